This design comes from an exercise in tuning for small area, a short achievable clock period and few clock cycles per item on the open sky130 flow, not from production work.
RTL that was checked went through simulation tests only; none was proved equivalent to the original.
Runs are listed by start time; runs that overlapped did not see each other's results, and the first one shown may already differ from the original design.
Not every run is shown, and edits may drop behaviour that the tests do not exercise.
For runs 3, 4, 10 and 41, only the layout was checked, not whether the RTL still works.
Power figures rest on the tool's default switching activity, not on a simulated workload.

==> design/flow/design.v <==
`timescale 1ns / 1ps
module scr_search(clk,rst,start,R_fixed,angle1,adder,error,X,Y,done
    );
wire [13:0] R_LUT[255:0];
wire [13:0] tan_LUT[255:0];
wire [3:0] adder_LUT[255:0];
wire [13:0] sind_LUT[19:0];
assign sind_LUT[0]=14'b00000001001001;
assign sind_LUT[1]=14'b00000001010000;
assign sind_LUT[2]=14'b00000001011000;
assign sind_LUT[3]=14'b00000001011111;
assign sind_LUT[4]=14'b00000001100110;
assign sind_LUT[5]=14'b00000001101110;
assign sind_LUT[6]=14'b00000001110101;
assign sind_LUT[7]=14'b00000001111100;
assign sind_LUT[8]=14'b00000010000100;
assign sind_LUT[9]=14'b00000010001011;
assign sind_LUT[10]=14'b00000010010010;
assign sind_LUT[11]=14'b00000010011010;
assign sind_LUT[12]=14'b00000010100001;
assign sind_LUT[13]=14'b00000010101000;
assign sind_LUT[14]=14'b00000010110000;
assign sind_LUT[15]=14'b00000010110111;
assign sind_LUT[16]=14'b00000010111110;
assign sind_LUT[17]=14'b00000011000110;
assign sind_LUT[18]=14'b00000011001101;
assign sind_LUT[19]=14'b00000011010100;
assign R_LUT[0]=14'b000000000000000;
assign R_LUT[1]=14'b000000010000000;
assign R_LUT[2]=14'b000000100000000;
assign R_LUT[3]=14'b000000110000000;
assign R_LUT[4]=14'b000001000000000;
assign R_LUT[5]=14'b000001010000000;
assign R_LUT[6]=14'b000001100000000;
assign R_LUT[7]=14'b000001110000000;
assign R_LUT[8]=14'b000010000000000;
assign R_LUT[9]=14'b000010010000000;
assign R_LUT[10]=14'b00010100000000;
assign R_LUT[11]=14'b00010110000000;
assign R_LUT[12]=14'b00011000000000;
assign R_LUT[13]=14'b00011010000000;
assign R_LUT[14]=14'b00011100000000;
assign R_LUT[15]=14'b00011110000000;
assign R_LUT[16]=14'b00000010000000;
assign R_LUT[17]=14'b00000010110101;
assign R_LUT[18]=14'b00000100011110;
assign R_LUT[19]=14'b00000110010100;
assign R_LUT[20]=14'b00001000001111;
assign R_LUT[21]=14'b00001010001100;
assign R_LUT[22]=14'b00001100001010;
assign R_LUT[23]=14'b00001110001001;
assign R_LUT[24]=14'b00010000000111;
assign R_LUT[25]=14'b00010010000111;
assign R_LUT[26]=14'b00010100000110;
assign R_LUT[27]=14'b00010110000101;
assign R_LUT[28]=14'b00011000000101;
assign R_LUT[29]=14'b00011010000100;
assign R_LUT[30]=14'b00011100000100;
assign R_LUT[31]=14'b00011110000100;
assign R_LUT[32]=14'b00000100000000;
assign R_LUT[33]=14'b00000100011110;
assign R_LUT[34]=14'b00000101101010;
assign R_LUT[35]=14'b00000111001101;
assign R_LUT[36]=14'b00001000111100;
assign R_LUT[37]=14'b00001010110001;
assign R_LUT[38]=14'b00001100101001;
assign R_LUT[39]=14'b00001110100011;
assign R_LUT[40]=14'b00010000011111;
assign R_LUT[41]=14'b00010010011100;
assign R_LUT[42]=14'b00010100011001;
assign R_LUT[43]=14'b00010110010111;
assign R_LUT[44]=14'b00011000010101;
assign R_LUT[45]=14'b00011010010011;
assign R_LUT[46]=14'b00011100010010;
assign R_LUT[47]=14'b00011110010000;
assign R_LUT[48]=14'b00000110000000;
assign R_LUT[49]=14'b00000110010100;
assign R_LUT[50]=14'b00000111001101;
assign R_LUT[51]=14'b00001000011111;
assign R_LUT[52]=14'b00001010000000;
assign R_LUT[53]=14'b00001011101010;
assign R_LUT[54]=14'b00001101011010;
assign R_LUT[55]=14'b00001111001110;
assign R_LUT[56]=14'b00010001000101;
assign R_LUT[57]=14'b00010010111110;
assign R_LUT[58]=14'b00010100111000;
assign R_LUT[59]=14'b00010110110011;
assign R_LUT[60]=14'b00011000101111;
assign R_LUT[61]=14'b00011010101011;
assign R_LUT[62]=14'b00011100101000;
assign R_LUT[63]=14'b00011110100110;
assign R_LUT[64]=14'b00001000000000;
assign R_LUT[65]=14'b00001000001111;
assign R_LUT[66]=14'b00001000111100;
assign R_LUT[67]=14'b00001010000000;
assign R_LUT[68]=14'b00001011010100;
assign R_LUT[69]=14'b00001100110011;
assign R_LUT[70]=14'b00001110011011;
assign R_LUT[71]=14'b00010000000111;
assign R_LUT[72]=14'b00010001111000;
assign R_LUT[73]=14'b00010011101100;
assign R_LUT[74]=14'b00010101100010;
assign R_LUT[75]=14'b00010111011010;
assign R_LUT[76]=14'b00011001010011;
assign R_LUT[77]=14'b00011011001100;
assign R_LUT[78]=14'b00011101000111;
assign R_LUT[79]=14'b00011111000011;
assign R_LUT[80]=14'b00001010000000;
assign R_LUT[81]=14'b00001010001100;
assign R_LUT[82]=14'b00001010110001;
assign R_LUT[83]=14'b00001011101010;
assign R_LUT[84]=14'b00001100110011;
assign R_LUT[85]=14'b00001110001001;
assign R_LUT[86]=14'b00001111100111;
assign R_LUT[87]=14'b00010001001101;
assign R_LUT[88]=14'b00010010110111;
assign R_LUT[89]=14'b00010100100101;
assign R_LUT[90]=14'b00010110010111;
assign R_LUT[91]=14'b00011000001010;
assign R_LUT[92]=14'b00011010000000;
assign R_LUT[93]=14'b00011011110110;
assign R_LUT[94]=14'b00011101101110;
assign R_LUT[95]=14'b00011111100111;
assign R_LUT[96]=14'b00001100000000;
assign R_LUT[97]=14'b00001100001010;
assign R_LUT[98]=14'b00001100101001;
assign R_LUT[99]=14'b00001101011010;
assign R_LUT[100]=14'b00001110011011;
assign R_LUT[101]=14'b00001111100111;
assign R_LUT[102]=14'b00010000111110;
assign R_LUT[103]=14'b00010010011100;
assign R_LUT[104]=14'b00010100000000;
assign R_LUT[105]=14'b00010101101000;
assign R_LUT[106]=14'b00010111010100;
assign R_LUT[107]=14'b00011001000011;
assign R_LUT[108]=14'b00011010110101;
assign R_LUT[109]=14'b00011100101000;
assign R_LUT[110]=14'b00011110011101;
assign R_LUT[111]=14'b00100000010011;
assign R_LUT[112]=14'b00001110000000;
assign R_LUT[113]=14'b00001110001001;
assign R_LUT[114]=14'b00001110100011;
assign R_LUT[115]=14'b00001111001110;
assign R_LUT[116]=14'b00010000000111;
assign R_LUT[117]=14'b00010001001101;
assign R_LUT[118]=14'b00010010011100;
assign R_LUT[119]=14'b00010011110011;
assign R_LUT[120]=14'b00010101010000;
assign R_LUT[121]=14'b00010110110011;
assign R_LUT[122]=14'b00011000011010;
assign R_LUT[123]=14'b00011010000100;
assign R_LUT[124]=14'b00011011110010;
assign R_LUT[125]=14'b00011101100001;
assign R_LUT[126]=14'b00011111010011;
assign R_LUT[127]=14'b00100001000110;
assign R_LUT[128]=14'b00010000000000;
assign R_LUT[129]=14'b00010000000111;
assign R_LUT[130]=14'b00010000011111;
assign R_LUT[131]=14'b00010001000101;
assign R_LUT[132]=14'b00010001111000;
assign R_LUT[133]=14'b00010010110111;
assign R_LUT[134]=14'b00010100000000;
assign R_LUT[135]=14'b00010101010000;
assign R_LUT[136]=14'b00010110101000;
assign R_LUT[137]=14'b00011000000101;
assign R_LUT[138]=14'b00011001100111;
assign R_LUT[139]=14'b00011011001100;
assign R_LUT[140]=14'b00011100110110;
assign R_LUT[141]=14'b00011110100001;
assign R_LUT[142]=14'b00100000001111;
assign R_LUT[143]=14'b00100010000000;
assign R_LUT[144]=14'b00010010000000;
assign R_LUT[145]=14'b00010010000111;
assign R_LUT[146]=14'b00010010011100;
assign R_LUT[147]=14'b00010010111110;
assign R_LUT[148]=14'b00010011101100;
assign R_LUT[149]=14'b00010100100101;
assign R_LUT[150]=14'b00010101101000;
assign R_LUT[151]=14'b00010110110011;
assign R_LUT[152]=14'b00011000000101;
assign R_LUT[153]=14'b00011001011101;
assign R_LUT[154]=14'b00011010111010;
assign R_LUT[155]=14'b00011100011011;
assign R_LUT[156]=14'b00011110000000;
assign R_LUT[157]=14'b00011111100111;
assign R_LUT[158]=14'b00100001010010;
assign R_LUT[159]=14'b00100010111111;
assign R_LUT[160]=14'b00010100000000;
assign R_LUT[161]=14'b00010100000110;
assign R_LUT[162]=14'b00010100011001;
assign R_LUT[163]=14'b00010100111000;
assign R_LUT[164]=14'b00010101100010;
assign R_LUT[165]=14'b00010110010111;
assign R_LUT[166]=14'b00010111010100;
assign R_LUT[167]=14'b00011000011010;
assign R_LUT[168]=14'b00011001100111;
assign R_LUT[169]=14'b00011010111010;
assign R_LUT[170]=14'b00011100010010;
assign R_LUT[171]=14'b00011101101110;
assign R_LUT[172]=14'b00011111001111;
assign R_LUT[173]=14'b00100000110011;
assign R_LUT[174]=14'b00100010011010;
assign R_LUT[175]=14'b00100100000011;
assign R_LUT[176]=14'b00010110000000;
assign R_LUT[177]=14'b00010110000101;
assign R_LUT[178]=14'b00010110010111;
assign R_LUT[179]=14'b00010110110011;
assign R_LUT[180]=14'b00010111011010;
assign R_LUT[181]=14'b00011000001010;
assign R_LUT[182]=14'b00011001000011;
assign R_LUT[183]=14'b00011010000100;
assign R_LUT[184]=14'b00011011001100;
assign R_LUT[185]=14'b00011100011011;
assign R_LUT[186]=14'b00011101101110;
assign R_LUT[187]=14'b00011111000111;
assign R_LUT[188]=14'b00100000100011;
assign R_LUT[189]=14'b00100010000011;
assign R_LUT[190]=14'b00100011100110;
assign R_LUT[191]=14'b00100101001100;
assign R_LUT[192]=14'b00011000000000;
assign R_LUT[193]=14'b00011000000101;
assign R_LUT[194]=14'b00011000010101;
assign R_LUT[195]=14'b00011000101111;
assign R_LUT[196]=14'b00011001010011;
assign R_LUT[197]=14'b00011010000000;
assign R_LUT[198]=14'b00011010110101;
assign R_LUT[199]=14'b00011011110010;
assign R_LUT[200]=14'b00011100110110;
assign R_LUT[201]=14'b00011110000000;
assign R_LUT[202]=14'b00011111001111;
assign R_LUT[203]=14'b00100000100011;
assign R_LUT[204]=14'b00100001111100;
assign R_LUT[205]=14'b00100011011000;
assign R_LUT[206]=14'b00100100111000;
assign R_LUT[207]=14'b00100110011010;
assign R_LUT[208]=14'b00011010000000;
assign R_LUT[209]=14'b00011010000100;
assign R_LUT[210]=14'b00011010010011;
assign R_LUT[211]=14'b00011010101011;
assign R_LUT[212]=14'b00011011001100;
assign R_LUT[213]=14'b00011011110110;
assign R_LUT[214]=14'b00011100101000;
assign R_LUT[215]=14'b00011101100001;
assign R_LUT[216]=14'b00011110100001;
assign R_LUT[217]=14'b00011111100111;
assign R_LUT[218]=14'b00100000110011;
assign R_LUT[219]=14'b00100010000011;
assign R_LUT[220]=14'b00100011011000;
assign R_LUT[221]=14'b00100100110001;
assign R_LUT[222]=14'b00100110001101;
assign R_LUT[223]=14'b00100111101100;
assign R_LUT[224]=14'b00011100000000;
assign R_LUT[225]=14'b00011100000100;
assign R_LUT[226]=14'b00011100010010;
assign R_LUT[227]=14'b00011100101000;
assign R_LUT[228]=14'b00011101000111;
assign R_LUT[229]=14'b00011101101110;
assign R_LUT[230]=14'b00011110011101;
assign R_LUT[231]=14'b00011111010011;
assign R_LUT[232]=14'b00100000001111;
assign R_LUT[233]=14'b00100001010010;
assign R_LUT[234]=14'b00100010011010;
assign R_LUT[235]=14'b00100011100110;
assign R_LUT[236]=14'b00100100111000;
assign R_LUT[237]=14'b00100110001101;
assign R_LUT[238]=14'b00100111100110;
assign R_LUT[239]=14'b00101001000010;
assign R_LUT[240]=14'b00011110000000;
assign R_LUT[241]=14'b00011110000100;
assign R_LUT[242]=14'b00011110010000;
assign R_LUT[243]=14'b00011110100110;
assign R_LUT[244]=14'b00011111000011;
assign R_LUT[245]=14'b00011111100111;
assign R_LUT[246]=14'b00100000010011;
assign R_LUT[247]=14'b00100001000110;
assign R_LUT[248]=14'b00100010000000;
assign R_LUT[249]=14'b00100010111111;
assign R_LUT[250]=14'b00100100000011;
assign R_LUT[251]=14'b00100101001100;
assign R_LUT[252]=14'b00100110011010;
assign R_LUT[253]=14'b00100111101100;
assign R_LUT[254]=14'b00101001000010;
assign R_LUT[255]=14'b00101010011011;
assign adder_LUT[0]=4'b0010;
assign adder_LUT[1]=4'b0010;
assign adder_LUT[2]=4'b0011;
assign adder_LUT[3]=4'b0010;
assign adder_LUT[4]=4'b0011;
assign adder_LUT[5]=4'b0011;
assign adder_LUT[6]=4'b0100;
assign adder_LUT[7]=4'b0010;
assign adder_LUT[8]=4'b0011;
assign adder_LUT[9]=4'b0011;
assign adder_LUT[10]=4'b0100;
assign adder_LUT[11]=4'b0011;
assign adder_LUT[12]=4'b0100;
assign adder_LUT[13]=4'b0100;
assign adder_LUT[14]=4'b0101;
assign adder_LUT[15]=4'b0010;
assign adder_LUT[16]=4'b0010;
assign adder_LUT[17]=4'b0010;
assign adder_LUT[18]=4'b0011;
assign adder_LUT[19]=4'b0010;
assign adder_LUT[20]=4'b0011;
assign adder_LUT[21]=4'b0011;
assign adder_LUT[22]=4'b0100;
assign adder_LUT[23]=4'b0010;
assign adder_LUT[24]=4'b0011;
assign adder_LUT[25]=4'b0011;
assign adder_LUT[26]=4'b0100;
assign adder_LUT[27]=4'b011;
assign adder_LUT[28]=4'b0100;
assign adder_LUT[29]=4'b0100;
assign adder_LUT[30]=4'b0101;
assign adder_LUT[31]=4'b0010;
assign adder_LUT[32]=4'b0011;
assign adder_LUT[33]=4'b0011;
assign adder_LUT[34]=4'b0100;
assign adder_LUT[35]=4'b0011;
assign adder_LUT[36]=4'b0100;
assign adder_LUT[37]=4'b0100;
assign adder_LUT[38]=4'b0101;
assign adder_LUT[39]=4'b0011;
assign adder_LUT[40]=4'b0100;
assign adder_LUT[41]=4'b0100;
assign adder_LUT[42]=4'b0101;
assign adder_LUT[43]=4'b0100;
assign adder_LUT[44]=4'b0101;
assign adder_LUT[45]=4'b0101;
assign adder_LUT[46]=4'b0110;
assign adder_LUT[47]=4'b0011;
assign adder_LUT[48]=4'b0010;
assign adder_LUT[49]=4'b0010;
assign adder_LUT[50]=4'b0011;
assign adder_LUT[51]=4'b0010;
assign adder_LUT[52]=4'b0011;
assign adder_LUT[53]=4'b0011;
assign adder_LUT[54]=4'b0100;
assign adder_LUT[55]=4'b0010;
assign adder_LUT[56]=4'b0011;
assign adder_LUT[57]=4'b0011;
assign adder_LUT[58]=4'b0100;
assign adder_LUT[59]=4'b0011;
assign adder_LUT[60]=4'b0100;
assign adder_LUT[61]=4'b0100;
assign adder_LUT[62]=4'b0101;
assign adder_LUT[63]=4'b0010;
assign adder_LUT[64]=4'b0011;
assign adder_LUT[65]=4'b0011;
assign adder_LUT[66]=4'b0100;
assign adder_LUT[67]=4'b0011;
assign adder_LUT[68]=4'b0100;
assign adder_LUT[69]=4'b0100;
assign adder_LUT[70]=4'b0101;
assign adder_LUT[71]=4'b0011;
assign adder_LUT[72]=4'b0100;
assign adder_LUT[73]=4'b0100;
assign adder_LUT[74]=4'b0101;
assign adder_LUT[75]=4'b0100;
assign adder_LUT[76]=4'b0101;
assign adder_LUT[77]=4'b0101;
assign adder_LUT[78]=4'b0110;
assign adder_LUT[79]=4'b0011;
assign adder_LUT[80]=4'b0011;
assign adder_LUT[81]=4'b0011;
assign adder_LUT[82]=4'b0100;
assign adder_LUT[83]=4'b0011;
assign adder_LUT[84]=4'b0100;
assign adder_LUT[85]=4'b0100;
assign adder_LUT[86]=4'b0101;
assign adder_LUT[87]=4'b0011;
assign adder_LUT[88]=4'b0100;
assign adder_LUT[89]=4'b0100;
assign adder_LUT[90]=4'b0101;
assign adder_LUT[91]=4'b0100;
assign adder_LUT[92]=4'b0101;
assign adder_LUT[93]=4'b0101;
assign adder_LUT[94]=4'b0110;
assign adder_LUT[95]=4'b0011;
assign adder_LUT[96]=4'b0100;
assign adder_LUT[97]=4'b0100;
assign adder_LUT[98]=4'b0101;
assign adder_LUT[99]=4'b0100;
assign adder_LUT[100]=4'b0101;
assign adder_LUT[101]=4'b0101;
assign adder_LUT[102]=4'b0110;
assign adder_LUT[103]=4'b0100;
assign adder_LUT[104]=4'b0101;
assign adder_LUT[105]=4'b0101;
assign adder_LUT[106]=4'b0110;
assign adder_LUT[107]=4'b0101;
assign adder_LUT[108]=4'b0110;
assign adder_LUT[109]=4'b0110;
assign adder_LUT[110]=4'b0111;
assign adder_LUT[111]=4'b0100;
assign adder_LUT[112]=4'b0010;
assign adder_LUT[113]=4'b0010;
assign adder_LUT[114]=4'b0011;
assign adder_LUT[115]=4'b0010;
assign adder_LUT[116]=4'b0011;
assign adder_LUT[117]=4'b0011;
assign adder_LUT[118]=4'b0100;
assign adder_LUT[119]=4'b0010;
assign adder_LUT[120]=4'b0011;
assign adder_LUT[121]=4'b0011;
assign adder_LUT[122]=4'b0100;
assign adder_LUT[123]=4'b0011;
assign adder_LUT[124]=4'b0100;
assign adder_LUT[125]=4'b0100;
assign adder_LUT[126]=4'b0101;
assign adder_LUT[127]=4'b0010;
assign adder_LUT[128]=4'b0011;
assign adder_LUT[129]=4'b0011;
assign adder_LUT[130]=4'b0100;
assign adder_LUT[131]=4'b0011;
assign adder_LUT[132]=4'b0100;
assign adder_LUT[133]=4'b0100;
assign adder_LUT[134]=4'b0101;
assign adder_LUT[135]=4'b0011;
assign adder_LUT[136]=4'b0100;
assign adder_LUT[137]=4'b0100;
assign adder_LUT[138]=4'b0101;
assign adder_LUT[139]=4'b0100;
assign adder_LUT[140]=4'b0101;
assign adder_LUT[141]=4'b0101;
assign adder_LUT[142]=4'b0110;
assign adder_LUT[143]=4'b0011;
assign adder_LUT[144]=4'b0011;
assign adder_LUT[145]=4'b0011;
assign adder_LUT[146]=4'b0100;
assign adder_LUT[147]=4'b0011;
assign adder_LUT[148]=4'b0100;
assign adder_LUT[149]=4'b0100;
assign adder_LUT[150]=4'b0101;
assign adder_LUT[151]=4'b0011;
assign adder_LUT[152]=4'b0100;
assign adder_LUT[153]=4'b0100;
assign adder_LUT[154]=4'b0101;
assign adder_LUT[155]=4'b0100;
assign adder_LUT[156]=4'b0101;
assign adder_LUT[157]=4'b0101;
assign adder_LUT[158]=4'b0110;
assign adder_LUT[159]=4'b0011;
assign adder_LUT[160]=4'b0100;
assign adder_LUT[161]=4'b0100;
assign adder_LUT[162]=4'b0101;
assign adder_LUT[163]=4'b0100;
assign adder_LUT[164]=4'b0101;
assign adder_LUT[165]=4'b0101;
assign adder_LUT[166]=4'b0110;
assign adder_LUT[167]=4'b0100;
assign adder_LUT[168]=4'b0101;
assign adder_LUT[169]=4'b0101;
assign adder_LUT[170]=4'b0110;
assign adder_LUT[171]=4'b0101;
assign adder_LUT[172]=4'b0110;
assign adder_LUT[173]=4'b0110;
assign adder_LUT[174]=4'b0111;
assign adder_LUT[175]=4'b0100;
assign adder_LUT[176]=4'b0011;
assign adder_LUT[177]=4'b0011;
assign adder_LUT[178]=4'b0100;
assign adder_LUT[179]=4'b0011;
assign adder_LUT[180]=4'b0100;
assign adder_LUT[181]=4'b0100;
assign adder_LUT[182]=4'b0101;
assign adder_LUT[183]=4'b0011;
assign adder_LUT[184]=4'b0100;
assign adder_LUT[185]=4'b0100;
assign adder_LUT[186]=4'b0101;
assign adder_LUT[187]=4'b0100;
assign adder_LUT[188]=4'b0101;
assign adder_LUT[189]=4'b0101;
assign adder_LUT[190]=4'b0110;
assign adder_LUT[191]=4'b0011;
assign adder_LUT[192]=4'b0100;
assign adder_LUT[193]=4'b0100;
assign adder_LUT[194]=4'b0101;
assign adder_LUT[195]=4'b0100;
assign adder_LUT[196]=4'b0101;
assign adder_LUT[197]=4'b0101;
assign adder_LUT[198]=4'b0110;
assign adder_LUT[199]=4'b0100;
assign adder_LUT[200]=4'b0101;
assign adder_LUT[201]=4'b0101;
assign adder_LUT[202]=4'b0110;
assign adder_LUT[203]=4'b0101;
assign adder_LUT[204]=4'b0110;
assign adder_LUT[205]=4'b0110;
assign adder_LUT[206]=4'b0111;
assign adder_LUT[207]=4'b0100;
assign adder_LUT[208]=4'b0100;
assign adder_LUT[209]=4'b0100;
assign adder_LUT[210]=4'b0101;
assign adder_LUT[211]=4'b0100;
assign adder_LUT[212]=4'b0101;
assign adder_LUT[213]=4'b0101;
assign adder_LUT[214]=4'b0110;
assign adder_LUT[215]=4'b0100;
assign adder_LUT[216]=4'b0101;
assign adder_LUT[217]=4'b0101;
assign adder_LUT[218]=4'b0110;
assign adder_LUT[219]=4'b0101;
assign adder_LUT[220]=4'b0110;
assign adder_LUT[221]=4'b0110;
assign adder_LUT[222]=4'b0111;
assign adder_LUT[223]=4'b0100;
assign adder_LUT[224]=4'b0101;
assign adder_LUT[225]=4'b0101;
assign adder_LUT[226]=4'b0110;
assign adder_LUT[227]=4'b0101;
assign adder_LUT[228]=4'b0110;
assign adder_LUT[229]=4'b0110;
assign adder_LUT[230]=4'b0111;
assign adder_LUT[231]=4'b0101;
assign adder_LUT[232]=4'b0110;
assign adder_LUT[233]=4'b0110;
assign adder_LUT[234]=4'b0111;
assign adder_LUT[235]=4'b0110;
assign adder_LUT[236]=4'b0111;
assign adder_LUT[237]=4'b0111;
assign adder_LUT[238]=4'b1000;
assign adder_LUT[239]=4'b0101;
assign adder_LUT[240]=4'b0010;
assign adder_LUT[241]=4'b0010;
assign adder_LUT[242]=4'b00011;
assign adder_LUT[243]=4'b0010;
assign adder_LUT[244]=4'b0011;
assign adder_LUT[245]=4'b0011;
assign adder_LUT[246]=4'b0100;
assign adder_LUT[247]=4'b0010;
assign adder_LUT[248]=4'b0011;
assign adder_LUT[249]=4'b0011;
assign adder_LUT[250]=4'b0100;
assign adder_LUT[251]=4'b0011;
assign adder_LUT[252]=4'b0100;
assign adder_LUT[253]=4'b0100;
assign adder_LUT[254]=4'b0101;
assign adder_LUT[255]=4'b0010;
assign tan_LUT[0]=14'b10110100000000;
assign tan_LUT[1]=14'b10110100000000;
assign tan_LUT[2]=14'b10110100000000;
assign tan_LUT[3]=14'b10110100000000;
assign tan_LUT[4]=14'b10110100000000;
assign tan_LUT[5]=14'b10110100000000;
assign tan_LUT[6]=14'b10110100000000;
assign tan_LUT[7]=14'b10110100000000;
assign tan_LUT[8]=14'b10110100000000;
assign tan_LUT[9]=14'b10110100000000;
assign tan_LUT[10]=14'b10110100000000;
assign tan_LUT[11]=14'b10110100000000;
assign tan_LUT[12]=14'b10110100000000;
assign tan_LUT[13]=14'b10110100000000;
assign tan_LUT[14]=14'b10110100000000;
assign tan_LUT[15]=14'b10110100000000;
assign tan_LUT[16]=14'b00000000000000;
assign tan_LUT[17]=14'b01011010000000;
assign tan_LUT[18]=14'b01111110110111;
assign tan_LUT[19]=14'b10001111001000;
assign tan_LUT[20]=14'b10010111111011;
assign tan_LUT[21]=14'b10011101011000;
assign tan_LUT[22]=14'b10100001000100;
assign tan_LUT[23]=14'b10100011101111;
assign tan_LUT[24]=14'b10100101110000;
assign tan_LUT[25]=14'b10100111010100;
assign tan_LUT[26]=14'b10101000100101;
assign tan_LUT[27]=14'b10101001100111;
assign tan_LUT[28]=14'b10101010011110;
assign tan_LUT[29]=14'b10101011001100;
assign tan_LUT[30]=14'b10101011110101;
assign tan_LUT[31]=14'b10101100010111;
assign tan_LUT[32]=14'b00000000000000;
assign tan_LUT[33]=14'b00110101001000;
assign tan_LUT[34]=14'b01011010000000;
assign tan_LUT[35]=14'b01110000100111;
assign tan_LUT[36]=14'b01111110110111;
assign tan_LUT[37]=14'b10001000011001;
assign tan_LUT[38]=14'b10001111001000;
assign tan_LUT[39]=14'b10010100000110;
assign tan_LUT[40]=14'b10010111111011;
assign tan_LUT[41]=14'b10011010111100;
assign tan_LUT[42]=14'b10011101011000;
assign tan_LUT[43]=14'b10011111011000;
assign tan_LUT[44]=14'b10100001000100;
assign tan_LUT[45]=14'b10100010100000;
assign tan_LUT[46]=14'b10100011101111;
assign tan_LUT[47]=14'b10100100110011;
assign tan_LUT[48]=14'b00000000000000;
assign tan_LUT[49]=14'b00100100110111;
assign tan_LUT[50]=14'b01000011011000;
assign tan_LUT[51]=14'b01011010000000;
assign tan_LUT[52]=14'b01101010010000;
assign tan_LUT[53]=14'b01110110000100;
assign tan_LUT[54]=14'b01111110110111;
assign tan_LUT[55]=14'b10000101100110;
assign tan_LUT[56]=14'b10001010111000;
assign tan_LUT[57]=14'b10001111001000;
assign tan_LUT[58]=14'b10010010100110;
assign tan_LUT[59]=14'b10010101011111;
assign tan_LUT[60]=14'b10010111111011;
assign tan_LUT[61]=14'b10011010000000;
assign tan_LUT[62]=14'b10011011110011;
assign tan_LUT[63]=14'b10011101011000;
assign tan_LUT[64]=14'b00000000000000;
assign tan_LUT[65]=14'b00011100000100;
assign tan_LUT[66]=14'b00110101001000;
assign tan_LUT[67]=14'b01001001101111;
assign tan_LUT[68]=14'b01011010000000;
assign tan_LUT[69]=14'b01100110101011;
assign tan_LUT[70]=14'b01110000100111;
assign tan_LUT[71]=14'b01111000100000;
assign tan_LUT[72]=14'b01111110110111;
assign tan_LUT[73]=14'b10000100000100;
assign tan_LUT[74]=14'b10001000011001;
assign tan_LUT[75]=14'b10001100000010;
assign tan_LUT[76]=14'b10001111001000;
assign tan_LUT[77]=14'b10010001110010;
assign tan_LUT[78]=14'b10010100000110;
assign tan_LUT[79]=14'b10010110001000;
assign tan_LUT[80]=14'b00000000000000;
assign tan_LUT[81]=14'b00010110100111;
assign tan_LUT[82]=14'b00101011100110;
assign tan_LUT[83]=14'b00111101111011;
assign tan_LUT[84]=14'b01001101010100;
assign tan_LUT[85]=14'b01011010000000;
assign tan_LUT[86]=14'b01100100011000;
assign tan_LUT[87]=14'b01101100111011;
assign tan_LUT[88]=14'b01110011111111;
assign tan_LUT[89]=14'b01111001111001;
assign tan_LUT[90]=14'b01111110110111;
assign tan_LUT[91]=14'b10000011000111;
assign tan_LUT[92]=14'b10000110110000;
assign tan_LUT[93]=14'b10001001111011;
assign tan_LUT[94]=14'b10001100101100;
assign tan_LUT[95]=14'b10001111001000;
assign tan_LUT[96]=14'b00000000000000;
assign tan_LUT[97]=14'b00010010111011;
assign tan_LUT[98]=14'b00100100110111;
assign tan_LUT[99]=14'b00110101001000;
assign tan_LUT[100]=14'b01000011011000;
assign tan_LUT[101]=14'b01001111100111;
assign tan_LUT[102]=14'b01011010000000;
assign tan_LUT[103]=14'b01100010110011;
assign tan_LUT[104]=14'b01101010010000;
assign tan_LUT[105]=14'b01110000100111;
assign tan_LUT[106]=14'b01110110000100;
assign tan_LUT[107]=14'b01111010110001;
assign tan_LUT[108]=14'b01111110110111;
assign tan_LUT[109]=14'b10000010011100;
assign tan_LUT[110]=14'b10000101100110;
assign tan_LUT[111]=14'b10001000011001;
assign tan_LUT[112]=14'b00000000000000;
assign tan_LUT[113]=14'b00010000010000;
assign tan_LUT[114]=14'b00011111111001;
assign tan_LUT[115]=14'b00101110011001;
assign tan_LUT[116]=14'b00111011011111;
assign tan_LUT[117]=14'b01000111000100;
assign tan_LUT[118]=14'b01010001001100;
assign tan_LUT[119]=14'b01011010000000;
assign tan_LUT[120]=14'b01100001101000;
assign tan_LUT[121]=14'b01101000010000;
assign tan_LUT[122]=14'b01101110000001;
assign tan_LUT[123]=14'b01110011000011;
assign tan_LUT[124]=14'b01110111011111;
assign tan_LUT[125]=14'b01111011011001;
assign tan_LUT[126]=14'b01111110110111;
assign tan_LUT[127]=14'b10000001111101;
assign tan_LUT[128]=14'b00000000000000;
assign tan_LUT[129]=14'b00001110010000;
assign tan_LUT[130]=14'b00011100000100;
assign tan_LUT[131]=14'b00101001000111;
assign tan_LUT[132]=14'b00110101001000;
assign tan_LUT[133]=14'b01000000000000;
assign tan_LUT[134]=14'b01001001101111;
assign tan_LUT[135]=14'b01010010010111;
assign tan_LUT[136]=14'b01011010000000;
assign tan_LUT[137]=14'b01100000101110;
assign tan_LUT[138]=14'b01100110101011;
assign tan_LUT[139]=14'b01101011111100;
assign tan_LUT[140]=14'b01110000100111;
assign tan_LUT[141]=14'b01110100110010;
assign tan_LUT[142]=14'b01111000100000;
assign tan_LUT[143]=14'b01111011110110;
assign tan_LUT[144]=14'b00000000000000;
assign tan_LUT[145]=14'b00001100101011;
assign tan_LUT[146]=14'b00011001000011;
assign tan_LUT[147]=14'b00100100110111;
assign tan_LUT[148]=14'b00101111111011;
assign tan_LUT[149]=14'b00111010000110;
assign tan_LUT[150]=14'b01000011011000;
assign tan_LUT[151]=14'b01001011110000;
assign tan_LUT[152]=14'b01010011010001;
assign tan_LUT[153]=14'b01011010000000;
assign tan_LUT[154]=14'b01100000000001;
assign tan_LUT[155]=14'b01100101011010;
assign tan_LUT[156]=14'b01101010010000;
assign tan_LUT[157]=14'b01101110100111;
assign tan_LUT[158]=14'b01110010100001;
assign tan_LUT[159]=14'b01110110000100;
assign tan_LUT[160]=14'b00000000000000;
assign tan_LUT[161]=14'b00001011011010;
assign tan_LUT[162]=14'b00010110100111;
assign tan_LUT[163]=14'b00100001011001;
assign tan_LUT[164]=14'b00101011100110;
assign tan_LUT[165]=14'b00110101001000;
assign tan_LUT[166]=14'b00111101111011;
assign tan_LUT[167]=14'b01000101111110;
assign tan_LUT[168]=14'b01001101010100;
assign tan_LUT[169]=14'b01010011111110;
assign tan_LUT[170]=14'b01011010000000;
assign tan_LUT[171]=14'b01011111011100;
assign tan_LUT[172]=14'b01100100011000;
assign tan_LUT[173]=14'b01101000110111;
assign tan_LUT[174]=14'b01101100111011;
assign tan_LUT[175]=14'b01110000100111;
assign tan_LUT[176]=14'b00000000000000;
assign tan_LUT[177]=14'b00001010011000;
assign tan_LUT[178]=14'b00010100100111;
assign tan_LUT[179]=14'b00011110100000;
assign tan_LUT[180]=14'b00100111111101;
assign tan_LUT[181]=14'b00110000111000;
assign tan_LUT[182]=14'b00111001001110;
assign tan_LUT[183]=14'b01000000111100;
assign tan_LUT[184]=14'b01001000000011;
assign tan_LUT[185]=14'b01001110100101;
assign tan_LUT[186]=14'b01010100100011;
assign tan_LUT[187]=14'b01011010000000;
assign tan_LUT[188]=14'b01011110111110;
assign tan_LUT[189]=14'b01100011100001;
assign tan_LUT[190]=14'b01100111101011;
assign tan_LUT[191]=14'b01101011011111;
assign tan_LUT[192]=14'b00000000000000;
assign tan_LUT[193]=14'b00001001100001;
assign tan_LUT[194]=14'b00010010111011;
assign tan_LUT[195]=14'b00011100000100;
assign tan_LUT[196]=14'b00100100110111;
assign tan_LUT[197]=14'b00101101001111;
assign tan_LUT[198]=14'b00110101001000;
assign tan_LUT[199]=14'b00111100100000;
assign tan_LUT[200]=14'b01000011011000;
assign tan_LUT[201]=14'b01001001101111;
assign tan_LUT[202]=14'b01001111100111;
assign tan_LUT[203]=14'b01010101000001;
assign tan_LUT[204]=14'b01011010000000;
assign tan_LUT[205]=14'b01011110100101;
assign tan_LUT[206]=14'b01100010110011;
assign tan_LUT[207]=14'b01100110101011;
assign tan_LUT[208]=14'b00000000000000;
assign tan_LUT[209]=14'b00001000110011;
assign tan_LUT[210]=14'b00010001011111;
assign tan_LUT[211]=14'b00011001111111;
assign tan_LUT[212]=14'b00100010001101;
assign tan_LUT[213]=14'b00101010000100;
assign tan_LUT[214]=14'b00110001100011;
assign tan_LUT[215]=14'b00111000100110;
assign tan_LUT[216]=14'b00111111001101;
assign tan_LUT[217]=14'b01000101011000;
assign tan_LUT[218]=14'b01001011001000;
assign tan_LUT[219]=14'b01010000011110;
assign tan_LUT[220]=14'b01010101011010;
assign tan_LUT[221]=14'b01011010000000;
assign tan_LUT[222]=14'b01011110001111;
assign tan_LUT[223]=14'b01100010001010;
assign tan_LUT[224]=14'b00000000000000;
assign tan_LUT[225]=14'b00001000001010;
assign tan_LUT[226]=14'b00010000010000;
assign tan_LUT[227]=14'b00011000001100;
assign tan_LUT[228]=14'b00011111111001;
assign tan_LUT[229]=14'b00100111010011;
assign tan_LUT[230]=14'b00101110011001;
assign tan_LUT[231]=14'b00110101001000;
assign tan_LUT[232]=14'b00111011011111;
assign tan_LUT[233]=14'b01000001011110;
assign tan_LUT[234]=14'b01000111000100;
assign tan_LUT[235]=14'b01001100010100;
assign tan_LUT[236]=14'b01010001001100;
assign tan_LUT[237]=14'b01010101110000;
assign tan_LUT[238]=14'b01011010000000;
assign tan_LUT[239]=14'b01011101111100;
assign tan_LUT[240]=14'b00000000000000;
assign tan_LUT[241]=14'b00000111101000;
assign tan_LUT[242]=14'b00001111001100;
assign tan_LUT[243]=14'b00010110100111;
assign tan_LUT[244]=14'b00011101110111;
assign tan_LUT[245]=14'b00100100110111;
assign tan_LUT[246]=14'b00101011100110;
assign tan_LUT[247]=14'b00110010000010;
assign tan_LUT[248]=14'b00111000001001;
assign tan_LUT[249]=14'b00111101111011;
assign tan_LUT[250]=14'b01000011011000;
assign tan_LUT[251]=14'b01001000100000;
assign tan_LUT[252]=14'b01001101010100;
assign tan_LUT[253]=14'b01010001110101;
assign tan_LUT[254]=14'b01010110000011;
assign tan_LUT[255]=14'b01011010000000;
input clk;
input rst;
input start;
input [13:0] R_fixed ;
input [13:0] angle1;
input [3:0] adder;
input [4:0] error;
output [3:0] X;
output [3:0] Y;
output done;
reg [13:0] data_outR; 
reg [13:0] data_outtan; 
reg [3:0] data_outadder; 
reg [7:0] count;
reg [9:0] globalcount;
reg [13:0] temp;
reg [3:0] X;
reg [3:0] Y;
reg [13:0] temp_tan;
reg busy;
reg done;
always@(posedge clk)
begin
	if(rst)
	begin
		busy = 1'b0;
		done = 1'b0;
	end
	else if(!busy)
	begin
		if(start)
		begin
			busy = 1'b1;
			done = 1'b0;
			count = 8'b00000000;
			globalcount = 10'b0000000000;
			temp_tan = 14'b11111111111111;
			X = 4'b0000;
			Y = 4'b0000;
		end
	end
	else if(globalcount < 764)
	begin
	globalcount=globalcount+1;
	if(globalcount==1 || globalcount==4 || globalcount==7 || globalcount==10 || globalcount==13 || globalcount==16 || globalcount==19 || globalcount==22 || globalcount==25 || globalcount==28 || globalcount==31 || globalcount==34 || globalcount==37 || globalcount==40 || globalcount==43 || globalcount==46 || globalcount==49 || globalcount==52 || globalcount==55 || globalcount==58 || globalcount==61 || globalcount==64 || globalcount==67 || globalcount==70 || globalcount==73 || globalcount==76 || globalcount==79 || globalcount==82 || globalcount==85 || globalcount==88 || globalcount==91 || globalcount==94 || globalcount==97 ||globalcount==100 || globalcount==103 || globalcount==106 || globalcount==109 || globalcount==112 || globalcount==115 || globalcount==118 || globalcount==121 || globalcount==124 || globalcount==127 || globalcount==130 || globalcount==133 || globalcount==136 || globalcount==139 || globalcount==142 || globalcount==145 || globalcount==148 || globalcount==151 || globalcount==154 || globalcount==157 || globalcount==160 || globalcount==163 || globalcount==166 || globalcount==169 || globalcount==172 || globalcount==175 || globalcount==178 || globalcount==181 || globalcount==184 || globalcount==187 || globalcount==190 || globalcount==193 || globalcount==196 || globalcount==199 || globalcount==202 || globalcount==205 || globalcount==208 || globalcount==211 || globalcount==214 || globalcount==217 || globalcount==220 || globalcount==223 || globalcount==226 || globalcount==229 || globalcount==232 || globalcount==235 || globalcount==238 || globalcount==241 || globalcount==244 || globalcount==247 || globalcount==250 || globalcount==253 || globalcount==256 || globalcount==259 || globalcount==262 || globalcount==265 || globalcount==268 || globalcount==271 || globalcount==274 || globalcount==277 || globalcount==280 || globalcount==283 || globalcount==286 || globalcount==289 || globalcount==292 || globalcount==295 || globalcount==298 || globalcount==301 || globalcount==304 || globalcount==307 || globalcount==310 || globalcount==313 || globalcount==316 || globalcount==319 || globalcount==322 || globalcount==325 || globalcount==328 || globalcount==331 || globalcount==334 || globalcount==337 || globalcount==340 || globalcount==343 || globalcount==346 || globalcount==349 || globalcount==352 || globalcount==355 || globalcount==358 || globalcount==361 || globalcount==364 || globalcount==367 || globalcount==370 || globalcount==373 || globalcount==376 || globalcount==379 || globalcount==382 || globalcount==385 || globalcount==388 || globalcount==391 || globalcount==394 || globalcount==397 || globalcount==400 || globalcount==403 || globalcount==406 || globalcount==409 || globalcount==412 || globalcount==415 || globalcount==418 || globalcount==421 || globalcount==424 || globalcount==427 || globalcount==430 || globalcount==433 || globalcount==436 || globalcount==439 || globalcount==442 || globalcount==445 || globalcount==448 || globalcount==451 || globalcount==454 || globalcount==457 || globalcount==460 || globalcount==463 ||globalcount==466 || globalcount==469 || globalcount==472 || globalcount==475 || globalcount==478 || globalcount==481 || globalcount==484 || globalcount==487 || globalcount==490 || globalcount==493 || globalcount==496 || globalcount==499 || globalcount==502 || globalcount==505 || globalcount==508 || globalcount==511 || globalcount==514 || globalcount==517 || globalcount==520 || globalcount==523 || globalcount==526 || globalcount==529 || globalcount==532 || globalcount==535 || globalcount==538 || globalcount==541 || globalcount==544 || globalcount==547 || globalcount==550 || globalcount==553 || globalcount==556 || globalcount==559 || globalcount==562 || globalcount==565 || globalcount==568 || globalcount==571 || globalcount==574 || globalcount==577 || globalcount==580 || globalcount==583 || globalcount==586 || globalcount==589 || globalcount==592 || globalcount==595 || globalcount==598 || globalcount==601 || globalcount==604 || globalcount==607 || globalcount==610 || globalcount==613 || globalcount==616 || globalcount==619 || globalcount==622 || globalcount==625 || globalcount==628 || globalcount==631 || globalcount==634 || globalcount==637 || globalcount==640 || globalcount==643 || globalcount==646 || globalcount==649 || globalcount==652 || globalcount==655 || globalcount==658 || globalcount==661 || globalcount==664 || globalcount==667 || globalcount==670 || globalcount==673 || globalcount==676 || globalcount==679 || globalcount==682 || globalcount==685 || globalcount==688 || globalcount==691 || globalcount==694 || globalcount==697 || globalcount==700 || globalcount==703 || globalcount==706 || globalcount==709 || globalcount==712 || globalcount==715 || globalcount==718 || globalcount==721 || globalcount==724 || globalcount==727 || globalcount==730 ||globalcount==733 ||globalcount==736 || globalcount==739 || globalcount==742 || globalcount==745 || globalcount==748 || globalcount==751 || globalcount==754 || globalcount==757 || globalcount==760 || globalcount==763) 
	begin
		count = count + 8'b00000001;
		data_outR = R_LUT[count];
		data_outadder = adder_LUT[count];
		data_outtan = tan_LUT[count];
		temp=(data_outtan>angle1)?(data_outtan-angle1):(angle1-data_outtan);
		if(data_outR < R_fixed  && data_outadder < adder && (temp)< sind_LUT[error])
		begin
			if ( temp < temp_tan  ) 
			begin
				  temp_tan=temp;
				  X[3:0] = count[7:4];
				  Y[3:0] = count[3:0];
			end
			end	
		end
	end
	else
	begin
		busy = 1'b0;
		done = 1'b1;
	end
end
endmodule
==> design/flow/run.sh <==
#!/bin/bash
# synth_recipe.tcl (not shown) runs the flow's synth.tcl, then flattens the netlist and writes it again
# the make line also repeats each setting of config.mk as NAME=value (left out here)
make -C /OpenROAD-flow-scripts/flow DESIGN_CONFIG=/design/flow/config.mk WORK_HOME=/design/flow/orfs CLKGATE_MAP_FILE= SYNTH_SCRIPT=/design/flow/synth_recipe.tcl finish
==> design/flow/config.mk <==
export PLATFORM = sky130hd
export DESIGN_NAME = scr_search
export DESIGN_NICKNAME = scr_search
export VERILOG_FILES = /design/flow/design.v
export SDC_FILE = /design/flow/constraint.sdc
export NUM_CORES = 4
export LEC_CHECK = 0
export CAP_MARGIN = 20
export CORE_MARGIN = 2
export CORE_UTILIZATION = 25
export PLACE_DENSITY = 0.45
export SLEW_MARGIN = 20
==> design/flow/constraint.sdc <==
create_clock -name core_clock -period 12.0 [get_ports {clk}]
set_input_delay 2.4000 -clock core_clock [delete_from_list [all_inputs] [get_ports {clk}]]
set_output_delay 2.4000 -clock core_clock [all_outputs]
set_load 0.01 [all_outputs]
==> flow_metrics.tcl, run 1 <==
set metrics [dict create \
    fin_crit_sh 0.924 \
    n_antenna_cell 0 \
    async_flop_share 0 \
    utilization 0.290 \
    post_cts_buffers 0 \
    drc 0 \
    cp_max_fo 22 \
    cp_num_buf_inv 4 \
    syn_to_final_growth_pct 15.1 \
    cp-end-kind "register" \
    startpoint_type "register" \
    fp.dieW_um 223 \
    synth-main-ff-cell "edfxtp_1" \
    worstRegToRegCells 32 \
    routedWlPerCell_um 41.0 \
    clk_root_buffer_cell "clkbuf_16" \
    grt_pass1_wl_um 135000 \
    io_buffers 48 \
    initial_utilization 0.252 \
    grt_pass1_vias 16100 \
    drtAntennaViolNets 0 \
    ctsHoldBuffers 0 \
    row_count 80 \
    p_int_mw 0.836 \
    cts_sinks 42 \
    fp.dieH_um 223 \
    drive_gt1_frac 0.103 \
    p_clk_frac 0.080 \
    status "finished clean" \
    placedCellCount 2412 \
    reg2reg_slack_ns 0.92 \
    crit_path_frequent_cell "nand4_1" \
    wirelength_um 99200 \
    swShare 0.560 \
    die_area_sq_mm 0.0497 \
    fmax_mhz 90.2 \
    fp.coreArea_sq_mm 0.0475 \
    ys_seq_elements 42 \
    hp-start "done" \
    r2r_end "Y[1]" \
    clock_latency_ns 0.29 \
    vdd_drop_max_mv 0.0687 \
    p_per_area_mw_per_mm2 138 \
    firstDrtPassIters 6 \
    gp_congestion 1.04 \
    rsz0062_at_grt "no" \
    maxCapViolCount 0 \
    dp_hpwl_um 76200 \
    antenna_found_initial 4 \
    hold_viol_final 0 \
    worstMarginPinSlew_ns 1.16 \
    whs_path_depth 2 \
    finalPower_mw 1.90 \
    crit_path_top_delay_cell "edfxtp_1" \
    slowest_delay_ns 0.84 \
    yosysWarnings 1 \
    crit_family "simple AND/OR/NAND/NOR gates" \
    max-clock-path-buffers 2 \
    timing.rr.start "count[2]" \
    ys_types 100 \
    syn-cell-area_sq_mm 0.0120 \
    finClkSkew_ns 0.00325 \
    drv_slew 0 \
    drtIter0Drc 2983 \
    numCtsBuffers 5 \
    ctsHtreeMaxLevel 2 \
    slew_headroom 0.217 \
    final_nets 1917 \
    netSwitchingPower_mw 1.06 \
    grt_max_degree 34 \
    cts_resized 0 \
    cts.clk_slew.worst_paths_ns 0.06 \
    arrival_ns 11.08 \
    post-route-min-period_ns 11.08 \
    critPathKind "reg2reg" \
    nFillCells 5296 \
    p_leak_nw 5.39 \
    cts_tree "built" \
    ys_seq_area_frac 0.104 \
    pwr-share-comb 0.810 \
    io_pins 49 \
    viasPerCell 7.03 \
    synth_edf_count 40 \
    p_seq_frac 0.110 \
    hold_class "reg2reg" \
    track_usage 0.386 \
    grt.overflow.total 0 \
    instances_no_fill 2420 \
    setup_violations 0 \
    route.vias.total 17000 \
    synth_fp_nets 1905 \
    tns_ns 0 \
    holdWs_ns 0.508 \
    cp.required_ns 11.99 \
    avgSynthCellArea_sq_um 6.68 \
    hold_end "done" \
    syn_inst 1792 \
]
-- metrics by stage --
step / setup WS (ns) / instance area (sq um)
2_1_floorplan: 2.51 / 12000
3_3_place_gp: 0.953 / 13600
3_5_place_dp: 0.861 / 13600
4_1_cts: 0.809 / 13800
5_1_grt: 0.334 / 13800
6_report: 0.917 / 13800
-- layer usage --
| metal | GRT usage | share of wire |
|---|---|---|
| met2 | 0.598 | 0.42 |
| met5 | 0 | 0.00040 |
| met3 | 0.0918 | 0.11 |
| met4 | 0.238 | 0.081 |
| met1 | 0.482 | 0.39 |
-- registers in the layout, indices dropped and copies added (netlist names) --
register and cells:
Y 4, done 1, globalcount 10, X 4, busy 1, temp_tan 14
count 8
-- cells in the mapped netlist (all sizes together) (27+ instances only) --
cell type  instances  share of area
clkbuf            96          0.030
o221ai            30          0.022
inv               69          0.022
nor3              66          0.028
nand3             77          0.033
nor2             162          0.051
a22oi             37          0.023
a221oi            27          0.020
edfxtp            40           0.10
o22ai             53          0.028
buf               68          0.028
nand2            161          0.051
o21ai            115          0.049
nor4              59          0.033
ha                71          0.074
nand4             46          0.024
a21oi            136          0.057
-- power groups by stage --
stage	Combinational [mW]	Clock [mW]	Sequential (mW)
after floorplan	0.960	0	0.198
after detailed placement	1.49	0	0.212
after global placement	1.51	0	0.211
after global routing	1.65	0.161	0.212
after CTS	1.50	0.155	0.209
final	1.54	0.153	0.209
-- area by class of cell --
cell class | instances | area, sq um | area share
Sequential cell | 42 | 1240 | 0.0901
Timing Repair Buffer | 169 | 1430 | 0.104
Multi-Input combinational cell | 1516 | 9920 | 0.720
Tap cell | 615 | 769 | 0.0558
Clock inverter | 1 | 30.0 | 0.00218
Inverter | 70 | 263 | 0.0191
Clock buffer | 7 | 133 | 0.00962
-- worst max-delay path by stage --
stage | from | end | cells past startpoint
floorplan | count[0] | X[0] | 33
global placement | count[2] | X[0] | 31
detailed placement | count[2] | X[2] | 32
CTS | count[2] | Y[1] | 32
global route | count[2] | Y[1] | 32
finish | count[2] | Y[1] | 32
-- cells by family (layout without fill, tap and decap cells) --
logic type | Yosys count | in the layout | share of synthesized area
adders and majority gates | 73 | 73 | 0.0776
xor gates and xnor gates | 36 | 36 | 0.0282
and+or+nand+nor | 763 | 763 | 0.336
DFF | 42 | 42 | 0.104
buffers and inverters | 234 | 247 | 0.0796
muxes | 21 | 21 | 0.0191
AOI/OAI and AO/OA | 623 | 623 | 0.355
-- tightest hold or removal path, cell delays in order (launching register included) --
cell and delay [ns]:
dfxtp_1 0.31, nor2_1 0.10, a211oi_1 0.05
-- placed cells by master (no fill, tap or decap), types with 10 or more instances in the layout --
| master | instances |
|---|---|
| nor2_1 | 159 |
| nand2_1 | 158 |
| a21oi_1 | 129 |
| buf_4 | 118 |
| o21ai_0 | 100 |
| nand3_1 | 76 |
| ha_1 | 71 |
| inv_1 | 69 |
| nor3_1 | 63 |
| nor4_1 | 57 |
| o22ai_1 | 53 |
| clkdlybuf4s50_1 | 48 |
| nand4_1 | 46 |
| edfxtp_1 | 40 |
| a22oi_1 | 37 |
| o221ai_1 | 30 |
| a221oi_1 | 27 |
| o211ai_1 | 25 |
| a21o_1 | 24 |
| or3_1 | 24 |
| xnor2_1 | 23 |
| nand2b_1 | 20 |
| nor2b_1 | 19 |
| and3_1 | 19 |
| a211oi_1 | 19 |
| or4_1 | 17 |
| o2111ai_1 | 17 |
| and2_1 | 16 |
| o21a_1 | 16 |
| a31oi_1 | 16 |
| a32oi_1 | 16 |
| mux2i_1 | 15 |
| a2111oi_0 | 12 |
| o21ai_1 | 11 |
| nor3b_1 | 11 |
| nor4bb_1 | 10 |
| or2_2 | 10 |
| xor2_1 | 10 |
Testbench counts, summed over its fixed seeds: cycles 294,144, queries 384.
--- run 2: outline of the changes from run 1 ---
design/flow/design.v: 864 -> 1594 lines; modules unchanged: 0
  scr_search: edited, 863 -> 1594 lines, shown in part
  code outside the modules changed too, not shown
==> module scr_search as of run 2, first 49 of 1594 lines <==
module scr_search(clk,rst,start,R_fixed,angle1,adder,error,X,Y,done);
input clk; input rst; input start; input [13:0] R_fixed; input [13:0] angle1; input [3:0] adder; input [4:0] error;
output reg [3:0] X; output reg [3:0] Y; output reg done;
wire rl_128 = R_fixed > 14'd128;
wire rl_181 = R_fixed > 14'd181;
wire rl_256 = R_fixed > 14'd256;
wire rl_286 = R_fixed > 14'd286;
wire rl_362 = R_fixed > 14'd362;
wire rl_384 = R_fixed > 14'd384;
wire rl_404 = R_fixed > 14'd404;
wire rl_461 = R_fixed > 14'd461;
wire rl_512 = R_fixed > 14'd512;
wire rl_527 = R_fixed > 14'd527;
wire rl_543 = R_fixed > 14'd543;
wire rl_572 = R_fixed > 14'd572;
wire rl_640 = R_fixed > 14'd640;
wire rl_652 = R_fixed > 14'd652;
wire rl_689 = R_fixed > 14'd689;
wire rl_724 = R_fixed > 14'd724;
wire rl_746 = R_fixed > 14'd746;
wire rl_768 = R_fixed > 14'd768;
wire rl_778 = R_fixed > 14'd778;
wire rl_809 = R_fixed > 14'd809;
wire rl_819 = R_fixed > 14'd819;
wire rl_858 = R_fixed > 14'd858;
wire rl_896 = R_fixed > 14'd896;
wire rl_905 = R_fixed > 14'd905;
wire rl_923 = R_fixed > 14'd923;
wire rl_931 = R_fixed > 14'd931;
wire rl_974 = R_fixed > 14'd974;
wire rl_999 = R_fixed > 14'd999;
wire rl_1024 = R_fixed > 14'd1024;
wire rl_1031 = R_fixed > 14'd1031;
wire rl_1055 = R_fixed > 14'd1055;
wire rl_1086 = R_fixed > 14'd1086;
wire rl_1093 = R_fixed > 14'd1093;
wire rl_1101 = R_fixed > 14'd1101;
wire rl_1144 = R_fixed > 14'd1144;
wire rl_1152 = R_fixed > 14'd1152;
wire rl_1159 = R_fixed > 14'd1159;
wire rl_1180 = R_fixed > 14'd1180;
wire rl_1207 = R_fixed > 14'd1207;
wire rl_1214 = R_fixed > 14'd1214;
wire rl_1260 = R_fixed > 14'd1260;
wire rl_1267 = R_fixed > 14'd1267;
wire rl_1280 = R_fixed > 14'd1280;
wire rl_1286 = R_fixed > 14'd1286;
wire rl_1305 = R_fixed > 14'd1305;
wire rl_1317 = R_fixed > 14'd1317;
==> run 2 against run 1 <==
Effect of this change:
- area after synthesis grew 52%
- synthesized cell count grew 62%
- the run now fails in 5_1_grt
==> flow_metrics.tcl, run 2 <==
set metrics [dict create \
    status "aborted with a tool error" \
    failing_step "5_1_grt" \
    error "[ERROR GRT-0116] Global routing finished with congestion. Check the congestion regions in the DRC Viewer." \
    ys_types 102 \
    grt_max_degree 53 \
    cts_resized 0 \
    io_pins 49 \
    grt.overflow.total 70 \
    avgSynthCellArea_sq_um 6.26 \
    synth-main-ff-cell "edfxtp_1" \
    synth_area_leader_cell "nand2_1" \
    synth_edf_count 8 \
    gp_congestion 1.31 \
    row_count 98 \
    grt_pass1_wl_um 318000 \
    syn_inst 2898 \
    synth_most_common_cell "nand2_1" \
    post_cts_buffers 0 \
    numCtsBuffers 3 \
    grt_pass1_vias 33200 \
    synth_top_area_frac 0.0612 \
    clk_root_buffer_cell "clkbuf_16" \
    async_flop_share 0 \
    fp.dieH_um 273 \
    ys_seq_elements 9 \
    ys_seq_area_frac 0.0143 \
    syn-cell-area_sq_mm 0.0181 \
    dp_hpwl_um 187000 \
    ctsHoldBuffers 0 \
    synth.top_cells.by_count "296 x nand2_1, 280 x nor2_1, 145 x o21ai_0, 144 x nand4_1, 140 x a21oi_1" \
    post-place-ws_ns 0.0148 \
    synth_fp_nets 2981 \
    yosysWarnings 1 \
    max-clock-path-buffers 2 \
    synthTopCellsByArea "nand2_1 6.1%, nor2_1 5.8%, nand4_1 5.0%" \
    track_usage 0.623 \
    cts_sinks 9 \
    ctsHtreeMaxLevel 1 \
    io_buffers 48 \
    fp.dieW_um 273 \
    initial_utilization 0.253 \
]
run 2: cells by family after synthesis:
logic type | Yosys count | share of synthesized area
compound gates | 899 | 0.364
xor+xnor | 17 | 0.00821
fa+ha+maj | 43 | 0.0305
buf+inv | 251 | 0.0573
flops | 9 | 0.0143
mux | 5 | 0.00310
simple gates | 1674 | 0.523
run 2: worst max path at each step:
| stage | endpoint | depth (start not counted) | startpoint |
|---|---|---|---|
| floorplan | X[0] | 35 | R_fixed[13] |
| global placement | X[0] | 36 | angle1[1] |
| detailed placement | X[0] | 36 | R_fixed[6] |
| CTS | X[0] | 36 | R_fixed[6] |
run 2: routing by layer:
layer / GRT overflow / GRT usage
met3: 0 / 0.454
met5: 1 / 0.125
met4: 40 / 0.580
met2: 29 / 0.787
met1: 0 / 0.651
run 2: through the flow:
| stage | hold WS, ns | cells | util | cell area (sq um) | power (mW) |
|---|---|---|---|---|---|
| after floorplan | 0.503 | 2898 | - | 18100 | 0.699 |
| after CTS | 0.476 | 4159 | 0.316 | 22700 | 1.55 |
| after global placement | 0.453 | 4154 | 0.314 | 22500 | 1.52 |
| after detailed placement | 0.475 | 4155 | 0.315 | 22600 | 1.48 |
run 2: power groups by stage:
| stage | registers, mW | logic [mW] | clock network, mW |
|---|---|---|---|
| 2_1_floorplan | 0.0452 | 0.654 | 0 |
| 3_3_place_gp | 0.0431 | 1.48 | 0 |
| 3_5_place_dp | 0.0432 | 1.44 | 0 |
| 4_1_cts | 0.0429 | 1.45 | 0.0604 |
Testbench counts for the RTL of run 2, summed over its fixed seeds: cycles 384, queries 384.
--- run 3: outline of the changes from run 2 ---
design/flow/design.v: 1594 -> 1562 lines; modules unchanged: 0
  scr_search: edited, 1594 -> 1562 lines, shown in part
==> module scr_search, changes in run 3, first 60 of 1777 lines <==
@@ -401,49 +401,40 @@
 wire g_0 = angle1 >= 14'd0;
-wire bb_0 = v_0 & g_0;
+wire bb_0 = v_0 & g_0 & (angle1 < 14'd256);
 wire aa_0 = v_0 & ~g_0;
 wire v_1 = m_241;
-wire f_241 = 1'b1;
 wire g_1 = angle1 >= 14'd488;
-wire bb_1 = v_1 & g_1;
-wire aa_1 = v_1 & ~g_1;
+wire bb_1 = v_1 & g_1 & (angle1 < 14'd768);
+wire aa_1 = v_1 & ~g_1 & (angle1 >= 14'd256);
 wire v_2 = m_225;
-wire f_225 = 1'b1;
 wire g_2 = angle1 >= 14'd522;
-wire bb_2 = v_2 & g_2;
-wire aa_2 = v_2 & ~g_2;
+wire bb_2 = v_2 & g_2 & (angle1 < 14'd768);
+wire aa_2 = v_2 & ~g_2 & (angle1 >= 14'd256);
 wire v_3 = m_209;
-wire f_209 = 1'b1;
 wire g_3 = angle1 >= 14'd563;
-wire bb_3 = v_3 & g_3;
-wire aa_3 = v_3 & ~g_3;
+wire bb_3 = v_3 & g_3 & (angle1 < 14'd1024);
+wire aa_3 = v_3 & ~g_3 & (angle1 >= 14'd256);
 wire v_4 = m_193;
-wire f_193 = 1'b1;
 wire g_4 = angle1 >= 14'd609;
-wire bb_4 = v_4 & g_4;
-wire aa_4 = v_4 & ~g_4;
+wire bb_4 = v_4 & g_4 & (angle1 < 14'd1024);
+wire aa_4 = v_4 & ~g_4 & (angle1 >= 14'd256);
 wire v_5 = m_177;
-wire f_177 = 1'b1;
 wire g_5 = angle1 >= 14'd664;
-wire bb_5 = v_5 & g_5;
-wire aa_5 = v_5 & ~g_5;
+wire bb_5 = v_5 & g_5 & (angle1 < 14'd1024);
+wire aa_5 = v_5 & ~g_5 & (angle1 >= 14'd256);
 wire v_6 = m_161;
-wire f_161 = 1'b1;
 wire g_6 = angle1 >= 14'd730;
-wire bb_6 = v_6 & g_6;
-wire aa_6 = v_6 & ~g_6;
+wire bb_6 = v_6 & g_6 & (angle1 < 14'd1024);
+wire aa_6 = v_6 & ~g_6 & (angle1 >= 14'd512);
 wire v_7 = m_145;
-wire f_145 = 1'b1;
 wire g_7 = angle1 >= 14'd811;
-wire bb_7 = v_7 & g_7;
-wire aa_7 = v_7 & ~g_7;
+wire bb_7 = v_7 & g_7 & (angle1 < 14'd1024);
+wire aa_7 = v_7 & ~g_7 & (angle1 >= 14'd512);
 wire v_8 = m_129;
-wire f_129 = 1'b1;
 wire g_8 = angle1 >= 14'd912;
-wire bb_8 = v_8 & g_8;
-wire aa_8 = v_8 & ~g_8;
+wire bb_8 = v_8 & g_8 & (angle1 < 14'd1280);
--- a/design/flow/config.mk
+++ b/design/flow/config.mk
@@ -9,4 +9,4 @@
 export CORE_MARGIN = 2
-export CORE_UTILIZATION = 25
-export PLACE_DENSITY = 0.45
+export CORE_UTILIZATION = 15
+export PLACE_DENSITY = 0.3
 export SLEW_MARGIN = 20
==> run 3 against run 2 <==
Effect of this change:
- synthesized cell count grew 5.7%
- area after synthesis grew 6.2%
- the run now finishes clean
==> flow_metrics.tcl, run 3 <==
set metrics [dict create \
    maxCapViolCount 0 \
    p_int_mw 0.493 \
    synthTopCellsByArea "nand2_1 5.4%, nor2_1 5.2%, nor3_1 5.1%" \
    async_flop_share 0 \
    pwr-share-comb 0.934 \
    fin_ws_ns 0.630 \
    fin_crit_sh 0.948 \
    cts_resized 0 \
    fp.dieW_um 362 \
    cts_tree "built" \
    final_common_cell "buf_4" \
    firstDrtPassIters 9 \
    ctsHoldBuffers 0 \
    crit_path_top_delay_cell "clkdlybuf4s50_1" \
    viasPerCell 6.74 \
    post-route-min-period_ns 11.37 \
    max-clock-path-buffers 2 \
    die_area_sq_mm 0.131 \
    synth_fp_nets 3162 \
    fmax_mhz 87.9 \
    arrival_ns 11.30 \
    clk_root_buffer_cell "clkbuf_16" \
    tns_ns 0 \
    wirelength_um 272000 \
    rsz0062_at_grt "no" \
    clock_latency_ns 0.23 \
    ys_seq_elements 9 \
    netSwitchingPower_mw 1.13 \
    critPathKind "in2reg" \
    dp_hpwl_um 233000 \
    multiInputGateArea_sq_mm 0.0181 \
    finClkSkew_ns 0 \
    final_nets 3433 \
    fp.dieH_um 362 \
    row_count 131 \
    p_leak_nw 9.30 \
    slowest_delay_ns 0.87 \
    crit_family "simple AND/OR/NAND/NOR gates" \
    swShare 0.696 \
    final_cell_mix "427 x buf_4, 275 x nand2_1, 264 x nor2_1" \
    synth_top_area_frac 0.0536 \
    synth_edf_count 8 \
    grt_pass1_wl_um 344000 \
    syn_inst 3063 \
    cp_max_fo 12 \
    p_seq_frac 0.030 \
    worstMarginPinSlew_ns 1.27 \
    ys_types 112 \
    synth_most_common_cell "nand2_1" \
    synth_area_leader_cell "nand2_1" \
    regArea_sq_um 260 \
    grt_max_degree 69 \
    gp_congestion 1.15 \
    nFillCells 14900 \
    p_per_area_mw_per_mm2 66.0 \
    vdd_drop_max_mv 0.0383 \
    drc 0 \
    grt.overflow.total 0 \
    finalPower_mw 1.62 \
    status "finished clean" \
    post_cts_buffers 0 \
    numCtsBuffers 3 \
    io_buffers 48 \
    setup_violations 0 \
    syn-cell-area_sq_mm 0.0193 \
    hold_viol_final 0 \
    avgSynthCellArea_sq_um 6.29 \
    initial_utilization 0.151 \
    drtAntennaViolNets 0 \
    cp_num_buf_inv 6 \
    fp.coreArea_sq_mm 0.128 \
    antenna_found_initial 38 \
    startpoint_type "primary input" \
    cp.required_ns 11.93 \
    synth.top_cells.by_count "275 x nand2_1, 267 x nor2_1, 197 x nor3_1, 168 x nand3_1, 141 x nand4_1" \
    cp-end-kind "register" \
    routedWlPerCell_um 54.3 \
    slew_headroom 0.144 \
    p_clk_frac 0.036 \
    post-place-ws_ns 0.782 \
    synth-main-ff-cell "edfxtp_1" \
    io_pins 49 \
    hold_class "reg2reg" \
    ctsHtreeMaxLevel 1 \
    crit_path_frequent_cell "buf_4" \
    grt_pass1_vias 31400 \
    cts.clk_slew.worst_paths_ns 0.04 \
    cts_sinks 9 \
    drv_slew 0 \
    route.vias.total 33700 \
    drtIter0Drc 5871 \
    syn_to_final_growth_pct 27.7 \
    drive_gt1_frac 0.186 \
    yosysWarnings 1 \
    track_usage 0.396 \
    ys_seq_area_frac 0.0135 \
    utilization 0.193 \
]
[run 3: changes by cell type after synthesis, moves of 22 or more]
cell     delta
and4_1     +23
buf_2      +27
inv_1      +43
nand3_1    +41
nor3_1     +73
nor4_1     +23
o21ai_0    -22
or3_1      +24
[run 3: final timing paths]
| path | startpoint | to | slack [ns] | cells past startpoint |
|---|---|---|---|---|
| worst max-delay path | R_fixed[13] | Y[1] | 0.63 | 30 |
| worst min-delay path | done | done | 0.50 | 2 |
| worst min register to register | done | done | 0.50 | 2 |
| worst max register to register | done | done | 11.44 | 2 |
[run 3: cell families after synthesis]
family,synth area share
XOR/XNOR,0.00500
adder cells (fa/ha/maj),0.0461
flip-flops,0.0135
buffers and inverters,0.0666
AO/OA/AOI/OAI,0.302
multiplexers,0.00156
AND/OR/NAND/NOR,0.565
[run 3: power groups by stage]
stage | combinational [mW] | sequential (mW) | clock [mW]
finish | 1.52 | 0.0479 | 0.0585
global route | 1.50 | 0.0488 | 0.0611
CTS | 1.41 | 0.0486 | 0.0589
floorplan | 0.602 | 0.0501 | 0
detailed placement | 1.41 | 0.0486 | 0
global placement | 1.45 | 0.0489 | 0
[run 3: stage by stage]
stage | hold slack, ns | std cells | cell area, sq um
after floorplan | 0.503 | 3063 | 19300
after global placement | 0.483 | 4989 | 24400
after detailed placement | 0.480 | 4989 | 24500
after CTS | 0.492 | 4993 | 24500
after global routing | 0.502 | 4995 | 24600
final | 0.499 | 5004 | 24600
[run 3: worst register-to-register path, stage by stage (launching register included)]
cell	delay, ns
dfxtp_1	0.31
nor2_1	0.10
nor2_1	0.04
[run 3: cell type report]
cell class                      instances  area share
Inverter                               90      0.0137
Multi-Input combinational cell       2750       0.736
Tap cell                             1662      0.0845
Antenna cell                            9    0.000915
Clock buffer                            4     0.00320
Sequential cell                         9      0.0106
Timing Repair Buffer                  480       0.151
[run 3: layer usage]
layer / routed length [um] / global-route usage / vias to the layer above
met1: 109000 / 0.503 / 17100
met2: 105000 / 0.550 / 3036
met4: 24500 / 0.280 / 24
met5: 371 / 0.00962 / -
li1: - / - / 12700
met3: 33300 / 0.140 / 857
==> run 4, diff against run 3 <==
--- a/design/flow/config.mk
+++ b/design/flow/config.mk
@@ -7,2 +7,3 @@
 export LEC_CHECK = 0
+export ABC_CLOCK_PERIOD_IN_PS = 7000
 export CAP_MARGIN = 20
@@ -11,2 +12,3 @@
 export PLACE_DENSITY = 0.3
+export SETUP_SLACK_MARGIN = 4
 export SLEW_MARGIN = 20
==> run 4 against run 3 <==
Effect of this change:
- flip-flop and latch count unchanged
- sequential power down 2%
- combinational power up 18%
- non-clock buffer count up 187
- largest cell class unchanged
==> flow_metrics.tcl, run 4 <==
set metrics [dict create \
    r2r_end "done" \
    timing.rr.start "done" \
    final_common_cell "buf_4" \
    io_pins 49 \
    grt_pass1_vias 32700 \
    hold_viol_final 0 \
    cts_tree "built" \
    io_buffers 48 \
    ctsHoldBuffers 0 \
    dp_hpwl_um 234000 \
    wirelength_um 280000 \
    synth_area_leader_cell "nand2_1" \
    clk_root_buffer_cell "clkbuf_16" \
    holdWs_ns 0.472 \
    async_flop_share 0 \
    critPathKind "in2reg" \
    ys_types 112 \
    cp-end-kind "register" \
    syn_to_final_growth_pct 59.3 \
    ys_seq_elements 9 \
    place_area_sq_mm 0.0244 \
    slew_headroom 0.186 \
    tns_ns 0 \
    row_count 131 \
    p_per_area_mw_per_mm2 61.9 \
    drc 0 \
    drive_gt1_frac 0.385 \
    worstRegToRegCells 2 \
    hold_class "reg2reg" \
    worstMarginPinSlew_ns 1.21 \
    maxCapViolCount 0 \
    max-clock-path-buffers 2 \
    fp.dieH_um 362 \
    antenna_found_initial 28 \
    post-route-min-period_ns 9.14 \
    drtIter0Drc 5521 \
    whs_path_depth 2 \
    pwr-share-comb 0.945 \
    p_int_mw 0.643 \
    avgSynthCellArea_sq_um 6.29 \
    startpoint_type "primary input" \
    synth_edf_count 8 \
    ctsHtreeMaxLevel 1 \
    viasPerCell 6.75 \
    ys_seq_area_frac 0.0135 \
    setup_violations 0 \
    gp_congestion 1.13 \
    grt_max_degree 53 \
    synth_fp_nets 3162 \
    reg2reg_slack_ns 11.46 \
    vdd_drop_max_mv 0.0313 \
    cp_max_fo 13 \
    synth_top_area_frac 0.0536 \
    initial_utilization 0.151 \
    synth_most_common_cell "nand2_1" \
    status "finished clean" \
    clock_latency_ns 0.23 \
    arrival_ns 9.21 \
    rsz0062_at_grt "yes" \
    fmax_mhz 109 \
    swShare 0.662 \
    hold_end "done" \
    p_seq_frac 0.025 \
    final_nets 3623 \
    p_clk_frac 0.030 \
    drv_slew 0 \
    yosysWarnings 1 \
    synth.top_cells.by_count "275 x nand2_1, 267 x nor2_1, 197 x nor3_1, 168 x nand3_1, 141 x nand4_1" \
    numCtsBuffers 3 \
    final_cell_mix "537 x buf_4, 251 x nand2_1, 223 x nor2_1" \
    die_area_sq_mm 0.131 \
    cp.required_ns 12.06 \
    synth-main-ff-cell "edfxtp_1" \
    grt_pass1_wl_um 354000 \
    fp.coreArea_sq_mm 0.128 \
    syn_inst 3063 \
    fp.dieW_um 362 \
    track_usage 0.408 \
    final_cell_area_sq_mm 0.0307 \
    firstDrtPassIters 6 \
    finClkSkew_ns 0 \
    cts_sinks 9 \
    cts.clk_slew.worst_paths_ns 0.04 \
    fin_crit_sh 0.762 \
    grt.overflow.total 0 \
    netSwitchingPower_mw 1.26 \
    p_leak_nw 11.4 \
    syn-cell-area_sq_mm 0.0193 \
    drtAntennaViolNets 0 \
    synthTopCellsByArea "nand2_1 5.4%, nor2_1 5.2%, nor3_1 5.1%" \
    route.vias.total 35100 \
    hp-start "done" \
    routedWlPerCell_um 53.7 \
]
[run 4: cell counts after synthesis]
No cell type changed its count.
[run 4: power by group through the flow]
stage	Clock [mW]	Sequential (mW)	Combinational (mW)
4_1_cts	0.0591	0.0475	1.65
3_3_place_gp	0	0.0478	1.46
5_1_grt	0.0606	0.0479	1.78
2_1_floorplan	0	0.0501	0.627
3_5_place_dp	0	0.0477	1.41
6_report	0.0578	0.0470	1.80
[run 4: cell families (layout without fill, tap and decap cells)]
family | count (synthesis) | in the layout | synth area share
and+or+nand+nor | 1872 | 1875 | 0.565
AOI/OAI and AO/OA | 805 | 805 | 0.302
buffers and inverters | 304 | 761 | 0.0666
adders and majority gates | 59 | 59 | 0.0461
xor gates and xnor gates | 11 | 11 | 0.00500
DFF | 9 | 9 | 0.0135
muxes | 3 | 3 | 0.00156
other | 0 | 19 | 0
[run 4: through the flow]
stage               power [mW]  instances  utilization  setup WS (ns)
finish                    1.90       5204        0.241           2.86
global route              1.89       5185        0.240           2.82
CTS                       1.76       5165        0.237           3.18
detailed placement        1.46       4951        0.192          0.762
global placement          1.50       4950        0.191          0.508
floorplan                0.677       3063            -           3.93
[run 4: repair_timing]
action	4_1_cts	5_1_grt
cloned	11	0
hold endpoints to repair	0	0
gates resized for setup	879	57
endpoints found under the setup margin	8	8
setup buffers	199	19
pin swaps	155	21
[run 4: cell type report]
class	count	area [sq um]
Fill cell	14500	96800
Multi-Input combinational cell	2753	21800
Timing Repair Buffer	667	6040
Tap cell	1662	2080
Inverter	90	369
Sequential cell	9	260
Clock buffer	4	78.8
Antenna cell	19	47.5
[run 4: layer usage]
metal  wire (um)  vias to the layer above  share of wire  track usage
li1            -                    13200              -            -
met1      111000                    17900           0.40        0.507
met2      108000                     3191           0.39        0.568
met3       37800                      886           0.14        0.179
met4       23200                       20          0.083        0.261
met5         135                        -        0.00048     0.000370
[run 4: worst max-delay path: stages]
cell and delay, ns:
buf_8 0.22, buf_4 0.24, nor3_1 0.07, buf_4 0.17, buf_4 0.15, o21ai_0 0.53
nand4b_1 0.58, nand3_1 0.61, nand3_1 0.18, a21oi_1 0.50, nand4_1 0.30, or4_1 0.65
nor4_4 0.24, buf_4 0.19, ha_1 0.23, nand4_1 0.13, nand4b_1 0.11, a211oi_1 0.17
o21ai_1 0.12, nor4_2 0.18, o221ai_2 0.15, nor2b_1 0.15, o211ai_1 0.13, buf_4 0.15
and3_4 0.22, buf_6 0.13, nor2_2 0.04, a211oi_2 0.20
[run 4: worst max path at each step]
stage / start / to / cells past startpoint
floorplan: R_fixed[8] / Y[0] / 30
global placement: R_fixed[11] / Y[0] / 26
detailed placement: R_fixed[11] / Y[0] / 29
CTS: R_fixed[12] / Y[0] / 29
global route: R_fixed[13] / Y[3] / 36
finish: angle1[4] / Y[3] / 28
==> run 5: too many edits to list; what changed since run 4 <==
design/flow/design.v: 1562 -> 1257 lines; modules unchanged: 0
  scr_search: edited, 1562 -> 1257 lines, shown in part
==> module scr_search as of run 5, first 48 of 1257 lines <==
module scr_search(clk,rst,start,R_fixed,angle1,adder,error,X,Y,done);
input clk; input rst; input start; input [13:0] R_fixed; input [13:0] angle1; input [3:0] adder; input [4:0] error;
output reg [3:0] X; output reg [3:0] Y; output reg done;
wire rl_128 = R_fixed > 14'd128;
wire rl_181 = R_fixed > 14'd181;
wire rl_286 = R_fixed > 14'd286;
wire rl_404 = R_fixed > 14'd404;
wire rl_461 = R_fixed > 14'd461;
wire rl_527 = R_fixed > 14'd527;
wire rl_640 = R_fixed > 14'd640;
wire rl_652 = R_fixed > 14'd652;
wire rl_689 = R_fixed > 14'd689;
wire rl_746 = R_fixed > 14'd746;
wire rl_778 = R_fixed > 14'd778;
wire rl_819 = R_fixed > 14'd819;
wire rl_905 = R_fixed > 14'd905;
wire rl_931 = R_fixed > 14'd931;
wire rl_974 = R_fixed > 14'd974;
wire rl_999 = R_fixed > 14'd999;
wire rl_1031 = R_fixed > 14'd1031;
wire rl_1093 = R_fixed > 14'd1093;
wire rl_1101 = R_fixed > 14'd1101;
wire rl_1159 = R_fixed > 14'd1159;
wire rl_1180 = R_fixed > 14'd1180;
wire rl_1207 = R_fixed > 14'd1207;
wire rl_1260 = R_fixed > 14'd1260;
wire rl_1286 = R_fixed > 14'd1286;
wire rl_1317 = R_fixed > 14'd1317;
wire rl_1336 = R_fixed > 14'd1336;
wire rl_1360 = R_fixed > 14'd1360;
wire rl_1413 = R_fixed > 14'd1413;
wire rl_1431 = R_fixed > 14'd1431;
wire rl_1459 = R_fixed > 14'd1459;
wire rl_1498 = R_fixed > 14'd1498;
wire rl_1541 = R_fixed > 14'd1541;
wire rl_1546 = R_fixed > 14'd1546;
wire rl_1562 = R_fixed > 14'd1562;
wire rl_1603 = R_fixed > 14'd1603;
wire rl_1664 = R_fixed > 14'd1664;
wire rl_1668 = R_fixed > 14'd1668;
wire rl_1683 = R_fixed > 14'd1683;
wire rl_1707 = R_fixed > 14'd1707;
wire rl_1722 = R_fixed > 14'd1722;
wire rl_1740 = R_fixed > 14'd1740;
wire rl_1778 = R_fixed > 14'd1778;
wire rl_1782 = R_fixed > 14'd1782;
wire rl_1796 = R_fixed > 14'd1796;
wire rl_1819 = R_fixed > 14'd1819;
--- a/design/flow/config.mk
+++ b/design/flow/config.mk
@@ -7,3 +7,2 @@
 export LEC_CHECK = 0
-export ABC_CLOCK_PERIOD_IN_PS = 7000
 export CAP_MARGIN = 20
@@ -12,3 +11,2 @@
 export PLACE_DENSITY = 0.3
-export SETUP_SLACK_MARGIN = 4
 export SLEW_MARGIN = 20
==> run 5 against run 4 <==
Effect of this change:
- global-route usage decreased by 6.5 points
- via count decreased by 15%
- routed wire length decreased by 20%
- largest cell class unchanged
==> flow_metrics.tcl, run 5 <==
set metrics [dict create \
    status "finished clean" \
    cts_resized 0 \
    cp.required_ns 11.98 \
    viasPerCell 6.36 \
    setup_violations 0 \
    maxCapViolCount 0 \
    route.vias.total 29900 \
    synth.top_cells.by_count "314 x nand2_1, 288 x nor2_1, 177 x nand3_1, 164 x nor3_1, 125 x a21oi_1" \
    initial_utilization 0.151 \
    drive_gt1_frac 0.143 \
    crit_path_top_delay_cell "clkdlybuf4s50_1" \
    maxUsedRoutingLayer "met5" \
    cp-end-kind "register" \
    finClkSkew_ns 0 \
    grt_pass1_vias 28300 \
    max-clock-path-buffers 2 \
    synth_most_common_cell "nand2_1" \
    cts.clk_slew.worst_paths_ns 0.04 \
    fp.dieH_um 353 \
    numCtsBuffers 3 \
    nFillCells 14300 \
    io_pins 49 \
    tns_ns 0 \
    cts_tree "built" \
    slowest_delay_ns 0.92 \
    drtAntennaViolNets 0 \
    cp_max_fo 14 \
    fp.dieW_um 353 \
    routedWlPerCell_um 47.6 \
    critPathKind "in2reg" \
    fp.coreArea_sq_mm 0.122 \
    yosysWarnings 1 \
    avgSynthCellArea_sq_um 6.18 \
    reg2reg_slack_ns 11.45 \
    instances_no_fill 4696 \
    dp_hpwl_um 191000 \
    p_per_area_mw_per_mm2 64.7 \
    ys_seq_area_frac 0.0142 \
    synth_edf_count 8 \
    wirelength_um 223000 \
    drc 0 \
    final_nets 3163 \
    async_flop_share 0 \
    wl_met3_um 19700 \
    drtIter0Drc 4695 \
    track_usage 0.343 \
    placedCellCount 4683 \
    rsz0062_at_grt "no" \
    firstDrtPassIters 8 \
    p_seq_frac 0.033 \
    arrival_ns 11.45 \
    slew_headroom 0.134 \
    hold_viol_final 0 \
    syn_inst 2964 \
    p_leak_nw 8.22 \
    pwr-share-comb 0.926 \
    synth_area_leader_cell "nand2_1" \
    synthTopCellsByArea "nand2_1 6.4%, nor2_1 5.9%, nand3_1 4.8%" \
    antenna_found_initial 22 \
    fmax_mhz 87.2 \
    p_int_mw 0.448 \
    fin_crit_sh 0.956 \
    syn_to_final_growth_pct 20.2 \
    synth-main-ff-cell "edfxtp_1" \
    synth_top_area_frac 0.0643 \
    wl_met1_um 89700 \
    ctsHoldBuffers 0 \
    clk_root_buffer_cell "clkbuf_16" \
    synth_fp_nets 3063 \
    dr_wl_met2_um 93000 \
    cp_num_buf_inv 4 \
    worstMarginPinSlew_ns 1.29 \
    post_cts_buffers 0 \
    drv_slew 0 \
    syn-cell-area_sq_mm 0.0183 \
    vdd_drop_max_mv 0.0412 \
    post-route-min-period_ns 11.47 \
    ys_types 97 \
    swShare 0.686 \
    crit_family "simple AND/OR/NAND/NOR gates" \
    hold_class "reg2reg" \
    row_count 128 \
    startpoint_type "primary input" \
    crit_path_frequent_cell "a21oi_1" \
    final_common_cell "nand2_1" \
    grt.overflow.total 0 \
    gp_congestion 1.10 \
    final_cell_mix "314 x nand2_1, 286 x nor2_1, 251 x buf_4" \
    io_buffers 48 \
    ys_seq_elements 9 \
    clock_latency_ns 0.23 \
    ctsHtreeMaxLevel 1 \
    netSwitchingPower_mw 0.977 \
    cts_sinks 9 \
    die_area_sq_mm 0.125 \
    grt_pass1_wl_um 290000 \
    p_clk_frac 0.041 \
    grt_max_degree 50 \
]
-- run 5: cell types whose count changed after synthesis, moves of 15 or more --
cell,before,now
and4_1,38,20
buf_2,81,66
nand2_1,275,314
nand2b_1,49,65
nand4_1,141,105
nor2_1,267,288
nor3_1,197,164
nor4_1,139,121
or4_1,64,40
or4b_2,7,23
-- run 5: kinds of logic after synthesis --
group / count (synthesis) / synth area share
adders and majority gates: 59 / 0.0485
DFF: 9 / 0.0142
AOI/OAI and AO/OA: 744 / 0.291
xor gates and xnor gates: 15 / 0.00799
and+or+nand+nor: 1835 / 0.567
buffers and inverters: 292 / 0.0658
muxes: 10 / 0.00560
-- run 5: layout make-up --
class | instances | area, sq um | share of cell area
Tap cell | 1625 | 2030 | 0.0923
Inverter | 85 | 319 | 0.0145
Antenna cell | 8 | 20.0 | 0.000909
Sequential cell | 9 | 260 | 0.0118
Clock buffer | 4 | 78.8 | 0.00358
Timing Repair Buffer | 302 | 2300 | 0.105
Multi-Input combinational cell | 2663 | 17000 | 0.772
-- run 5: worst paths after layout --
check | startpoint | end | depth (start not counted)
max reg2reg | done | done | 2
min reg2reg | done | done | 2
min | done | done | 2
max | R_fixed[9] | Y[3] | 29
-- run 5: metal layers --
metal | up-vias | track usage
li1 | 11800 | -
met1 | 15000 | 0.437
met2 | 2405 | 0.519
met3 | 704 | 0.0616
met4 | 16 | 0.248
met5 | - | 0
-- run 5: worst reg2reg max path: stages (launching register included) --
cell and delay, ns:
dfxtp_1 0.31, nor2_1 0.10, nor2_1 0.04
-- run 5: stage by stage --
| step | hold WS [ns] | setup slack [ns] | power (mW) | instance area [sq um] | utilization |
|---|---|---|---|---|---|
| 6_report | 0.478 | 0.533 | 1.43 | 22000 | 0.181 |
| 5_1_grt | 0.564 | 0.241 | 1.44 | 22000 | 0.181 |
| 4_1_cts | 0.484 | 0.786 | 1.36 | 22000 | 0.181 |
| 3_5_place_dp | 0.471 | 0.551 | 1.29 | 21900 | 0.180 |
| 3_3_place_gp | 0.473 | 0.586 | 1.33 | 21900 | 0.180 |
| 2_1_floorplan | 0.503 | 2.77 | 0.638 | 18300 | - |
-- run 5: power by group through the flow --
stage / logic, mW / registers, mW / clock network [mW]
global placement: 1.29 / 0.0485 / 0
detailed placement: 1.24 / 0.0479 / 0
global route: 1.33 / 0.0482 / 0.0629
CTS: 1.25 / 0.0476 / 0.0605
floorplan: 0.588 / 0.0501 / 0
finish: 1.32 / 0.0471 / 0.0589
Testbench counts for the RTL of run 5, summed over its fixed seeds: cycles 384, queries 384.
==> run 6, diff against run 5 <==
--- a/design/flow/config.mk
+++ b/design/flow/config.mk
@@ -7,2 +7,3 @@
 export LEC_CHECK = 0
+export ABC_AREA = 1
 export CAP_MARGIN = 20
==> run 6 against run 5 <==
Effect of this change:
- area after synthesis grew 9.7%
- count of clock-buffer cells in the layout is the same
- flip-flop and latch count is the same
- combinational power grew 22%
- synthesized cell count grew 48%
- cell area grew 6.9%
- critical path depth grew 8
- critical endpoint is now Y[1]
- sequential share of layout area shrank 0.077 points
==> flow_metrics.tcl, run 6 <==
set metrics [dict create \
    fp.dieH_um 370 \
    cts_tree "built" \
    drc 0 \
    cp.required_ns 11.98 \
    wirelength_um 246000 \
    max-clock-path-buffers 2 \
    synth_area_leader_cell "nand2_1" \
    numCtsBuffers 3 \
    synth.top_cells.by_count "1247 x nand2_1, 934 x nor2_1, 691 x inv_1, 479 x nand3_1, 173 x nand4_1" \
    p_leak_nw 13.1 \
    placedCellCount 6275 \
    gp_congestion 1.11 \
    finClkSkew_ns 0 \
    ys_seq_elements 9 \
    synth_top_area_frac 0.233 \
    cts_resized 0 \
    drtIter0Drc 5952 \
    cts_sinks 9 \
    slew_headroom 0.235 \
    synth_fp_nets 4484 \
    drtAntennaViolNets 0 \
    hold_class "reg2reg" \
    slowest_delay_ns 0.85 \
    ctsHoldBuffers 0 \
    fp.coreArea_sq_mm 0.133 \
    tns_ns 0 \
    cts.clk_slew.worst_paths_ns 0.04 \
    synth-main-ff-cell "edfxtp_1" \
    status "finished clean" \
    io_buffers 48 \
    reg2reg_slack_ns 11.46 \
    crit_path_frequent_cell "inv_1" \
    grt.overflow.total 0 \
    final_nets 4611 \
    syn-cell-area_sq_mm 0.0201 \
    ys_seq_area_frac 0.0129 \
    track_usage 0.347 \
    p_per_area_mw_per_mm2 72.3 \
    synth_edf_count 8 \
    rsz0062_at_grt "no" \
    cp_max_fo 24 \
    row_count 134 \
    final_cell_mix "1247 x nand2_1, 933 x nor2_1, 691 x inv_1" \
    dp_hpwl_um 219000 \
    maxCapViolCount 0 \
    arrival_ns 10.86 \
    fp.dieW_um 370 \
    firstDrtPassIters 7 \
    drive_gt1_frac 0.0594 \
    grt_pass1_vias 32200 \
    syn_inst 4385 \
    critPathKind "in2reg" \
    worstMarginPinSlew_ns 1.14 \
    grt_max_degree 25 \
    vdd_drop_max_mv 0.0311 \
    startpoint_type "primary input" \
    avgSynthCellArea_sq_um 4.58 \
    synth_most_common_cell "nand2_1" \
    setup_violations 0 \
    viasPerCell 5.45 \
    async_flop_share 0 \
    crit_path_top_delay_cell "inv_1" \
    drv_slew 0 \
    yosysWarnings 1 \
    synthTopCellsByArea "nand2_1 23%, nor2_1 17%, inv_1 13%" \
    post-route-min-period_ns 10.88 \
    io_pins 49 \
    fin_crit_sh 0.907 \
    ctsHtreeMaxLevel 1 \
    clock_latency_ns 0.23 \
    ys_types 63 \
    fmax_mhz 91.9 \
    final_common_cell "nand2_1" \
    die_area_sq_mm 0.137 \
    post_cts_buffers 0 \
    hold_viol_final 0 \
    routedWlPerCell_um 39.2 \
    route.vias.total 34200 \
    grt_pass1_wl_um 316000 \
    initial_utilization 0.151 \
    antenna_found_initial 11 \
    cp-end-kind "register" \
    instances_no_fill 6282 \
    clk_root_buffer_cell "clkbuf_16" \
    syn_to_final_growth_pct 17.1 \
]
==> run 6: changes by cell type after synthesis, sizes merged, moves of 61 or more <==
cell / delta
nand2b: -64
nand4: +68
nor2: +693
nand3: +310
inv: +631
clkbuf: -115
nand2: +967
nor2b: -61
or3: -63
==> run 6: path summary, 6_finish.rpt <==
kind / startpoint / end / cells after the start
max: adder[1] / Y[1] / 37
max reg2reg: done / done / 2
min reg2reg: done / done / 2
min: done / done / 2
==> run 6: critical path: cells and delay by family <==
| kind | cells | cell delay (ns) |
|---|---|---|
| adder cells (fa/ha/maj) | 2 | 0.60 |
| buffers and inverters | 9 | 2.49 |
| AO/OA/AOI/OAI | 6 | 1.02 |
| AND/OR/NAND/NOR | 20 | 4.32 |
==> run 6: stage by stage <==
stage	hold slack, ns	setup WS (ns)	power, mW	util	cell area, sq um
floorplan	0.503	4.61	0.756	-	20100
global placement	0.460	0.685	1.59	0.176	23400
detailed placement	0.469	1.27	1.55	0.176	23500
CTS	0.478	1.51	1.61	0.177	23500
global route	0.521	0.827	1.72	0.177	23500
finish	0.472	1.12	1.70	0.177	23500
==> run 6: power by group <==
group,switching [mW],internal (mW),leakage (nW)
Combinational,1.27,0.337,13.0
Sequential,0.000841,0.0403,0.0802
Clock,0.0125,0.0442,0.0382
Total,1.28,0.421,13.1
==> run 6: per-layer routing <==
layer,GRT usage,vias to the layer above,wire length (um)
met5,0,-,65
met4,0.234,10,21100
met3,0.0708,640,23200
met2,0.514,2543,101000
met1,0.450,16700,101000
li1,-,14400,-
==> run 6: cell type report <==
cell class	count	area, sq um
diodes	3	7.51
clock buffers	4	78.8
fillers	16300	110000
inverters	720	2710
multi-input cells	3608	16900
flip-flops and latches	9	260
well taps	1768	2210
repair buffers	170	1400
==> run 6: cells by family (layout without fill, tap and decap cells) <==
logic type	count (synthesis)	in the layout	share of synthesized area
buffers and inverters	768	894	0.149
other	0	3	0
and+or+nand+nor	3248	3248	0.709
DFF	9	9	0.0129
xor gates and xnor gates	11	11	0.00479
AOI/OAI and AO/OA	290	290	0.0802
adders and majority gates	59	59	0.0442
--- run 7: outline of the changes from run 6 ---
design/flow/design.v: 1257 -> 1916 lines; modules unchanged: 0
  scr_search: edited, 1257 -> 1916 lines, shown in part
==> module scr_search, changes in run 7, first 50 of 1292 lines <==
@@ -3,68 +3,681 @@
 output reg [3:0] X; output reg [3:0] Y; output reg done;
-wire rl_128 = R_fixed > 14'd128;
-wire rl_181 = R_fixed > 14'd181;
-wire rl_286 = R_fixed > 14'd286;
-wire rl_404 = R_fixed > 14'd404;
-wire rl_461 = R_fixed > 14'd461;
-wire rl_527 = R_fixed > 14'd527;
-wire rl_640 = R_fixed > 14'd640;
-wire rl_652 = R_fixed > 14'd652;
-wire rl_689 = R_fixed > 14'd689;
-wire rl_746 = R_fixed > 14'd746;
-wire rl_778 = R_fixed > 14'd778;
-wire rl_819 = R_fixed > 14'd819;
-wire rl_905 = R_fixed > 14'd905;
-wire rl_931 = R_fixed > 14'd931;
-wire rl_974 = R_fixed > 14'd974;
-wire rl_999 = R_fixed > 14'd999;
-wire rl_1031 = R_fixed > 14'd1031;
-wire rl_1093 = R_fixed > 14'd1093;
-wire rl_1101 = R_fixed > 14'd1101;
-wire rl_1159 = R_fixed > 14'd1159;
-wire rl_1180 = R_fixed > 14'd1180;
-wire rl_1207 = R_fixed > 14'd1207;
-wire rl_1260 = R_fixed > 14'd1260;
-wire rl_1286 = R_fixed > 14'd1286;
-wire rl_1317 = R_fixed > 14'd1317;
-wire rl_1336 = R_fixed > 14'd1336;
-wire rl_1360 = R_fixed > 14'd1360;
-wire rl_1413 = R_fixed > 14'd1413;
-wire rl_1431 = R_fixed > 14'd1431;
-wire rl_1459 = R_fixed > 14'd1459;
-wire rl_1498 = R_fixed > 14'd1498;
-wire rl_1541 = R_fixed > 14'd1541;
-wire rl_1546 = R_fixed > 14'd1546;
-wire rl_1562 = R_fixed > 14'd1562;
-wire rl_1603 = R_fixed > 14'd1603;
-wire rl_1664 = R_fixed > 14'd1664;
-wire rl_1668 = R_fixed > 14'd1668;
-wire rl_1683 = R_fixed > 14'd1683;
-wire rl_1707 = R_fixed > 14'd1707;
-wire rl_1722 = R_fixed > 14'd1722;
-wire rl_1740 = R_fixed > 14'd1740;
-wire rl_1778 = R_fixed > 14'd1778;
-wire rl_1782 = R_fixed > 14'd1782;
-wire rl_1796 = R_fixed > 14'd1796;
-wire rl_1819 = R_fixed > 14'd1819;
-wire rl_1832 = R_fixed > 14'd1832;
-wire rl_1889 = R_fixed > 14'd1889;
-wire rl_1902 = R_fixed > 14'd1902;
--- a/design/flow/config.mk
+++ b/design/flow/config.mk
@@ -7,3 +7,2 @@
 export LEC_CHECK = 0
-export ABC_AREA = 1
 export CAP_MARGIN = 20
@@ -12,2 +11,3 @@
 export PLACE_DENSITY = 0.3
+export SETUP_SLACK_MARGIN = 3
 export SLEW_MARGIN = 20
==> run 7 against run 6 <==
Effect of this change:
- still clean
- hold slack improved by 0.0027 ns
- register-to-register slack about the same
- synthesized cell count is 35% lower
- sequential power is 8.3% higher
- die area is 11% lower
- count of clock-buffer cells in the layout unchanged
- non-clock buffer count grew 390
- via count is 12% lower
- cell area is 15% higher
- critical endpoint unchanged
==> flow_metrics.tcl, run 7 <==
set metrics [dict create \
    max-clock-path-buffers 2 \
    initial_utilization 0.151 \
    hold_viol_final 0 \
    drc 0 \
    synth.top_cells.by_count "311 x nand2_1, 304 x nor2_1, 176 x a21oi_1, 170 x nand3_1, 160 x nor3_1" \
    drtAntennaViolNets 0 \
    final_nets 3367 \
    post-route-min-period_ns 8.94 \
    grt_max_degree 36 \
    syn_to_final_growth_pct 51.7 \
    gp_congestion 1.09 \
    finalPower_mw 1.81 \
    syn_inst 2851 \
    synth.mux.area_fraction 0.00574 \
    grt.overflow.total 0 \
    synthXorXnorAreaFrac 0.0171 \
    ctsHtreeMaxLevel 1 \
    final_cell_mix "460 x buf_4, 277 x nand2_1, 247 x nor2_1" \
    instances_no_fill 4796 \
    cp_max_fo 14 \
    clk_root_buffer_cell "clkbuf_16" \
    slew_headroom 0.120 \
    synthTopCellsByArea "nand2_1 6.5%, nor2_1 6.4%, a21oi_1 4.9%" \
    drtIter0Drc 4108 \
    cts.clk_slew.worst_paths_ns 0.04 \
    fin_ws_ns 3.06 \
    yosysWarnings 1 \
    cts_tree "built" \
    worstMarginPinSlew_ns 1.31 \
    fp.dieW_um 349 \
    ys_seq_area_frac 0.0146 \
    grt_pass1_wl_um 310000 \
    cp.required_ns 11.93 \
    hold_class "reg2reg" \
    io_buffers 48 \
    synth_top_family_by_area "simple AND/OR/NAND/NOR gates" \
    avgSynthCellArea_sq_um 6.27 \
    track_usage 0.387 \
    fmax_mhz 112 \
    placedCellCount 4604 \
    drv_slew 0 \
    fp.dieH_um 349 \
    startpoint_type "primary input" \
    cts_sinks 9 \
    rsz0062_at_grt "yes" \
    utilization 0.230 \
    status "finished clean" \
    crit_start "R_fixed[6]" \
    ctsHoldBuffers 0 \
    async_flop_share 0 \
    clock_latency_ns 0.23 \
    fp.coreArea_sq_mm 0.118 \
    synth_most_common_cell "nand2_1" \
    synth_top_area_frac 0.0653 \
    critPathKind "in2reg" \
    arrival_ns 8.87 \
    ys_seq_elements 9 \
    antenna_found_initial 17 \
    ys_types 120 \
    vdd_drop_max_mv 0.0319 \
    numCtsBuffers 3 \
    cp-end-kind "register" \
    syn-cell-area_sq_mm 0.0179 \
    hp-start "done" \
    io_pins 49 \
    route.vias.total 30200 \
    fin_crit_sh 0.745 \
    p_per_area_mw_per_mm2 66.9 \
    routedWlPerCell_um 51.2 \
    drive_gt1_frac 0.370 \
    setup_violations 0 \
    tns_ns 0 \
    yosys.area_share.simple 0.499 \
    maxCapViolCount 0 \
    synth_fp_nets 2963 \
    timing.rr.start "done" \
    dp_hpwl_um 214000 \
    finClkSkew_ns 0 \
    wirelength_um 246000 \
    row_count 126 \
    die_area_sq_mm 0.122 \
    synth_edf_count 8 \
    worstRegToRegCells 2 \
    grt_pass1_vias 28300 \
    synth-main-ff-cell "edfxtp_1" \
    synthAdderAreaFrac 0.0547 \
    synth_area_leader_cell "nand2_1" \
    p_leak_nw 10.3 \
    firstDrtPassIters 7 \
    synth_compound_area_frac 0.334 \
    viasPerCell 6.29 \
    post-place-ws_ns 0.882 \
    final_common_cell "buf_4" \
    whs_path_depth 2 \
]
==> run 7: where the power goes <==
part | internal [mW] | switching (mW)
sequential | 0.0433 | 0.00124
combinational | 0.503 | 1.21
clock | 0.0444 | 0.0140
total | 0.590 | 1.22
==> run 7: final cells by class <==
type                            instances  area (sq um)
Fill cell                           13500         91000
Antenna cell                            6          15.0
Timing Repair Buffer                  560          4810
Inverter                               79           304
Sequential cell                         9           260
Tap cell                             1536          1920
Multi-Input combinational cell       2602         19700
Clock buffer                            4          78.8
==> run 7: metal layers <==
metal  up-vias  share of wire  track usage
li1      11800              -            -
met1     15300           0.41        0.497
met2      2308           0.40        0.562
met3       683          0.096       0.0954
met4         6          0.095        0.276
met5         -        0.00017            0
==> run 7: cells by family after synthesis <==
kind of cell / count (synthesis)
buffers and inverters: 241
DFF: 9
muxes: 10
AOI/OAI and AO/OA: 849
adders and majority gates: 73
xor gates and xnor gates: 35
and+or+nand+nor: 1634
==> run 7: timing repair <==
item	4_1_cts	5_1_grt
resized for setup	541	354
buffers inserted	84	94
hold endpoints to repair	0	0
setup endpoints to repair	8	8
pin swaps	67	97
gates cloned	0	4
==> run 7: worst paths after layout <==
path | endpoint | slack, ns
worst max-delay path | Y[1] | 3.06
worst min-delay path | done | 0.47
worst max register to register | done | 11.46
worst min register to register | done | 0.47
==> run 7: critical path: stages <==
cell             delay (ns)
clkdlybuf4s50_1        0.47
buf_12                 0.19
or4_4                  0.59
o21bai_1               0.36
a21o_1                 0.39
or4_1                  0.31
nand2_1                0.16
nor3_1                 0.58
nand2b_1               0.30
nor4_2                 0.07
and4_4                 0.21
fa_1                   0.59
inv_1                  0.06
ha_1                   0.30
xnor2_1                0.13
nor4_1                 0.18
nand4_1                0.25
a31oi_1                0.25
o32ai_1                0.11
and3_1                 0.20
o21bai_2               0.15
nand3_2                0.13
and2_4                 0.20
buf_4                  0.15
mux2i_1                0.12
==> run 7: through the flow <==
| stage | hold slack (ns) | cell area, sq um |
|---|---|---|
| 2_1_floorplan | 0.503 | 17900 |
| 3_3_place_gp | 0.473 | 21800 |
| 3_5_place_dp | 0.474 | 21800 |
| 4_1_cts | 0.483 | 24800 |
| 5_1_grt | 0.524 | 27100 |
| 6_report | 0.475 | 27100 |
Testbench counts for the RTL of run 7, summed over its fixed seeds: cycles 384, queries 384.
==> run 8, diff against run 7 <==
--- a/design/flow/config.mk
+++ b/design/flow/config.mk
@@ -9,5 +9,5 @@
 export CORE_MARGIN = 2
-export CORE_UTILIZATION = 15
-export PLACE_DENSITY = 0.3
-export SETUP_SLACK_MARGIN = 3
+export CORE_UTILIZATION = 20
+export PLACE_DENSITY = 0.35
+export SETUP_SLACK_MARGIN = 1.5
 export SLEW_MARGIN = 20
==> run 8 against run 7 <==
Effect of this change:
- still clean
- area after synthesis unchanged
- final cell count down 12%
- clock skew unchanged
- core utilization up 1.4 points
- first-iteration DRC count up 31%
- largest power group unchanged
- highest routed layer unchanged
==> flow_metrics.tcl, run 8 <==
set metrics [dict create \
    status "finished clean" \
    clock_latency_ns 0.23 \
    setup_violations 0 \
    tns_ns 0 \
    drv_slew 0 \
    hold_class "reg2reg" \
    synth-main-ff-cell "edfxtp_1" \
    ys_types 120 \
    io_pins 49 \
    syn_inst 2851 \
    io_buffers 48 \
    synth_area_leader_cell "nand2_1" \
    final_nets 3164 \
    synth_most_common_cell "nand2_1" \
    max-clock-path-buffers 2 \
    drtAntennaViolNets 0 \
    gp_congestion 1.15 \
    fp.dieH_um 303 \
    final_common_cell "nand2_1" \
    synth_fp_nets 2963 \
    clk_root_buffer_cell "clkbuf_16" \
    wirelength_um 229000 \
    row_count 109 \
    maxCapViolCount 0 \
    die_area_sq_mm 0.0918 \
    p_per_area_mw_per_mm2 73.0 \
    hold_viol_final 0 \
    drtIter0Drc 5386 \
    critPathKind "in2reg" \
    synth.top_cells.by_count "311 x nand2_1, 304 x nor2_1, 176 x a21oi_1, 170 x nand3_1, 160 x nor3_1" \
    fin_crit_sh 0.871 \
    synth_edf_count 8 \
    fp.coreArea_sq_mm 0.0885 \
    grt_pass1_wl_um 292000 \
    instances_no_fill 4223 \
    vdd_drop_max_mv 0.0361 \
    cp_max_fo 30 \
    cts.clk_slew.worst_paths_ns 0.04 \
    grt_max_degree 42 \
    ys_seq_area_frac 0.0146 \
    track_usage 0.485 \
    syn_to_final_growth_pct 20.6 \
    finClkSkew_ns 0 \
    placedCellCount 4204 \
    grt_pass1_vias 28000 \
    arrival_ns 10.39 \
    cts_sinks 9 \
    numCtsBuffers 3 \
    worstMarginPinSlew_ns 1.35 \
    grt.overflow.total 0 \
    cts_tree "built" \
    routedWlPerCell_um 54.2 \
    drc 0 \
    drive_gt1_frac 0.175 \
    cp-end-kind "register" \
    fp.dieW_um 303 \
    synth_top_area_frac 0.0653 \
    fmax_mhz 95.7 \
    rsz0062_at_grt "no" \
    synthTopCellsByArea "nand2_1 6.5%, nor2_1 6.4%, a21oi_1 4.9%" \
    antenna_found_initial 26 \
    route.vias.total 30000 \
    cp.required_ns 11.93 \
    slew_headroom 0.0875 \
    syn-cell-area_sq_mm 0.0179 \
    async_flop_share 0 \
    post-route-min-period_ns 10.45 \
    p_leak_nw 8.49 \
    final_cell_mix "310 x nand2_1, 305 x buf_4, 302 x nor2_1" \
    ys_seq_elements 9 \
    startpoint_type "primary input" \
    yosysWarnings 1 \
    ctsHtreeMaxLevel 1 \
    dp_hpwl_um 195000 \
    viasPerCell 7.10 \
    initial_utilization 0.202 \
    avgSynthCellArea_sq_um 6.27 \
    firstDrtPassIters 22 \
]
## run 8: routing by layer
layer  up-vias  part of all wire  global-route usage
met5         -           0.00099             0.00362
met4        30              0.10               0.380
met3       918              0.14               0.229
met2      2838              0.39               0.678
met1     14800              0.37               0.565
li1      11400                 -                   -
## run 8: area by class of cell
class                      instances  area [sq um]
tap                             1165          1460
timing repair buffer             358          2790
multi-input combinational       2601         16700
clock buffer                       4          78.8
fill                           10300         66900
sequential                         9           260
inverter                          79           297
antenna                            7          17.5
## run 8: timing repair
item | CTS | global route
resized for setup | 0 | 60
hold buffers | 0 | 0
setup endpoints to repair | 0 | 8
setup buffers | 0 | 4
## run 8: logic make-up (layout without fill, tap and decap cells)
kind of cell	count (synthesis)	count (layout)	synth area share
simple gates	1634	1634	0.499
compound gates	849	849	0.334
buf+inv	241	441	0.0754
fa+ha+maj	73	73	0.0547
xor+xnor	35	35	0.0171
mux	10	10	0.00574
flops	9	9	0.0146
other cells	0	7	0
## run 8: through the flow
stage               cell area (sq um)  hold WS (ns)  setup WS, ns   util  power [mW]
finish                          21600         0.464          1.55  0.244        1.57
global route                    21500         0.525          1.49  0.243        1.56
CTS                             21200         0.474          1.52  0.239        1.44
detailed placement              21100         0.465          1.33  0.238        1.38
global placement                21100         0.470          1.14  0.238        1.42
floorplan                       17900         0.503          3.99      -       0.665
## run 8: path summary, 6_finish.rpt
kind | end | depth (start not counted) | from | slack (ns)
setup / recovery | Y[2] | 25 | angle1[10] | 1.55
hold / removal | done | 2 | done | 0.46
setup reg to reg | done | 2 | done | 11.46
hold reg to reg | done | 2 | done | 0.46
## run 8: worst max-delay path, cell delays in order
cell and delay (ns):
buf_2 0.33, buf_4 0.34, nor4bb_1 0.81, nand2_1 0.40, nor3b_1 0.85, nand2_1 0.45
nand2_1 0.37, nand2_1 0.16, nor3_1 0.71, nand4_1 0.25, nor3_1 0.47, fa_1 0.55
inv_1 0.08, ha_1 0.23, xnor2_1 0.13, nor4_1 0.25, nand4_1 0.22, a31oi_1 0.21
o32ai_1 0.12, a21boi_0 0.14, o21ai_0 0.30, nand3_2 0.11, buf_4 0.17, a32oi_1 0.24
a311oi_1 0.07
## run 8: where the power goes
| part | switching, mW | total, mW | internal (mW) |
|---|---|---|---|
| clock network | 0.0132 | 0.0575 | 0.0443 |
| registers | 0.00125 | 0.0446 | 0.0433 |
| logic | 1.09 | 1.47 | 0.381 |
| total | 1.11 | 1.57 | 0.468 |
==> run 9, diff against run 8 <==
--- a/design/flow/config.mk
+++ b/design/flow/config.mk
@@ -9,4 +9,4 @@
 export CORE_MARGIN = 2
-export CORE_UTILIZATION = 20
-export PLACE_DENSITY = 0.35
+export CORE_UTILIZATION = 15
+export PLACE_DENSITY = 0.3
 export SETUP_SLACK_MARGIN = 1.5
==> run 9 against run 8 <==
Effect of this change:
- routed wire length is 6.1% higher
- core utilization shrank 5.4 points
- cell area is 3.9% higher
==> flow_metrics.tcl, run 9 <==
set metrics [dict create \
    routedWlPerCell_um 52.5 \
    cts.clk_slew.worst_paths_ns 0.04 \
    fp.dieW_um 349 \
    track_usage 0.385 \
    rsz0062_at_grt "no" \
    drive_gt1_frac 0.189 \
    p_per_area_mw_per_mm2 72.2 \
    viasPerCell 6.31 \
    synth_fp_nets 2963 \
    fin_crit_sh 0.863 \
    synth_most_common_cell "nand2_1" \
    syn-cell-area_sq_mm 0.0179 \
    slew_headroom 0.0807 \
    tns_ns 0 \
    max-clock-path-buffers 2 \
    async_flop_share 0 \
    cp_max_fo 10 \
    synth_area_leader_cell "nand2_1" \
    synthTopCellsByArea "nand2_1 6.5%, nor2_1 6.4%, a21oi_1 4.9%" \
    synth_edf_count 8 \
    ys_seq_elements 9 \
    drtIter0Drc 4515 \
    post-route-min-period_ns 10.35 \
    gp_congestion 1.09 \
    clock_latency_ns 0.23 \
    die_area_sq_mm 0.122 \
    syn_inst 2851 \
    grt_pass1_vias 27800 \
    finClkSkew_ns 0 \
    synth-main-ff-cell "edfxtp_1" \
    holdWs_ns 0.475 \
    drv_slew 0 \
    final_cell_mix "344 x buf_4, 311 x nand2_1, 300 x nor2_1" \
    critPathKind "in2reg" \
    vdd_drop_max_mv 0.0302 \
    setup_violations 0 \
    io_pins 49 \
    drc 0 \
    ctsHtreeMaxLevel 1 \
    startpoint_type "primary input" \
    hold_viol_final 0 \
    hold_class "reg2reg" \
    grt.overflow.total 0 \
    synth.top_cells.by_count "311 x nand2_1, 304 x nor2_1, 176 x a21oi_1, 170 x nand3_1, 160 x nor3_1" \
    utilization 0.190 \
    cp-end-kind "register" \
    final_common_cell "buf_4" \
    cts_sinks 9 \
    numCtsBuffers 3 \
    p_leak_nw 8.64 \
    status "finished clean" \
    avgSynthCellArea_sq_um 6.27 \
    antenna_found_initial 18 \
    fp.coreArea_sq_mm 0.118 \
    grt_pass1_wl_um 307000 \
    cts_tree "built" \
    synth_top_area_frac 0.0653 \
    worstMarginPinSlew_ns 1.38 \
    clk_root_buffer_cell "clkbuf_16" \
    wirelength_um 243000 \
    row_count 126 \
    fp.dieH_um 349 \
    io_buffers 48 \
    drtAntennaViolNets 0 \
    final_nets 3200 \
    route.vias.total 29200 \
    firstDrtPassIters 7 \
    dp_hpwl_um 214000 \
    maxCapViolCount 0 \
    ys_seq_area_frac 0.0146 \
    reg2reg_slack_ns 11.46 \
    initial_utilization 0.151 \
    syn_to_final_growth_pct 25.3 \
    ys_types 120 \
    grt_max_degree 36 \
    cp.required_ns 11.93 \
    arrival_ns 10.29 \
    fmax_mhz 96.6 \
    ctsHoldBuffers 0 \
    yosysWarnings 1 \
]
-- run 9: final cells by class --
class,count,area (sq um)
Clock buffer,4,78.8
Multi-Input combinational cell,2601,16800
Fill cell,13900,95700
Timing Repair Buffer,394,3040
Inverter,79,300
Tap cell,1536,1920
Antenna cell,6,15.0
Sequential cell,9,260
-- run 9: kinds of logic after synthesis --
kind of cell | Yosys count | share of synthesized area
compound gates | 849 | 0.334
xor+xnor | 35 | 0.0171
fa+ha+maj | 73 | 0.0547
buf+inv | 241 | 0.0754
flops | 9 | 0.0146
mux | 10 | 0.00574
simple gates | 1634 | 0.499
-- run 9: worst paths after layout --
check,from,cells after the start,to
worst min register to register,done,2,done
worst min-delay path,done,2,done
worst max register to register,done,2,done
worst max-delay path,angle1[0],27,Y[1]
-- run 9: what timing repair did --
| action | in CTS | in global routing |
|---|---|---|
| resized for setup | 9 | 66 |
| pin swaps | 1 | 6 |
| endpoints found under the setup margin | 8 | 8 |
| buffers inserted | 3 | 10 |
-- run 9: power by group --
group	internal, mW	switching, mW	total, mW
clock network	0.0444	0.0140	0.0584
logic	0.392	1.12	1.51
registers	0.0433	0.00124	0.0445
total	0.480	1.14	1.62
-- run 9: metal layers --
metal / global-route usage / share of wire / vias up
met5: 0 / 0.00029 / -
met2: 0.569 / 0.41 / 2205
met3: 0.0911 / 0.096 / 579
li1: - / - / 11500
met4: 0.250 / 0.085 / 8
met1: 0.496 / 0.41 / 14900
-- run 9: metrics by stage --
step           total power [mW]  instances  cell area (sq um)  setup slack (ns)
2_1_floorplan             0.665       2851              17900              3.99
3_3_place_gp               1.50       4604              21800             0.817
3_5_place_dp               1.46       4604              21800             0.882
4_1_cts                    1.52       4611              22000              1.51
5_1_grt                    1.62       4626              22400              1.51
6_report                   1.62       4629              22400              1.65
-- run 9: critical path: stages --
cell,delay (ns)
clkdlybuf4s50_1,0.54
ha_2,0.35
buf_4,0.23
a211oi_4,0.48
o31ai_1,0.36
a211oi_1,0.91
o21ai_1,0.32
and4b_1,0.42
nor2_1,0.19
and3_1,0.21
nand2_1,0.14
nor4_1,0.44
nand2_1,0.31
fa_1,0.64
inv_1,0.05
ha_1,0.21
xnor2_1,0.13
nor4_1,0.28
nand4_1,0.23
a31oi_1,0.23
o32ai_1,0.12
a21boi_0,0.13
o21ai_0,0.29
nand3_2,0.16
and2_1,0.21
buf_4,0.16
mux2i_1,0.12
==> run 10: too many edits to list; what changed since run 9 <==
design/flow/design.v: 1916 -> 1921 lines; modules unchanged: 0
  scr_search: edited, 1916 -> 1921 lines, shown in part
==> module scr_search, changes in run 10, first 8 of 116 lines <==
@@ -2,3 +2,3 @@
 input clk; input rst; input start; input [13:0] R_fixed; input [13:0] angle1; input [3:0] adder; input [4:0] error;
-output reg [3:0] X; output reg [3:0] Y; output reg done;
+output [3:0] X; output [3:0] Y; output reg done;
 wire [6:0] trH = R_fixed[13:7];
@@ -1783,48 +1783,53 @@
 wire ah_144 = aa_144 & ~1'b0;
-wire bv = ((((bh_0 | bh_1 | bh_2) | (bh_3 | bh_4 | bh_5) | (bh_6 | bh_7 | bh_8) | bh_9) | ((bh_10 | bh_11 | bh_12) | (bh_13 | bh_14 | bh_15) | (bh_16 | bh_17 | bh_18) | bh_19) | ((bh_20 | bh_21 | bh_22) | (bh_23 | bh_24 | bh_25) | (bh_26 | bh_27 | bh_28) | bh_29) | ((bh_30 | bh_31) | (bh_32 | bh_33) | (bh_34 | bh_35) | bh_36)) | (((bh_37 | bh_38 | bh_39) | (bh_40 | bh_41 | bh_42) | (bh_43 | bh_44 | bh_45) | bh_46) | ((bh_47 | bh_48 | bh_49) | (bh_50 | bh_51 | bh_52) | (bh_53 | bh_54 | bh_55) | bh_56) | ((bh_57 | bh_58 | bh_59) | (bh_60 | bh_61 | bh_62) | (bh_63 | bh_64 | bh_65) | bh_66) | ((bh_67 | bh_68) | (bh_69 | bh_70) | (bh_71 | bh_72) | bh_73)) | (((bh_74 | bh_75 | bh_76) | (bh_77 | bh_78 | bh_79) | (bh_80 | bh_81 | bh_82) | bh_83) | ((bh_84 | bh_85 | bh_86) | (bh_87 | bh_88 | bh_89) | (bh_90 | bh_91 | bh_92) | bh_93) | ((bh_94 | bh_95 | bh_96) | (bh_97 | bh_98 | bh_99) | (bh_100 | bh_101 | bh_102) | bh_103) | ((bh_104 | bh_105) | (bh_106 | bh_107) | (bh_108 | bh_109) | bh_110)) | (((bh_111 | bh_112 | bh_113) | (bh_114 | bh_115 | bh_116) | (bh_117 | bh_118 | bh_119)) | ((bh_120 | bh_121 | bh_122) | (bh_123 | bh_124 | bh_125) | (bh_126 | bh_127 | bh_128)) | ((bh_129 | bh_130 | bh_131) | (bh_132 | bh_133 | bh_134) | (bh_135 | bh_136 | bh_137)) | ((bh_138 | bh_139) | (bh_140 | bh_141) | (bh_142 | bh_143) | bh_144)));
==> run 10 against run 9 <==
Effect of this change:
- still clean
- die area rose by 10%
- cell area rose by 5.9%
- area after synthesis rose by 10%
- sequential power rose to 6.2 times the previous value
- total power rose by 36%
- first-iteration DRC count fell by 0.44%
- register-to-register slack got worse by 1.3 ns
- combinational power rose by 7%
- non-clock buffer count fell by 136
- clock power rose to 5.2 times the previous value
- hold slack improved by 0.013 ns
- critical path type unchanged
- critical endpoint is now Ya[3]
- largest power group unchanged
==> flow_metrics.tcl, run 10 <==
set metrics [dict create \
    status "finished clean" \
    fp.dieW_um 367 \
    p_leak_nw 8.40 \
    clock_latency_ns 0.38 \
    fin_ws_ns 3.72 \
    synth_top_area_frac 0.0806 \
    drtIter0Drc 4495 \
    crit_chain "clkdlybuf4s50_1 > o21ai_1 > o311ai_2 > nand2_1 > o32ai_1 > nor3_1 > a2111oi_0 > nand4_1 > nor3_1 > nand4_1" \
    hold_viol_final 0 \
    ctsHtreeMaxLevel 3 \
    crit_family "compound AO/OA/AOI/OAI gates" \
    placedCellCount 4740 \
    track_usage 0.341 \
    arrival_ns 8.38 \
    maxCapViolCount 0 \
    slowest_delay_ns 1.10 \
    finalPower_mw 2.20 \
    r2r_end "emax[1]" \
    hold_end "done" \
    ys_types 119 \
    rsz0062_at_grt "no" \
    die_area_sq_mm 0.135 \
    fin_crit_sh 0.690 \
    grt_max_degree 49 \
    final_cell_mix "275 x nor2_1, 214 x nand2_1, 208 x buf_4" \
    synth-main-ff-cell "edfxtp_1" \
    instances_no_fill 4764 \
    cp_max_fo 25 \
    cts_tree "built" \
    cts_resized 0 \
    initial_utilization 0.151 \
    gp_congestion 1.09 \
    cts_sinks 62 \
    ctsHoldBuffers 0 \
    avgSynthCellArea_sq_um 6.82 \
    whs_path_depth 2 \
    cts.clk_slew.worst_paths_ns 0.07 \
    synthXorXnorAreaFrac 0.0146 \
    max-clock-path-buffers 2 \
    cp.required_ns 12.10 \
    clk_root_buffer_cell "clkbuf_16" \
    synthTopCellsByArea "edfxtp_1 8.1%, nor2_1 5.3%, nor3_1 5.0%" \
    drive_gt1_frac 0.139 \
    worstRegToRegCells 5 \
    dp_hpwl_um 206000 \
    route.vias.total 30100 \
    drc 0 \
    row_count 133 \
    finClkSkew_ns 0.00747 \
    drv_slew 0 \
    timing.rr.start "err[1]" \
    utilization 0.181 \
    final_nets 3109 \
    tns_ns 0 \
    ys_seq_elements 62 \
    synth_top_family_by_area "simple AND/OR/NAND/NOR gates" \
    crit_path_top_delay_cell "clkdlybuf4s50_1" \
    io_pins 49 \
    yosys.area_share.simple 0.426 \
    hp-start "done" \
    ys_seq_area_frac 0.0897 \
    slew_headroom 0.0900 \
    drtAntennaViolNets 0 \
    hold_class "reg2reg" \
    synth_compound_area_frac 0.351 \
    final_common_cell "nor2_1" \
    post_cts_buffers 0 \
    io_buffers 48 \
    synth_fp_nets 3006 \
    yosysWarnings 1 \
    synth.top_cells.by_count "277 x nor2_1, 214 x nand2_1, 197 x nor3_1, 159 x nand3_1, 133 x a21oi_1" \
    routedWlPerCell_um 50.1 \
    critPathKind "in2reg" \
    post-place-ws_ns 3.67 \
    syn_to_final_growth_pct 20.1 \
    startpoint_type "primary input" \
    setup_violations 0 \
    grt.overflow.total 0 \
    synth_area_leader_cell "edfxtp_1" \
    synth_edf_count 53 \
    grt_pass1_wl_um 304000 \
    fmax_mhz 121 \
    syn_inst 2894 \
    antenna_found_initial 22 \
    vdd_drop_max_mv 0.0745 \
    fp.dieH_um 367 \
    synthAdderAreaFrac 0.0494 \
    wirelength_um 239000 \
    numCtsBuffers 9 \
    cp_num_buf_inv 1 \
    viasPerCell 6.32 \
    synth.mux.area_fraction 0.00640 \
    worstMarginPinSlew_ns 1.35 \
    nFillCells 15300 \
    grt_pass1_vias 28400 \
    async_flop_share 0 \
    post-route-min-period_ns 8.28 \
    cp-end-kind "register" \
    synth_most_common_cell "nor2_1" \
    syn-cell-area_sq_mm 0.0197 \
    fp.coreArea_sq_mm 0.131 \
    p_per_area_mw_per_mm2 92.6 \
    reg2reg_slack_ns 10.18 \
    firstDrtPassIters 8 \
]
[run 10: layout make-up]
class,instances,area (sq um),share of cell area
multi-input combinational,2580,17100,0.720
tap,1755,2200,0.0926
timing repair buffer,258,2000,0.0843
sequential,62,1770,0.0747
inverter,86,323,0.0136
clock buffer,9,225,0.00950
clock inverter,7,97.6,0.00412
antenna,7,17.5,0.000739
[run 10: metal layers]
| metal | global-route usage | wire length, um | part of all wire |
|---|---|---|---|
| met5 | 0 | 36 | 0.00015 |
| met1 | 0.426 | 95600 | 0.40 |
| met2 | 0.505 | 98200 | 0.41 |
| met3 | 0.0737 | 21200 | 0.089 |
| met4 | 0.267 | 23500 | 0.099 |
[run 10: worst reg2reg max path: stages, from the launching register on]
cell	delay [ns]
edfxtp_1	0.35
mux2i_1	0.43
inv_1	0.22
ha_1	0.25
a221oi_1	0.31
o22ai_1	0.14
[run 10: how the worst max path moves through the flow]
stage,start,to,slack (ns),cells past startpoint
after floorplan,ang[2],X[0],6.17,17
after global placement,angle1[7],Yb[3],3.37,12
after detailed placement,R_fixed[8],tb[4],3.67,10
after global routing,R_fixed[8],Ya[3],3.80,10
after CTS,R_fixed[8],tb[4],4.07,10
final,R_fixed[8],Ya[3],3.72,10
[run 10: report_power, final]
part           internal (mW)  total (mW)  switching, mW
Sequential             0.251       0.276         0.0250
Clock                  0.182       0.302          0.120
Combinational          0.426        1.62           1.19
[run 10: cell families after synthesis]
| logic type | count (synthesis) |
|---|---|
| XOR/XNOR | 33 |
| adder cells (fa/ha/maj) | 72 |
| multiplexers | 12 |
| AND/OR/NAND/NOR | 1531 |
| flip-flops | 62 |
| AO/OA/AOI/OAI | 932 |
| buffers and inverters | 252 |
[run 10: metrics by stage]
stage / hold WS, ns / instance area, sq um
finish: 0.487 / 23700
global route: 0.544 / 23700
CTS: 0.506 / 23700
detailed placement: 0.490 / 23400
global placement: 0.470 / 23300
floorplan: 0.503 / 19700
--- run 11: outline of the changes from run 10 ---
design/flow/design.v: 1921 -> 1226 lines; modules unchanged: 0
  scr_search: edited, 1921 -> 1226 lines, shown in part
==> module scr_search as of run 11, first 44 of 1226 lines <==
module scr_search(clk,rst,start,R_fixed,angle1,adder,error,X,Y,done);
input clk; input rst; input start; input [13:0] R_fixed; input [13:0] angle1; input [3:0] adder; input [4:0] error;
output [3:0] X; output [3:0] Y; output reg done;
wire [6:0] trH = R_fixed[13:7];
wire [2:0] trhH = trH[6:4];
wire trhh_1 = trhH[2:0] >= 3'd1;
wire trhh_2 = trhH[2:0] >= 3'd2;
wire [3:0] trhL = trH[3:0];
wire [1:0] trhlH = trhL[3:2];
wire trhlh_1 = trhlH[1:0] >= 2'd1;
wire trhlh_2 = trhlH[1:0] >= 2'd2;
wire trhlh_3 = trhlH[1:0] >= 2'd3;
wire [1:0] trhlL = trhL[1:0];
wire trhll_1 = trhlL[1:0] >= 2'd1;
wire trhll_2 = trhlL[1:0] >= 2'd2;
wire trhll_3 = trhlL[1:0] >= 2'd3;
wire trhl_1 = trhlh_1 | (1'b1 & trhll_1);
wire trhl_2 = trhlh_1 | (1'b1 & trhll_2);
wire trhl_3 = trhlh_1 | (1'b1 & trhll_3);
wire trhl_4 = trhlh_1;
wire trhl_5 = trhlh_2 | (trhlh_1 & trhll_1);
wire trhl_6 = trhlh_2 | (trhlh_1 & trhll_2);
wire trhl_7 = trhlh_2 | (trhlh_1 & trhll_3);
wire trhl_8 = trhlh_2;
wire trhl_9 = trhlh_3 | (trhlh_2 & trhll_1);
wire trhl_10 = trhlh_3 | (trhlh_2 & trhll_2);
wire trhl_11 = trhlh_3 | (trhlh_2 & trhll_3);
wire trhl_12 = trhlh_3;
wire trhl_13 = 1'b0 | (trhlh_3 & trhll_1);
wire trhl_14 = 1'b0 | (trhlh_3 & trhll_2);
wire trhl_15 = 1'b0 | (trhlh_3 & trhll_3);
wire trh_1 = trhh_1 | (1'b1 & trhl_1);
wire trh_2 = trhh_1 | (1'b1 & trhl_2);
wire trh_3 = trhh_1 | (1'b1 & trhl_3);
wire trh_4 = trhh_1 | (1'b1 & trhl_4);
wire trh_5 = trhh_1 | (1'b1 & trhl_5);
wire trh_6 = trhh_1 | (1'b1 & trhl_6);
wire trh_7 = trhh_1 | (1'b1 & trhl_7);
wire trh_8 = trhh_1 | (1'b1 & trhl_8);
wire trh_9 = trhh_1 | (1'b1 & trhl_9);
wire trh_10 = trhh_1 | (1'b1 & trhl_10);
wire trh_11 = trhh_1 | (1'b1 & trhl_11);
wire trh_12 = trhh_1 | (1'b1 & trhl_12);
wire trh_13 = trhh_1 | (1'b1 & trhl_13);
==> run 11 against run 10 <==
Effect of this change:
- still clean on timing, DRC and antenna
- combinational power shrank 14%
- worst setup slack lost 1.3 ns
- core utilization shrank 0.51 points
- non-clock buffer count shrank 145
- area after synthesis shrank 23%
- critical path type unchanged
- highest routed layer is now met4
==> flow_metrics.tcl, run 11 <==
set metrics [dict create \
    synthXorXnorAreaFrac 0.0231 \
    wirelength_um 116000 \
    slowest_delay_ns 1.08 \
    drc 0 \
    max-clock-path-buffers 2 \
    viasPerCell 5.73 \
    yosys.area_share.simple 0.358 \
    finClkSkew_ns 0.00887 \
    cp-end-kind "register" \
    initial_utilization 0.152 \
    fin_ws_ns 2.41 \
    cp_num_buf_inv 5 \
    syn_to_final_growth_pct 15.9 \
    yosysWarnings 1 \
    maxUsedRoutingLayer "met4" \
    crit_path_frequent_cell "buf_4" \
    vdd_drop_max_mv 0.0674 \
    track_usage 0.218 \
    ctsHoldBuffers 0 \
    fp.coreArea_sq_mm 0.100 \
    final_common_cell "nand2_1" \
    ys_types 103 \
    fp.dieW_um 322 \
    placedCellCount 3470 \
    status "finished clean" \
    clk_root_buffer_cell "clkbuf_16" \
    final_cell_mix "197 x nand2_1, 191 x nor2_1, 137 x nand3_1" \
    cts_sinks 63 \
    p_per_area_mw_per_mm2 112 \
    rsz0062_at_grt "no" \
    startpoint_type "primary input" \
    critPathKind "in2reg" \
    synth_top_family_by_area "simple AND/OR/NAND/NOR gates" \
    ys_seq_elements 63 \
    drtIter0Drc 2746 \
    synth_compound_area_frac 0.315 \
    crit_chain "clkdlybuf4s50_1 > buf_4 > inv_1 > ha_1 > and3b_1 > o32a_2 > inv_4 > buf_4 > mux2i_2 > nand2_1 > a311oi_2 > a211oi_2 > a2111oi_0 > nand4b_1 > nor4_1 > nand4_1" \
    maxCapViolCount 0 \
    die_area_sq_mm 0.104 \
    wl_met3_um 8930 \
    firstDrtPassIters 6 \
    io_pins 49 \
    syn_inst 2194 \
    worstMarginPinSlew_ns 1.24 \
    row_count 116 \
    cts_tree "built" \
    route.vias.total 20000 \
    numCtsBuffers 9 \
    instances_no_fill 3491 \
    clock_latency_ns 0.36 \
    p_leak_nw 6.43 \
    post-place-ws_ns 2.45 \
    grt_max_degree 63 \
    final_nets 2302 \
    fmax_mhz 104 \
    drtAntennaViolNets 0 \
    grt_pass1_vias 19300 \
    synth-main-ff-cell "edfxtp_1" \
    synth_top_area_frac 0.107 \
    cts_resized 0 \
    avgSynthCellArea_sq_um 6.92 \
    synth.mux.area_fraction 0.0541 \
    dr_wl_met2_um 52400 \
    cts.clk_slew.worst_paths_ns 0.07 \
    fp.dieH_um 322 \
    gp_congestion 1.01 \
    wl_met1_um 47400 \
    reg2reg_slack_ns 10.14 \
    ys_seq_area_frac 0.119 \
    synthTopCellsByArea "edfxtp_1 11%, ha_1 5.7%, nand2_1 4.9%" \
    holdWs_ns 0.478 \
    synthAdderAreaFrac 0.0700 \
    drive_gt1_frac 0.0868 \
    hold_viol_final 0 \
    crit_path_top_delay_cell "mux2i_2" \
    grt.overflow.total 0 \
    tns_ns 0 \
    synth.top_cells.by_count "197 x nand2_1, 191 x nor2_1, 137 x nand3_1, 135 x a21oi_1, 118 x nor3_1" \
    post_cts_buffers 0 \
    arrival_ns 9.65 \
    grt_pass1_wl_um 160000 \
    routedWlPerCell_um 33.3 \
    ctsHtreeMaxLevel 3 \
    post-route-min-period_ns 9.59 \
    cp.required_ns 12.06 \
    synth_most_common_cell "nand2_1" \
    synth_area_leader_cell "edfxtp_1" \
    async_flop_share 0 \
    drv_slew 0 \
    setup_violations 0 \
    hold_class "reg2reg" \
    cp_max_fo 62 \
    slew_headroom 0.166 \
    dp_hpwl_um 96500 \
    io_buffers 48 \
    crit_family "compound AO/OA/AOI/OAI gates" \
    fin_crit_sh 0.799 \
    synth_edf_count 54 \
    antenna_found_initial 1 \
    utilization 0.176 \
    synth_fp_nets 2313 \
    syn-cell-area_sq_mm 0.0152 \
]
[run 11: cell count changes in the layout (fill, tap and decap cells not counted), moves of 27 or more]
cell and change:
and3_1 -35, nor4_1 -27, nor3_1 -77, buf_4 -143, nand4_1 -42, o211ai_1 -27, mux2i_1 +35, nor2_1 -84
[run 11: path summary, 6_finish.rpt]
kind / from / end / depth (start not counted)
setup / recovery: angle1[8] / av / 16
hold / removal: done / done / 2
setup reg to reg: err[1] / emax[1] / 5
hold reg to reg: done / done / 2
[run 11: per-layer routing]
metal,vias to the layer above,GRT usage
li1,8481,-
met5,-,0
met4,0,0.114
met3,313,0.0372
met1,9967,0.274
met2,1236,0.356
[run 11: power by group]
group	switching [mW]	total, mW	leakage [nW]	internal, mW
combinational	0.959	1.40	5.69	0.441
sequential	0.0345	0.311	0.613	0.277
clock	0.115	0.257	0.136	0.142
[run 11: through the flow]
step           total power, mW  cell area (sq um)
2_1_floorplan             1.10              15200
3_3_place_gp              1.70              17300
3_5_place_dp              1.68              17300
4_1_cts                   1.95              17600
5_1_grt                   2.07              17600
6_report                  1.97              17600
[run 11: tightest hold or removal path, stage by stage (launching register included)]
cell and delay [ns]:
dfxtp_1 0.33, nor2_1 0.05, nor2_1 0.07
[run 11: final cells by class]
class	instances	area [sq um]
sequential	63	1800
fill	11500	82500
inverter	90	340
multi-input combinational	1906	12600
clock inverter	7	56.3
antenna	5	12.5
clock buffer	9	225
tap	1298	1620
timing repair buffer	113	958
[run 11: logic make-up after synthesis]
| family | Yosys count |
|---|---|
| xor gates and xnor gates | 40 |
| DFF | 63 |
| and+or+nand+nor | 1040 |
| AOI/OAI and AO/OA | 678 |
| adders and majority gates | 79 |
| muxes | 69 |
| buffers and inverters | 225 |
Testbench counts for the RTL of run 11, summed over its fixed seeds: cycles 384, queries 384.
==> run 12, diff against run 11 <==
--- a/design/flow/config.mk
+++ b/design/flow/config.mk
@@ -11,3 +11,3 @@
 export PLACE_DENSITY = 0.3
-export SETUP_SLACK_MARGIN = 1.5
+export SETUP_SLACK_MARGIN = 3
 export SLEW_MARGIN = 20
==> run 12 against run 11 <==
Effect of this change:
- still clean on timing, DRC and antenna
- total power is 0.17% higher
- first-iteration DRC count is 0.87% higher
- combinational power hardly changed
- register-to-register slack hardly changed
- die area stayed put
- count of clock-buffer cells in the layout stayed put
- final cell count hardly changed
- cell area is 0.11% higher
- critical path type unchanged
- largest power group unchanged
- highest routed layer is now met5
==> flow_metrics.tcl, run 12 <==
set metrics [dict create \
    fin_ws_ns 3.27 \
    place_area_sq_mm 0.0173 \
    drc 0 \
    cp.required_ns 12.09 \
    cp_max_fo 55 \
    slowest_delay_ns 0.96 \
    pwr-share-comb 0.712 \
    synthTopCellsByArea "edfxtp_1 11%, ha_1 5.7%, nand2_1 4.9%" \
    fmax_mhz 115 \
    r2r_end "emax[1]" \
    track_usage 0.218 \
    gp_congestion 1.01 \
    ys_seq_elements 63 \
    syn_inst 2194 \
    synth_fp_nets 2313 \
    fp.coreArea_sq_mm 0.100 \
    timing.rr.start "err[1]" \
    initial_utilization 0.152 \
    dp_hpwl_um 96500 \
    worstMarginPinSlew_ns 1.21 \
    wirelength_um 116000 \
    crit_path_top_delay_cell "a2111oi_0" \
    max-clock-path-buffers 2 \
    critPathKind "in2reg" \
    fp.dieW_um 322 \
    clock_latency_ns 0.36 \
    final_common_cell "nand2_1" \
    ys_types 103 \
    status "finished clean" \
    met2_usage 0.355 \
    avgSynthCellArea_sq_um 6.92 \
    numCtsBuffers 9 \
    cts.clk_slew.worst_paths_ns 0.07 \
    reg2reg_slack_ns 10.14 \
    final_cell_area_sq_mm 0.0176 \
    synth-main-ff-cell "edfxtp_1" \
    vdd_drop_max_mv 0.0675 \
    use_met3 0.0365 \
    antenna_found_initial 1 \
    p_seq_frac 0.158 \
    io_pins 49 \
    arrival_ns 8.82 \
    utilization 0.176 \
    met1_usage 0.276 \
    nFillCells 11500 \
    ys_seq_area_frac 0.119 \
    slew_headroom 0.184 \
    routedWlPerCell_um 33.3 \
    syn-cell-area_sq_mm 0.0152 \
    yosysWarnings 1 \
    final_nets 2304 \
    synth_top_area_frac 0.107 \
    fin_crit_sh 0.728 \
    tns_ns 0 \
    cts_sinks 63 \
    grt.busiest_layer "met2" \
    p_per_area_mw_per_mm2 112 \
    grt.overflow.total 0 \
    crit_chain "clkdlybuf4s50_1 > buf_4 > inv_1 > ha_1 > a211oi_1 > o32a_2 > buf_4 > mux2i_1 > o311ai_0 > a2111oi_0 > nor4_2 > a311oi_1 > nand2_1 > nor4_1 > nand4_1" \
    grt_pass1_wl_um 160000 \
    worstRegToRegCells 5 \
    swShare 0.564 \
    hold_class "reg2reg" \
    cts_tree "built" \
    synth.top_cells.by_count "197 x nand2_1, 191 x nor2_1, 137 x nand3_1, 135 x a21oi_1, 118 x nor3_1" \
    netSwitchingPower_mw 1.11 \
    finClkSkew_ns 0.00911 \
    synth_most_common_cell "nand2_1" \
    drv_slew 0 \
    final_cell_mix "197 x nand2_1, 191 x nor2_1, 137 x nand3_1" \
    crit_start "angle1[8]" \
    syn_to_final_growth_pct 16.0 \
    ctsHtreeMaxLevel 3 \
    holdWs_ns 0.478 \
    ctsHoldBuffers 0 \
    placedCellCount 3470 \
    drtAntennaViolNets 0 \
    die_area_sq_mm 0.104 \
    startpoint_type "primary input" \
    finalPower_mw 1.97 \
    post-route-min-period_ns 8.73 \
    hold_viol_final 0 \
    route.vias.total 20000 \
    firstDrtPassIters 7 \
    viasPerCell 5.73 \
    cp-end-kind "register" \
    grt_pass1_vias 19400 \
    io_buffers 48 \
    endpoint "bv" \
    drtIter0Drc 2770 \
    setup_violations 0 \
    p_int_mw 0.860 \
    drive_gt1_frac 0.0877 \
    rsz0062_at_grt "no" \
    maxCapViolCount 0 \
    post-place-ws_ns 2.45 \
    fp.dieH_um 322 \
    grt_max_degree 63 \
    instances_no_fill 3490 \
    row_count 116 \
    synth_area_leader_cell "edfxtp_1" \
    crit_path_frequent_cell "buf_4" \
    synth_edf_count 54 \
    p_clk_frac 0.130 \
    p_leak_nw 6.45 \
    async_flop_share 0 \
    clk_root_buffer_cell "clkbuf_16" \
]
-- run 12: cell types whose count changed in the layout (fill, tap and decap cells not counted) --
cell and change:
buf_6 +1, diode_2 -3, mux2i_4 +1, buf_4 +1, mux2i_2 -1
-- run 12: power by group through the flow --
stage,clock [mW],combinational [mW],sequential [mW]
2_1_floorplan,0,0.804,0.296
3_3_place_gp,0,1.39,0.318
4_1_cts,0.270,1.37,0.314
3_5_place_dp,0,1.36,0.318
6_report,0.257,1.40,0.311
5_1_grt,0.275,1.48,0.316
-- run 12: critical path, delay by kind of cell --
kind,cells,cell delay [ns]
fa+ha+maj,1,0.28
simple gates,4,1.13
compound gates,5,2.60
mux,1,0.60
buf+inv,4,1.73
-- run 12: cell families after synthesis --
group,share of synthesized area
simple gates,0.358
compound gates,0.315
buf+inv,0.0616
fa+ha+maj,0.0700
mux,0.0541
flops,0.119
xor+xnor,0.0231
-- run 12: worst min path at each step --
stage / startpoint / end / slack [ns] / cells after the start
after floorplan: done / done / 0.50 / 2
after global placement: done / done / 0.47 / 2
after detailed placement: done / done / 0.48 / 2
after CTS: done / done / 0.49 / 2
after global routing: done / done / 0.55 / 2
final: done / done / 0.48 / 2
-- run 12: layer usage --
metal	part of all wire	up-vias
li1	-	8490
met3	0.076	325
met4	0.065	4
met5	0.00025	-
met2	0.45	1244
met1	0.41	9932
-- run 12: timing repair --
item	in CTS	in global routing
setup endpoints to repair	1	7
gates resized for setup	1	1
setup buffers	0	2
-- run 12: cell type report --
| type | instances | area [sq um] | area share |
|---|---|---|---|
| Sequential cell | 63 | 1800 | 0.102 |
| Inverter | 90 | 340 | 0.0193 |
| Antenna cell | 2 | 5.00 | 0.000284 |
| Clock buffer | 9 | 225 | 0.0128 |
| Multi-Input combinational cell | 1906 | 12600 | 0.715 |
| Tap cell | 1298 | 1620 | 0.0922 |
| Timing Repair Buffer | 115 | 977 | 0.0555 |
| Clock inverter | 7 | 56.3 | 0.00320 |
==> run 13, diff against run 12 <==
==> design/flow/flow/run.sh (new file) <==
#!/bin/bash
# The standard layout (standard.sh, unchanged synthesis and steps), with one change:
# the port buffers that global placement inserts are plain buffers instead of the default cell.
set -euo pipefail
export BUFFER_PORTS_ARGS="-buffer_cell sky130_fd_sc_hd__buf_2"
bash standard.sh > standard_flow.log 2>&1
==> design/flow/standard.sh (new file) <==
#!/bin/bash
# synth_recipe.tcl (not shown) runs the flow's synth.tcl, then flattens the netlist and writes it again
# the make line also repeats each setting of config.mk as NAME=value (left out here)
make -C /OpenROAD-flow-scripts/flow DESIGN_CONFIG=/design/flow/config.mk WORK_HOME=/design/flow/orfs CLKGATE_MAP_FILE= SYNTH_SCRIPT=/design/flow/synth_recipe.tcl "${@:-finish}"
--- a/design/flow/config.mk
+++ b/design/flow/config.mk
@@ -11,3 +11,3 @@
 export PLACE_DENSITY = 0.3
-export SETUP_SLACK_MARGIN = 3
+export SETUP_SLACK_MARGIN = 1.5
 export SLEW_MARGIN = 20
removed: design/flow/run.sh
==> run 13 against run 12 <==
Effect of this change:
- worst setup slack got worse by 0.48 ns
- synthesized cell count is the same
- total power is 0.63% higher
- critical path type unchanged
- critical endpoint is now tb[1]
- largest power group unchanged
- highest routed layer unchanged
==> flow_metrics.tcl, run 13 <==
set metrics [dict create \
    status "finished clean" \
    finClkSkew_ns 0.00815 \
    arrival_ns 9.22 \
    synth_edf_count 54 \
    utilization 0.173 \
    io_pins 49 \
    drtIter0Drc 2629 \
    grt.overflow.total 0 \
    avgSynthCellArea_sq_um 6.92 \
    ys_seq_elements 63 \
    antenna_found_initial 3 \
    final_common_cell "nand2_1" \
    nFillCells 11500 \
    rsz0062_at_grt "no" \
    cp_max_fo 50 \
    synth_top_family_by_area "simple AND/OR/NAND/NOR gates" \
    die_area_sq_mm 0.104 \
    fp.dieW_um 322 \
    synth_top_area_frac 0.107 \
    vdd_drop_max_mv 0.0619 \
    track_usage 0.221 \
    synth-main-ff-cell "edfxtp_1" \
    post-route-min-period_ns 9.21 \
    final_cell_mix "197 x nand2_1, 191 x nor2_1, 137 x nand3_1" \
    startpoint_type "primary input" \
    placedCellCount 3458 \
    drv_slew 0 \
    hold_viol_final 0 \
    synthTopCellsByArea "edfxtp_1 11%, ha_1 5.7%, nand2_1 4.9%" \
    dp_hpwl_um 98400 \
    synth.top_cells.by_count "197 x nand2_1, 191 x nor2_1, 137 x nand3_1, 135 x a21oi_1, 118 x nor3_1" \
    tns_ns 0 \
    synth.mux.area_fraction 0.0541 \
    wirelength_um 118000 \
    maxCapViolCount 0 \
    synth_fp_nets 2313 \
    synth_area_leader_cell "edfxtp_1" \
    cp-end-kind "register" \
    drive_gt1_frac 0.106 \
    clk_root_buffer_cell "clkbuf_16" \
    cts_sinks 63 \
    fp.coreArea_sq_mm 0.100 \
    syn_to_final_growth_pct 14.3 \
    cts.clk_slew.worst_paths_ns 0.06 \
    route.vias.total 20000 \
    ys_types 103 \
    viasPerCell 5.75 \
    numCtsBuffers 9 \
    p_per_area_mw_per_mm2 114 \
    syn-cell-area_sq_mm 0.0152 \
    fmax_mhz 109 \
    gp_congestion 1.03 \
    synthAdderAreaFrac 0.0700 \
    slew_headroom 0.193 \
    grt_pass1_vias 19300 \
    ys_seq_area_frac 0.119 \
    yosysWarnings 1 \
    drtAntennaViolNets 0 \
    post_cts_buffers 0 \
    synth_most_common_cell "nand2_1" \
    syn_inst 2194 \
    p_leak_nw 6.43 \
    routedWlPerCell_um 34.0 \
    clock_latency_ns 0.35 \
    instances_no_fill 3475 \
    final_nets 2290 \
    cts_resized 0 \
    holdWs_ns 0.474 \
    ctsHtreeMaxLevel 3 \
    setup_violations 0 \
    critPathKind "in2reg" \
    drc 0 \
    cts_tree "built" \
    fin_crit_sh 0.768 \
    grt_max_degree 63 \
    initial_utilization 0.152 \
    max-clock-path-buffers 2 \
    cp.required_ns 12.01 \
    worstMarginPinSlew_ns 1.20 \
    synthXorXnorAreaFrac 0.0231 \
    firstDrtPassIters 6 \
    async_flop_share 0 \
    io_buffers 48 \
    ctsHoldBuffers 0 \
    grt_pass1_wl_um 161000 \
    fp.dieH_um 322 \
    synth_compound_area_frac 0.315 \
    row_count 116 \
    yosys.area_share.simple 0.358 \
    hold_class "reg2reg" \
]
[run 13: cell types whose count changed in the layout (fill, tap and decap cells not counted), sizes merged]
cell and delta:
clkdlybuf4s50 -46, buf +32, bufinv +2, clkinvlp -1, diode -1, inv -1
[run 13: stage by stage]
step                      cell area [sq um]  setup slack, ns  power (mW)
after global routing                  17400             2.61        2.09
after detailed placement              17000             2.70        1.66
after floorplan                       15200             5.61        1.10
final                                 17400             2.79        1.98
after CTS                             17300             3.06        1.97
after global placement                17000             2.17        1.68
[run 13: critical path, stage by stage]
cell and delay (ns):
buf_2 0.46, inv_1 0.31, ha_1 0.34, and3b_1 0.25, o32a_2 0.59, buf_4 0.71, mux2i_1 0.86, nand2_1 0.54
o311a_1 0.50, nand2_1 0.26, a2bb2oi_1 0.65, nand4b_1 0.21, nor4_1 0.73, nand4_1 0.34
[run 13: report_power, final]
group          internal (mW)  switching (mW)  total [mW]
logic                  0.421           0.953        1.37
registers              0.277          0.0368       0.314
clock network          0.183           0.113       0.296
total                  0.881            1.10        1.98
[run 13: worst paths after layout]
kind              cells past startpoint      start  slack, ns      end
setup reg to reg                      5     err[0]      10.15  emax[1]
hold / removal                        2       done       0.47     done
setup / recovery                     14  angle1[8]       2.79    tb[1]
hold reg to reg                       2       done       0.47     done
[run 13: cell type report]
type | count | area [sq um] | area share
antenna | 1 | 2.50 | 0.000144
clock buffer | 9 | 225 | 0.0130
clock inverter | 7 | 96.3 | 0.00555
inverter | 90 | 340 | 0.0196
multi-input combinational | 1906 | 12600 | 0.728
sequential | 63 | 1800 | 0.104
tap | 1298 | 1620 | 0.0936
timing repair buffer | 101 | 638 | 0.0368
[run 13: routing by layer]
| layer | wire, um | GRT usage | up-vias | part of all wire |
|---|---|---|---|---|
| li1 | - | - | 8481 | - |
| met1 | 48900 | 0.279 | 9971 | 0.41 |
| met2 | 53500 | 0.363 | 1230 | 0.45 |
| met3 | 8500 | 0.0352 | 305 | 0.072 |
| met4 | 7080 | 0.112 | 2 | 0.060 |
| met5 | 13 | 0 | - | 0.00011 |
[run 13: cells by family after synthesis]
logic type,after synthesis
flops,63
compound gates,678
mux,69
xor+xnor,40
simple gates,1040
fa+ha+maj,79
buf+inv,225
==> run 14, diff against run 13 <==
--- a/design/flow/config.mk
+++ b/design/flow/config.mk
@@ -11,3 +11,3 @@
 export PLACE_DENSITY = 0.3
-export SETUP_SLACK_MARGIN = 1.5
+export SETUP_SLACK_MARGIN = 5
 export SLEW_MARGIN = 20
==> run 14 against run 13 <==
Effect of this change:
- synthesized cell count did not move
- first-iteration DRC count rose by 0.76%
- combinational power rose by about 10%
- global-route usage rose by 0.45 points
- die area did not move
- clock power barely moved
- final cell count rose by 1.5%
- worst setup slack improved by 2.2 ns
- core utilization rose by 1.5 points
- total power rose by 6.9%
- non-clock buffer count rose by 49
- critical endpoint is now tb[5]
- largest cell class unchanged
- highest routed layer unchanged
==> flow_metrics.tcl, run 14 <==
set metrics [dict create \
    cp_max_fo 24 \
    p_leak_nw 6.92 \
    yosysWarnings 1 \
    grt_pass1_vias 19700 \
    routedWlPerCell_um 34.2 \
    final_cell_area_sq_mm 0.0189 \
    drive_gt1_frac 0.181 \
    synth_area_leader_cell "edfxtp_1" \
    grt_max_degree 63 \
    hold_viol_final 0 \
    cts_sinks 63 \
    wirelength_um 121000 \
    fp.dieW_um 322 \
    dp_hpwl_um 98400 \
    clock_latency_ns 0.35 \
    syn-cell-area_sq_mm 0.0152 \
    synth-main-ff-cell "edfxtp_1" \
    maxCapViolCount 0 \
    hold_class "reg2reg" \
    synth_most_common_cell "nand2_1" \
    grt.overflow.total 0 \
    ys_seq_area_frac 0.119 \
    arrival_ns 7.03 \
    vdd_drop_max_mv 0.0622 \
    place_area_sq_mm 0.0170 \
    slew_headroom 0.220 \
    syn_inst 2194 \
    ctsHoldBuffers 0 \
    p_per_area_mw_per_mm2 112 \
    grt_pass1_wl_um 164000 \
    worstMarginPinSlew_ns 1.15 \
    route.vias.total 20500 \
    io_buffers 48 \
    drtAntennaViolNets 0 \
    finClkSkew_ns 0.00542 \
    cp.required_ns 12.02 \
    hold_end "done" \
    final_cell_mix "194 x nand2_1, 183 x nor2_1, 131 x a21oi_1" \
    whs_path_depth 2 \
    n_antenna_cell 0 \
    fin_crit_sh 0.584 \
    fin_ws_ns 4.99 \
    synthTopCellsByArea "edfxtp_1 11%, ha_1 5.7%, nand2_1 4.9%" \
    holdWs_ns 0.474 \
    setup_violations 0 \
    status "finished clean" \
    drtIter0Drc 2649 \
    fp.dieH_um 322 \
    fmax_mhz 143 \
    utilization 0.189 \
    reg2reg_slack_ns 10.15 \
    viasPerCell 5.80 \
    synth.top_cells.by_count "197 x nand2_1, 191 x nor2_1, 137 x nand3_1, 135 x a21oi_1, 118 x nor3_1" \
    post-route-min-period_ns 7.01 \
    final_common_cell "nand2_1" \
    cts.clk_slew.worst_paths_ns 0.06 \
    critPathKind "in2reg" \
    drc 0 \
    synth_fp_nets 2313 \
    async_flop_share 0 \
    firstDrtPassIters 7 \
    track_usage 0.225 \
    ctsHtreeMaxLevel 3 \
    initial_utilization 0.152 \
    tns_ns 0 \
    hp-start "done" \
    ys_types 103 \
    fp.coreArea_sq_mm 0.100 \
    worstRegToRegCells 5 \
    r2r_end "emax[1]" \
    drv_slew 0 \
    ys_seq_elements 63 \
    cts_tree "built" \
    rsz0062_at_grt "yes" \
    synth_edf_count 54 \
    gp_congestion 1.03 \
    synth_top_area_frac 0.107 \
    io_pins 49 \
    numCtsBuffers 9 \
    post-place-ws_ns 2.70 \
    startpoint_type "primary input" \
    avgSynthCellArea_sq_um 6.92 \
    row_count 116 \
    syn_to_final_growth_pct 24.4 \
    cp-end-kind "register" \
    antenna_found_initial 2 \
    final_nets 2342 \
    max-clock-path-buffers 2 \
    clk_root_buffer_cell "clkbuf_16" \
    timing.rr.start "err[0]" \
    die_area_sq_mm 0.104 \
]
-- run 14: logic make-up (layout without fill, tap and decap cells) --
group           Yosys count  in the layout  share of synthesized area
simple gates           1040           1040                      0.358
flops                    63             63                      0.119
mux                      69             69                     0.0541
buf+inv                 225            256                     0.0616
xor+xnor                 40             40                     0.0231
fa+ha+maj                79             79                     0.0700
compound gates          678            681                      0.315
-- run 14: cell type report --
class,instances,area (sq um)
fillers,11400,81300
multi-input cells,1909,13600
flip-flops and latches,63,1800
well taps,1298,1620
repair buffers,150,1180
inverters,90,349
clock buffers,9,225
clock inverters,7,96.3
-- run 14: worst max-delay path by stage --
stage / from / end / depth (start not counted)
global placement: angle1[8] / tb[1] / 14
global route: xr[3] / Y[0] / 19
CTS: xr[3] / Y[0] / 19
finish: angle1[8] / tb[5] / 14
floorplan: angle1[8] / bv / 17
detailed placement: angle1[8] / tb[1] / 14
-- run 14: routing by layer --
| layer | up-vias | global-route usage | share of wire |
|---|---|---|---|
| met3 | 332 | 0.0368 | 0.077 |
| met5 | - | 0 | 0.00011 |
| met2 | 1308 | 0.370 | 0.45 |
| met4 | 2 | 0.112 | 0.064 |
| met1 | 10200 | 0.285 | 0.41 |
| li1 | 8582 | - | - |
-- run 14: metrics by stage --
step           total power, mW  cells
6_report                  2.12   3526
5_1_grt                   2.22   3526
4_1_cts                   2.06   3509
3_5_place_dp              1.66   3458
3_3_place_gp              1.68   3457
2_1_floorplan             1.10   2194
-- run 14: worst max-delay path, stage by stage --
cell	delay (ns)
buf_6	0.24
clkinvlp_4	0.20
ha_1	0.27
a211oi_4	0.37
o32a_4	0.30
buf_4	0.18
buf_4	0.15
mux2_2	0.44
or4_1	0.67
nor3_2	0.47
a31oi_1	0.13
a41o_1	0.41
nor3_1	0.46
nand4_1	0.31
-- run 14: report_power, final --
part           switching, mW  internal (mW)
Clock                  0.113          0.183
Sequential            0.0363          0.277
Combinational           1.02          0.492
-- run 14: timing repair --
item	in CTS	in global routing
gates resized for setup	140	68
buffers inserted	31	15
endpoints found under the hold margin	0	0
gates cloned	4	2
pin swaps	19	17
endpoints found under the setup margin	46	46
==> run 15, diff against run 14 <==
==> design/flow/run.sh (new file) <==
#!/bin/bash
# synth_recipe.tcl (not shown) runs the flow's synth.tcl, then flattens the netlist and writes it again
# the make line also repeats each setting of config.mk as NAME=value (left out here)
make -C /OpenROAD-flow-scripts/flow DESIGN_CONFIG=/design/flow/config.mk WORK_HOME=/design/flow/orfs CLKGATE_MAP_FILE= SYNTH_SCRIPT=/design/flow/synth_recipe.tcl finish
removed: design/flow/flow/run.sh
removed: design/flow/standard.sh
==> run 15 against run 14 <==
Effect of this change:
- synthesized cell count unchanged
- first-iteration DRC count up 0.45%
- area after synthesis unchanged
- sequential power about the same
- routed wire length down 0.94%
- largest cell class unchanged
- fmax down 1.1%
- combinational power up 6%
- largest power group unchanged
- still clean
- register-to-register slack about the same
==> flow_metrics.tcl, run 15 <==
set metrics [dict create \
    synth_most_common_cell "nand2_1" \
    clk_root_buffer_cell "clkbuf_16" \
    syn-cell-area_sq_mm 0.0152 \
    yosys.area_share.simple 0.358 \
    ys_seq_elements 63 \
    drv_slew 0 \
    drtIter0Drc 2661 \
    syn_inst 2194 \
    cp_num_buf_inv 5 \
    arrival_ns 7.14 \
    ys_types 103 \
    vdd_drop_max_mv 0.0675 \
    slew_headroom 0.182 \
    p_leak_nw 7.20 \
    ys_seq_area_frac 0.119 \
    cp_max_fo 31 \
    final_cell_area_sq_mm 0.0198 \
    numCtsBuffers 9 \
    hp-start "done" \
    cts_sinks 63 \
    grt_pass1_wl_um 164000 \
    regArea_sq_mm 0.00180 \
    final_common_cell "nand2_1" \
    synth_compound_area_frac 0.315 \
    synthXorXnorAreaFrac 0.0231 \
    io_buffers 48 \
    die_area_sq_mm 0.104 \
    finClkSkew_ns 0.00719 \
    fin_crit_sh 0.591 \
    multiInputGateArea_sq_mm 0.0140 \
    fmax_mhz 141 \
    crit_path_frequent_cell "nand3_1" \
    hold_class "reg2reg" \
    final_nets 2385 \
    maxCapViolCount 0 \
    max-clock-path-buffers 2 \
    synth-main-ff-cell "edfxtp_1" \
    antenna_found_initial 0 \
    post-route-min-period_ns 7.09 \
    final_cell_mix "190 x nand2_1, 182 x nor2_1, 128 x a21oi_1" \
    rsz0062_at_grt "yes" \
    viasPerCell 5.75 \
    crit_path_top_delay_cell "a31oi_1" \
    synth.top_cells.by_count "197 x nand2_1, 191 x nor2_1, 137 x nand3_1, 135 x a21oi_1, 118 x nor3_1" \
    clock_latency_ns 0.35 \
    route.vias.total 20500 \
    cts_tree "built" \
    critPathKind "in2reg" \
    syn_to_final_growth_pct 30.4 \
    grt.overflow.total 0 \
    row_count 116 \
    setup_violations 0 \
    gp_congestion 1.01 \
    slowest_delay_ns 0.77 \
    whs_path_depth 2 \
    routedWlPerCell_um 33.5 \
    fp.dieH_um 322 \
    drive_gt1_frac 0.203 \
    synth_top_family_by_area "simple AND/OR/NAND/NOR gates" \
    status "finished clean" \
    hold_end "done" \
    synthAdderAreaFrac 0.0700 \
    initial_utilization 0.152 \
    fin_ws_ns 4.91 \
    avgSynthCellArea_sq_um 6.92 \
    place_area_sq_mm 0.0173 \
    grt_max_degree 58 \
    nFillCells 11300 \
    reg2reg_slack_ns 10.16 \
    r2r_end "emax[1]" \
    synthTopCellsByArea "edfxtp_1 11%, ha_1 5.7%, nand2_1 4.9%" \
    cp.required_ns 12.04 \
    worstRegToRegCells 5 \
    tns_ns 0 \
    fp.coreArea_sq_mm 0.100 \
    post-place-ws_ns 2.45 \
    grt_pass1_vias 19800 \
    track_usage 0.224 \
    firstDrtPassIters 7 \
    synth_top_area_frac 0.107 \
    p_per_area_mw_per_mm2 109 \
    worstMarginPinSlew_ns 1.21 \
    wirelength_um 120000 \
    startpoint_type "primary input" \
    dp_hpwl_um 96500 \
    io_pins 49 \
    fp.dieW_um 322 \
    crit_chain "clkdlybuf4s15_2 > buf_12 > clkinvlp_4 > ha_2 > and3b_1 > o32a_4 > clkinv_8 > bufbuf_16 > o211ai_1 > nand3_1 > a21oi_1 > a211oi_1 > a31oi_1 > nand4_1 > nor3_1 > nand3_1" \
    hold_viol_final 0 \
    drc 0 \
    crit_family "compound AO/OA/AOI/OAI gates" \
    synth_edf_count 54 \
    cp-end-kind "register" \
    synth_fp_nets 2313 \
    timing.rr.start "err[1]" \
    ctsHtreeMaxLevel 3 \
    synth.mux.area_fraction 0.0541 \
    drtAntennaViolNets 0 \
    synth_area_leader_cell "edfxtp_1" \
    cts.clk_slew.worst_paths_ns 0.07 \
    yosysWarnings 1 \
    async_flop_share 0 \
]
[run 15: power by group]
part           total, mW  internal (mW)  switching [mW]
sequential         0.312          0.277          0.0347
clock              0.256          0.142           0.114
combinational       1.60          0.544            1.05
total               2.17          0.962            1.20
[run 15: metal layers]
metal,GRT usage,up-vias,share of wire
li1,-,8665,-
met1,0.285,10200,0.41
met2,0.362,1333,0.45
met3,0.0343,333,0.075
met4,0.123,0,0.069
met5,0,-,0
[run 15: cells by family after synthesis]
logic type	after synthesis
XOR/XNOR	40
multiplexers	69
buffers and inverters	225
adder cells (fa/ha/maj)	79
AND/OR/NAND/NOR	1040
AO/OA/AOI/OAI	678
flip-flops	63
[run 15: cell type report]
| cell class | instances | share of cell area |
|---|---|---|
| Multi-Input combinational cell | 1908 | 0.705 |
| Timing Repair Buffer | 193 | 0.0890 |
| Inverter | 90 | 0.0181 |
| Tap cell | 1298 | 0.0820 |
| Sequential cell | 63 | 0.0910 |
| Clock inverter | 7 | 0.00284 |
| Timing Repair inverter | 1 | 0.000379 |
| Clock buffer | 9 | 0.0114 |
| Antenna cell | 1 | 0.000126 |
[run 15: tightest hold or removal path: stages, from the launching register on]
cell and delay (ns):
dfxtp_1 0.33, nor2_1 0.05, nor2_1 0.07
[run 15: how the worst max path moves through the flow]
stage	from	endpoint	cells after the start
3_5_place_dp	angle1[8]	av	16
5_1_grt	xr[1]	Y[1]	17
2_1_floorplan	angle1[8]	bv	17
6_report	angle1[8]	tb[8]	16
3_3_place_gp	angle1[8]	av	16
4_1_cts	xr[3]	Y[1]	18
[run 15: per-stage QoR]
stage | utilization | cells | power (mW) | hold WS, ns
after floorplan | - | 2194 | 1.10 | 0.503
after global placement | 0.173 | 3470 | 1.70 | 0.467
after detailed placement | 0.173 | 3470 | 1.68 | 0.475
after CTS | 0.189 | 3545 | 2.06 | 0.490
after global routing | 0.198 | 3569 | 2.27 | 0.554
final | 0.198 | 3570 | 2.17 | 0.478
[run 15: what timing repair did]
item,4_1_cts,5_1_grt
endpoints found under the setup margin,46,43
hold endpoints to repair,0,0
resized for setup,212,131
pin swaps,33,38
gates cloned,6,0
buffers inserted,53,24
hold buffers,0,0
==> run 16, diff against run 15 <==
==> design/flow/flow/run.sh (new file) <==
#!/bin/bash
set -euo pipefail
export BUFFER_PORTS_ARGS="-buffer_cell sky130_fd_sc_hd__buf_2"
sed 's/SETUP_SLACK_MARGIN=[0-9.]*/SETUP_SLACK_MARGIN=7/' standard.sh > standard_m.sh
grep -q 'SETUP_SLACK_MARGIN=7' standard_m.sh
bash standard_m.sh > standard_flow.log 2>&1
==> design/flow/standard.sh (new file) <==
#!/bin/bash
# synth_recipe.tcl (not shown) runs the flow's synth.tcl, then flattens the netlist and writes it again
# the make line also repeats each setting of config.mk as NAME=value (left out here)
make -C /OpenROAD-flow-scripts/flow DESIGN_CONFIG=/design/flow/config.mk WORK_HOME=/design/flow/orfs CLKGATE_MAP_FILE= SYNTH_SCRIPT=/design/flow/synth_recipe.tcl "${@:-finish}"
removed: design/flow/run.sh
==> run 16 against run 15 <==
Effect of this change:
- critical endpoint is now X[0]
- register-to-register slack improved by 0.07 ns
- flip-flop and latch count did not move
- sequential power hardly changed
- routed wire length up 7.2%
- fmax up 1.4%
==> flow_metrics.tcl, run 16 <==
set metrics [dict create \
    dp_hpwl_um 96600 \
    post-route-min-period_ns 7.00 \
    synth_top_area_frac 0.107 \
    syn_inst 2194 \
    crit_chain "nor2_4 > nand3_4 > nor4_4 > xor2_2 > fa_2 > inv_2 > ha_4 > xor2_1 > nand4_1 > or2_4 > nor3_4 > a221oi_2 > a211o_1 > o211ai_1 > buf_4 > o21ai_4 > mux4_2 > a21boi_2 > buf_2" \
    utilization 0.261 \
    grt_pass1_wl_um 176000 \
    track_usage 0.240 \
    instances_no_fill 3866 \
    ys_seq_area_frac 0.119 \
    cts_tree "built" \
    antenna_found_initial 2 \
    netSwitchingPower_mw 1.40 \
    drtAntennaViolNets 0 \
    finClkSkew_ns 0.00270 \
    clock_latency_ns 0.36 \
    hold_viol_final 0 \
    fp.dieW_um 322 \
    swShare 0.517 \
    tns_ns 0 \
    routedWlPerCell_um 33.2 \
    avgSynthCellArea_sq_um 6.92 \
    startpoint_type "register" \
    drc 0 \
    slew_headroom 0.205 \
    holdWs_ns 0.468 \
    async_flop_share 0 \
    fin_crit_sh 0.583 \
    initial_utilization 0.152 \
    synth-main-ff-cell "edfxtp_1" \
    p_int_mw 1.31 \
    fmax_mhz 143 \
    synth_most_common_cell "nand2_1" \
    viasPerCell 5.75 \
    p_seq_frac 0.115 \
    syn_to_final_growth_pct 72.0 \
    final_cell_area_sq_mm 0.0261 \
    yosysWarnings 1 \
    p_per_area_mw_per_mm2 104 \
    n_antenna_cell 0 \
    critPathKind "reg2out" \
    route.vias.total 22200 \
    final_cell_mix "316 x buf_4, 163 x nand2_1, 159 x nor2_1" \
    syn-cell-area_sq_mm 0.0152 \
    status "finished clean" \
    cp-end-kind "output pin" \
    p_clk_frac 0.117 \
    io_buffers 48 \
    final_common_cell "buf_4" \
    worstMarginPinSlew_ns 1.19 \
    synth.top_cells.by_count "197 x nand2_1, 191 x nor2_1, 137 x nand3_1, 135 x a21oi_1, 118 x nor3_1" \
    max-clock-path-buffers 2 \
    cp.required_ns 9.60 \
    crit_path_top_delay_cell "mux4_2" \
    hold_class "reg2reg" \
    fp.dieH_um 322 \
    final_nets 2682 \
    placedCellCount 3445 \
    wirelength_um 128000 \
    numCtsBuffers 9 \
    cts_sinks 63 \
    p_leak_nw 9.73 \
    drive_gt1_frac 0.452 \
    pwr-share-comb 0.768 \
    grt.overflow.total 0 \
    row_count 116 \
    slowest_delay_ns 0.54 \
    grt_pass1_vias 21700 \
    cts.clk_slew.worst_paths_ns 0.07 \
    synth_area_leader_cell "edfxtp_1" \
    ctsHtreeMaxLevel 3 \
    nFillCells 10900 \
    die_area_sq_mm 0.104 \
    rsz0062_at_grt "yes" \
    vdd_drop_max_mv 0.0730 \
    synth_edf_count 54 \
    firstDrtPassIters 6 \
    maxCapViolCount 0 \
    cp_max_fo 4 \
    drtIter0Drc 2590 \
    synthTopCellsByArea "edfxtp_1 11%, ha_1 5.7%, nand2_1 4.9%" \
    drv_slew 0 \
    setup_violations 0 \
    clk_root_buffer_cell "clkbuf_16" \
    ys_seq_elements 63 \
    synth_fp_nets 2313 \
    gp_congestion 1.00 \
    reg2reg_slack_ns 10.23 \
    fp.coreArea_sq_mm 0.100 \
    grt_max_degree 61 \
    crit_family "compound AO/OA/AOI/OAI gates" \
    ys_types 103 \
    cp_num_buf_inv 3 \
    arrival_ns 4.60 \
    place_area_sq_mm 0.0177 \
    io_pins 49 \
]
run 16: cell types whose count changed in the layout (fill, tap and decap cells not counted), moves of 25 or more:
cell             previous run  this run
nor3_2                      8        35
nand2_1                   190       163
buf_2                       9        37
nor4_4                      7        32
clkdlybuf4s50_1            31         0
nor4_1                     41         8
buf_4                     122       316
nor3_1                    105        60
nand3_1                   125        90
buf_12                      6        35
buf_6                      11        70
run 16: power by group through the flow:
stage,registers [mW],clock network (mW),logic [mW]
global placement,0.320,0,1.41
CTS,0.315,0.331,1.87
global route,0.318,0.337,2.17
finish,0.312,0.317,2.08
detailed placement,0.321,0,1.38
floorplan,0.296,0,0.873
run 16: per-layer routing:
layer	vias up	track usage	share of wire
li1	9258	-	-
met1	11100	0.301	0.40
met2	1442	0.384	0.44
met3	442	0.0460	0.083
met4	2	0.135	0.075
met5	-	0	0.00010
run 16: worst min-delay path, stage by stage, from the launching register on:
cell and delay [ns]:
dfxtp_1 0.32, nor2_1 0.05, nor2_1 0.07
run 16: repair_timing:
item	4_1_cts	5_1_grt
gates cloned	20	1
pin swaps	236	170
buffers inserted	285	99
setup endpoints to repair	52	46
resized for setup	659	200
hold buffers	0	0
run 16: path summary, 6_finish.rpt:
| path | start | endpoint | cells after the start |
|---|---|---|---|
| setup / recovery | xr[2] | X[0] | 19 |
| hold / removal | done | done | 2 |
| setup reg to reg | err[1] | emax[1] | 5 |
| hold reg to reg | done | done | 2 |
run 16: cell families (layout without fill, tap and decap cells):
| family | count (synthesis) | count (layout) | synth area share |
|---|---|---|---|
| compound gates | 678 | 680 | 0.315 |
| flops | 63 | 63 | 0.119 |
| fa+ha+maj | 79 | 79 | 0.0700 |
| xor+xnor | 40 | 40 | 0.0231 |
| simple gates | 1040 | 1040 | 0.358 |
| mux | 69 | 70 | 0.0541 |
| buf+inv | 225 | 596 | 0.0616 |
run 16: cell type report:
cell class	instances	area, sq um	share of cell area
Clock inverter	7	120	0.00460
Timing Repair inverter	5	80.1	0.00307
Tap cell	1298	1620	0.0622
Sequential cell	63	1800	0.0690
Multi-Input combinational cell	1909	17200	0.659
Timing Repair Buffer	485	4670	0.179
Clock buffer	9	225	0.00862
Inverter	90	397	0.0152
run 16: per-stage QoR:
| step | worst slack, ns | power, mW |
|---|---|---|
| after floorplan | 5.93 | 1.17 |
| after global placement | 3.42 | 1.73 |
| after detailed placement | 3.48 | 1.70 |
| after CTS | 4.85 | 2.52 |
| after global routing | 4.75 | 2.82 |
| final | 5.00 | 2.71 |
--- run 17: outline of the changes from run 16 ---
design/flow/design.v: 1226 -> 1251 lines; modules unchanged: 0
  scr_search: edited, 1226 -> 1251 lines, shown in part
==> module scr_search, changes in run 17, first 52 of 283 lines <==
@@ -273,5 +273,5 @@
 wire al_7 = adder > 4'd7;
-wire mir = (angle1 >= 14'd5760) & (angle1 < 14'd11520);
-wire [13:0] xf = ~angle1 + 14'd11520;    
-wire [13:0] x = mir ? xf : angle1;
+wire mir = (angle1[13:8] >= 6'd22) & (angle1[13:8] < 6'd45);
+wire [5:0] xh = mir ? (6'd44 - angle1[13:8]) : angle1[13:8];
+wire [13:0] x = {xh, angle1[7:0] ^ {8{mir}}};
 wire [6:0] txH = x[13:7];
@@ -281,2 +281,3 @@
 wire txhh_3 = txhH[2:0] >= 3'd3;
+wire txhh_4 = txhH[2:0] >= 3'd4;
 wire txhh_5 = txhH[2:0] >= 3'd5;
@@ -351,3 +352,6 @@
 wire txh_45 = txhh_3 | (txhh_2 & txhl_13);
+wire txh_46 = txhh_3 | (txhh_2 & txhl_14);
+wire txh_47 = txhh_3 | (txhh_2 & txhl_15);
 wire txh_48 = txhh_3;
+wire txh_50 = txhh_4 | (txhh_3 & txhl_2);
 wire txh_88 = txhh_6 | (txhh_5 & txhl_8);
@@ -415,2 +419,3 @@
 wire txl_60 = txlh_4 | (txlh_3 & txll_12);
+wire txl_62 = txlh_4 | (txlh_3 & txll_14);
 wire txl_65 = txlh_5 | (txlh_4 & txll_1);
@@ -443,2 +448,3 @@
 wire txl_123 = 1'b0 | (txlh_7 & txll_11);
+wire txl_124 = 1'b0 | (txlh_7 & txll_12);
 wire txl_125 = 1'b0 | (txlh_7 & txll_13);
@@ -522,3 +528,7 @@
 wire tx_5760 = txh_45;
-wire tx_6144 = txh_48;
+wire tx_6012 = txh_47 | (txh_46 & txl_124);
+wire tx_6031 = txh_48 | (txh_47 & txl_15);
+wire tx_6053 = txh_48 | (txh_47 & txl_37);
+wire tx_6078 = txh_48 | (txh_47 & txl_62);
+wire tx_6400 = txh_50;
 wire tx_11264 = txh_88;
@@ -600,3 +610,7 @@
 wire g_72 = mir ? tx_5759 : tx_5760;
-wire g_73 = mir ? tx_11519 : tx_11520;
+wire g_73 = tx_6012;
+wire g_74 = tx_6031;
+wire g_75 = tx_6053;
+wire g_76 = tx_6078;
+wire g_77 = mir ? tx_11519 : tx_11520;
 wire m_16 = rl_128 & al_2;
@@ -894,8 +908,24 @@
 wire v_72 = m_17;
-wire bb_72 = v_72 & g_72 & ~tx_6144;
+wire bb_72 = v_72 & g_72 & ~g_73;
 wire aa_72 = v_72 & ~g_72 & g_71;
+wire m_239 = rl_2626 & al_5;
==> design/flow/flow/run.sh (replaced) <==
#!/bin/bash
# The standard layout (standard.sh, unchanged synthesis and steps), with one change:
# the port buffers that global placement inserts are plain buffers instead of the default cell.
set -euo pipefail
export BUFFER_PORTS_ARGS="-buffer_cell sky130_fd_sc_hd__buf_2"
bash standard.sh > standard_flow.log 2>&1
==> run 17 against run 16 <==
Effect of this change:
- still clean on timing, DRC and antenna
- fmax about the same
- non-clock buffer count is 346 lower
- sequential share of layout area increased by 2.8 points
- sequential power barely moved
- worst setup slack is essentially flat
- area after synthesis is 0.89% higher
- total power down 27%
- routed wire length is 0.33% lower
- via count fell by 10%
- final cell count fell by 8.0%
- largest power group unchanged
==> flow_metrics.tcl, run 17 <==
set metrics [dict create \
    io_buffers 48 \
    io_pins 49 \
    wirelength_um 128000 \
    firstDrtPassIters 5 \
    die_area_sq_mm 0.105 \
    whs_path_depth 2 \
    worstMarginPinSlew_ns 1.24 \
    synth-main-ff-cell "edfxtp_1" \
    synth.top_cells.by_count "186 x nand2_1, 185 x nor2_1, 148 x nor3_1, 122 x nand3_1, 117 x o21ai_0" \
    arrival_ns 7.22 \
    drtIter0Drc 2495 \
    cp_max_fo 41 \
    grt.overflow.total 0 \
    synth_area_leader_cell "edfxtp_1" \
    drc 0 \
    finalPower_mw 1.97 \
    p_seq_frac 0.158 \
    ys_seq_area_frac 0.118 \
    clock_latency_ns 0.36 \
    cp-end-kind "register" \
    setup_violations 0 \
    final_cell_area_sq_mm 0.0186 \
    grt_max_degree 61 \
    fin_crit_sh 0.583 \
    fp.dieH_um 324 \
    ys_seq_elements 63 \
    nFillCells 11700 \
    timing.rr.start "err[0]" \
    hold_viol_final 0 \
    avgSynthCellArea_sq_um 7.08 \
    final_cell_mix "184 x nand2_1, 181 x nor2_1, 134 x nor3_1" \
    critPathKind "in2reg" \
    p_leak_nw 6.64 \
    max-clock-path-buffers 2 \
    fp.coreArea_sq_mm 0.102 \
    place_area_sq_mm 0.0172 \
    p_clk_frac 0.134 \
    gp_congestion 0.990 \
    regArea_sq_mm 0.00180 \
    drive_gt1_frac 0.183 \
    finClkSkew_ns 0.00221 \
    cts_sinks 63 \
    swShare 0.571 \
    drtAntennaViolNets 0 \
    final_common_cell "nand2_1" \
    ys_types 119 \
    track_usage 0.239 \
    utilization 0.183 \
    drv_slew 0 \
    synth_fp_nets 2260 \
    route.vias.total 20000 \
    dp_hpwl_um 107000 \
    synthTopCellsByArea "edfxtp_1 11%, nor3_1 4.8%, nand2_1 4.6%" \
    ctsHtreeMaxLevel 3 \
    multiInputGateArea_sq_mm 0.0135 \
    worstRegToRegCells 5 \
    pwr-share-comb 0.708 \
    vdd_drop_max_mv 0.0541 \
    r2r_end "emax[1]" \
    numCtsBuffers 9 \
    status "finished clean" \
    cts_tree "built" \
    syn-cell-area_sq_mm 0.0153 \
    startpoint_type "primary input" \
    final_nets 2278 \
    hold_class "reg2reg" \
    grt_pass1_wl_um 172000 \
    syn_to_final_growth_pct 21.6 \
    hold_end "done" \
    initial_utilization 0.151 \
    viasPerCell 5.63 \
    tns_ns 0 \
    syn_inst 2164 \
    async_flop_share 0 \
    hp-start "done" \
    fmax_mhz 143 \
    reg2reg_slack_ns 10.03 \
    grt_pass1_vias 19500 \
    p_per_area_mw_per_mm2 106 \
    routedWlPerCell_um 35.9 \
    p_int_mw 0.843 \
    yosysWarnings 1 \
    antenna_found_initial 4 \
    synth_edf_count 54 \
    fp.dieW_um 324 \
    synth_top_area_frac 0.106 \
    row_count 117 \
    cp.required_ns 12.22 \
    synth_most_common_cell "nand2_1" \
    cts.clk_slew.worst_paths_ns 0.06 \
    netSwitchingPower_mw 1.12 \
    maxCapViolCount 0 \
    rsz0062_at_grt "yes" \
    post-route-min-period_ns 7.00 \
    slew_headroom 0.170 \
    clk_root_buffer_cell "clkbuf_16" \
]
[run 17: repair_timing]
item,in CTS,in global routing
hold buffers,0,0
endpoints found under the setup margin,46,44
gates resized for setup,100,71
setup buffers,12,10
pin swaps,7,14
cloned,2,0
[run 17: layout make-up]
cell class | instances | area share
timing repair buffer | 139 | 0.0546
multi-input combinational | 1878 | 0.723
antenna | 1 | 0.000134
clock inverter | 7 | 0.00296
sequential | 63 | 0.0968
tap | 1368 | 0.0919
clock buffer | 9 | 0.0121
inverter | 91 | 0.0187
[run 17: cells by family after synthesis]
family,synth area share
xor+xnor,0.0131
flops,0.118
simple gates,0.396
buf+inv,0.0689
fa+ha+maj,0.0565
compound gates,0.292
mux,0.0558
[run 17: per-stage QoR]
step | setup slack [ns] | std cells | hold slack (ns)
6_report | 5.00 | 3556 | 0.481
3_5_place_dp | 1.88 | 3514 | 0.482
3_3_place_gp | 1.98 | 3511 | 0.452
2_1_floorplan | 5.86 | 2164 | 0.503
5_1_grt | 4.94 | 3555 | 0.538
4_1_cts | 4.95 | 3544 | 0.492
[run 17: critical path: stages]
cell and delay (ns):
buf_6 0.17, inv_1 0.20, ha_4 0.29, and4b_2 0.36, a211o_4 0.38, buf_12 0.16, inv_8 0.19, buf_16 0.28
mux2i_1 0.18, o2111a_2 0.32, buf_4 0.18, nand4bb_1 0.43, nor2_1 0.29, nand3_1 0.32, a21oi_1 0.67, nor2b_1 0.18
nand4_1 0.16
[run 17: power by group through the flow]
stage | Sequential, mW | Combinational (mW) | Clock (mW)
after floorplan | 0.292 | 0.749 | 0
after global placement | 0.318 | 1.29 | 0
after detailed placement | 0.319 | 1.26 | 0
after CTS | 0.315 | 1.32 | 0.278
after global routing | 0.316 | 1.46 | 0.281
final | 0.311 | 1.39 | 0.263
[run 17: routing by layer]
metal / vias up / GRT usage / routed length [um]
met1: 10200 / 0.307 / 53500
met3: 286 / 0.0328 / 8710
li1: 8438 / - / -
met2: 1138 / 0.383 / 57000
met5: - / 0 / 13
met4: 2 / 0.135 / 8590
[run 17: worst max path at each step]
stage | startpoint | to | slack (ns) | cells past startpoint
2_1_floorplan | angle1[9] | av | 5.86 | 20
3_3_place_gp | angle1[8] | ta[9] | 1.98 | 15
3_5_place_dp | angle1[8] | ta[9] | 1.88 | 15
4_1_cts | angle1[8] | ta[9] | 4.95 | 12
5_1_grt | angle1[8] | Xa[3] | 4.94 | 16
6_report | angle1[8] | tb[2] | 5.00 | 17
Testbench counts for the RTL of run 17, summed over its fixed seeds: cycles 384, queries 384.
## Run 18: large edit since run 17, in outline
design/flow/design.v: 1251 -> 1474 lines; modules unchanged: 0
  scr_search: edited, 1251 -> 1474 lines, shown in part
==> module scr_search, changes in run 18, first 47 of 748 lines <==
@@ -276,263 +276,486 @@
 wire [13:0] x = {xh, angle1[7:0] ^ {8{mir}}};
-wire [6:0] txH = x[13:7];
-wire [2:0] txhH = txH[6:4];
-wire txhh_1 = txhH[2:0] >= 3'd1;
-wire txhh_2 = txhH[2:0] >= 3'd2;
-wire txhh_3 = txhH[2:0] >= 3'd3;
-wire txhh_4 = txhH[2:0] >= 3'd4;
-wire txhh_5 = txhH[2:0] >= 3'd5;
-wire txhh_6 = txhH[2:0] >= 3'd6;
-wire [3:0] txhL = txH[3:0];
-wire [1:0] txhlH = txhL[3:2];
-wire txhlh_1 = txhlH[1:0] >= 2'd1;
-wire txhlh_2 = txhlH[1:0] >= 2'd2;
-wire txhlh_3 = txhlH[1:0] >= 2'd3;
-wire [1:0] txhlL = txhL[1:0];
-wire txhll_1 = txhlL[1:0] >= 2'd1;
-wire txhll_2 = txhlL[1:0] >= 2'd2;
-wire txhll_3 = txhlL[1:0] >= 2'd3;
-wire txhl_1 = txhlh_1 | (1'b1 & txhll_1);
-wire txhl_2 = txhlh_1 | (1'b1 & txhll_2);
-wire txhl_3 = txhlh_1 | (1'b1 & txhll_3);
-wire txhl_4 = txhlh_1;
-wire txhl_5 = txhlh_2 | (txhlh_1 & txhll_1);
-wire txhl_6 = txhlh_2 | (txhlh_1 & txhll_2);
-wire txhl_7 = txhlh_2 | (txhlh_1 & txhll_3);
-wire txhl_8 = txhlh_2;
-wire txhl_9 = txhlh_3 | (txhlh_2 & txhll_1);
-wire txhl_10 = txhlh_3 | (txhlh_2 & txhll_2);
-wire txhl_11 = txhlh_3 | (txhlh_2 & txhll_3);
-wire txhl_12 = txhlh_3;
-wire txhl_13 = 1'b0 | (txhlh_3 & txhll_1);
-wire txhl_14 = 1'b0 | (txhlh_3 & txhll_2);
-wire txhl_15 = 1'b0 | (txhlh_3 & txhll_3);
-wire txh_2 = txhh_1 | (1'b1 & txhl_2);
-wire txh_3 = txhh_1 | (1'b1 & txhl_3);
-wire txh_4 = txhh_1 | (1'b1 & txhl_4);
-wire txh_5 = txhh_1 | (1'b1 & txhl_5);
-wire txh_6 = txhh_1 | (1'b1 & txhl_6);
-wire txh_7 = txhh_1 | (1'b1 & txhl_7);
-wire txh_8 = txhh_1 | (1'b1 & txhl_8);
-wire txh_9 = txhh_1 | (1'b1 & txhl_9);
-wire txh_10 = txhh_1 | (1'b1 & txhl_10);
-wire txh_11 = txhh_1 | (1'b1 & txhl_11);
-wire txh_12 = txhh_1 | (1'b1 & txhl_12);
-wire txh_13 = txhh_1 | (1'b1 & txhl_13);
-wire txh_14 = txhh_1 | (1'b1 & txhl_14);
==> design/flow/flow/run.sh (replaced) <==
#!/bin/bash
set -euo pipefail
export BUFFER_PORTS_ARGS="-buffer_cell sky130_fd_sc_hd__buf_2"
sed 's/SETUP_SLACK_MARGIN=[0-9.]*/SETUP_SLACK_MARGIN=5.5/' standard.sh > standard_m.sh
grep -q 'SETUP_SLACK_MARGIN=5.5' standard_m.sh
bash standard_m.sh > standard_flow.log 2>&1
==> run 18 against run 17 <==
Effect of this change:
- register-to-register slack gained 0.17 ns
- fmax grew 5.8%
- combinational power shrank 24%
- critical path type unchanged
- cell area shrank 8.3%
==> flow_metrics.tcl, run 18 <==
set metrics [dict create \
    place_area_sq_mm 0.0164 \
    antenna_found_initial 3 \
    async_flop_share 0 \
    hold_end "done" \
    setup_violations 0 \
    synth_most_common_cell "nor2_1" \
    crit_chain "buf_2 > buf_6 > and2_1 > nand4_1 > a31o_1 > nand4_1 > a21oi_1 > or3_1 > or3_1 > or4b_1 > or4_1" \
    drc 0 \
    r2r_end "emax[3]" \
    critPathKind "in2reg" \
    synth.top_cells.by_count "169 x nor2_1, 145 x nand2_1, 107 x a21oi_1, 103 x o21ai_0, 98 x nor3_1" \
    slowest_delay_ns 0.65 \
    io_buffers 48 \
    ys_types 116 \
    final_nets 2142 \
    post-route-min-period_ns 6.62 \
    crit_path_top_delay_cell "and2_1" \
    cp-end-kind "register" \
    fin_crit_sh 0.551 \
    grt_pass1_vias 18700 \
    wirelength_um 115000 \
    multiInputGateArea_sq_mm 0.0121 \
    numCtsBuffers 9 \
    yosysWarnings 1 \
    gp_congestion 0.992 \
    ys_seq_elements 63 \
    p_leak_nw 5.97 \
    fmax_mhz 151 \
    synth-main-ff-cell "edfxtp_1" \
    drtIter0Drc 2554 \
    final_common_cell "nor2_1" \
    final_cell_mix "167 x nor2_1, 144 x nand2_1, 103 x a21oi_1" \
    syn_to_final_growth_pct 15.0 \
    cp_max_fo 49 \
    die_area_sq_mm 0.101 \
    fp.coreArea_sq_mm 0.0983 \
    drive_gt1_frac 0.133 \
    worstRegToRegCells 7 \
    ctsHoldBuffers 0 \
    track_usage 0.219 \
    viasPerCell 5.74 \
    timing.rr.start "err[0]" \
    synth_fp_nets 2159 \
    drtAntennaViolNets 0 \
    cp_num_buf_inv 2 \
    route.vias.total 19200 \
    drv_slew 0 \
    reg2reg_slack_ns 10.20 \
    firstDrtPassIters 6 \
    regArea_sq_mm 0.00180 \
    finClkSkew_ns 0.00211 \
    grt.overflow.total 0 \
    routedWlPerCell_um 34.5 \
    fin_ws_ns 5.38 \
    fp.dieW_um 319 \
    io_pins 49 \
    clk_root_buffer_cell "clkbuf_16" \
    worstMarginPinSlew_ns 1.35 \
    slew_headroom 0.0936 \
    whs_path_depth 2 \
    cts.clk_slew.worst_paths_ns 0.05 \
    max-clock-path-buffers 2 \
    synth_area_leader_cell "edfxtp_1" \
    syn-cell-area_sq_mm 0.0148 \
    vdd_drop_max_mv 0.0783 \
    synth_edf_count 54 \
    syn_inst 2063 \
    maxCapViolCount 0 \
    avgSynthCellArea_sq_um 7.19 \
    finalPower_mw 1.65 \
    grt_pass1_wl_um 158000 \
    hold_viol_final 0 \
    arrival_ns 6.69 \
    synthTopCellsByArea "edfxtp_1 11%, nor2_1 4.3%, nand2_1 3.7%" \
    clock_latency_ns 0.34 \
    cp.required_ns 12.07 \
    ctsHtreeMaxLevel 3 \
    p_per_area_mw_per_mm2 96.5 \
    cts_sinks 63 \
    ys_seq_area_frac 0.121 \
    status "finished clean" \
    hold_class "reg2reg" \
    dp_hpwl_um 94800 \
    grt_max_degree 65 \
    initial_utilization 0.151 \
    startpoint_type "primary input" \
    hp-start "done" \
    tns_ns 0 \
    synth_top_area_frac 0.109 \
    rsz0062_at_grt "yes" \
    crit_family "simple AND/OR/NAND/NOR gates" \
    fp.dieH_um 319 \
    post-place-ws_ns 4.48 \
    final_cell_area_sq_mm 0.0171 \
    row_count 115 \
    cts_tree "built" \
    nFillCells 11300 \
]
[run 18: cell count changes after synthesis, sizes merged, moves of 21 or more]
cell    change
nand3      -29
buf        +38
nor3       -51
clkbuf     -26
mux2i      -21
nand2      -42
[run 18: how the worst max path moves through the flow]
stage	slack [ns]	cells past startpoint	endpoint	startpoint
2_1_floorplan	5.93	18	tb[0]	angle1[8]
3_3_place_gp	4.26	14	Xa[3]	angle1[12]
3_5_place_dp	4.48	12	tb[0]	angle1[13]
4_1_cts	5.30	11	tb[0]	angle1[5]
5_1_grt	5.35	13	tb[0]	angle1[12]
6_report	5.38	11	tb[0]	angle1[6]
[run 18: routing by layer]
metal  up-vias  routed length (um)  part of all wire  GRT usage
li1       8134                   -                 -          -
met1      9638               48400              0.42      0.286
met2      1141               50800              0.44      0.351
met3       269                8530             0.074     0.0299
met4         0                7460             0.065      0.117
met5         -                   0                 0          0
[run 18: final cells by class]
class	count	share of cell area
diodes	2	0.000293
clock buffers	11	0.0136
clock inverters	5	0.00623
inverters	94	0.0212
multi-input cells	1760	0.710
flip-flops and latches	63	0.106
well taps	1287	0.0943
repair buffers	118	0.0487
[run 18: what timing repair did]
action	CTS	global route
setup buffers	3	7
endpoints found under the setup margin	41	36
resized for setup	38	38
pin swaps	2	3
[run 18: power breakdown]
group	internal, mW	switching, mW
Sequential	0.265	0.0255
Combinational	0.318	0.731
Clock	0.204	0.105
[run 18: metrics by stage]
stage | utilization | cells | hold slack, ns
4_1_cts | 0.172 | 3331 | 0.469
6_report | 0.174 | 3340 | 0.463
3_5_place_dp | 0.166 | 3312 | 0.455
5_1_grt | 0.174 | 3338 | 0.489
2_1_floorplan | - | 2063 | 0.503
3_3_place_gp | 0.166 | 3312 | 0.450
[run 18: worst register-to-register path: stages (launching register included)]
cell and delay [ns]:
edfxtp_1 0.35, mux2i_1 0.42, inv_1 0.21, ha_1 0.27
nand2_1 0.05, o21ai_0 0.07, a21oi_1 0.19, o22ai_1 0.11
[run 18: logic make-up after synthesis]
family	Yosys count	synth area share
and+or+nand+nor	972	0.368
AOI/OAI and AO/OA	687	0.342
DFF	63	0.121
muxes	27	0.0186
buffers and inverters	240	0.0812
adders and majority gates	56	0.0583
xor gates and xnor gates	18	0.0106
Testbench counts for the RTL of run 18, summed over its fixed seeds: cycles 384, queries 384.
==> run 19, diff against run 18 <==
==> design/flow/flow/run.sh (replaced) <==
#!/bin/bash
set -euo pipefail
export BUFFER_PORTS_ARGS="-buffer_cell sky130_fd_sc_hd__buf_2"
sed 's/SETUP_SLACK_MARGIN=[0-9.]*/SETUP_SLACK_MARGIN=6.5/' standard.sh > standard_m.sh
grep -q 'SETUP_SLACK_MARGIN=6.5' standard_m.sh
bash standard_m.sh > standard_flow.log 2>&1
==> run 19 against run 18 <==
Effect of this change:
- clock power down 12%
- global-route usage up 2.3 points
- die area is the same
- fmax grew 7.5%
- count of clock-buffer cells in the layout fell by 2
- flip-flop and latch count did not move
- critical endpoint is now X[2]
- largest cell class unchanged
- largest power group unchanged
==> flow_metrics.tcl, run 19 <==
set metrics [dict create \
    status "finished clean" \
    nFillCells 10800 \
    n_antenna_cell 0 \
    final_cell_area_sq_mm 0.0235 \
    crit_path_top_delay_cell "fa_1" \
    fp.coreArea_sq_mm 0.0983 \
    row_count 115 \
    final_cell_mix "262 x buf_4, 142 x nor2_1, 132 x nand2_1" \
    crit_cells 13 \
    cp-end-kind "output pin" \
    fp.dieH_um 319 \
    drive_gt1_frac 0.424 \
    ys_seq_elements 63 \
    synth_edf_count 54 \
    instances_no_fill 3608 \
    endpoint "X[2]" \
    antenna_found_initial 3 \
    drtIter0Drc 2501 \
    syn-cell-area_sq_mm 0.0148 \
    synthTopCellsByArea "edfxtp_1 11%, nor2_1 4.3%, nand2_1 3.7%" \
    post-place-ws_ns 4.61 \
    gp_congestion 0.994 \
    cts.clk_slew.worst_paths_ns 0.06 \
    finClkSkew_ns 0.00301 \
    p_per_area_mw_per_mm2 84.4 \
    fp.dieW_um 319 \
    rsz0062_at_grt "yes" \
    hold_viol_final 0 \
    p_seq_frac 0.144 \
    final_common_cell "buf_4" \
    crit_chain "fa_1 > inv_1 > ha_1 > nand2_2 > or4_4 > nand3b_1 > mux2i_2 > a311oi_4 > buf_6 > mux2i_2 > mux2i_1 > and2_1 > buf_2" \
    worstRegToRegCells 5 \
    syn_to_final_growth_pct 58.4 \
    arrival_ns 3.75 \
    numCtsBuffers 9 \
    placedCellCount 3313 \
    synth_fp_nets 2159 \
    crit_start "xr[6]" \
    drtAntennaViolNets 0 \
    synth_top_area_frac 0.109 \
    ys_types 116 \
    fin_ws_ns 5.85 \
    syn_inst 2063 \
    critPathKind "reg2out" \
    synth-main-ff-cell "edfxtp_1" \
    io_pins 49 \
    cp.required_ns 9.60 \
    viasPerCell 5.90 \
    worstMarginPinSlew_ns 1.17 \
    clock_latency_ns 0.35 \
    route.vias.total 21300 \
    wirelength_um 129000 \
    finalPower_mw 1.99 \
    synth.top_cells.by_count "169 x nor2_1, 145 x nand2_1, 107 x a21oi_1, 103 x o21ai_0, 98 x nor3_1" \
    synth_area_leader_cell "edfxtp_1" \
    final_nets 2412 \
    die_area_sq_mm 0.101 \
    cts_sinks 63 \
    firstDrtPassIters 10 \
    regArea_sq_mm 0.00180 \
    holdWs_ns 0.470 \
    post-route-min-period_ns 6.15 \
    clk_root_buffer_cell "clkbuf_16" \
    drc 0 \
    maxCapViolCount 0 \
    tns_ns 0 \
    track_usage 0.242 \
    grt.overflow.total 0 \
    avgSynthCellArea_sq_um 7.19 \
    yosysWarnings 1 \
    routedWlPerCell_um 35.8 \
    hold_class "reg2reg" \
    pwr-share-comb 0.718 \
    grt_pass1_wl_um 173000 \
    crit_path_frequent_cell "mux2i_2" \
    swShare 0.520 \
    utilization 0.239 \
    slowest_delay_ns 0.57 \
    grt_max_degree 52 \
    p_int_mw 0.953 \
    synth_most_common_cell "nor2_1" \
    max-clock-path-buffers 2 \
    ctsHoldBuffers 0 \
    fin_crit_sh 0.513 \
    netSwitchingPower_mw 1.03 \
    setup_violations 0 \
    drv_slew 0 \
    initial_utilization 0.151 \
    cp_num_buf_inv 3 \
    fmax_mhz 162 \
    multiInputGateArea_sq_mm 0.0153 \
    crit_family "simple AND/OR/NAND/NOR gates" \
    p_clk_frac 0.138 \
    startpoint_type "register" \
    grt_pass1_vias 20300 \
    p_leak_nw 8.48 \
    cts_tree "built" \
    reg2reg_slack_ns 10.13 \
    ctsHtreeMaxLevel 3 \
    ys_seq_area_frac 0.121 \
    io_buffers 48 \
    slew_headroom 0.215 \
    place_area_sq_mm 0.0164 \
    dp_hpwl_um 98900 \
    cp_max_fo 7 \
    vdd_drop_max_mv 0.0548 \
    r2r_end "emax[1]" \
    async_flop_share 0 \
    timing.rr.start "err[1]" \
]
## run 19: cell counts after synthesis
Identical to the previous run, type by type.
## run 19: how the worst min path moves through the flow
stage | from | end | slack [ns] | cells past startpoint
floorplan | done | done | 0.50 | 2
detailed placement | done | done | 0.47 | 2
global placement | done | done | 0.45 | 2
finish | done | done | 0.47 | 2
global route | done | done | 0.50 | 2
CTS | done | done | 0.48 | 2
## run 19: worst reg2reg max path, cell delays in order, from the launching register on
cell,delay (ns)
edfxtp_1,0.35
mux2i_1,0.43
inv_1,0.22
ha_1,0.25
a221oi_1,0.34
o22ai_1,0.15
## run 19: kinds of logic after synthesis
family | count (synthesis) | share of synthesized area
and+or+nand+nor | 972 | 0.368
AOI/OAI and AO/OA | 687 | 0.342
buffers and inverters | 240 | 0.0812
DFF | 63 | 0.121
adders and majority gates | 56 | 0.0583
muxes | 27 | 0.0186
xor gates and xnor gates | 18 | 0.0106
## run 19: area by class of cell
| cell class | instances | area share |
|---|---|---|
| tap | 1287 | 0.0685 |
| inverter | 94 | 0.0164 |
| sequential | 63 | 0.0766 |
| multi-input combinational | 1760 | 0.653 |
| clock inverter | 7 | 0.00314 |
| clock buffer | 9 | 0.00958 |
| timing repair buffer | 388 | 0.173 |
## run 19: timing repair
item                                    4_1_cts  5_1_grt
endpoints found under the setup margin       46       45
cloned                                       22        6
resized for setup                           620      252
buffers inserted                            145      106
pin swaps                                   107      106
endpoints found under the hold margin         0        0
## run 19: power by group through the flow
stage	logic, mW	clock network, mW	registers [mW]
5_1_grt	1.47	0.296	0.290
4_1_cts	1.26	0.285	0.290
3_5_place_dp	0.999	0	0.297
2_1_floorplan	0.591	0	0.279
3_3_place_gp	1.02	0	0.297
6_report	1.43	0.273	0.287
## run 19: layer usage
layer  wire length, um  vias up  GRT usage
met5                 0        -   0.000473
met4             11200        0      0.155
met3             10800      470     0.0422
met2             55500     1483      0.382
met1             51600    10600      0.304
li1                  -     8701          -
==> run 20, diff against run 19 <==
==> design/flow/flow/run.sh (replaced) <==
#!/bin/bash
# The standard layout (standard.sh, unchanged synthesis and steps), with one change:
# the port buffers that global placement inserts are plain buffers instead of the default cell.
set -euo pipefail
export BUFFER_PORTS_ARGS="-buffer_cell sky130_fd_sc_hd__buf_2"
bash standard.sh > standard_flow.log 2>&1
==> run 20 against run 19 <==
Effect of this change:
- hold slack got worse by 0.0070 ns
- total power decreased by 18%
- fmax decreased by 13%
- via count decreased by 10%
- sequential power about the same
- critical path depth decreased by 3
- non-clock buffer count decreased by 279
- area after synthesis unchanged
- die area unchanged
- clock skew decreased by 0.00084 ns
- first-iteration DRC count decreased by 2.7%
- core utilization decreased by 6.9 points
==> flow_metrics.tcl, run 20 <==
set metrics [dict create \
    synth_fp_nets 2159 \
    cts_tree "built" \
    fin_crit_sh 0.586 \
    dp_hpwl_um 94800 \
    post-place-ws_ns 4.48 \
    tns_ns 0 \
    critPathKind "in2reg" \
    hold_viol_final 0 \
    drc 0 \
    track_usage 0.219 \
    crit_path_top_delay_cell "o311ai_0" \
    yosysWarnings 1 \
    drtAntennaViolNets 0 \
    syn-cell-area_sq_mm 0.0148 \
    finClkSkew_ns 0.00218 \
    gp_congestion 0.992 \
    finalPower_mw 1.62 \
    fmax_mhz 142 \
    drv_slew 0 \
    vdd_drop_max_mv 0.0776 \
    worstMarginPinSlew_ns 1.30 \
    post-route-min-period_ns 7.04 \
    nFillCells 11300 \
    crit_chain "buf_2 > o311ai_0 > nand2_1 > a221o_1 > nor3_1 > nor2b_1 > a21oi_1 > nand4_1 > nor3_1 > nand4_1" \
    holdWs_ns 0.463 \
    avgSynthCellArea_sq_um 7.19 \
    ys_seq_elements 63 \
    numCtsBuffers 9 \
    hold_class "reg2reg" \
    rsz0062_at_grt "yes" \
    ys_types 116 \
    route.vias.total 19100 \
    p_per_area_mw_per_mm2 96.9 \
    fp.dieW_um 319 \
    instances_no_fill 3330 \
    slowest_delay_ns 1.03 \
    async_flop_share 0 \
    final_nets 2133 \
    fin_ws_ns 4.96 \
    grt_pass1_wl_um 158000 \
    grt.overflow.total 0 \
    reg2reg_slack_ns 10.20 \
    syn_inst 2063 \
    drtIter0Drc 2433 \
    grt_max_degree 65 \
    ctsHtreeMaxLevel 3 \
    synth_area_leader_cell "edfxtp_1" \
    final_cell_area_sq_mm 0.0167 \
    io_pins 49 \
    grt_pass1_vias 18700 \
    initial_utilization 0.151 \
    utilization 0.170 \
    synth_most_common_cell "nor2_1" \
    startpoint_type "primary input" \
    synth_top_area_frac 0.109 \
    synth.top_cells.by_count "169 x nor2_1, 145 x nand2_1, 107 x a21oi_1, 103 x o21ai_0, 98 x nor3_1" \
    firstDrtPassIters 7 \
    syn_to_final_growth_pct 12.8 \
    max-clock-path-buffers 2 \
    cts.clk_slew.worst_paths_ns 0.06 \
    placedCellCount 3312 \
    slew_headroom 0.119 \
    clock_latency_ns 0.34 \
    cp_max_fo 36 \
    ys_seq_area_frac 0.121 \
    fp.coreArea_sq_mm 0.0983 \
    place_area_sq_mm 0.0164 \
    cp.required_ns 12.01 \
    io_buffers 48 \
    cts_sinks 63 \
    final_cell_mix "168 x nor2_1, 144 x nand2_1, 106 x a21oi_1" \
    wirelength_um 115000 \
    row_count 115 \
    drive_gt1_frac 0.110 \
    antenna_found_initial 3 \
    synth_edf_count 54 \
    fp.dieH_um 319 \
    routedWlPerCell_um 34.5 \
    cp-end-kind "register" \
    die_area_sq_mm 0.101 \
    status "finished clean" \
    arrival_ns 7.05 \
    clk_root_buffer_cell "clkbuf_16" \
    final_common_cell "nor2_1" \
    p_leak_nw 5.86 \
    synthTopCellsByArea "edfxtp_1 11%, nor2_1 4.3%, nand2_1 3.7%" \
    synth-main-ff-cell "edfxtp_1" \
    viasPerCell 5.75 \
    setup_violations 0 \
    maxCapViolCount 0 \
]
run 20: changes by cell type in the layout (fill, tap and decap cells not counted), moves of 23 or more:
cell	previous run	this run
nor4_1	18	66
a21oi_2	25	2
a21oi_1	77	106
o21ai_0	59	103
nand3_1	66	93
nor2_1	142	168
buf_6	36	3
buf_12	28	0
nor3_1	52	97
nor4_2	39	9
nor3_2	31	4
buf_4	262	58
buf_2	25	48
run 20: critical path, delay by kind of cell:
family / cells / cell delay, ns
compound gates: 3 / 1.96
buf+inv: 1 / 0.38
simple gates: 6 / 2.29
run 20: path summary, 6_finish.rpt:
kind	from	to	cells after the start
setup / recovery	angle1[1]	ta[4]	10
hold / removal	done	done	2
setup reg to reg	err[0]	emax[3]	7
hold reg to reg	done	done	2
run 20: kinds of logic after synthesis:
| kind of cell | synth area share |
|---|---|
| xor+xnor | 0.0106 |
| flops | 0.121 |
| mux | 0.0186 |
| fa+ha+maj | 0.0583 |
| simple gates | 0.368 |
| buf+inv | 0.0812 |
| compound gates | 0.342 |
run 20: cell type report:
type | instances | area, sq um | share of cell area
well taps | 1287 | 1610 | 0.0962
inverters | 94 | 355 | 0.0212
clock buffers | 11 | 233 | 0.0139
multi-input cells | 1760 | 11900 | 0.712
repair buffers | 109 | 709 | 0.0424
diodes | 1 | 2.50 | 0.000149
clock inverters | 5 | 106 | 0.00635
flip-flops and latches | 63 | 1800 | 0.108
run 20: metal layers:
layer / part of all wire / track usage / wire length, um
met1: 0.43 / 0.286 / 49000
met2: 0.44 / 0.349 / 50800
met3: 0.068 / 0.0276 / 7800
met4: 0.064 / 0.118 / 7370
met5: 0.00014 / 0 / 16
run 20: timing repair:
item / in CTS / in global routing
pin swaps: 0 / 2
hold buffers: 0 / 0
resized for setup: 2 / 9
setup endpoints to repair: 6 / 26
setup buffers: 0 / 1
run 20: power breakdown:
group | switching (mW) | internal (mW) | total (mW)
sequential | 0.0256 | 0.265 | 0.290
clock | 0.105 | 0.204 | 0.309
combinational | 0.722 | 0.302 | 1.02
total | 0.853 | 0.770 | 1.62
==> run 21, diff against run 20 <==
--- a/design/flow/design.v
+++ b/design/flow/design.v
@@ -1352,19 +1352,19 @@
 wire [9:0] tbA;
-assign tbA[0] = ((((bh_0 & mir) | bh_3 | bh_4) | (bh_7 | (bh_8 & mir) | bh_11) | (bh_12 | bh_13 | bh_14) | (bh_16 | bh_17)) | ((bh_19 | bh_21 | bh_22) | (bh_23 | bh_24 | bh_25) | (bh_26 | bh_27 | bh_30) | (bh_31 | bh_32)) | ((bh_34 | bh_37 | bh_41) | (bh_43 | bh_44 | bh_52) | (bh_54 | (bh_56 & mir) | bh_59) | (bh_60 | bh_63)) | ((bh_64 | bh_65 | bh_67) | (bh_68 | bh_71 | (bh_72 & mir)) | (bh_74 | bh_75 | (bh_77 & mir))));
-assign tbA[1] = ((((bh_0 & mir) | bh_2 | bh_3) | (bh_6 | bh_7 | (bh_8 & mir)) | (bh_11 | bh_12 | bh_13) | (bh_14 | bh_16)) | ((bh_17 | bh_19 | bh_24) | (bh_25 | bh_27 | bh_29) | (bh_30 | bh_32 | bh_34) | (bh_35 | bh_38)) | ((bh_39 | bh_40 | bh_41) | (bh_43 | bh_47 | bh_50) | (bh_52 | bh_54 | (bh_56 & mir)) | (bh_60 | bh_61)) | ((bh_64 | bh_66 | bh_67) | (bh_69 | bh_71 | (bh_72 & mir)) | (bh_74 | bh_76 | (bh_77 & mir))));
-assign tbA[2] = ((((bh_0 & mir) | (bh_8 & mir) | bh_9) | (bh_11 | bh_13 | bh_14) | (bh_15 | bh_17 | bh_18) | (bh_19 | bh_23)) | ((bh_24 | bh_26 | bh_27) | (bh_28 | bh_29 | bh_30) | (bh_38 | bh_39 | bh_40) | (bh_41 | bh_44)) | ((bh_46 | bh_47 | bh_50) | (bh_51 | bh_54 | (bh_56 & mir)) | (bh_57 | bh_58 | bh_59) | (bh_60 | bh_61)) | ((bh_62 | bh_63 | bh_64) | (bh_66 | (bh_72 & mir) | bh_73) | (bh_74 | bh_75 | bh_76) | (bh_77 & mir)));
-assign tbA[3] = ((((bh_0 & mir) | bh_1 | bh_2) | (bh_5 | bh_6 | bh_7) | ((bh_8 & mir) | bh_9 | bh_11) | (bh_12 | bh_15)) | ((bh_17 | bh_21 | bh_22) | (bh_23 | bh_26 | bh_30) | (bh_31 | bh_32 | bh_33) | (bh_36 | bh_37)) | ((bh_39 | bh_41 | bh_43) | (bh_44 | bh_46 | bh_47) | (bh_48 | bh_49 | bh_50) | (bh_54 | bh_55)) | (((bh_56 & mir) | bh_61 | bh_62) | (bh_66 | bh_69 | (bh_72 & mir)) | (bh_73 | bh_74 | bh_76) | (bh_77 & mir)));
-assign tbA[4] = ((((bh_0 & mir) | bh_3 | bh_5) | (bh_6 | (bh_8 & ~mir) | bh_10) | (bh_11 | bh_12 | bh_17) | bh_19) | ((bh_21 | bh_22 | bh_24) | (bh_25 | bh_26 | bh_31) | (bh_32 | bh_33 | bh_41) | bh_43) | ((bh_46 | bh_47 | bh_48) | (bh_49 | bh_50 | (bh_56 & ~mir)) | (bh_57 | bh_58 | bh_61) | bh_63) | ((bh_64 | bh_65 | bh_66) | (bh_69 | bh_70 | (bh_72 & mir)) | (bh_73 | bh_76 | (bh_77 & mir))));
-assign tbA[5] = ((((bh_0 & mir) | bh_1 | bh_3) | (bh_4 | bh_7 | bh_12) | (bh_13 | bh_14 | bh_17) | bh_19) | ((bh_20 | bh_21 | bh_24) | (bh_26 | bh_29 | bh_32) | (bh_33 | bh_34 | bh_38) | bh_42) | ((bh_43 | bh_46 | bh_50) | (bh_53 | bh_54 | bh_56) | (bh_59 | bh_60 | bh_63) | bh_66) | ((bh_67 | bh_70) | ((bh_72 & mir) | bh_73) | (bh_75 | bh_76) | (bh_77 & mir)));
-assign tbA[6] = ((((bh_0 & mir) | bh_1 | bh_4) | (bh_6 | bh_9 | bh_11) | (bh_16 | bh_17 | bh_19) | (bh_21 | bh_22)) | ((bh_25 | bh_26 | bh_27) | (bh_29 | bh_30 | bh_32) | (bh_34 | bh_36 | bh_39) | (bh_41 | bh_43)) | ((bh_44 | bh_47 | bh_48) | (bh_49 | bh_50 | bh_51) | (bh_54 | bh_55 | bh_56) | (bh_58 | bh_60)) | ((bh_62 | bh_63 | bh_65) | (bh_66 | bh_68 | bh_69) | (bh_70 | (bh_72 & mir) | bh_73) | (bh_77 & mir)));
-assign tbA[7] = ((((bh_0 & mir) | bh_1 | bh_5) | (bh_6 | bh_8 | bh_9) | (bh_12 | bh_14 | bh_20)) | ((bh_21 | bh_23 | bh_25) | (bh_26 | bh_28 | bh_29) | (bh_31 | bh_32 | bh_35)) | ((bh_40 | bh_41 | bh_44) | (bh_48 | bh_51 | bh_55) | (bh_56 | bh_59 | bh_60)) | ((bh_64 | bh_65 | bh_66) | (bh_71 | (bh_72 & ~mir) | bh_74) | (bh_75 | bh_76 | (bh_77 & mir))));
-assign tbA[8] = ((((bh_0 & mir) | bh_1 | bh_7) | (bh_8 | bh_9 | bh_13) | (bh_14 | bh_18 | bh_19) | bh_20) | ((bh_21 | bh_24 | bh_25) | (bh_26 | bh_30 | bh_31) | (bh_32 | bh_36 | bh_42) | bh_43) | ((bh_44 | bh_49 | bh_50) | (bh_51 | bh_57 | bh_58) | (bh_59 | bh_60 | bh_67) | bh_68) | ((bh_69 | bh_70) | (bh_71 | bh_73) | (bh_74 | bh_75) | (bh_76 | (bh_77 & ~mir))));
-assign tbA[9] = ((((bh_0 & mir) | bh_2 | bh_3) | (bh_4 | bh_5 | bh_6) | (bh_7 | bh_8 | bh_9) | (bh_15 | bh_16)) | ((bh_17 | bh_18 | bh_19) | (bh_20 | bh_21 | bh_27) | (bh_28 | bh_29 | bh_30) | (bh_31 | bh_32)) | ((bh_37 | bh_38 | bh_39) | (bh_40 | bh_41 | bh_42) | (bh_43 | bh_44 | bh_52) | (bh_53 | bh_54)) | ((bh_55 | bh_56 | bh_57) | (bh_58 | bh_59 | bh_60) | (bh_72 | bh_73 | bh_74) | (bh_75 | bh_76)));
+assign tbA[0] = ((((bh_0 & ~mir) | bh_1 | bh_2) | (bh_5 | bh_6 | (bh_8 & ~mir)) | (bh_9 | bh_10 | bh_15) | (bh_18 | bh_20)) | ((bh_28 | bh_29 | bh_33) | (bh_35 | bh_36 | bh_38) | (bh_39 | bh_40 | bh_42) | (bh_45 | bh_46)) | ((bh_47 | bh_48 | bh_49) | (bh_50 | bh_51 | bh_53) | (bh_55 | (bh_56 & ~mir) | bh_57) | (bh_58 | bh_61)) | ((bh_62 | bh_66) | (bh_69 | bh_70) | ((bh_72 & ~mir) | bh_73) | (bh_76 | (bh_77 & ~mir))));
+assign tbA[1] = ~(((bh_2 | bh_4) | (bh_6 | bh_21) | (bh_22 | bh_23) | bh_26) | ((bh_29 | bh_31) | (bh_35 | bh_37) | (bh_38 | bh_39) | bh_40) | ((bh_44 | bh_47) | (bh_50 | bh_59) | (bh_61 | bh_63) | bh_65) | ((bh_66 | bh_68) | (bh_69 | bh_75) | bh_76));
+assign tbA[2] = ~(((bh_2 | bh_3) | (bh_4 | bh_6) | (bh_7 | bh_9) | (bh_12 | bh_15)) | ((bh_16 | bh_18) | (bh_21 | bh_22) | (bh_25 | bh_28) | (bh_31 | bh_32)) | ((bh_34 | bh_35) | (bh_37 | bh_43) | (bh_46 | bh_51) | (bh_52 | bh_57)) | ((bh_58 | bh_62) | (bh_65 | bh_67) | (bh_68 | bh_69) | (bh_71 | bh_73)));
+assign tbA[3] = (((bh_1 | bh_3 | bh_4) | (bh_5 | bh_13 | bh_14) | (bh_16 | bh_18 | bh_19)) | ((bh_24 | bh_25 | bh_27) | (bh_28 | bh_29 | bh_33) | (bh_34 | bh_35 | bh_36)) | ((bh_38 | bh_40 | bh_48) | (bh_49 | bh_51 | bh_52) | (bh_55 | bh_57 | bh_58)) | ((bh_59 | bh_60 | bh_63) | (bh_64 | bh_65 | bh_67) | (bh_68 | bh_71 | bh_75)));
+assign tbA[4] = (((bh_2 | bh_3) | (bh_5 | bh_7) | (bh_8 | bh_9) | (bh_10 | bh_15)) | ((bh_19 | bh_23) | (bh_24 | bh_25) | (bh_30 | bh_33) | (bh_37 | bh_39)) | ((bh_44 | bh_48) | (bh_49 | bh_54) | (bh_56 | bh_57) | (bh_58 | bh_62)) | ((bh_63 | bh_64) | (bh_65 | bh_70) | bh_74));
+assign tbA[5] = ~(((bh_1 | bh_3) | (bh_4 | bh_6) | (bh_7 | bh_11) | (bh_13 | bh_14)) | ((bh_19 | bh_20) | (bh_22 | bh_24) | (bh_29 | bh_31) | (bh_33 | bh_34)) | ((bh_38 | bh_41) | (bh_42 | bh_47) | (bh_53 | bh_54) | (bh_56 | bh_59)) | ((bh_60 | bh_61) | (bh_63 | bh_67) | (bh_69 | bh_70) | bh_75));
+assign tbA[6] = ~(((bh_3 | bh_7 | bh_9) | (bh_12 | bh_13 | bh_14) | (bh_16 | bh_20 | bh_24)) | ((bh_25 | bh_27 | bh_30) | (bh_31 | bh_33 | bh_36) | (bh_38 | bh_39 | bh_42)) | ((bh_44 | bh_46 | bh_48) | (bh_49 | bh_51 | bh_53) | (bh_55 | bh_58 | bh_59)) | ((bh_61 | bh_62) | (bh_65 | bh_67) | (bh_68 | bh_75) | bh_76));
+assign tbA[7] = ~(((bh_0 | bh_1 | bh_2) | (bh_6 | bh_9 | bh_10) | (bh_12 | bh_14 | bh_15)) | ((bh_18 | bh_20 | bh_21) | (bh_25 | bh_26 | bh_29) | (bh_31 | bh_32 | bh_37)) | ((bh_41 | bh_44 | bh_45) | (bh_48 | bh_51 | bh_52) | (bh_55 | bh_56 | bh_57)) | ((bh_59 | bh_60) | (bh_65 | bh_66) | (bh_75 | bh_76) | bh_77));
+assign tbA[8] = ~(((bh_6 | bh_7) | (bh_8 | bh_12) | (bh_13 | bh_18) | (bh_19 | bh_24)) | ((bh_29 | bh_30) | (bh_36 | bh_41) | (bh_42 | bh_43) | (bh_48 | bh_49)) | ((bh_50 | bh_55) | (bh_56 | bh_57) | (bh_58 | bh_65) | (bh_66 | bh_67)) | ((bh_68 | bh_69) | (bh_70 | bh_71) | (bh_73 | bh_74) | bh_77));
+assign tbA[9] = ~(((bh_1 | bh_2 | bh_3) | (bh_4 | bh_5 | bh_12) | (bh_13 | bh_14 | bh_15) | bh_16) | ((bh_17 | bh_24 | bh_25) | (bh_26 | bh_27 | bh_28) | (bh_36 | bh_37 | bh_38) | bh_39) | ((bh_40 | bh_48 | bh_49) | (bh_50 | bh_51 | bh_52) | (bh_53 | bh_54 | bh_65) | bh_66) | ((bh_67 | bh_68) | (bh_69 | bh_70) | (bh_71 | bh_72) | bh_77));
 wire [3:0] XbA;
-assign XbA[0] = (((bh_0 | bh_1 | bh_3 | bh_5) | (bh_7 | bh_9 | bh_10 | bh_11) | (bh_13 | (bh_14 & f_81) | (bh_14 & f_243) | bh_16) | (bh_17 | bh_19)) | ((bh_20 | bh_21 | bh_23 | bh_24) | (bh_26 | bh_28 | bh_29 | bh_31) | (bh_32 | bh_33 | bh_34 | bh_35) | (bh_37 | bh_38)) | ((bh_39 | bh_40 | bh_41 | bh_43) | (bh_44 | bh_46 | bh_48 | bh_49) | (bh_51 | bh_52 | bh_53 | bh_55) | (bh_56 | bh_58)) | ((bh_59 | bh_61 | bh_62) | (bh_63 | bh_65 | bh_67) | (bh_69 | bh_71 | bh_72) | (bh_74 | bh_76)));
-assign XbA[1] = (((bh_1 | bh_2 | bh_5) | (bh_6 | bh_9 | bh_10) | (bh_12 | bh_13 | (bh_14 & f_243)) | (bh_15 | bh_19)) | ((bh_20 | bh_21 | bh_22) | (bh_24 | bh_25 | bh_26) | (bh_31 | bh_33 | bh_35) | (bh_36 | bh_37)) | ((bh_39 | bh_41 | bh_46) | (bh_47 | bh_48 | bh_50) | (bh_51 | bh_52 | bh_53) | (bh_57 | bh_59)) | ((bh_60 | bh_62 | bh_63) | (bh_66 | bh_67 | bh_70) | (bh_71 | bh_73 | bh_76)));
-assign XbA[2] = (((bh_1 | bh_2 | bh_3) | (bh_4 | bh_9 | bh_10) | (bh_11 | bh_12 | (bh_14 & f_81)) | ((bh_14 & f_243) | bh_15 | bh_17)) | ((bh_18 | bh_19 | bh_21) | (bh_23 | bh_25 | bh_28) | (bh_29 | bh_30 | bh_31) | (bh_34 | bh_35 | bh_37)) | ((bh_38 | bh_41 | bh_42) | (bh_43 | bh_44 | bh_47) | (bh_49 | bh_51 | bh_53) | (bh_54 | bh_55 | bh_57)) | ((bh_58 | bh_60 | bh_61) | (bh_62 | bh_63 | bh_68) | (bh_69 | bh_70 | bh_71) | (bh_73 | bh_74 | bh_75)));
-assign XbA[3] = (((bh_1 | bh_2 | bh_3 | bh_4) | (bh_5 | bh_6 | bh_7 | bh_8) | (bh_9 | bh_11 | bh_13 | (bh_14 & f_243)) | (bh_15 | bh_16 | bh_17)) | ((bh_19 | bh_20 | bh_22 | bh_23) | (bh_25 | bh_26 | bh_27 | bh_28) | (bh_30 | bh_32 | bh_33 | bh_34) | (bh_35 | bh_37 | bh_38)) | ((bh_39 | bh_40 | bh_42 | bh_44) | (bh_45 | bh_46 | bh_47 | bh_49) | (bh_50 | bh_52 | bh_53 | bh_55) | (bh_56 | bh_57 | bh_59)) | ((bh_61 | bh_63 | bh_64 | bh_65) | (bh_66 | bh_67 | bh_68 | bh_69) | (bh_70 | bh_71 | bh_73 | bh_74) | (bh_75 | bh_76)));
+assign XbA[0] = ~(((bh_2 | bh_4) | (bh_6 | bh_8) | (bh_12 | bh_15) | bh_18) | ((bh_22 | bh_25) | (bh_27 | bh_30) | (bh_36 | bh_42) | bh_45) | ((bh_47 | bh_50) | (bh_54 | bh_57) | (bh_60 | bh_64) | bh_66) | ((bh_68 | bh_70) | (bh_73 | bh_75) | bh_77));
+assign XbA[1] = ~(((bh_0 | bh_3 | bh_4) | (bh_7 | bh_8 | bh_11) | ((bh_14 & f_81) | bh_16 | bh_17) | bh_18) | ((bh_23 | bh_27 | bh_28) | (bh_29 | bh_30 | bh_32) | (bh_34 | bh_38 | bh_40) | bh_42) | ((bh_43 | bh_44 | bh_45) | (bh_49 | bh_54 | bh_55) | (bh_56 | bh_58 | bh_61) | bh_64) | ((bh_65 | bh_68) | (bh_69 | bh_72) | (bh_74 | bh_75) | bh_77));
+assign XbA[2] = ~(((bh_0 | bh_5) | (bh_6 | bh_7) | (bh_8 | bh_13) | (bh_16 | bh_20)) | ((bh_22 | bh_24) | (bh_26 | bh_27) | (bh_32 | bh_33) | (bh_36 | bh_39)) | ((bh_40 | bh_45) | (bh_46 | bh_48) | (bh_50 | bh_52) | (bh_56 | bh_59)) | ((bh_64 | bh_65) | (bh_66 | bh_67) | (bh_72 | bh_76) | bh_77));
+assign XbA[3] = ~(((bh_0 | bh_10) | (bh_12 | (bh_14 & f_81)) | bh_18) | ((bh_21 | bh_24) | (bh_29 | bh_31) | bh_36) | ((bh_41 | bh_43) | (bh_48 | bh_51) | bh_54) | ((bh_58 | bh_60) | (bh_62 | bh_72) | bh_77));
 wire [3:0] YbA;
-assign YbA[0] = (((bh_1 | bh_2 | bh_3 | bh_4) | (bh_5 | bh_6 | bh_7 | bh_8) | (bh_10 | bh_12 | (bh_14 & f_81) | (bh_14 & f_243)) | bh_15) | ((bh_17 | bh_18 | bh_20 | bh_22) | (bh_24 | bh_25 | bh_27 | bh_28) | (bh_30 | bh_31 | bh_33 | bh_35) | bh_36) | ((bh_38 | bh_40 | bh_42 | bh_43) | (bh_45 | bh_46 | bh_47 | bh_49) | (bh_50 | bh_51 | bh_53 | bh_54) | bh_56) | ((bh_57 | bh_59 | bh_60 | bh_61) | (bh_63 | bh_64 | bh_66 | bh_68) | (bh_70 | bh_72 | bh_73 | bh_75) | bh_77));
+assign YbA[0] = ~(((bh_0 | bh_9) | (bh_11 | bh_13) | (bh_16 | bh_19) | bh_21) | ((bh_23 | bh_26) | (bh_29 | bh_32) | (bh_34 | bh_37) | bh_39) | ((bh_41 | bh_44) | (bh_48 | bh_52) | (bh_55 | bh_58) | bh_62) | ((bh_65 | bh_67) | (bh_69 | bh_71) | (bh_74 | bh_76)));
 assign YbA[1] = (((bh_9 | bh_11 | bh_13) | ((bh_14 & f_243) | bh_15 | bh_16) | (bh_17 | bh_20 | bh_21)) | ((bh_22 | bh_27 | bh_29) | (bh_31 | bh_34 | bh_35) | (bh_38 | bh_39 | bh_42)) | ((bh_43 | bh_46 | bh_48) | (bh_50 | bh_53 | bh_54) | (bh_55 | bh_56 | bh_57)) | ((bh_61 | bh_62) | (bh_64 | bh_67) | (bh_68 | bh_71) | (bh_73 | bh_74)));
@@ -1373,19 +1373,19 @@
 wire [9:0] taA;
-assign taA[0] = ((((ah_0 & mir) | ah_3 | ah_4) | (ah_7 | (ah_8 & mir) | ah_11) | (ah_12 | ah_13 | ah_14) | (ah_16 | ah_17)) | ((ah_19 | ah_21 | ah_22) | (ah_23 | ah_24 | ah_25) | (ah_26 | ah_27 | ah_30) | (ah_31 | ah_32)) | ((ah_34 | ah_37 | ah_41) | (ah_43 | ah_44 | ah_52) | (ah_54 | (ah_56 & mir) | ah_59) | (ah_60 | ah_63)) | ((ah_64 | ah_65 | ah_67) | (ah_68 | ah_71 | (ah_72 & mir)) | (ah_74 | ah_75 | (ah_77 & mir))));
-assign taA[1] = ((((ah_0 & mir) | ah_2 | ah_3) | (ah_6 | ah_7 | (ah_8 & mir)) | (ah_11 | ah_12 | ah_13) | (ah_14 | ah_16)) | ((ah_17 | ah_19 | ah_24) | (ah_25 | ah_27 | ah_29) | (ah_30 | ah_32 | ah_34) | (ah_35 | ah_38)) | ((ah_39 | ah_40 | ah_41) | (ah_43 | ah_47 | ah_50) | (ah_52 | ah_54 | (ah_56 & mir)) | (ah_60 | ah_61)) | ((ah_64 | ah_66 | ah_67) | (ah_69 | ah_71 | (ah_72 & mir)) | (ah_74 | ah_76 | (ah_77 & mir))));
-assign taA[2] = ((((ah_0 & mir) | (ah_8 & mir) | ah_9) | (ah_11 | ah_13 | ah_14) | (ah_15 | ah_17 | ah_18) | (ah_19 | ah_23)) | ((ah_24 | ah_26 | ah_27) | (ah_28 | ah_29 | ah_30) | (ah_38 | ah_39 | ah_40) | (ah_41 | ah_44)) | ((ah_46 | ah_47 | ah_50) | (ah_51 | ah_54 | (ah_56 & mir)) | (ah_57 | ah_58 | ah_59) | (ah_60 | ah_61)) | ((ah_62 | ah_63 | ah_64) | (ah_66 | (ah_72 & mir) | ah_73) | (ah_74 | ah_75 | ah_76) | (ah_77 & mir)));
-assign taA[3] = ((((ah_0 & mir) | ah_1 | ah_2) | (ah_5 | ah_6 | ah_7) | ((ah_8 & mir) | ah_9 | ah_11) | (ah_12 | ah_15)) | ((ah_17 | ah_21 | ah_22) | (ah_23 | ah_26 | ah_30) | (ah_31 | ah_32 | ah_33) | (ah_36 | ah_37)) | ((ah_39 | ah_41 | ah_43) | (ah_44 | ah_46 | ah_47) | (ah_48 | ah_49 | ah_50) | (ah_54 | ah_55)) | (((ah_56 & mir) | ah_61 | ah_62) | (ah_66 | ah_69 | (ah_72 & mir)) | (ah_73 | ah_74 | ah_76) | (ah_77 & mir)));
-assign taA[4] = ((((ah_0 & mir) | ah_3 | ah_5) | (ah_6 | (ah_8 & ~mir) | ah_10) | (ah_11 | ah_12 | ah_17) | ah_19) | ((ah_21 | ah_22 | ah_24) | (ah_25 | ah_26 | ah_31) | (ah_32 | ah_33 | ah_41) | ah_43) | ((ah_46 | ah_47 | ah_48) | (ah_49 | ah_50 | (ah_56 & ~mir)) | (ah_57 | ah_58 | ah_61) | ah_63) | ((ah_64 | ah_65 | ah_66) | (ah_69 | ah_70 | (ah_72 & mir)) | (ah_73 | ah_76 | (ah_77 & mir))));
-assign taA[5] = ((((ah_0 & mir) | ah_1 | ah_3) | (ah_4 | ah_7 | ah_12) | (ah_13 | ah_14 | ah_17) | ah_19) | ((ah_20 | ah_21 | ah_24) | (ah_26 | ah_29 | ah_32) | (ah_33 | ah_34 | ah_38) | ah_42) | ((ah_43 | ah_46 | ah_50) | (ah_53 | ah_54 | ah_56) | (ah_59 | ah_60 | ah_63) | ah_66) | ((ah_67 | ah_70) | ((ah_72 & mir) | ah_73) | (ah_75 | ah_76) | (ah_77 & mir)));
-assign taA[6] = ((((ah_0 & mir) | ah_1 | ah_4) | (ah_6 | ah_9 | ah_11) | (ah_16 | ah_17 | ah_19) | (ah_21 | ah_22)) | ((ah_25 | ah_26 | ah_27) | (ah_29 | ah_30 | ah_32) | (ah_34 | ah_36 | ah_39) | (ah_41 | ah_43)) | ((ah_44 | ah_47 | ah_48) | (ah_49 | ah_50 | ah_51) | (ah_54 | ah_55 | ah_56) | (ah_58 | ah_60)) | ((ah_62 | ah_63 | ah_65) | (ah_66 | ah_68 | ah_69) | (ah_70 | (ah_72 & mir) | ah_73) | (ah_77 & mir)));
-assign taA[7] = ((((ah_0 & mir) | ah_1 | ah_5) | (ah_6 | ah_8 | ah_9) | (ah_12 | ah_14 | ah_20)) | ((ah_21 | ah_23 | ah_25) | (ah_26 | ah_28 | ah_29) | (ah_31 | ah_32 | ah_35)) | ((ah_40 | ah_41 | ah_44) | (ah_48 | ah_51 | ah_55) | (ah_56 | ah_59 | ah_60)) | ((ah_64 | ah_65 | ah_66) | (ah_71 | (ah_72 & ~mir) | ah_74) | (ah_75 | ah_76 | (ah_77 & mir))));
-assign taA[8] = ((((ah_0 & mir) | ah_1 | ah_7) | (ah_8 | ah_9 | ah_13) | (ah_14 | ah_18 | ah_19) | ah_20) | ((ah_21 | ah_24 | ah_25) | (ah_26 | ah_30 | ah_31) | (ah_32 | ah_36 | ah_42) | ah_43) | ((ah_44 | ah_49 | ah_50) | (ah_51 | ah_57 | ah_58) | (ah_59 | ah_60 | ah_67) | ah_68) | ((ah_69 | ah_70) | (ah_71 | ah_73) | (ah_74 | ah_75) | (ah_76 | (ah_77 & ~mir))));
-assign taA[9] = ((((ah_0 & mir) | ah_2 | ah_3) | (ah_4 | ah_5 | ah_6) | (ah_7 | ah_8 | ah_9) | (ah_15 | ah_16)) | ((ah_17 | ah_18 | ah_19) | (ah_20 | ah_21 | ah_27) | (ah_28 | ah_29 | ah_30) | (ah_31 | ah_32)) | ((ah_37 | ah_38 | ah_39) | (ah_40 | ah_41 | ah_42) | (ah_43 | ah_44 | ah_52) | (ah_53 | ah_54)) | ((ah_55 | ah_56 | ah_57) | (ah_58 | ah_59 | ah_60) | (ah_72 | ah_73 | ah_74) | (ah_75 | ah_76)));
+assign taA[0] = ((((ah_0 & ~mir) | ah_1 | ah_2) | (ah_5 | ah_6 | (ah_8 & ~mir)) | (ah_9 | ah_10 | ah_15) | (ah_18 | ah_20)) | ((ah_28 | ah_29 | ah_33) | (ah_35 | ah_36 | ah_38) | (ah_39 | ah_40 | ah_42) | (ah_45 | ah_46)) | ((ah_47 | ah_48 | ah_49) | (ah_50 | ah_51 | ah_53) | (ah_55 | (ah_56 & ~mir) | ah_57) | (ah_58 | ah_61)) | ((ah_62 | ah_66) | (ah_69 | ah_70) | ((ah_72 & ~mir) | ah_73) | (ah_76 | (ah_77 & ~mir))));
+assign taA[1] = ~(((ah_2 | ah_4) | (ah_6 | ah_21) | (ah_22 | ah_23) | ah_26) | ((ah_29 | ah_31) | (ah_35 | ah_37) | (ah_38 | ah_39) | ah_40) | ((ah_44 | ah_47) | (ah_50 | ah_59) | (ah_61 | ah_63) | ah_65) | ((ah_66 | ah_68) | (ah_69 | ah_75) | ah_76));
+assign taA[2] = ~(((ah_2 | ah_3) | (ah_4 | ah_6) | (ah_7 | ah_9) | (ah_12 | ah_15)) | ((ah_16 | ah_18) | (ah_21 | ah_22) | (ah_25 | ah_28) | (ah_31 | ah_32)) | ((ah_34 | ah_35) | (ah_37 | ah_43) | (ah_46 | ah_51) | (ah_52 | ah_57)) | ((ah_58 | ah_62) | (ah_65 | ah_67) | (ah_68 | ah_69) | (ah_71 | ah_73)));
+assign taA[3] = (((ah_1 | ah_3 | ah_4) | (ah_5 | ah_13 | ah_14) | (ah_16 | ah_18 | ah_19)) | ((ah_24 | ah_25 | ah_27) | (ah_28 | ah_29 | ah_33) | (ah_34 | ah_35 | ah_36)) | ((ah_38 | ah_40 | ah_48) | (ah_49 | ah_51 | ah_52) | (ah_55 | ah_57 | ah_58)) | ((ah_59 | ah_60 | ah_63) | (ah_64 | ah_65 | ah_67) | (ah_68 | ah_71 | ah_75)));
+assign taA[4] = (((ah_2 | ah_3) | (ah_5 | ah_7) | (ah_8 | ah_9) | (ah_10 | ah_15)) | ((ah_19 | ah_23) | (ah_24 | ah_25) | (ah_30 | ah_33) | (ah_37 | ah_39)) | ((ah_44 | ah_48) | (ah_49 | ah_54) | (ah_56 | ah_57) | (ah_58 | ah_62)) | ((ah_63 | ah_64) | (ah_65 | ah_70) | ah_74));
+assign taA[5] = ~(((ah_1 | ah_3) | (ah_4 | ah_6) | (ah_7 | ah_11) | (ah_13 | ah_14)) | ((ah_19 | ah_20) | (ah_22 | ah_24) | (ah_29 | ah_31) | (ah_33 | ah_34)) | ((ah_38 | ah_41) | (ah_42 | ah_47) | (ah_53 | ah_54) | (ah_56 | ah_59)) | ((ah_60 | ah_61) | (ah_63 | ah_67) | (ah_69 | ah_70) | ah_75));
+assign taA[6] = ~(((ah_3 | ah_7 | ah_9) | (ah_12 | ah_13 | ah_14) | (ah_16 | ah_20 | ah_24)) | ((ah_25 | ah_27 | ah_30) | (ah_31 | ah_33 | ah_36) | (ah_38 | ah_39 | ah_42)) | ((ah_44 | ah_46 | ah_48) | (ah_49 | ah_51 | ah_53) | (ah_55 | ah_58 | ah_59)) | ((ah_61 | ah_62) | (ah_65 | ah_67) | (ah_68 | ah_75) | ah_76));
+assign taA[7] = ~(((ah_0 | ah_1 | ah_2) | (ah_6 | ah_9 | ah_10) | (ah_12 | ah_14 | ah_15)) | ((ah_18 | ah_20 | ah_21) | (ah_25 | ah_26 | ah_29) | (ah_31 | ah_32 | ah_37)) | ((ah_41 | ah_44 | ah_45) | (ah_48 | ah_51 | ah_52) | (ah_55 | ah_56 | ah_57)) | ((ah_59 | ah_60) | (ah_65 | ah_66) | (ah_75 | ah_76) | ah_77));
+assign taA[8] = ~(((ah_6 | ah_7) | (ah_8 | ah_12) | (ah_13 | ah_18) | (ah_19 | ah_24)) | ((ah_29 | ah_30) | (ah_36 | ah_41) | (ah_42 | ah_43) | (ah_48 | ah_49)) | ((ah_50 | ah_55) | (ah_56 | ah_57) | (ah_58 | ah_65) | (ah_66 | ah_67)) | ((ah_68 | ah_69) | (ah_70 | ah_71) | (ah_73 | ah_74) | ah_77));
+assign taA[9] = ~(((ah_1 | ah_2 | ah_3) | (ah_4 | ah_5 | ah_12) | (ah_13 | ah_14 | ah_15) | ah_16) | ((ah_17 | ah_24 | ah_25) | (ah_26 | ah_27 | ah_28) | (ah_36 | ah_37 | ah_38) | ah_39) | ((ah_40 | ah_48 | ah_49) | (ah_50 | ah_51 | ah_52) | (ah_53 | ah_54 | ah_65) | ah_66) | ((ah_67 | ah_68) | (ah_69 | ah_70) | (ah_71 | ah_72) | ah_77));
 wire [3:0] XaA;
-assign XaA[0] = (((ah_0 | ah_1 | ah_3 | ah_5) | (ah_7 | ah_9 | ah_10 | ah_11) | (ah_13 | (ah_14 & f_81) | (ah_14 & f_243) | ah_16) | (ah_17 | ah_19)) | ((ah_20 | ah_21 | ah_23 | ah_24) | (ah_26 | ah_28 | ah_29 | ah_31) | (ah_32 | ah_33 | ah_34 | ah_35) | (ah_37 | ah_38)) | ((ah_39 | ah_40 | ah_41 | ah_43) | (ah_44 | ah_46 | ah_48 | ah_49) | (ah_51 | ah_52 | ah_53 | ah_55) | (ah_56 | ah_58)) | ((ah_59 | ah_61 | ah_62) | (ah_63 | ah_65 | ah_67) | (ah_69 | ah_71 | ah_72) | (ah_74 | ah_76)));
-assign XaA[1] = (((ah_1 | ah_2 | ah_5) | (ah_6 | ah_9 | ah_10) | (ah_12 | ah_13 | (ah_14 & f_243)) | (ah_15 | ah_19)) | ((ah_20 | ah_21 | ah_22) | (ah_24 | ah_25 | ah_26) | (ah_31 | ah_33 | ah_35) | (ah_36 | ah_37)) | ((ah_39 | ah_41 | ah_46) | (ah_47 | ah_48 | ah_50) | (ah_51 | ah_52 | ah_53) | (ah_57 | ah_59)) | ((ah_60 | ah_62 | ah_63) | (ah_66 | ah_67 | ah_70) | (ah_71 | ah_73 | ah_76)));
-assign XaA[2] = (((ah_1 | ah_2 | ah_3) | (ah_4 | ah_9 | ah_10) | (ah_11 | ah_12 | (ah_14 & f_81)) | ((ah_14 & f_243) | ah_15 | ah_17)) | ((ah_18 | ah_19 | ah_21) | (ah_23 | ah_25 | ah_28) | (ah_29 | ah_30 | ah_31) | (ah_34 | ah_35 | ah_37)) | ((ah_38 | ah_41 | ah_42) | (ah_43 | ah_44 | ah_47) | (ah_49 | ah_51 | ah_53) | (ah_54 | ah_55 | ah_57)) | ((ah_58 | ah_60 | ah_61) | (ah_62 | ah_63 | ah_68) | (ah_69 | ah_70 | ah_71) | (ah_73 | ah_74 | ah_75)));
-assign XaA[3] = (((ah_1 | ah_2 | ah_3 | ah_4) | (ah_5 | ah_6 | ah_7 | ah_8) | (ah_9 | ah_11 | ah_13 | (ah_14 & f_243)) | (ah_15 | ah_16 | ah_17)) | ((ah_19 | ah_20 | ah_22 | ah_23) | (ah_25 | ah_26 | ah_27 | ah_28) | (ah_30 | ah_32 | ah_33 | ah_34) | (ah_35 | ah_37 | ah_38)) | ((ah_39 | ah_40 | ah_42 | ah_44) | (ah_45 | ah_46 | ah_47 | ah_49) | (ah_50 | ah_52 | ah_53 | ah_55) | (ah_56 | ah_57 | ah_59)) | ((ah_61 | ah_63 | ah_64 | ah_65) | (ah_66 | ah_67 | ah_68 | ah_69) | (ah_70 | ah_71 | ah_73 | ah_74) | (ah_75 | ah_76)));
+assign XaA[0] = ~(((ah_2 | ah_4) | (ah_6 | ah_8) | (ah_12 | ah_15) | ah_18) | ((ah_22 | ah_25) | (ah_27 | ah_30) | (ah_36 | ah_42) | ah_45) | ((ah_47 | ah_50) | (ah_54 | ah_57) | (ah_60 | ah_64) | ah_66) | ((ah_68 | ah_70) | (ah_73 | ah_75) | ah_77));
+assign XaA[1] = ~(((ah_0 | ah_3 | ah_4) | (ah_7 | ah_8 | ah_11) | ((ah_14 & f_81) | ah_16 | ah_17) | ah_18) | ((ah_23 | ah_27 | ah_28) | (ah_29 | ah_30 | ah_32) | (ah_34 | ah_38 | ah_40) | ah_42) | ((ah_43 | ah_44 | ah_45) | (ah_49 | ah_54 | ah_55) | (ah_56 | ah_58 | ah_61) | ah_64) | ((ah_65 | ah_68) | (ah_69 | ah_72) | (ah_74 | ah_75) | ah_77));
+assign XaA[2] = ~(((ah_0 | ah_5) | (ah_6 | ah_7) | (ah_8 | ah_13) | (ah_16 | ah_20)) | ((ah_22 | ah_24) | (ah_26 | ah_27) | (ah_32 | ah_33) | (ah_36 | ah_39)) | ((ah_40 | ah_45) | (ah_46 | ah_48) | (ah_50 | ah_52) | (ah_56 | ah_59)) | ((ah_64 | ah_65) | (ah_66 | ah_67) | (ah_72 | ah_76) | ah_77));
+assign XaA[3] = ~(((ah_0 | ah_10) | (ah_12 | (ah_14 & f_81)) | ah_18) | ((ah_21 | ah_24) | (ah_29 | ah_31) | ah_36) | ((ah_41 | ah_43) | (ah_48 | ah_51) | ah_54) | ((ah_58 | ah_60) | (ah_62 | ah_72) | ah_77));
 wire [3:0] YaA;
-assign YaA[0] = (((ah_1 | ah_2 | ah_3 | ah_4) | (ah_5 | ah_6 | ah_7 | ah_8) | (ah_10 | ah_12 | (ah_14 & f_81) | (ah_14 & f_243)) | ah_15) | ((ah_17 | ah_18 | ah_20 | ah_22) | (ah_24 | ah_25 | ah_27 | ah_28) | (ah_30 | ah_31 | ah_33 | ah_35) | ah_36) | ((ah_38 | ah_40 | ah_42 | ah_43) | (ah_45 | ah_46 | ah_47 | ah_49) | (ah_50 | ah_51 | ah_53 | ah_54) | ah_56) | ((ah_57 | ah_59 | ah_60 | ah_61) | (ah_63 | ah_64 | ah_66 | ah_68) | (ah_70 | ah_72 | ah_73 | ah_75) | ah_77));
+assign YaA[0] = ~(((ah_0 | ah_9) | (ah_11 | ah_13) | (ah_16 | ah_19) | ah_21) | ((ah_23 | ah_26) | (ah_29 | ah_32) | (ah_34 | ah_37) | ah_39) | ((ah_41 | ah_44) | (ah_48 | ah_52) | (ah_55 | ah_58) | ah_62) | ((ah_65 | ah_67) | (ah_69 | ah_71) | (ah_74 | ah_76)));
 assign YaA[1] = (((ah_9 | ah_11 | ah_13) | ((ah_14 & f_243) | ah_15 | ah_16) | (ah_17 | ah_20 | ah_21)) | ((ah_22 | ah_27 | ah_29) | (ah_31 | ah_34 | ah_35) | (ah_38 | ah_39 | ah_42)) | ((ah_43 | ah_46 | ah_48) | (ah_50 | ah_53 | ah_54) | (ah_55 | ah_56 | ah_57)) | ((ah_61 | ah_62) | (ah_64 | ah_67) | (ah_68 | ah_71) | (ah_73 | ah_74)));
@@ -1393,2 +1393,3 @@
 assign YaA[3] = (((ah_37 | ah_44) | (ah_47 | ah_49) | (ah_52 | ah_53)) | ((ah_55 | ah_57) | (ah_59 | ah_61) | (ah_63 | ah_65)) | ((ah_66 | ah_67) | (ah_68 | ah_69) | (ah_70 | ah_71)) | (ah_73 | ah_74 | ah_75 | ah_76));
+wire [9:0] xo = x[9:0] - 10'd153;
 reg bv, av, mr; reg [9:0] tb, ta, xr; reg [3:0] Xb, Yb, Xa, Ya; reg [4:0] err;
@@ -1396,3 +1397,3 @@
   bv <= bvA; av <= avA; tb <= tbA; ta <= taA; Xb <= XbA; Yb <= YbA; Xa <= XaA; Ya <= YaA;
-  xr <= x[9:0]; err <= error; mr <= mir;
+  xr <= xo; err <= error; mr <= mir;
 end
==> design/flow/flow/run.sh (replaced) <==
#!/bin/bash
set -euo pipefail
export BUFFER_PORTS_ARGS="-buffer_cell sky130_fd_sc_hd__buf_2"
sed 's/SETUP_SLACK_MARGIN=[0-9.]*/SETUP_SLACK_MARGIN=6/' standard.sh > standard_m.sh
grep -q 'SETUP_SLACK_MARGIN=6' standard_m.sh
bash standard_m.sh > standard_flow.log 2>&1
==> run 21 against run 20 <==
Effect of this change:
- still clean on timing, DRC and antenna
- final cell count grew 0.66%
- count of clock-buffer cells in the layout shrank 1
- sequential share of layout area shrank 0.95 points
- via count is essentially flat
- clock power shrank 14%
- highest routed layer unchanged
- largest power group unchanged
- area after synthesis shrank 3.6%
- core utilization grew 2.4 points
- critical endpoint is now bv
- flip-flop and latch count is the same
- fmax grew 13%
- worst setup slack gained 0.83 ns
- clock skew grew 0.0022 ns
- register-to-register slack lost 0.15 ns
==> flow_metrics.tcl, run 21 <==
set metrics [dict create \
    status "finished clean" \
    grt_pass1_vias 18500 \
    initial_utilization 0.151 \
    ys_seq_area_frac 0.126 \
    hold_class "reg2reg" \
    firstDrtPassIters 6 \
    pwr-share-comb 0.665 \
    p_seq_frac 0.177 \
    cp_max_fo 61 \
    slew_headroom 0.243 \
    clock_latency_ns 0.36 \
    wirelength_um 111000 \
    synth.top_cells.by_count "175 x nand2_1, 148 x nor2_1, 111 x a21oi_1, 110 x nor3_1, 95 x o21ai_0" \
    whs_path_depth 2 \
    hp-start "done" \
    avgSynthCellArea_sq_um 7.10 \
    cts_sinks 63 \
    synth_fp_nets 2115 \
    max-clock-path-buffers 2 \
    p_clk_frac 0.158 \
    synth-main-ff-cell "edfxtp_1" \
    grt_max_degree 72 \
    ctsHtreeMaxLevel 3 \
    async_flop_share 0 \
    worstRegToRegCells 5 \
    tns_ns 0 \
    grt_pass1_wl_um 151000 \
    crit_path_top_delay_cell "a221oi_1" \
    swShare 0.522 \
    cp.required_ns 12.09 \
    final_cell_area_sq_mm 0.0184 \
    drtIter0Drc 2592 \
    final_common_cell "nand2_1" \
    ctsHoldBuffers 0 \
    r2r_end "emax[1]" \
    fp.coreArea_sq_mm 0.0947 \
    numCtsBuffers 9 \
    arrival_ns 6.30 \
    instances_no_fill 3352 \
    hold_end "done" \
    yosysWarnings 1 \
    fp.dieW_um 313 \
    drv_slew 0 \
    io_pins 49 \
    maxCapViolCount 0 \
    antenna_found_initial 2 \
    synth_top_area_frac 0.113 \
    syn-cell-area_sq_mm 0.0143 \
    io_buffers 48 \
    cp-end-kind "register" \
    post-route-min-period_ns 6.20 \
    hold_viol_final 0 \
    synthTopCellsByArea "edfxtp_1 11%, nand2_1 4.6%, a21oi_1 3.9%" \
    drc 0 \
    finClkSkew_ns 0.00439 \
    worstMarginPinSlew_ns 1.13 \
    synth_edf_count 54 \
    syn_to_final_growth_pct 28.5 \
    gp_congestion 1.05 \
    viasPerCell 5.71 \
    timing.rr.start "err[1]" \
    p_int_mw 0.807 \
    crit_chain "buf_2 > buf_12 > nor2b_4 > nand2_1 > a221oi_1 > buf_4 > nor2_1 > o211a_1 > a211oi_1 > nor4b_4 > nand4_1 > or4_1" \
    final_cell_mix "171 x nand2_1, 141 x nor2_1, 116 x buf_4" \
    ys_types 113 \
    slowest_delay_ns 0.60 \
    grt.overflow.total 0 \
    routedWlPerCell_um 33.2 \
    cts.clk_slew.worst_paths_ns 0.06 \
    setup_violations 0 \
    die_area_sq_mm 0.0979 \
    p_per_area_mw_per_mm2 91.9 \
    reg2reg_slack_ns 10.05 \
    fp.dieH_um 313 \
    fin_crit_sh 0.517 \
    synth_area_leader_cell "edfxtp_1" \
    syn_inst 2016 \
    row_count 113 \
    ys_seq_elements 63 \
    startpoint_type "primary input" \
    final_nets 2180 \
    drtAntennaViolNets 0 \
    clk_root_buffer_cell "clkbuf_16" \
    critPathKind "in2reg" \
    place_area_sq_mm 0.0158 \
    netSwitchingPower_mw 0.881 \
    drive_gt1_frac 0.223 \
    vdd_drop_max_mv 0.0665 \
    rsz0062_at_grt "yes" \
    track_usage 0.217 \
    synth_most_common_cell "nand2_1" \
    p_leak_nw 6.55 \
    dp_hpwl_um 89400 \
    placedCellCount 3248 \
    route.vias.total 19100 \
    fmax_mhz 161 \
    cts_tree "built" \
    nFillCells 10800 \
]
-- run 21: changes by cell type after synthesis, moves of 10 or more --
| cell | delta |
|---|---|
| a2111oi_0 | -10 |
| and3_1 | +10 |
| buf_2 | +11 |
| buf_6 | -15 |
| nand2_1 | +30 |
| nand4_1 | -16 |
| nor2_1 | -21 |
| nor3_1 | +12 |
| nor4_1 | -19 |
| o2111ai_1 | -11 |
| o21ai_1 | +15 |
| or2_2 | -11 |
-- run 21: layout make-up --
| type | instances | area, sq um | area share |
|---|---|---|---|
| Antenna cell | 1 | 2.50 | 0.000136 |
| Multi-Input combinational cell | 1730 | 12800 | 0.695 |
| Inverter | 89 | 358 | 0.0195 |
| Clock inverter | 6 | 61.3 | 0.00334 |
| Tap cell | 1265 | 1580 | 0.0861 |
| Timing Repair Buffer | 188 | 1570 | 0.0854 |
| Sequential cell | 63 | 1800 | 0.0980 |
| Clock buffer | 10 | 229 | 0.0125 |
-- run 21: power groups by stage --
stage | sequential (mW) | clock (mW) | combinational (mW)
after floorplan | 0.285 | 0 | 0.572
after global placement | 0.305 | 0 | 0.975
after detailed placement | 0.306 | 0 | 0.952
after CTS | 0.302 | 0.280 | 1.04
after global routing | 0.303 | 0.285 | 1.18
final | 0.299 | 0.266 | 1.12
-- run 21: what timing repair did --
item                       in CTS  in global routing
gates cloned                    0                  5
setup buffers                  38                 44
pin swaps                      27                 40
gates resized for setup       180                132
setup endpoints to repair      46                 42
-- run 21: cells by family after synthesis --
kind of cell / count (synthesis) / synth area share
AND/OR/NAND/NOR: 963 / 0.373
multiplexers: 27 / 0.0192
XOR/XNOR: 19 / 0.0116
flip-flops: 63 / 0.126
adder cells (fa/ha/maj): 60 / 0.0638
buffers and inverters: 223 / 0.0729
AO/OA/AOI/OAI: 661 / 0.333
-- run 21: worst max-delay path by stage --
stage	from	end	slack (ns)	depth (start not counted)
2_1_floorplan	angle1[8]	ta[0]	6.04	15
3_3_place_gp	angle1[9]	Ya[1]	3.90	14
3_5_place_dp	angle1[9]	bv	4.08	14
4_1_cts	ta[6]	X[3]	5.67	14
5_1_grt	ta[6]	Y[3]	5.54	14
6_report	angle1[12]	bv	5.80	12
-- run 21: routing by layer --
layer | track usage | routed length [um] | up-vias
met2 | 0.347 | 49400 | 1243
met5 | 0 | 13 | -
li1 | - | - | 8043
met3 | 0.0343 | 8570 | 336
met4 | 0.120 | 7940 | 2
met1 | 0.277 | 45500 | 9522
-- run 21: stage by stage --
step	setup slack (ns)	power, mW	util	hold slack, ns
floorplan	6.04	0.857	-	0.503
global placement	3.90	1.28	0.167	0.450
detailed placement	4.08	1.26	0.167	0.486
CTS	5.67	1.62	0.183	0.495
global route	5.54	1.77	0.194	0.529
finish	5.80	1.69	0.194	0.487
-- run 21: worst max-delay path: cells and delay by family --
kind                   cells  cell delay, ns
buffers and inverters      3            0.66
AND/OR/NAND/NOR            6            1.83
AO/OA/AOI/OAI              3            1.31
Testbench counts for the RTL of run 21, summed over its fixed seeds: cycles 384, queries 384.
==> run 22, diff against run 21 <==
==> design/flow/flow/run.sh (replaced) <==
#!/bin/bash
set -euo pipefail
export BUFFER_PORTS_ARGS="-buffer_cell sky130_fd_sc_hd__buf_2"
sed 's/SETUP_SLACK_MARGIN=[0-9.]*/SETUP_SLACK_MARGIN=5.5/' standard.sh > standard_m.sh
grep -q 'SETUP_SLACK_MARGIN=5.5' standard_m.sh
bash standard_m.sh > standard_flow.log 2>&1
==> run 22 against run 21 <==
Effect of this change:
- register-to-register slack about the same
- critical path depth decreased by 2
- still clean on timing, DRC and antenna
- clock skew decreased by 0.0013 ns
- sequential share of layout area increased by 0.91 points
==> flow_metrics.tcl, run 22 <==
set metrics [dict create \
    hp-start "done" \
    synth.top_cells.by_count "175 x nand2_1, 148 x nor2_1, 111 x a21oi_1, 110 x nor3_1, 95 x o21ai_0" \
    fp.dieH_um 313 \
    numCtsBuffers 9 \
    route.vias.total 18800 \
    netSwitchingPower_mw 0.842 \
    clock_latency_ns 0.35 \
    track_usage 0.215 \
    avgSynthCellArea_sq_um 7.10 \
    cts.clk_slew.worst_paths_ns 0.06 \
    cp.required_ns 12.06 \
    async_flop_share 0 \
    arrival_ns 6.61 \
    rsz0062_at_grt "yes" \
    p_leak_nw 5.99 \
    timing.rr.start "err[1]" \
    viasPerCell 5.72 \
    fp.dieW_um 313 \
    max-clock-path-buffers 2 \
    fmax_mhz 153 \
    synth-main-ff-cell "edfxtp_1" \
    p_clk_frac 0.166 \
    swShare 0.527 \
    cp-end-kind "register" \
    die_area_sq_mm 0.0979 \
    utilization 0.178 \
    ys_seq_elements 63 \
    drive_gt1_frac 0.146 \
    clk_root_buffer_cell "clkbuf_16" \
    startpoint_type "primary input" \
    syn_to_final_growth_pct 17.6 \
    tns_ns 0 \
    hold_class "reg2reg" \
    met1_usage 0.277 \
    drtIter0Drc 2524 \
    fp.coreArea_sq_mm 0.0947 \
    row_count 113 \
    ctsHtreeMaxLevel 3 \
    grt.overflow.total 0 \
    finClkSkew_ns 0.00311 \
    pwr-share-comb 0.648 \
    cp_max_fo 71 \
    synth_edf_count 54 \
    fin_crit_sh 0.545 \
    vdd_drop_max_mv 0.0663 \
    post-place-ws_ns 4.08 \
    final_nets 2113 \
    syn_inst 2016 \
    grt_pass1_vias 18200 \
    syn-cell-area_sq_mm 0.0143 \
    p_int_mw 0.756 \
    worstMarginPinSlew_ns 1.23 \
    p_seq_frac 0.186 \
    synth_most_common_cell "nand2_1" \
    hold_viol_final 0 \
    wirelength_um 109000 \
    firstDrtPassIters 8 \
    final_cell_mix "175 x nand2_1, 146 x nor2_1, 107 x a21oi_1" \
    fin_ws_ns 5.45 \
    antenna_found_initial 1 \
    gp_congestion 1.05 \
    cts_tree "built" \
    nFillCells 10900 \
    initial_utilization 0.151 \
    grt_pass1_wl_um 149000 \
    setup_violations 0 \
    status "finished clean" \
    drc 0 \
    drv_slew 0 \
    ys_types 113 \
    p_per_area_mw_per_mm2 95.0 \
    grt.busiest_layer "met2" \
    synth_area_leader_cell "edfxtp_1" \
    placedCellCount 3248 \
    io_buffers 48 \
    maxCapViolCount 0 \
    slew_headroom 0.168 \
    drtAntennaViolNets 0 \
    ys_seq_area_frac 0.126 \
    io_pins 49 \
    use_met3 0.0306 \
    dp_hpwl_um 89400 \
    final_common_cell "nand2_1" \
    post-route-min-period_ns 6.55 \
    grt_max_degree 72 \
    synth_fp_nets 2115 \
    n_antenna_cell 0 \
    instances_no_fill 3284 \
    yosysWarnings 1 \
    routedWlPerCell_um 33.1 \
    critPathKind "in2reg" \
    cts_sinks 63 \
    met2_usage 0.343 \
    crit_start "angle1[10]" \
    synthTopCellsByArea "edfxtp_1 11%, nand2_1 4.6%, a21oi_1 3.9%" \
    synth_top_area_frac 0.113 \
]
==> run 22: final cells by class <==
type | count | area [sq um] | area share
multi-input cells | 1730 | 12000 | 0.710
inverters | 89 | 347 | 0.0206
flip-flops and latches | 63 | 1800 | 0.107
clock buffers | 10 | 229 | 0.0136
well taps | 1265 | 1580 | 0.0941
repair buffers | 121 | 850 | 0.0505
clock inverters | 6 | 61.3 | 0.00364
==> run 22: cell families (layout without fill, tap and decap cells) <==
group	Yosys count	in the layout	share of synthesized area
simple gates	963	963	0.373
compound gates	661	661	0.333
buf+inv	223	226	0.0729
flops	63	63	0.126
fa+ha+maj	60	60	0.0638
mux	27	27	0.0192
xor+xnor	19	19	0.0116
==> run 22: what timing repair did <==
| action | 4_1_cts | 5_1_grt |
|---|---|---|
| setup endpoints to repair | 45 | 34 |
| resized for setup | 49 | 63 |
| endpoints found under the hold margin | 0 | 0 |
| buffers inserted | 7 | 13 |
| pin swaps | 4 | 11 |
| hold buffers | 0 | 0 |
==> run 22: worst paths after layout <==
kind | to | slack [ns] | cells after the start
setup / recovery | tb[0] | 5.45 | 10
setup reg to reg | emax[1] | 10.06 | 5
hold / removal | done | 0.49 | 2
hold reg to reg | done | 0.49 | 2
==> run 22: routing by layer <==
metal | routed length [um] | vias to the layer above
met5 | 0 | -
met4 | 7540 | 0
met3 | 8250 | 305
met2 | 48200 | 1305
met1 | 44700 | 9285
li1 | - | 7886
==> run 22: power groups by stage <==
| stage | Sequential (mW) | Clock, mW | Combinational (mW) |
|---|---|---|---|
| after floorplan | 0.285 | 0 | 0.572 |
| after global routing | 0.302 | 0.286 | 1.09 |
| after detailed placement | 0.306 | 0 | 0.952 |
| after CTS | 0.299 | 0.280 | 0.978 |
| final | 0.298 | 0.265 | 1.04 |
| after global placement | 0.305 | 0 | 0.975 |
==> run 22: per-stage QoR <==
| step | hold WS (ns) | total power [mW] | instance area (sq um) |
|---|---|---|---|
| final | 0.487 | 1.60 | 16800 |
| after detailed placement | 0.486 | 1.26 | 15800 |
| after CTS | 0.495 | 1.56 | 16400 |
| after floorplan | 0.503 | 0.857 | 14300 |
| after global routing | 0.529 | 1.68 | 16800 |
| after global placement | 0.450 | 1.28 | 15800 |
==> run 22: critical path: stages <==
cell and delay, ns:
buf_2 0.09, buf_6 0.48, nand3_1 0.45, mux2_2 0.45
o221a_2 0.20, nor3b_1 0.79, nor2_1 0.17, nor4b_1 0.68
nand4_1 0.24, or4_1 0.61
==> run 23, diff against run 22 <==
--- a/design/flow/config.mk
+++ b/design/flow/config.mk
@@ -9,4 +9,4 @@
 export CORE_MARGIN = 2
-export CORE_UTILIZATION = 15
-export PLACE_DENSITY = 0.3
+export CORE_UTILIZATION = 25
+export PLACE_DENSITY = 0.45
 export SETUP_SLACK_MARGIN = 5
==> run 23 against run 22 <==
Effect of this change:
- clock power increased by 9.1%
- largest cell class unchanged
- via count increased by 1.6%
- critical path depth increased by 2
- flip-flop and latch count unchanged
- sequential power about the same
- non-clock buffer count decreased by 2
- first-iteration DRC count increased by 15%
==> flow_metrics.tcl, run 23 <==
set metrics [dict create \
    status "finished clean" \
    crit_path_top_delay_cell "or4_4" \
    synthXorXnorAreaFrac 0.0116 \
    syn-cell-area_sq_mm 0.0143 \
    viasPerCell 6.88 \
    dr_wl_met2_um 41100 \
    p_leak_nw 6.00 \
    synthTopCellsByArea "edfxtp_1 11%, nand2_1 4.6%, a21oi_1 3.9%" \
    vdd_drop_max_mv 0.0541 \
    synth_compound_area_frac 0.333 \
    finClkSkew_ns 0.00208 \
    synth-main-ff-cell "edfxtp_1" \
    ys_types 113 \
    max-clock-path-buffers 2 \
    rsz0062_at_grt "yes" \
    tns_ns 0 \
    fp.dieW_um 243 \
    drtIter0Drc 2910 \
    dp_hpwl_um 82500 \
    syn_to_final_growth_pct 12.9 \
    final_nets 2111 \
    cp-end-kind "register" \
    p_per_area_mw_per_mm2 101 \
    drtAntennaViolNets 0 \
    worstMarginPinSlew_ns 1.40 \
    wl_met3_um 10300 \
    cts_sinks 63 \
    track_usage 0.332 \
    maxUsedRoutingLayer "met4" \
    avgSynthCellArea_sq_um 7.10 \
    drive_gt1_frac 0.134 \
    synth_top_family_by_area "simple AND/OR/NAND/NOR gates" \
    wirelength_um 101000 \
    post-route-min-period_ns 6.59 \
    cp.required_ns 12.07 \
    grt_max_degree 71 \
    startpoint_type "primary input" \
    maxCapViolCount 0 \
    crit_chain "buf_4 > buf_6 > nor2_1 > buf_4 > nor4_2 > o21ai_1 > or4_4 > nand2_1 > o211ai_1 > or4_4 > or4_1 > or4_1" \
    initial_utilization 0.253 \
    drv_slew 0 \
    ys_seq_elements 63 \
    route.vias.total 19100 \
    synth_edf_count 54 \
    final_cell_mix "175 x nand2_1, 146 x nor2_1, 109 x a21oi_1" \
    synth_top_area_frac 0.113 \
    cts.clk_slew.worst_paths_ns 0.05 \
    antenna_found_initial 2 \
    reg2reg_slack_ns 10.19 \
    syn_inst 2016 \
    setup_violations 0 \
    ctsHtreeMaxLevel 3 \
    wl_met1_um 40900 \
    cts_tree "built" \
    drc 0 \
    cp_max_fo 34 \
    clock_latency_ns 0.35 \
    yosys.area_share.simple 0.373 \
    synth_most_common_cell "nand2_1" \
    final_common_cell "nand2_1" \
    cp_num_buf_inv 3 \
    yosysWarnings 1 \
    ys_seq_area_frac 0.126 \
    crit_family "simple AND/OR/NAND/NOR gates" \
    grt.overflow.total 0 \
    synth.top_cells.by_count "175 x nand2_1, 148 x nor2_1, 111 x a21oi_1, 110 x nor3_1, 95 x o21ai_0" \
    row_count 87 \
    grt_pass1_wl_um 141000 \
    firstDrtPassIters 8 \
    hold_class "reg2reg" \
    grt_pass1_vias 17900 \
    async_flop_share 0 \
    instances_no_fill 2774 \
    gp_congestion 1.08 \
    clk_root_buffer_cell "clkbuf_16" \
    routedWlPerCell_um 36.6 \
    fmax_mhz 152 \
    slew_headroom 0.0568 \
    ctsHoldBuffers 0 \
    synth_fp_nets 2115 \
    synth_area_leader_cell "edfxtp_1" \
    fp.coreArea_sq_mm 0.0565 \
    io_pins 49 \
    synthAdderAreaFrac 0.0639 \
    critPathKind "in2reg" \
    io_buffers 48 \
    hold_viol_final 0 \
    placedCellCount 2741 \
    die_area_sq_mm 0.0591 \
    fp.dieH_um 243 \
    fin_crit_sh 0.549 \
    numCtsBuffers 9 \
    synth.mux.area_fraction 0.0192 \
    slowest_delay_ns 0.60 \
    arrival_ns 6.66 \
]
-- run 23: cell types whose count changed in the layout (fill, tap and decap cells not counted), moves of 3 or more --
cell | before | now
buf_2 | 47 | 39
nor4_2 | 12 | 5
buf_6 | 7 | 13
nor4_1 | 45 | 51
and2_4 | 0 | 5
and2_1 | 34 | 30
inv_1 | 81 | 85
clkbuf_16 | 9 | 12
inv_2 | 5 | 2
-- run 23: kinds of logic after synthesis --
group	after synthesis
simple gates	963
buf+inv	223
fa+ha+maj	60
compound gates	661
mux	27
xor+xnor	19
flops	63
-- run 23: worst paths after layout --
kind	endpoint	startpoint	cells after the start
max	ta[0]	angle1[12]	12
min	done	done	2
max reg2reg	emax[1]	err[1]	5
min reg2reg	done	done	2
-- run 23: cell type report --
type                            instances  area, sq um
Fill cell                            6231        40300
Timing Repair Buffer                  119          862
Inverter                               89          343
Multi-Input combinational cell       1730        11900
Antenna cell                            1         2.50
Clock buffer                           14          328
Sequential cell                        63         1800
Clock inverter                          2         13.8
Tap cell                              756          946
-- run 23: timing repair --
action | in CTS | in global routing
buffers inserted | 11 | 4
endpoints found under the setup margin | 42 | 31
endpoints found under the hold margin | 0 | 0
pin swaps | 6 | 17
resized for setup | 46 | 52
-- run 23: routing by layer --
metal | vias to the layer above | global-route usage
li1 | 7896 | -
met1 | 9247 | 0.436
met2 | 1556 | 0.484
met3 | 391 | 0.0609
met4 | 0 | 0.239
met5 | - | 0
-- run 23: where the power goes --
group	switching (mW)	leakage, nW	internal [mW]	total (mW)
sequential	0.0288	0.601	0.269	0.298
clock	0.101	0.170	0.189	0.289
combinational	0.700	5.23	0.344	1.04
total	0.829	6.00	0.802	1.63
-- run 23: through the flow --
stage	hold slack, ns	worst slack, ns	power [mW]	cell area [sq um]	utilization
2_1_floorplan	0.503	6.04	0.857	14300	-
3_3_place_gp	0.444	4.33	1.24	15200	0.269
3_5_place_dp	0.470	4.35	1.23	15200	0.269
4_1_cts	0.482	5.41	1.56	15900	0.281
5_1_grt	0.519	5.38	1.70	16200	0.286
6_report	0.473	5.41	1.63	16200	0.286
-- run 23: worst register-to-register path, cell delays in order, from the launching register on --
cell      delay (ns)
edfxtp_1        0.37
mux2i_1         0.47
inv_1           0.17
ha_1            0.26
a221oi_1        0.27
o22ai_1         0.15
==> run 24, diff against run 23 <==
--- a/design/flow/config.mk
+++ b/design/flow/config.mk
@@ -9,4 +9,7 @@
 export CORE_MARGIN = 2
-export CORE_UTILIZATION = 25
-export PLACE_DENSITY = 0.45
+export CORE_UTILIZATION = 15
+export CTS_BUF_LIST = sky130_fd_sc_hd__clkbuf_4 sky130_fd_sc_hd__clkbuf_8
+export CTS_CLUSTER_DIAMETER = 150
+export CTS_CLUSTER_SIZE = 30
+export PLACE_DENSITY = 0.3
 export SETUP_SLACK_MARGIN = 5
==> run 24 against run 23 <==
Effect of this change:
- still clean
- sequential share of layout area fell by 0.33 points
- area after synthesis did not move
- global-route usage fell by 12 points
- hold slack improved by 0.017 ns
==> flow_metrics.tcl, run 24 <==
set metrics [dict create \
    status "finished clean" \
    drive_gt1_frac 0.143 \
    crit_cells 10 \
    setup_violations 0 \
    syn_to_final_growth_pct 16.4 \
    initial_utilization 0.151 \
    drc 0 \
    wirelength_um 109000 \
    row_count 113 \
    hold_viol_final 0 \
    finClkSkew_ns 0.00568 \
    synth_most_common_cell "nand2_1" \
    rsz0062_at_grt "yes" \
    ys_seq_elements 63 \
    fp.dieW_um 313 \
    arrival_ns 6.71 \
    worstRegToRegCells 5 \
    synth_fp_nets 2115 \
    synth_area_leader_cell "edfxtp_1" \
    io_pins 49 \
    cp-end-kind "register" \
    async_flop_share 0 \
    fp.coreArea_sq_mm 0.0947 \
    reg2reg_slack_ns 10.06 \
    drv_slew 0 \
    vdd_drop_max_mv 0.0527 \
    cp_max_fo 71 \
    cts_sinks 63 \
    routedWlPerCell_um 33.1 \
    timing.rr.start "err[1]" \
    cp.required_ns 12.10 \
    gp_congestion 1.05 \
    grt_pass1_vias 18300 \
    crit_family "simple AND/OR/NAND/NOR gates" \
    nFillCells 10900 \
    slowest_delay_ns 0.69 \
    fp.dieH_um 313 \
    clock_latency_ns 0.39 \
    r2r_end "emax[1]" \
    antenna_found_initial 3 \
    ctsHtreeMaxLevel 3 \
    final_nets 2108 \
    whs_path_depth 2 \
    grt_max_degree 72 \
    dp_hpwl_um 89400 \
    io_buffers 48 \
    worstMarginPinSlew_ns 1.21 \
    hold_class "reg2reg" \
    synth_edf_count 54 \
    slew_headroom 0.186 \
    cp_num_buf_inv 2 \
    avgSynthCellArea_sq_um 7.10 \
    clk_root_buffer_cell "clkbuf_8" \
    utilization 0.176 \
    viasPerCell 5.72 \
    critPathKind "in2reg" \
    die_area_sq_mm 0.0979 \
    synth_top_area_frac 0.113 \
    crit_chain "buf_2 > buf_6 > nand3_1 > mux2_2 > o311ai_2 > nor3_1 > nor2b_1 > nor4b_1 > nand4_1 > or4_1" \
    final_common_cell "nand2_1" \
    syn_inst 2016 \
    ys_types 113 \
    synth-main-ff-cell "edfxtp_1" \
    cts.clk_slew.worst_paths_ns 0.07 \
    p_leak_nw 5.92 \
    firstDrtPassIters 8 \
    maxCapViolCount 0 \
    hold_end "done" \
    startpoint_type "primary input" \
    drtIter0Drc 2483 \
    cts_tree "built" \
    route.vias.total 18800 \
    yosysWarnings 1 \
    fin_crit_sh 0.551 \
    crit_path_top_delay_cell "nor3_1" \
    synthTopCellsByArea "edfxtp_1 11%, nand2_1 4.6%, a21oi_1 3.9%" \
    drtAntennaViolNets 0 \
    track_usage 0.215 \
    hp-start "done" \
    numCtsBuffers 9 \
    post-route-min-period_ns 6.61 \
    fmax_mhz 151 \
    max-clock-path-buffers 2 \
    tns_ns 0 \
    final_cell_mix "175 x nand2_1, 145 x nor2_1, 108 x a21oi_1" \
    grt_pass1_wl_um 149000 \
    ys_seq_area_frac 0.126 \
    synth.top_cells.by_count "175 x nand2_1, 148 x nor2_1, 111 x a21oi_1, 110 x nor3_1, 95 x o21ai_0" \
    syn-cell-area_sq_mm 0.0143 \
    grt.overflow.total 0 \
    p_per_area_mw_per_mm2 91.6 \
    finalPower_mw 1.52 \
]
-- run 24: cell types whose count changed in the layout (fill, tap and decap cells not counted), moves of 3 or more --
cell       before  now
inv_2           2    5
inv_1          85   82
nor4_1         51   45
buf_4          64   58
buf_6          13    8
nor4_2          5   12
and2_4          5    0
buf_2          39   48
o21ai_2         4    7
a221oi_2        2    5
and2_1         30   34
clkbuf_16      12    0
clkbuf_8        2    9
-- run 24: timing repair --
item                       in CTS  in global routing
pin swaps                       3                  8
setup endpoints to repair      44                 33
gates resized for setup        47                 57
hold buffers                    0                  0
setup buffers                   5                 10
-- run 24: where the power goes --
group          internal [mW]  leakage [nW]  total (mW)  switching, mW
sequential             0.269         0.601       0.298         0.0290
clock                 0.0973        0.0994       0.194         0.0971
combinational          0.327          5.22        1.03          0.706
total                  0.693          5.92        1.52          0.832
-- run 24: area by class of cell --
cell class	instances	area [sq um]	share of cell area
Inverter	89	343	0.0206
Multi-Input combinational cell	1730	11900	0.716
Clock inverter	6	61.3	0.00368
Tap cell	1265	1580	0.0951
Sequential cell	63	1800	0.108
Clock buffer	10	131	0.00789
Timing Repair Buffer	116	801	0.0481
Antenna cell	1	2.50	0.000150
-- run 24: cell families after synthesis --
kind of cell	share of synthesized area
fa+ha+maj	0.0638
buf+inv	0.0729
simple gates	0.373
compound gates	0.333
mux	0.0192
xor+xnor	0.0116
flops	0.126
-- run 24: worst max-delay path by stage --
stage                    start    end  slack (ns)
finish              angle1[10]  tb[0]        5.39
detailed placement   angle1[9]     bv        4.08
global placement     angle1[9]  Ya[1]        3.90
floorplan            angle1[8]  ta[0]        6.04
global route         angle1[1]  Xa[1]        5.46
CTS                  angle1[6]     bv        5.44
-- run 24: worst register-to-register path, delay by kind of cell (launching register included) --
family / cells / cell delay, ns
AOI/OAI and AO/OA: 2 / 0.44
adders and majority gates: 1 / 0.28
buffers and inverters: 1 / 0.20
DFF: 1 / 0.36
muxes: 1 / 0.54
-- run 24: routing by layer --
layer | track usage | share of wire | up-vias
met4 | 0.122 | 0.071 | 2
met5 | 0 | 0.00012 | -
met1 | 0.276 | 0.41 | 9287
met3 | 0.0327 | 0.075 | 322
met2 | 0.341 | 0.44 | 1278
li1 | - | - | 7881
-- run 24: metrics by stage --
stage	worst slack (ns)	hold slack [ns]	area (sq um)	cells
floorplan	6.04	0.503	14300	2016
global placement	3.90	0.450	15800	3246
detailed placement	4.08	0.486	15800	3248
CTS	5.44	0.498	16300	3269
global route	5.46	0.533	16600	3279
finish	5.39	0.490	16600	3280
==> run 25, diff against run 24 <==
--- a/design/flow/config.mk
+++ b/design/flow/config.mk
@@ -7,2 +7,3 @@
 export LEC_CHECK = 0
+export ABC_AREA = 1
 export CAP_MARGIN = 20
@@ -10,5 +11,2 @@
 export CORE_UTILIZATION = 15
-export CTS_BUF_LIST = sky130_fd_sc_hd__clkbuf_4 sky130_fd_sc_hd__clkbuf_8
-export CTS_CLUSTER_DIAMETER = 150
-export CTS_CLUSTER_SIZE = 30
 export PLACE_DENSITY = 0.3
==> run 25 against run 24 <==
Effect of this change:
- still clean on timing, DRC and antenna
- total power grew 15%
- synthesized cell count grew 45%
- final cell count is 31% higher
- via count is 9.0% higher
- sequential share of layout area shrank 0.36 points
- critical path depth rose by 7
- flip-flop and latch count did not move
- clock power is 44% higher
- sequential power up 2%
- clock skew grew 0.0029 ns
- critical endpoint is now Xa[1]
- highest routed layer is now met4
==> flow_metrics.tcl, run 25 <==
set metrics [dict create \
    post-route-min-period_ns 6.39 \
    p_leak_nw 9.28 \
    critPathKind "in2reg" \
    grt_pass1_vias 19700 \
    setup_violations 0 \
    p_per_area_mw_per_mm2 101 \
    drc 0 \
    tns_ns 0 \
    reg2reg_slack_ns 9.87 \
    hold_viol_final 0 \
    avgSynthCellArea_sq_um 5.20 \
    multiInputGateArea_sq_mm 0.0117 \
    fin_ws_ns 5.61 \
    async_flop_share 0 \
    grt_pass1_wl_um 148000 \
    routedWlPerCell_um 24.4 \
    row_count 116 \
    ys_types 60 \
    vdd_drop_max_mv 0.0643 \
    synth_area_leader_cell "nand2_1" \
    worstMarginPinSlew_ns 0.943 \
    grt_max_degree 65 \
    place_area_sq_mm 0.0169 \
    viasPerCell 4.75 \
    antenna_found_initial 1 \
    finalPower_mw 1.75 \
    drive_gt1_frac 0.0781 \
    synth_edf_count 54 \
    initial_utilization 0.152 \
    ctsHoldBuffers 0 \
    status "finished clean" \
    endpoint "Xa[1]" \
    crit_start "angle1[3]" \
    dp_hpwl_um 89700 \
    io_pins 49 \
    nFillCells 12000 \
    startpoint_type "primary input" \
    wirelength_um 105000 \
    final_cell_area_sq_mm 0.0172 \
    synth_top_area_frac 0.234 \
    cts.clk_slew.worst_paths_ns 0.06 \
    final_cell_mix "947 x nand2_1, 512 x nor2_1, 342 x inv_1" \
    finClkSkew_ns 0.00861 \
    worstRegToRegCells 7 \
    grt.overflow.total 0 \
    syn_to_final_growth_pct 13.1 \
    gp_congestion 1.03 \
    final_common_cell "nand2_1" \
    synth_most_common_cell "nand2_1" \
    cp-end-kind "register" \
    io_buffers 48 \
    cts_tree "built" \
    fp.dieH_um 323 \
    post_cts_buffers 0 \
    timing.rr.start "err[0]" \
    clk_root_buffer_cell "clkbuf_16" \
    fmax_mhz 156 \
    synth_fp_nets 3024 \
    synthTopCellsByArea "nand2_1 23%, nor2_1 13%, nand3_1 11%" \
    firstDrtPassIters 9 \
    synth.top_cells.by_count "949 x nand2_1, 512 x nor2_1, 342 x inv_1, 334 x nand3_1, 113 x a21oi_1" \
    ctsHtreeMaxLevel 3 \
    syn-cell-area_sq_mm 0.0152 \
    die_area_sq_mm 0.104 \
    synth-main-ff-cell "edfxtp_1" \
    numCtsBuffers 9 \
    final_nets 3039 \
    cts_sinks 63 \
    yosysWarnings 1 \
    drtAntennaViolNets 0 \
    ys_seq_area_frac 0.118 \
    syn_inst 2925 \
    track_usage 0.199 \
    post-place-ws_ns 5.35 \
    cp_max_fo 16 \
    fin_crit_sh 0.532 \
    cp.required_ns 12.10 \
    drv_slew 0 \
    r2r_end "emax[3]" \
    n_antenna_cell 0 \
    maxCapViolCount 0 \
    arrival_ns 6.49 \
    drtIter0Drc 2285 \
    rsz0062_at_grt "no" \
    hold_class "reg2reg" \
    max-clock-path-buffers 2 \
    clock_latency_ns 0.36 \
    ys_seq_elements 63 \
    slew_headroom 0.367 \
    fp.dieW_um 323 \
    route.vias.total 20500 \
    fp.coreArea_sq_mm 0.100 \
    regArea_sq_mm 0.00180 \
]
[run 25: cell count changes after synthesis, sizes merged, moves of 46 or more]
cell and change:
o211ai -46, nor2 +392, nand3 +259, nor4 -58
buf -50, nand2 +806, inv +300
[run 25: cell type report]
cell class	count	share of cell area
Clock buffer	9	0.0131
Clock inverter	7	0.00451
Inverter	393	0.0858
Multi-Input combinational cell	2421	0.678
Sequential cell	63	0.105
Tap cell	1357	0.0986
Timing Repair Buffer	52	0.0157
[run 25: per-layer routing]
metal  up-vias  track usage  part of all wire
met3       254       0.0209             0.061
li1       9424            -                 -
met1      9687        0.257              0.43
met2      1085        0.321              0.44
met4         0        0.114             0.069
met5         -            0                 0
[run 25: cell families (layout without fill, tap and decap cells)]
logic type / count (synthesis) / in the layout / share of synthesized area
buffers and inverters: 441 / 461 / 0.116
adders and majority gates: 59 / 59 / 0.0594
xor gates and xnor gates: 20 / 20 / 0.0125
and+or+nand+nor: 2067 / 2067 / 0.594
DFF: 63 / 63 / 0.118
AOI/OAI and AO/OA: 275 / 275 / 0.100
[run 25: per-stage QoR]
step	cells	hold slack, ns	util
after floorplan	2925	0.503	-
after global placement	4286	0.473	0.169
after CTS	4302	0.483	0.172
after global routing	4302	0.528	0.172
after detailed placement	4286	0.467	0.169
final	4302	0.472	0.172
[run 25: worst min-delay path by stage]
stage                     from  endpoint  depth (start not counted)
final                     done      done                          2
after global routing      done      done                          2
after CTS                 done      done                          2
after detailed placement  done      done                          2
after global placement    done      done                          2
after floorplan           done      done                          2
[run 25: repair_timing]
item | 4_1_cts | 5_1_grt
gates cloned | 0 | 0
endpoints found under the setup margin | 8 | 8
gates resized for setup | 2 | 2
[run 25: critical path: stages]
cell and delay (ns):
buf_2 0.22, inv_1 0.34, nand2_1 0.36, a21oi_1 0.53
nand2_1 0.15, nand2_1 0.09, nor2_1 0.12, inv_2 0.09
nand3_1 0.46, nor2_1 0.79, nand2_1 0.30, nand2_1 0.19
nor2_1 0.07, nand3_1 0.06, nor2_1 0.05, nand2_1 0.16
nor2_1 0.08
[run 25: power by group]
part           total (mW)  switching [mW]  internal (mW)
sequential          0.305          0.0309          0.274
combinational        1.16           0.847          0.315
clock               0.279           0.116          0.163
total                1.75           0.994          0.753
==> run 26, diff against run 25 <==
--- a/design/flow/design.v
+++ b/design/flow/design.v
@@ -5,13 +5,13 @@
 wire [2:0] trhH = trH[6:4];
-wire trhh_1 = trhH[2:0] >= 3'd1;
-wire trhh_2 = trhH[2:0] >= 3'd2;
+wire trhh_1 = (trhH[2] | (trhH[1] | trhH[0]));
+wire trhh_2 = (trhH[2] | (trhH[1] & 1'b1));
 wire [3:0] trhL = trH[3:0];
 wire [1:0] trhlH = trhL[3:2];
-wire trhlh_1 = trhlH[1:0] >= 2'd1;
-wire trhlh_2 = trhlH[1:0] >= 2'd2;
-wire trhlh_3 = trhlH[1:0] >= 2'd3;
+wire trhlh_1 = (trhlH[1] | trhlH[0]);
+wire trhlh_2 = (trhlH[1] & 1'b1);
+wire trhlh_3 = (trhlH[1] & trhlH[0]);
 wire [1:0] trhlL = trhL[1:0];
-wire trhll_1 = trhlL[1:0] >= 2'd1;
-wire trhll_2 = trhlL[1:0] >= 2'd2;
-wire trhll_3 = trhlL[1:0] >= 2'd3;
+wire trhll_1 = (trhlL[1] | trhlL[0]);
+wire trhll_2 = (trhlL[1] & 1'b1);
+wire trhll_3 = (trhlL[1] & trhlL[0]);
 wire trhl_1 = trhlh_1 | (1'b1 & trhll_1);
@@ -54,18 +54,18 @@
 wire [2:0] trlH = trL[6:4];
-wire trlh_1 = trlH[2:0] >= 3'd1;
-wire trlh_2 = trlH[2:0] >= 3'd2;
-wire trlh_3 = trlH[2:0] >= 3'd3;
-wire trlh_4 = trlH[2:0] >= 3'd4;
-wire trlh_5 = trlH[2:0] >= 3'd5;
-wire trlh_6 = trlH[2:0] >= 3'd6;
-wire trlh_7 = trlH[2:0] >= 3'd7;
+wire trlh_1 = (trlH[2] | (trlH[1] | trlH[0]));
+wire trlh_2 = (trlH[2] | (trlH[1] & 1'b1));
+wire trlh_3 = (trlH[2] | (trlH[1] & trlH[0]));
+wire trlh_4 = (trlH[2] & 1'b1);
+wire trlh_5 = (trlH[2] & (trlH[1] | trlH[0]));
+wire trlh_6 = (trlH[2] & (trlH[1] & 1'b1));
+wire trlh_7 = (trlH[2] & (trlH[1] & trlH[0]));
 wire [3:0] trlL = trL[3:0];
 wire [1:0] trllH = trlL[3:2];
-wire trllh_1 = trllH[1:0] >= 2'd1;
-wire trllh_2 = trllH[1:0] >= 2'd2;
-wire trllh_3 = trllH[1:0] >= 2'd3;
+wire trllh_1 = (trllH[1] | trllH[0]);
+wire trllh_2 = (trllH[1] & 1'b1);
+wire trllh_3 = (trllH[1] & trllH[0]);
 wire [1:0] trllL = trlL[1:0];
-wire trlll_1 = trllL[1:0] >= 2'd1;
-wire trlll_2 = trllL[1:0] >= 2'd2;
-wire trlll_3 = trllL[1:0] >= 2'd3;
+wire trlll_1 = (trllL[1] | trllL[0]);
+wire trlll_2 = (trllL[1] & 1'b1);
+wire trlll_3 = (trllL[1] & trllL[0]);
 wire trll_1 = trllh_1 | (1'b1 & trlll_1);
@@ -278,17 +278,17 @@
 wire [2:0] tahH = taH[6:4];
-wire tahh_1 = tahH[2:0] >= 3'd1;
-wire tahh_2 = tahH[2:0] >= 3'd2;
-wire tahh_3 = tahH[2:0] >= 3'd3;
-wire tahh_4 = tahH[2:0] >= 3'd4;
-wire tahh_5 = tahH[2:0] >= 3'd5;
-wire tahh_6 = tahH[2:0] >= 3'd6;
+wire tahh_1 = (tahH[2] | (tahH[1] | tahH[0]));
+wire tahh_2 = (tahH[2] | (tahH[1] & 1'b1));
+wire tahh_3 = (tahH[2] | (tahH[1] & tahH[0]));
+wire tahh_4 = (tahH[2] & 1'b1);
+wire tahh_5 = (tahH[2] & (tahH[1] | tahH[0]));
+wire tahh_6 = (tahH[2] & (tahH[1] & 1'b1));
 wire [3:0] tahL = taH[3:0];
 wire [1:0] tahlH = tahL[3:2];
-wire tahlh_1 = tahlH[1:0] >= 2'd1;
-wire tahlh_2 = tahlH[1:0] >= 2'd2;
-wire tahlh_3 = tahlH[1:0] >= 2'd3;
+wire tahlh_1 = (tahlH[1] | tahlH[0]);
+wire tahlh_2 = (tahlH[1] & 1'b1);
+wire tahlh_3 = (tahlH[1] & tahlH[0]);
 wire [1:0] tahlL = tahL[1:0];
-wire tahll_1 = tahlL[1:0] >= 2'd1;
-wire tahll_2 = tahlL[1:0] >= 2'd2;
-wire tahll_3 = tahlL[1:0] >= 2'd3;
+wire tahll_1 = (tahlL[1] | tahlL[0]);
+wire tahll_2 = (tahlL[1] & 1'b1);
+wire tahll_3 = (tahlL[1] & tahlL[0]);
 wire tahl_1 = tahlh_1 | (1'b1 & tahll_1);
@@ -399,18 +399,18 @@
 wire [2:0] talH = taL[6:4];
-wire talh_1 = talH[2:0] >= 3'd1;
-wire talh_2 = talH[2:0] >= 3'd2;
-wire talh_3 = talH[2:0] >= 3'd3;
-wire talh_4 = talH[2:0] >= 3'd4;
-wire talh_5 = talH[2:0] >= 3'd5;
-wire talh_6 = talH[2:0] >= 3'd6;
-wire talh_7 = talH[2:0] >= 3'd7;
+wire talh_1 = (talH[2] | (talH[1] | talH[0]));
+wire talh_2 = (talH[2] | (talH[1] & 1'b1));
+wire talh_3 = (talH[2] | (talH[1] & talH[0]));
+wire talh_4 = (talH[2] & 1'b1);
+wire talh_5 = (talH[2] & (talH[1] | talH[0]));
+wire talh_6 = (talH[2] & (talH[1] & 1'b1));
+wire talh_7 = (talH[2] & (talH[1] & talH[0]));
 wire [3:0] talL = taL[3:0];
 wire [1:0] tallH = talL[3:2];
-wire tallh_1 = tallH[1:0] >= 2'd1;
-wire tallh_2 = tallH[1:0] >= 2'd2;
-wire tallh_3 = tallH[1:0] >= 2'd3;
+wire tallh_1 = (tallH[1] | tallH[0]);
+wire tallh_2 = (tallH[1] & 1'b1);
+wire tallh_3 = (tallH[1] & tallH[0]);
 wire [1:0] tallL = talL[1:0];
-wire talll_1 = tallL[1:0] >= 2'd1;
-wire talll_2 = tallL[1:0] >= 2'd2;
-wire talll_3 = tallL[1:0] >= 2'd3;
+wire talll_1 = (tallL[1] | tallL[0]);
+wire talll_2 = (tallL[1] & 1'b1);
+wire talll_3 = (tallL[1] & tallL[0]);
 wire tall_1 = tallh_1 | (1'b1 & talll_1);
--- a/design/flow/config.mk
+++ b/design/flow/config.mk
@@ -7,3 +7,2 @@
 export LEC_CHECK = 0
-export ABC_AREA = 1
 export CAP_MARGIN = 20
==> run 26 against run 25 <==
Effect of this change:
- still clean on timing, DRC and antenna
- global-route usage grew 1.1 points
- worst setup slack lost 0.20 ns
- area after synthesis is 6.9% lower
- clock skew is 0.0054 ns lower
- critical endpoint is now tb[7]
- largest cell class unchanged
==> flow_metrics.tcl, run 26 <==
set metrics [dict create \
    gp_congestion 1.02 \
    io_buffers 48 \
    timing.rr.start "err[0]" \
    avgSynthCellArea_sq_um 7.14 \
    r2r_end "emax[1]" \
    synth_area_leader_cell "edfxtp_1" \
    tns_ns 0 \
    p_int_mw 0.786 \
    ys_seq_elements 63 \
    syn_inst 1986 \
    synth_fp_nets 2085 \
    final_cell_area_sq_mm 0.0166 \
    rsz0062_at_grt "no" \
    fp.coreArea_sq_mm 0.0935 \
    p_seq_frac 0.184 \
    reg2reg_slack_ns 10.12 \
    synthTopCellsByArea "edfxtp_1 11%, nor2_1 4.3%, nand2_1 3.7%" \
    p_per_area_mw_per_mm2 96.4 \
    slew_headroom 0.101 \
    startpoint_type "primary input" \
    drtIter0Drc 2391 \
    antenna_found_initial 2 \
    final_nets 2054 \
    synth_edf_count 54 \
    fmax_mhz 152 \
    yosysWarnings 1 \
    row_count 112 \
    syn_to_final_growth_pct 17.3 \
    whs_path_depth 2 \
    ctsHoldBuffers 0 \
    final_common_cell "nor2_1" \
    async_flop_share 0 \
    drc 0 \
    worstMarginPinSlew_ns 1.34 \
    hold_class "reg2reg" \
    clk_root_buffer_cell "clkbuf_16" \
    synth.top_cells.by_count "162 x nor2_1, 140 x nand2_1, 95 x nand3_1, 92 x o21ai_0" \
    max-clock-path-buffers 2 \
    clock_latency_ns 0.34 \
    fin_crit_sh 0.549 \
    hp-start "done" \
    nFillCells 10700 \
    firstDrtPassIters 6 \
    routedWlPerCell_um 33.0 \
    synth_top_area_frac 0.114 \
    hold_end "done" \
    crit_chain "buf_2 > inv_1 > ha_1 > or4b_4 > a21o_1 > a221oi_1 > nor4b_2 > a211oi_1 > a31oi_1 > nand4_1 > nor4_1" \
    arrival_ns 6.66 \
    viasPerCell 5.77 \
    synth_most_common_cell "nor2_1" \
    maxCapViolCount 0 \
    utilization 0.178 \
    ys_types 100 \
    synth-main-ff-cell "edfxtp_1" \
    slowest_delay_ns 0.79 \
    cp_max_fo 12 \
    crit_path_top_delay_cell "a221oi_1" \
    netSwitchingPower_mw 0.817 \
    p_leak_nw 5.68 \
    drv_slew 0 \
    drive_gt1_frac 0.138 \
    fp.dieW_um 311 \
    pwr-share-comb 0.624 \
    worstRegToRegCells 7 \
    ys_seq_area_frac 0.127 \
    cp_num_buf_inv 2 \
    swShare 0.510 \
    cp.required_ns 12.07 \
    initial_utilization 0.152 \
    syn-cell-area_sq_mm 0.0142 \
    io_pins 49 \
    track_usage 0.210 \
    grt.overflow.total 0 \
    fp.dieH_um 311 \
    ctsHtreeMaxLevel 3 \
    cts.clk_slew.worst_paths_ns 0.06 \
    grt_pass1_vias 18000 \
    hold_viol_final 0 \
    final_cell_mix "158 x nor2_1, 140 x nand2_1, 95 x nand3_1" \
    finalPower_mw 1.60 \
    status "finished clean" \
    drtAntennaViolNets 0 \
    die_area_sq_mm 0.0970 \
    p_clk_frac 0.192 \
    finClkSkew_ns 0.00319 \
    critPathKind "in2reg" \
    vdd_drop_max_mv 0.0750 \
    dp_hpwl_um 85200 \
    numCtsBuffers 9 \
    grt_pass1_wl_um 147000 \
    post-route-min-period_ns 6.59 \
    place_area_sq_mm 0.0157 \
    cts_sinks 63 \
    cts_tree "built" \
    cp-end-kind "register" \
    wirelength_um 106000 \
    crit_family "simple AND/OR/NAND/NOR gates" \
    grt_max_degree 64 \
    route.vias.total 18500 \
    setup_violations 0 \
]
run 26: metrics by stage:
stage	hold slack (ns)	setup slack, ns	cells
final	0.489	5.41	3215
after global routing	0.496	5.51	3214
after CTS	0.477	5.43	3209
after detailed placement	0.463	4.09	3183
after global placement	0.459	4.09	3183
after floorplan	0.503	5.92	1986
run 26: worst min-delay path, stage by stage, from the launching register on:
cell     delay (ns)
dfxtp_1        0.30
nor2_1         0.09
nor2_1         0.05
run 26: worst max path at each step:
| stage | from | endpoint | depth (start not counted) |
|---|---|---|---|
| after global routing | angle1[13] | Xb[2] | 10 |
| final | angle1[1] | tb[7] | 11 |
| after CTS | angle1[12] | Ya[1] | 12 |
| after detailed placement | angle1[9] | tb[0] | 13 |
| after global placement | angle1[8] | tb[0] | 13 |
| after floorplan | angle1[8] | tb[0] | 15 |
run 26: cells by family (layout without fill, tap and decap cells):
| group | after synthesis | in the layout | synth area share |
|---|---|---|---|
| adders and majority gates | 62 | 62 | 0.0658 |
| muxes | 19 | 19 | 0.0139 |
| buffers and inverters | 232 | 205 | 0.0722 |
| DFF | 63 | 63 | 0.127 |
| and+or+nand+nor | 961 | 961 | 0.386 |
| xor gates and xnor gates | 19 | 19 | 0.0117 |
| AOI/OAI and AO/OA | 630 | 631 | 0.323 |
| other | 0 | 1 | 0 |
run 26: power by group through the flow:
stage	logic, mW	clock network [mW]	registers [mW]
CTS	0.956	0.320	0.298
floorplan	0.560	0	0.284
finish	1.00	0.308	0.295
detailed placement	0.927	0	0.303
global route	1.05	0.330	0.299
global placement	0.943	0	0.302
run 26: layout make-up:
class,count,area [sq um],share of cell area
clock inverter,7,121,0.00730
inverter,88,338,0.0203
sequential,63,1800,0.108
timing repair buffer,101,716,0.0430
tap,1254,1570,0.0943
multi-input combinational,1692,11900,0.713
clock buffer,9,225,0.0135
antenna,1,2.50,0.000150
run 26: what timing repair did:
| action | CTS | global route |
|---|---|---|
| setup buffers | 9 | 5 |
| pin swaps | 3 | 5 |
| endpoints found under the setup margin | 46 | 28 |
| cloned | 1 | 0 |
| resized for setup | 56 | 52 |
run 26: metal layers:
| layer | vias up | wire [um] | part of all wire | global-route usage |
|---|---|---|---|---|
| li1 | 7715 | - | - | - |
| met5 | - | 0 | 0 | 0 |
| met3 | 312 | 7920 | 0.075 | 0.0332 |
| met4 | 0 | 7730 | 0.073 | 0.129 |
| met2 | 1186 | 47500 | 0.45 | 0.337 |
| met1 | 9328 | 43000 | 0.41 | 0.264 |
Testbench counts for the RTL of run 26, summed over its fixed seeds: cycles 384, queries 384.
==> run 27, diff against run 26 <==
--- a/design/flow/config.mk
+++ b/design/flow/config.mk
@@ -7,2 +7,3 @@
 export LEC_CHECK = 0
+export ABC_AREA = 1
 export CAP_MARGIN = 20
==> run 27 against run 26 <==
Effect of this change:
- still clean on timing, DRC and antenna
- critical path depth up 6
- clock power down about 10%
- synthesized cell count up 47%
- first-iteration DRC count down 11%
- die area up 4.4%
- sequential share of layout area down 0.16 points
- area after synthesis up 4.4%
- final cell count up 32%
- core utilization down 0.60 points
==> flow_metrics.tcl, run 27 <==
set metrics [dict create \
    grt.overflow.total 0 \
    synth-main-ff-cell "edfxtp_1" \
    numCtsBuffers 9 \
    tns_ns 0 \
    drtIter0Drc 2137 \
    synth.top_cells.by_count "903 x nand2_1, 523 x nor2_1, 399 x inv_1, 365 x nand3_1, 104 x a21oi_1" \
    reg2reg_slack_ns 10.04 \
    holdWs_ns 0.474 \
    yosysWarnings 1 \
    post-place-ws_ns 4.75 \
    vdd_drop_max_mv 0.0716 \
    post-route-min-period_ns 6.43 \
    final_nets 3045 \
    fin_ws_ns 5.57 \
    synth_area_leader_cell "nand2_1" \
    track_usage 0.210 \
    critPathKind "in2reg" \
    r2r_end "emax[2]" \
    utilization 0.172 \
    cp-end-kind "register" \
    fin_crit_sh 0.536 \
    instances_no_fill 4238 \
    setup_violations 0 \
    cp_max_fo 18 \
    clock_latency_ns 0.35 \
    grt_pass1_wl_um 152000 \
    synth_most_common_cell "nand2_1" \
    grt_pass1_vias 19900 \
    avgSynthCellArea_sq_um 5.07 \
    synth_fp_nets 3019 \
    drv_slew 0 \
    route.vias.total 20300 \
    final_cell_area_sq_mm 0.0169 \
    finClkSkew_ns 0.00117 \
    slew_headroom 0.133 \
    status "finished clean" \
    initial_utilization 0.151 \
    wirelength_um 109000 \
    ctsHtreeMaxLevel 3 \
    p_seq_frac 0.181 \
    fmax_mhz 156 \
    grt_max_degree 50 \
    die_area_sq_mm 0.101 \
    cts_sinks 63 \
    synthTopCellsByArea "nand2_1 23%, nor2_1 13%, nand3_1 12%" \
    rsz0062_at_grt "yes" \
    startpoint_type "primary input" \
    p_clk_frac 0.158 \
    whs_path_depth 2 \
    p_per_area_mw_per_mm2 104 \
    hp-start "done" \
    drive_gt1_frac 0.0515 \
    final_cell_mix "898 x nand2_1, 523 x nor2_1, 398 x inv_1" \
    p_leak_nw 9.41 \
    fp.dieH_um 318 \
    max-clock-path-buffers 2 \
    cts_tree "built" \
    drtAntennaViolNets 0 \
    netSwitchingPower_mw 0.989 \
    hold_class "reg2reg" \
    finalPower_mw 1.75 \
    synth_top_area_frac 0.229 \
    maxCapViolCount 0 \
    fp.coreArea_sq_mm 0.0981 \
    swShare 0.566 \
    syn_inst 2920 \
    placedCellCount 4222 \
    cp.required_ns 12.08 \
    routedWlPerCell_um 25.7 \
    io_buffers 48 \
    io_pins 49 \
    arrival_ns 6.51 \
    worstMarginPinSlew_ns 1.29 \
    worstRegToRegCells 7 \
    ys_types 50 \
    n_antenna_cell 0 \
    syn-cell-area_sq_mm 0.0148 \
    syn_to_final_growth_pct 14.0 \
    timing.rr.start "err[1]" \
    fp.dieW_um 318 \
    place_area_sq_mm 0.0165 \
    antenna_found_initial 0 \
    hold_end "done" \
    ctsHoldBuffers 0 \
    hold_viol_final 0 \
    gp_congestion 1.03 \
    final_common_cell "nand2_1" \
    ys_seq_area_frac 0.122 \
    row_count 115 \
    p_int_mw 0.758 \
    firstDrtPassIters 8 \
    dp_hpwl_um 93800 \
    ys_seq_elements 63 \
    cts.clk_slew.worst_paths_ns 0.06 \
    drc 0 \
    synth_edf_count 54 \
    viasPerCell 4.80 \
    clk_root_buffer_cell "clkbuf_16" \
    pwr-share-comb 0.661 \
    async_flop_share 0 \
]
[run 27: changes by cell type after synthesis, moves of 44 or more]
cell,change
a211oi_1,-51
clkbuf_1,-52
inv_1,+312
nand2_1,+763
nand3_1,+270
nand4_1,+47
nor2_1,+361
nor2b_1,-44
nor4_1,-58
[run 27: final cells by class]
| cell class | instances | area, sq um |
|---|---|---|
| multi-input cells | 2376 | 11200 |
| well taps | 1287 | 1610 |
| clock inverters | 7 | 77.6 |
| flip-flops and latches | 63 | 1800 |
| repair buffers | 59 | 327 |
| fillers | 11800 | 81300 |
| clock buffers | 9 | 225 |
| inverters | 437 | 1650 |
[run 27: worst max-delay path, stage by stage]
cell and delay [ns]:
buf_2 0.21, inv_2 0.40, nand2_1 0.59, nand2_1 0.34, nand2_1 0.18, nand2_1 0.11
nand3_1 0.07, nor2_1 0.30, nand2_1 0.09, nor2_1 0.34, nor2_1 0.10, nand3_1 0.36
nand2_1 0.14, nor2_1 0.20, nand3_1 0.12, nor3_1 0.38, nand3_1 0.14
[run 27: kinds of logic (layout without fill, tap and decap cells)]
| logic type | count (synthesis) | count (layout) | share of synthesized area |
|---|---|---|---|
| AND/OR/NAND/NOR | 2027 | 2027 | 0.583 |
| AO/OA/AOI/OAI | 273 | 273 | 0.0986 |
| adder cells (fa/ha/maj) | 59 | 59 | 0.0610 |
| buffers and inverters | 481 | 512 | 0.125 |
| XOR/XNOR | 17 | 17 | 0.0101 |
| flip-flops | 63 | 63 | 0.122 |
[run 27: layer usage]
layer | share of wire | GRT usage | vias up
li1 | - | - | 9435
met1 | 0.43 | 0.278 | 9624
met2 | 0.44 | 0.338 | 1041
met3 | 0.066 | 0.0256 | 236
met4 | 0.054 | 0.0982 | 0
met5 | 0 | 0 | -
[run 27: worst max-delay path by stage]
stage                from  endpoint  slack [ns]  depth (start not counted)
2_1_floorplan       ta[1]      X[0]        6.81                         18
3_3_place_gp   angle1[13]        bv        4.75                         16
3_5_place_dp   angle1[13]        bv        4.75                         16
4_1_cts             xr[0]      Y[2]        5.55                         18
5_1_grt        angle1[13]        bv        5.48                         16
6_report        angle1[6]     tb[0]        5.57                         17
[run 27: power by group through the flow]
stage | Combinational (mW) | Clock (mW) | Sequential [mW]
2_1_floorplan | 0.694 | 0 | 0.296
3_3_place_gp | 1.15 | 0 | 0.324
3_5_place_dp | 1.12 | 0 | 0.324
4_1_cts | 1.13 | 0.288 | 0.320
5_1_grt | 1.27 | 0.297 | 0.320
6_report | 1.15 | 0.276 | 0.316
[run 27: repair_timing]
action	CTS	global route
setup buffers	0	0
endpoints found under the setup margin	24	25
resized for setup	4	9
==> run 28, diff against run 27 <==
==> design/flow/flow/run.sh (replaced) <==
#!/bin/bash
set -euo pipefail
export BUFFER_PORTS_ARGS="-buffer_cell sky130_fd_sc_hd__buf_2"
sed 's/SETUP_SLACK_MARGIN=[0-9.]*/SETUP_SLACK_MARGIN=5.75/' standard.sh > standard_m.sh
grep -q 'SETUP_SLACK_MARGIN=5.75' standard_m.sh
bash standard_m.sh > standard_flow.log 2>&1
==> run 28 against run 27 <==
Effect of this change:
- sequential power is essentially flat
- critical path depth down 1
- worst setup slack improved by 0.21 ns
- core utilization grew 0.078 points
- largest power group unchanged
==> flow_metrics.tcl, run 28 <==
set metrics [dict create \
    synth_fp_nets 3019 \
    swShare 0.566 \
    hold_viol_final 0 \
    drive_gt1_frac 0.0559 \
    fin_crit_sh 0.518 \
    dp_hpwl_um 93800 \
    fp.dieW_um 318 \
    die_area_sq_mm 0.101 \
    reg2reg_slack_ns 10.04 \
    use_met3 0.0256 \
    tns_ns 0 \
    cts_sinks 63 \
    synth_area_leader_cell "nand2_1" \
    utilization 0.173 \
    numCtsBuffers 9 \
    max-clock-path-buffers 2 \
    io_pins 49 \
    p_leak_nw 9.42 \
    clk_root_buffer_cell "clkbuf_16" \
    yosysWarnings 1 \
    worstMarginPinSlew_ns 1.12 \
    post-route-min-period_ns 6.22 \
    route.vias.total 20300 \
    row_count 115 \
    final_nets 3046 \
    p_per_area_mw_per_mm2 103 \
    ys_seq_area_frac 0.122 \
    ctsHoldBuffers 0 \
    initial_utilization 0.151 \
    ys_seq_elements 63 \
    met1_usage 0.278 \
    drtAntennaViolNets 0 \
    grt.overflow.total 0 \
    final_cell_mix "895 x nand2_1, 519 x nor2_1, 398 x inv_1" \
    grt_pass1_vias 19900 \
    instances_no_fill 4239 \
    post-place-ws_ns 4.75 \
    finalPower_mw 1.75 \
    cp-end-kind "register" \
    syn_inst 2920 \
    pwr-share-comb 0.663 \
    grt_max_degree 50 \
    met2_usage 0.338 \
    clock_latency_ns 0.35 \
    final_common_cell "nand2_1" \
    syn-cell-area_sq_mm 0.0148 \
    n_antenna_cell 0 \
    holdWs_ns 0.474 \
    critPathKind "in2reg" \
    routedWlPerCell_um 25.7 \
    track_usage 0.210 \
    drv_slew 0 \
    finClkSkew_ns 0.00117 \
    syn_to_final_growth_pct 14.5 \
    grt.busiest_layer "met2" \
    io_buffers 48 \
    fp.dieH_um 318 \
    avgSynthCellArea_sq_um 5.07 \
    synth-main-ff-cell "edfxtp_1" \
    slew_headroom 0.242 \
    firstDrtPassIters 6 \
    drtIter0Drc 2218 \
    fmax_mhz 161 \
    ys_types 50 \
    cp_max_fo 14 \
    synth.top_cells.by_count "903 x nand2_1, 523 x nor2_1, 399 x inv_1, 365 x nand3_1, 104 x a21oi_1" \
    fp.coreArea_sq_mm 0.0981 \
    p_seq_frac 0.180 \
    synth_most_common_cell "nand2_1" \
    rsz0062_at_grt "no" \
    synth_edf_count 54 \
    drc 0 \
    vdd_drop_max_mv 0.0710 \
    netSwitchingPower_mw 0.991 \
    p_int_mw 0.761 \
    synthTopCellsByArea "nand2_1 23%, nor2_1 13%, nand3_1 12%" \
    ctsHtreeMaxLevel 3 \
    cts.clk_slew.worst_paths_ns 0.06 \
    cp.required_ns 12.09 \
    cts_tree "built" \
    viasPerCell 4.79 \
    maxCapViolCount 0 \
    status "finished clean" \
    final_cell_area_sq_mm 0.0169 \
    place_area_sq_mm 0.0165 \
    hold_class "reg2reg" \
    setup_violations 0 \
    antenna_found_initial 0 \
    synth_top_area_frac 0.229 \
    fin_ws_ns 5.78 \
    grt_pass1_wl_um 152000 \
    wirelength_um 109000 \
    p_clk_frac 0.157 \
    async_flop_share 0 \
    startpoint_type "primary input" \
    placedCellCount 4222 \
    gp_congestion 1.03 \
    arrival_ns 6.30 \
]
run 28: changes by cell type in the layout (fill, tap and decap cells not counted), sizes merged:
cell and delta:
clkinv +1, clkbuf +1, inv -1
run 28: path summary, 6_finish.rpt:
check,from,to,depth (start not counted)
worst max-delay path,angle1[4],bv,16
worst min-delay path,done,done,2
worst max register to register,err[1],emax[2],7
worst min register to register,done,done,2
run 28: routing by layer:
| metal | wire [um] | vias to the layer above |
|---|---|---|
| li1 | - | 9435 |
| met3 | 7230 | 241 |
| met4 | 6160 | 0 |
| met1 | 47400 | 9642 |
| met5 | 0 | - |
| met2 | 48300 | 1003 |
run 28: cell type report:
class / count / area (sq um)
well taps: 1287 / 1610
fillers: 11800 / 81200
repair buffers: 60 / 340
inverters: 437 / 1650
flip-flops and latches: 63 / 1800
clock buffers: 9 / 225
multi-input cells: 2376 / 11200
clock inverters: 7 / 77.6
run 28: kinds of logic after synthesis:
family	share of synthesized area
buf+inv	0.125
simple gates	0.583
fa+ha+maj	0.0610
xor+xnor	0.0101
flops	0.122
compound gates	0.0986
run 28: worst max-delay path, stage by stage:
cell and delay, ns:
buf_2 0.27, clkinv_1 0.47, nand2_2 0.44, inv_1 0.28, nand2_1 0.12, nand2_1 0.06, nand2_1 0.06, nor2_1 0.13
nor2_2 0.31, nand2_1 0.15, nand3_1 0.47, nand2_1 0.21, nor3_1 0.53, nand3_1 0.13, nor2_1 0.16, nand3_1 0.10
run 28: power groups by stage:
| stage | Sequential [mW] | Clock [mW] | Combinational [mW] |
|---|---|---|---|
| floorplan | 0.296 | 0 | 0.694 |
| global placement | 0.324 | 0 | 1.15 |
| detailed placement | 0.324 | 0 | 1.12 |
| CTS | 0.320 | 0.288 | 1.13 |
| global route | 0.319 | 0.297 | 1.28 |
| finish | 0.315 | 0.276 | 1.16 |
run 28: repair_timing:
action	in CTS	in global routing
endpoints found under the setup margin	44	39
pin swaps	0	1
buffers inserted	0	1
resized for setup	9	26
==> run 29, diff against run 28 <==
==> design/flow/flow/run.sh (replaced) <==
#!/bin/bash
set -euo pipefail
export BUFFER_PORTS_ARGS="-buffer_cell sky130_fd_sc_hd__buf_2"
sed 's/SETUP_SLACK_MARGIN=[0-9.]*/SETUP_SLACK_MARGIN=5.5/' standard.sh > standard_m.sh
grep -q 'SETUP_SLACK_MARGIN=5.5' standard_m.sh
bash standard_m.sh > standard_flow.log 2>&1
--- a/design/flow/config.mk
+++ b/design/flow/config.mk
@@ -11,2 +11,3 @@
 export CORE_UTILIZATION = 15
+export GPL_TIMING_DRIVEN = 0
 export PLACE_DENSITY = 0.3
==> run 29 against run 28 <==
Effect of this change:
- still clean on timing, DRC and antenna
- clock skew up 0.0030 ns
- flip-flop and latch count unchanged
- register-to-register slack better by 0.06 ns
- critical path depth up 2
- global-route usage up 0.084 points
- synthesized cell count unchanged
- area after synthesis unchanged
- die area unchanged
- sequential share of layout area about the same
- fmax down 3.1%
- core utilization about the same
- critical path type unchanged
- critical endpoint unchanged
- highest routed layer is now met5
==> flow_metrics.tcl, run 29 <==
set metrics [dict create \
    status "finished clean" \
    synth_area_leader_cell "nand2_1" \
    dr_wl_met2_um 47100 \
    p_seq_frac 0.177 \
    synthTopCellsByArea "nand2_1 23%, nor2_1 13%, nand3_1 12%" \
    async_flop_share 0 \
    regArea_sq_mm 0.00180 \
    grt.overflow.total 0 \
    fmax_mhz 156 \
    finalPower_mw 1.75 \
    clock_latency_ns 0.36 \
    drive_gt1_frac 0.0554 \
    fin_crit_sh 0.534 \
    max-clock-path-buffers 2 \
    nFillCells 11900 \
    route.vias.total 20400 \
    syn_to_final_growth_pct 14.6 \
    track_usage 0.211 \
    arrival_ns 6.46 \
    wl_met1_um 48800 \
    maxUsedRoutingLayer "met5" \
    rsz0062_at_grt "no" \
    firstDrtPassIters 6 \
    antenna_found_initial 1 \
    setup_violations 0 \
    cp.required_ns 12.05 \
    routedWlPerCell_um 25.6 \
    p_int_mw 0.756 \
    die_area_sq_mm 0.101 \
    vdd_drop_max_mv 0.0590 \
    grt_pass1_vias 19800 \
    synthXorXnorAreaFrac 0.0101 \
    drtAntennaViolNets 0 \
    cp-end-kind "register" \
    final_nets 3074 \
    row_count 115 \
    hold_viol_final 0 \
    post-route-min-period_ns 6.41 \
    critPathKind "in2reg" \
    drv_slew 0 \
    yosys.area_share.simple 0.583 \
    synth.top_cells.by_count "903 x nand2_1, 523 x nor2_1, 399 x inv_1, 365 x nand3_1, 104 x a21oi_1" \
    netSwitchingPower_mw 0.990 \
    io_buffers 43 \
    cts_sinks 63 \
    cp_max_fo 10 \
    clk_root_buffer_cell "clkbuf_16" \
    ctsHtreeMaxLevel 3 \
    hold_class "reg2reg" \
    ys_seq_elements 63 \
    tns_ns 0 \
    synth.mux.area_fraction 0 \
    synth_compound_area_frac 0.0986 \
    finClkSkew_ns 0.00419 \
    final_common_cell "nand2_1" \
    gp_congestion 0.997 \
    initial_utilization 0.151 \
    ys_seq_area_frac 0.122 \
    multiInputGateArea_sq_mm 0.0112 \
    n_antenna_cell 0 \
    cts_tree "built" \
    p_per_area_mw_per_mm2 103 \
    syn-cell-area_sq_mm 0.0148 \
    final_cell_mix "902 x nand2_1, 523 x nor2_1, 399 x inv_1" \
    startpoint_type "primary input" \
    avgSynthCellArea_sq_um 5.07 \
    p_leak_nw 9.48 \
    drtIter0Drc 2497 \
    wirelength_um 109000 \
    drc 0 \
    synth_top_family_by_area "simple AND/OR/NAND/NOR gates" \
    wl_met3_um 7580 \
    synth_fp_nets 3019 \
    synth_edf_count 54 \
    grt_pass1_wl_um 152000 \
    grt_max_degree 53 \
    fp.dieH_um 318 \
    fp.dieW_um 318 \
    maxCapViolCount 0 \
    fp.coreArea_sq_mm 0.0981 \
    viasPerCell 4.79 \
    numCtsBuffers 9 \
    worstRegToRegCells 7 \
    ys_types 50 \
    p_clk_frac 0.157 \
    whs_path_depth 2 \
    worstMarginPinSlew_ns 1.09 \
    cts.clk_slew.worst_paths_ns 0.06 \
    pwr-share-comb 0.666 \
    yosysWarnings 1 \
    io_pins 49 \
    synth_most_common_cell "nand2_1" \
    synth_top_area_frac 0.229 \
    syn_inst 2920 \
    synthAdderAreaFrac 0.0610 \
    slew_headroom 0.267 \
    dp_hpwl_um 93700 \
    synth-main-ff-cell "edfxtp_1" \
    swShare 0.567 \
]
==> run 29: timing repair <==
action / 4_1_cts / 5_1_grt
resized for setup: 0 / 4
setup buffers: 0 / 0
setup endpoints to repair: 0 / 9
hold buffers: 0 / 0
==> run 29: per-layer routing <==
layer,vias up,GRT usage
met1,9774,0.288
met2,953,0.328
met5,-,0
met4,2,0.102
met3,208,0.0248
li1,9509,-
==> run 29: metrics by stage <==
| step | hold slack [ns] | area (sq um) | std cells | util | setup WS [ns] |
|---|---|---|---|---|---|
| after floorplan | 0.503 | 14800 | 2920 | - | 6.81 |
| after global placement | 0.454 | 16600 | 4250 | 0.169 | 5.02 |
| after detailed placement | 0.469 | 16700 | 4251 | 0.170 | 5.13 |
| after CTS | 0.488 | 17000 | 4267 | 0.173 | 5.53 |
| after global routing | 0.541 | 17000 | 4267 | 0.173 | 5.53 |
| final | 0.475 | 17000 | 4267 | 0.173 | 5.59 |
==> run 29: cell type report <==
class	count	area share
plain buffers	44	0.0127
clock buffers	9	0.0133
clock inverters	7	0.00420
inverters	437	0.0967
multi-input cells	2376	0.658
flip-flops and latches	63	0.106
well taps	1287	0.0949
repair buffers	44	0.0145
==> run 29: power groups by stage <==
stage / logic [mW] / registers, mW / clock network, mW
2_1_floorplan: 0.694 / 0.296 / 0
3_3_place_gp: 1.15 / 0.317 / 0
6_report: 1.16 / 0.309 / 0.275
5_1_grt: 1.27 / 0.313 / 0.294
4_1_cts: 1.14 / 0.312 / 0.288
3_5_place_dp: 1.13 / 0.316 / 0
==> run 29: worst paths after layout <==
path | startpoint | endpoint | slack (ns)
min reg2reg | done | done | 0.47
max | angle1[6] | bv | 5.59
max reg2reg | err[1] | emax[1] | 10.10
min | done | done | 0.47
==> run 29: cell families (layout without fill, tap and decap cells) <==
group,Yosys count,in the layout
and+or+nand+nor,2027,2027
buffers and inverters,481,541
DFF,63,63
AOI/OAI and AO/OA,273,273
adders and majority gates,59,59
xor gates and xnor gates,17,17
==> run 29: critical path, stage by stage <==
cell and delay, ns:
buf_2 0.12, buf_2 0.22, nand2_1 0.17, nand2_1 0.36, inv_2 0.40, o21ai_0 0.34
nand2_1 0.15, nand3_1 0.07, nand2_1 0.18, nand2_1 0.17, nor2_1 0.46, nor2_1 0.18
nand2_1 0.27, nand2_1 0.16, nor2_1 0.15, nand3_1 0.10, nor3_1 0.29, nand3_1 0.24
==> run 30, diff against run 29 <==
==> design/flow/flow/run.sh (replaced) <==
#!/bin/bash
set -euo pipefail
export BUFFER_PORTS_ARGS="-buffer_cell sky130_fd_sc_hd__buf_2"
sed 's/SETUP_SLACK_MARGIN=[0-9.]*/SETUP_SLACK_MARGIN=6/' standard.sh > standard_m.sh
grep -q 'SETUP_SLACK_MARGIN=6' standard_m.sh
bash standard_m.sh > standard_flow.log 2>&1
--- a/design/flow/config.mk
+++ b/design/flow/config.mk
@@ -11,3 +11,2 @@
 export CORE_UTILIZATION = 15
-export GPL_TIMING_DRIVEN = 0
 export PLACE_DENSITY = 0.3
==> run 30 against run 29 <==
Effect of this change:
- clock power is essentially flat
- core utilization grew 0.20 points
- via count shrank 0.41%
- count of clock-buffer cells in the layout is the same
- global-route usage shrank 0.072 points
- hold slack lost 0.0010 ns
- combinational power grew 4%
- sequential power grew 2%
- worst setup slack gained 0.22 ns
- flip-flop and latch count is the same
==> flow_metrics.tcl, run 30 <==
set metrics [dict create \
    nFillCells 11800 \
    fin_crit_sh 0.516 \
    wirelength_um 109000 \
    cp_max_fo 14 \
    maxCapViolCount 0 \
    n_antenna_cell 0 \
    cp.required_ns 12.09 \
    synth_most_common_cell "nand2_1" \
    synthTopCellsByArea "nand2_1 23%, nor2_1 13%, nand3_1 12%" \
    regArea_sq_mm 0.00180 \
    yosysWarnings 1 \
    status "finished clean" \
    drtAntennaViolNets 0 \
    startpoint_type "primary input" \
    track_usage 0.210 \
    fmax_mhz 162 \
    drv_slew 0 \
    io_buffers 48 \
    grt_pass1_wl_um 152000 \
    ctsHoldBuffers 0 \
    gp_congestion 1.03 \
    row_count 115 \
    syn_to_final_growth_pct 16.0 \
    p_leak_nw 9.47 \
    hold_class "reg2reg" \
    final_nets 3055 \
    vdd_drop_max_mv 0.0713 \
    fp.coreArea_sq_mm 0.0981 \
    syn-cell-area_sq_mm 0.0148 \
    cts_tree "built" \
    cts_sinks 63 \
    grt_pass1_vias 19900 \
    fp.dieW_um 318 \
    synth_fp_nets 3019 \
    hold_viol_final 0 \
    whs_path_depth 2 \
    dp_hpwl_um 93800 \
    io_pins 49 \
    worstRegToRegCells 7 \
    viasPerCell 4.79 \
    grt.overflow.total 0 \
    worstMarginPinSlew_ns 1.11 \
    ctsHtreeMaxLevel 3 \
    routedWlPerCell_um 25.7 \
    holdWs_ns 0.474 \
    route.vias.total 20400 \
    p_per_area_mw_per_mm2 105 \
    synth_top_area_frac 0.229 \
    finClkSkew_ns 0.00117 \
    rsz0062_at_grt "yes" \
    final_common_cell "nand2_1" \
    synth.top_cells.by_count "903 x nand2_1, 523 x nor2_1, 399 x inv_1, 365 x nand3_1, 104 x a21oi_1" \
    arrival_ns 6.28 \
    firstDrtPassIters 5 \
    drive_gt1_frac 0.0672 \
    async_flop_share 0 \
    clk_root_buffer_cell "clkbuf_16" \
    initial_utilization 0.151 \
    critPathKind "in2reg" \
    final_cell_mix "889 x nand2_1, 514 x nor2_1, 396 x inv_1" \
    placedCellCount 4222 \
    instances_no_fill 4248 \
    avgSynthCellArea_sq_um 5.07 \
    grt_max_degree 50 \
    ys_seq_elements 63 \
    slew_headroom 0.255 \
    setup_violations 0 \
    multiInputGateArea_sq_mm 0.0114 \
    drc 0 \
    numCtsBuffers 9 \
    synth_area_leader_cell "nand2_1" \
    die_area_sq_mm 0.101 \
    post-route-min-period_ns 6.19 \
    max-clock-path-buffers 2 \
    cp-end-kind "register" \
    antenna_found_initial 0 \
    syn_inst 2920 \
    ys_types 50 \
    clock_latency_ns 0.35 \
    ys_seq_area_frac 0.122 \
    tns_ns 0 \
    synth_edf_count 54 \
    fp.dieH_um 318 \
    synth-main-ff-cell "edfxtp_1" \
    cts.clk_slew.worst_paths_ns 0.06 \
    drtIter0Drc 2239 \
]
run 30: cell counts after synthesis:
Identical to the previous run, type by type.
run 30: where the power goes:
group / total (mW) / switching (mW) / leakage, nW / internal (mW)
logic: 1.21 / 0.865 / 8.73 / 0.344
clock network: 0.275 / 0.111 / 0.147 / 0.163
registers: 0.316 / 0.0378 / 0.601 / 0.278
total: 1.80 / 1.01 / 9.47 / 0.785
run 30: what timing repair did:
action / in CTS / in global routing
setup buffers: 1 / 8
gates cloned: 0 / 1
pin swaps: 1 / 14
gates resized for setup: 24 / 44
endpoints found under the hold margin: 0 / 0
setup endpoints to repair: 46 / 43
run 30: worst max-delay path: stages:
cell and delay, ns:
buf_2 0.29, clkinvlp_4 0.37, nand2_2 0.39, clkinvlp_4 0.33, nand2_1 0.12, nand2_1 0.06, nand2_1 0.06, nor2_1 0.13
nor2_2 0.30, nand2_1 0.14, nand3_1 0.46, nand2_1 0.21, nor3_1 0.57, nand3_1 0.13, nor2_1 0.17, nand3_1 0.10
run 30: final cells by class:
type | count | share of cell area
clock buffers | 9 | 0.0131
inverters | 437 | 0.0967
multi-input cells | 2377 | 0.663
flip-flops and latches | 63 | 0.105
clock inverters | 7 | 0.00452
well taps | 1287 | 0.0938
repair buffers | 68 | 0.0237
run 30: logic make-up (layout without fill, tap and decap cells):
group	Yosys count	in the layout	share of synthesized area
DFF	63	63	0.122
adders and majority gates	59	59	0.0610
buffers and inverters	481	521	0.125
xor gates and xnor gates	17	17	0.0101
and+or+nand+nor	2027	2028	0.583
AOI/OAI and AO/OA	273	273	0.0986
run 30: final timing paths:
check | start | endpoint | slack (ns)
setup reg to reg | err[1] | emax[2] | 10.04
setup / recovery | angle1[4] | bv | 5.81
hold / removal | done | done | 0.47
hold reg to reg | done | done | 0.47
run 30: metal layers:
layer  track usage  wire, um  share of wire  vias to the layer above
li1              -         -              -                     9463
met2         0.339     48200           0.44                     1021
met1         0.279     47600           0.44                     9647
met4        0.0967      6260          0.057                        0
met3        0.0251      7200          0.066                      231
met5             0         0              0                        -
run 30: stage by stage:
step                      instance area [sq um]  total power, mW   util  worst slack [ns]
final                                     17200             1.80  0.175              5.81
after global routing                      17200             1.94  0.175              5.86
after global placement                    16500             1.48  0.168              4.75
after detailed placement                  16500             1.45  0.168              4.75
after floorplan                           14800            0.990      -              6.81
after CTS                                 16900             1.74  0.172              5.99
==> run 31, diff against run 30 <==
==> design/flow/flow/run.sh (replaced) <==
#!/bin/bash
set -euo pipefail
export BUFFER_PORTS_ARGS="-buffer_cell sky130_fd_sc_hd__buf_2"
sed 's/SETUP_SLACK_MARGIN=[0-9.]*/SETUP_SLACK_MARGIN=6.5/' standard.sh > standard_m.sh
grep -q 'SETUP_SLACK_MARGIN=6.5' standard_m.sh
bash standard_m.sh > standard_flow.log 2>&1
==> run 31 against run 30 <==
Effect of this change:
- still clean
- clock skew hardly changed
- die area stayed put
- clock power hardly changed
- combinational power is 3% higher
==> flow_metrics.tcl, run 31 <==
set metrics [dict create \
    fin_crit_sh 0.478 \
    final_common_cell "nand2_1" \
    slowest_delay_ns 0.61 \
    p_seq_frac 0.172 \
    syn-cell-area_sq_mm 0.0148 \
    antenna_found_initial 1 \
    synth_most_common_cell "nand2_1" \
    crit_chain "inv_1 > fa_1 > inv_2 > ha_4 > o21bai_1 > a21oi_1 > nor2_1 > nor2_1 > nor2_1 > o21ai_2 > nand4_1 > nand3_4 > nand4_1 > nand2_8 > nand2_2 > nor2_2 > buf_2" \
    drv_slew 0 \
    cp.required_ns 9.60 \
    drc 0 \
    worstMarginPinSlew_ns 0.801 \
    critPathKind "reg2out" \
    viasPerCell 4.80 \
    synth.top_cells.by_count "903 x nand2_1, 523 x nor2_1, 399 x inv_1, 365 x nand3_1, 104 x a21oi_1" \
    crit_path_frequent_cell "nor2_1" \
    avgSynthCellArea_sq_um 5.07 \
    holdWs_ns 0.474 \
    cts_tree "built" \
    gp_congestion 1.03 \
    synth-main-ff-cell "edfxtp_1" \
    clock_latency_ns 0.35 \
    fp.dieH_um 318 \
    p_clk_frac 0.150 \
    cts.clk_slew.worst_paths_ns 0.06 \
    crit_family "simple AND/OR/NAND/NOR gates" \
    final_cell_mix "857 x nand2_1, 485 x nor2_1, 390 x inv_1" \
    synth_edf_count 54 \
    grt.overflow.total 0 \
    grt_pass1_vias 20000 \
    instances_no_fill 4267 \
    crit_path_top_delay_cell "fa_1" \
    status "finished clean" \
    ys_types 50 \
    routedWlPerCell_um 25.6 \
    syn_inst 2920 \
    synthTopCellsByArea "nand2_1 23%, nor2_1 13%, nand3_1 12%" \
    p_per_area_mw_per_mm2 102 \
    n_antenna_cell 0 \
    slew_headroom 0.460 \
    cp_max_fo 8 \
    cp-end-kind "output pin" \
    drive_gt1_frac 0.115 \
    startpoint_type "register" \
    fp.dieW_um 318 \
    maxCapViolCount 0 \
    syn_to_final_growth_pct 21.3 \
    final_nets 3074 \
    post-route-min-period_ns 5.74 \
    p_int_mw 0.804 \
    hold_viol_final 0 \
    synth_fp_nets 3019 \
    tns_ns 0 \
    ctsHtreeMaxLevel 3 \
    multiInputGateArea_sq_mm 0.0119 \
    drtIter0Drc 2055 \
    yosysWarnings 1 \
    die_area_sq_mm 0.101 \
    p_leak_nw 9.69 \
    rsz0062_at_grt "yes" \
    place_area_sq_mm 0.0165 \
    hold_class "reg2reg" \
    vdd_drop_max_mv 0.0713 \
    numCtsBuffers 9 \
    io_pins 49 \
    synth_area_leader_cell "nand2_1" \
    grt_pass1_wl_um 153000 \
    async_flop_share 0 \
    cp_num_buf_inv 3 \
    pwr-share-comb 0.678 \
    row_count 115 \
    placedCellCount 4222 \
    synth_top_area_frac 0.229 \
    ctsHoldBuffers 0 \
    arrival_ns 3.34 \
    ys_seq_elements 63 \
    route.vias.total 20500 \
    ys_seq_area_frac 0.122 \
    final_cell_area_sq_mm 0.0180 \
    initial_utilization 0.151 \
    fmax_mhz 174 \
    nFillCells 11700 \
    setup_violations 0 \
    io_buffers 48 \
    netSwitchingPower_mw 1.03 \
    dp_hpwl_um 93800 \
    fp.coreArea_sq_mm 0.0981 \
    wirelength_um 109000 \
    track_usage 0.210 \
    utilization 0.183 \
    firstDrtPassIters 6 \
    finClkSkew_ns 0.00117 \
    clk_root_buffer_cell "clkbuf_16" \
    regArea_sq_mm 0.00180 \
    grt_max_degree 50 \
    drtAntennaViolNets 0 \
    swShare 0.563 \
    max-clock-path-buffers 2 \
    cts_sinks 63 \
]
## run 31: cell counts after synthesis
No cell type changed its count.
## run 31: layer usage
layer	part of all wire	vias up	track usage
met3	0.066	244	0.0252
met2	0.44	963	0.338
met5	0	-	0
li1	-	9496	-
met4	0.060	0	0.103
met1	0.43	9794	0.278
## run 31: worst min-delay path, cell delays in order, from the launching register on
cell	delay, ns
dfxtp_1	0.32
nor2_1	0.04
nor2_1	0.07
## run 31: power groups by stage
stage | Sequential [mW] | Clock [mW] | Combinational [mW]
2_1_floorplan | 0.296 | 0 | 0.694
3_3_place_gp | 0.324 | 0 | 1.15
3_5_place_dp | 0.324 | 0 | 1.12
4_1_cts | 0.320 | 0.288 | 1.18
5_1_grt | 0.320 | 0.296 | 1.36
6_report | 0.316 | 0.275 | 1.25
## run 31: final timing paths
kind	from	to	slack (ns)	cells past startpoint
hold reg to reg	done	done	0.47	2
setup reg to reg	err[1]	emax[2]	10.04	7
hold / removal	done	done	0.47	2
setup / recovery	tb[1]	X[0]	6.26	17
## run 31: cell type report
class / instances / share of cell area
clock buffer: 9 / 0.0125
clock inverter: 7 / 0.00432
inverter: 437 / 0.0941
multi-input combinational: 2377 / 0.665
sequential: 63 / 0.100
tap: 1287 / 0.0897
timing repair buffer: 87 / 0.0337
## run 31: logic make-up (layout without fill, tap and decap cells)
family / Yosys count / in the layout / share of synthesized area
and+or+nand+nor: 2027 / 2028 / 0.583
xor gates and xnor gates: 17 / 17 / 0.0101
DFF: 63 / 63 / 0.122
adders and majority gates: 59 / 59 / 0.0610
AOI/OAI and AO/OA: 273 / 273 / 0.0986
buffers and inverters: 481 / 540 / 0.125
## run 31: through the flow
stage / setup slack, ns / total power, mW
after floorplan: 6.81 / 0.990
after global placement: 4.75 / 1.48
after detailed placement: 4.75 / 1.45
after CTS: 6.21 / 1.79
after global routing: 5.97 / 1.98
final: 6.26 / 1.84
## run 31: repair_timing
item                                    CTS  global route
buffers inserted                         15            13
endpoints found under the setup margin   47            46
pin swaps                                16            16
gates cloned                              1             0
resized for setup                       106           141
==> run 32, diff against run 31 <==
==> design/flow/flow/run.sh (replaced) <==
#!/bin/bash
set -euo pipefail
export BUFFER_PORTS_ARGS="-buffer_cell sky130_fd_sc_hd__buf_2"
sed 's/SETUP_SLACK_MARGIN=[0-9.]*/SETUP_SLACK_MARGIN=7/' standard.sh > standard_m.sh
grep -q 'SETUP_SLACK_MARGIN=7' standard_m.sh
bash standard_m.sh > standard_flow.log 2>&1
==> run 32 against run 31 <==
Effect of this change:
- still clean
- synthesized cell count stayed put
- sequential power hardly changed
- hold slack worse by 0.0051 ns
- global-route usage is 0.16 points higher
- clock skew is 0.0040 ns higher
- cell area is 13% higher
- via count is 4.2% higher
- routed wire length is 0.81% higher
- critical path type unchanged
- critical endpoint is now Y[2]
- largest power group unchanged
==> flow_metrics.tcl, run 32 <==
set metrics [dict create \
    yosys.area_share.simple 0.583 \
    vdd_drop_max_mv 0.108 \
    grt_max_degree 63 \
    drc 0 \
    rsz0062_at_grt "yes" \
    syn_to_final_growth_pct 36.8 \
    ys_seq_elements 63 \
    final_cell_mix "786 x nand2_1, 383 x nor2_1, 377 x inv_1" \
    slew_headroom 0.469 \
    io_pins 49 \
    synth-main-ff-cell "edfxtp_1" \
    yosysWarnings 1 \
    arrival_ns 3.41 \
    wirelength_um 110000 \
    fp.dieH_um 318 \
    max-clock-path-buffers 2 \
    syn-cell-area_sq_mm 0.0148 \
    synth_most_common_cell "nand2_1" \
    dp_hpwl_um 92500 \
    synth.mux.area_fraction 0 \
    setup_violations 0 \
    synth_compound_area_frac 0.0986 \
    synth_edf_count 54 \
    row_count 115 \
    ctsHoldBuffers 0 \
    initial_utilization 0.151 \
    critPathKind "reg2out" \
    maxCapViolCount 0 \
    post-route-min-period_ns 5.81 \
    io_buffers 48 \
    synth_top_family_by_area "simple AND/OR/NAND/NOR gates" \
    reg2reg_slack_ns 10.00 \
    cts_tree "built" \
    p_per_area_mw_per_mm2 97.7 \
    finClkSkew_ns 0.00521 \
    route.vias.total 21400 \
    ctsHtreeMaxLevel 3 \
    hold_viol_final 0 \
    synth_fp_nets 3019 \
    antenna_found_initial 4 \
    grt_pass1_wl_um 154000 \
    routedWlPerCell_um 25.3 \
    ys_types 50 \
    clk_root_buffer_cell "clkbuf_16" \
    nFillCells 11600 \
    ys_seq_area_frac 0.122 \
    tns_ns 0 \
    fin_ws_ns 6.19 \
    grt.overflow.total 0 \
    startpoint_type "register" \
    viasPerCell 4.90 \
    syn_inst 2920 \
    drv_slew 0 \
    synthAdderAreaFrac 0.0610 \
    drtIter0Drc 2168 \
    final_nets 3162 \
    p_leak_nw 10.4 \
    fp.coreArea_sq_mm 0.0981 \
    synth.top_cells.by_count "903 x nand2_1, 523 x nor2_1, 399 x inv_1, 365 x nand3_1, 104 x a21oi_1" \
    synth_area_leader_cell "nand2_1" \
    cp.required_ns 9.60 \
    n_antenna_cell 0 \
    hold_class "reg2reg" \
    track_usage 0.212 \
    drive_gt1_frac 0.236 \
    fin_crit_sh 0.484 \
    cts.clk_slew.worst_paths_ns 0.06 \
    synth_top_area_frac 0.229 \
    worstMarginPinSlew_ns 0.789 \
    avgSynthCellArea_sq_um 5.07 \
    clock_latency_ns 0.37 \
    synthXorXnorAreaFrac 0.0101 \
    status "finished clean" \
    cp-end-kind "output pin" \
    final_common_cell "nand2_1" \
    async_flop_share 0 \
    gp_congestion 1.03 \
    post-place-ws_ns 4.78 \
    grt_pass1_vias 20400 \
    fp.dieW_um 318 \
    fmax_mhz 172 \
    synthTopCellsByArea "nand2_1 23%, nor2_1 13%, nand3_1 12%" \
    firstDrtPassIters 6 \
    cts_sinks 63 \
    cp_max_fo 6 \
    die_area_sq_mm 0.101 \
    drtAntennaViolNets 0 \
    numCtsBuffers 9 \
]
-- run 32: cell counts after synthesis --
No cell type changed its count.
-- run 32: critical path: stages, from the launching register on --
cell	delay [ns]
edfxtp_1	0.46
inv_2	0.06
fa_1	0.59
inv_2	0.06
ha_4	0.14
o21bai_4	0.16
a21oi_2	0.14
nor2_1	0.06
nor2_1	0.13
nor2_1	0.07
o21ai_2	0.17
nand2_1	0.09
nand2_2	0.10
nand3_4	0.12
nand2_4	0.12
buf_12	0.14
nand2_4	0.05
nand3_2	0.08
nand2_2	0.07
nor2_2	0.10
buf_2	0.13
-- run 32: path summary, 6_finish.rpt --
check              start  endpoint  cells after the start
hold / removal      done      done                      2
hold reg to reg     done      done                      2
setup reg to reg  err[1]   emax[2]                      7
setup / recovery   ta[1]      Y[2]                     20
-- run 32: logic make-up after synthesis --
logic type      Yosys count
simple gates           2027
buf+inv                 481
compound gates          273
flops                    63
fa+ha+maj                59
xor+xnor                 17
-- run 32: cell type report --
type                       instances  area [sq um]  area share
inverter                         437          1730      0.0854
timing repair buffer             176          1420      0.0699
clock inverter                     6          71.3     0.00352
tap                             1287          1610      0.0795
sequential                        63          1800      0.0890
clock buffer                      10           229      0.0113
multi-input combinational       2376         13400       0.661
-- run 32: per-stage QoR --
| stage | hold WS, ns | power [mW] | area [sq um] | cells | utilization |
|---|---|---|---|---|---|
| after floorplan | 0.503 | 1.00 | 14800 | 2920 | - |
| after global placement | 0.454 | 1.49 | 16500 | 4220 | 0.169 |
| after detailed placement | 0.464 | 1.46 | 16500 | 4220 | 0.169 |
| after CTS | 0.480 | 1.86 | 18500 | 4283 | 0.189 |
| after global routing | 0.534 | 2.11 | 20300 | 4355 | 0.206 |
| final | 0.468 | 1.98 | 20300 | 4355 | 0.206 |
-- run 32: repair_timing --
| action | in CTS | in global routing |
|---|---|---|
| gates cloned | 1 | 0 |
| pin swaps | 40 | 72 |
| buffers inserted | 46 | 72 |
| endpoints found under the setup margin | 54 | 48 |
| resized for setup | 360 | 303 |
-- run 32: where the power goes --
part           total, mW  internal [mW]  switching [mW]
sequential         0.315          0.278          0.0375
combinational       1.38          0.429           0.955
clock              0.279          0.162           0.117
-- run 32: per-layer routing --
metal	up-vias	GRT usage	wire length, um
met3	276	0.0258	8360
met1	10200	0.280	46600
met4	4	0.107	7050
li1	9698	-	-
met5	-	0	32
met2	1157	0.338	48100
==> run 33, diff against run 32 <==
==> design/flow/flow/run.sh (replaced) <==
#!/bin/bash
set -euo pipefail
export BUFFER_PORTS_ARGS="-buffer_cell sky130_fd_sc_hd__buf_2"
sed 's/SETUP_SLACK_MARGIN=[0-9.]*/SETUP_SLACK_MARGIN=6.25/' standard.sh > standard_m.sh
grep -q 'SETUP_SLACK_MARGIN=6.25' standard_m.sh
bash standard_m.sh > standard_flow.log 2>&1
==> run 33 against run 32 <==
Effect of this change:
- still clean on timing, DRC and antenna
- synthesized cell count is the same
- register-to-register slack improved by 0.04 ns
- clock skew decreased by 0.0040 ns
- combinational power is 12% lower
- count of clock-buffer cells in the layout is 1 lower
- area after synthesis unchanged
- total power fell by 8.6%
- core utilization shrank 2.9 points
- routed wire length is 0.95% lower
- largest cell class unchanged
- largest power group unchanged
- highest routed layer is now met4
==> flow_metrics.tcl, run 33 <==
set metrics [dict create \
    syn_to_final_growth_pct 17.8 \
    viasPerCell 4.78 \
    final_nets 3064 \
    synth_top_area_frac 0.229 \
    cp_max_fo 15 \
    hold_viol_final 0 \
    cp.required_ns 12.09 \
    finClkSkew_ns 0.00117 \
    yosysWarnings 1 \
    fp.dieW_um 318 \
    clock_latency_ns 0.35 \
    fmax_mhz 173 \
    row_count 115 \
    routedWlPerCell_um 25.6 \
    cts.clk_slew.worst_paths_ns 0.06 \
    ys_seq_elements 63 \
    grt_pass1_wl_um 153000 \
    setup_violations 0 \
    arrival_ns 5.86 \
    cts_sinks 63 \
    antenna_found_initial 0 \
    tns_ns 0 \
    slew_headroom 0.373 \
    fp.coreArea_sq_mm 0.0981 \
    final_common_cell "nand2_1" \
    track_usage 0.210 \
    grt_max_degree 50 \
    synth_fp_nets 3019 \
    place_area_sq_mm 0.0165 \
    finalPower_mw 1.81 \
    fp.dieH_um 318 \
    wirelength_um 109000 \
    syn_inst 2920 \
    synth-main-ff-cell "edfxtp_1" \
    synth.top_cells.by_count "903 x nand2_1, 523 x nor2_1, 399 x inv_1, 365 x nand3_1, 104 x a21oi_1" \
    p_per_area_mw_per_mm2 104 \
    final_cell_mix "874 x nand2_1, 505 x nor2_1, 394 x inv_1" \
    dp_hpwl_um 93800 \
    drv_slew 0 \
    startpoint_type "primary input" \
    cp-end-kind "register" \
    synth_area_leader_cell "nand2_1" \
    maxCapViolCount 0 \
    hold_class "reg2reg" \
    p_leak_nw 9.57 \
    drtAntennaViolNets 0 \
    critPathKind "in2reg" \
    n_antenna_cell 0 \
    worstMarginPinSlew_ns 0.940 \
    drc 0 \
    grt_pass1_vias 20000 \
    io_pins 49 \
    die_area_sq_mm 0.101 \
    max-clock-path-buffers 2 \
    synth_edf_count 54 \
    ys_seq_area_frac 0.122 \
    route.vias.total 20300 \
    synth_most_common_cell "nand2_1" \
    io_buffers 48 \
    holdWs_ns 0.474 \
    placedCellCount 4222 \
    fin_crit_sh 0.481 \
    syn-cell-area_sq_mm 0.0148 \
    clk_root_buffer_cell "clkbuf_16" \
    drtIter0Drc 2255 \
    ctsHtreeMaxLevel 3 \
    initial_utilization 0.151 \
    post-route-min-period_ns 5.77 \
    ctsHoldBuffers 0 \
    synthTopCellsByArea "nand2_1 23%, nor2_1 13%, nand3_1 12%" \
    status "finished clean" \
    vdd_drop_max_mv 0.0715 \
    gp_congestion 1.03 \
    drive_gt1_frac 0.0838 \
    avgSynthCellArea_sq_um 5.07 \
    ys_types 50 \
    numCtsBuffers 9 \
    rsz0062_at_grt "yes" \
    instances_no_fill 4257 \
    grt.overflow.total 0 \
    final_cell_area_sq_mm 0.0174 \
    cts_tree "built" \
    async_flop_share 0 \
    firstDrtPassIters 7 \
]
==> run 33: cell counts after synthesis <==
No cell type changed its count.
==> run 33: metal layers <==
layer / vias up / GRT usage / part of all wire
met4: 0 / 0.101 / 0.058
li1: 9479 / - / -
met1: 9613 / 0.280 / 0.43
met3: 229 / 0.0231 / 0.064
met2: 1015 / 0.338 / 0.44
met5: - / 0 / 0
==> run 33: timing repair <==
item / 4_1_cts / 5_1_grt
resized for setup: 66 / 65
pin swaps: 22 / 11
buffers inserted: 5 / 13
cloned: 1 / 0
setup endpoints to repair: 46 / 46
==> run 33: final timing paths <==
| check | startpoint | endpoint | slack [ns] | cells after the start |
|---|---|---|---|---|
| max | angle1[10] | av | 6.23 | 16 |
| min | done | done | 0.47 | 2 |
| max reg2reg | err[1] | emax[2] | 10.04 | 7 |
| min reg2reg | done | done | 0.47 | 2 |
==> run 33: cells by family (layout without fill, tap and decap cells) <==
| logic type | Yosys count | count (layout) | synth area share |
|---|---|---|---|
| fa+ha+maj | 59 | 59 | 0.0610 |
| xor+xnor | 17 | 17 | 0.0101 |
| compound gates | 273 | 273 | 0.0986 |
| flops | 63 | 63 | 0.122 |
| simple gates | 2027 | 2028 | 0.583 |
| buf+inv | 481 | 530 | 0.125 |
==> run 33: through the flow <==
stage / setup WS (ns) / util
after CTS: 6.17 / 0.174
after detailed placement: 4.75 / 0.168
after global placement: 4.75 / 0.168
final: 6.23 / 0.178
after floorplan: 6.81 / -
after global routing: 6.02 / 0.178
==> run 33: worst max-delay path: stages <==
cell,delay (ns)
buf_2,0.32
inv_2,0.21
nand2_1,0.35
nand2_1,0.17
nand2_2,0.26
nand2_1,0.08
nand3_1,0.09
nand2_1,0.18
nand2_1,0.36
nand4_1,0.38
nand3_1,0.35
nand3_1,0.12
nor2_1,0.12
nand3_1,0.10
nor2_1,0.21
nand3_1,0.12
==> run 33: layout make-up <==
class | instances | area [sq um]
Inverter | 437 | 1670
Timing Repair Buffer | 77 | 483
Tap cell | 1287 | 1610
Fill cell | 11700 | 80700
Clock inverter | 7 | 77.6
Sequential cell | 63 | 1800
Clock buffer | 9 | 225
Multi-Input combinational cell | 2377 | 11600
==> run 33: report_power, final <==
| part | switching (mW) | internal (mW) | leakage, nW |
|---|---|---|---|
| combinational | 0.868 | 0.347 | 8.82 |
| clock | 0.113 | 0.163 | 0.147 |
| sequential | 0.0393 | 0.278 | 0.601 |
| total | 1.02 | 0.788 | 9.57 |
==> run 34, diff against run 33 <==
--- a/design/flow/config.mk
+++ b/design/flow/config.mk
@@ -10,4 +10,4 @@
 export CORE_MARGIN = 2
-export CORE_UTILIZATION = 15
-export PLACE_DENSITY = 0.3
+export CORE_UTILIZATION = 20
+export PLACE_DENSITY = 0.4
 export SETUP_SLACK_MARGIN = 5
==> run 34 against run 33 <==
Effect of this change:
- count of clock-buffer cells in the layout unchanged
- sequential share of layout area increased by 0.25 points
- worst setup slack got worse by 0.025 ns
- final cell count is 7.8% lower
- register-to-register slack better by 0.04 ns
- still clean
==> flow_metrics.tcl, run 34 <==
set metrics [dict create \
    io_pins 49 \
    post-route-min-period_ns 5.80 \
    grt_pass1_vias 19700 \
    finClkSkew_ns 0.00943 \
    grt_pass1_wl_um 143000 \
    drive_gt1_frac 0.0822 \
    nFillCells 8831 \
    final_cell_mix "881 x nand2_1, 497 x nor2_1, 392 x inv_1" \
    ys_types 50 \
    wirelength_um 102000 \
    instances_no_fill 3927 \
    route.vias.total 20900 \
    post-place-ws_ns 5.07 \
    row_count 99 \
    synthTopCellsByArea "nand2_1 23%, nor2_1 13%, nand3_1 12%" \
    ys_seq_area_frac 0.122 \
    r2r_end "emax[2]" \
    p_leak_nw 9.53 \
    cp-end-kind "output pin" \
    synth_edf_count 54 \
    syn_to_final_growth_pct 15.0 \
    syn-cell-area_sq_mm 0.0148 \
    final_common_cell "nand2_1" \
    timing.rr.start "err[1]" \
    synth-main-ff-cell "edfxtp_1" \
    initial_utilization 0.203 \
    avgSynthCellArea_sq_um 5.07 \
    fin_ws_ns 6.20 \
    vdd_drop_max_mv 0.0714 \
    maxCapViolCount 0 \
    cp_num_buf_inv 4 \
    status "finished clean" \
    cp_max_fo 8 \
    cts_tree "built" \
    critPathKind "reg2out" \
    fp.dieW_um 276 \
    fin_crit_sh 0.483 \
    final_nets 3062 \
    reg2reg_slack_ns 10.08 \
    io_buffers 48 \
    routedWlPerCell_um 26.1 \
    cts_sinks 63 \
    worstRegToRegCells 7 \
    antenna_found_initial 2 \
    grt.overflow.total 0 \
    finalPower_mw 1.83 \
    synth.top_cells.by_count "903 x nand2_1, 523 x nor2_1, 399 x inv_1, 365 x nand3_1, 104 x a21oi_1" \
    gp_congestion 1.06 \
    ctsHtreeMaxLevel 3 \
    synth_most_common_cell "nand2_1" \
    cts.clk_slew.worst_paths_ns 0.06 \
    firstDrtPassIters 6 \
    arrival_ns 3.40 \
    synth_fp_nets 3019 \
    synth_top_area_frac 0.229 \
    grt_max_degree 63 \
    endpoint "Y[1]" \
    placedCellCount 3889 \
    async_flop_share 0 \
    drtIter0Drc 2866 \
    synth_area_leader_cell "nand2_1" \
    hold_class "reg2reg" \
    slew_headroom 0.426 \
    viasPerCell 5.33 \
    drv_slew 0 \
    setup_violations 0 \
    crit_cells 16 \
    n_antenna_cell 0 \
    startpoint_type "register" \
    fp.dieH_um 276 \
    ys_seq_elements 63 \
    clk_root_buffer_cell "clkbuf_16" \
    track_usage 0.258 \
    final_cell_area_sq_mm 0.0170 \
    crit_path_frequent_cell "inv_1" \
    ctsHoldBuffers 0 \
    dp_hpwl_um 86600 \
    rsz0062_at_grt "yes" \
    cp.required_ns 9.60 \
    drtAntennaViolNets 0 \
    tns_ns 0 \
    slowest_delay_ns 0.53 \
    worstMarginPinSlew_ns 0.852 \
    crit_family "simple AND/OR/NAND/NOR gates" \
    fp.coreArea_sq_mm 0.0731 \
    max-clock-path-buffers 2 \
    yosysWarnings 1 \
    die_area_sq_mm 0.0762 \
    hold_viol_final 0 \
    p_per_area_mw_per_mm2 107 \
    crit_path_top_delay_cell "fa_1" \
    fmax_mhz 173 \
    crit_start "ta[6]" \
    place_area_sq_mm 0.0161 \
    crit_chain "inv_1 > fa_1 > inv_1 > ha_1 > and3_1 > nand4_1 > nor2_1 > nand3_1 > nand2_1 > inv_1 > nand3_4 > nand4_1 > nand2_8 > nand2_2 > nor2_4 > buf_6" \
    syn_inst 2920 \
    clock_latency_ns 0.35 \
    drc 0 \
    numCtsBuffers 9 \
]
[run 34: worst min path at each step]
| stage | from | to | cells after the start |
|---|---|---|---|
| 6_report | done | done | 2 |
| 5_1_grt | done | done | 2 |
| 4_1_cts | done | done | 2 |
| 3_5_place_dp | done | done | 2 |
| 3_3_place_gp | done | done | 2 |
| 2_1_floorplan | done | done | 2 |
[run 34: per-stage QoR]
stage               utilization  hold WS, ns
finish                    0.233        0.467
global route              0.233        0.529
CTS                       0.228        0.470
detailed placement        0.220        0.455
global placement          0.220        0.447
floorplan                     -        0.503
[run 34: power breakdown]
group	switching [mW]	internal, mW
registers	0.0351	0.278
clock network	0.110	0.142
logic	0.889	0.376
total	1.03	0.796
[run 34: what timing repair did]
action	in CTS	in global routing
pin swaps	14	17
resized for setup	68	69
endpoints found under the setup margin	46	45
setup buffers	11	11
[run 34: final cells by class]
class                   instances  area [sq um]  share of cell area
inverters                     437          1670              0.0980
clock buffers                   9           225              0.0132
multi-input cells            2376         11600               0.679
repair buffers                 76           519              0.0305
clock inverters                 7          56.3             0.00331
well taps                     959          1200              0.0705
flip-flops and latches         63          1800               0.106
[run 34: metal layers]
layer | global-route usage | part of all wire
met5 | 0 | 0.00013
met4 | 0.161 | 0.075
met3 | 0.0389 | 0.083
met2 | 0.408 | 0.43
met1 | 0.330 | 0.41
[run 34: worst reg2reg max path, cell delays in order (launching register included)]
cell,delay (ns)
edfxtp_1,0.35
o21ai_0,0.56
inv_1,0.21
ha_1,0.26
inv_1,0.06
nor2_1,0.04
a211oi_1,0.18
o21ai_0,0.13
[run 34: kinds of logic (layout without fill, tap and decap cells)]
group                    Yosys count  in the layout  share of synthesized area
AO/OA/AOI/OAI                    273            273                     0.0986
XOR/XNOR                          17             17                     0.0101
adder cells (fa/ha/maj)           59             59                     0.0610
buffers and inverters            481            529                      0.125
flip-flops                        63             63                      0.122
AND/OR/NAND/NOR                 2027           2027                      0.583
==> run 35, diff against run 34 <==
--- a/design/flow/config.mk
+++ b/design/flow/config.mk
@@ -8,3 +8,3 @@
 export ABC_AREA = 1
-export CAP_MARGIN = 20
+export CAP_MARGIN = 0
 export CORE_MARGIN = 2
@@ -13,2 +13,2 @@
 export SETUP_SLACK_MARGIN = 5
-export SLEW_MARGIN = 20
+export SLEW_MARGIN = 0
==> run 35 against run 34 <==
Effect of this change:
- largest cell class unchanged
- largest power group unchanged
- worst setup slack is the same
- core utilization is the same
- final cell count is the same
- global-route usage is the same
- critical path depth is the same
- first-iteration DRC count is the same
- fmax is the same
- area after synthesis is the same
- clock skew is the same
==> flow_metrics.tcl, run 35 <==
set metrics [dict create \
    cts.clk_slew.worst_paths_ns 0.06 \
    synth_top_area_frac 0.229 \
    synth_most_common_cell "nand2_1" \
    cts_sinks 63 \
    routedWlPerCell_um 26.1 \
    final_nets 3062 \
    synth_edf_count 54 \
    fmax_mhz 173 \
    critPathKind "reg2out" \
    drtAntennaViolNets 0 \
    nFillCells 8831 \
    synth_fp_nets 3019 \
    grt_pass1_wl_um 143000 \
    arrival_ns 3.40 \
    netSwitchingPower_mw 1.03 \
    p_per_area_mw_per_mm2 107 \
    p_int_mw 0.796 \
    ctsHoldBuffers 0 \
    post-route-min-period_ns 5.80 \
    p_clk_frac 0.138 \
    rsz0062_at_grt "yes" \
    gp_congestion 1.06 \
    reg2reg_slack_ns 10.08 \
    numCtsBuffers 9 \
    grt.overflow.total 0 \
    final_common_cell "nand2_1" \
    final_cell_area_sq_mm 0.0170 \
    drive_gt1_frac 0.0822 \
    yosysWarnings 1 \
    die_area_sq_mm 0.0762 \
    ys_seq_area_frac 0.122 \
    drv_slew 0 \
    clock_latency_ns 0.35 \
    cts_tree "built" \
    fp.coreArea_sq_mm 0.0731 \
    grt_max_degree 63 \
    placedCellCount 3889 \
    route.vias.total 20900 \
    syn-cell-area_sq_mm 0.0148 \
    ctsHtreeMaxLevel 3 \
    ys_seq_elements 63 \
    tns_ns 0 \
    slowest_delay_ns 0.53 \
    antenna_found_initial 2 \
    syn_inst 2920 \
    hold_viol_final 0 \
    finalPower_mw 1.83 \
    swShare 0.565 \
    n_antenna_cell 0 \
    fp.dieH_um 276 \
    maxCapViolCount 0 \
    cp.required_ns 9.60 \
    drc 0 \
    pwr-share-comb 0.691 \
    initial_utilization 0.203 \
    io_pins 49 \
    viasPerCell 5.33 \
    synth_area_leader_cell "nand2_1" \
    avgSynthCellArea_sq_um 5.07 \
    finClkSkew_ns 0.00943 \
    vdd_drop_max_mv 0.0714 \
    cp_max_fo 8 \
    crit_path_top_delay_cell "fa_1" \
    track_usage 0.258 \
    grt_pass1_vias 19700 \
    syn_to_final_growth_pct 15.0 \
    instances_no_fill 3927 \
    slew_headroom 0.426 \
    p_seq_frac 0.171 \
    cp-end-kind "output pin" \
    firstDrtPassIters 6 \
    row_count 99 \
    fin_crit_sh 0.483 \
    synthTopCellsByArea "nand2_1 23%, nor2_1 13%, nand3_1 12%" \
    hold_class "reg2reg" \
    final_cell_mix "881 x nand2_1, 497 x nor2_1, 392 x inv_1" \
    startpoint_type "register" \
    drtIter0Drc 2866 \
    status "finished clean" \
    place_area_sq_mm 0.0161 \
    io_buffers 48 \
    setup_violations 0 \
    max-clock-path-buffers 2 \
    p_leak_nw 9.53 \
    dp_hpwl_um 86600 \
    fp.dieW_um 276 \
    clk_root_buffer_cell "clkbuf_16" \
    synth-main-ff-cell "edfxtp_1" \
    async_flop_share 0 \
    crit_path_frequent_cell "inv_1" \
    wirelength_um 102000 \
    ys_types 50 \
    crit_chain "inv_1 > fa_1 > inv_1 > ha_1 > and3_1 > nand4_1 > nor2_1 > nand3_1 > nand2_1 > inv_1 > nand3_4 > nand4_1 > nand2_8 > nand2_2 > nor2_4 > buf_6" \
    worstMarginPinSlew_ns 0.852 \
    synth.top_cells.by_count "903 x nand2_1, 523 x nor2_1, 399 x inv_1, 365 x nand3_1, 104 x a21oi_1" \
]
-- run 35: through the flow --
step            util  hold WS [ns]  setup WS [ns]
2_1_floorplan      -         0.503           6.81
3_3_place_gp   0.220         0.447           5.07
3_5_place_dp   0.220         0.455           5.07
4_1_cts        0.228         0.470           6.10
5_1_grt        0.233         0.529           5.97
6_report       0.233         0.467           6.20
-- run 35: cell type report --
type	instances	area, sq um	area share
well taps	959	1200	0.0705
repair buffers	76	519	0.0305
clock buffers	9	225	0.0132
inverters	437	1670	0.0980
multi-input cells	2376	11600	0.679
flip-flops and latches	63	1800	0.106
clock inverters	7	56.3	0.00331
-- run 35: path summary, 6_finish.rpt --
| kind | from | cells after the start | to |
|---|---|---|---|
| worst min register to register | done | 2 | done |
| worst min-delay path | done | 2 | done |
| worst max register to register | err[1] | 7 | emax[2] |
| worst max-delay path | ta[6] | 16 | Y[1] |
-- run 35: critical path, delay by kind of cell (launching register included) --
family / cells / cell delay, ns
and+or+nand+nor: 10 / 1.40
adders and majority gates: 2 / 0.79
buffers and inverters: 4 / 0.34
DFF: 1 / 0.50
-- run 35: cell families after synthesis --
kind of cell,share of synthesized area
AOI/OAI and AO/OA,0.0986
xor gates and xnor gates,0.0101
and+or+nand+nor,0.583
DFF,0.122
buffers and inverters,0.125
adders and majority gates,0.0610
-- run 35: repair_timing --
item                                    CTS  global route
endpoints found under the setup margin   46            45
buffers inserted                         11            11
resized for setup                        68            69
pin swaps                                14            17
-- run 35: per-layer routing --
layer  global-route usage  vias up  share of wire  wire length [um]
met3               0.0389      345          0.083              8500
met4                0.161        2          0.075              7720
met2                0.408     1318           0.43             44200
li1                     -     9490              -                 -
met5                    0        -        0.00013                13
met1                0.330     9776           0.41             42000
-- run 35: power by group through the flow --
| stage | Clock (mW) | Sequential, mW | Combinational (mW) |
|---|---|---|---|
| CTS | 0.259 | 0.313 | 1.19 |
| finish | 0.252 | 0.313 | 1.27 |
| detailed placement | 0 | 0.318 | 1.10 |
| floorplan | 0 | 0.296 | 0.694 |
| global route | 0.269 | 0.316 | 1.36 |
| global placement | 0 | 0.320 | 1.13 |
==> run 36, diff against run 35 <==
--- a/design/flow/config.mk
+++ b/design/flow/config.mk
@@ -8,7 +8,7 @@
 export ABC_AREA = 1
-export CAP_MARGIN = 0
+export CAP_MARGIN = 20
 export CORE_MARGIN = 2
-export CORE_UTILIZATION = 20
-export PLACE_DENSITY = 0.4
+export CORE_UTILIZATION = 25
+export PLACE_DENSITY = 0.5
 export SETUP_SLACK_MARGIN = 5
-export SLEW_MARGIN = 0
+export SLEW_MARGIN = 20
==> run 36 against run 35 <==
Effect of this change:
- worst setup slack got worse by 0.013 ns
- critical endpoint is now ta[8]
- critical path depth fell by 2
- via count rose by 1.8%
- die area fell by 20%
==> flow_metrics.tcl, run 36 <==
set metrics [dict create \
    wl_met1_um 41300 \
    syn_inst 2920 \
    final_nets 3056 \
    die_area_sq_mm 0.0612 \
    grt_pass1_wl_um 145000 \
    crit_path_top_delay_cell "nor2_1" \
    instances_no_fill 3735 \
    fp.coreArea_sq_mm 0.0588 \
    ctsHoldBuffers 0 \
    synth.top_cells.by_count "903 x nand2_1, 523 x nor2_1, 399 x inv_1, 365 x nand3_1, 104 x a21oi_1" \
    final_common_cell "nand2_1" \
    synth_top_area_frac 0.229 \
    setup_violations 0 \
    grt_pass1_vias 20000 \
    status "finished clean" \
    fmax_mhz 172 \
    viasPerCell 5.70 \
    gp_congestion 1.09 \
    ys_seq_elements 63 \
    clock_latency_ns 0.35 \
    track_usage 0.334 \
    slew_headroom 0.272 \
    nFillCells 7025 \
    slowest_delay_ns 0.62 \
    cp.required_ns 12.10 \
    crit_path_frequent_cell "nor2_1" \
    hold_class "reg2reg" \
    wirelength_um 104000 \
    fp.dieH_um 247 \
    cts.clk_slew.worst_paths_ns 0.06 \
    fin_crit_sh 0.484 \
    io_buffers 48 \
    drtIter0Drc 3181 \
    wl_met3_um 10100 \
    cp_max_fo 23 \
    ys_types 50 \
    ctsHtreeMaxLevel 3 \
    drive_gt1_frac 0.0709 \
    synth_area_leader_cell "nand2_1" \
    row_count 89 \
    firstDrtPassIters 7 \
    grt.overflow.total 0 \
    dp_hpwl_um 88000 \
    syn_to_final_growth_pct 11.8 \
    antenna_found_initial 0 \
    placedCellCount 3707 \
    avgSynthCellArea_sq_um 5.07 \
    n_antenna_cell 0 \
    maxCapViolCount 0 \
    tns_ns 0 \
    clk_root_buffer_cell "clkbuf_16" \
    worstRegToRegCells 7 \
    p_per_area_mw_per_mm2 107 \
    routedWlPerCell_um 27.7 \
    dr_wl_met2_um 43500 \
    synth_edf_count 54 \
    whs_path_depth 2 \
    p_leak_nw 9.49 \
    crit_chain "buf_4 > inv_4 > nand2_2 > a21oi_2 > nor3b_2 > nor2_1 > nand2_1 > nand2_1 > nor2_1 > nor2_1 > nand4_1 > nor2_1 > nand2_1 > nor2_1" \
    finClkSkew_ns 0.00680 \
    arrival_ns 5.91 \
    cts_tree "built" \
    vdd_drop_max_mv 0.0636 \
    synth_most_common_cell "nand2_1" \
    initial_utilization 0.252 \
    yosysWarnings 1 \
    cts_sinks 63 \
    rsz0062_at_grt "yes" \
    numCtsBuffers 9 \
    synth_fp_nets 3019 \
    io_pins 49 \
    max-clock-path-buffers 2 \
    route.vias.total 21300 \
    post-route-min-period_ns 5.81 \
    synthTopCellsByArea "nand2_1 23%, nor2_1 13%, nand3_1 12%" \
    maxUsedRoutingLayer "met4" \
    worstMarginPinSlew_ns 1.08 \
    drv_slew 0 \
    syn-cell-area_sq_mm 0.0148 \
    grt_max_degree 63 \
    async_flop_share 0 \
    critPathKind "in2reg" \
    final_cell_mix "887 x nand2_1, 514 x nor2_1, 395 x inv_1" \
    synth-main-ff-cell "edfxtp_1" \
    drtAntennaViolNets 0 \
    startpoint_type "primary input" \
    drc 0 \
    hold_viol_final 0 \
    fp.dieW_um 247 \
    cp-end-kind "register" \
    ys_seq_area_frac 0.122 \
]
[run 36: cell counts after synthesis]
Identical to the previous run, type by type.
[run 36: routing by layer]
| layer | vias up | global-route usage |
|---|---|---|
| li1 | 9471 | - |
| met4 | 0 | 0.205 |
| met5 | - | 0 |
| met1 | 9883 | 0.429 |
| met3 | 419 | 0.0631 |
| met2 | 1532 | 0.515 |
[run 36: critical path, delay by kind of cell]
kind | cells | cell delay [ns]
AND/OR/NAND/NOR | 11 | 2.39
AO/OA/AOI/OAI | 1 | 0.59
buffers and inverters | 2 | 0.47
[run 36: worst paths after layout]
path                                  from  slack, ns      end
worst max-delay path            angle1[13]       6.19    ta[8]
worst min-delay path                  done       0.47     done
worst max register to register      err[1]       9.95  emax[1]
worst min register to register        done       0.47     done
[run 36: power by group]
group	leakage, nW	total (mW)	internal [mW]	switching, mW
Clock	0.142	0.266	0.161	0.105
Combinational	8.74	1.18	0.337	0.843
Sequential	0.601	0.321	0.278	0.0424
[run 36: what timing repair did]
item | CTS | global route
endpoints found under the hold margin | 0 | 0
endpoints found under the setup margin | 46 | 46
pin swaps | 4 | 9
cloned | 1 | 0
setup buffers | 5 | 6
resized for setup | 27 | 54
[run 36: area by class of cell]
cell class                      count  area, sq um  area share
Multi-Input combinational cell   2377        11400       0.689
Sequential cell                    63         1800       0.109
Inverter                          437         1650      0.0999
Tap cell                          773          967      0.0585
Timing Repair Buffer               69          420      0.0254
Clock buffer                        9          225      0.0136
Clock inverter                      7         72.6     0.00439
[run 36: cell families after synthesis]
logic type | count (synthesis) | share of synthesized area
AOI/OAI and AO/OA | 273 | 0.0986
xor gates and xnor gates | 17 | 0.0101
adders and majority gates | 59 | 0.0610
buffers and inverters | 481 | 0.125
DFF | 63 | 0.122
and+or+nand+nor | 2027 | 0.583
[run 36: metrics by stage]
step | power (mW) | instance area (sq um) | hold slack (ns) | util | worst slack, ns
final | 1.77 | 16500 | 0.470 | 0.281 | 6.19
after global routing | 1.88 | 16500 | 0.501 | 0.281 | 6.10
after CTS | 1.70 | 16300 | 0.478 | 0.277 | 6.19
after detailed placement | 1.41 | 15900 | 0.464 | 0.270 | 4.91
after global placement | 1.44 | 15900 | 0.449 | 0.270 | 4.80
after floorplan | 0.990 | 14800 | 0.503 | - | 6.81
==> run 37, diff against run 36 <==
--- a/design/flow/config.mk
+++ b/design/flow/config.mk
@@ -10,4 +10,4 @@
 export CORE_MARGIN = 2
-export CORE_UTILIZATION = 25
-export PLACE_DENSITY = 0.5
+export CORE_UTILIZATION = 30
+export PLACE_DENSITY = 0.6
 export SETUP_SLACK_MARGIN = 5
==> run 37 against run 36 <==
Effect of this change:
- clock power rose by 11%
- sequential power is essentially flat
- fmax down 1.4%
- final cell count down 3.0%
- combinational power barely moved
- largest power group unchanged
- highest routed layer unchanged
==> flow_metrics.tcl, run 37 <==
set metrics [dict create \
    clk_root_buffer_cell "clkbuf_16" \
    grt.busiest_layer "met2" \
    grt_pass1_vias 19800 \
    syn_to_final_growth_pct 11.0 \
    clock_latency_ns 0.35 \
    timing.rr.start "err[1]" \
    synth_edf_count 54 \
    cts.clk_slew.worst_paths_ns 0.06 \
    synth.top_cells.by_count "903 x nand2_1, 523 x nor2_1, 399 x inv_1, 365 x nand3_1, 104 x a21oi_1" \
    post-route-min-period_ns 5.89 \
    reg2reg_slack_ns 10.04 \
    slew_headroom 0.306 \
    hold_class "reg2reg" \
    avgSynthCellArea_sq_um 5.07 \
    utilization 0.336 \
    drtIter0Drc 3217 \
    hp-start "done" \
    cp-end-kind "register" \
    grt_pass1_wl_um 143000 \
    track_usage 0.398 \
    drc 0 \
    yosysWarnings 1 \
    fp.dieH_um 226 \
    synth_fp_nets 3019 \
    synth_area_leader_cell "nand2_1" \
    cp_max_fo 55 \
    grt_max_degree 63 \
    ctsHoldBuffers 0 \
    initial_utilization 0.303 \
    crit_start "angle1[10]" \
    status "finished clean" \
    drv_slew 0 \
    antenna_found_initial 0 \
    hold_end "done" \
    worstRegToRegCells 7 \
    cts_sinks 63 \
    synth_top_area_frac 0.229 \
    final_cell_area_sq_mm 0.0164 \
    worstMarginPinSlew_ns 1.03 \
    maxCapViolCount 0 \
    arrival_ns 6.04 \
    rsz0062_at_grt "yes" \
    fp.dieW_um 226 \
    ys_seq_elements 63 \
    final_common_cell "nand2_1" \
    fmax_mhz 170 \
    startpoint_type "primary input" \
    place_area_sq_mm 0.0157 \
    die_area_sq_mm 0.0511 \
    met2_usage 0.621 \
    synth-main-ff-cell "edfxtp_1" \
    use_met3 0.108 \
    setup_violations 0 \
    async_flop_share 0 \
    row_count 81 \
    p_leak_nw 9.49 \
    syn_inst 2920 \
    ctsHtreeMaxLevel 3 \
    gp_congestion 1.12 \
    critPathKind "in2reg" \
    ys_types 50 \
    hold_viol_final 0 \
    synth_most_common_cell "nand2_1" \
    dp_hpwl_um 87300 \
    syn-cell-area_sq_mm 0.0148 \
    drive_gt1_frac 0.0706 \
    viasPerCell 5.81 \
    max-clock-path-buffers 2 \
    numCtsBuffers 9 \
    wirelength_um 103000 \
    firstDrtPassIters 9 \
    ys_seq_area_frac 0.122 \
    placedCellCount 3597 \
    fin_crit_sh 0.491 \
    met1_usage 0.479 \
    instances_no_fill 3623 \
    fp.coreArea_sq_mm 0.0488 \
    cp.required_ns 12.15 \
    finalPower_mw 1.79 \
    io_pins 49 \
    r2r_end "emax[2]" \
    drtAntennaViolNets 0 \
    final_nets 3053 \
    p_per_area_mw_per_mm2 109 \
    n_antenna_cell 0 \
    cts_tree "built" \
    final_cell_mix "889 x nand2_1, 508 x nor2_1, 394 x inv_1" \
    grt.overflow.total 0 \
    whs_path_depth 2 \
    route.vias.total 21000 \
    routedWlPerCell_um 28.4 \
    tns_ns 0 \
    io_buffers 48 \
    finClkSkew_ns 0.00363 \
    vdd_drop_max_mv 0.0722 \
    synthTopCellsByArea "nand2_1 23%, nor2_1 13%, nand3_1 12%" \
]
==> run 37: area by class of cell <==
| class | instances | area (sq um) |
|---|---|---|
| sequential | 63 | 1800 |
| clock buffer | 9 | 225 |
| timing repair buffer | 67 | 410 |
| multi-input combinational | 2376 | 11400 |
| fill | 5869 | 32400 |
| tap | 664 | 831 |
| inverter | 437 | 1650 |
| clock inverter | 7 | 97.6 |
==> run 37: repair_timing <==
action,4_1_cts,5_1_grt
setup endpoints to repair,46,47
resized for setup,25,59
buffers inserted,7,3
pin swaps,4,9
hold endpoints to repair,0,0
==> run 37: cells by family after synthesis <==
| kind of cell | Yosys count | share of synthesized area |
|---|---|---|
| and+or+nand+nor | 2027 | 0.583 |
| buffers and inverters | 481 | 0.125 |
| AOI/OAI and AO/OA | 273 | 0.0986 |
| DFF | 63 | 0.122 |
| adders and majority gates | 59 | 0.0610 |
| xor gates and xnor gates | 17 | 0.0101 |
==> run 37: report_power, final <==
group	switching, mW	leakage [nW]	internal (mW)	total [mW]
clock network	0.113	0.152	0.182	0.295
registers	0.0428	0.601	0.278	0.321
logic	0.837	8.73	0.334	1.17
total	0.993	9.49	0.794	1.79
==> run 37: how the worst max path moves through the flow <==
| stage | endpoint | depth (start not counted) |
|---|---|---|
| after detailed placement | tb[0] | 16 |
| after floorplan | X[0] | 18 |
| after CTS | bv | 16 |
| after global routing | X[1] | 18 |
| after global placement | tb[9] | 15 |
| final | tb[9] | 17 |
==> run 37: worst max-delay path, cell delays in order <==
cell      delay, ns
buf_2          0.35
inv_2          0.20
nor2_4         0.29
nand2_1        0.11
nand2_2        0.37
inv_2          0.09
buf_12         0.22
nand2_1        0.27
inv_2          0.08
nand3_1        0.24
inv_1          0.09
nand3_2        0.25
nand2_1        0.28
nand3b_1       0.23
nor2_1         0.18
nand3_1        0.09
nor2_1         0.27
==> run 37: metrics by stage <==
step | hold slack, ns | setup WS [ns]
floorplan | 0.503 | 6.81
global placement | 0.451 | 4.85
detailed placement | 0.460 | 4.97
CTS | 0.473 | 6.26
global route | 0.495 | 6.10
finish | 0.470 | 6.11
==> run 37: per-layer routing <==
| metal | vias up | routed length, um |
|---|---|---|
| li1 | 9468 | - |
| met1 | 9659 | 38900 |
| met2 | 1516 | 44200 |
| met3 | 405 | 11100 |
| met4 | 0 | 8640 |
| met5 | - | 0 |
==> run 38, diff against run 37 <==
==> design/flow/flow/run.sh (replaced) <==
#!/bin/bash
set -euo pipefail
export BUFFER_PORTS_ARGS="-buffer_cell sky130_fd_sc_hd__buf_2"
sed 's/SETUP_SLACK_MARGIN=[0-9.]*/SETUP_SLACK_MARGIN=6.5/' standard.sh > standard_m.sh
grep -q 'SETUP_SLACK_MARGIN=6.5' standard_m.sh
bash standard_m.sh > standard_flow.log 2>&1
--- a/design/flow/config.mk
+++ b/design/flow/config.mk
@@ -10,4 +10,4 @@
 export CORE_MARGIN = 2
-export CORE_UTILIZATION = 30
-export PLACE_DENSITY = 0.6
+export CORE_UTILIZATION = 25
+export PLACE_DENSITY = 0.5
 export SETUP_SLACK_MARGIN = 5
==> run 38 against run 37 <==
Effect of this change:
- first-iteration DRC count down 9.1%
- core utilization fell by 4.8 points
- still clean on timing, DRC and antenna
- count of clock-buffer cells in the layout stayed put
- register-to-register slack lost 0.09 ns
- synthesized cell count stayed put
- highest routed layer unchanged
- largest power group unchanged
- hold slack is essentially flat
- area after synthesis did not move
==> flow_metrics.tcl, run 38 <==
set metrics [dict create \
    viasPerCell 5.69 \
    final_nets 3066 \
    drtAntennaViolNets 0 \
    gp_congestion 1.09 \
    instances_no_fill 3745 \
    async_flop_share 0 \
    die_area_sq_mm 0.0612 \
    crit_path_top_delay_cell "fa_1" \
    place_area_sq_mm 0.0159 \
    synthAdderAreaFrac 0.0610 \
    final_common_cell "nand2_1" \
    grt_pass1_vias 20000 \
    clk_root_buffer_cell "clkbuf_16" \
    final_cell_mix "875 x nand2_1, 498 x nor2_1, 391 x inv_1" \
    synth-main-ff-cell "edfxtp_1" \
    slowest_delay_ns 0.57 \
    timing.rr.start "err[1]" \
    cp-end-kind "output pin" \
    avgSynthCellArea_sq_um 5.07 \
    utilization 0.289 \
    synth_most_common_cell "nand2_1" \
    tns_ns 0 \
    critPathKind "reg2out" \
    max-clock-path-buffers 2 \
    final_cell_area_sq_mm 0.0170 \
    syn_inst 2920 \
    synthTopCellsByArea "nand2_1 23%, nor2_1 13%, nand3_1 12%" \
    grt_pass1_wl_um 145000 \
    grt_max_degree 63 \
    ys_seq_elements 63 \
    yosysWarnings 1 \
    finClkSkew_ns 0.00851 \
    row_count 89 \
    route.vias.total 21300 \
    cts.clk_slew.worst_paths_ns 0.06 \
    synth_area_leader_cell "nand2_1" \
    placedCellCount 3707 \
    synth.top_cells.by_count "903 x nand2_1, 523 x nor2_1, 399 x inv_1, 365 x nand3_1, 104 x a21oi_1" \
    worstMarginPinSlew_ns 1.05 \
    initial_utilization 0.252 \
    hp-start "done" \
    hold_class "reg2reg" \
    crit_chain "inv_1 > fa_1 > inv_1 > ha_1 > o21bai_1 > a221oi_1 > nand4_1 > nand3_4 > nand4_1 > nand2_4 > nand2_1 > nor2_1 > buf_2" \
    grt.overflow.total 0 \
    dp_hpwl_um 88000 \
    antenna_found_initial 0 \
    syn_to_final_growth_pct 14.6 \
    synth_edf_count 54 \
    drtIter0Drc 2924 \
    ys_types 50 \
    p_leak_nw 9.60 \
    crit_start "tb[6]" \
    synth_fp_nets 3019 \
    setup_violations 0 \
    track_usage 0.334 \
    ys_seq_area_frac 0.122 \
    p_per_area_mw_per_mm2 105 \
    io_buffers 48 \
    arrival_ns 3.30 \
    hold_viol_final 0 \
    synth.mux.area_fraction 0 \
    status "finished clean" \
    drive_gt1_frac 0.0949 \
    cts_sinks 63 \
    vdd_drop_max_mv 0.0621 \
    cts_tree "built" \
    slew_headroom 0.290 \
    synth_compound_area_frac 0.0986 \
    startpoint_type "register" \
    yosys.area_share.simple 0.583 \
    maxCapViolCount 0 \
    drv_slew 0 \
    drc 0 \
    cp_max_fo 8 \
    fp.dieW_um 247 \
    numCtsBuffers 9 \
    firstDrtPassIters 6 \
    clock_latency_ns 0.35 \
    n_antenna_cell 0 \
    io_pins 49 \
    fp.dieH_um 247 \
    synthXorXnorAreaFrac 0.0101 \
    synth_top_family_by_area "simple AND/OR/NAND/NOR gates" \
    rsz0062_at_grt "yes" \
    synth_top_area_frac 0.229 \
    post-route-min-period_ns 5.70 \
    fin_crit_sh 0.475 \
    routedWlPerCell_um 27.8 \
    wirelength_um 104000 \
    ctsHtreeMaxLevel 3 \
    fmax_mhz 175 \
    cp.required_ns 9.60 \
    syn-cell-area_sq_mm 0.0148 \
    fp.coreArea_sq_mm 0.0588 \
]
==> run 38: changes by cell type in the layout (fill, tap and decap cells not counted), moves of 6 or more <==
| cell | previous run | this run |
|---|---|---|
| buf_4 | 18 | 27 |
| nand2_4 | 7 | 16 |
| nand2_2 | 17 | 23 |
| nand3_1 | 358 | 336 |
| nor2_1 | 508 | 498 |
| o21ai_0 | 96 | 89 |
| nand2_1 | 889 | 875 |
| nor2_2 | 22 | 28 |
| nand3_2 | 10 | 32 |
==> run 38: cells by family (layout without fill, tap and decap cells) <==
group           Yosys count  count (layout)
flops                    63              63
xor+xnor                 17              17
compound gates          273             273
fa+ha+maj                59              59
buf+inv                 481             532
simple gates           2027            2028
==> run 38: metal layers <==
metal | GRT usage | routed length (um) | vias to the layer above
li1 | - | - | 9487
met2 | 0.518 | 44200 | 1499
met3 | 0.0631 | 9720 | 365
met4 | 0.203 | 8090 | 0
met5 | 0 | 0 | -
met1 | 0.429 | 41900 | 9943
==> run 38: cell type report <==
type                       instances  area, sq um
clock buffer                       9          225
timing repair buffer              79          524
inverter                         437         1670
multi-input combinational       2377        11700
tap                              773          967
fill                            7008        41800
clock inverter                     7         72.6
sequential                        63         1800
==> run 38: worst paths after layout <==
path	end	slack (ns)	depth (start not counted)
hold reg to reg	done	0.47	2
setup / recovery	Y[0]	6.30	13
hold / removal	done	0.47	2
setup reg to reg	emax[1]	9.95	7
==> run 38: per-stage QoR <==
| step | hold WS [ns] | setup WS, ns | power [mW] |
|---|---|---|---|
| 2_1_floorplan | 0.503 | 6.81 | 0.990 |
| 5_1_grt | 0.501 | 6.09 | 1.90 |
| 3_3_place_gp | 0.449 | 4.80 | 1.44 |
| 3_5_place_dp | 0.464 | 4.91 | 1.41 |
| 6_report | 0.470 | 6.30 | 1.79 |
| 4_1_cts | 0.478 | 6.29 | 1.72 |
==> run 38: report_power, final <==
group / leakage, nW / switching [mW] / internal [mW]
sequential: 0.601 / 0.0395 / 0.278
clock: 0.142 / 0.105 / 0.161
combinational: 8.86 / 0.856 / 0.348
==> run 38: timing repair <==
item	in CTS	in global routing
endpoints found under the setup margin	47	46
cloned	1	1
pin swaps	9	16
setup buffers	7	13
hold buffers	0	0
resized for setup	67	109
==> run 38: worst max-delay path: cells and delay by family, from the launching register on <==
family | cells | cell delay, ns
AO/OA/AOI/OAI | 2 | 0.53
adder cells (fa/ha/maj) | 2 | 0.73
buffers and inverters | 3 | 0.35
flip-flops | 1 | 0.44
AND/OR/NAND/NOR | 6 | 0.91
==> run 39, diff against run 38 <==
==> design/flow/flow/run.sh (replaced) <==
#!/bin/bash
set -euo pipefail
export BUFFER_PORTS_ARGS="-buffer_cell sky130_fd_sc_hd__buf_2"
sed 's/SETUP_SLACK_MARGIN=[0-9.]*/SETUP_SLACK_MARGIN=6.25/' standard.sh > standard_m.sh
grep -q 'SETUP_SLACK_MARGIN=6.25' standard_m.sh
bash standard_m.sh > standard_flow.log 2>&1
--- a/design/flow/config.mk
+++ b/design/flow/config.mk
@@ -7,3 +7,2 @@
 export LEC_CHECK = 0
-export ABC_AREA = 1
 export CAP_MARGIN = 20
==> run 39 against run 38 <==
Effect of this change:
- still clean on timing, DRC and antenna
- largest cell class unchanged
- count of clock-buffer cells in the layout up 1
- via count is 6.2% lower
- sequential share of layout area down 1.2 points
- cell area up 13%
- highest routed layer unchanged
- clock skew is 0.0047 ns lower
- register-to-register slack better by 0.10 ns
==> flow_metrics.tcl, run 39 <==
set metrics [dict create \
    status "finished clean" \
    rsz0062_at_grt "yes" \
    p_per_area_mw_per_mm2 90.2 \
    ctsHoldBuffers 0 \
    synth.top_cells.by_count "162 x nor2_1, 140 x nand2_1, 95 x nand3_1, 92 x o21ai_0" \
    fp.dieH_um 242 \
    hold_viol_final 0 \
    die_area_sq_mm 0.0586 \
    finalPower_mw 1.73 \
    worstMarginPinSlew_ns 1.07 \
    fmax_mhz 164 \
    syn_to_final_growth_pct 35.5 \
    cp-end-kind "output pin" \
    hold_class "reg2reg" \
    max-clock-path-buffers 2 \
    synth-main-ff-cell "edfxtp_1" \
    finClkSkew_ns 0.00378 \
    routedWlPerCell_um 34.8 \
    fp.dieW_um 242 \
    drc 0 \
    cts_tree "built" \
    cp_max_fo 8 \
    drtIter0Drc 3236 \
    row_count 87 \
    crit_path_frequent_cell "maj3_2" \
    fin_crit_sh 0.508 \
    track_usage 0.319 \
    utilization 0.342 \
    final_cell_mix "172 x buf_4, 151 x nor2_1, 134 x nand2_1" \
    slowest_delay_ns 0.46 \
    initial_utilization 0.252 \
    synth_area_leader_cell "edfxtp_1" \
    swShare 0.498 \
    yosys.area_share.simple 0.386 \
    grt_max_degree 64 \
    tns_ns 0 \
    grt.overflow.total 0 \
    cts_sinks 63 \
    vdd_drop_max_mv 0.0596 \
    synth_edf_count 54 \
    syn-cell-area_sq_mm 0.0142 \
    final_common_cell "buf_4" \
    fp.coreArea_sq_mm 0.0562 \
    p_int_mw 0.869 \
    io_pins 49 \
    synth_fp_nets 2085 \
    pwr-share-comb 0.670 \
    synth_top_area_frac 0.114 \
    synth_compound_area_frac 0.323 \
    final_nets 2206 \
    clk_root_buffer_cell "clkbuf_16" \
    synth_top_family_by_area "simple AND/OR/NAND/NOR gates" \
    avgSynthCellArea_sq_um 7.14 \
    cts.clk_slew.worst_paths_ns 0.06 \
    slew_headroom 0.286 \
    numCtsBuffers 9 \
    async_flop_share 0 \
    timing.rr.start "err[0]" \
    wirelength_um 99900 \
    crit_path_top_delay_cell "edfxtp_1" \
    grt_pass1_wl_um 137000 \
    ys_seq_elements 63 \
    ctsHtreeMaxLevel 3 \
    final_cell_area_sq_mm 0.0192 \
    clock_latency_ns 0.33 \
    drtAntennaViolNets 0 \
    setup_violations 0 \
    ys_types 100 \
    route.vias.total 20000 \
    firstDrtPassIters 10 \
    drv_slew 0 \
    synth.mux.area_fraction 0.0139 \
    arrival_ns 3.70 \
    gp_congestion 1.09 \
    yosysWarnings 1 \
    crit_start "tb[2]" \
    crit_chain "inv_2 > fa_1 > a21o_1 > a221oi_2 > a2111oi_1 > or4_1 > maj3_2 > maj3_2 > xnor2_2 > a22oi_2 > buf_6 > a211oi_4 > buf_2" \
    synthTopCellsByArea "edfxtp_1 11%, nor2_1 4.3%, nand2_1 3.7%" \
    antenna_found_initial 1 \
    p_leak_nw 6.93 \
    io_buffers 48 \
    cp.required_ns 9.60 \
    maxCapViolCount 0 \
    dp_hpwl_um 74500 \
    synthXorXnorAreaFrac 0.0117 \
    viasPerCell 6.96 \
    grt_pass1_vias 18600 \
    netSwitchingPower_mw 0.863 \
    ys_seq_area_frac 0.127 \
    synthAdderAreaFrac 0.0658 \
    startpoint_type "register" \
    p_clk_frac 0.161 \
    drive_gt1_frac 0.297 \
    post-route-min-period_ns 6.10 \
    syn_inst 1986 \
    critPathKind "reg2out" \
    p_seq_frac 0.170 \
    place_area_sq_mm 0.0151 \
    holdWs_ns 0.470 \
    synth_most_common_cell "nor2_1" \
    hp-start "done" \
]
-- run 39: final timing paths --
check	end	slack [ns]	depth (start not counted)
hold reg to reg	done	0.47	2
hold / removal	done	0.47	2
setup / recovery	Y[2]	5.90	13
setup reg to reg	emax[1]	10.05	7
-- run 39: cell families after synthesis --
family | Yosys count
buffers and inverters | 232
multiplexers | 19
flip-flops | 63
AND/OR/NAND/NOR | 961
AO/OA/AOI/OAI | 630
XOR/XNOR | 19
adder cells (fa/ha/maj) | 62
-- run 39: layout make-up --
cell class | count | area (sq um)
Clock inverter | 6 | 85.1
Inverter | 88 | 349
Tap cell | 756 | 946
Antenna cell | 1 | 2.50
Multi-Input combinational cell | 1692 | 13500
Fill cell | 6038 | 37000
Timing Repair Buffer | 253 | 2320
Sequential cell | 63 | 1800
Clock buffer | 10 | 229
-- run 39: timing repair --
item,4_1_cts,5_1_grt
gates cloned,7,5
buffers inserted,75,71
pin swaps,52,74
resized for setup,287,197
setup endpoints to repair,46,42
-- run 39: per-stage QoR --
| step | worst slack [ns] | std cells |
|---|---|---|
| after global placement | 4.30 | 2693 |
| after global routing | 5.72 | 2869 |
| after floorplan | 6.23 | 1986 |
| final | 5.90 | 2869 |
| after CTS | 5.91 | 2791 |
| after detailed placement | 4.40 | 2693 |
-- run 39: worst max-delay path: cells and delay by family (launching register included) --
family                     cells  cell delay (ns)
and+or+nand+nor                1             0.44
adders and majority gates      3             1.09
DFF                            1             0.46
xor gates and xnor gates       1             0.17
buffers and inverters          3             0.46
AOI/OAI and AO/OA              5             0.72
-- run 39: layer usage --
layer,vias up,GRT usage,routed length [um],share of wire
met5,-,0,0,0
met1,9517,0.398,37500,0.37
met3,597,0.0769,11900,0.12
li1,8043,-,-,-
met4,0,0.228,9850,0.099
met2,1822,0.481,40700,0.41
-- run 39: power by group through the flow --
stage | Clock, mW | Sequential (mW) | Combinational (mW)
6_report | 0.278 | 0.294 | 1.16
5_1_grt | 0.297 | 0.297 | 1.21
4_1_cts | 0.287 | 0.295 | 1.02
3_5_place_dp | 0 | 0.300 | 0.882
3_3_place_gp | 0 | 0.300 | 0.897
2_1_floorplan | 0 | 0.284 | 0.563
==> run 40, diff against run 39 <==
==> design/flow/flow/run.sh (replaced) <==
#!/bin/bash
set -euo pipefail
export BUFFER_PORTS_ARGS="-buffer_cell sky130_fd_sc_hd__buf_2"
sed 's/SETUP_SLACK_MARGIN=[0-9.]*/SETUP_SLACK_MARGIN=6.4/' standard.sh > standard_m.sh
grep -q 'SETUP_SLACK_MARGIN=6.4' standard_m.sh
bash standard_m.sh > standard_flow.log 2>&1
--- a/design/flow/config.mk
+++ b/design/flow/config.mk
@@ -7,2 +7,3 @@
 export LEC_CHECK = 0
+export ABC_AREA = 1
 export CAP_MARGIN = 20
==> run 40 against run 39 <==
Effect of this change:
- die area rose by 4.4%
- final cell count rose by 30%
- sequential power rose by 7.8%
- clock power is 5% lower
- fmax up 7.1%
- global-route usage increased by 1.5 points
- worst setup slack better by 0.40 ns
- non-clock buffer count is 180 lower
- flip-flop and latch count did not move
- core utilization is 5.7 points lower
- register-to-register slack worse by 0.10 ns
- critical endpoint is now Y[0]
- largest power group unchanged
==> flow_metrics.tcl, run 40 <==
set metrics [dict create \
    cp_num_buf_inv 2 \
    drv_slew 0 \
    crit_chain "fa_1 > inv_1 > ha_2 > o21bai_4 > a21oi_2 > nor2_1 > nor2_1 > nor2_1 > o21ai_2 > nand4_1 > nand3_4 > nand4_1 > nand2_4 > nand2_1 > nor2_1 > buf_2" \
    whs_path_depth 2 \
    firstDrtPassIters 14 \
    clk_root_buffer_cell "clkbuf_16" \
    ys_types 50 \
    route.vias.total 21200 \
    synthTopCellsByArea "nand2_1 23%, nor2_1 13%, nand3_1 12%" \
    synth_most_common_cell "nand2_1" \
    synth.top_cells.by_count "903 x nand2_1, 523 x nor2_1, 399 x inv_1, 365 x nand3_1, 104 x a21oi_1" \
    reg2reg_slack_ns 9.95 \
    tns_ns 0 \
    cts.clk_slew.worst_paths_ns 0.06 \
    ctsHtreeMaxLevel 3 \
    hold_class "reg2reg" \
    ys_seq_area_frac 0.122 \
    grt_pass1_vias 20000 \
    syn-cell-area_sq_mm 0.0148 \
    yosysWarnings 1 \
    setup_violations 0 \
    hp-start "done" \
    dp_hpwl_um 88000 \
    clock_latency_ns 0.35 \
    async_flop_share 0 \
    io_buffers 48 \
    crit_family "simple AND/OR/NAND/NOR gates" \
    syn_inst 2920 \
    hold_viol_final 0 \
    holdWs_ns 0.470 \
    startpoint_type "register" \
    place_area_sq_mm 0.0159 \
    post-route-min-period_ns 5.69 \
    r2r_end "emax[1]" \
    final_nets 3060 \
    cp_max_fo 8 \
    drtIter0Drc 3103 \
    worstRegToRegCells 7 \
    cp-end-kind "output pin" \
    synth_edf_count 54 \
    die_area_sq_mm 0.0612 \
    n_antenna_cell 0 \
    fin_crit_sh 0.474 \
    fmax_mhz 176 \
    avgSynthCellArea_sq_um 5.07 \
    status "finished clean" \
    cts_sinks 63 \
    vdd_drop_max_mv 0.0620 \
    p_per_area_mw_per_mm2 106 \
    synth_top_area_frac 0.229 \
    drive_gt1_frac 0.0833 \
    fp.coreArea_sq_mm 0.0588 \
    critPathKind "reg2out" \
    ys_seq_elements 63 \
    track_usage 0.334 \
    p_leak_nw 9.53 \
    drtAntennaViolNets 0 \
    fp.dieW_um 247 \
    final_cell_mix "884 x nand2_1, 506 x nor2_1, 392 x inv_1" \
    row_count 89 \
    initial_utilization 0.252 \
    synth_area_leader_cell "nand2_1" \
    routedWlPerCell_um 27.8 \
    antenna_found_initial 0 \
    nFillCells 7023 \
    slowest_delay_ns 0.58 \
    grt_pass1_wl_um 145000 \
    fp.dieH_um 247 \
    synth_fp_nets 3019 \
    io_pins 49 \
    cp.required_ns 9.60 \
    crit_path_top_delay_cell "fa_1" \
    syn_to_final_growth_pct 13.2 \
    slew_headroom 0.313 \
    final_cell_area_sq_mm 0.0167 \
    grt_max_degree 63 \
    hold_end "done" \
    post-place-ws_ns 4.91 \
    fin_ws_ns 6.31 \
    final_common_cell "nand2_1" \
    viasPerCell 5.67 \
    finalPower_mw 1.77 \
    wirelength_um 104000 \
    arrival_ns 3.29 \
    maxCapViolCount 0 \
    gp_congestion 1.09 \
    rsz0062_at_grt "yes" \
    grt.overflow.total 0 \
    ctsHoldBuffers 0 \
    max-clock-path-buffers 2 \
    synth-main-ff-cell "edfxtp_1" \
    crit_path_frequent_cell "nor2_1" \
    cts_tree "built" \
    numCtsBuffers 9 \
    worstMarginPinSlew_ns 1.02 \
    finClkSkew_ns 0.00683 \
    drc 0 \
    timing.rr.start "err[1]" \
]
==> run 40: changes by cell type after synthesis, sizes merged, moves of 47 or more <==
cell	delta
nand4	+47
nand3	+276
clkbuf	-52
nor2	+373
buf	-48
inv	+344
nor4	-64
nand2	+773
a211oi	-52
==> run 40: cell families (layout without fill, tap and decap cells) <==
family,count (synthesis),count (layout),synth area share
buffers and inverters,481,526,0.125
flip-flops,63,63,0.122
AO/OA/AOI/OAI,273,273,0.0986
AND/OR/NAND/NOR,2027,2028,0.583
XOR/XNOR,17,17,0.0101
adder cells (fa/ha/maj),59,59,0.0610
==> run 40: how the worst max path moves through the flow <==
stage,from,endpoint,slack [ns],depth (start not counted)
floorplan,ta[1],X[0],6.81,18
global route,xr[5],Y[0],6.07,13
finish,xr[0],Y[0],6.31,16
CTS,xr[0],Y[0],6.29,16
detailed placement,angle1[13],bv,4.91,16
global placement,angle1[13],bv,4.80,16
==> run 40: per-stage QoR <==
stage | utilization | instances
3_3_place_gp | 0.270 | 3707
3_5_place_dp | 0.270 | 3707
6_report | 0.285 | 3739
2_1_floorplan | - | 2920
4_1_cts | 0.279 | 3731
5_1_grt | 0.285 | 3739
==> run 40: metal layers <==
layer  GRT usage  vias up  routed length [um]
met5           0        -                   0
met4       0.203        0                8100
met3      0.0593      387                9310
met2       0.518     1473               44200
met1       0.430     9880               42200
li1            -     9478                   -
==> run 40: worst min-delay path, delay by kind of cell (launching register included) <==
kind | cells | cell delay [ns]
AND/OR/NAND/NOR | 2 | 0.11
flip-flops | 1 | 0.32
==> run 40: power breakdown <==
group	switching, mW	internal (mW)	leakage (nW)
combinational	0.850	0.342	8.79
clock	0.105	0.161	0.142
sequential	0.0390	0.278	0.601
total	0.994	0.780	9.53
==> run 40: what timing repair did <==
item / CTS / global route
pin swaps: 9 / 16
gates cloned: 1 / 0
setup buffers: 7 / 8
setup endpoints to repair: 47 / 46
resized for setup: 55 / 77
==> run 40: cell type report <==
class / count / area (sq um) / area share
Tap cell: 773 / 967 / 0.0577
Inverter: 437 / 1670 / 0.0996
Multi-Input combinational cell: 2377 / 11600 / 0.690
Timing Repair Buffer: 73 / 455 / 0.0272
Clock buffer: 9 / 225 / 0.0134
Clock inverter: 7 / 72.6 / 0.00433
Sequential cell: 63 / 1800 / 0.108
## Run 41: large edit since run 40, in outline
design/flow/design.v: 1475 -> 1440 lines; modules unchanged: 0
  scr_search: edited, 1475 -> 1440 lines, shown in part
==> module scr_search, changes in run 41, first 56 of 174 lines <==
@@ -273,3 +273,3 @@
 wire al_7 = adder > 4'd7;
-wire mir = (angle1[13:8] >= 6'd22) & (angle1[13:8] < 6'd45);
+wire mir = (angle1 >= 14'd5760) & (angle1 < 14'd11520);
 wire [5:0] xh = mir ? (6'd44 - angle1[13:8]) : angle1[13:8];
@@ -596,4 +596,3 @@
 wire ta_5507 = tah_44 | (tah_43 & tal_3);
-wire ta_5632 = tah_44;
-wire ta_5760 = tah_45;
+wire ta_5759 = tah_45 | (tah_44 & tal_127);
 wire ta_5761 = tah_46 | (tah_45 & tal_1);
@@ -749,9 +748,5 @@
 wire tx_5507 = (ta_5507 & ~ta_6013) | ta_11520;
-wire tx_5759 = (ta_5632 & ~ta_5761) | ta_11520;
-wire tx_5760 = (ta_5632 & ~ta_5760) | ta_11520;
-wire tx_6012 = ta_11520;
-wire tx_6031 = ta_11520;
-wire tx_6053 = ta_11520;
-wire tx_6078 = ta_11520;
-wire tx_6400 = ta_11520;
+wire tx_5759 = (ta_5759 & ~ta_5761) | ta_11520;
+wire tx_5760 = ta_11520;
+wire tx_6144 = ta_11520;
 wire tx_11264 = ta_11520;
@@ -833,7 +828,3 @@
 wire g_72 = mir ? tx_5759 : tx_5760;
-wire g_73 = tx_6012;
-wire g_74 = tx_6031;
-wire g_75 = tx_6053;
-wire g_76 = tx_6078;
-wire g_77 = mir ? tx_11519 : tx_11520;
+wire g_73 = mir ? tx_11519 : tx_11520;
 wire m_16 = rl_128 & al_2;
@@ -1131,24 +1122,8 @@
 wire v_72 = m_17;
-wire bb_72 = v_72 & g_72 & ~g_73;
+wire bb_72 = v_72 & g_72 & ~tx_6144;
 wire aa_72 = v_72 & ~g_72 & g_71;
-wire m_239 = rl_2626 & al_5;
-wire v_73 = m_239;
-wire bb_73 = v_73 & g_73 & ~tx_6400;
-wire aa_73 = v_73 & ~g_73 & g_72;
-wire m_222 = rl_2445 & al_7;
-wire v_74 = m_222;
-wire bb_74 = v_74 & g_74 & ~tx_6400;
-wire aa_74 = v_74 & ~g_74 & g_72;
-wire m_205 = rl_2264 & al_6;
-wire v_75 = m_205;
-wire bb_75 = v_75 & g_75 & ~tx_6400;
-wire aa_75 = v_75 & ~g_75 & g_72;
-wire m_188 = rl_2083 & al_5;
-wire v_76 = m_188;
-wire bb_76 = v_76 & g_76 & ~tx_6400;
-wire aa_76 = v_76 & ~g_76 & g_72;
 wire m_1 = rl_128 & al_2;
-wire v_77 = m_1;
==> run 41 against run 40 <==
Effect of this change:
- global-route usage shrank 3.5 points
- largest cell class unchanged
- clock power shrank 3%
- fmax shrank 0.65%
- critical path depth is the same
- synthesized cell count grew 0.62%
- sequential power shrank 3%
==> flow_metrics.tcl, run 41 <==
set metrics [dict create \
    hold_viol_final 0 \
    syn-cell-area_sq_mm 0.0152 \
    firstDrtPassIters 7 \
    fin_crit_sh 0.477 \
    die_area_sq_mm 0.0627 \
    fp.dieW_um 250 \
    holdWs_ns 0.470 \
    cp_max_fo 8 \
    async_flop_share 0 \
    final_nets 3067 \
    rsz0062_at_grt "yes" \
    yosysWarnings 1 \
    endpoint "Y[3]" \
    maxCapViolCount 0 \
    ctsHtreeMaxLevel 3 \
    grt.overflow.total 0 \
    clock_latency_ns 0.35 \
    initial_utilization 0.252 \
    crit_start "xr[4]" \
    timing.rr.start "err[1]" \
    drive_gt1_frac 0.0915 \
    slew_headroom 0.415 \
    nFillCells 7122 \
    synth_compound_area_frac 0.102 \
    fp.dieH_um 250 \
    place_area_sq_mm 0.0161 \
    ys_types 54 \
    worstRegToRegCells 7 \
    viasPerCell 5.56 \
    status "finished clean" \
    synthTopCellsByArea "nand2_1 23%, nor2_1 13%, nand3_1 12%" \
    numCtsBuffers 9 \
    antenna_found_initial 0 \
    drc 0 \
    route.vias.total 20900 \
    ys_seq_area_frac 0.119 \
    synth_fp_nets 3038 \
    reg2reg_slack_ns 10.10 \
    yosys.area_share.simple 0.587 \
    syn_inst 2938 \
    fmax_mhz 175 \
    cts_tree "built" \
    synth-main-ff-cell "edfxtp_1" \
    synth_edf_count 54 \
    dp_hpwl_um 81100 \
    synth.mux.area_fraction 0 \
    gp_congestion 1.07 \
    critPathKind "reg2out" \
    row_count 90 \
    multiInputGateArea_sq_mm 0.0118 \
    synth_most_common_cell "nand2_1" \
    startpoint_type "register" \
    ctsHoldBuffers 0 \
    final_common_cell "nand2_1" \
    final_cell_area_sq_mm 0.0168 \
    hold_class "reg2reg" \
    routedWlPerCell_um 25.6 \
    r2r_end "emax[1]" \
    io_buffers 48 \
    finalPower_mw 1.72 \
    arrival_ns 3.33 \
    tns_ns 0 \
    track_usage 0.299 \
    syn_to_final_growth_pct 10.6 \
    p_leak_nw 9.53 \
    grt_pass1_vias 19200 \
    worstMarginPinSlew_ns 0.877 \
    drtIter0Drc 3078 \
    io_pins 49 \
    avgSynthCellArea_sq_um 5.17 \
    max-clock-path-buffers 2 \
    finClkSkew_ns 0.00291 \
    n_antenna_cell 0 \
    synth_top_area_frac 0.230 \
    grt_pass1_wl_um 136000 \
    drtAntennaViolNets 0 \
    cts_sinks 63 \
    final_cell_mix "917 x nand2_1, 499 x nor2_1, 359 x inv_1" \
    cts.clk_slew.worst_paths_ns 0.06 \
    regArea_sq_mm 0.00180 \
    drv_slew 0 \
    vdd_drop_max_mv 0.0669 \
    p_per_area_mw_per_mm2 103 \
    synth_area_leader_cell "nand2_1" \
    clk_root_buffer_cell "clkbuf_16" \
    cp.required_ns 9.60 \
    cp-end-kind "output pin" \
    synth.top_cells.by_count "932 x nand2_1, 509 x nor2_1, 363 x inv_1, 350 x nand3_1, 121 x a21oi_1" \
    ys_seq_elements 63 \
    hp-start "done" \
    fp.coreArea_sq_mm 0.0602 \
    grt_max_degree 63 \
    wirelength_um 96100 \
    post-route-min-period_ns 5.73 \
    synthXorXnorAreaFrac 0.00923 \
    setup_violations 0 \
    synth_top_family_by_area "simple AND/OR/NAND/NOR gates" \
    synthAdderAreaFrac 0.0603 \
]
[run 41: area by class of cell]
| cell class | count | area share |
|---|---|---|
| repair buffers | 68 | 0.0238 |
| well taps | 782 | 0.0583 |
| inverters | 411 | 0.0932 |
| multi-input cells | 2414 | 0.701 |
| flip-flops and latches | 63 | 0.107 |
| clock buffers | 9 | 0.0134 |
| clock inverters | 7 | 0.00343 |
[run 41: stage by stage]
stage	util	cells	setup WS, ns
detailed placement	0.268	3723	5.64
global placement	0.268	3723	5.62
global route	0.279	3754	6.06
floorplan	-	2938	6.83
finish	0.279	3754	6.27
CTS	0.275	3745	6.24
[run 41: metal layers]
layer  part of all wire  global-route usage  up-vias  wire length, um
li1                   -                   -     9496                -
met5                  0                   0        -                0
met1               0.41               0.402     9639            39800
met4              0.068               0.157        0             6540
met3              0.093              0.0399      301             8920
met2               0.42               0.465     1431            40800
[run 41: worst min-delay path by stage]
stage                       to  cells past startpoint
after floorplan           done                      2
after global placement    done                      2
after detailed placement  done                      2
after CTS                 done                      2
after global routing      done                      2
final                     done                      2
[run 41: cells by family after synthesis]
logic type | Yosys count
AND/OR/NAND/NOR | 2054
buffers and inverters | 462
AO/OA/AOI/OAI | 283
flip-flops | 63
adder cells (fa/ha/maj) | 60
XOR/XNOR | 16
[run 41: report_power, final]
group	internal [mW]	switching [mW]
sequential	0.274	0.0326
combinational	0.331	0.830
clock	0.142	0.114
total	0.747	0.977
[run 41: repair_timing]
item | CTS | global route
resized for setup | 24 | 51
pin swaps | 12 | 9
gates cloned | 1 | 0
setup endpoints to repair | 45 | 45
setup buffers | 5 | 9
[run 41: worst max-delay path, cell delays in order (launching register included)]
cell and delay, ns:
edfxtp_1 0.54, fa_1 0.57, inv_2 0.05, ha_4 0.26
nand2_2 0.05, nor3b_2 0.18, nand4_1 0.19, nor2_1 0.17
nand3_1 0.09, nand2_1 0.09, inv_2 0.06, nand3_4 0.11
nand4_1 0.15, nand2_4 0.16, nand2_1 0.06, nor2_1 0.10
buf_2 0.13
==> run 42, diff against run 41 <==
==> design/flow/design.v: back to that of run 26 <==
--- a/design/flow/config.mk
+++ b/design/flow/config.mk
@@ -11,3 +11,3 @@
 export CORE_UTILIZATION = 25
-export PLACE_DENSITY = 0.5
+export PLACE_DENSITY = 0.6
 export SETUP_SLACK_MARGIN = 5
==> run 42 against run 41 <==
Effect of this change:
- global-route usage rose by 1.7 points
- largest power group unchanged
- worst setup slack got worse by 0.028 ns
- sequential power rose by 4%
- core utilization rose by 0.54 points
- highest routed layer is now met5
- fmax fell by 0.49%
- cell area fell by 0.50%
- area after synthesis fell by 2.5%
- still clean
==> flow_metrics.tcl, run 42 <==
set metrics [dict create \
    fp.dieW_um 247 \
    r2r_end "emax[1]" \
    crit_family "simple AND/OR/NAND/NOR gates" \
    p_clk_frac 0.153 \
    row_count 89 \
    ys_seq_area_frac 0.122 \
    cts.clk_slew.worst_paths_ns 0.05 \
    crit_path_top_delay_cell "nand3_1" \
    fp.dieH_um 247 \
    crit_cells 17 \
    p_seq_frac 0.178 \
    routedWlPerCell_um 26.4 \
    synth_area_leader_cell "nand2_1" \
    drive_gt1_frac 0.0791 \
    synth-main-ff-cell "edfxtp_1" \
    fmax_mhz 174 \
    grt_pass1_wl_um 139000 \
    finClkSkew_ns 0.00172 \
    clock_latency_ns 0.35 \
    ys_types 50 \
    reg2reg_slack_ns 10.16 \
    synth.top_cells.by_count "903 x nand2_1, 523 x nor2_1, 399 x inv_1, 365 x nand3_1, 104 x a21oi_1" \
    ctsHtreeMaxLevel 3 \
    slew_headroom 0.381 \
    status "finished clean" \
    drtAntennaViolNets 0 \
    pwr-share-comb 0.669 \
    vdd_drop_max_mv 0.0814 \
    syn-cell-area_sq_mm 0.0148 \
    io_buffers 48 \
    hold_class "reg2reg" \
    track_usage 0.316 \
    grt_max_degree 63 \
    synth_edf_count 54 \
    die_area_sq_mm 0.0612 \
    final_common_cell "nand2_1" \
    cp_max_fo 23 \
    synthTopCellsByArea "nand2_1 23%, nor2_1 13%, nand3_1 12%" \
    cp-end-kind "register" \
    avgSynthCellArea_sq_um 5.07 \
    holdWs_ns 0.467 \
    yosysWarnings 1 \
    critPathKind "in2reg" \
    ys_seq_elements 63 \
    synth_top_area_frac 0.229 \
    worstMarginPinSlew_ns 0.919 \
    nFillCells 7016 \
    async_flop_share 0 \
    rsz0062_at_grt "yes" \
    synth_most_common_cell "nand2_1" \
    grt_pass1_vias 19500 \
    p_int_mw 0.782 \
    finalPower_mw 1.78 \
    hold_viol_final 0 \
    swShare 0.560 \
    final_cell_mix "881 x nand2_1, 508 x nor2_1, 392 x inv_1" \
    clk_root_buffer_cell "clkbuf_16" \
    netSwitchingPower_mw 0.994 \
    arrival_ns 5.83 \
    fp.coreArea_sq_mm 0.0588 \
    cts_sinks 63 \
    numCtsBuffers 9 \
    gp_congestion 1.07 \
    crit_start "angle1[13]" \
    final_nets 3064 \
    initial_utilization 0.252 \
    whs_path_depth 2 \
    synth_fp_nets 3019 \
    slowest_delay_ns 0.33 \
    antenna_found_initial 1 \
    tns_ns 0 \
    cp_num_buf_inv 4 \
    drc 0 \
    viasPerCell 5.65 \
    startpoint_type "primary input" \
    p_per_area_mw_per_mm2 106 \
    n_antenna_cell 0 \
    max-clock-path-buffers 2 \
    drv_slew 0 \
    utilization 0.284 \
    endpoint "bv" \
    cp.required_ns 12.07 \
    dp_hpwl_um 83100 \
    timing.rr.start "err[1]" \
    grt.overflow.total 0 \
    setup_violations 0 \
    syn_to_final_growth_pct 12.8 \
    cts_tree "built" \
    ctsHoldBuffers 0 \
    firstDrtPassIters 10 \
    wirelength_um 98800 \
    io_pins 49 \
    syn_inst 2920 \
    drtIter0Drc 3386 \
    maxCapViolCount 0 \
    p_leak_nw 9.52 \
    crit_chain "buf_4 > inv_4 > nand2_4 > inv_2 > o21ai_1 > nand2_4 > clkinv_2 > nand2_1 > nand3_2 > nor2_1 > nand2_1 > nand3_1 > nand2_1 > nor2_1 > nand3_1 > nor2_1 > nand3_1" \
    fin_crit_sh 0.480 \
    worstRegToRegCells 7 \
    route.vias.total 21200 \
    post-route-min-period_ns 5.76 \
]
run 42: changes by cell type in the layout (fill, tap and decap cells not counted), sizes merged, moves of 9 or more:
cell / before / now
nand2: 965 / 913
inv: 408 / 428
a21oi: 123 / 106
nand4: 81 / 96
nor3: 57 / 69
buf: 66 / 76
o21ai: 123 / 132
run 42: worst min path at each step:
stage                     slack [ns]  start  endpoint
after CTS                       0.47   done      done
after detailed placement        0.46   done      done
final                           0.47   done      done
after global placement          0.44   done      done
after global routing            0.50   done      done
after floorplan                 0.50   done      done
run 42: worst min-delay path, cell delays in order, from the launching register on:
cell and delay, ns:
dfxtp_1 0.32, nor2_1 0.05, nor2_1 0.06
run 42: per-stage QoR:
step | cells | setup WS (ns) | cell area (sq um)
4_1_cts | 3726 | 6.36 | 16300
6_report | 3743 | 6.24 | 16700
3_5_place_dp | 3704 | 4.99 | 15800
3_3_place_gp | 3704 | 4.99 | 15800
2_1_floorplan | 2920 | 6.81 | 14800
5_1_grt | 3743 | 6.10 | 16700
run 42: what timing repair did:
item | in CTS | in global routing
gates resized for setup | 50 | 61
pin swaps | 8 | 11
endpoints found under the hold margin | 0 | 0
buffers inserted | 6 | 16
gates cloned | 0 | 1
endpoints found under the setup margin | 51 | 44
run 42: cell families after synthesis:
kind of cell | count (synthesis) | share of synthesized area
adders and majority gates | 59 | 0.0610
xor gates and xnor gates | 17 | 0.0101
and+or+nand+nor | 2027 | 0.583
DFF | 63 | 0.122
buffers and inverters | 481 | 0.125
AOI/OAI and AO/OA | 273 | 0.0986
run 42: cell type report:
| cell class | count | area (sq um) | share of cell area |
|---|---|---|---|
| sequential | 63 | 1800 | 0.108 |
| timing repair inverter | 1 | 8.76 | 0.000525 |
| multi-input combinational | 2376 | 11500 | 0.687 |
| tap | 773 | 967 | 0.0579 |
| inverter | 437 | 1690 | 0.101 |
| clock buffer | 9 | 225 | 0.0135 |
| clock inverter | 7 | 71.3 | 0.00427 |
| timing repair buffer | 77 | 470 | 0.0282 |
run 42: per-layer routing:
layer / wire (um) / share of wire / global-route usage / vias to the layer above
met1: 39600 / 0.40 / 0.411 / 9647
met4: 8990 / 0.091 / 0.225 / 2
met2: 40300 / 0.41 / 0.474 / 1599
li1: - / - / - / 9492
met3: 9970 / 0.10 / 0.0514 / 422
met5: 13 / 0.00013 / 0 / -
run 42: power groups by stage:
stage                     clock [mW]  sequential (mW)  combinational, mW
after global placement             0            0.321               1.10
after global routing           0.281            0.320               1.28
final                          0.271            0.317               1.19
after CTS                      0.275            0.316               1.11
after floorplan                    0            0.296              0.694
after detailed placement           0            0.321               1.08
Testbench counts for the RTL of run 42, summed over its fixed seeds: cycles 384, queries 384.
==> run 43, diff against run 42 <==
--- a/design/flow/config.mk
+++ b/design/flow/config.mk
@@ -11,3 +11,6 @@
 export CORE_UTILIZATION = 25
-export PLACE_DENSITY = 0.6
+export CTS_BUF_LIST = sky130_fd_sc_hd__clkbuf_4 sky130_fd_sc_hd__clkbuf_8
+export CTS_CLUSTER_DIAMETER = 100
+export CTS_CLUSTER_SIZE = 30
+export PLACE_DENSITY = 0.5
 export SETUP_SLACK_MARGIN = 5
==> run 43 against run 42 <==
Effect of this change:
- clock skew is 0.0045 ns higher
- total power is 4.1% lower
- critical path type is now reg2out
- largest cell class unchanged
- count of clock-buffer cells in the layout stayed put
==> flow_metrics.tcl, run 43 <==
set metrics [dict create \
    fmax_mhz 175 \
    viasPerCell 5.72 \
    crit_path_frequent_cell "nand2_1" \
    async_flop_share 0 \
    grt_max_degree 63 \
    status "finished clean" \
    initial_utilization 0.252 \
    drive_gt1_frac 0.0819 \
    grt_pass1_wl_um 145000 \
    die_area_sq_mm 0.0612 \
    post-route-min-period_ns 5.72 \
    vdd_drop_max_mv 0.0575 \
    critPathKind "reg2out" \
    grt_pass1_vias 20000 \
    synth-main-ff-cell "edfxtp_1" \
    syn-cell-area_sq_mm 0.0148 \
    p_per_area_mw_per_mm2 103 \
    crit_family "simple AND/OR/NAND/NOR gates" \
    synth_most_common_cell "nand2_1" \
    gp_congestion 1.09 \
    antenna_found_initial 1 \
    avgSynthCellArea_sq_um 5.07 \
    synth_area_leader_cell "nand2_1" \
    fin_ws_ns 6.28 \
    ys_types 50 \
    finalPower_mw 1.70 \
    cts.clk_slew.worst_paths_ns 0.08 \
    synth.top_cells.by_count "903 x nand2_1, 523 x nor2_1, 399 x inv_1, 365 x nand3_1, 104 x a21oi_1" \
    synth_fp_nets 3019 \
    startpoint_type "register" \
    syn_to_final_growth_pct 12.2 \
    ctsHtreeMaxLevel 3 \
    hold_viol_final 0 \
    clock_latency_ns 0.37 \
    drc 0 \
    drv_slew 0 \
    fp.coreArea_sq_mm 0.0588 \
    synth_top_area_frac 0.229 \
    ys_seq_area_frac 0.122 \
    io_buffers 48 \
    crit_path_top_delay_cell "fa_1" \
    numCtsBuffers 9 \
    reg2reg_slack_ns 9.95 \
    holdWs_ns 0.475 \
    drtAntennaViolNets 0 \
    io_pins 49 \
    fp.dieW_um 247 \
    tns_ns 0 \
    wirelength_um 104000 \
    synth_edf_count 54 \
    max-clock-path-buffers 2 \
    row_count 89 \
    crit_chain "fa_1 > inv_1 > ha_1 > nand2_1 > nor3b_1 > nand4_1 > nor2_1 > nand3_1 > nand2_1 > inv_1 > nand3_4 > nand4_1 > nand2_4 > nand2_1 > nor2_1 > buf_2" \
    yosysWarnings 1 \
    worstMarginPinSlew_ns 1.00 \
    hold_class "reg2reg" \
    ys_seq_elements 63 \
    routedWlPerCell_um 27.7 \
    final_common_cell "nand2_1" \
    ctsHoldBuffers 0 \
    slowest_delay_ns 0.60 \
    fin_crit_sh 0.477 \
    post-place-ws_ns 4.91 \
    cp_num_buf_inv 3 \
    cp_max_fo 8 \
    drtIter0Drc 3290 \
    finClkSkew_ns 0.00625 \
    p_leak_nw 9.47 \
    utilization 0.282 \
    nFillCells 7027 \
    syn_inst 2920 \
    dp_hpwl_um 88000 \
    clk_root_buffer_cell "clkbuf_8" \
    track_usage 0.333 \
    firstDrtPassIters 7 \
    arrival_ns 3.32 \
    final_cell_mix "883 x nand2_1, 506 x nor2_1, 392 x inv_1" \
    cp.required_ns 9.60 \
    cts_sinks 63 \
    fp.dieH_um 247 \
    slew_headroom 0.326 \
    route.vias.total 21400 \
    synthTopCellsByArea "nand2_1 23%, nor2_1 13%, nand3_1 12%" \
    grt.overflow.total 0 \
    cp-end-kind "output pin" \
    rsz0062_at_grt "yes" \
    maxCapViolCount 0 \
    final_nets 3060 \
    cts_tree "built" \
    n_antenna_cell 0 \
    setup_violations 0 \
]
run 43: cell counts after synthesis:
No cell type changed its count.
run 43: final cells by class:
class / count / area, sq um / share of cell area
flip-flops and latches: 63 / 1800 / 0.109
clock buffers: 9 / 124 / 0.00746
inverters: 437 / 1670 / 0.100
multi-input cells: 2377 / 11500 / 0.694
well taps: 773 / 967 / 0.0582
repair buffers: 73 / 453 / 0.0273
clock inverters: 7 / 72.6 / 0.00437
run 43: what timing repair did:
item                       in CTS  in global routing
setup endpoints to repair      46                 46
cloned                          1                  0
setup buffers                   7                  8
pin swaps                       9                 16
gates resized for setup        43                 79
run 43: report_power, final:
part / leakage (nW) / switching (mW) / total (mW) / internal, mW
sequential: 0.601 / 0.0407 / 0.318 / 0.278
clock: 0.0956 / 0.0954 / 0.191 / 0.0960
combinational: 8.78 / 0.852 / 1.19 / 0.342
total: 9.47 / 0.988 / 1.70 / 0.715
run 43: path summary, 6_finish.rpt:
kind / cells past startpoint / start / endpoint
worst max register to register: 7 / err[1] / emax[1]
worst min register to register: 2 / done / done
worst min-delay path: 2 / done / done
worst max-delay path: 16 / xr[3] / X[0]
run 43: layer usage:
layer	GRT usage	up-vias	part of all wire
met3	0.0570	397	0.093
met1	0.431	9996	0.40
li1	-	9475	-
met4	0.203	2	0.081
met2	0.516	1505	0.42
met5	0	-	0.00013
run 43: kinds of logic after synthesis:
group / synth area share
flops: 0.122
buf+inv: 0.125
compound gates: 0.0986
simple gates: 0.583
xor+xnor: 0.0101
fa+ha+maj: 0.0610
run 43: through the flow:
stage               cell area [sq um]  cells
floorplan                       14800   2920
global placement                15900   3707
detailed placement              15900   3707
CTS                             16300   3731
global route                    16600   3739
finish                          16600   3739
run 43: worst reg2reg max path, delay by kind of cell, from the launching register on:
kind | cells | cell delay [ns]
DFF | 1 | 0.39
and+or+nand+nor | 1 | 0.05
AOI/OAI and AO/OA | 3 | 0.95
adders and majority gates | 1 | 0.27
buffers and inverters | 2 | 0.28

==> separate check: timing with driven ports <==
No port has a modelled driver above. Below, the same layouts with a new extraction and two added sets of constraints.
Step 1: set_driving_cell puts a clkbuf_16 on clk and a buf_2 on each other input, an assumption about the parent block.
Step 2, shift: input delay + t, output delay - t, t = (earliest + latest rising clock arrival at the registers) / 2. This alone moves slack from input paths to output paths.
a / b / c = no drivers / after step 1 / after step 2; a / b = the first two.
run | t (ns) | slack for setup (ns) | latest minus earliest clock arrival (ns) | pins driven straight from the clock port
run 1 | 0.321 | 0.917 / 0.917 / 0.917 | 0.003 / 0.003 | 1
run 3 | 0.258 | 0.630 / 0.630 / 0.372 | 0.004 / 0.004 | 1
run 4 | 0.259 | 2.857 / 2.837 / 2.578 | 0.002 / 0.001 | 1
run 5 | 0.258 | 0.533 / 0.530 / 0.272 | 0.002 / 0.002 | 1
run 6 | 0.252 | 1.121 / 1.124 / 0.872 | 0.001 / 0.001 | 1
run 7 | 0.259 | 3.065 / 3.068 / 2.809 | 0.001 / 0.001 | 1
run 8 | 0.252 | 1.550 / 1.555 / 1.303 | 0.002 / 0.002 | 1
run 9 | 0.259 | 1.647 / 1.625 / 1.366 | 0.001 / 0.001 | 1
run 10 | 0.445 | 3.720 / 3.758 / 3.313 | 0.019 / 0.019 | 1
run 11 | 0.400 | 2.414 / 2.439 / 2.039 | 0.016 / 0.016 | 1
run 12 | 0.400 | 3.267 / 3.291 / 2.890 | 0.015 / 0.015 | 1
run 13 | 0.399 | 2.787 / 2.813 / 2.413 | 0.020 / 0.019 | 1
run 14 | 0.403 | 4.987 / 4.943 / 4.598 | 0.016 / 0.015 | 1
run 15 | 0.397 | 4.909 / 4.894 / 4.534 | 0.014 / 0.014 | 1
run 16 | 0.408 | 5.003 / 4.952 / 5.184 | 0.012 / 0.012 | 1
run 17 | 0.425 | 5.004 / 5.020 / 4.595 | 0.029 / 0.029 | 1
run 18 | 0.392 | 5.385 / 5.409 / 5.018 | 0.011 / 0.011 | 1
run 19 | 0.398 | 5.846 / 5.798 / 5.743 | 0.008 / 0.009 | 1
run 20 | 0.392 | 4.963 / 4.987 / 4.595 | 0.012 / 0.012 | 1
run 21 | 0.412 | 5.797 / 5.758 / 5.415 | 0.010 / 0.010 | 1
run 22 | 0.408 | 5.455 / 5.485 / 5.077 | 0.009 / 0.009 | 1
run 23 | 0.396 | 5.410 / 5.437 / 5.041 | 0.006 / 0.006 | 1
run 24 | 0.443 | 5.388 / 5.413 / 4.971 | 0.015 / 0.015 | 1
run 25 | 0.401 | 5.610 / 5.638 / 5.238 | 0.011 / 0.011 | 1
run 26 | 0.389 | 5.411 / 5.432 / 5.044 | 0.010 / 0.009 | 1
run 27 | 0.402 | 5.571 / 5.594 / 5.192 | 0.006 / 0.006 | 1
run 28 | 0.401 | 5.785 / 5.801 / 5.401 | 0.007 / 0.007 | 1
run 29 | 0.402 | 5.588 / 5.606 / 5.204 | 0.010 / 0.010 | 1
run 30 | 0.401 | 5.812 / 5.828 / 5.427 | 0.006 / 0.007 | 1
run 31 | 0.401 | 6.262 / 6.215 / 6.119 | 0.006 / 0.007 | 1
run 32 | 0.415 | 6.193 / 6.142 / 6.557 | 0.015 / 0.014 | 1
run 33 | 0.403 | 6.228 / 6.221 / 5.848 | 0.007 / 0.007 | 1
run 34 | 0.396 | 6.203 / 6.156 / 5.877 | 0.011 / 0.011 | 1
run 35 | 0.396 | 6.203 / 6.156 / 5.877 | 0.011 / 0.011 | 1
run 36 | 0.397 | 6.190 / 6.212 / 5.816 | 0.008 / 0.007 | 1
run 37 | 0.400 | 6.110 / 6.134 / 5.735 | 0.010 / 0.009 | 1
run 38 | 0.396 | 6.296 / 6.248 / 6.073 | 0.012 / 0.011 | 1
run 39 | 0.370 | 5.904 / 5.865 / 5.636 | 0.005 / 0.005 | 1
run 40 | 0.402 | 6.308 / 6.258 / 5.967 | 0.009 / 0.009 | 1
run 41 | 0.394 | 6.271 / 6.226 / 6.036 | 0.013 / 0.014 | 1
run 42 | 0.395 | 6.243 / 6.264 / 5.872 | 0.018 / 0.017 | 1
run 43 | 0.412 | 6.281 / 6.239 / 5.911 | 0.006 / 0.006 | 1
After both steps setup and hold are still met in every run listed. The setup slack of run 24, which loses most, moves by +0.025 ns with the drivers and by -0.417 ns with both steps.
